This is an optimization exercise on Yosys and OpenROAD, whose aim is small area, not a production implementation. The RTL was checked by simulation tests, not by an equivalence proof against the original design. Order is by start time. A run may have started before the one above it ended, and the first run may already hold edits. Some runs may be left out. An edit can pass the tests and still lose a function that they never use. Power figures rest on the tool's default switching activity, not on a simulated workload.

## flow/constraint.sdc

```tcl
create_clock -name core_clock -period 8.0 [get_ports {clk}]
set_input_delay 1.6000 -clock core_clock [delete_from_list [all_inputs] [get_ports {clk}]]
set_output_delay 1.6000 -clock core_clock [all_outputs]
set_load 0.01 [all_outputs]
```

## flow/run.sh

```bash
#!/bin/bash
# synth_recipe.tcl (not shown) runs the flow's synth.tcl, then flattens the netlist and writes it again
# the make line also repeats each setting of config.mk as NAME=value (left out here)
make -C /OpenROAD-flow-scripts/flow DESIGN_CONFIG=/design/flow/config.mk WORK_HOME=/design/flow/orfs CLKGATE_MAP_FILE= SYNTH_SCRIPT=/design/flow/synth_recipe.tcl finish
```

## flow/config.mk

```make
export PLATFORM = sky130hd
export DESIGN_NAME = top
export DESIGN_NICKNAME = top
export VERILOG_FILES = /design/flow/design.v
export SDC_FILE = /design/flow/constraint.sdc
export NUM_CORES = 4
export LEC_CHECK = 0
export CAP_MARGIN = 20
export CORE_MARGIN = 2
export CORE_UTILIZATION = 40
export SLEW_MARGIN = 20
```

## flow/design.v

```verilog
`timescale 1ns / 1ps
module dds_sincos_lut(
    input      [7:0] addr,
    output reg [7:0] sin_out,
    output reg [7:0] cos_out
    );
    always @(*)
    begin
        case (addr)
            8'd0: begin sin_out = 8'h02; cos_out = 8'h7f; end
            8'd1: begin sin_out = 8'h05; cos_out = 8'h7f; end
            8'd2: begin sin_out = 8'h08; cos_out = 8'h7f; end
            8'd3: begin sin_out = 8'h0b; cos_out = 8'h7f; end
            8'd4: begin sin_out = 8'h0e; cos_out = 8'h7e; end
            8'd5: begin sin_out = 8'h11; cos_out = 8'h7e; end
            8'd6: begin sin_out = 8'h14; cos_out = 8'h7d; end
            8'd7: begin sin_out = 8'h17; cos_out = 8'h7d; end
            8'd8: begin sin_out = 8'h1a; cos_out = 8'h7c; end
            8'd9: begin sin_out = 8'h1d; cos_out = 8'h7c; end
            8'd10: begin sin_out = 8'h20; cos_out = 8'h7b; end
            8'd11: begin sin_out = 8'h23; cos_out = 8'h7a; end
            8'd12: begin sin_out = 8'h26; cos_out = 8'h79; end
            8'd13: begin sin_out = 8'h29; cos_out = 8'h78; end
            8'd14: begin sin_out = 8'h2c; cos_out = 8'h77; end
            8'd15: begin sin_out = 8'h2f; cos_out = 8'h76; end
            8'd16: begin sin_out = 8'h32; cos_out = 8'h75; end
            8'd17: begin sin_out = 8'h35; cos_out = 8'h73; end
            8'd18: begin sin_out = 8'h38; cos_out = 8'h72; end
            8'd19: begin sin_out = 8'h3a; cos_out = 8'h71; end
            8'd20: begin sin_out = 8'h3d; cos_out = 8'h6f; end
            8'd21: begin sin_out = 8'h40; cos_out = 8'h6e; end
            8'd22: begin sin_out = 8'h43; cos_out = 8'h6c; end
            8'd23: begin sin_out = 8'h45; cos_out = 8'h6a; end
            8'd24: begin sin_out = 8'h48; cos_out = 8'h69; end
            8'd25: begin sin_out = 8'h4a; cos_out = 8'h67; end
            8'd26: begin sin_out = 8'h4d; cos_out = 8'h65; end
            8'd27: begin sin_out = 8'h4f; cos_out = 8'h63; end
            8'd28: begin sin_out = 8'h52; cos_out = 8'h61; end
            8'd29: begin sin_out = 8'h54; cos_out = 8'h5f; end
            8'd30: begin sin_out = 8'h56; cos_out = 8'h5d; end
            8'd31: begin sin_out = 8'h59; cos_out = 8'h5b; end
            8'd32: begin sin_out = 8'h5b; cos_out = 8'h59; end
            8'd33: begin sin_out = 8'h5d; cos_out = 8'h56; end
            8'd34: begin sin_out = 8'h5f; cos_out = 8'h54; end
            8'd35: begin sin_out = 8'h61; cos_out = 8'h52; end
            8'd36: begin sin_out = 8'h63; cos_out = 8'h4f; end
            8'd37: begin sin_out = 8'h65; cos_out = 8'h4d; end
            8'd38: begin sin_out = 8'h67; cos_out = 8'h4a; end
            8'd39: begin sin_out = 8'h69; cos_out = 8'h48; end
            8'd40: begin sin_out = 8'h6a; cos_out = 8'h45; end
            8'd41: begin sin_out = 8'h6c; cos_out = 8'h43; end
            8'd42: begin sin_out = 8'h6e; cos_out = 8'h40; end
            8'd43: begin sin_out = 8'h6f; cos_out = 8'h3d; end
            8'd44: begin sin_out = 8'h71; cos_out = 8'h3a; end
            8'd45: begin sin_out = 8'h72; cos_out = 8'h38; end
            8'd46: begin sin_out = 8'h73; cos_out = 8'h35; end
            8'd47: begin sin_out = 8'h75; cos_out = 8'h32; end
            8'd48: begin sin_out = 8'h76; cos_out = 8'h2f; end
            8'd49: begin sin_out = 8'h77; cos_out = 8'h2c; end
            8'd50: begin sin_out = 8'h78; cos_out = 8'h29; end
            8'd51: begin sin_out = 8'h79; cos_out = 8'h26; end
            8'd52: begin sin_out = 8'h7a; cos_out = 8'h23; end
            8'd53: begin sin_out = 8'h7b; cos_out = 8'h20; end
            8'd54: begin sin_out = 8'h7c; cos_out = 8'h1d; end
            8'd55: begin sin_out = 8'h7c; cos_out = 8'h1a; end
            8'd56: begin sin_out = 8'h7d; cos_out = 8'h17; end
            8'd57: begin sin_out = 8'h7d; cos_out = 8'h14; end
            8'd58: begin sin_out = 8'h7e; cos_out = 8'h11; end
            8'd59: begin sin_out = 8'h7e; cos_out = 8'h0e; end
            8'd60: begin sin_out = 8'h7f; cos_out = 8'h0b; end
            8'd61: begin sin_out = 8'h7f; cos_out = 8'h08; end
            8'd62: begin sin_out = 8'h7f; cos_out = 8'h05; end
            8'd63: begin sin_out = 8'h7f; cos_out = 8'h02; end
            8'd64: begin sin_out = 8'h7f; cos_out = 8'hfe; end
            8'd65: begin sin_out = 8'h7f; cos_out = 8'hfb; end
            8'd66: begin sin_out = 8'h7f; cos_out = 8'hf8; end
            8'd67: begin sin_out = 8'h7f; cos_out = 8'hf5; end
            8'd68: begin sin_out = 8'h7e; cos_out = 8'hf2; end
            8'd69: begin sin_out = 8'h7e; cos_out = 8'hef; end
            8'd70: begin sin_out = 8'h7d; cos_out = 8'hec; end
            8'd71: begin sin_out = 8'h7d; cos_out = 8'he9; end
            8'd72: begin sin_out = 8'h7c; cos_out = 8'he6; end
            8'd73: begin sin_out = 8'h7c; cos_out = 8'he3; end
            8'd74: begin sin_out = 8'h7b; cos_out = 8'he0; end
            8'd75: begin sin_out = 8'h7a; cos_out = 8'hdd; end
            8'd76: begin sin_out = 8'h79; cos_out = 8'hda; end
            8'd77: begin sin_out = 8'h78; cos_out = 8'hd7; end
            8'd78: begin sin_out = 8'h77; cos_out = 8'hd4; end
            8'd79: begin sin_out = 8'h76; cos_out = 8'hd1; end
            8'd80: begin sin_out = 8'h75; cos_out = 8'hce; end
            8'd81: begin sin_out = 8'h73; cos_out = 8'hcb; end
            8'd82: begin sin_out = 8'h72; cos_out = 8'hc8; end
            8'd83: begin sin_out = 8'h71; cos_out = 8'hc6; end
            8'd84: begin sin_out = 8'h6f; cos_out = 8'hc3; end
            8'd85: begin sin_out = 8'h6e; cos_out = 8'hc0; end
            8'd86: begin sin_out = 8'h6c; cos_out = 8'hbd; end
            8'd87: begin sin_out = 8'h6a; cos_out = 8'hbb; end
            8'd88: begin sin_out = 8'h69; cos_out = 8'hb8; end
            8'd89: begin sin_out = 8'h67; cos_out = 8'hb6; end
            8'd90: begin sin_out = 8'h65; cos_out = 8'hb3; end
            8'd91: begin sin_out = 8'h63; cos_out = 8'hb1; end
            8'd92: begin sin_out = 8'h61; cos_out = 8'hae; end
            8'd93: begin sin_out = 8'h5f; cos_out = 8'hac; end
            8'd94: begin sin_out = 8'h5d; cos_out = 8'haa; end
            8'd95: begin sin_out = 8'h5b; cos_out = 8'ha7; end
            8'd96: begin sin_out = 8'h59; cos_out = 8'ha5; end
            8'd97: begin sin_out = 8'h56; cos_out = 8'ha3; end
            8'd98: begin sin_out = 8'h54; cos_out = 8'ha1; end
            8'd99: begin sin_out = 8'h52; cos_out = 8'h9f; end
            8'd100: begin sin_out = 8'h4f; cos_out = 8'h9d; end
            8'd101: begin sin_out = 8'h4d; cos_out = 8'h9b; end
            8'd102: begin sin_out = 8'h4a; cos_out = 8'h99; end
            8'd103: begin sin_out = 8'h48; cos_out = 8'h97; end
            8'd104: begin sin_out = 8'h45; cos_out = 8'h96; end
            8'd105: begin sin_out = 8'h43; cos_out = 8'h94; end
            8'd106: begin sin_out = 8'h40; cos_out = 8'h92; end
            8'd107: begin sin_out = 8'h3d; cos_out = 8'h91; end
            8'd108: begin sin_out = 8'h3a; cos_out = 8'h8f; end
            8'd109: begin sin_out = 8'h38; cos_out = 8'h8e; end
            8'd110: begin sin_out = 8'h35; cos_out = 8'h8d; end
            8'd111: begin sin_out = 8'h32; cos_out = 8'h8b; end
            8'd112: begin sin_out = 8'h2f; cos_out = 8'h8a; end
            8'd113: begin sin_out = 8'h2c; cos_out = 8'h89; end
            8'd114: begin sin_out = 8'h29; cos_out = 8'h88; end
            8'd115: begin sin_out = 8'h26; cos_out = 8'h87; end
            8'd116: begin sin_out = 8'h23; cos_out = 8'h86; end
            8'd117: begin sin_out = 8'h20; cos_out = 8'h85; end
            8'd118: begin sin_out = 8'h1d; cos_out = 8'h84; end
            8'd119: begin sin_out = 8'h1a; cos_out = 8'h84; end
            8'd120: begin sin_out = 8'h17; cos_out = 8'h83; end
            8'd121: begin sin_out = 8'h14; cos_out = 8'h83; end
            8'd122: begin sin_out = 8'h11; cos_out = 8'h82; end
            8'd123: begin sin_out = 8'h0e; cos_out = 8'h82; end
            8'd124: begin sin_out = 8'h0b; cos_out = 8'h81; end
            8'd125: begin sin_out = 8'h08; cos_out = 8'h81; end
            8'd126: begin sin_out = 8'h05; cos_out = 8'h81; end
            8'd127: begin sin_out = 8'h02; cos_out = 8'h81; end
            8'd128: begin sin_out = 8'hfe; cos_out = 8'h81; end
            8'd129: begin sin_out = 8'hfb; cos_out = 8'h81; end
            8'd130: begin sin_out = 8'hf8; cos_out = 8'h81; end
            8'd131: begin sin_out = 8'hf5; cos_out = 8'h81; end
            8'd132: begin sin_out = 8'hf2; cos_out = 8'h82; end
            8'd133: begin sin_out = 8'hef; cos_out = 8'h82; end
            8'd134: begin sin_out = 8'hec; cos_out = 8'h83; end
            8'd135: begin sin_out = 8'he9; cos_out = 8'h83; end
            8'd136: begin sin_out = 8'he6; cos_out = 8'h84; end
            8'd137: begin sin_out = 8'he3; cos_out = 8'h84; end
            8'd138: begin sin_out = 8'he0; cos_out = 8'h85; end
            8'd139: begin sin_out = 8'hdd; cos_out = 8'h86; end
            8'd140: begin sin_out = 8'hda; cos_out = 8'h87; end
            8'd141: begin sin_out = 8'hd7; cos_out = 8'h88; end
            8'd142: begin sin_out = 8'hd4; cos_out = 8'h89; end
            8'd143: begin sin_out = 8'hd1; cos_out = 8'h8a; end
            8'd144: begin sin_out = 8'hce; cos_out = 8'h8b; end
            8'd145: begin sin_out = 8'hcb; cos_out = 8'h8d; end
            8'd146: begin sin_out = 8'hc8; cos_out = 8'h8e; end
            8'd147: begin sin_out = 8'hc6; cos_out = 8'h8f; end
            8'd148: begin sin_out = 8'hc3; cos_out = 8'h91; end
            8'd149: begin sin_out = 8'hc0; cos_out = 8'h92; end
            8'd150: begin sin_out = 8'hbd; cos_out = 8'h94; end
            8'd151: begin sin_out = 8'hbb; cos_out = 8'h96; end
            8'd152: begin sin_out = 8'hb8; cos_out = 8'h97; end
            8'd153: begin sin_out = 8'hb6; cos_out = 8'h99; end
            8'd154: begin sin_out = 8'hb3; cos_out = 8'h9b; end
            8'd155: begin sin_out = 8'hb1; cos_out = 8'h9d; end
            8'd156: begin sin_out = 8'hae; cos_out = 8'h9f; end
            8'd157: begin sin_out = 8'hac; cos_out = 8'ha1; end
            8'd158: begin sin_out = 8'haa; cos_out = 8'ha3; end
            8'd159: begin sin_out = 8'ha7; cos_out = 8'ha5; end
            8'd160: begin sin_out = 8'ha5; cos_out = 8'ha7; end
            8'd161: begin sin_out = 8'ha3; cos_out = 8'haa; end
            8'd162: begin sin_out = 8'ha1; cos_out = 8'hac; end
            8'd163: begin sin_out = 8'h9f; cos_out = 8'hae; end
            8'd164: begin sin_out = 8'h9d; cos_out = 8'hb1; end
            8'd165: begin sin_out = 8'h9b; cos_out = 8'hb3; end
            8'd166: begin sin_out = 8'h99; cos_out = 8'hb6; end
            8'd167: begin sin_out = 8'h97; cos_out = 8'hb8; end
            8'd168: begin sin_out = 8'h96; cos_out = 8'hbb; end
            8'd169: begin sin_out = 8'h94; cos_out = 8'hbd; end
            8'd170: begin sin_out = 8'h92; cos_out = 8'hc0; end
            8'd171: begin sin_out = 8'h91; cos_out = 8'hc3; end
            8'd172: begin sin_out = 8'h8f; cos_out = 8'hc6; end
            8'd173: begin sin_out = 8'h8e; cos_out = 8'hc8; end
            8'd174: begin sin_out = 8'h8d; cos_out = 8'hcb; end
            8'd175: begin sin_out = 8'h8b; cos_out = 8'hce; end
            8'd176: begin sin_out = 8'h8a; cos_out = 8'hd1; end
            8'd177: begin sin_out = 8'h89; cos_out = 8'hd4; end
            8'd178: begin sin_out = 8'h88; cos_out = 8'hd7; end
            8'd179: begin sin_out = 8'h87; cos_out = 8'hda; end
            8'd180: begin sin_out = 8'h86; cos_out = 8'hdd; end
            8'd181: begin sin_out = 8'h85; cos_out = 8'he0; end
            8'd182: begin sin_out = 8'h84; cos_out = 8'he3; end
            8'd183: begin sin_out = 8'h84; cos_out = 8'he6; end
            8'd184: begin sin_out = 8'h83; cos_out = 8'he9; end
            8'd185: begin sin_out = 8'h83; cos_out = 8'hec; end
            8'd186: begin sin_out = 8'h82; cos_out = 8'hef; end
            8'd187: begin sin_out = 8'h82; cos_out = 8'hf2; end
            8'd188: begin sin_out = 8'h81; cos_out = 8'hf5; end
            8'd189: begin sin_out = 8'h81; cos_out = 8'hf8; end
            8'd190: begin sin_out = 8'h81; cos_out = 8'hfb; end
            8'd191: begin sin_out = 8'h81; cos_out = 8'hfe; end
            8'd192: begin sin_out = 8'h81; cos_out = 8'h02; end
            8'd193: begin sin_out = 8'h81; cos_out = 8'h05; end
            8'd194: begin sin_out = 8'h81; cos_out = 8'h08; end
            8'd195: begin sin_out = 8'h81; cos_out = 8'h0b; end
            8'd196: begin sin_out = 8'h82; cos_out = 8'h0e; end
            8'd197: begin sin_out = 8'h82; cos_out = 8'h11; end
            8'd198: begin sin_out = 8'h83; cos_out = 8'h14; end
            8'd199: begin sin_out = 8'h83; cos_out = 8'h17; end
            8'd200: begin sin_out = 8'h84; cos_out = 8'h1a; end
            8'd201: begin sin_out = 8'h84; cos_out = 8'h1d; end
            8'd202: begin sin_out = 8'h85; cos_out = 8'h20; end
            8'd203: begin sin_out = 8'h86; cos_out = 8'h23; end
            8'd204: begin sin_out = 8'h87; cos_out = 8'h26; end
            8'd205: begin sin_out = 8'h88; cos_out = 8'h29; end
            8'd206: begin sin_out = 8'h89; cos_out = 8'h2c; end
            8'd207: begin sin_out = 8'h8a; cos_out = 8'h2f; end
            8'd208: begin sin_out = 8'h8b; cos_out = 8'h32; end
            8'd209: begin sin_out = 8'h8d; cos_out = 8'h35; end
            8'd210: begin sin_out = 8'h8e; cos_out = 8'h38; end
            8'd211: begin sin_out = 8'h8f; cos_out = 8'h3a; end
            8'd212: begin sin_out = 8'h91; cos_out = 8'h3d; end
            8'd213: begin sin_out = 8'h92; cos_out = 8'h40; end
            8'd214: begin sin_out = 8'h94; cos_out = 8'h43; end
            8'd215: begin sin_out = 8'h96; cos_out = 8'h45; end
            8'd216: begin sin_out = 8'h97; cos_out = 8'h48; end
            8'd217: begin sin_out = 8'h99; cos_out = 8'h4a; end
            8'd218: begin sin_out = 8'h9b; cos_out = 8'h4d; end
            8'd219: begin sin_out = 8'h9d; cos_out = 8'h4f; end
            8'd220: begin sin_out = 8'h9f; cos_out = 8'h52; end
            8'd221: begin sin_out = 8'ha1; cos_out = 8'h54; end
            8'd222: begin sin_out = 8'ha3; cos_out = 8'h56; end
            8'd223: begin sin_out = 8'ha5; cos_out = 8'h59; end
            8'd224: begin sin_out = 8'ha7; cos_out = 8'h5b; end
            8'd225: begin sin_out = 8'haa; cos_out = 8'h5d; end
            8'd226: begin sin_out = 8'hac; cos_out = 8'h5f; end
            8'd227: begin sin_out = 8'hae; cos_out = 8'h61; end
            8'd228: begin sin_out = 8'hb1; cos_out = 8'h63; end
            8'd229: begin sin_out = 8'hb3; cos_out = 8'h65; end
            8'd230: begin sin_out = 8'hb6; cos_out = 8'h67; end
            8'd231: begin sin_out = 8'hb8; cos_out = 8'h69; end
            8'd232: begin sin_out = 8'hbb; cos_out = 8'h6a; end
            8'd233: begin sin_out = 8'hbd; cos_out = 8'h6c; end
            8'd234: begin sin_out = 8'hc0; cos_out = 8'h6e; end
            8'd235: begin sin_out = 8'hc3; cos_out = 8'h6f; end
            8'd236: begin sin_out = 8'hc6; cos_out = 8'h71; end
            8'd237: begin sin_out = 8'hc8; cos_out = 8'h72; end
            8'd238: begin sin_out = 8'hcb; cos_out = 8'h73; end
            8'd239: begin sin_out = 8'hce; cos_out = 8'h75; end
            8'd240: begin sin_out = 8'hd1; cos_out = 8'h76; end
            8'd241: begin sin_out = 8'hd4; cos_out = 8'h77; end
            8'd242: begin sin_out = 8'hd7; cos_out = 8'h78; end
            8'd243: begin sin_out = 8'hda; cos_out = 8'h79; end
            8'd244: begin sin_out = 8'hdd; cos_out = 8'h7a; end
            8'd245: begin sin_out = 8'he0; cos_out = 8'h7b; end
            8'd246: begin sin_out = 8'he3; cos_out = 8'h7c; end
            8'd247: begin sin_out = 8'he6; cos_out = 8'h7c; end
            8'd248: begin sin_out = 8'he9; cos_out = 8'h7d; end
            8'd249: begin sin_out = 8'hec; cos_out = 8'h7d; end
            8'd250: begin sin_out = 8'hef; cos_out = 8'h7e; end
            8'd251: begin sin_out = 8'hf2; cos_out = 8'h7e; end
            8'd252: begin sin_out = 8'hf5; cos_out = 8'h7f; end
            8'd253: begin sin_out = 8'hf8; cos_out = 8'h7f; end
            8'd254: begin sin_out = 8'hfb; cos_out = 8'h7f; end
            8'd255: begin sin_out = 8'hfe; cos_out = 8'h7f; end
            default: begin sin_out = 8'h00; cos_out = 8'h00; end
        endcase
    end
endmodule
`timescale 1ns / 1ps
module dds_config_gen(
    input [26:0] freq_config,
    input [26:0] phas_config,
    output [63:0] m_axis_config_tdata,
    output m_axis_config_tvalid
    );
    assign m_axis_config_tdata = { 10'b0, phas_config, freq_config};
    assign m_axis_config_tvalid = 1'b1;
endmodule
`timescale 1ns / 1ps
module dds_compiler(
    input         aclk,
    input         rst,
    input  [63:0] s_axis_config_tdata,
    input         s_axis_config_tvalid,
    output [15:0] m_axis_data_tdata,
    output        m_axis_data_tvalid
    );
    reg  [26:0] pinc;
    reg  [26:0] poff;
    reg  [26:0] acc;
    reg  [26:0] phase;
    reg  [7:0]  sin_r;
    reg  [7:0]  cos_r;
    wire [7:0]  sin_w;
    wire [7:0]  cos_w;
    always @(posedge aclk)
    begin
        if (s_axis_config_tvalid)
        begin
            pinc <= s_axis_config_tdata[26:0];
            poff <= s_axis_config_tdata[53:27];
        end
    end
    always @(posedge aclk)
    begin
        if (rst)
            acc <= 27'd0;
        else
            acc <= acc + pinc;
    end
    always @(posedge aclk)
    begin
        phase <= acc + poff;
    end
    dds_sincos_lut lut(
        .addr(phase[26:19]),
        .sin_out(sin_w),
        .cos_out(cos_w)
    );
    always @(posedge aclk)
    begin
        sin_r <= sin_w;
        cos_r <= cos_w;
    end
    assign m_axis_data_tdata  = {sin_r, cos_r};
    assign m_axis_data_tvalid = 1'b1;
endmodule
`timescale 1ns / 1ps
module cplx_sep(
    input clk,
    input [15:0] s_axis_data_tdata,
    input s_axis_data_tvalid,
    output reg [7:0] q_out,
    output reg [7:0] i_out
    );
    always @ (posedge clk)
    begin
        if (s_axis_data_tvalid)
        begin
            q_out <= s_axis_data_tdata[15:8];
            i_out <= s_axis_data_tdata[7:0];
        end
    end
endmodule
`timescale 1ns / 1ps
module c_counter_binary #(
    parameter WIDTH = 14,
    parameter INCR  = 1
    )(
    input                  CLK,
    input                  SCLR,
    output reg [WIDTH-1:0] Q
    );
    always @(posedge CLK)
    begin
        if (SCLR)
            Q <= {WIDTH{1'b0}};
        else
            Q <= Q + INCR;
    end
endmodule
`timescale 1ns / 1ps
module mult_gen(
    input             CLK,
    input      [13:0] A,
    input      [7:0]  B,
    output reg [12:0] P
    );
    wire signed [22:0] prod = $signed({1'b0, A}) * $signed(B);
    always @(posedge CLK)
    begin
        P <= prod[21:9];
    end
endmodule
`timescale 1ns / 1ps
module c_addsub(
    input             CLK,
    input      [12:0] A,
    input      [12:0] B,
    output reg [13:0] S
    );
    always @(posedge CLK)
    begin
        S <= {A[12], A} + {B[12], B};
    end
endmodule
`timescale 1ns / 1ps
module top(
    input         clk,
    input         rst,
    input  [26:0] freq_config,
    input  [26:0] phas_config,
    output [13:0] S
    );
    wire [63:0] config_tdata;
    wire        config_tvalid;
    wire [15:0] dds_tdata;
    wire        dds_tvalid;
    wire [7:0]  i_out;
    wire [7:0]  q_out;
    wire [13:0] cnt_i;
    wire [13:0] cnt_q;
    wire [12:0] p_i;
    wire [12:0] p_q;
    dds_config_gen dds_config_gen_0(
        .freq_config(freq_config),
        .phas_config(phas_config),
        .m_axis_config_tdata(config_tdata),
        .m_axis_config_tvalid(config_tvalid)
    );
    dds_compiler dds_compiler_0(
        .aclk(clk),
        .rst(rst),
        .s_axis_config_tdata(config_tdata),
        .s_axis_config_tvalid(config_tvalid),
        .m_axis_data_tdata(dds_tdata),
        .m_axis_data_tvalid(dds_tvalid)
    );
    cplx_sep cplx_sep_0(
        .clk(clk),
        .s_axis_data_tdata(dds_tdata),
        .s_axis_data_tvalid(dds_tvalid),
        .q_out(q_out),
        .i_out(i_out)
    );
    c_counter_binary #(.WIDTH(14), .INCR(11)) c_counter_binary_i(
        .CLK(clk),
        .SCLR(rst),
        .Q(cnt_i)
    );
    c_counter_binary #(.WIDTH(14), .INCR(13)) c_counter_binary_q(
        .CLK(clk),
        .SCLR(rst),
        .Q(cnt_q)
    );
    mult_gen mult_gen_i(
        .CLK(clk),
        .A(cnt_i),
        .B(i_out),
        .P(p_i)
    );
    mult_gen mult_gen_q(
        .CLK(clk),
        .A(cnt_q),
        .B(q_out),
        .P(p_q)
    );
    c_addsub c_addsub_0(
        .CLK(clk),
        .A(p_q),
        .B(p_i),
        .S(S)
    );
endmodule
```

==> run_results.csv, run 1 <==
group,metric,value,unit
run_status,outcome,"no timing/DRC/antenna violations",
yosys,synth_ff_type,"dfxtp_1",
grt,grt_pass1_wl,58100,µm
yosys,yosysTopAreaCell,"dfxtp_1",
layout,areaGrowthSynthToFinish,10.5,%
timing,finClkSkew,25.6,ps
yosys,yosys-top-cells-count,"inv_1 (211), dfxtp_1 (189), ha_1 (177), and2_1 (150), fa_1 (144)",
timing,tightest_slew,839,ps
worst_hold_path,worst_hold_path_type,"reg2reg",
timing,finalSetupViolCount,0,
timing,setup_tns,0,ps
worst_setup_path,worst_ep_required_time,8380,ps
worst_setup_path,cp_data_arrival_time,5520,ps
routing,drt-pass1-iter-count,5,
timing,maxSlewViolCount,0,
timing,finalHoldViolCount,0,
routing,via_count,12000,
clock_tree,clock_sinks,189,
layout,drive_gt1_frac,0.0355,
grt,grt.overflow.total,0,
yosys,synth_top_area_share,0.238,
placement,place_hpwl,26100,µm
clock_tree,cts_tree,"yes",
worst_setup_path,critPathKind,"reg2reg",
routing,ant_nets,0,
routing,postRouteWirelength,34000,µm
grt,antenna_found_initial,0,
yosys,yosysSeqAreaShare,0.238,
pwr,p_total,6550,µW
run,maxCapViolCount,0,
clock_tree,clockBufferDepth,2,
grt,grt_usage,0.171,
yosys,synth_area_leaders,"dfxtp_1 (24%), fa_1 (18%), ha_1 (14%), and2_1 (5.9%), inv_1 (5.0%)",
timing,rsz0062_at_grt,"no",
yosys,syn_area_per_cell,8.76,µm²
worst_setup_path,crit_family,"adder cells",
routing,drt_iter0_markers,751,
yosys,ys_ff_latch,189,
worst_setup_path,crit_path_max_incr_delay,600,ps
pwr,power.density,372,mW/mm²
clock_tree,cts_hold_buffers,0,
worst_setup_path,cp_cell_sequence,"nand2_1 > fa_1 > fa_1 > inv_1 > fa_1 > fa_1 > ha_1 > nor2_1 > o311ai_0 > a41oi_1 > o31a_2 > o21ai_2 > or3_1 > a31oi_1 > xnor2_1",
pwr,peakVddDrop,236,µV
worst_setup_path,path_max_fanout,14,
clock_tree,post-cts-setup-buffers,0,
floorplan,dieArea,0.0414,mm²
clock_tree,postCtsResizedCells,0,
worst_setup_path,worst-path-buf-inv,1,
placement,place_inst,2326,
yosys,yosys_warnings,7,
layout,fillerInstances,3811,
placement,port_buffers,69,
grt,grt_max_degree,66,
routing,viasPerCell,5.09,
yosys,async_reset_ff_frac,0,
layout,layout.nets,2197,
timing,max-slew-margin-rel,0.437,
clock_tree,clock_latency,460,ps
layout,diodes,0,
timing,max_freq,0.194,GHz
clock_tree,htree_levels,4,
yosys,syn-cell-area,0.0159,mm²
placement,place_congestion,0.869,
clock_tree,clkTransAtPathRegs,80,ps
timing,hold_ws,326,ps
floorplan,die_w,204,µm
timing,fin_crit_sh,0.643,
yosys,syn_inst,1818,
worst_setup_path,cpMostUsedCell,"fa_1",
clock_tree,cts-root-buf,"clkbuf_16",
floorplan,die_height,204,µm
worst_setup_path,worstSetupStartpointType,"flip-flop",
floorplan,coreArea,0.0395,mm²
routing,drt_drc_violations_left,0,
grt,first_global_vias,12000,
routing,wl_per_cell,14.4,µm
pwr,leakagePower,0.00832,µW
clock_tree,cts_buffers,17,
worst_setup_path,endpoint_kind,"flip-flop",
yosys,synthDistinctLibCells,63,
floorplan,initial_core_util,0.403,
timing,period_minus_slack,5150,ps
worst_setup_path,worst_path_max_delay_cell,"dfxtp_1",
layout,finalNonFillerCells,2358,
yosys,synth_most_common_cell,"inv_1",
floorplan,row_count,73,
yosys,synth_enable_flop_cells,0,
floorplan,ios,70,
==> placed cells by master (no fill, tap or decap), types with 7 or more instances in the layout <==
master	synthesis	final
inv_1	211	211
xor2_1	29	29
and2_1	150	150
o21ai_0	79	79
or3_1	7	7
nand2_1	125	125
nor2b_1	19	19
nand2b_1	17	17
and3_1	19	19
a211oi_1	14	14
nor2_1	139	139
o211ai_1	11	11
a21o_1	31	31
mux2i_1	19	19
clkdlybuf4s50_1	0	68
or2_2	13	13
dfxtp_1	189	188
buf_4	0	7
fa_1	144	144
nand4_1	13	13
xnor2_1	51	51
clkbuf_16	0	17
o21a_1	17	17
o21bai_1	13	13
a21oi_1	105	105
a31oi_1	13	13
nor3_1	23	23
nand3_1	22	22
ha_1	177	177
==> state kept, by name, indices dropped and copies added (netlist names) <==
| register | count |
|---|---|
| dds_compiler_0.pinc | 27 |
| c_counter_binary_i.Q | 14 |
| cplx_sep_0.i_out | 8 |
| dds_compiler_0.phase | 8 |
| cplx_sep_0.q_out | 8 |
| dds_compiler_0.poff | 27 |
| c_addsub_0.S | 14 |
| dds_compiler_0.cos_r | 8 |
| dds_compiler_0.sin_r | 8 |
| mult_gen_i.P | 13 |
| mult_gen_q.P | 13 |
| c_counter_binary_q.Q | 14 |
| dds_compiler_0.acc | 27 |
==> metrics by stage <==
stage / util / setup slack (ps) / area, µm²
2_1_floorplan: - / 3250 / 15900
3_3_place_gp: 0.429 / 2990 / 17000
3_5_place_dp: 0.429 / 2830 / 17000
4_1_cts: 0.445 / 2830 / 17600
5_1_grt: 0.445 / 2630 / 17600
6_report: 0.445 / 2850 / 17600
==> power by group <==
group / total (µW) / switching (µW) / internal, µW
Combinational: 4100 / 2370 / 1740
Clock: 875 / 422 / 454
Sequential: 1570 / 303 / 1260
Total: 6550 / 3090 / 3450
==> worst paths after layout <==
kind,start,end,slack (ps),depth (start not counted)
worst min-delay path,dds_compiler_0.cos_r[0],cplx_sep_0.i_out[0],330,0
worst max-delay path,cplx_sep_0.q_out[6],mult_gen_q.P[12],2850,15
worst max register to register,cplx_sep_0.q_out[6],mult_gen_q.P[12],2850,15
worst min register to register,dds_compiler_0.cos_r[0],cplx_sep_0.i_out[0],330,0
==> cells by family after synthesis <==
kind of cell / Yosys count / share of synthesized area
multiplexers: 23 / 0.0148
AND/OR/NAND/NOR: 555 / 0.174
flip-flops: 189 / 0.238
adder cells (fa/ha/maj): 321 / 0.320
XOR/XNOR: 80 / 0.0440
buffers and inverters: 306 / 0.0724
AO/OA/AOI/OAI: 344 / 0.138
==> final cells by class <==
| type | instances | area (µm²) | share of cell area |
|---|---|---|---|
| Clock buffer | 17 | 425 | 0.0242 |
| Sequential cell | 189 | 3780 | 0.215 |
| Multi-Input combinational cell | 1323 | 11000 | 0.625 |
| Clock inverter | 15 | 199 | 0.0113 |
| Tap cell | 525 | 657 | 0.0373 |
| Inverter | 213 | 800 | 0.0454 |
| Timing Repair Buffer | 76 | 738 | 0.0420 |
==> routing by layer <==
layer	GRT usage	wire, µm	share of wire
met1	0.231	16400	0.48
met2	0.289	16100	0.47
met5	0	0	0
met4	0.0428	427	0.013
met3	0.0251	1080	0.032
==> worst reg2reg max path, delay by kind of cell (launching register included) <==
family,cells,cell delay [ps]
fa+ha+maj,5,2320
simple gates,3,560
flops,1,600
xor+xnor,1,140
buf+inv,1,60
compound gates,5,1400
==> inputs of run 2 (changes only) <==
==> flow/design.v (replaced) <==
`timescale 1ns / 1ps
module top(
    input         clk,
    input         rst,
    input  [26:0] freq_config,
    input  [26:0] phas_config,
    output reg [13:0] S
    );
    reg [26:0] T;
    reg        tc;
    wire [26:0] a = T & {27{~rst}};
    wire        am = tc & ~rst;
    wire s0 = a[0] ^ freq_config[0];
    wire c1 = a[0] & freq_config[0];
    wire s2 = a[1] ^ freq_config[1] ^ c1;
    wire c3 = (a[1] & freq_config[1]) | (c1 & (a[1] ^ freq_config[1]));
    wire s4 = a[2] ^ freq_config[2] ^ c3;
    wire c5 = (a[2] & freq_config[2]) | (c3 & (a[2] ^ freq_config[2]));
    wire s6 = a[3] ^ freq_config[3] ^ c5;
    wire c7 = (a[3] & freq_config[3]) | (c5 & (a[3] ^ freq_config[3]));
    wire s8 = a[4] ^ freq_config[4] ^ c7;
    wire c9 = (a[4] & freq_config[4]) | (c7 & (a[4] ^ freq_config[4]));
    wire s10 = a[5] ^ freq_config[5] ^ c9;
    wire c11 = (a[5] & freq_config[5]) | (c9 & (a[5] ^ freq_config[5]));
    wire s12 = a[6] ^ freq_config[6] ^ c11;
    wire c13 = (a[6] & freq_config[6]) | (c11 & (a[6] ^ freq_config[6]));
    wire s14 = a[7] ^ freq_config[7] ^ c13;
    wire c15 = (a[7] & freq_config[7]) | (c13 & (a[7] ^ freq_config[7]));
    wire s16 = a[8] ^ freq_config[8] ^ c15;
    wire c17 = (a[8] & freq_config[8]) | (c15 & (a[8] ^ freq_config[8]));
    wire s18 = a[9] ^ freq_config[9] ^ c17;
    wire c19 = (a[9] & freq_config[9]) | (c17 & (a[9] ^ freq_config[9]));
    wire s20 = a[10] ^ freq_config[10] ^ c19;
    wire c21 = (a[10] & freq_config[10]) | (c19 & (a[10] ^ freq_config[10]));
    wire s22 = a[11] ^ freq_config[11] ^ c21;
    wire c23 = (a[11] & freq_config[11]) | (c21 & (a[11] ^ freq_config[11]));
    wire s24 = a[12] ^ freq_config[12] ^ c23;
    wire c25 = (a[12] & freq_config[12]) | (c23 & (a[12] ^ freq_config[12]));
    wire s26 = a[13] ^ freq_config[13] ^ c25;
    wire c27 = (a[13] & freq_config[13]) | (c25 & (a[13] ^ freq_config[13]));
    wire s28 = a[14] ^ freq_config[14] ^ am;
    wire c29 = (a[14] & freq_config[14]) | (am & (a[14] ^ freq_config[14]));
    wire s30 = a[15] ^ freq_config[15] ^ c29;
    wire c31 = (a[15] & freq_config[15]) | (c29 & (a[15] ^ freq_config[15]));
    wire s32 = a[16] ^ freq_config[16] ^ c31;
    wire c33 = (a[16] & freq_config[16]) | (c31 & (a[16] ^ freq_config[16]));
    wire s34 = a[17] ^ freq_config[17] ^ c33;
    wire c35 = (a[17] & freq_config[17]) | (c33 & (a[17] ^ freq_config[17]));
    wire s36 = a[18] ^ freq_config[18] ^ c35;
    wire c37 = (a[18] & freq_config[18]) | (c35 & (a[18] ^ freq_config[18]));
    wire s38 = a[19] ^ freq_config[19] ^ c37;
    wire c39 = (a[19] & freq_config[19]) | (c37 & (a[19] ^ freq_config[19]));
    wire s40 = a[20] ^ freq_config[20] ^ c39;
    wire c41 = (a[20] & freq_config[20]) | (c39 & (a[20] ^ freq_config[20]));
    wire s42 = a[21] ^ freq_config[21] ^ c41;
    wire c43 = (a[21] & freq_config[21]) | (c41 & (a[21] ^ freq_config[21]));
    wire s44 = a[22] ^ freq_config[22] ^ c43;
    wire c45 = (a[22] & freq_config[22]) | (c43 & (a[22] ^ freq_config[22]));
    wire s46 = a[23] ^ freq_config[23] ^ c45;
    wire c47 = (a[23] & freq_config[23]) | (c45 & (a[23] ^ freq_config[23]));
    wire s48 = a[24] ^ freq_config[24] ^ c47;
    wire c49 = (a[24] & freq_config[24]) | (c47 & (a[24] ^ freq_config[24]));
    wire s50 = a[25] ^ freq_config[25] ^ c49;
    wire c51 = (a[25] & freq_config[25]) | (c49 & (a[25] ^ freq_config[25]));
    wire s52 = a[26] ^ freq_config[26] ^ c51;
    wire c53 = (a[26] & freq_config[26]) | (c51 & (a[26] ^ freq_config[26]));
    always @(posedge clk) begin
        T  <= {s52, s50, s48, s46, s44, s42, s40, s38, s36, s34, s32, s30, s28, s26, s24, s22, s20, s18, s16, s14, s12, s10, s8, s6, s4, s2, s0};
        tc <= c27;
    end
    wire s54 = a[14] ^ am;
    wire c55 = a[14] & am;
    wire s56 = a[15] ^ c55;
    wire c57 = a[15] & c55;
    wire s58 = a[16] ^ c57;
    wire c59 = a[16] & c57;
    wire s60 = a[17] ^ c59;
    wire c61 = a[17] & c59;
    wire s62 = a[18] ^ c61;
    wire c63 = a[18] & c61;
    wire s64 = a[19] ^ phas_config[19] ^ c63;
    wire c65 = (a[19] & phas_config[19]) | (c63 & (a[19] ^ phas_config[19]));
    wire s66 = a[20] ^ phas_config[20] ^ c65;
    wire c67 = (a[20] & phas_config[20]) | (c65 & (a[20] ^ phas_config[20]));
    wire s68 = a[21] ^ phas_config[21] ^ c67;
    wire c69 = (a[21] & phas_config[21]) | (c67 & (a[21] ^ phas_config[21]));
    wire s70 = a[22] ^ phas_config[22] ^ c69;
    wire c71 = (a[22] & phas_config[22]) | (c69 & (a[22] ^ phas_config[22]));
    wire s72 = a[23] ^ phas_config[23] ^ c71;
    wire c73 = (a[23] & phas_config[23]) | (c71 & (a[23] ^ phas_config[23]));
    wire s74 = a[24] ^ phas_config[24] ^ c73;
    wire c75 = (a[24] & phas_config[24]) | (c73 & (a[24] ^ phas_config[24]));
    wire s76 = a[25] ^ phas_config[25] ^ c75;
    wire c77 = (a[25] & phas_config[25]) | (c75 & (a[25] ^ phas_config[25]));
    wire s78 = a[26] ^ phas_config[26] ^ c77;
    wire c79 = a[0] & phas_config[0];
    wire c80 = (a[1] & phas_config[1]) | (c79 & (a[1] | phas_config[1]));
    wire c81 = (a[2] & phas_config[2]) | (c80 & (a[2] | phas_config[2]));
    wire c82 = (a[3] & phas_config[3]) | (c81 & (a[3] | phas_config[3]));
    wire c83 = (a[4] & phas_config[4]) | (c82 & (a[4] | phas_config[4]));
    wire c84 = (a[5] & phas_config[5]) | (c83 & (a[5] | phas_config[5]));
    wire c85 = (a[6] & phas_config[6]) | (c84 & (a[6] | phas_config[6]));
    wire c86 = (a[7] & phas_config[7]) | (c85 & (a[7] | phas_config[7]));
    wire c87 = (a[8] & phas_config[8]) | (c86 & (a[8] | phas_config[8]));
    wire c88 = (a[9] & phas_config[9]) | (c87 & (a[9] | phas_config[9]));
    wire c89 = (a[10] & phas_config[10]) | (c88 & (a[10] | phas_config[10]));
    wire c90 = (a[11] & phas_config[11]) | (c89 & (a[11] | phas_config[11]));
    wire c91 = (a[12] & phas_config[12]) | (c90 & (a[12] | phas_config[12]));
    wire c92 = (a[13] & phas_config[13]) | (c91 & (a[13] | phas_config[13]));
    wire c93 = (s54 & phas_config[14]) | (c92 & (s54 | phas_config[14]));
    wire c94 = (s56 & phas_config[15]) | (c93 & (s56 | phas_config[15]));
    wire c95 = (s58 & phas_config[16]) | (c94 & (s58 | phas_config[16]));
    wire c96 = (s60 & phas_config[17]) | (c95 & (s60 | phas_config[17]));
    wire c97 = (s62 & phas_config[18]) | (c96 & (s62 | phas_config[18]));
    reg [7:0] z0;
    reg       k0;
    always @(posedge clk) begin
        z0 <= {s78, s76, s74, s72, s70, s68, s66, s64};
        k0 <= c97;
    end
    wire k98 = k0;
    wire s99 = z0[0] ^ k98;
    wire c100 = z0[0] & k98;
    wire s101 = z0[1] ^ c100;
    wire c102 = z0[1] & c100;
    wire s103 = z0[2] ^ c102;
    wire c104 = z0[2] & c102;
    wire s105 = z0[3] ^ c104;
    wire c106 = z0[3] & c104;
    wire s107 = z0[4] ^ c106;
    wire c108 = z0[4] & c106;
    wire s109 = z0[5] ^ c108;
    wire c110 = z0[5] & c108;
    wire s111 = z0[6] ^ c110;
    wire c112 = z0[6] & c110;
    wire s113 = z0[7] ^ c112;
    reg [7:0] ph1, ph2, ph3;
    reg [5:0] u4;
    reg       ss4, sc4;
    always @(posedge clk) begin
        ph1 <= {s113, s111, s109, s107, s105, s103, s101, s99};
        ph2 <= ph1;
        ph3 <= ph2;
        u4  <= ph3[5:0] ^ {6{ph3[6]}};
        ss4 <= ph3[7];
        sc4 <= ph3[7] ^ ph3[6];
    end
    reg        rd;
    reg [13:0] ci, cq;
    wire s114 = ~ci[0];
    wire s115 = ~(ci[1] ^ ci[0]);
    wire c116 = ci[1] | ci[0];
    wire s117 = ci[2] ^ c116;
    wire c118 = ci[2] & c116;
    wire s119 = ~(ci[3] ^ c118);
    wire c120 = ci[3] | c118;
    wire s121 = ci[4] ^ c120;
    wire c122 = ci[4] & c120;
    wire s123 = ci[5] ^ c122;
    wire c124 = ci[5] & c122;
    wire s125 = ci[6] ^ c124;
    wire c126 = ci[6] & c124;
    wire s127 = ci[7] ^ c126;
    wire c128 = ci[7] & c126;
    wire s129 = ci[8] ^ c128;
    wire c130 = ci[8] & c128;
    wire s131 = ci[9] ^ c130;
    wire c132 = ci[9] & c130;
    wire s133 = ci[10] ^ c132;
    wire c134 = ci[10] & c132;
    wire s135 = ci[11] ^ c134;
    wire c136 = ci[11] & c134;
    wire s137 = ci[12] ^ c136;
    wire c138 = ci[12] & c136;
    wire s139 = ci[13] ^ c138;
    wire c140 = ci[13] & c138;
    wire s141 = ~cq[0];
    wire s142 = cq[1] ^ cq[0];
    wire c143 = cq[1] & cq[0];
    wire s144 = ~(cq[2] ^ c143);
    wire c145 = cq[2] | c143;
    wire s146 = ~(cq[3] ^ c145);
    wire c147 = cq[3] | c145;
    wire s148 = cq[4] ^ c147;
    wire c149 = cq[4] & c147;
    wire s150 = cq[5] ^ c149;
    wire c151 = cq[5] & c149;
    wire s152 = cq[6] ^ c151;
    wire c153 = cq[6] & c151;
    wire s154 = cq[7] ^ c153;
    wire c155 = cq[7] & c153;
    wire s156 = cq[8] ^ c155;
    wire c157 = cq[8] & c155;
    wire s158 = cq[9] ^ c157;
    wire c159 = cq[9] & c157;
    wire s160 = cq[10] ^ c159;
    wire c161 = cq[10] & c159;
    wire s162 = cq[11] ^ c161;
    wire c163 = cq[11] & c161;
    wire s164 = cq[12] ^ c163;
    wire c165 = cq[12] & c163;
    wire s166 = cq[13] ^ c165;
    wire c167 = cq[13] & c165;
    always @(posedge clk) begin
        rd <= rst;
        ci <= {s139, s137, s135, s133, s131, s129, s127, s125, s123, s121, s119, s117, s115, s114} & {14{~rd}};
        cq <= {s166, s164, s162, s160, s158, s156, s154, s152, s150, s148, s146, s144, s142, s141} & {14{~rd}};
    end
    wire [5:0] ul = u4;
    reg [3:0] qs_one, qs_two, qs_neg;
    always @(*) begin
        case (u4)
            6'd0: begin qs_one = 4'd2; qs_two = 4'd1; qs_neg = 4'd1; end
            6'd1: begin qs_one = 4'd3; qs_two = 4'd0; qs_neg = 4'd0; end
            6'd2: begin qs_one = 4'd4; qs_two = 4'd2; qs_neg = 4'd2; end
            6'd3: begin qs_one = 4'd7; qs_two = 4'd0; qs_neg = 4'd3; end
            6'd4: begin qs_one = 4'd4; qs_two = 4'd1; qs_neg = 4'd1; end
            6'd5: begin qs_one = 4'd5; qs_two = 4'd0; qs_neg = 4'd0; end
            6'd6: begin qs_one = 4'd6; qs_two = 4'd0; qs_neg = 4'd0; end
            6'd7: begin qs_one = 4'd5; qs_two = 4'd2; qs_neg = 4'd1; end
            6'd8: begin qs_one = 4'd2; qs_two = 4'd5; qs_neg = 4'd3; end
            6'd9: begin qs_one = 4'd3; qs_two = 4'd4; qs_neg = 4'd2; end
            6'd10: begin qs_one = 4'd8; qs_two = 4'd4; qs_neg = 4'd4; end
            6'd11: begin qs_one = 4'd11; qs_two = 4'd4; qs_neg = 4'd5; end
            6'd12: begin qs_one = 4'd8; qs_two = 4'd7; qs_neg = 4'd5; end
            6'd13: begin qs_one = 4'd13; qs_two = 4'd2; qs_neg = 4'd6; end
            6'd14: begin qs_one = 4'd14; qs_two = 4'd0; qs_neg = 4'd6; end
            6'd15: begin qs_one = 4'd13; qs_two = 4'd0; qs_neg = 4'd5; end
            6'd16: begin qs_one = 4'd14; qs_two = 4'd1; qs_neg = 4'd5; end
            6'd17: begin qs_one = 4'd15; qs_two = 4'd0; qs_neg = 4'd4; end
            6'd18: begin qs_one = 4'd8; qs_two = 4'd2; qs_neg = 4'd2; end
            6'd19: begin qs_one = 4'd10; qs_two = 4'd1; qs_neg = 4'd3; end
            6'd20: begin qs_one = 4'd11; qs_two = 4'd0; qs_neg = 4'd2; end
            6'd21: begin qs_one = 4'd8; qs_two = 4'd0; qs_neg = 4'd0; end
            6'd22: begin qs_one = 4'd11; qs_two = 4'd0; qs_neg = 4'd1; end
            6'd23: begin qs_one = 4'd11; qs_two = 4'd0; qs_neg = 4'd0; end
            6'd24: begin qs_one = 4'd12; qs_two = 4'd2; qs_neg = 4'd2; end
            6'd25: begin qs_one = 4'd14; qs_two = 4'd1; qs_neg = 4'd3; end
            6'd26: begin qs_one = 4'd15; qs_two = 4'd0; qs_neg = 4'd2; end
            6'd27: begin qs_one = 4'd13; qs_two = 4'd0; qs_neg = 4'd1; end
            6'd28: begin qs_one = 4'd14; qs_two = 4'd1; qs_neg = 4'd1; end
            6'd29: begin qs_one = 4'd14; qs_two = 4'd0; qs_neg = 4'd0; end
            6'd30: begin qs_one = 4'd12; qs_two = 4'd3; qs_neg = 4'd1; end
            6'd31: begin qs_one = 4'd9; qs_two = 4'd6; qs_neg = 4'd2; end
            6'd32: begin qs_one = 4'd11; qs_two = 4'd4; qs_neg = 4'd3; end
            6'd33: begin qs_one = 4'd11; qs_two = 4'd4; qs_neg = 4'd2; end
            6'd34: begin qs_one = 4'd9; qs_two = 4'd4; qs_neg = 4'd1; end
            6'd35: begin qs_one = 4'd1; qs_two = 4'd12; qs_neg = 4'd4; end
            6'd36: begin qs_one = 4'd3; qs_two = 4'd12; qs_neg = 4'd5; end
            6'd37: begin qs_one = 4'd3; qs_two = 4'd12; qs_neg = 4'd4; end
            6'd38: begin qs_one = 4'd1; qs_two = 4'd14; qs_neg = 4'd5; end
            6'd39: begin qs_one = 4'd5; qs_two = 4'd10; qs_neg = 4'd6; end
            6'd40: begin qs_one = 4'd6; qs_two = 4'd9; qs_neg = 4'd7; end
            6'd41: begin qs_one = 4'd6; qs_two = 4'd8; qs_neg = 4'd6; end
            6'd42: begin qs_one = 4'd4; qs_two = 4'd9; qs_neg = 4'd5; end
            6'd43: begin qs_one = 4'd5; qs_two = 4'd8; qs_neg = 4'd5; end
            6'd44: begin qs_one = 4'd5; qs_two = 4'd8; qs_neg = 4'd4; end
            6'd45: begin qs_one = 4'd6; qs_two = 4'd9; qs_neg = 4'd5; end
            6'd46: begin qs_one = 4'd7; qs_two = 4'd8; qs_neg = 4'd5; end
            6'd47: begin qs_one = 4'd7; qs_two = 4'd8; qs_neg = 4'd4; end
            6'd48: begin qs_one = 4'd4; qs_two = 4'd11; qs_neg = 4'd5; end
            6'd49: begin qs_one = 4'd5; qs_two = 4'd10; qs_neg = 4'd5; end
            6'd50: begin qs_one = 4'd0; qs_two = 4'd10; qs_neg = 4'd2; end
            6'd51: begin qs_one = 4'd1; qs_two = 4'd10; qs_neg = 4'd2; end
            6'd52: begin qs_one = 4'd2; qs_two = 4'd9; qs_neg = 4'd3; end
            6'd53: begin qs_one = 4'd3; qs_two = 4'd8; qs_neg = 4'd3; end
            6'd54: begin qs_one = 4'd2; qs_two = 4'd8; qs_neg = 4'd2; end
            6'd55: begin qs_one = 4'd2; qs_two = 4'd8; qs_neg = 4'd2; end
            6'd56: begin qs_one = 4'd3; qs_two = 4'd8; qs_neg = 4'd2; end
            6'd57: begin qs_one = 4'd3; qs_two = 4'd8; qs_neg = 4'd2; end
            6'd58: begin qs_one = 4'd0; qs_two = 4'd9; qs_neg = 4'd1; end
            6'd59: begin qs_one = 4'd0; qs_two = 4'd9; qs_neg = 4'd1; end
            6'd60: begin qs_one = 4'd1; qs_two = 4'd8; qs_neg = 4'd1; end
            6'd61: begin qs_one = 4'd1; qs_two = 4'd8; qs_neg = 4'd1; end
            6'd62: begin qs_one = 4'd1; qs_two = 4'd8; qs_neg = 4'd1; end
            6'd63: begin qs_one = 4'd1; qs_two = 4'd8; qs_neg = 4'd1; end
            default: begin qs_one = 4'd0; qs_two = 4'd0; qs_neg = 4'd0; end
        endcase
    end
    reg [3:0] qc_one, qc_two, qc_neg;
    always @(*) begin
        case (u4)
            6'd0: begin qc_one = 4'd1; qc_two = 4'd8; qc_neg = 4'd1; end
            6'd1: begin qc_one = 4'd1; qc_two = 4'd8; qc_neg = 4'd1; end
            6'd2: begin qc_one = 4'd1; qc_two = 4'd8; qc_neg = 4'd1; end
            6'd3: begin qc_one = 4'd1; qc_two = 4'd8; qc_neg = 4'd1; end
            6'd4: begin qc_one = 4'd0; qc_two = 4'd9; qc_neg = 4'd1; end
            6'd5: begin qc_one = 4'd0; qc_two = 4'd9; qc_neg = 4'd1; end
            6'd6: begin qc_one = 4'd3; qc_two = 4'd8; qc_neg = 4'd2; end
            6'd7: begin qc_one = 4'd3; qc_two = 4'd8; qc_neg = 4'd2; end
            6'd8: begin qc_one = 4'd2; qc_two = 4'd8; qc_neg = 4'd2; end
            6'd9: begin qc_one = 4'd2; qc_two = 4'd8; qc_neg = 4'd2; end
            6'd10: begin qc_one = 4'd3; qc_two = 4'd8; qc_neg = 4'd3; end
            6'd11: begin qc_one = 4'd2; qc_two = 4'd9; qc_neg = 4'd3; end
            6'd12: begin qc_one = 4'd1; qc_two = 4'd10; qc_neg = 4'd2; end
            6'd13: begin qc_one = 4'd0; qc_two = 4'd10; qc_neg = 4'd2; end
            6'd14: begin qc_one = 4'd5; qc_two = 4'd10; qc_neg = 4'd5; end
            6'd15: begin qc_one = 4'd4; qc_two = 4'd11; qc_neg = 4'd5; end
            6'd16: begin qc_one = 4'd7; qc_two = 4'd8; qc_neg = 4'd4; end
            6'd17: begin qc_one = 4'd7; qc_two = 4'd8; qc_neg = 4'd5; end
            6'd18: begin qc_one = 4'd6; qc_two = 4'd9; qc_neg = 4'd5; end
            6'd19: begin qc_one = 4'd5; qc_two = 4'd8; qc_neg = 4'd4; end
            6'd20: begin qc_one = 4'd5; qc_two = 4'd8; qc_neg = 4'd5; end
            6'd21: begin qc_one = 4'd4; qc_two = 4'd9; qc_neg = 4'd5; end
            6'd22: begin qc_one = 4'd6; qc_two = 4'd8; qc_neg = 4'd6; end
            6'd23: begin qc_one = 4'd6; qc_two = 4'd9; qc_neg = 4'd7; end
            6'd24: begin qc_one = 4'd5; qc_two = 4'd10; qc_neg = 4'd6; end
            6'd25: begin qc_one = 4'd1; qc_two = 4'd14; qc_neg = 4'd5; end
            6'd26: begin qc_one = 4'd3; qc_two = 4'd12; qc_neg = 4'd4; end
            6'd27: begin qc_one = 4'd3; qc_two = 4'd12; qc_neg = 4'd5; end
            6'd28: begin qc_one = 4'd1; qc_two = 4'd12; qc_neg = 4'd4; end
            6'd29: begin qc_one = 4'd9; qc_two = 4'd4; qc_neg = 4'd1; end
            6'd30: begin qc_one = 4'd11; qc_two = 4'd4; qc_neg = 4'd2; end
            6'd31: begin qc_one = 4'd11; qc_two = 4'd4; qc_neg = 4'd3; end
            6'd32: begin qc_one = 4'd9; qc_two = 4'd6; qc_neg = 4'd2; end
            6'd33: begin qc_one = 4'd12; qc_two = 4'd3; qc_neg = 4'd1; end
            6'd34: begin qc_one = 4'd14; qc_two = 4'd0; qc_neg = 4'd0; end
            6'd35: begin qc_one = 4'd14; qc_two = 4'd1; qc_neg = 4'd1; end
            6'd36: begin qc_one = 4'd13; qc_two = 4'd0; qc_neg = 4'd1; end
            6'd37: begin qc_one = 4'd15; qc_two = 4'd0; qc_neg = 4'd2; end
            6'd38: begin qc_one = 4'd14; qc_two = 4'd1; qc_neg = 4'd3; end
            6'd39: begin qc_one = 4'd12; qc_two = 4'd2; qc_neg = 4'd2; end
            6'd40: begin qc_one = 4'd11; qc_two = 4'd0; qc_neg = 4'd0; end
            6'd41: begin qc_one = 4'd11; qc_two = 4'd0; qc_neg = 4'd1; end
            6'd42: begin qc_one = 4'd8; qc_two = 4'd0; qc_neg = 4'd0; end
            6'd43: begin qc_one = 4'd11; qc_two = 4'd0; qc_neg = 4'd2; end
            6'd44: begin qc_one = 4'd10; qc_two = 4'd1; qc_neg = 4'd3; end
            6'd45: begin qc_one = 4'd8; qc_two = 4'd2; qc_neg = 4'd2; end
            6'd46: begin qc_one = 4'd15; qc_two = 4'd0; qc_neg = 4'd4; end
            6'd47: begin qc_one = 4'd14; qc_two = 4'd1; qc_neg = 4'd5; end
            6'd48: begin qc_one = 4'd13; qc_two = 4'd0; qc_neg = 4'd5; end
            6'd49: begin qc_one = 4'd14; qc_two = 4'd0; qc_neg = 4'd6; end
            6'd50: begin qc_one = 4'd13; qc_two = 4'd2; qc_neg = 4'd6; end
            6'd51: begin qc_one = 4'd8; qc_two = 4'd7; qc_neg = 4'd5; end
            6'd52: begin qc_one = 4'd11; qc_two = 4'd4; qc_neg = 4'd5; end
            6'd53: begin qc_one = 4'd8; qc_two = 4'd4; qc_neg = 4'd4; end
            6'd54: begin qc_one = 4'd3; qc_two = 4'd4; qc_neg = 4'd2; end
            6'd55: begin qc_one = 4'd2; qc_two = 4'd5; qc_neg = 4'd3; end
            6'd56: begin qc_one = 4'd5; qc_two = 4'd2; qc_neg = 4'd1; end
            6'd57: begin qc_one = 4'd6; qc_two = 4'd0; qc_neg = 4'd0; end
            6'd58: begin qc_one = 4'd5; qc_two = 4'd0; qc_neg = 4'd0; end
            6'd59: begin qc_one = 4'd4; qc_two = 4'd1; qc_neg = 4'd1; end
            6'd60: begin qc_one = 4'd7; qc_two = 4'd0; qc_neg = 4'd3; end
            6'd61: begin qc_one = 4'd4; qc_two = 4'd2; qc_neg = 4'd2; end
            6'd62: begin qc_one = 4'd3; qc_two = 4'd0; qc_neg = 4'd0; end
            6'd63: begin qc_one = 4'd2; qc_two = 4'd1; qc_neg = 4'd1; end
            default: begin qc_one = 4'd0; qc_two = 4'd0; qc_neg = 4'd0; end
        endcase
    end
    wire g168 = qc_neg[0] ^ sc4;
    wire p169 = ((qc_one[0] & ci[0])) ^ g168;
    wire p170 = ((qc_one[0] & ci[1]) | (qc_two[0] & ci[0])) ^ g168;
    wire p171 = ((qc_one[0] & ci[2]) | (qc_two[0] & ci[1])) ^ g168;
    wire p172 = ((qc_one[0] & ci[3]) | (qc_two[0] & ci[2])) ^ g168;
    wire p173 = ((qc_one[0] & ci[4]) | (qc_two[0] & ci[3])) ^ g168;
    wire p174 = ((qc_one[0] & ci[5]) | (qc_two[0] & ci[4])) ^ g168;
    wire p175 = ((qc_one[0] & ci[6]) | (qc_two[0] & ci[5])) ^ g168;
    wire p176 = ((qc_one[0] & ci[7]) | (qc_two[0] & ci[6])) ^ g168;
    wire p177 = ((qc_one[0] & ci[8]) | (qc_two[0] & ci[7])) ^ g168;
    wire p178 = ((qc_one[0] & ci[9]) | (qc_two[0] & ci[8])) ^ g168;
    wire p179 = ((qc_one[0] & ci[10]) | (qc_two[0] & ci[9])) ^ g168;
    wire p180 = ((qc_one[0] & ci[11]) | (qc_two[0] & ci[10])) ^ g168;
    wire p181 = ((qc_one[0] & ci[12]) | (qc_two[0] & ci[11])) ^ g168;
    wire p182 = ((qc_one[0] & ci[13]) | (qc_two[0] & ci[12])) ^ g168;
    wire p183 = ((qc_two[0] & ci[13])) ^ g168;
    wire g184 = ~g168;
    wire g185 = qc_neg[1] ^ sc4;
    wire p186 = ((qc_one[1] & ci[0])) ^ g185;
    wire p187 = ((qc_one[1] & ci[1]) | (qc_two[1] & ci[0])) ^ g185;
    wire p188 = ((qc_one[1] & ci[2]) | (qc_two[1] & ci[1])) ^ g185;
    wire p189 = ((qc_one[1] & ci[3]) | (qc_two[1] & ci[2])) ^ g185;
    wire p190 = ((qc_one[1] & ci[4]) | (qc_two[1] & ci[3])) ^ g185;
    wire p191 = ((qc_one[1] & ci[5]) | (qc_two[1] & ci[4])) ^ g185;
    wire p192 = ((qc_one[1] & ci[6]) | (qc_two[1] & ci[5])) ^ g185;
    wire p193 = ((qc_one[1] & ci[7]) | (qc_two[1] & ci[6])) ^ g185;
    wire p194 = ((qc_one[1] & ci[8]) | (qc_two[1] & ci[7])) ^ g185;
    wire p195 = ((qc_one[1] & ci[9]) | (qc_two[1] & ci[8])) ^ g185;
    wire p196 = ((qc_one[1] & ci[10]) | (qc_two[1] & ci[9])) ^ g185;
    wire p197 = ((qc_one[1] & ci[11]) | (qc_two[1] & ci[10])) ^ g185;
    wire p198 = ((qc_one[1] & ci[12]) | (qc_two[1] & ci[11])) ^ g185;
    wire p199 = ((qc_one[1] & ci[13]) | (qc_two[1] & ci[12])) ^ g185;
    wire p200 = ((qc_two[1] & ci[13])) ^ g185;
    wire g201 = ~g185;
    wire g202 = qc_neg[2] ^ sc4;
    wire p203 = ((qc_one[2] & ci[0])) ^ g202;
    wire p204 = ((qc_one[2] & ci[1]) | (qc_two[2] & ci[0])) ^ g202;
    wire p205 = ((qc_one[2] & ci[2]) | (qc_two[2] & ci[1])) ^ g202;
    wire p206 = ((qc_one[2] & ci[3]) | (qc_two[2] & ci[2])) ^ g202;
    wire p207 = ((qc_one[2] & ci[4]) | (qc_two[2] & ci[3])) ^ g202;
    wire p208 = ((qc_one[2] & ci[5]) | (qc_two[2] & ci[4])) ^ g202;
    wire p209 = ((qc_one[2] & ci[6]) | (qc_two[2] & ci[5])) ^ g202;
    wire p210 = ((qc_one[2] & ci[7]) | (qc_two[2] & ci[6])) ^ g202;
    wire p211 = ((qc_one[2] & ci[8]) | (qc_two[2] & ci[7])) ^ g202;
    wire p212 = ((qc_one[2] & ci[9]) | (qc_two[2] & ci[8])) ^ g202;
    wire p213 = ((qc_one[2] & ci[10]) | (qc_two[2] & ci[9])) ^ g202;
    wire p214 = ((qc_one[2] & ci[11]) | (qc_two[2] & ci[10])) ^ g202;
    wire p215 = ((qc_one[2] & ci[12]) | (qc_two[2] & ci[11])) ^ g202;
    wire p216 = ((qc_one[2] & ci[13]) | (qc_two[2] & ci[12])) ^ g202;
    wire p217 = ((qc_two[2] & ci[13])) ^ g202;
    wire g218 = ~g202;
    wire g219 = qc_neg[3] ^ sc4;
    wire p220 = ((qc_one[3] & ci[0])) ^ g219;
    wire p221 = ((qc_one[3] & ci[1]) | (qc_two[3] & ci[0])) ^ g219;
    wire p222 = ((qc_one[3] & ci[2]) | (qc_two[3] & ci[1])) ^ g219;
    wire p223 = ((qc_one[3] & ci[3]) | (qc_two[3] & ci[2])) ^ g219;
    wire p224 = ((qc_one[3] & ci[4]) | (qc_two[3] & ci[3])) ^ g219;
    wire p225 = ((qc_one[3] & ci[5]) | (qc_two[3] & ci[4])) ^ g219;
    wire p226 = ((qc_one[3] & ci[6]) | (qc_two[3] & ci[5])) ^ g219;
    wire p227 = ((qc_one[3] & ci[7]) | (qc_two[3] & ci[6])) ^ g219;
    wire p228 = ((qc_one[3] & ci[8]) | (qc_two[3] & ci[7])) ^ g219;
    wire p229 = ((qc_one[3] & ci[9]) | (qc_two[3] & ci[8])) ^ g219;
    wire p230 = ((qc_one[3] & ci[10]) | (qc_two[3] & ci[9])) ^ g219;
    wire p231 = ((qc_one[3] & ci[11]) | (qc_two[3] & ci[10])) ^ g219;
    wire p232 = ((qc_one[3] & ci[12]) | (qc_two[3] & ci[11])) ^ g219;
    wire p233 = ((qc_one[3] & ci[13]) | (qc_two[3] & ci[12])) ^ g219;
    wire p234 = ((qc_two[3] & ci[13])) ^ g219;
    wire g235 = ~g219;
    wire g236 = qs_neg[0] ^ ss4;
    wire p237 = ((qs_one[0] & cq[0])) ^ g236;
    wire p238 = ((qs_one[0] & cq[1]) | (qs_two[0] & cq[0])) ^ g236;
    wire p239 = ((qs_one[0] & cq[2]) | (qs_two[0] & cq[1])) ^ g236;
    wire p240 = ((qs_one[0] & cq[3]) | (qs_two[0] & cq[2])) ^ g236;
    wire p241 = ((qs_one[0] & cq[4]) | (qs_two[0] & cq[3])) ^ g236;
    wire p242 = ((qs_one[0] & cq[5]) | (qs_two[0] & cq[4])) ^ g236;
    wire p243 = ((qs_one[0] & cq[6]) | (qs_two[0] & cq[5])) ^ g236;
    wire p244 = ((qs_one[0] & cq[7]) | (qs_two[0] & cq[6])) ^ g236;
    wire p245 = ((qs_one[0] & cq[8]) | (qs_two[0] & cq[7])) ^ g236;
    wire p246 = ((qs_one[0] & cq[9]) | (qs_two[0] & cq[8])) ^ g236;
    wire p247 = ((qs_one[0] & cq[10]) | (qs_two[0] & cq[9])) ^ g236;
    wire p248 = ((qs_one[0] & cq[11]) | (qs_two[0] & cq[10])) ^ g236;
    wire p249 = ((qs_one[0] & cq[12]) | (qs_two[0] & cq[11])) ^ g236;
    wire p250 = ((qs_one[0] & cq[13]) | (qs_two[0] & cq[12])) ^ g236;
    wire p251 = ((qs_two[0] & cq[13])) ^ g236;
    wire g252 = ~g236;
    wire g253 = qs_neg[1] ^ ss4;
    wire p254 = ((qs_one[1] & cq[0])) ^ g253;
    wire p255 = ((qs_one[1] & cq[1]) | (qs_two[1] & cq[0])) ^ g253;
    wire p256 = ((qs_one[1] & cq[2]) | (qs_two[1] & cq[1])) ^ g253;
    wire p257 = ((qs_one[1] & cq[3]) | (qs_two[1] & cq[2])) ^ g253;
    wire p258 = ((qs_one[1] & cq[4]) | (qs_two[1] & cq[3])) ^ g253;
    wire p259 = ((qs_one[1] & cq[5]) | (qs_two[1] & cq[4])) ^ g253;
    wire p260 = ((qs_one[1] & cq[6]) | (qs_two[1] & cq[5])) ^ g253;
    wire p261 = ((qs_one[1] & cq[7]) | (qs_two[1] & cq[6])) ^ g253;
    wire p262 = ((qs_one[1] & cq[8]) | (qs_two[1] & cq[7])) ^ g253;
    wire p263 = ((qs_one[1] & cq[9]) | (qs_two[1] & cq[8])) ^ g253;
    wire p264 = ((qs_one[1] & cq[10]) | (qs_two[1] & cq[9])) ^ g253;
    wire p265 = ((qs_one[1] & cq[11]) | (qs_two[1] & cq[10])) ^ g253;
    wire p266 = ((qs_one[1] & cq[12]) | (qs_two[1] & cq[11])) ^ g253;
    wire p267 = ((qs_one[1] & cq[13]) | (qs_two[1] & cq[12])) ^ g253;
    wire p268 = ((qs_two[1] & cq[13])) ^ g253;
    wire g269 = ~g253;
    wire g270 = qs_neg[2] ^ ss4;
    wire p271 = ((qs_one[2] & cq[0])) ^ g270;
    wire p272 = ((qs_one[2] & cq[1]) | (qs_two[2] & cq[0])) ^ g270;
    wire p273 = ((qs_one[2] & cq[2]) | (qs_two[2] & cq[1])) ^ g270;
    wire p274 = ((qs_one[2] & cq[3]) | (qs_two[2] & cq[2])) ^ g270;
    wire p275 = ((qs_one[2] & cq[4]) | (qs_two[2] & cq[3])) ^ g270;
    wire p276 = ((qs_one[2] & cq[5]) | (qs_two[2] & cq[4])) ^ g270;
    wire p277 = ((qs_one[2] & cq[6]) | (qs_two[2] & cq[5])) ^ g270;
    wire p278 = ((qs_one[2] & cq[7]) | (qs_two[2] & cq[6])) ^ g270;
    wire p279 = ((qs_one[2] & cq[8]) | (qs_two[2] & cq[7])) ^ g270;
    wire p280 = ((qs_one[2] & cq[9]) | (qs_two[2] & cq[8])) ^ g270;
    wire p281 = ((qs_one[2] & cq[10]) | (qs_two[2] & cq[9])) ^ g270;
    wire p282 = ((qs_one[2] & cq[11]) | (qs_two[2] & cq[10])) ^ g270;
    wire p283 = ((qs_one[2] & cq[12]) | (qs_two[2] & cq[11])) ^ g270;
    wire p284 = ((qs_one[2] & cq[13]) | (qs_two[2] & cq[12])) ^ g270;
    wire p285 = ((qs_two[2] & cq[13])) ^ g270;
    wire g286 = ~g270;
    wire g287 = qs_neg[3] ^ ss4;
    wire p288 = ((qs_one[3] & cq[0])) ^ g287;
    wire p289 = ((qs_one[3] & cq[1]) | (qs_two[3] & cq[0])) ^ g287;
    wire p290 = ((qs_one[3] & cq[2]) | (qs_two[3] & cq[1])) ^ g287;
    wire p291 = ((qs_one[3] & cq[3]) | (qs_two[3] & cq[2])) ^ g287;
    wire p292 = ((qs_one[3] & cq[4]) | (qs_two[3] & cq[3])) ^ g287;
    wire p293 = ((qs_one[3] & cq[5]) | (qs_two[3] & cq[4])) ^ g287;
    wire p294 = ((qs_one[3] & cq[6]) | (qs_two[3] & cq[5])) ^ g287;
    wire p295 = ((qs_one[3] & cq[7]) | (qs_two[3] & cq[6])) ^ g287;
    wire p296 = ((qs_one[3] & cq[8]) | (qs_two[3] & cq[7])) ^ g287;
    wire p297 = ((qs_one[3] & cq[9]) | (qs_two[3] & cq[8])) ^ g287;
    wire p298 = ((qs_one[3] & cq[10]) | (qs_two[3] & cq[9])) ^ g287;
    wire p299 = ((qs_one[3] & cq[11]) | (qs_two[3] & cq[10])) ^ g287;
    wire p300 = ((qs_one[3] & cq[12]) | (qs_two[3] & cq[11])) ^ g287;
    wire p301 = ((qs_one[3] & cq[13]) | (qs_two[3] & cq[12])) ^ g287;
    wire p302 = ((qs_two[3] & cq[13])) ^ g287;
    wire g303 = ~g287;
    wire s304 = g185 ^ p171;
    wire c305 = g185 & p171;
    wire s306 = p172 ^ p187;
    wire c307 = p172 & p187;
    wire s308 = g202 ^ p173 ^ p188;
    wire c309 = (g202 & p173) | (p188 & (g202 ^ p173));
    wire s310 = p203 ^ c307;
    wire c311 = p203 & c307;
    wire s312 = p174 ^ p189 ^ p204;
    wire c313 = (p174 & p189) | (p204 & (p174 ^ p189));
    wire s314 = c309 ^ s312;
    wire c315 = c309 & s312;
    wire s316 = g219 ^ p175 ^ p190;
    wire c317 = (g219 & p175) | (p190 & (g219 ^ p175));
    wire s318 = p205 ^ p220 ^ c313;
    wire c319 = (p205 & p220) | (c313 & (p205 ^ p220));
    wire s320 = s316 ^ c315;
    wire c321 = s316 & c315;
    wire s322 = p176 ^ p191 ^ p206;
    wire c323 = (p176 & p191) | (p206 & (p176 ^ p191));
    wire s324 = p221 ^ c317 ^ s322;
    wire c325 = (p221 & c317) | (s322 & (p221 ^ c317));
    wire s326 = c319 ^ s324;
    wire c327 = c319 & s324;
    wire s328 = p177 ^ p192 ^ p207;
    wire c329 = (p177 & p192) | (p207 & (p177 ^ p192));
    wire s330 = p222 ^ c323 ^ s328;
    wire c331 = (p222 & c323) | (s328 & (p222 ^ c323));
    wire s332 = c325 ^ s330;
    wire c333 = c325 & s330;
    wire [8:0] lxA = {c327, c321, s318, c311, s308, c305, p186, p170, g168};
    wire [8:0] lyA = {s332, s326, s320, s314, s310, s306, s304, 1'b0, p169};
    wire [9:0] lsA = lxA + lyA;
    wire s334 = g253 ^ p239;
    wire c335 = g253 & p239;
    wire s336 = p240 ^ p255;
    wire c337 = p240 & p255;
    wire s338 = g270 ^ p241 ^ p256;
    wire c339 = (g270 & p241) | (p256 & (g270 ^ p241));
    wire s340 = p271 ^ c337;
    wire c341 = p271 & c337;
    wire s342 = p242 ^ p257 ^ p272;
    wire c343 = (p242 & p257) | (p272 & (p242 ^ p257));
    wire s344 = c339 ^ s342;
    wire c345 = c339 & s342;
    wire s346 = g287 ^ p243 ^ p258;
    wire c347 = (g287 & p243) | (p258 & (g287 ^ p243));
    wire s348 = p273 ^ p288 ^ c343;
    wire c349 = (p273 & p288) | (c343 & (p273 ^ p288));
    wire s350 = s346 ^ c345;
    wire c351 = s346 & c345;
    wire s352 = p244 ^ p259 ^ p274;
    wire c353 = (p244 & p259) | (p274 & (p244 ^ p259));
    wire s354 = p289 ^ c347 ^ s352;
    wire c355 = (p289 & c347) | (s352 & (p289 ^ c347));
    wire s356 = c349 ^ s354;
    wire c357 = c349 & s354;
    wire s358 = p245 ^ p260 ^ p275;
    wire c359 = (p245 & p260) | (p275 & (p245 ^ p260));
    wire s360 = p290 ^ c353 ^ s358;
    wire c361 = (p290 & c353) | (s358 & (p290 ^ c353));
    wire s362 = c355 ^ s360;
    wire c363 = c355 & s360;
    wire [8:0] lxB = {c357, c351, s348, c341, s338, c335, p254, p238, g236};
    wire [8:0] lyB = {s362, s356, s350, s344, s340, s336, s334, 1'b0, p237};
    wire [9:0] lsB = lxB + lyB;
    wire s364 = p178 ^ p193 ^ p208;
    wire c365 = (p178 & p193) | (p208 & (p178 ^ p193));
    wire s366 = p223 ^ p246 ^ p261;
    wire c367 = (p223 & p246) | (p261 & (p223 ^ p246));
    wire s368 = p276 ^ p291 ^ c329;
    wire c369 = (p276 & p291) | (c329 & (p276 ^ p291));
    wire s370 = c359 ^ s364 ^ s366;
    wire c371 = (c359 & s364) | (s366 & (c359 ^ s364));
    wire s372 = c331 ^ c361 ^ s368;
    wire c373 = (c331 & c361) | (s368 & (c331 ^ c361));
    wire s374 = s370 ^ c333 ^ c363;
    wire c375 = (s370 & c333) | (c363 & (s370 ^ c333));
    wire s376 = s372 ^ s374;
    wire c377 = s372 & s374;
    wire s378 = p179 ^ p194 ^ p209;
    wire c379 = (p179 & p194) | (p209 & (p179 ^ p194));
    wire s380 = p224 ^ p247 ^ p262;
    wire c381 = (p224 & p247) | (p262 & (p224 ^ p247));
    wire s382 = p277 ^ p292 ^ c365;
    wire c383 = (p277 & p292) | (c365 & (p277 ^ p292));
    wire s384 = c367 ^ s378 ^ s380;
    wire c385 = (c367 & s378) | (s380 & (c367 ^ s378));
    wire s386 = c369 ^ c371 ^ s382;
    wire c387 = (c369 & c371) | (s382 & (c369 ^ c371));
    wire s388 = s384 ^ c373 ^ s386;
    wire c389 = (s384 & c373) | (s386 & (s384 ^ c373));
    wire s390 = c375 ^ s388;
    wire c391 = c375 & s388;
    wire s392 = p180 ^ p195 ^ p210;
    wire c393 = (p180 & p195) | (p210 & (p180 ^ p195));
    wire s394 = p225 ^ p248 ^ p263;
    wire c395 = (p225 & p248) | (p263 & (p225 ^ p248));
    wire s396 = p278 ^ p293 ^ c379;
    wire c397 = (p278 & p293) | (c379 & (p278 ^ p293));
    wire s398 = c381 ^ s392 ^ s394;
    wire c399 = (c381 & s392) | (s394 & (c381 ^ s392));
    wire s400 = c383 ^ c385 ^ s396;
    wire c401 = (c383 & c385) | (s396 & (c383 ^ c385));
    wire s402 = s398 ^ c387 ^ s400;
    wire c403 = (s398 & c387) | (s400 & (s398 ^ c387));
    wire s404 = c389 ^ s402;
    wire c405 = c389 & s402;
    wire s406 = p181 ^ p196 ^ p211;
    wire c407 = (p181 & p196) | (p211 & (p181 ^ p196));
    wire s408 = p226 ^ p249 ^ p264;
    wire c409 = (p226 & p249) | (p264 & (p226 ^ p249));
    wire s410 = p279 ^ p294 ^ c393;
    wire c411 = (p279 & p294) | (c393 & (p279 ^ p294));
    wire s412 = c395 ^ s406 ^ s408;
    wire c413 = (c395 & s406) | (s408 & (c395 ^ s406));
    wire s414 = c397 ^ c399 ^ s410;
    wire c415 = (c397 & c399) | (s410 & (c397 ^ c399));
    wire s416 = s412 ^ c401 ^ s414;
    wire c417 = (s412 & c401) | (s414 & (s412 ^ c401));
    wire s418 = c403 ^ s416;
    wire c419 = c403 & s416;
    wire s420 = p182 ^ p197 ^ p212;
    wire c421 = (p182 & p197) | (p212 & (p182 ^ p197));
    wire s422 = p227 ^ p250 ^ p265;
    wire c423 = (p227 & p250) | (p265 & (p227 ^ p250));
    wire s424 = p280 ^ p295 ^ c407;
    wire c425 = (p280 & p295) | (c407 & (p280 ^ p295));
    wire s426 = c409 ^ s420 ^ s422;
    wire c427 = (c409 & s420) | (s422 & (c409 ^ s420));
    wire s428 = c411 ^ c413 ^ s424;
    wire c429 = (c411 & c413) | (s424 & (c411 ^ c413));
    wire s430 = s426 ^ c415 ^ s428;
    wire c431 = (s426 & c415) | (s428 & (s426 ^ c415));
    wire s432 = c417 ^ s430;
    wire c433 = c417 & s430;
    wire s434 = p183 ^ p198 ^ p213;
    wire c435 = (p183 & p198) | (p213 & (p183 ^ p198));
    wire s436 = p228 ^ p251 ^ p266;
    wire c437 = (p228 & p251) | (p266 & (p228 ^ p251));
    wire s438 = p281 ^ p296 ^ c421;
    wire c439 = (p281 & p296) | (c421 & (p281 ^ p296));
    wire s440 = c423 ^ s434 ^ s436;
    wire c441 = (c423 & s434) | (s436 & (c423 ^ s434));
    wire s442 = c425 ^ c427 ^ s438;
    wire c443 = (c425 & c427) | (s438 & (c425 ^ c427));
    wire s444 = s440 ^ c429 ^ s442;
    wire c445 = (s440 & c429) | (s442 & (s440 ^ c429));
    wire s446 = c431 ^ s444;
    wire c447 = c431 & s444;
    wire s448 = g184 ^ g252 ^ p199;
    wire c449 = (g184 & g252) | (p199 & (g184 ^ g252));
    wire s450 = p214 ^ p229 ^ p267;
    wire c451 = (p214 & p229) | (p267 & (p214 ^ p229));
    wire s452 = p282 ^ p297 ^ c435;
    wire c453 = (p282 & p297) | (c435 & (p282 ^ p297));
    wire s454 = c437 ^ s448 ^ s450;
    wire c455 = (c437 & s448) | (s450 & (c437 ^ s448));
    wire s456 = c439 ^ c441 ^ s452;
    wire c457 = (c439 & c441) | (s452 & (c439 ^ c441));
    wire s458 = s454 ^ c443 ^ s456;
    wire c459 = (s454 & c443) | (s456 & (s454 ^ c443));
    wire s460 = c445 ^ s458;
    wire c461 = c445 & s458;
    wire s462 = 1'b1 ^ p200 ^ p215;
    wire c463 = (1'b1 & p200) | (p215 & (1'b1 ^ p200));
    wire s464 = p230 ^ p268 ^ p283;
    wire c465 = (p230 & p268) | (p283 & (p230 ^ p268));
    wire s466 = p298 ^ c449 ^ c451;
    wire c467 = (p298 & c449) | (c451 & (p298 ^ c449));
    wire s468 = s462 ^ s464 ^ c453;
    wire c469 = (s462 & s464) | (c453 & (s462 ^ s464));
    wire s470 = c455 ^ s466 ^ c457;
    wire c471 = (c455 & s466) | (c457 & (c455 ^ s466));
    wire s472 = s468 ^ c459 ^ s470;
    wire c473 = (s468 & c459) | (s470 & (s468 ^ c459));
    wire s474 = 1'b1 ^ g201 ^ g269;
    wire c475 = (1'b1 & g201) | (g269 & (1'b1 ^ g201));
    wire s476 = p216 ^ p231 ^ p284;
    wire c477 = (p216 & p231) | (p284 & (p216 ^ p231));
    wire s478 = p299 ^ s474 ^ c463;
    wire c479 = (p299 & s474) | (c463 & (p299 ^ s474));
    wire s480 = c465 ^ s476 ^ c467;
    wire c481 = (c465 & s476) | (c467 & (c465 ^ s476));
    wire s482 = s478 ^ c469 ^ s480;
    wire c483 = (s478 & c469) | (s480 & (s478 ^ c469));
    wire s484 = c471 ^ s482;
    wire c485 = c471 & s482;
    wire s486 = p217 ^ p232 ^ p285;
    wire c487 = (p217 & p232) | (p285 & (p217 ^ p232));
    wire s488 = p300 ^ c475 ^ c477;
    wire c489 = (p300 & c475) | (c477 & (p300 ^ c475));
    wire s490 = s486 ^ c479 ^ s488;
    wire c491 = (s486 & c479) | (s488 & (s486 ^ c479));
    wire s492 = c481 ^ s490 ^ c483;
    wire c493 = (c481 & s490) | (c483 & (c481 ^ s490));
    wire s494 = 1'b1 ^ g218 ^ g286;
    wire c495 = (1'b1 & g218) | (g286 & (1'b1 ^ g218));
    wire s496 = p233 ^ p301 ^ s494;
    wire c497 = (p233 & p301) | (s494 & (p233 ^ p301));
    wire s498 = c487 ^ c489 ^ s496;
    wire c499 = (c487 & c489) | (s496 & (c487 ^ c489));
    wire s500 = c491 ^ s498;
    wire c501 = c491 & s498;
    wire s502 = p234 ^ p302 ^ c495;
    wire c503 = (p234 & p302) | (c495 & (p234 ^ p302));
    wire s504 = c497 ^ s502 ^ c499;
    wire c505 = (c497 & s502) | (c499 & (c497 ^ s502));
    wire s506 = 1'b1 ^ g235 ^ g303;
    wire c507 = (1'b1 & g235) | (g303 & (1'b1 ^ g235));
    wire s508 = s506 ^ c503;
    wire c509 = s506 & c503;
    wire [14:0] r1 = {c507, s508, c501, s500, c485, s484, c461, c447, c433, c419, c405, c391, c377, s376, 1'b1};
    wire [14:0] r2 = {c509, c505, s504, c493, s492, c473, s472, s460, s446, s432, s418, s404, s390, lsA[9], lsB[9]};
    wire [14:0] rs = r1 + r2;
    always @(posedge clk) S <= rs[14:1];
endmodule
==> run_results.csv, run 2 <==
group,metric,value,unit
layout,regMostFlops,"T",
yosys,async_reset_ff_frac,0,
clock_tree,postCtsResizedCells,0,
clock_tree,clkTransAtPathRegs,70,ps
timing,fin_crit_sh,0.892,
routing,ant_nets,0,
yosys,synthDistinctLibCells,64,
yosys,yosysSeqAreaShare,0.230,
routing,viasPerCell,5.29,
clock_tree,clockBufferDepth,2,
worst_setup_path,r2r_setup_slack,1870,ps
worst_hold_path,hp-start,"ph1[7]",
layout,postLayoutCellArea,0.0127,mm²
run,maxCapViolCount,0,
worst_setup_path,path_max_fanout,5,
grt,antenna_found_initial,0,
grt,grt_pass1_wl,41300,µm
timing,max-slew-margin-rel,0.273,
grt,grt.overflow.total,0,
yosys,ys_ff_latch,128,
run_status,outcome,"no timing/DRC/antenna violations",
yosys,yosysTopAreaCell,"dfxtp_1",
floorplan,die_w,171,µm
placement,place_congestion,0.866,
timing,rsz0062_at_grt,"no",
yosys,syn_area_per_cell,9.43,µm²
timing,setup_tns,0,ps
layout,multiInputGateArea,0.00797,mm²
timing,tightest_slew,1090,ps
yosys,synth_most_common_cell,"dfxtp_1",
floorplan,die_height,171,µm
layout,diodes,0,
worst_hold_path,worst_hold_path_type,"reg2reg",
layout,drive_gt1_frac,0.0545,
worst_setup_path,worstSetupStartpointType,"input port",
worst_setup_path,cp_data_arrival_time,7510,ps
yosys,synth_ff_type,"dfxtp_1",
placement,port_buffers,69,
timing,max_freq,0.140,GHz
routing,drt_drc_violations_left,0,
worst_setup_path,worst_ep_required_time,8370,ps
floorplan,initial_core_util,0.404,
clock_tree,clock_latency,420,ps
timing,maxSlewViolCount,0,
layout,final_cell_mix,"dfxtp_1 (128), fa_1 (108), xnor2_1 (106)",
worst_hold_path,hold_end,"ph2[7]",
timing,period_minus_slack,7130,ps
placement,dpl_cell_area,0.0121,mm²
worst_hold_path,holdPathStages,0,
worst_setup_path,endpoint_kind,"flip-flop",
worst_setup_path,cp_cell_sequence,"clkdlybuf4s50_1 > nor2b_1 > ha_1 > fa_1 > inv_1 > fa_1 > inv_1 > fa_1 > fa_1 > fa_1 > fa_1 > fa_1 > fa_1 > fa_1 > fa_1 > fa_1 > fa_1 > inv_1 > fa_1 > inv_1",
grt,grt_usage,0.174,
yosys,synth_top_area_share,0.230,
floorplan,row_count,61,
layout,final_common_cell,"dfxtp_1",
routing,via_count,8403,
grt,grt_max_degree,32,
worst_setup_path,critPathKind,"in2reg",
worst_setup_path,crit_path_max_incr_delay,540,ps
clock_tree,htree_levels,4,
placement,place_hpwl,18300,µm
worst_setup_path,r2r-end,"S[12]",
layout,largest_reg_flops,27,
layout,regArea,0.00256,mm²
yosys,yosys_warnings,1,
layout,layout.nets,1459,
clock_tree,cts_buffers,17,
yosys,synth_area_leaders,"dfxtp_1 (23%), fa_1 (19%), ha_1 (11%), xnor2_1 (8.4%), a22oi_1 (7.0%)",
yosys,yosys-top-cells-count,"dfxtp_1 (128), fa_1 (108), xnor2_1 (107), a22oi_1 (104), ha_1 (98)",
floorplan,dieArea,0.0292,mm²
worst_setup_path,reg2reg_from,"sc4",
clock_tree,cts_hold_buffers,0,
routing,drt-pass1-iter-count,5,
worst_setup_path,worst_path_max_delay_cell,"clkdlybuf4s50_1",
timing,finalHoldViolCount,0,
grt,first_global_vias,8476,
clock_tree,post-cts-setup-buffers,0,
yosys,syn_inst,1182,
timing,finalSetupViolCount,0,
layout,fillerInstances,2678,
worst_setup_path,worstRegToRegCells,19,
clock_tree,cts-root-buf,"clkbuf_16",
floorplan,ios,70,
yosys,synth_enable_flop_cells,0,
yosys,syn-cell-area,0.0112,mm²
worst_setup_path,cpMostUsedCell,"fa_1",
clock_tree,clock_sinks,128,
routing,wl_per_cell,15.3,µm
layout,areaGrowthSynthToFinish,14.2,%
floorplan,coreArea,0.0276,mm²
routing,drt_iter0_markers,529,
clock_tree,cts_tree,"yes",
timing,finClkSkew,8.75,ps
routing,postRouteWirelength,24200,µm
[run 2: cell count changes in the layout (fill, tap and decap cells not counted), moves of 36 or more]
cell	change
and2_1	-148
inv_1	-127
a22oi_1	+102
ha_1	-79
nor2_1	-79
nand2_1	-70
dfxtp_1	-60
a21oi_1	-56
xnor2_1	+55
o21ai_0	-49
fa_1	-36
[run 2: final cells by class]
class | count | share of cell area
Multi-Input combinational cell | 880 | 0.625
Clock inverter | 15 | 0.0142
Timing Repair Buffer | 85 | 0.0637
Inverter | 85 | 0.0250
Tap cell | 378 | 0.0371
Clock buffer | 17 | 0.0334
Sequential cell | 128 | 0.201
[run 2: how the worst max path moves through the flow]
stage | startpoint | end | slack [ps] | cells past startpoint
4_1_cts | rst | T[13] | 830 | 20
3_3_place_gp | rst | T[13] | 470 | 20
6_report | rst | T[13] | 870 | 20
5_1_grt | rst | T[13] | 650 | 20
3_5_place_dp | rst | T[13] | 380 | 20
2_1_floorplan | rst | T[13] | 680 | 21
[run 2: cell families (layout without fill, tap and decap cells)]
logic type               Yosys count  after routing  synth area share
flip-flops                       128            128             0.230
buffers and inverters            174            202            0.0607
AND/OR/NAND/NOR                  224            224            0.0979
multiplexers                       4              4           0.00471
adder cells (fa/ha/maj)          209            209             0.307
AO/OA/AOI/OAI                    289            289             0.178
XOR/XNOR                         154            154             0.123
[run 2: worst max-delay path, delay by kind of cell]
family / cells / cell delay, ps
adders and majority gates: 14 / 5020
and+or+nand+nor: 1 / 70
buffers and inverters: 5 / 800
[run 2: per-layer routing]
layer | up-vias | wire [µm] | GRT usage | part of all wire
met5 | - | 0 | 0 | 0
met4 | 0 | 355 | 0.0490 | 0.015
met3 | 35 | 1450 | 0.0368 | 0.060
met2 | 264 | 11400 | 0.291 | 0.47
met1 | 4018 | 11000 | 0.228 | 0.46
li1 | 4086 | - | - | -
[run 2: through the flow]
step	setup slack, ps	utilization	hold slack [ps]	instances
2_1_floorplan	676	-	310	1182
3_3_place_gp	469	0.439	311	1556
3_5_place_dp	379	0.439	312	1556
4_1_cts	832	0.461	323	1588
5_1_grt	645	0.461	319	1588
6_report	866	0.461	325	1588
Power of run 2 is left out: the tool's default activity adds up to more than one toggle a clock period on the data nets, which glitch-free logic cannot reach.
==> inputs of run 3 (changes only) <==
==> flow/design.v (replaced) <==
`timescale 1ns / 1ps
module top(
    input         clk,
    input         rst,
    input  [26:0] freq_config,
    input  [26:0] phas_config,
    output reg [13:0] S
    );
    reg [26:0] T;
    reg        tc;
    wire [26:0] a = T & {27{~rst}};
    wire        am = tc & ~rst;
    wire s0, c1;
    hadd us0 (.a(a[0]), .b(freq_config[0]), .s(s0), .co(c1));
    wire s2, c3;
    fadd us2 (.a(a[1]), .b(freq_config[1]), .c(c1), .s(s2), .co(c3));
    wire s4, c5;
    fadd us4 (.a(a[2]), .b(freq_config[2]), .c(c3), .s(s4), .co(c5));
    wire s6, c7;
    fadd us6 (.a(a[3]), .b(freq_config[3]), .c(c5), .s(s6), .co(c7));
    wire s8, c9;
    fadd us8 (.a(a[4]), .b(freq_config[4]), .c(c7), .s(s8), .co(c9));
    wire s10, c11;
    fadd us10 (.a(a[5]), .b(freq_config[5]), .c(c9), .s(s10), .co(c11));
    wire s12, c13;
    fadd us12 (.a(a[6]), .b(freq_config[6]), .c(c11), .s(s12), .co(c13));
    wire s14, c15;
    fadd us14 (.a(a[7]), .b(freq_config[7]), .c(c13), .s(s14), .co(c15));
    wire s16, c17;
    fadd us16 (.a(a[8]), .b(freq_config[8]), .c(c15), .s(s16), .co(c17));
    wire s18, c19;
    fadd us18 (.a(a[9]), .b(freq_config[9]), .c(c17), .s(s18), .co(c19));
    wire s20, c21;
    fadd us20 (.a(a[10]), .b(freq_config[10]), .c(c19), .s(s20), .co(c21));
    wire s22, c23;
    fadd us22 (.a(a[11]), .b(freq_config[11]), .c(c21), .s(s22), .co(c23));
    wire s24, c25;
    fadd us24 (.a(a[12]), .b(freq_config[12]), .c(c23), .s(s24), .co(c25));
    wire s26, c27;
    fadd us26 (.a(a[13]), .b(freq_config[13]), .c(c25), .s(s26), .co(c27));
    wire s28, c29;
    fadd us28 (.a(a[14]), .b(freq_config[14]), .c(am), .s(s28), .co(c29));
    wire s30, c31;
    fadd us30 (.a(a[15]), .b(freq_config[15]), .c(c29), .s(s30), .co(c31));
    wire s32, c33;
    fadd us32 (.a(a[16]), .b(freq_config[16]), .c(c31), .s(s32), .co(c33));
    wire s34, c35;
    fadd us34 (.a(a[17]), .b(freq_config[17]), .c(c33), .s(s34), .co(c35));
    wire s36, c37;
    fadd us36 (.a(a[18]), .b(freq_config[18]), .c(c35), .s(s36), .co(c37));
    wire s38, c39;
    fadd us38 (.a(a[19]), .b(freq_config[19]), .c(c37), .s(s38), .co(c39));
    wire s40, c41;
    fadd us40 (.a(a[20]), .b(freq_config[20]), .c(c39), .s(s40), .co(c41));
    wire s42, c43;
    fadd us42 (.a(a[21]), .b(freq_config[21]), .c(c41), .s(s42), .co(c43));
    wire s44, c45;
    fadd us44 (.a(a[22]), .b(freq_config[22]), .c(c43), .s(s44), .co(c45));
    wire s46, c47;
    fadd us46 (.a(a[23]), .b(freq_config[23]), .c(c45), .s(s46), .co(c47));
    wire s48, c49;
    fadd us48 (.a(a[24]), .b(freq_config[24]), .c(c47), .s(s48), .co(c49));
    wire s50, c51;
    fadd us50 (.a(a[25]), .b(freq_config[25]), .c(c49), .s(s50), .co(c51));
    wire s52 = a[26] ^ freq_config[26] ^ c51;
    always @(posedge clk) begin
        T  <= {s52, s50, s48, s46, s44, s42, s40, s38, s36, s34, s32, s30, s28, s26, s24, s22, s20, s18, s16, s14, s12, s10, s8, s6, s4, s2, s0};
        tc <= c27;
    end
    wire s53, c54;
    hadd us53 (.a(a[14]), .b(am), .s(s53), .co(c54));
    wire s55, c56;
    hadd us55 (.a(a[15]), .b(c54), .s(s55), .co(c56));
    wire s57, c58;
    hadd us57 (.a(a[16]), .b(c56), .s(s57), .co(c58));
    wire s59, c60;
    hadd us59 (.a(a[17]), .b(c58), .s(s59), .co(c60));
    wire s61, c62;
    hadd us61 (.a(a[18]), .b(c60), .s(s61), .co(c62));
    wire s63, c64;
    fadd us63 (.a(a[19]), .b(phas_config[19]), .c(c62), .s(s63), .co(c64));
    wire s65, c66;
    fadd us65 (.a(a[20]), .b(phas_config[20]), .c(c64), .s(s65), .co(c66));
    wire s67, c68;
    fadd us67 (.a(a[21]), .b(phas_config[21]), .c(c66), .s(s67), .co(c68));
    wire s69, c70;
    fadd us69 (.a(a[22]), .b(phas_config[22]), .c(c68), .s(s69), .co(c70));
    wire s71, c72;
    fadd us71 (.a(a[23]), .b(phas_config[23]), .c(c70), .s(s71), .co(c72));
    wire s73, c74;
    fadd us73 (.a(a[24]), .b(phas_config[24]), .c(c72), .s(s73), .co(c74));
    wire s75, c76;
    fadd us75 (.a(a[25]), .b(phas_config[25]), .c(c74), .s(s75), .co(c76));
    wire s77 = a[26] ^ phas_config[26] ^ c76;
    reg [7:0] z0;
    always @(posedge clk) z0 <= {s77, s75, s73, s71, s69, s67, s65, s63};
    wire c78 = a[0] & phas_config[0];
    wire c79;
    cmaj uc79 (.a(a[1]), .b(phas_config[1]), .c(c78), .co(c79));
    wire c80;
    cmaj uc80 (.a(a[2]), .b(phas_config[2]), .c(c79), .co(c80));
    wire c81;
    cmaj uc81 (.a(a[3]), .b(phas_config[3]), .c(c80), .co(c81));
    wire c82;
    cmaj uc82 (.a(a[4]), .b(phas_config[4]), .c(c81), .co(c82));
    wire c83;
    cmaj uc83 (.a(a[5]), .b(phas_config[5]), .c(c82), .co(c83));
    wire c84;
    cmaj uc84 (.a(a[6]), .b(phas_config[6]), .c(c83), .co(c84));
    wire c85;
    cmaj uc85 (.a(a[7]), .b(phas_config[7]), .c(c84), .co(c85));
    wire c86;
    cmaj uc86 (.a(a[8]), .b(phas_config[8]), .c(c85), .co(c86));
    wire c87;
    cmaj uc87 (.a(a[9]), .b(phas_config[9]), .c(c86), .co(c87));
    wire c88;
    cmaj uc88 (.a(a[10]), .b(phas_config[10]), .c(c87), .co(c88));
    wire c89;
    cmaj uc89 (.a(a[11]), .b(phas_config[11]), .c(c88), .co(c89));
    wire c90;
    cmaj uc90 (.a(a[12]), .b(phas_config[12]), .c(c89), .co(c90));
    wire c91;
    cmaj uc91 (.a(a[13]), .b(phas_config[13]), .c(c90), .co(c91));
    wire c92;
    cmaj uc92 (.a(s53), .b(phas_config[14]), .c(c91), .co(c92));
    wire c93;
    cmaj uc93 (.a(s55), .b(phas_config[15]), .c(c92), .co(c93));
    wire c94;
    cmaj uc94 (.a(s57), .b(phas_config[16]), .c(c93), .co(c94));
    wire c95;
    cmaj uc95 (.a(s59), .b(phas_config[17]), .c(c94), .co(c95));
    wire c96;
    cmaj uc96 (.a(s61), .b(phas_config[18]), .c(c95), .co(c96));
    reg k0;
    always @(posedge clk) k0 <= c96;
    wire k97 = k0;
    wire s98, c99;
    hadd us98 (.a(z0[0]), .b(k97), .s(s98), .co(c99));
    wire s100, c101;
    hadd us100 (.a(z0[1]), .b(c99), .s(s100), .co(c101));
    wire s102, c103;
    hadd us102 (.a(z0[2]), .b(c101), .s(s102), .co(c103));
    wire s104, c105;
    hadd us104 (.a(z0[3]), .b(c103), .s(s104), .co(c105));
    wire s106, c107;
    hadd us106 (.a(z0[4]), .b(c105), .s(s106), .co(c107));
    wire s108, c109;
    hadd us108 (.a(z0[5]), .b(c107), .s(s108), .co(c109));
    wire s110, c111;
    hadd us110 (.a(z0[6]), .b(c109), .s(s110), .co(c111));
    wire s112 = z0[7] ^ c111;
    reg [7:0] ph1, ph2, ph3;
    reg [5:0] u4;
    reg       ss4, sc4;
    always @(posedge clk) begin
        ph1 <= {s112, s110, s108, s106, s104, s102, s100, s98};
        ph2 <= ph1;
        ph3 <= ph2;
        u4  <= ph3[5:0] ^ {6{ph3[6]}};
        ss4 <= ph3[7];
        sc4 <= ph3[7] ^ ph3[6];
    end
    reg        rd;
    reg [13:0] ci, cq;
    wire s113 = ~ci[0];
    wire s114 = ~(ci[1] ^ ci[0]);
    wire c115 = ci[1] | ci[0];
    wire s116, c117;
    hadd us116 (.a(ci[2]), .b(c115), .s(s116), .co(c117));
    wire s118 = ~(ci[3] ^ c117);
    wire c119 = ci[3] | c117;
    wire s120, c121;
    hadd us120 (.a(ci[4]), .b(c119), .s(s120), .co(c121));
    wire s122, c123;
    hadd us122 (.a(ci[5]), .b(c121), .s(s122), .co(c123));
    wire s124, c125;
    hadd us124 (.a(ci[6]), .b(c123), .s(s124), .co(c125));
    wire s126, c127;
    hadd us126 (.a(ci[7]), .b(c125), .s(s126), .co(c127));
    wire s128, c129;
    hadd us128 (.a(ci[8]), .b(c127), .s(s128), .co(c129));
    wire s130, c131;
    hadd us130 (.a(ci[9]), .b(c129), .s(s130), .co(c131));
    wire s132, c133;
    hadd us132 (.a(ci[10]), .b(c131), .s(s132), .co(c133));
    wire s134, c135;
    hadd us134 (.a(ci[11]), .b(c133), .s(s134), .co(c135));
    wire s136, c137;
    hadd us136 (.a(ci[12]), .b(c135), .s(s136), .co(c137));
    wire s138, c139;
    hadd us138 (.a(ci[13]), .b(c137), .s(s138), .co(c139));
    wire s140 = ~cq[0];
    wire s141, c142;
    hadd us141 (.a(cq[1]), .b(cq[0]), .s(s141), .co(c142));
    wire s143 = ~(cq[2] ^ c142);
    wire c144 = cq[2] | c142;
    wire s145 = ~(cq[3] ^ c144);
    wire c146 = cq[3] | c144;
    wire s147, c148;
    hadd us147 (.a(cq[4]), .b(c146), .s(s147), .co(c148));
    wire s149, c150;
    hadd us149 (.a(cq[5]), .b(c148), .s(s149), .co(c150));
    wire s151, c152;
    hadd us151 (.a(cq[6]), .b(c150), .s(s151), .co(c152));
    wire s153, c154;
    hadd us153 (.a(cq[7]), .b(c152), .s(s153), .co(c154));
    wire s155, c156;
    hadd us155 (.a(cq[8]), .b(c154), .s(s155), .co(c156));
    wire s157, c158;
    hadd us157 (.a(cq[9]), .b(c156), .s(s157), .co(c158));
    wire s159, c160;
    hadd us159 (.a(cq[10]), .b(c158), .s(s159), .co(c160));
    wire s161, c162;
    hadd us161 (.a(cq[11]), .b(c160), .s(s161), .co(c162));
    wire s163, c164;
    hadd us163 (.a(cq[12]), .b(c162), .s(s163), .co(c164));
    wire s165, c166;
    hadd us165 (.a(cq[13]), .b(c164), .s(s165), .co(c166));
    always @(posedge clk) begin
        rd <= rst;
        ci <= {s138, s136, s134, s132, s130, s128, s126, s124, s122, s120, s118, s116, s114, s113} & {14{~rd}};
        cq <= {s165, s163, s161, s159, s157, s155, s153, s151, s149, s147, s145, s143, s141, s140} & {14{~rd}};
    end
    wire [3:0] qs_one;
    assign qs_one[0] = 64'hf32ad8ff8cd2aaaa >> u4;
    assign qs_one[1] = 64'h03f0e33336db4b4b >> u4;
    assign qs_one[2] = 64'h0003ff807f03e0fc >> u4;
    assign qs_one[3] = 64'h00000007fffffc00 >> u4;
    wire [3:0] qs_two;
    assign qs_two[0] = 64'h0c11250052091111 >> u4;
    assign qs_two[1] = 64'h000f00c0c1043084 >> u4;
    assign qs_two[2] = 64'h0000007f80001f00 >> u4;
    assign qs_two[3] = 64'hfffffff800000000 >> u4;
    wire [3:0] qs_neg;
    assign qs_neg[0] = 64'hfc336d555a499999 >> u4;
    assign qs_neg[1] = 64'h03fc0383871c630c >> u4;
    assign qs_neg[2] = 64'h0003fff80003fc00 >> u4;
    assign qs_neg[3] = 1'b0;
    wire [3:0] qc_one;
    assign qc_one[0] = 64'h55554b31ff1b54cf >> u4;
    assign qc_one[1] = 64'hd2d2db6cccc70fc0 >> u4;
    assign qc_one[2] = 64'h3f07c0fe01ffc000 >> u4;
    assign qc_one[3] = 64'h003fffffe0000000 >> u4;
    wire [3:0] qc_two;
    assign qc_two[0] = 64'h8888904a00a48830 >> u4;
    assign qc_two[1] = 64'h210c20830300f000 >> u4;
    assign qc_two[2] = 64'h00f80001fe000000 >> u4;
    assign qc_two[3] = 64'h000000001fffffff >> u4;
    wire [3:0] qc_neg;
    assign qc_neg[0] = 64'h9999925aaab6cc3f >> u4;
    assign qc_neg[1] = 64'h30c638e1c1c03fc0 >> u4;
    assign qc_neg[2] = 64'h003fc0001fffc000 >> u4;
    assign qc_neg[3] = 1'b0;
    wire g167 = qc_neg[0] ^ sc4;
    wire p168 = ((qc_one[0] & ci[0])) ^ g167;
    wire p169 = ((qc_one[0] & ci[1]) | (qc_two[0] & ci[0])) ^ g167;
    wire p170 = ((qc_one[0] & ci[2]) | (qc_two[0] & ci[1])) ^ g167;
    wire p171 = ((qc_one[0] & ci[3]) | (qc_two[0] & ci[2])) ^ g167;
    wire p172 = ((qc_one[0] & ci[4]) | (qc_two[0] & ci[3])) ^ g167;
    wire p173 = ((qc_one[0] & ci[5]) | (qc_two[0] & ci[4])) ^ g167;
    wire p174 = ((qc_one[0] & ci[6]) | (qc_two[0] & ci[5])) ^ g167;
    wire p175 = ((qc_one[0] & ci[7]) | (qc_two[0] & ci[6])) ^ g167;
    wire p176 = ((qc_one[0] & ci[8]) | (qc_two[0] & ci[7])) ^ g167;
    wire p177 = ((qc_one[0] & ci[9]) | (qc_two[0] & ci[8])) ^ g167;
    wire p178 = ((qc_one[0] & ci[10]) | (qc_two[0] & ci[9])) ^ g167;
    wire p179 = ((qc_one[0] & ci[11]) | (qc_two[0] & ci[10])) ^ g167;
    wire p180 = ((qc_one[0] & ci[12]) | (qc_two[0] & ci[11])) ^ g167;
    wire p181 = ((qc_one[0] & ci[13]) | (qc_two[0] & ci[12])) ^ g167;
    wire p182 = ((qc_two[0] & ci[13])) ^ g167;
    wire g183 = ~g167;
    wire g184 = qc_neg[1] ^ sc4;
    wire p185 = ((qc_one[1] & ci[0])) ^ g184;
    wire p186 = ((qc_one[1] & ci[1]) | (qc_two[1] & ci[0])) ^ g184;
    wire p187 = ((qc_one[1] & ci[2]) | (qc_two[1] & ci[1])) ^ g184;
    wire p188 = ((qc_one[1] & ci[3]) | (qc_two[1] & ci[2])) ^ g184;
    wire p189 = ((qc_one[1] & ci[4]) | (qc_two[1] & ci[3])) ^ g184;
    wire p190 = ((qc_one[1] & ci[5]) | (qc_two[1] & ci[4])) ^ g184;
    wire p191 = ((qc_one[1] & ci[6]) | (qc_two[1] & ci[5])) ^ g184;
    wire p192 = ((qc_one[1] & ci[7]) | (qc_two[1] & ci[6])) ^ g184;
    wire p193 = ((qc_one[1] & ci[8]) | (qc_two[1] & ci[7])) ^ g184;
    wire p194 = ((qc_one[1] & ci[9]) | (qc_two[1] & ci[8])) ^ g184;
    wire p195 = ((qc_one[1] & ci[10]) | (qc_two[1] & ci[9])) ^ g184;
    wire p196 = ((qc_one[1] & ci[11]) | (qc_two[1] & ci[10])) ^ g184;
    wire p197 = ((qc_one[1] & ci[12]) | (qc_two[1] & ci[11])) ^ g184;
    wire p198 = ((qc_one[1] & ci[13]) | (qc_two[1] & ci[12])) ^ g184;
    wire p199 = ((qc_two[1] & ci[13])) ^ g184;
    wire g200 = ~g184;
    wire g201 = qc_neg[2] ^ sc4;
    wire p202 = ((qc_one[2] & ci[0])) ^ g201;
    wire p203 = ((qc_one[2] & ci[1]) | (qc_two[2] & ci[0])) ^ g201;
    wire p204 = ((qc_one[2] & ci[2]) | (qc_two[2] & ci[1])) ^ g201;
    wire p205 = ((qc_one[2] & ci[3]) | (qc_two[2] & ci[2])) ^ g201;
    wire p206 = ((qc_one[2] & ci[4]) | (qc_two[2] & ci[3])) ^ g201;
    wire p207 = ((qc_one[2] & ci[5]) | (qc_two[2] & ci[4])) ^ g201;
    wire p208 = ((qc_one[2] & ci[6]) | (qc_two[2] & ci[5])) ^ g201;
    wire p209 = ((qc_one[2] & ci[7]) | (qc_two[2] & ci[6])) ^ g201;
    wire p210 = ((qc_one[2] & ci[8]) | (qc_two[2] & ci[7])) ^ g201;
    wire p211 = ((qc_one[2] & ci[9]) | (qc_two[2] & ci[8])) ^ g201;
    wire p212 = ((qc_one[2] & ci[10]) | (qc_two[2] & ci[9])) ^ g201;
    wire p213 = ((qc_one[2] & ci[11]) | (qc_two[2] & ci[10])) ^ g201;
    wire p214 = ((qc_one[2] & ci[12]) | (qc_two[2] & ci[11])) ^ g201;
    wire p215 = ((qc_one[2] & ci[13]) | (qc_two[2] & ci[12])) ^ g201;
    wire p216 = ((qc_two[2] & ci[13])) ^ g201;
    wire g217 = ~g201;
    wire g218 = qc_neg[3] ^ sc4;
    wire p219 = ((qc_one[3] & ci[0])) ^ g218;
    wire p220 = ((qc_one[3] & ci[1]) | (qc_two[3] & ci[0])) ^ g218;
    wire p221 = ((qc_one[3] & ci[2]) | (qc_two[3] & ci[1])) ^ g218;
    wire p222 = ((qc_one[3] & ci[3]) | (qc_two[3] & ci[2])) ^ g218;
    wire p223 = ((qc_one[3] & ci[4]) | (qc_two[3] & ci[3])) ^ g218;
    wire p224 = ((qc_one[3] & ci[5]) | (qc_two[3] & ci[4])) ^ g218;
    wire p225 = ((qc_one[3] & ci[6]) | (qc_two[3] & ci[5])) ^ g218;
    wire p226 = ((qc_one[3] & ci[7]) | (qc_two[3] & ci[6])) ^ g218;
    wire p227 = ((qc_one[3] & ci[8]) | (qc_two[3] & ci[7])) ^ g218;
    wire p228 = ((qc_one[3] & ci[9]) | (qc_two[3] & ci[8])) ^ g218;
    wire p229 = ((qc_one[3] & ci[10]) | (qc_two[3] & ci[9])) ^ g218;
    wire p230 = ((qc_one[3] & ci[11]) | (qc_two[3] & ci[10])) ^ g218;
    wire p231 = ((qc_one[3] & ci[12]) | (qc_two[3] & ci[11])) ^ g218;
    wire p232 = ((qc_one[3] & ci[13]) | (qc_two[3] & ci[12])) ^ g218;
    wire p233 = ((qc_two[3] & ci[13])) ^ g218;
    wire g234 = ~g218;
    wire g235 = qs_neg[0] ^ ss4;
    wire p236 = ((qs_one[0] & cq[0])) ^ g235;
    wire p237 = ((qs_one[0] & cq[1]) | (qs_two[0] & cq[0])) ^ g235;
    wire p238 = ((qs_one[0] & cq[2]) | (qs_two[0] & cq[1])) ^ g235;
    wire p239 = ((qs_one[0] & cq[3]) | (qs_two[0] & cq[2])) ^ g235;
    wire p240 = ((qs_one[0] & cq[4]) | (qs_two[0] & cq[3])) ^ g235;
    wire p241 = ((qs_one[0] & cq[5]) | (qs_two[0] & cq[4])) ^ g235;
    wire p242 = ((qs_one[0] & cq[6]) | (qs_two[0] & cq[5])) ^ g235;
    wire p243 = ((qs_one[0] & cq[7]) | (qs_two[0] & cq[6])) ^ g235;
    wire p244 = ((qs_one[0] & cq[8]) | (qs_two[0] & cq[7])) ^ g235;
    wire p245 = ((qs_one[0] & cq[9]) | (qs_two[0] & cq[8])) ^ g235;
    wire p246 = ((qs_one[0] & cq[10]) | (qs_two[0] & cq[9])) ^ g235;
    wire p247 = ((qs_one[0] & cq[11]) | (qs_two[0] & cq[10])) ^ g235;
    wire p248 = ((qs_one[0] & cq[12]) | (qs_two[0] & cq[11])) ^ g235;
    wire p249 = ((qs_one[0] & cq[13]) | (qs_two[0] & cq[12])) ^ g235;
    wire p250 = ((qs_two[0] & cq[13])) ^ g235;
    wire g251 = ~g235;
    wire g252 = qs_neg[1] ^ ss4;
    wire p253 = ((qs_one[1] & cq[0])) ^ g252;
    wire p254 = ((qs_one[1] & cq[1]) | (qs_two[1] & cq[0])) ^ g252;
    wire p255 = ((qs_one[1] & cq[2]) | (qs_two[1] & cq[1])) ^ g252;
    wire p256 = ((qs_one[1] & cq[3]) | (qs_two[1] & cq[2])) ^ g252;
    wire p257 = ((qs_one[1] & cq[4]) | (qs_two[1] & cq[3])) ^ g252;
    wire p258 = ((qs_one[1] & cq[5]) | (qs_two[1] & cq[4])) ^ g252;
    wire p259 = ((qs_one[1] & cq[6]) | (qs_two[1] & cq[5])) ^ g252;
    wire p260 = ((qs_one[1] & cq[7]) | (qs_two[1] & cq[6])) ^ g252;
    wire p261 = ((qs_one[1] & cq[8]) | (qs_two[1] & cq[7])) ^ g252;
    wire p262 = ((qs_one[1] & cq[9]) | (qs_two[1] & cq[8])) ^ g252;
    wire p263 = ((qs_one[1] & cq[10]) | (qs_two[1] & cq[9])) ^ g252;
    wire p264 = ((qs_one[1] & cq[11]) | (qs_two[1] & cq[10])) ^ g252;
    wire p265 = ((qs_one[1] & cq[12]) | (qs_two[1] & cq[11])) ^ g252;
    wire p266 = ((qs_one[1] & cq[13]) | (qs_two[1] & cq[12])) ^ g252;
    wire p267 = ((qs_two[1] & cq[13])) ^ g252;
    wire g268 = ~g252;
    wire g269 = qs_neg[2] ^ ss4;
    wire p270 = ((qs_one[2] & cq[0])) ^ g269;
    wire p271 = ((qs_one[2] & cq[1]) | (qs_two[2] & cq[0])) ^ g269;
    wire p272 = ((qs_one[2] & cq[2]) | (qs_two[2] & cq[1])) ^ g269;
    wire p273 = ((qs_one[2] & cq[3]) | (qs_two[2] & cq[2])) ^ g269;
    wire p274 = ((qs_one[2] & cq[4]) | (qs_two[2] & cq[3])) ^ g269;
    wire p275 = ((qs_one[2] & cq[5]) | (qs_two[2] & cq[4])) ^ g269;
    wire p276 = ((qs_one[2] & cq[6]) | (qs_two[2] & cq[5])) ^ g269;
    wire p277 = ((qs_one[2] & cq[7]) | (qs_two[2] & cq[6])) ^ g269;
    wire p278 = ((qs_one[2] & cq[8]) | (qs_two[2] & cq[7])) ^ g269;
    wire p279 = ((qs_one[2] & cq[9]) | (qs_two[2] & cq[8])) ^ g269;
    wire p280 = ((qs_one[2] & cq[10]) | (qs_two[2] & cq[9])) ^ g269;
    wire p281 = ((qs_one[2] & cq[11]) | (qs_two[2] & cq[10])) ^ g269;
    wire p282 = ((qs_one[2] & cq[12]) | (qs_two[2] & cq[11])) ^ g269;
    wire p283 = ((qs_one[2] & cq[13]) | (qs_two[2] & cq[12])) ^ g269;
    wire p284 = ((qs_two[2] & cq[13])) ^ g269;
    wire g285 = ~g269;
    wire g286 = qs_neg[3] ^ ss4;
    wire p287 = ((qs_one[3] & cq[0])) ^ g286;
    wire p288 = ((qs_one[3] & cq[1]) | (qs_two[3] & cq[0])) ^ g286;
    wire p289 = ((qs_one[3] & cq[2]) | (qs_two[3] & cq[1])) ^ g286;
    wire p290 = ((qs_one[3] & cq[3]) | (qs_two[3] & cq[2])) ^ g286;
    wire p291 = ((qs_one[3] & cq[4]) | (qs_two[3] & cq[3])) ^ g286;
    wire p292 = ((qs_one[3] & cq[5]) | (qs_two[3] & cq[4])) ^ g286;
    wire p293 = ((qs_one[3] & cq[6]) | (qs_two[3] & cq[5])) ^ g286;
    wire p294 = ((qs_one[3] & cq[7]) | (qs_two[3] & cq[6])) ^ g286;
    wire p295 = ((qs_one[3] & cq[8]) | (qs_two[3] & cq[7])) ^ g286;
    wire p296 = ((qs_one[3] & cq[9]) | (qs_two[3] & cq[8])) ^ g286;
    wire p297 = ((qs_one[3] & cq[10]) | (qs_two[3] & cq[9])) ^ g286;
    wire p298 = ((qs_one[3] & cq[11]) | (qs_two[3] & cq[10])) ^ g286;
    wire p299 = ((qs_one[3] & cq[12]) | (qs_two[3] & cq[11])) ^ g286;
    wire p300 = ((qs_one[3] & cq[13]) | (qs_two[3] & cq[12])) ^ g286;
    wire p301 = ((qs_two[3] & cq[13])) ^ g286;
    wire g302 = ~g286;
    wire s303, c304;
    hadd us303 (.a(g184), .b(p170), .s(s303), .co(c304));
    wire s305, c306;
    hadd us305 (.a(p171), .b(p186), .s(s305), .co(c306));
    wire s307, c308;
    fadd us307 (.a(g201), .b(p172), .c(p187), .s(s307), .co(c308));
    wire s309, c310;
    hadd us309 (.a(p202), .b(c306), .s(s309), .co(c310));
    wire s311, c312;
    fadd us311 (.a(p173), .b(p188), .c(p203), .s(s311), .co(c312));
    wire s313, c314;
    hadd us313 (.a(c308), .b(s311), .s(s313), .co(c314));
    wire s315, c316;
    fadd us315 (.a(g218), .b(p174), .c(p189), .s(s315), .co(c316));
    wire s317, c318;
    fadd us317 (.a(p204), .b(p219), .c(c312), .s(s317), .co(c318));
    wire s319, c320;
    hadd us319 (.a(s315), .b(c314), .s(s319), .co(c320));
    wire s321, c322;
    fadd us321 (.a(p175), .b(p190), .c(p205), .s(s321), .co(c322));
    wire s323, c324;
    fadd us323 (.a(p220), .b(c316), .c(s321), .s(s323), .co(c324));
    wire s325, c326;
    hadd us325 (.a(c318), .b(s323), .s(s325), .co(c326));
    wire s327, c328;
    fadd us327 (.a(p176), .b(p191), .c(p206), .s(s327), .co(c328));
    wire s329, c330;
    fadd us329 (.a(p221), .b(c322), .c(s327), .s(s329), .co(c330));
    wire s331, c332;
    hadd us331 (.a(c324), .b(s329), .s(s331), .co(c332));
    wire lg333 = g167 & p168;
    wire lg334 = p169 & 1'b0;
    wire lg335 = p185 & s303;
    wire lg336 = c304 & s305;
    wire lg337 = s307 & s309;
    wire lg338 = c310 & s313;
    wire lg339 = s317 & s319;
    wire lg340 = c320 & s325;
    wire lg341 = c326 & s331;
    wire lt342 = g167 | p168;
    wire lt343 = p169 | 1'b0;
    wire lt344 = p185 | s303;
    wire lt345 = c304 | s305;
    wire lt346 = s307 | s309;
    wire lt347 = c310 | s313;
    wire lt348 = s317 | s319;
    wire lt349 = c320 | s325;
    wire lt350 = c326 | s331;
    wire lg351 = lg334 | (lt343 & lg333);
    wire lt352 = lt343 & lt342;
    wire lg353 = lg336 | (lt345 & lg335);
    wire lt354 = lt345 & lt344;
    wire lg355 = lg338 | (lt347 & lg337);
    wire lt356 = lt347 & lt346;
    wire lg357 = lg340 | (lt349 & lg339);
    wire lt358 = lt349 & lt348;
    wire lg359 = lg353 | (lt354 & lg351);
    wire lt360 = lt354 & lt352;
    wire lg361 = lg357 | (lt358 & lg355);
    wire lt362 = lt358 & lt356;
    wire lg363 = lg361 | (lt362 & lg359);
    wire lt364 = lt362 & lt360;
    wire lg365 = lg341 | (lt350 & lg363);
    wire lt366 = lt350 & lt364;
    wire s367, c368;
    hadd us367 (.a(g252), .b(p238), .s(s367), .co(c368));
    wire s369, c370;
    hadd us369 (.a(p239), .b(p254), .s(s369), .co(c370));
    wire s371, c372;
    fadd us371 (.a(g269), .b(p240), .c(p255), .s(s371), .co(c372));
    wire s373, c374;
    hadd us373 (.a(p270), .b(c370), .s(s373), .co(c374));
    wire s375, c376;
    fadd us375 (.a(p241), .b(p256), .c(p271), .s(s375), .co(c376));
    wire s377, c378;
    hadd us377 (.a(c372), .b(s375), .s(s377), .co(c378));
    wire s379, c380;
    fadd us379 (.a(g286), .b(p242), .c(p257), .s(s379), .co(c380));
    wire s381, c382;
    fadd us381 (.a(p272), .b(p287), .c(c376), .s(s381), .co(c382));
    wire s383, c384;
    hadd us383 (.a(s379), .b(c378), .s(s383), .co(c384));
    wire s385, c386;
    fadd us385 (.a(p243), .b(p258), .c(p273), .s(s385), .co(c386));
    wire s387, c388;
    fadd us387 (.a(p288), .b(c380), .c(s385), .s(s387), .co(c388));
    wire s389, c390;
    hadd us389 (.a(c382), .b(s387), .s(s389), .co(c390));
    wire s391, c392;
    fadd us391 (.a(p244), .b(p259), .c(p274), .s(s391), .co(c392));
    wire s393, c394;
    fadd us393 (.a(p289), .b(c386), .c(s391), .s(s393), .co(c394));
    wire s395, c396;
    hadd us395 (.a(c388), .b(s393), .s(s395), .co(c396));
    wire lg397 = g235 & p236;
    wire lg398 = p237 & 1'b0;
    wire lg399 = p253 & s367;
    wire lg400 = c368 & s369;
    wire lg401 = s371 & s373;
    wire lg402 = c374 & s377;
    wire lg403 = s381 & s383;
    wire lg404 = c384 & s389;
    wire lg405 = c390 & s395;
    wire lt406 = g235 | p236;
    wire lt407 = p237 | 1'b0;
    wire lt408 = p253 | s367;
    wire lt409 = c368 | s369;
    wire lt410 = s371 | s373;
    wire lt411 = c374 | s377;
    wire lt412 = s381 | s383;
    wire lt413 = c384 | s389;
    wire lt414 = c390 | s395;
    wire lg415 = lg398 | (lt407 & lg397);
    wire lt416 = lt407 & lt406;
    wire lg417 = lg400 | (lt409 & lg399);
    wire lt418 = lt409 & lt408;
    wire lg419 = lg402 | (lt411 & lg401);
    wire lt420 = lt411 & lt410;
    wire lg421 = lg404 | (lt413 & lg403);
    wire lt422 = lt413 & lt412;
    wire lg423 = lg417 | (lt418 & lg415);
    wire lt424 = lt418 & lt416;
    wire lg425 = lg421 | (lt422 & lg419);
    wire lt426 = lt422 & lt420;
    wire lg427 = lg425 | (lt426 & lg423);
    wire lt428 = lt426 & lt424;
    wire lg429 = lg405 | (lt414 & lg427);
    wire lt430 = lt414 & lt428;
    wire s431, c432;
    fadd us431 (.a(p177), .b(p192), .c(p207), .s(s431), .co(c432));
    wire s433, c434;
    fadd us433 (.a(p222), .b(p245), .c(p260), .s(s433), .co(c434));
    wire s435, c436;
    fadd us435 (.a(p275), .b(p290), .c(c328), .s(s435), .co(c436));
    wire s437, c438;
    fadd us437 (.a(c392), .b(s431), .c(s433), .s(s437), .co(c438));
    wire s439, c440;
    fadd us439 (.a(c330), .b(c394), .c(s435), .s(s439), .co(c440));
    wire s441, c442;
    fadd us441 (.a(s437), .b(c332), .c(c396), .s(s441), .co(c442));
    wire s443, c444;
    hadd us443 (.a(s439), .b(s441), .s(s443), .co(c444));
    wire s445, c446;
    fadd us445 (.a(p178), .b(p193), .c(p208), .s(s445), .co(c446));
    wire s447, c448;
    fadd us447 (.a(p223), .b(p246), .c(p261), .s(s447), .co(c448));
    wire s449, c450;
    fadd us449 (.a(p276), .b(p291), .c(c432), .s(s449), .co(c450));
    wire s451, c452;
    fadd us451 (.a(c434), .b(s445), .c(s447), .s(s451), .co(c452));
    wire s453, c454;
    fadd us453 (.a(c436), .b(c438), .c(s449), .s(s453), .co(c454));
    wire s455, c456;
    fadd us455 (.a(s451), .b(c440), .c(s453), .s(s455), .co(c456));
    wire s457, c458;
    hadd us457 (.a(c442), .b(s455), .s(s457), .co(c458));
    wire s459, c460;
    fadd us459 (.a(p179), .b(p194), .c(p209), .s(s459), .co(c460));
    wire s461, c462;
    fadd us461 (.a(p224), .b(p247), .c(p262), .s(s461), .co(c462));
    wire s463, c464;
    fadd us463 (.a(p277), .b(p292), .c(c446), .s(s463), .co(c464));
    wire s465, c466;
    fadd us465 (.a(c448), .b(s459), .c(s461), .s(s465), .co(c466));
    wire s467, c468;
    fadd us467 (.a(c450), .b(c452), .c(s463), .s(s467), .co(c468));
    wire s469, c470;
    fadd us469 (.a(s465), .b(c454), .c(s467), .s(s469), .co(c470));
    wire s471, c472;
    hadd us471 (.a(c456), .b(s469), .s(s471), .co(c472));
    wire s473, c474;
    fadd us473 (.a(p180), .b(p195), .c(p210), .s(s473), .co(c474));
    wire s475, c476;
    fadd us475 (.a(p225), .b(p248), .c(p263), .s(s475), .co(c476));
    wire s477, c478;
    fadd us477 (.a(p278), .b(p293), .c(c460), .s(s477), .co(c478));
    wire s479, c480;
    fadd us479 (.a(c462), .b(s473), .c(s475), .s(s479), .co(c480));
    wire s481, c482;
    fadd us481 (.a(c464), .b(c466), .c(s477), .s(s481), .co(c482));
    wire s483, c484;
    fadd us483 (.a(s479), .b(c468), .c(s481), .s(s483), .co(c484));
    wire s485, c486;
    hadd us485 (.a(c470), .b(s483), .s(s485), .co(c486));
    wire s487, c488;
    fadd us487 (.a(p181), .b(p196), .c(p211), .s(s487), .co(c488));
    wire s489, c490;
    fadd us489 (.a(p226), .b(p249), .c(p264), .s(s489), .co(c490));
    wire s491, c492;
    fadd us491 (.a(p279), .b(p294), .c(c474), .s(s491), .co(c492));
    wire s493, c494;
    fadd us493 (.a(c476), .b(s487), .c(s489), .s(s493), .co(c494));
    wire s495, c496;
    fadd us495 (.a(c478), .b(c480), .c(s491), .s(s495), .co(c496));
    wire s497, c498;
    fadd us497 (.a(s493), .b(c482), .c(s495), .s(s497), .co(c498));
    wire s499, c500;
    hadd us499 (.a(c484), .b(s497), .s(s499), .co(c500));
    wire s501, c502;
    fadd us501 (.a(p182), .b(p197), .c(p212), .s(s501), .co(c502));
    wire s503, c504;
    fadd us503 (.a(p227), .b(p250), .c(p265), .s(s503), .co(c504));
    wire s505, c506;
    fadd us505 (.a(p280), .b(p295), .c(c488), .s(s505), .co(c506));
    wire s507, c508;
    fadd us507 (.a(c490), .b(s501), .c(s503), .s(s507), .co(c508));
    wire s509, c510;
    fadd us509 (.a(c492), .b(c494), .c(s505), .s(s509), .co(c510));
    wire s511, c512;
    fadd us511 (.a(s507), .b(c496), .c(s509), .s(s511), .co(c512));
    wire s513, c514;
    hadd us513 (.a(c498), .b(s511), .s(s513), .co(c514));
    wire s515, c516;
    fadd us515 (.a(g183), .b(g251), .c(p198), .s(s515), .co(c516));
    wire s517, c518;
    fadd us517 (.a(p213), .b(p228), .c(p266), .s(s517), .co(c518));
    wire s519, c520;
    fadd us519 (.a(p281), .b(p296), .c(c502), .s(s519), .co(c520));
    wire s521, c522;
    fadd us521 (.a(c504), .b(s515), .c(s517), .s(s521), .co(c522));
    wire s523, c524;
    fadd us523 (.a(c506), .b(c508), .c(s519), .s(s523), .co(c524));
    wire s525, c526;
    fadd us525 (.a(s521), .b(c510), .c(s523), .s(s525), .co(c526));
    wire s527, c528;
    hadd us527 (.a(c512), .b(s525), .s(s527), .co(c528));
    wire v529 = ~p199;
    wire s530, c531;
    fadd us530 (.a(p214), .b(p229), .c(p267), .s(s530), .co(c531));
    wire s532, c533;
    fadd us532 (.a(p282), .b(p297), .c(v529), .s(s532), .co(c533));
    wire s534, c535;
    fadd us534 (.a(c516), .b(c518), .c(s530), .s(s534), .co(c535));
    wire s536, c537;
    fadd us536 (.a(s532), .b(c520), .c(c522), .s(s536), .co(c537));
    wire s538, c539;
    fadd us538 (.a(s534), .b(c524), .c(s536), .s(s538), .co(c539));
    wire s540, c541;
    hadd us540 (.a(c526), .b(s538), .s(s540), .co(c541));
    wire v542 = ~g200;
    wire s543, c544;
    fadd us543 (.a(g268), .b(v542), .c(p199), .s(s543), .co(c544));
    wire s545, c546;
    fadd us545 (.a(p215), .b(p230), .c(p283), .s(s545), .co(c546));
    wire s547, c548;
    fadd us547 (.a(p298), .b(c531), .c(c533), .s(s547), .co(c548));
    wire s549, c550;
    fadd us549 (.a(s543), .b(s545), .c(c535), .s(s549), .co(c550));
    wire s551, c552;
    fadd us551 (.a(s547), .b(c537), .c(s549), .s(s551), .co(c552));
    wire s553, c554;
    hadd us553 (.a(c539), .b(s551), .s(s553), .co(c554));
    wire s555, c556;
    fadd us555 (.a(g200), .b(p216), .c(p231), .s(s555), .co(c556));
    wire s557, c558;
    fadd us557 (.a(p284), .b(p299), .c(c544), .s(s557), .co(c558));
    wire s559, c560;
    fadd us559 (.a(c546), .b(s555), .c(c548), .s(s559), .co(c560));
    wire s561, c562;
    fadd us561 (.a(s557), .b(c550), .c(s559), .s(s561), .co(c562));
    wire s563, c564;
    hadd us563 (.a(c552), .b(s561), .s(s563), .co(c564));
    wire v565 = ~g217;
    wire s566, c567;
    fadd us566 (.a(g285), .b(v565), .c(p232), .s(s566), .co(c567));
    wire s568, c569;
    fadd us568 (.a(p300), .b(c556), .c(s566), .s(s568), .co(c569));
    wire s570, c571;
    fadd us570 (.a(c558), .b(s568), .c(c560), .s(s570), .co(c571));
    wire s572, c573;
    hadd us572 (.a(c562), .b(s570), .s(s572), .co(c573));
    wire s574, c575;
    fadd us574 (.a(g217), .b(p233), .c(p301), .s(s574), .co(c575));
    wire s576, c577;
    fadd us576 (.a(c567), .b(s574), .c(c569), .s(s576), .co(c577));
    wire s578, c579;
    hadd us578 (.a(s576), .b(c571), .s(s578), .co(c579));
    wire v580 = ~g234;
    wire s581, c582;
    fadd us581 (.a(g302), .b(v580), .c(c575), .s(s581), .co(c582));
    wire s583, c584;
    hadd us583 (.a(s581), .b(c577), .s(s583), .co(c584));
    wire s585, c586;
    hadd us585 (.a(g234), .b(c582), .s(s585), .co(c586));
    wire [14:0] r1 = {s585, s583, s578, s572, c554, c541, c528, c514, c500, c486, c472, c458, c444, s443, 1'b1};
    wire [14:0] r2 = {c584, c579, c573, c564, s563, s553, s540, s527, s513, s499, s485, s471, s457, lg365, lg429};
    wire [14:0] rs = r1 + r2;
    always @(posedge clk) S <= rs[14:1];
endmodule
module fadd(input a, input b, input c, output s, output co);
    assign s  = a ^ b ^ c;
    assign co = (a & b) | (c & (a ^ b));
endmodule
module hadd(input a, input b, output s, output co);
    assign s  = a ^ b;
    assign co = a & b;
endmodule
module cmaj(input a, input b, input c, output co);
    assign co = (a & b) | (c & (a | b));
endmodule
--- a/flow/config.mk
+++ b/flow/config.mk
@@ -9,3 +9,5 @@
 export CORE_MARGIN = 2
-export CORE_UTILIZATION = 40
+export CORE_UTILIZATION = 60
 export SLEW_MARGIN = 20
+export SYNTH_HIERARCHICAL = 1
+export SYNTH_MINIMUM_KEEP_SIZE = 0
==> run_results.csv, run 3 <==
group,metric,value,unit
run_status,outcome,"no timing/DRC/antenna violations",
placement,place_hpwl,19300,µm
yosys,async_reset_ff_frac,0,
yosys,synth_enable_flop_cells,0,
placement,port_buffers,69,
timing,max_freq,0.131,GHz
floorplan,coreArea,0.0172,mm²
yosys,synth_most_common_cell,"dfxtp_1",
worst_setup_path,crit_family,"adder cells",
grt,first_global_vias,7870,
grt,grtUsageMet3,0.0418,
floorplan,ios,70,
routing,wl_per_cell,18.8,µm
routing,via_count,7819,
layout,regArea,0.00224,mm²
yosys,synth_ff_type,"dfxtp_1",
clock_tree,clockBufferDepth,2,
timing,finalSetupViolCount,0,
routing,postRouteWirelength,24500,µm
yosys,synth_top_area_share,0.214,
routing,drt_drc_violations_left,0,
timing,finClkSkew,14.7,ps
clock_tree,cts_tree,"yes",
timing,fin_crit_sh,0.952,
clock_tree,cts_hold_buffers,0,
grt,grt.overflow.total,0,
grt,grt_max_degree,37,
run,maxCapViolCount,0,
floorplan,die_height,136,µm
grt,antenna_found_initial,0,
grt,grt_pass1_wl,40200,µm
routing,viasPerCell,6.00,
floorplan,row_count,48,
layout,areaGrowthSynthToFinish,11.5,%
layout,layout.nets,1328,
yosys,synth_area_leaders,"dfxtp_1 (21%), fa_1 (21%), ha_1 (10%), xnor2_1 (8.6%), a22oi_1 (7.4%)",
clock_tree,post-cts-setup-buffers,0,
worst_setup_path,worst-path-buf-inv,1,
clock_tree,clock_sinks,112,
yosys,yosysTopAreaCell,"dfxtp_1",
timing,finalHoldViolCount,0,
floorplan,initial_core_util,0.611,
layout,fillerInstances,1429,
placement,place_congestion,0.943,
clock_tree,cts_buffers,9,
routing,drt_iter0_markers,642,
yosys,synthDistinctLibCells,82,
clock_tree,cts-root-buf,"clkbuf_16",
timing,period_minus_slack,7620,ps
grt,grt_usage,0.279,
layout,diodes,0,
floorplan,dieArea,0.0186,mm²
layout,regMostFlops,"T",
yosys,syn-cell-area,0.0105,mm²
worst_setup_path,path_max_fanout,2,
worst_setup_path,worst_path_max_delay_cell,"clkdlybuf4s50_1",
timing,rsz0062_at_grt,"no",
timing,maxSlewViolCount,0,
layout,multiInputGateArea,0.00778,mm²
worst_setup_path,critPathKind,"in2reg",
worst_setup_path,cpMostUsedCell,"maj3_2",
clock_tree,htree_levels,3,
timing,tightest_slew,1030,ps
floorplan,die_w,136,µm
grt,grt_use_met2,0.463,
routing,ant_nets,0,
yosys,yosysSeqAreaShare,0.214,
yosys,yosys-top-cells-count,"dfxtp_1 (112), fa_1 (111), a22oi_1 (103), xnor2_1 (103), ha_1 (88)",
worst_setup_path,cp_data_arrival_time,7870,ps
yosys,yosys_warnings,7,
worst_setup_path,cp_cell_sequence,"clkdlybuf4s50_1 > nor2b_1 > and2_1 > maj3_2 > maj3_2 > maj3_2 > maj3_2 > maj3_2 > maj3_2 > maj3_2 > maj3_2 > maj3_2 > maj3_2 > maj3_2 > maj3_2 > maj3_2 > maj3_2 > maj3_2 > maj3_2 > maj3_2 > maj3_2",
clock_tree,clock_latency,370,ps
layout,final_cell_mix,"dfxtp_1 (112), fa_1 (111), a22oi_1 (103)",
worst_setup_path,endpoint_kind,"flip-flop",
yosys,ys_ff_latch,112,
routing,drt-pass1-iter-count,5,
yosys,syn_inst,1041,
layout,final_common_cell,"dfxtp_1",
yosys,syn_area_per_cell,10.1,µm²
layout,drive_gt1_frac,0.0872,
clock_tree,postCtsResizedCells,0,
worst_setup_path,worstSetupStartpointType,"input port",
worst_setup_path,crit_path_max_incr_delay,470,ps
grt,busiest_layer,"met2",
clock_tree,clkTransAtPathRegs,80,ps
grt,met1_usage,0.375,
worst_hold_path,worst_hold_path_type,"reg2reg",
timing,max-slew-margin-rel,0.310,
timing,setup_tns,0,ps
layout,largest_reg_flops,27,
worst_setup_path,worst_ep_required_time,8250,ps
-- run 3: cell types whose count changed in the layout (fill, tap and decap cells not counted), sizes merged, moves of 8 or more --
| cell | delta |
|---|---|
| ha | -10 |
| nand2 | -18 |
| nor2 | -26 |
| buf | +21 |
| inv | -62 |
| maj3 | +17 |
| dfxtp | -16 |
| clkbuf | -8 |
| a21oi | -15 |
| o21ai | -17 |
-- run 3: logic make-up after synthesis --
| group | synth area share |
|---|---|
| compound gates | 0.179 |
| xor+xnor | 0.122 |
| fa+ha+maj | 0.338 |
| buf+inv | 0.0478 |
| flops | 0.214 |
| mux | 0.00608 |
| simple gates | 0.0939 |
-- run 3: routing by layer --
layer	vias to the layer above	wire, µm	share of wire
met1	3748	10600	0.43
met5	-	0	0
met2	308	11800	0.48
met3	42	1490	0.061
li1	3721	-	-
met4	0	665	0.027
-- run 3: final cells by class --
cell class / instances / area share
clock inverter: 7 / 0.00770
multi-input combinational: 813 / 0.665
sequential: 112 / 0.192
timing repair buffer: 106 / 0.0828
clock buffer: 9 / 0.0192
tap: 225 / 0.0241
inverter: 31 / 0.00994
-- run 3: worst reg2reg max path: stages (launching register included) --
cell and delay [ps]:
dfxtp_1 310, inv_1 260, ha_1 410, nand2b_1 170, a311oi_1 400, o221ai_1 350, xnor2_2 640, xnor2_1 210
fa_1 530, fa_1 430, fa_1 530, fa_1 420, ha_1 300, ha_1 340, a21o_1 200, a21oi_1 210
o21bai_1 90, a21oi_1 240, o21bai_1 110, a21oi_1 300, nor2_1 70, o21a_1 210, o21ai_0 270, a211oi_1 120
-- run 3: worst paths after layout --
kind / from / endpoint / slack (ps) / depth (start not counted)
min reg2reg: ph2[1] / ph3[1] / 330 / 0
max: rst / k0 / 380 / 21
min: ph2[1] / ph3[1] / 330 / 0
max reg2reg: u4[1] / S[13] / 780 / 23
-- run 3: through the flow --
step           hold slack [ps]  instance area, µm²  setup slack (ps)  std cells  utilization
6_report                   328               11700               380       1303        0.681
5_1_grt                    334               11700               233       1303        0.681
4_1_cts                    328               11700               354       1303        0.681
3_5_place_dp               312               11400             -14.8       1287        0.663
3_3_place_gp               310               11400              8.10       1287        0.663
2_1_floorplan              310               10500               630       1041            -
-- run 3: Yosys stat by module, one instance, submodules excluded --
| module | flops+latches | cells inside |
|---|---|---|
| cmaj | 0 | 1 |
| hadd | 0 | 1 |
| top | 112 | 850 |
| fadd | 0 | 1 |
Power of run 3 is left out for the same reason.
==> inputs of run 4 (changes only) <==
==> flow/flow/run.sh (new file) <==
#!/bin/bash
# The standard layout (standard.sh), with two changes:
#  - the port buffers are the smallest buffer, sky130_fd_sc_hd__buf_1;
#  - clock tree synthesis inserts no dummy loads.
set -euo pipefail
bash standard.sh \
  'BUFFER_PORTS_ARGS=-buffer_cell sky130_fd_sc_hd__buf_1' \
  'CTS_ARGS=-sink_clustering_enable -repair_clock_nets -dont_use_dummy_load' \
  finish > standard_flow.log 2>&1
==> flow/standard.sh (new file) <==
#!/bin/bash
# synth_recipe.tcl (not shown) runs the flow's synth.tcl, then flattens the netlist and writes it again
# the make line also repeats each setting of config.mk as NAME=value (left out here)
make -C /OpenROAD-flow-scripts/flow DESIGN_CONFIG=/design/flow/config.mk WORK_HOME=/design/flow/orfs CLKGATE_MAP_FILE= SYNTH_SCRIPT=/design/flow/synth_recipe.tcl "${@:-finish}"
removed: flow/run.sh
==> run_results.csv, run 4 <==
group,metric,value,unit
run_status,outcome,"no timing/DRC/antenna violations",
worst_setup_path,worst_path_max_delay_cell,"maj3_2",
layout,layout.nets,1326,
yosys,syn-cell-area,0.0105,mm²
layout,regMostFlops,"T",
placement,place_congestion,0.904,
grt,grt_max_degree,41,
clock_tree,clkTransAtPathRegs,80,ps
yosys,ys_ff_latch,112,
yosys,synth_ff_type,"dfxtp_1",
clock_tree,postCtsResizedCells,0,
yosys,synth_enable_flop_cells,0,
layout,drive_gt1_frac,0.0795,
worst_setup_path,worst_ep_required_time,8240,ps
yosys,yosys-top-cells-count,"dfxtp_1 (112), fa_1 (111), a22oi_1 (103), xnor2_1 (103), ha_1 (88)",
placement,dpl_cell_area,0.0109,mm²
clock_tree,clockBufferDepth,2,
worst_setup_path,cpMostUsedCell,"maj3_2",
worst_hold_path,worst_hold_path_type,"reg2reg",
clock_tree,cts-root-buf,"clkbuf_16",
floorplan,coreArea,0.0172,mm²
layout,postLayoutCellArea,0.0112,mm²
worst_setup_path,r2r_setup_slack,750,ps
grt,grt.overflow.total,0,
layout,diodes,0,
layout,largest_reg_flops,27,
grt,antenna_found_initial,0,
timing,maxSlewViolCount,0,
yosys,syn_area_per_cell,10.1,µm²
worst_setup_path,critPathKind,"in2reg",
timing,finalSetupViolCount,0,
clock_tree,clock_sinks,112,
routing,via_count,7768,
timing,setup_tns,0,ps
timing,tightest_slew,1010,ps
grt,grt_usage,0.274,
routing,viasPerCell,6.00,
worst_setup_path,worstSetupStartpointType,"input port",
floorplan,die_w,136,µm
timing,finClkSkew,25.0,ps
routing,drt_drc_violations_left,0,
timing,rsz0062_at_grt,"no",
yosys,synth_top_area_share,0.214,
routing,drt-pass1-iter-count,5,
layout,final_cell_mix,"dfxtp_1 (112), fa_1 (111), a22oi_1 (103)",
layout,final_common_cell,"dfxtp_1",
placement,port_buffers,69,
routing,drt_iter0_markers,521,
yosys,synthDistinctLibCells,82,
yosys,yosysSeqAreaShare,0.214,
placement,place_hpwl,18900,µm
yosys,yosysTopAreaCell,"dfxtp_1",
yosys,synth_most_common_cell,"dfxtp_1",
yosys,async_reset_ff_frac,0,
routing,ant_nets,0,
timing,fin_crit_sh,0.911,
routing,postRouteWirelength,24400,µm
floorplan,dieArea,0.0186,mm²
grt,first_global_vias,7621,
yosys,syn_inst,1041,
yosys,yosys_warnings,7,
clock_tree,htree_levels,3,
worst_setup_path,path_max_fanout,3,
yosys,synth_area_leaders,"dfxtp_1 (21%), fa_1 (21%), ha_1 (10%), xnor2_1 (8.6%), a22oi_1 (7.4%)",
grt,grt_pass1_wl,39300,µm
worst_setup_path,cp_data_arrival_time,7530,ps
routing,wl_per_cell,18.8,µm
timing,max_freq,0.137,GHz
worst_setup_path,cp_cell_sequence,"buf_1 > nor2b_1 > and2_1 > maj3_2 > maj3_2 > maj3_2 > maj3_2 > maj3_2 > maj3_2 > maj3_2 > maj3_2 > maj3_2 > maj3_2 > maj3_2 > maj3_2 > maj3_2 > maj3_2 > maj3_2 > maj3_2 > maj3_2 > maj3_2",
clock_tree,cts_hold_buffers,0,
clock_tree,cts_buffers,9,
worst_setup_path,crit_path_max_incr_delay,320,ps
floorplan,row_count,48,
floorplan,ios,70,
floorplan,initial_core_util,0.611,
floorplan,die_height,136,µm
timing,period_minus_slack,7290,ps
clock_tree,clock_latency,370,ps
run,maxCapViolCount,0,
timing,finalHoldViolCount,0,
clock_tree,post-cts-setup-buffers,0,
timing,max-slew-margin-rel,0.325,
layout,areaGrowthSynthToFinish,6.34,%
worst_setup_path,endpoint_kind,"flip-flop",
clock_tree,cts_tree,"yes",
## run 4: area by class of cell
cell class | count | area (µm²)
clock buffer | 9 | 225
timing repair buffer | 104 | 522
sequential | 112 | 2240
multi-input combinational | 813 | 7780
tap | 225 | 282
fill | 1455 | 6010
inverter | 31 | 116
## run 4: stage by stage
stage | hold WS, ps | cells | worst slack, ps | utilization
global placement | 310 | 1285 | 364 | 0.637
global route | 322 | 1294 | 301 | 0.650
detailed placement | 312 | 1285 | 332 | 0.637
finish | 315 | 1294 | 713 | 0.650
CTS | 316 | 1294 | 692 | 0.650
floorplan | 310 | 1041 | 630 | -
## run 4: kinds of logic (layout without fill, tap and decap cells)
group	after synthesis	in the layout	share of synthesized area
XOR/XNOR	145	145	0.122
buffers and inverters	116	144	0.0478
multiplexers	5	5	0.00608
AO/OA/AOI/OAI	260	260	0.179
adder cells (fa/ha/maj)	219	219	0.338
flip-flops	112	112	0.214
AND/OR/NAND/NOR	184	184	0.0939
## run 4: Yosys stat by module (local to each module, per instance)
module / times used / flops+latches / cells inside / cell area [µm²]
cmaj: 18 / 0 / 1 / 11.3
hadd: 63 / 0 / 1 / 12.5
fadd: 110 / 0 / 1 / 20.0
top: 1 / 112 / 850 / 7310
## run 4: worst max-delay path, delay by kind of cell
family,cells,cell delay (ps)
buffers and inverters,1,110
adder cells (fa/ha/maj),18,5590
AND/OR/NAND/NOR,2,230
## run 4: per-layer routing
layer / share of wire / vias to the layer above / track usage
met4: 0.035 / 0 / 0.108
li1: - / 3699 / -
met2: 0.47 / 288 / 0.450
met3: 0.052 / 56 / 0.0399
met5: 0 / - / 0
met1: 0.44 / 3725 / 0.364
## run 4: worst paths after layout
check,from,end,cells after the start
worst max-delay path,rst,k0,21
worst min-delay path,ph1[6],ph2[6],0
worst max register to register,u4[3],S[13],25
worst min register to register,ph1[6],ph2[6],0
Power of run 4 is left out for the same reason.
==> inputs of run 5 (changes only) <==
--- a/flow/config.mk
+++ b/flow/config.mk
@@ -7,6 +7,6 @@
 export LEC_CHECK = 0
-export CAP_MARGIN = 20
+export CAP_MARGIN = 0
 export CORE_MARGIN = 2
 export CORE_UTILIZATION = 60
-export SLEW_MARGIN = 20
+export SLEW_MARGIN = 0
 export SYNTH_HIERARCHICAL = 1
==> run_results.csv, run 5 <==
group,metric,value,unit
routing,via_count,7768,
routing,ant_nets,0,
routing,wl_per_cell,18.8,µm
grt,antenna_found_initial,0,
clock_tree,clkTransAtPathRegs,80,ps
yosys,yosysSeqAreaShare,0.214,
yosys,syn_area_per_cell,10.1,µm²
clock_tree,post-cts-setup-buffers,0,
yosys,yosys_warnings,7,
yosys,yosys-top-cells-count,"dfxtp_1 (112), fa_1 (111), a22oi_1 (103), xnor2_1 (103), ha_1 (88)",
yosys,synth_ff_type,"dfxtp_1",
worst_setup_path,worstSetupStartpointType,"input port",
timing,fin_crit_sh,0.911,
floorplan,initial_core_util,0.611,
run_status,outcome,"no timing/DRC/antenna violations",
worst_setup_path,critPathKind,"in2reg",
floorplan,coreArea,0.0172,mm²
layout,drive_gt1_frac,0.0795,
timing,rsz0062_at_grt,"no",
placement,place_hpwl,18900,µm
timing,finalSetupViolCount,0,
routing,postRouteWirelength,24400,µm
layout,largest_reg_flops,27,
grt,grt.overflow.total,0,
yosys,yosys.area_share.simple,0.0939,
yosys,yosysTopAreaCell,"dfxtp_1",
worst_setup_path,cp_data_arrival_time,7530,ps
yosys,synth_most_common_cell,"dfxtp_1",
yosys,synthDistinctLibCells,82,
floorplan,row_count,48,
timing,finalHoldViolCount,0,
yosys,synth_top_area_share,0.214,
layout,regMostFlops,"T",
clock_tree,cts_hold_buffers,0,
timing,finClkSkew,25.0,ps
clock_tree,clock_sinks,112,
worst_setup_path,endpoint_kind,"flip-flop",
clock_tree,cts_tree,"yes",
floorplan,die_height,136,µm
grt,grt_pass1_wl,39300,µm
yosys,synth_enable_flop_cells,0,
routing,viasPerCell,6.00,
timing,max-slew-margin-rel,0.325,
clock_tree,cts_buffers,9,
routing,drt_iter0_markers,521,
layout,final_common_cell,"dfxtp_1",
layout,diodes,0,
yosys,ys_ff_latch,112,
grt,first_global_vias,7621,
yosys,synth_top_family_by_area,"adder cells",
timing,setup_tns,0,ps
floorplan,dieArea,0.0186,mm²
routing,drt_drc_violations_left,0,
worst_hold_path,worst_hold_path_type,"reg2reg",
placement,port_buffers,69,
timing,tightest_slew,1010,ps
layout,fillerInstances,1455,
yosys,synth_xor_area_frac,0.122,
yosys,syn-cell-area,0.0105,mm²
timing,period_minus_slack,7290,ps
layout,areaGrowthSynthToFinish,6.34,%
run,maxCapViolCount,0,
yosys,muxShareOfSynthArea,0.00608,
yosys,async_reset_ff_frac,0,
clock_tree,cts-root-buf,"clkbuf_16",
layout,final_cell_mix,"dfxtp_1 (112), fa_1 (111), a22oi_1 (103)",
grt,grt_max_degree,41,
worst_setup_path,path_max_fanout,3,
floorplan,die_w,136,µm
yosys,synth_area_leaders,"dfxtp_1 (21%), fa_1 (21%), ha_1 (10%), xnor2_1 (8.6%), a22oi_1 (7.4%)",
grt,grt_usage,0.274,
timing,maxSlewViolCount,0,
clock_tree,postCtsResizedCells,0,
routing,drt-pass1-iter-count,5,
clock_tree,clock_latency,370,ps
timing,max_freq,0.137,GHz
placement,place_congestion,0.904,
clock_tree,clockBufferDepth,2,
floorplan,ios,70,
worst_setup_path,worst_ep_required_time,8240,ps
yosys,syn_inst,1041,
layout,layout.nets,1326,
yosys,synth_fa_ha_area_frac,0.338,
clock_tree,htree_levels,3,
yosys,synth_compound_area_frac,0.179,
[run 5: cell counts in the layout (fill, tap and decap cells not counted)]
Identical to the previous run, type by type.
[run 5: through the flow]
| stage | hold slack (ps) | instance area (µm²) | cells | utilization | setup slack, ps |
|---|---|---|---|---|---|
| 4_1_cts | 316 | 11200 | 1294 | 0.650 | 692 |
| 6_report | 315 | 11200 | 1294 | 0.650 | 713 |
| 5_1_grt | 322 | 11200 | 1294 | 0.650 | 301 |
| 2_1_floorplan | 310 | 10500 | 1041 | - | 630 |
| 3_5_place_dp | 312 | 10900 | 1285 | 0.637 | 332 |
| 3_3_place_gp | 310 | 10900 | 1285 | 0.637 | 364 |
[run 5: per-module statistics from Yosys (local to each module, per instance)]
module | cells inside | copies in the design | flip-flops and latches
fadd | 1 | 110 | 0
cmaj | 1 | 18 | 0
hadd | 1 | 63 | 0
top | 850 | 1 | 112
[run 5: cell families after synthesis]
family / after synthesis
compound gates: 260
xor+xnor: 145
mux: 5
flops: 112
fa+ha+maj: 219
simple gates: 184
buf+inv: 116
[run 5: worst paths after layout]
| kind | from | endpoint | slack [ps] | cells after the start |
|---|---|---|---|---|
| setup reg to reg | u4[3] | S[13] | 750 | 25 |
| hold / removal | ph1[6] | ph2[6] | 310 | 0 |
| setup / recovery | rst | k0 | 710 | 21 |
| hold reg to reg | ph1[6] | ph2[6] | 310 | 0 |
[run 5: worst max-delay path, cell delays in order]
cell and delay, ps:
buf_1 110, nor2b_1 70, and2_1 160, maj3_2 310, maj3_2 310, maj3_2 320, maj3_2 310, maj3_2 310
maj3_2 310, maj3_2 310, maj3_2 310, maj3_2 310, maj3_2 320, maj3_2 310, maj3_2 310, maj3_2 310
maj3_2 310, maj3_2 310, maj3_2 310, maj3_2 310, maj3_2 300
[run 5: layout make-up]
class	count	area (µm²)	share of cell area
Clock buffer	9	225	0.0202
Inverter	31	116	0.0104
Multi-Input combinational cell	813	7780	0.697
Sequential cell	112	2240	0.201
Tap cell	225	282	0.0252
Timing Repair Buffer	104	522	0.0467
[run 5: metal layers]
metal  wire length [µm]  GRT usage
met2              11600      0.450
met4                852      0.108
met5                  0          0
met3               1270     0.0399
met1              10700      0.364
Power of run 5 is left out for the same reason.
==> inputs of run 6 (changes only) <==
--- a/flow/flow/run.sh
+++ b/flow/flow/run.sh
@@ -7,3 +7,3 @@
   'BUFFER_PORTS_ARGS=-buffer_cell sky130_fd_sc_hd__buf_1' \
-  'CTS_ARGS=-sink_clustering_enable -repair_clock_nets -dont_use_dummy_load' \
+  'CTS_ARGS=-sink_clustering_enable -repair_clock_nets -dont_use_dummy_load -buf_list sky130_fd_sc_hd__clkbuf_8 -sink_clustering_size 10 -sink_clustering_max_diameter 50' \
   finish > standard_flow.log 2>&1
--- a/flow/config.mk
+++ b/flow/config.mk
@@ -7,6 +7,6 @@
 export LEC_CHECK = 0
-export CAP_MARGIN = 0
+export CAP_MARGIN = 20
 export CORE_MARGIN = 2
 export CORE_UTILIZATION = 60
-export SLEW_MARGIN = 0
+export SLEW_MARGIN = 20
 export SYNTH_HIERARCHICAL = 1
==> run_results.csv, run 6 <==
group,metric,value,unit
clock_tree,clkTransAtPathRegs,110,ps
floorplan,dieArea,0.0186,mm²
yosys,synth_area_leaders,"dfxtp_1 (21%), fa_1 (21%), ha_1 (10%), xnor2_1 (8.6%), a22oi_1 (7.4%)",
worst_setup_path,path_max_fanout,3,
timing,finalSetupViolCount,0,
yosys,yosysTopAreaCell,"dfxtp_1",
worst_setup_path,crit_path_max_incr_delay,320,ps
placement,place_hpwl,18900,µm
timing,finalHoldViolCount,0,
clock_tree,cts_hold_buffers,0,
timing,max-slew-margin-rel,0.319,
placement,port_buffers,69,
worst_hold_path,hp-start,"ph1[6]",
placement,place_inst,1285,
layout,finalNonFillerCells,1294,
worst_setup_path,worst-path-buf-inv,1,
yosys,yosys_warnings,7,
routing,wl_per_cell,18.8,µm
worst_setup_path,worstRegToRegCells,25,
timing,fin_crit_sh,0.908,
routing,drt_drc_violations_left,0,
yosys,syn_inst,1041,
worst_setup_path,worst_ep_required_time,8260,ps
clock_tree,cts_buffers,9,
layout,drive_gt1_frac,0.0795,
yosys,yosysSeqAreaShare,0.214,
worst_setup_path,critPathKind,"in2reg",
worst_setup_path,r2r_setup_slack,740,ps
grt,antenna_found_initial,0,
clock_tree,clockBufferDepth,2,
clock_tree,clock_sinks,112,
floorplan,coreArea,0.0172,mm²
timing,rsz0062_at_grt,"no",
timing,setup_tns,0,ps
worst_setup_path,worstSetupStartpointType,"input port",
worst_setup_path,cp_cell_sequence,"buf_1 > nor2b_1 > and2_1 > maj3_2 > maj3_2 > maj3_2 > maj3_2 > maj3_2 > maj3_2 > maj3_2 > maj3_2 > maj3_2 > maj3_2 > maj3_2 > maj3_2 > maj3_2 > maj3_2 > maj3_2 > maj3_2 > maj3_2 > maj3_2",
worst_setup_path,cpMostUsedCell,"maj3_2",
worst_setup_path,cp_data_arrival_time,7520,ps
yosys,syn-cell-area,0.0105,mm²
routing,viasPerCell,6.00,
layout,layout.nets,1326,
clock_tree,postCtsResizedCells,0,
worst_hold_path,holdPathStages,0,
routing,drt_iter0_markers,550,
layout,diodes,0,
clock_tree,cts-root-buf,"clkbuf_8",
grt,grt.overflow.total,0,
timing,max_freq,0.138,GHz
routing,drt-pass1-iter-count,6,
floorplan,initial_core_util,0.611,
timing,finClkSkew,35.2,ps
worst_setup_path,worst_path_max_delay_cell,"maj3_2",
timing,maxSlewViolCount,0,
yosys,ys_ff_latch,112,
grt,grt_usage,0.273,
floorplan,ios,70,
yosys,yosys-top-cells-count,"dfxtp_1 (112), fa_1 (111), a22oi_1 (103), xnor2_1 (103), ha_1 (88)",
clock_tree,post-cts-setup-buffers,0,
yosys,synth_enable_flop_cells,0,
worst_hold_path,hold_end,"ph2[6]",
layout,regMostFlops,"T",
grt,grt_max_degree,41,
timing,tightest_slew,1020,ps
routing,via_count,7764,
layout,areaGrowthSynthToFinish,5.37,%
clock_tree,htree_levels,3,
floorplan,die_height,136,µm
yosys,synthDistinctLibCells,82,
layout,postLayoutCoreUtil,0.644,
yosys,synth_ff_type,"dfxtp_1",
clock_tree,clock_latency,390,ps
yosys,syn_area_per_cell,10.1,µm²
layout,largest_reg_flops,27,
layout,final_common_cell,"dfxtp_1",
run_status,outcome,"no timing/DRC/antenna violations",
layout,final_cell_mix,"dfxtp_1 (112), fa_1 (111), a22oi_1 (103)",
grt,first_global_vias,7620,
worst_setup_path,r2r-end,"S[13]",
placement,place_congestion,0.904,
floorplan,die_w,136,µm
yosys,async_reset_ff_frac,0,
routing,ant_nets,0,
floorplan,row_count,48,
worst_hold_path,worst_hold_path_type,"reg2reg",
grt,grt_pass1_wl,39300,µm
yosys,synth_top_area_share,0.214,
routing,postRouteWirelength,24300,µm
worst_setup_path,crit_family,"adder cells",
worst_setup_path,endpoint_kind,"flip-flop",
worst_setup_path,reg2reg_from,"u4[3]",
timing,period_minus_slack,7260,ps
yosys,synth_most_common_cell,"dfxtp_1",
clock_tree,cts_tree,"yes",
run,maxCapViolCount,0,
-- run 6: cell counts after synthesis --
Identical to the previous run, type by type.
-- run 6: layout make-up --
type,count,area [µm²]
Timing Repair Buffer,104,522
Sequential cell,112,2240
Inverter,31,116
Clock buffer,9,124
Multi-Input combinational cell,813,7780
Fill cell,1468,6110
Tap cell,225,282
-- run 6: per-stage QoR --
step           setup WS (ps)  hold WS, ps  cell area [µm²]
2_1_floorplan            630          310            10500
3_3_place_gp             364          310            10900
6_report                 740          308            11100
4_1_cts                  727          309            11100
5_1_grt                  297          314            11100
3_5_place_dp             332          312            10900
-- run 6: worst max path at each step --
stage,from,to,slack (ps),cells after the start
floorplan,rst,k0,630,20
global placement,rst,k0,360,21
detailed placement,rst,k0,330,21
CTS,rst,k0,730,21
global route,u4[3],S[13],300,25
finish,rst,k0,740,21
-- run 6: routing by layer --
metal | part of all wire | up-vias | GRT usage
met3 | 0.050 | 50 | 0.0429
met5 | 0 | - | 0
li1 | - | 3698 | -
met2 | 0.48 | 258 | 0.451
met4 | 0.031 | 0 | 0.104
met1 | 0.44 | 3758 | 0.362
-- run 6: logic make-up after synthesis --
kind of cell	count (synthesis)	share of synthesized area
AO/OA/AOI/OAI	260	0.179
flip-flops	112	0.214
adder cells (fa/ha/maj)	219	0.338
AND/OR/NAND/NOR	184	0.0939
buffers and inverters	116	0.0478
XOR/XNOR	145	0.122
multiplexers	5	0.00608
-- run 6: worst register-to-register path: stages (launching register included) --
cell      delay [ps]
dfxtp_1          750
buf_4            360
nand2b_1         220
a21boi_0         200
o21ai_1          110
or3_1            640
a22oi_1          310
xor2_1           120
fa_1             580
fa_1             420
ha_1             310
a31oi_1          150
o32ai_1          110
maj3_1           440
a21o_1           220
fa_1             410
a21o_1           170
a21oi_1          210
o21bai_1         100
a21oi_1          250
o21bai_1         110
a21oi_1          270
nor2_1            70
o21a_1           230
o21ai_0          290
a211oi_1         120
-- run 6: per-module statistics from Yosys (local to each module, per instance) --
module | area [µm²] | cells | copies in the design | flops+latches
cmaj | 11.3 | 1 | 18 | 0
top | 7310 | 850 | 1 | 112
fadd | 20.0 | 1 | 110 | 0
hadd | 12.5 | 1 | 63 | 0
Power of run 6 is left out for the same reason.
==> inputs of run 7 (changes only) <==
--- a/flow/design.v
+++ b/flow/design.v
@@ -97,38 +97,20 @@
     wire c78 = a[0] & phas_config[0];
-    wire c79;
-    cmaj uc79 (.a(a[1]), .b(phas_config[1]), .c(c78), .co(c79));
-    wire c80;
-    cmaj uc80 (.a(a[2]), .b(phas_config[2]), .c(c79), .co(c80));
-    wire c81;
-    cmaj uc81 (.a(a[3]), .b(phas_config[3]), .c(c80), .co(c81));
-    wire c82;
-    cmaj uc82 (.a(a[4]), .b(phas_config[4]), .c(c81), .co(c82));
-    wire c83;
-    cmaj uc83 (.a(a[5]), .b(phas_config[5]), .c(c82), .co(c83));
-    wire c84;
-    cmaj uc84 (.a(a[6]), .b(phas_config[6]), .c(c83), .co(c84));
-    wire c85;
-    cmaj uc85 (.a(a[7]), .b(phas_config[7]), .c(c84), .co(c85));
-    wire c86;
-    cmaj uc86 (.a(a[8]), .b(phas_config[8]), .c(c85), .co(c86));
-    wire c87;
-    cmaj uc87 (.a(a[9]), .b(phas_config[9]), .c(c86), .co(c87));
-    wire c88;
-    cmaj uc88 (.a(a[10]), .b(phas_config[10]), .c(c87), .co(c88));
-    wire c89;
-    cmaj uc89 (.a(a[11]), .b(phas_config[11]), .c(c88), .co(c89));
-    wire c90;
-    cmaj uc90 (.a(a[12]), .b(phas_config[12]), .c(c89), .co(c90));
-    wire c91;
-    cmaj uc91 (.a(a[13]), .b(phas_config[13]), .c(c90), .co(c91));
-    wire c92;
-    cmaj uc92 (.a(s53), .b(phas_config[14]), .c(c91), .co(c92));
-    wire c93;
-    cmaj uc93 (.a(s55), .b(phas_config[15]), .c(c92), .co(c93));
-    wire c94;
-    cmaj uc94 (.a(s57), .b(phas_config[16]), .c(c93), .co(c94));
-    wire c95;
-    cmaj uc95 (.a(s59), .b(phas_config[17]), .c(c94), .co(c95));
-    wire c96;
-    cmaj uc96 (.a(s61), .b(phas_config[18]), .c(c95), .co(c96));
+    wire c79 = (a[1] & phas_config[1]) | (c78 & (a[1] | phas_config[1]));
+    wire c80 = (a[2] & phas_config[2]) | (c79 & (a[2] | phas_config[2]));
+    wire c81 = (a[3] & phas_config[3]) | (c80 & (a[3] | phas_config[3]));
+    wire c82 = (a[4] & phas_config[4]) | (c81 & (a[4] | phas_config[4]));
+    wire c83 = (a[5] & phas_config[5]) | (c82 & (a[5] | phas_config[5]));
+    wire c84 = (a[6] & phas_config[6]) | (c83 & (a[6] | phas_config[6]));
+    wire c85 = (a[7] & phas_config[7]) | (c84 & (a[7] | phas_config[7]));
+    wire c86 = (a[8] & phas_config[8]) | (c85 & (a[8] | phas_config[8]));
+    wire c87 = (a[9] & phas_config[9]) | (c86 & (a[9] | phas_config[9]));
+    wire c88 = (a[10] & phas_config[10]) | (c87 & (a[10] | phas_config[10]));
+    wire c89 = (a[11] & phas_config[11]) | (c88 & (a[11] | phas_config[11]));
+    wire c90 = (a[12] & phas_config[12]) | (c89 & (a[12] | phas_config[12]));
+    wire c91 = (a[13] & phas_config[13]) | (c90 & (a[13] | phas_config[13]));
+    wire c92 = (s53 & phas_config[14]) | (c91 & (s53 | phas_config[14]));
+    wire c93 = (s55 & phas_config[15]) | (c92 & (s55 | phas_config[15]));
+    wire c94 = (s57 & phas_config[16]) | (c93 & (s57 | phas_config[16]));
+    wire c95 = (s59 & phas_config[17]) | (c94 & (s59 | phas_config[17]));
+    wire c96 = (s61 & phas_config[18]) | (c95 & (s61 | phas_config[18]));
     reg k0;
@@ -163,3 +145,5 @@
     reg        rd;
-    reg [13:0] ci, cq;
+    reg [13:0] ci;
+    reg [13:1] cqh;
+    wire [13:0] cq = {cqh, ci[0]};
     wire s113 = ~ci[0];
@@ -221,34 +205,6 @@
         ci <= {s138, s136, s134, s132, s130, s128, s126, s124, s122, s120, s118, s116, s114, s113} & {14{~rd}};
-        cq <= {s165, s163, s161, s159, s157, s155, s153, s151, s149, s147, s145, s143, s141, s140} & {14{~rd}};
+        cqh <= {s165, s163, s161, s159, s157, s155, s153, s151, s149, s147, s145, s143, s141} & {13{~rd}};
     end
-    wire [3:0] qs_one;
-    assign qs_one[0] = 64'hf32ad8ff8cd2aaaa >> u4;
-    assign qs_one[1] = 64'h03f0e33336db4b4b >> u4;
-    assign qs_one[2] = 64'h0003ff807f03e0fc >> u4;
-    assign qs_one[3] = 64'h00000007fffffc00 >> u4;
-    wire [3:0] qs_two;
-    assign qs_two[0] = 64'h0c11250052091111 >> u4;
-    assign qs_two[1] = 64'h000f00c0c1043084 >> u4;
-    assign qs_two[2] = 64'h0000007f80001f00 >> u4;
-    assign qs_two[3] = 64'hfffffff800000000 >> u4;
-    wire [3:0] qs_neg;
-    assign qs_neg[0] = 64'hfc336d555a499999 >> u4;
-    assign qs_neg[1] = 64'h03fc0383871c630c >> u4;
-    assign qs_neg[2] = 64'h0003fff80003fc00 >> u4;
-    assign qs_neg[3] = 1'b0;
-    wire [3:0] qc_one;
-    assign qc_one[0] = 64'h55554b31ff1b54cf >> u4;
-    assign qc_one[1] = 64'hd2d2db6cccc70fc0 >> u4;
-    assign qc_one[2] = 64'h3f07c0fe01ffc000 >> u4;
-    assign qc_one[3] = 64'h003fffffe0000000 >> u4;
-    wire [3:0] qc_two;
-    assign qc_two[0] = 64'h8888904a00a48830 >> u4;
-    assign qc_two[1] = 64'h210c20830300f000 >> u4;
-    assign qc_two[2] = 64'h00f80001fe000000 >> u4;
-    assign qc_two[3] = 64'h000000001fffffff >> u4;
-    wire [3:0] qc_neg;
-    assign qc_neg[0] = 64'h9999925aaab6cc3f >> u4;
-    assign qc_neg[1] = 64'h30c638e1c1c03fc0 >> u4;
-    assign qc_neg[2] = 64'h003fc0001fffc000 >> u4;
-    assign qc_neg[3] = 1'b0;
+    wire [3:0] qs_one, qs_two, qs_neg, qc_one, qc_two, qc_neg;
+    tlut ut(.u(u4), .qs_one(qs_one), .qs_two(qs_two), .qs_neg(qs_neg), .qc_one(qc_one), .qc_two(qc_two), .qc_neg(qc_neg));
     wire g167 = qc_neg[0] ^ sc4;
@@ -689 +645,28 @@
 endmodule
+module tlut(input [5:0] u, output [3:0] qs_one, output [3:0] qs_two, output [3:0] qs_neg,
+            output [3:0] qc_one, output [3:0] qc_two, output [3:0] qc_neg);
+    assign qs_one[0] = 64'hf32ad8ff8cd2aaaa >> u;
+    assign qs_one[1] = 64'h03e0c23364d25a5a >> u;
+    assign qs_one[2] = 64'h000cfe00fc03c1f8 >> u;
+    assign qs_one[3] = 64'h0000017fffffc000 >> u;
+    assign qs_two[0] = 64'h0c11250052091111 >> u;
+    assign qs_two[1] = 64'h001f01c0830c2184 >> u;
+    assign qs_two[2] = 64'h000001ff00003e00 >> u;
+    assign qs_two[3] = 64'hfffffe8000000000 >> u;
+    assign qs_neg[0] = 64'hfc234c5508408888 >> u;
+    assign qs_neg[1] = 64'h03f30203041c4218 >> u;
+    assign qs_neg[2] = 64'h000cfe800003c000 >> u;
+    assign qs_neg[3] = 64'h0000000000000000 >> u;
+    assign qc_one[0] = 64'h55554b31ff1b54cf >> u;
+    assign qc_one[1] = 64'h525a4b26cc4307c0 >> u;
+    assign qc_one[2] = 64'h1f83c03f00ff0000 >> u;
+    assign qc_one[3] = 64'h0003ffffff000000 >> u;
+    assign qc_two[0] = 64'h8888904a00a48830 >> u;
+    assign qc_two[1] = 64'h218430c10380f800 >> u;
+    assign qc_two[2] = 64'h007c0000ff000000 >> u;
+    assign qc_two[3] = 64'h0000000000ffffff >> u;
+    assign qc_neg[0] = 64'h19110210aa32c43f >> u;
+    assign qc_neg[1] = 64'h10423820c0c0ffc0 >> u;
+    assign qc_neg[2] = 64'h0003c00000ff0000 >> u;
+    assign qc_neg[3] = 64'h0000000000000000 >> u;
+endmodule
==> flow/flow/run.sh (replaced) <==
#!/bin/bash
# The standard layout (standard.sh), with two changes:
#  - the port buffers are the smallest buffer, sky130_fd_sc_hd__buf_1;
#  - clock tree synthesis inserts no dummy loads.
set -euo pipefail
bash standard.sh \
  'BUFFER_PORTS_ARGS=-buffer_cell sky130_fd_sc_hd__buf_1' \
  'CTS_ARGS=-sink_clustering_enable -repair_clock_nets -dont_use_dummy_load' \
  finish > standard_flow.log 2>&1
==> run_results.csv, run 7 <==
group,metric,value,unit
routing,drt_iter0_markers,646,
timing,setup_tns,0,ps
yosys,synth_xor_area_frac,0.129,
layout,largest_reg_flops,27,
layout,diodes,0,
floorplan,coreArea,0.0171,mm²
timing,max_freq,0.136,GHz
grt,antenna_found_initial,0,
worst_setup_path,worst_ep_required_time,8250,ps
layout,drive_gt1_frac,0.0657,
clock_tree,htree_levels,3,
layout,largestRegisters,"T (27), S (14), ci (14)",
yosys,synth_top_area_share,0.214,
grt,grt_max_degree,28,
routing,via_count,7893,
placement,dpl_cell_area,0.0109,mm²
floorplan,dieArea,0.0184,mm²
yosys,synth_enable_flop_cells,0,
yosys,synth_area_leaders,"dfxtp_1 (21%), fa_1 (21%), xnor2_1 (11%), ha_1 (10%), a22oi_1 (7.6%)",
routing,postRouteWirelength,23600,µm
yosys,yosysTopAreaCell,"dfxtp_1",
yosys,yosysSeqAreaShare,0.214,
run_status,outcome,"no timing/DRC/antenna violations",
clock_tree,cts-root-buf,"clkbuf_16",
routing,wl_per_cell,18.0,µm
layout,areaGrowthSynthToFinish,7.35,%
layout,postLayoutCellArea,0.0112,mm²
yosys,syn_inst,1046,
timing,finClkSkew,29.7,ps
placement,place_hpwl,18400,µm
timing,finalSetupViolCount,0,
worst_setup_path,cp_data_arrival_time,7580,ps
clock_tree,clockBufferDepth,2,
yosys,muxShareOfSynthArea,0.0124,
layout,regMostFlops,"T",
routing,drt_drc_violations_left,0,
grt,grt.overflow.total,0,
yosys,synth_most_common_cell,"xnor2_1",
floorplan,die_w,136,µm
yosys,async_reset_ff_frac,0,
layout,postLayoutCoreUtil,0.652,
floorplan,row_count,48,
yosys,synth_compound_area_frac,0.181,
yosys,synthDistinctLibCells,75,
worst_setup_path,path_max_fanout,19,
worst_hold_path,worst_hold_path_type,"reg2reg",
run,maxCapViolCount,0,
timing,finalHoldViolCount,0,
yosys,yosys_warnings,7,
grt,first_global_vias,7829,
layout,final_common_cell,"xnor2_1",
worst_setup_path,endpoint_kind,"flip-flop",
yosys,synth_top_family_by_area,"adder cells",
yosys,syn-cell-area,0.0104,mm²
clock_tree,cts_hold_buffers,0,
routing,ant_nets,0,
grt,grt_usage,0.268,
yosys,yosys.area_share.simple,0.0959,
timing,tightest_slew,1130,ps
worst_setup_path,critPathKind,"reg2reg",
yosys,yosys-top-cells-count,"xnor2_1 (127), dfxtp_1 (111), fa_1 (111), a22oi_1 (105), ha_1 (86)",
layout,fillerInstances,1440,
clock_tree,cts_buffers,9,
grt,grt_pass1_wl,38800,µm
yosys,syn_area_per_cell,9.94,µm²
timing,maxSlewViolCount,0,
timing,max-slew-margin-rel,0.248,
routing,viasPerCell,6.04,
timing,rsz0062_at_grt,"no",
layout,regArea,0.00222,mm²
worst_hold_path,holdPathStages,0,
placement,port_buffers,69,
timing,period_minus_slack,7330,ps
yosys,synth_fa_ha_area_frac,0.319,
clock_tree,clock_sinks,111,
timing,fin_crit_sh,0.917,
layout,final_cell_mix,"xnor2_1 (127), dfxtp_1 (111), fa_1 (111)",
clock_tree,clkTransAtPathRegs,90,ps
layout,multiInputGateArea,0.00771,mm²
floorplan,die_height,136,µm
floorplan,initial_core_util,0.607,
floorplan,ios,70,
clock_tree,postCtsResizedCells,0,
worst_setup_path,worstSetupStartpointType,"flip-flop",
placement,place_congestion,0.965,
routing,drt-pass1-iter-count,6,
yosys,synth_ff_type,"dfxtp_1",
yosys,ys_ff_latch,111,
layout,layout.nets,1336,
clock_tree,post-cts-setup-buffers,0,
clock_tree,clock_latency,370,ps
worst_setup_path,worstRegToRegCells,20,
clock_tree,cts_tree,"yes",
-- run 7: cell count changes after synthesis, sizes merged, moves of 4 or more --
cell,before,now
a21o,7,2
inv,30,35
mux2i,3,8
and3,2,6
nor3,9,18
o21bai,6,1
xor2,40,22
and2,9,4
a31oi,9,14
maj3,20,2
o21ai,27,31
xnor2,105,127
nor2,34,27
buf,27,32
-- run 7: final timing paths --
check | end | slack [ps] | startpoint
hold / removal | ph3[4] | 310 | ph2[4]
hold reg to reg | ph3[4] | 310 | ph2[4]
setup reg to reg | S[12] | 670 | u4[3]
setup / recovery | S[12] | 670 | u4[3]
-- run 7: per-layer routing --
metal	global-route usage	share of wire	routed length (µm)
met4	0.113	0.032	743
met1	0.339	0.42	9930
met2	0.464	0.50	11800
met3	0.0299	0.045	1060
met5	0	0	0
-- run 7: cell families (layout without fill, tap and decap cells) --
kind of cell	after synthesis	in the layout
muxes	10	10
DFF	111	111
other	1	2
adders and majority gates	199	199
buffers and inverters	123	157
AOI/OAI and AO/OA	267	267
and+or+nand+nor	186	186
xor gates and xnor gates	149	149
-- run 7: critical path, stage by stage, from the launching register on --
cell and delay [ps]:
dfxtp_1 770, or3b_4 490, o21ai_0 110, a21oi_1 90, a21oi_1 860, a22oi_1 250, xnor2_1 260, fa_1 460
fa_1 470, fa_1 490, fa_1 470, ha_1 290, ha_1 360, o21a_1 170, o221ai_1 150, or3b_2 470
o22ai_1 310, nor3_4 90, o311ai_1 380, a21oi_1 140, xnor2_1 130
-- run 7: modules after synthesis, one instance, submodules excluded --
module	cells	copies in the design	flops+latches
tlut	203	1	0
top	670	1	111
fadd	1	110	0
hadd	1	63	0
-- run 7: final cells by class --
class                           count  share of cell area
Multi-Input combinational cell    813               0.691
Tap cell                          225              0.0252
Timing Repair Buffer              113              0.0528
Inverter                           35              0.0118
Clock buffer                        9              0.0202
Sequential cell                   111               0.199
-- run 7: through the flow --
step                      setup WS (ps)  instances  hold WS [ps]
after CTS                           712       1306           313
after global placement              621       1297           310
after global routing                354       1306           325
final                               667       1306           313
after detailed placement            557       1297           314
after floorplan                     750       1047           310
Power of run 7 is left out for the same reason.
==> inputs of run 8 (changes only) <==
--- a/flow/config.mk
+++ b/flow/config.mk
@@ -9,3 +9,3 @@
 export CORE_MARGIN = 2
-export CORE_UTILIZATION = 60
+export CORE_UTILIZATION = 75
 export SLEW_MARGIN = 20
==> run_results.csv, run 8 <==
group,metric,value,unit
worst_setup_path,worst-path-buf-inv,2,
grt,first_global_vias,7807,
grt,grt_max_degree,48,
clock_tree,htree_levels,3,
yosys,synth_enable_flop_cells,0,
layout,layout.nets,1330,
timing,finalHoldViolCount,0,
routing,wl_per_cell,18.4,µm
clock_tree,clock_latency,370,ps
clock_tree,clockBufferDepth,2,
grt,grt_usage,0.321,
worst_setup_path,crit_path_max_incr_delay,590,ps
routing,drt-pass1-iter-count,5,
routing,postRouteWirelength,23100,µm
timing,fin_crit_sh,0.900,
grt,antenna_found_initial,0,
yosys,async_reset_ff_frac,0,
worst_setup_path,cp_cell_sequence,"inv_1 > ha_1 > inv_1 > a2111oi_0 > o41a_1 > xor2_4 > xnor2_1 > fa_1 > fa_1 > fa_1 > fa_1 > ha_1 > ha_1 > o21a_1 > o221ai_1 > or3b_2 > o22ai_1 > nor3_4 > o311ai_1 > a21oi_1 > xnor2_1",
timing,finalSetupViolCount,0,
worst_setup_path,cpMostUsedCell,"fa_1",
timing,max-slew-margin-rel,0.373,
routing,met2_length,11200,µm
timing,rsz0062_at_grt,"no",
clock_tree,clkTransAtPathRegs,70,ps
worst_setup_path,r2r_setup_slack,800,ps
routing,via_count,8011,
worst_setup_path,critPathKind,"reg2reg",
yosys,synth_area_leaders,"dfxtp_1 (21%), fa_1 (21%), xnor2_1 (11%), ha_1 (10%), a22oi_1 (7.6%)",
clock_tree,postCtsResizedCells,0,
placement,place_hpwl,17800,µm
worst_setup_path,worst_ep_required_time,8240,ps
placement,port_buffers,69,
run,maxCapViolCount,0,
worst_setup_path,worstSetupStartpointType,"flip-flop",
yosys,ys_ff_latch,111,
layout,largest_reg_flops,27,
grt,grt.overflow.total,0,
timing,maxSlewViolCount,0,
worst_setup_path,cp_data_arrival_time,7440,ps
layout,regMostFlops,"T",
floorplan,die_w,122,µm
clock_tree,post-cts-setup-buffers,0,
clock_tree,cts_tree,"yes",
floorplan,ios,70,
worst_setup_path,path_max_fanout,12,
yosys,syn_area_per_cell,9.94,µm²
timing,max_freq,0.139,GHz
timing,tightest_slew,940,ps
placement,place_congestion,0.930,
yosys,yosys-top-cells-count,"xnor2_1 (127), dfxtp_1 (111), fa_1 (111), a22oi_1 (105), ha_1 (86)",
grt,grt_pass1_wl,37500,µm
floorplan,row_count,43,
layout,areaGrowthSynthToFinish,6.38,%
routing,ant_nets,0,
yosys,yosysTopAreaCell,"dfxtp_1",
yosys,synth_top_area_share,0.214,
timing,setup_tns,0,ps
routing,wl_met3,1620,µm
layout,largestRegisters,"T (27), S (14), ci (14)",
yosys,synthDistinctLibCells,75,
routing,dr.max_layer_used,"met4",
clock_tree,cts_buffers,9,
yosys,syn-cell-area,0.0104,mm²
yosys,synth_most_common_cell,"xnor2_1",
yosys,synth_ff_type,"dfxtp_1",
layout,final_cell_mix,"xnor2_1 (127), dfxtp_1 (111), fa_1 (111)",
worst_hold_path,worst_hold_path_type,"reg2reg",
routing,viasPerCell,6.38,
yosys,syn_inst,1046,
layout,diodes,0,
clock_tree,cts-root-buf,"clkbuf_16",
floorplan,die_height,122,µm
yosys,yosys_warnings,7,
layout,drive_gt1_frac,0.0605,
routing,m1WireLength,9320,µm
routing,drt_drc_violations_left,0,
floorplan,coreArea,0.0137,mm²
clock_tree,cts_hold_buffers,0,
yosys,yosysSeqAreaShare,0.214,
timing,period_minus_slack,7200,ps
floorplan,initial_core_util,0.758,
routing,drt_iter0_markers,666,
layout,final_common_cell,"xnor2_1",
worst_setup_path,worst_path_max_delay_cell,"dfxtp_1",
clock_tree,clock_sinks,111,
worst_setup_path,crit_family,"adder cells",
floorplan,dieArea,0.0148,mm²
run_status,outcome,"no timing/DRC/antenna violations",
worst_setup_path,endpoint_kind,"flip-flop",
timing,finClkSkew,25.8,ps
run 8: final timing paths:
| path | from | to | cells past startpoint |
|---|---|---|---|
| worst max-delay path | u4[0] | S[12] | 21 |
| worst min register to register | ph1[0] | ph2[0] | 0 |
| worst max register to register | u4[0] | S[12] | 21 |
| worst min-delay path | ph1[0] | ph2[0] | 0 |
run 8: per-stage QoR:
step	std cells	instance area (µm²)	setup slack, ps	utilization	hold slack [ps]
after floorplan	1047	10400	750	-	310
after global placement	1246	10800	739	0.790	310
after detailed placement	1246	10800	667	0.790	312
after CTS	1255	11100	816	0.806	333
after global routing	1255	11100	466	0.806	336
final	1255	11100	804	0.806	331
run 8: kinds of logic after synthesis:
family / share of synthesized area
AOI/OAI and AO/OA: 0.181
xor gates and xnor gates: 0.129
adders and majority gates: 0.319
buffers and inverters: 0.0478
DFF: 0.214
muxes: 0.0124
other: 0.000361
and+or+nand+nor: 0.0959
run 8: cell type report:
type	instances	area, µm²
repair buffers	107	544
inverters	35	131
multi-input cells	813	7710
flip-flops and latches	111	2220
clock buffers	9	225
well taps	180	225
fillers	905	2660
run 8: routing by layer:
layer  global-route usage  up-vias
met5                    0        -
met1                0.409     3830
met3               0.0393       51
li1                     -     3740
met4                0.149        0
met2                0.547      390
run 8: per-module statistics from Yosys, one instance, submodules excluded:
module | cells | flip-flops and latches | copies in the design | area [µm²]
tlut | 203 | 0 | 1 | 1290
fadd | 1 | 0 | 110 | 20.0
top | 670 | 111 | 1 | 6110
hadd | 1 | 0 | 63 | 12.5
run 8: worst register-to-register path, stage by stage, from the launching register on:
cell and delay, ps:
dfxtp_1 590, inv_1 180, ha_1 350, inv_1 160, a2111oi_0 110, o41a_1 540
xor2_4 510, xnor2_1 230, fa_1 480, fa_1 410, fa_1 540, fa_1 420
ha_1 290, ha_1 390, o21a_1 150, o221ai_1 150, or3b_2 460, o22ai_1 330
nor3_4 90, o311ai_1 420, a21oi_1 150, xnor2_1 140
Power of run 8 is left out for the same reason.
==> inputs of run 9 (changes only) <==
--- a/flow/flow/run.sh
+++ b/flow/flow/run.sh
@@ -8,2 +8,3 @@
   'CTS_ARGS=-sink_clustering_enable -repair_clock_nets -dont_use_dummy_load' \
+  REMOVE_ABC_BUFFERS=1 \
   finish > standard_flow.log 2>&1
--- a/flow/config.mk
+++ b/flow/config.mk
@@ -9,3 +9,4 @@
 export CORE_MARGIN = 2
-export CORE_UTILIZATION = 75
+export CORE_UTILIZATION = 60
+export GPL_TIMING_DRIVEN = 0
 export SLEW_MARGIN = 20
==> run_results.csv, run 9 <==
group,metric,value,unit
yosys,async_reset_ff_frac,0,
routing,via_count,7690,
layout,fillerInstances,1471,
timing,max-slew-margin-rel,0.341,
floorplan,initial_core_util,0.607,
worst_setup_path,cp_data_arrival_time,7820,ps
run_status,outcome,"no timing/DRC/antenna violations",
worst_setup_path,worstSetupStartpointType,"flip-flop",
routing,drt-pass1-iter-count,5,
worst_setup_path,crit_end,"S[12]",
timing,max_freq,0.132,GHz
routing,drt_iter0_markers,671,
clock_tree,cts-root-buf,"clkbuf_16",
yosys,synth_most_common_cell,"xnor2_1",
yosys,synth_ff_type,"dfxtp_1",
clock_tree,cts_buffers,9,
grt,first_global_vias,7443,
placement,dp_slack,-19.0,ps
yosys,synthDistinctLibCells,75,
yosys,syn_area_per_cell,9.94,µm²
routing,wl_per_cell,17.8,µm
timing,finalHoldViolCount,0,
layout,regMostFlops,"T",
layout,final_cell_mix,"xnor2_1 (127), fa_1 (111), dfxtp_1 (106)",
worst_hold_path,worst_hold_path_type,"reg2reg",
timing,finClkSkew,27.9,ps
timing,fin_crit_sh,0.947,
routing,ant_nets,0,
yosys,synth_enable_flop_cells,0,
worst_setup_path,worstRegToRegCells,21,
run,maxCapViolCount,0,
timing,maxSlewViolCount,0,
clock_tree,clock_latency,360,ps
clock_tree,clkTransAtPathRegs,80,ps
timing,fin_ws,427,ps
layout,diodes,0,
clock_tree,htree_levels,3,
yosys,syn-cell-area,0.0104,mm²
grt,grt_max_degree,48,
worst_setup_path,endpoint_kind,"flip-flop",
layout,drive_gt1_frac,0.0570,
routing,viasPerCell,6.02,
grt,grt.overflow.total,0,
yosys,synth_area_leaders,"dfxtp_1 (21%), fa_1 (21%), xnor2_1 (11%), ha_1 (10%), a22oi_1 (7.6%)",
yosys,yosysTopAreaCell,"dfxtp_1",
worst_setup_path,critPathKind,"reg2reg",
floorplan,coreArea,0.0171,mm²
worst_setup_path,reg2reg_from,"u4[0]",
layout,final_common_cell,"xnor2_1",
floorplan,dieArea,0.0184,mm²
floorplan,die_w,136,µm
worst_setup_path,r2r-end,"S[12]",
layout,layout.nets,1307,
clock_tree,clock_sinks,111,
routing,postRouteWirelength,22700,µm
grt,grt_usage,0.257,
yosys,yosys_warnings,7,
yosys,ys_ff_latch,111,
layout,areaGrowthSynthToFinish,7.27,%
timing,tightest_slew,987,ps
clock_tree,cts_tree,"yes",
worst_setup_path,critPathLaunch,"u4[0]",
floorplan,row_count,48,
floorplan,ios,70,
yosys,yosys-top-cells-count,"xnor2_1 (127), dfxtp_1 (111), fa_1 (111), a22oi_1 (105), ha_1 (86)",
worst_setup_path,worst_ep_required_time,8240,ps
clock_tree,cts_hold_buffers,0,
routing,drt_drc_violations_left,0,
grt,grt_pass1_wl,37300,µm
layout,largestRegisters,"T (27), S (14), ci (14)",
worst_setup_path,path_max_fanout,11,
layout,largest_reg_flops,27,
yosys,yosysSeqAreaShare,0.214,
placement,place_hpwl,17400,µm
clock_tree,clockBufferDepth,2,
timing,finalSetupViolCount,0,
timing,rsz0062_at_grt,"no",
grt,antenna_found_initial,0,
floorplan,die_height,136,µm
yosys,syn_inst,1046,
placement,port_buffers,69,
worst_setup_path,r2r_setup_slack,430,ps
yosys,synth_top_area_share,0.214,
timing,period_minus_slack,7570,ps
placement,place_congestion,0.911,
run 9: changes by cell type in the layout (fill, tap and decap cells not counted), sizes merged:
cell | previous run | this run
buf | 107 | 84
run 9: worst min-delay path by stage:
stage	start	end	slack (ps)	depth (start not counted)
after global placement	ph2[7]	ph3[7]	310	0
final	ph2[3]	ph3[3]	310	0
after CTS	ph2[3]	ph3[3]	300	0
after floorplan	ph1[0]	ph2[0]	310	0
after global routing	ph2[4]	ph3[4]	320	0
after detailed placement	ph2[0]	ph3[0]	310	0
run 9: per-module statistics from Yosys (local to each module, per instance):
module  copies in the design  flip-flops and latches
hadd                      63                       0
fadd                     110                       0
tlut                       1                       0
top                        1                     111
run 9: timing repair:
item	4_1_cts	5_1_grt
setup endpoints to repair	1	3
buffers inserted	0	3
pin swaps	0	1
resized for setup	1	3
run 9: cell type report:
cell class                      instances  area (µm²)  area share
Clock buffer                            9         225      0.0202
Inverter                               35         131      0.0118
Sequential cell                       111        2230       0.200
Timing Repair Buffer                   84         448      0.0402
Tap cell                              225         282      0.0252
Multi-Input combinational cell        813        7830       0.702
run 9: per-layer routing:
layer	GRT usage	vias up	wire length, µm
met2	0.416	249	10800
met4	0.106	0	789
li1	-	3690	-
met3	0.0397	42	1240
met5	0	-	0
met1	0.345	3709	9930
run 9: kinds of logic after synthesis:
logic type	Yosys count	synth area share
muxes	10	0.0124
AOI/OAI and AO/OA	267	0.181
adders and majority gates	199	0.319
other	1	0.000361
and+or+nand+nor	186	0.0959
xor gates and xnor gates	149	0.129
DFF	111	0.214
buffers and inverters	123	0.0478
run 9: critical path, stage by stage (launching register included):
cell,delay [ps]
dfxtp_1,600
ha_1,420
nand2b_1,250
mux4_2,510
o22ai_1,260
xor2_2,450
buf_6,230
xnor2_1,200
fa_1,500
fa_1,450
fa_1,570
fa_1,420
ha_1,280
ha_1,370
o21a_1,150
o221ai_1,160
or3b_2,470
o22ai_1,340
nor3_4,90
o311ai_1,420
a21oi_1,160
xnor2_1,150
run 9: through the flow:
step	hold WS (ps)	std cells	utilization	cell area [µm²]	TNS [ps]
final	308	1277	0.652	11200	0
after CTS	303	1273	0.648	11100	0
after floorplan	310	959	-	10000	0
after global routing	321	1277	0.652	11200	0
after detailed placement	312	1264	0.635	10900	-19.0
after global placement	310	1253	0.618	10600	-6330
Power of run 9 is left out for the same reason.
==> inputs of run 10 (changes only) <==
--- a/flow/design.v
+++ b/flow/design.v
@@ -648,4 +648,4 @@
     assign qs_one[0] = 64'hf32ad8ff8cd2aaaa >> u;
-    assign qs_one[1] = 64'h03e0c23364d25a5a >> u;
-    assign qs_one[2] = 64'h000cfe00fc03c1f8 >> u;
+    assign qs_one[1] = 64'h03e0e23364d25a5a >> u;
+    assign qs_one[2] = 64'h0004fe00fc03c1f8 >> u;
     assign qs_one[3] = 64'h0000017fffffc000 >> u;
@@ -655,5 +655,5 @@
     assign qs_two[3] = 64'hfffffe8000000000 >> u;
-    assign qs_neg[0] = 64'hfc234c5508408888 >> u;
-    assign qs_neg[1] = 64'h03f30203041c4218 >> u;
-    assign qs_neg[2] = 64'h000cfe800003c000 >> u;
+    assign qs_neg[0] = 64'hfc236c5508408888 >> u;
+    assign qs_neg[1] = 64'h03fb0203041c4218 >> u;
+    assign qs_neg[2] = 64'h0004fe800003c000 >> u;
     assign qs_neg[3] = 64'h0000000000000000 >> u;
--- a/flow/flow/run.sh
+++ b/flow/flow/run.sh
@@ -8,3 +8,2 @@
   'CTS_ARGS=-sink_clustering_enable -repair_clock_nets -dont_use_dummy_load' \
-  REMOVE_ABC_BUFFERS=1 \
   finish > standard_flow.log 2>&1
--- a/flow/config.mk
+++ b/flow/config.mk
@@ -7,2 +7,3 @@
 export LEC_CHECK = 0
+export ABC_AREA = 1
 export CAP_MARGIN = 20
@@ -10,3 +11,2 @@
 export CORE_UTILIZATION = 60
-export GPL_TIMING_DRIVEN = 0
 export SLEW_MARGIN = 20
==> run_results.csv, run 10 <==
group,metric,value,unit
timing,finalSetupViolCount,0,
clock_tree,clock_sinks,111,
yosys,async_reset_ff_frac,0,
clock_tree,postCtsResizedCells,0,
worst_setup_path,endpoint_kind,"flip-flop",
clock_tree,cts_hold_buffers,0,
placement,port_buffers,69,
yosys,synth_fa_ha_area_frac,0.324,
floorplan,die_w,134,µm
layout,largestRegisters,"T (27), S (14), ci (14)",
worst_setup_path,cp_cell_sequence,"buf_1 > nor2_1 > ha_1 > fa_1 > fa_1 > fa_1 > fa_1 > fa_1 > fa_1 > fa_1 > fa_1 > fa_1 > fa_1 > fa_1 > fa_1 > fa_1",
worst_setup_path,cp_data_arrival_time,7200,ps
placement,place_hpwl,18400,µm
floorplan,initial_core_util,0.615,
yosys,yosys.area_share.simple,0.142,
routing,via_count,8121,
worst_setup_path,crit_family,"adder cells",
clock_tree,cts_buffers,9,
yosys,synth_compound_area_frac,0.114,
yosys,synth_xor_area_frac,0.124,
routing,viasPerCell,5.59,
timing,max-slew-margin-rel,0.318,
clock_tree,clock_latency,360,ps
layout,fillerInstances,1488,
layout,layout.nets,1487,
yosys,muxShareOfSynthArea,0,
worst_setup_path,r2r_setup_slack,1150,ps
layout,regArea,0.00222,mm²
worst_hold_path,worst_hold_path_type,"reg2reg",
worst_setup_path,path_max_fanout,4,
worst_setup_path,worst_ep_required_time,8220,ps
yosys,synth_ff_type,"dfxtp_1",
yosys,yosys-top-cells-count,"nand2_1 (178), inv_1 (136), xor2_1 (134), dfxtp_1 (111), fa_1 (111)",
floorplan,ios,70,
yosys,synth_enable_flop_cells,0,
run_status,outcome,"no timing/DRC/antenna violations",
routing,postRouteWirelength,23100,µm
timing,rsz0062_at_grt,"no",
timing,finalHoldViolCount,0,
worst_setup_path,worstSetupStartpointType,"input port",
timing,finClkSkew,30.1,ps
floorplan,dieArea,0.0180,mm²
yosys,synth_top_area_share,0.218,
yosys,synthDistinctLibCells,46,
yosys,syn_area_per_cell,8.59,µm²
clock_tree,clockBufferDepth,2,
clock_tree,htree_levels,3,
yosys,ys_ff_latch,111,
clock_tree,post-cts-setup-buffers,0,
yosys,yosys_warnings,7,
floorplan,die_height,134,µm
routing,drt_drc_violations_left,0,
layout,largest_reg_flops,27,
yosys,syn-cell-area,0.0102,mm²
run,maxCapViolCount,0,
clock_tree,cts-root-buf,"clkbuf_16",
grt,grt_usage,0.272,
yosys,yosysTopAreaCell,"dfxtp_1",
layout,final_common_cell,"nand2_1",
routing,ant_nets,0,
yosys,synth_area_leaders,"dfxtp_1 (22%), fa_1 (22%), xor2_1 (12%), ha_1 (11%), nand2_1 (6.6%)",
timing,period_minus_slack,6980,ps
worst_setup_path,worst-path-buf-inv,1,
layout,final_cell_mix,"nand2_1 (178), inv_1 (136), xor2_1 (134)",
grt,grt_max_degree,28,
yosys,synth_top_family_by_area,"adder cells",
timing,max_freq,0.143,GHz
timing,tightest_slew,1020,ps
yosys,synth_most_common_cell,"nand2_1",
timing,setup_tns,0,ps
layout,diodes,0,
yosys,yosysSeqAreaShare,0.218,
timing,maxSlewViolCount,0,
worst_setup_path,crit_path_max_incr_delay,420,ps
layout,multiInputGateArea,0.00717,mm²
floorplan,row_count,47,
clock_tree,clkTransAtPathRegs,80,ps
routing,drt-pass1-iter-count,5,
floorplan,coreArea,0.0166,mm²
routing,wl_per_cell,15.9,µm
grt,first_global_vias,7754,
worst_setup_path,critPathKind,"in2reg",
routing,drt_iter0_markers,629,
grt,grt.overflow.total,0,
timing,fin_crit_sh,0.872,
layout,regMostFlops,"T",
yosys,syn_inst,1187,
layout,areaGrowthSynthToFinish,6.31,%
placement,place_congestion,0.975,
worst_setup_path,worst_path_max_delay_cell,"fa_1",
worst_setup_path,cpMostUsedCell,"fa_1",
clock_tree,cts_tree,"yes",
grt,grt_pass1_wl,38500,µm
grt,antenna_found_initial,0,
layout,drive_gt1_frac,0.0479,
==> run 10: final timing paths <==
path,start,end,depth (start not counted)
setup / recovery,rst,T[13],16
hold / removal,ph2[1],ph3[1],0
setup reg to reg,u4[4],S[13],28
hold reg to reg,ph2[1],ph3[1],0
==> run 10: metal layers <==
metal	up-vias	track usage	routed length (µm)
li1	3937	-	-
met1	3823	0.393	10500
met2	319	0.403	10300
met3	42	0.0525	1670
met4	0	0.105	694
met5	-	0	0
==> run 10: metrics by stage <==
step                worst slack, ps   util  cell area [µm²]  std cells  hold WS, ps
CTS                            1040  0.653            10800       1452          311
floorplan                       574      -            10200       1188          310
global route                    649  0.653            10800       1452          318
finish                         1020  0.653            10800       1452          309
global placement                702  0.640            10600       1443          310
detailed placement              669  0.640            10600       1443          312
==> run 10: layout make-up <==
type                            count  area share
Multi-Input combinational cell    876       0.662
Sequential cell                   111       0.205
Inverter                          154      0.0536
Timing Repair Buffer               82      0.0329
Tap cell                          220      0.0254
Clock buffer                        9      0.0208
==> run 10: cell families (layout without fill, tap and decap cells) <==
logic type / after synthesis / in the layout
simple gates: 345 / 345
compound gates: 189 / 189
flops: 111 / 111
other cells: 1 / 2
buf+inv: 201 / 245
fa+ha+maj: 197 / 197
xor+xnor: 143 / 143
==> run 10: modules after synthesis (local to each module, per instance) <==
module	cells	area, µm²	copies in the design
tlut	251	1160	1
fadd	1	20.0	110
hadd	1	12.5	63
top	763	6040	1
Power of run 10 is left out for the same reason.
==> inputs of run 11 (changes only) <==
--- a/flow/design.v
+++ b/flow/design.v
@@ -631,3 +631,17 @@
     wire [14:0] r2 = {c584, c579, c573, c564, s563, s553, s540, s527, s513, s499, s485, s471, s457, lg365, lg429};
-    wire [14:0] rs = r1 + r2;
+    wire [14:0] rs;
+    assign rs[0] = 1'b0;
+    wire s587, c588;
+    fadd us587 (.a(r1[1]), .b(r2[1]), .c(r2[0]), .s(s587), .co(c588));
+    assign rs[1] = s587;
+    wire s589, c590;
+    fadd us589 (.a(r1[2]), .b(r2[2]), .c(c588), .s(s589), .co(c590));
+    assign rs[2] = s589;
+    wire [11:0] sg591 = {1'b0, r1[12:3], 1'b1} + {1'b0, r2[12:3], c590};
+    assign rs[12:3] = sg591[10:1];
+    wire s592, c593;
+    fadd us592 (.a(r1[13]), .b(r2[13]), .c(sg591[11]), .s(s592), .co(c593));
+    assign rs[13] = s592;
+    wire s594 = r1[14] ^ r2[14] ^ c593;
+    assign rs[14] = s594;
     always @(posedge clk) S <= rs[14:1];
==> run_results.csv, run 11 <==
group,metric,value,unit
yosys,async_reset_ff_frac,0,
layout,layout.nets,1481,
worst_hold_path,worst_hold_path_type,"reg2reg",
grt,grt_usage,0.264,
grt,first_global_vias,7572,
routing,postRouteWirelength,22600,µm
worst_setup_path,worst_path_max_delay_cell,"fa_1",
layout,regMostFlops,"T",
clock_tree,clock_latency,370,ps
yosys,synth_enable_flop_cells,0,
worst_setup_path,worstSetupStartpointType,"flip-flop",
timing,max_freq,0.136,GHz
worst_setup_path,critPathLaunch,"u4[3]",
worst_setup_path,r2r_setup_slack,640,ps
layout,drive_gt1_frac,0.0457,
grt,grt_pass1_wl,37400,µm
timing,fin_crit_sh,0.920,
routing,ant_nets,0,
routing,drt-pass1-iter-count,6,
yosys,yosys-top-cells-count,"nand2_1 (180), inv_1 (145), xor2_1 (129), fa_1 (114), dfxtp_1 (111)",
timing,finalHoldViolCount,0,
run,maxCapViolCount,0,
timing,period_minus_slack,7360,ps
layout,largestRegisters,"T (27), S (14), ci (14)",
clock_tree,postCtsResizedCells,0,
clock_tree,cts_tree,"yes",
floorplan,initial_core_util,0.610,
layout,diodes,0,
floorplan,row_count,47,
floorplan,coreArea,0.0165,mm²
yosys,syn_area_per_cell,8.59,µm²
timing,finClkSkew,29.8,ps
worst_setup_path,crit_end,"S[13]",
placement,place_hpwl,17900,µm
yosys,syn-cell-area,0.0101,mm²
clock_tree,cts_buffers,9,
timing,setup_tns,0,ps
layout,final_cell_mix,"nand2_1 (180), inv_1 (145), xor2_1 (129)",
clock_tree,htree_levels,3,
timing,maxSlewViolCount,0,
clock_tree,clkTransAtPathRegs,70,ps
placement,place_congestion,0.963,
yosys,synth_area_leaders,"fa_1 (23%), dfxtp_1 (22%), xor2_1 (11%), ha_1 (10%), nand2_1 (6.7%)",
worst_setup_path,crit_path_max_incr_delay,580,ps
timing,max-slew-margin-rel,0.527,
routing,drt_iter0_markers,734,
layout,areaGrowthSynthToFinish,6.82,%
routing,wl_per_cell,15.6,µm
worst_setup_path,r2r-end,"S[13]",
floorplan,die_w,134,µm
grt,grt_max_degree,28,
floorplan,die_height,134,µm
timing,finalSetupViolCount,0,
yosys,synth_most_common_cell,"nand2_1",
worst_setup_path,critPathKind,"reg2reg",
worst_setup_path,cp_data_arrival_time,7590,ps
grt,antenna_found_initial,0,
worst_setup_path,endpoint_kind,"flip-flop",
worst_setup_path,worst_ep_required_time,8230,ps
worst_setup_path,reg2reg_from,"u4[3]",
worst_setup_path,cpMostUsedCell,"fa_1",
timing,tightest_slew,709,ps
floorplan,ios,70,
yosys,synth_top_area_share,0.227,
placement,port_buffers,69,
clock_tree,post-cts-setup-buffers,0,
layout,largest_reg_flops,27,
yosys,yosysTopAreaCell,"fa_1",
yosys,ys_ff_latch,111,
timing,rsz0062_at_grt,"no",
routing,viasPerCell,5.51,
yosys,syn_inst,1173,
clock_tree,clockBufferDepth,2,
worst_setup_path,worstRegToRegCells,29,
routing,drt_drc_violations_left,0,
grt,grt.overflow.total,0,
clock_tree,cts-root-buf,"clkbuf_16",
yosys,synthDistinctLibCells,34,
layout,final_common_cell,"nand2_1",
yosys,yosys_warnings,7,
clock_tree,clock_sinks,111,
yosys,synth_ff_type,"dfxtp_1",
clock_tree,cts_hold_buffers,0,
yosys,yosysSeqAreaShare,0.221,
worst_setup_path,path_max_fanout,22,
run_status,outcome,"no timing/DRC/antenna violations",
floorplan,dieArea,0.0178,mm²
routing,via_count,7973,
## run 11: cell count changes after synthesis, moves of 3 or more
| cell | previous run | this run |
|---|---|---|
| buf_1 | 11 | 1 |
| buf_2 | 9 | 17 |
| clkinv_1 | 6 | 11 |
| fa_1 | 111 | 114 |
| ha_1 | 86 | 83 |
| inv_1 | 136 | 145 |
| inv_2 | 11 | 5 |
| nand3_1 | 51 | 47 |
| nor2_1 | 81 | 78 |
| o21ai_0 | 22 | 18 |
| or2_1 | 6 | 0 |
| or2_2 | 9 | 15 |
| xor2_1 | 134 | 129 |
## run 11: how the worst min path moves through the flow
stage | to | from | cells past startpoint | slack (ps)
2_1_floorplan | ph2[0] | ph1[0] | 0 | 310
3_3_place_gp | ph2[3] | ph1[3] | 0 | 310
3_5_place_dp | ph2[0] | ph1[0] | 0 | 310
6_report | ph3[3] | ph2[3] | 0 | 330
4_1_cts | ph3[0] | ph2[0] | 0 | 330
5_1_grt | ph2[7] | ph1[7] | 0 | 340
## run 11: logic make-up (layout without fill, tap and decap cells)
family / count (synthesis) / after routing / synth area share
AO/OA/AOI/OAI: 183 / 183 / 0.108
XOR/XNOR: 139 / 139 / 0.121
adder cells (fa/ha/maj): 197 / 197 / 0.330
buffers and inverters: 209 / 261 / 0.0840
flip-flops: 111 / 111 / 0.221
other: 1 / 2 / 0.000372
AND/OR/NAND/NOR: 333 / 333 / 0.136
## run 11: area by class of cell
type                            count  area, µm²
Clock buffer                        9        225
Fill cell                        1454       5770
Inverter                          162        611
Multi-Input combinational cell    854       7010
Sequential cell                   111       2220
Tap cell                          220        275
Timing Repair Buffer               90        417
## run 11: per-layer routing
metal / track usage / vias to the layer above / wire length, µm
met1: 0.383 / 3752 / 10300
met4: 0.0822 / 0 / 443
met5: 0 / - / 0
met3: 0.0377 / 29 / 1660
met2: 0.412 / 316 / 10200
li1: - / 3876 / -
## run 11: modules after synthesis, one instance, submodules excluded
module,area (µm²),cells
top,5860,746
tlut,1160,251
fadd,20.0,1
hadd,12.5,1
## run 11: through the flow
step,hold slack [ps],setup WS (ps),std cells,util,area (µm²)
2_1_floorplan,310,766,1174,-,10100
3_3_place_gp,311,721,1437,0.637,10500
3_5_place_dp,312,688,1437,0.637,10500
4_1_cts,330,666,1446,0.651,10800
5_1_grt,340,117,1446,0.651,10800
6_report,328,642,1446,0.651,10800
## run 11: critical path: cells and delay by family, from the launching register on
kind	cells	cell delay, ps
fa+ha+maj	8	3140
compound gates	8	1450
buf+inv	4	980
simple gates	7	910
xor+xnor	2	420
flops	1	310
Power of run 11 is left out for the same reason.
==> inputs of run 12 (changes only) <==
--- a/flow/config.mk
+++ b/flow/config.mk
@@ -10,3 +10,3 @@
 export CORE_MARGIN = 2
-export CORE_UTILIZATION = 60
+export CORE_UTILIZATION = 75
 export SLEW_MARGIN = 20
==> run_results.csv, run 12 <==
group,metric,value,unit
yosys,yosysSeqAreaShare,0.221,
timing,max-slew-margin-rel,0.583,
floorplan,initial_core_util,0.764,
routing,ant_nets,0,
layout,largest_reg_flops,27,
yosys,synth_top_area_share,0.227,
routing,viasPerCell,5.98,
run_status,outcome,"no timing/DRC/antenna violations",
timing,fin_crit_sh,0.938,
routing,drt_drc_violations_left,0,
clock_tree,cts-root-buf,"clkbuf_16",
timing,max_freq,0.133,GHz
grt,antenna_found_initial,0,
worst_setup_path,cp_data_arrival_time,7740,ps
timing,maxSlewViolCount,0,
layout,layout.nets,1480,
clock_tree,clock_sinks,111,
placement,port_buffers,69,
timing,tightest_slew,626,ps
routing,met2_length,11700,µm
clock_tree,htree_levels,3,
routing,m1WireLength,9830,µm
timing,setup_tns,0,ps
layout,diodes,0,
routing,wl_met3,2120,µm
yosys,syn_inst,1173,
grt,first_global_vias,8453,
worst_setup_path,critPathKind,"reg2reg",
layout,largestRegisters,"T (27), S (14), ci (14)",
layout,drive_gt1_frac,0.0449,
timing,rsz0062_at_grt,"no",
placement,place_hpwl,18700,µm
layout,regArea,0.00222,mm²
clock_tree,clock_latency,360,ps
timing,period_minus_slack,7510,ps
yosys,yosys_warnings,7,
grt,grt_pass1_wl,40600,µm
clock_tree,cts_buffers,9,
yosys,ys_ff_latch,111,
clock_tree,cts_hold_buffers,0,
clock_tree,post-cts-setup-buffers,0,
floorplan,die_height,120,µm
floorplan,die_w,120,µm
worst_setup_path,cpMostUsedCell,"fa_1",
yosys,syn-cell-area,0.0101,mm²
worst_setup_path,worst_path_max_delay_cell,"fa_1",
yosys,yosysTopAreaCell,"fa_1",
clock_tree,postCtsResizedCells,0,
floorplan,dieArea,0.0144,mm²
worst_setup_path,crit_path_max_incr_delay,580,ps
routing,dr.max_layer_used,"met4",
grt,grt_max_degree,28,
floorplan,ios,70,
clock_tree,clockBufferDepth,2,
clock_tree,cts_tree,"yes",
yosys,syn_area_per_cell,8.59,µm²
routing,drt_iter0_markers,855,
grt,grt_usage,0.363,
worst_setup_path,endpoint_kind,"flip-flop",
worst_setup_path,path_max_fanout,12,
layout,final_common_cell,"nand2_1",
grt,grt.overflow.total,0,
layout,regMostFlops,"T",
yosys,synth_ff_type,"dfxtp_1",
floorplan,coreArea,0.0132,mm²
yosys,synth_most_common_cell,"nand2_1",
yosys,synth_enable_flop_cells,0,
run,maxCapViolCount,0,
worst_setup_path,worstSetupStartpointType,"flip-flop",
clock_tree,clkTransAtPathRegs,60,ps
timing,finalHoldViolCount,0,
layout,multiInputGateArea,0.00701,mm²
yosys,async_reset_ff_frac,0,
placement,place_congestion,1.02,
layout,fillerInstances,843,
yosys,yosys-top-cells-count,"nand2_1 (180), inv_1 (145), xor2_1 (129), fa_1 (114), dfxtp_1 (111)",
routing,postRouteWirelength,24800,µm
yosys,synthDistinctLibCells,34,
yosys,synth_area_leaders,"fa_1 (23%), dfxtp_1 (22%), xor2_1 (11%), ha_1 (10%), nand2_1 (6.7%)",
routing,wl_per_cell,17.7,µm
timing,finalSetupViolCount,0,
worst_setup_path,worst_ep_required_time,8230,ps
routing,via_count,8373,
timing,finClkSkew,21.2,ps
routing,drt-pass1-iter-count,6,
layout,final_cell_mix,"nand2_1 (180), inv_1 (145), xor2_1 (129)",
layout,areaGrowthSynthToFinish,6.20,%
worst_hold_path,worst_hold_path_type,"reg2reg",
floorplan,row_count,42,
run 12: cell counts after synthesis:
No cell type changed its count.
run 12: metal layers:
layer / global-route usage / vias to the layer above
li1: - / 3872
met1: 0.464 / 3951
met2: 0.590 / 455
met3: 0.0789 / 95
met4: 0.174 / 0
met5: 0 / -
run 12: Yosys stat by module (local to each module, per instance):
module	flip-flops and latches	area (µm²)	copies in the design	cells
top	111	5860	1	746
hadd	0	12.5	63	1
tlut	0	1160	1	251
fadd	0	20.0	113	1
run 12: cell families after synthesis:
logic type / count (synthesis) / share of synthesized area
fa+ha+maj: 197 / 0.330
compound gates: 183 / 0.108
buf+inv: 209 / 0.0840
flops: 111 / 0.221
simple gates: 333 / 0.136
other cells: 1 / 0.000372
xor+xnor: 139 / 0.121
run 12: through the flow:
stage	std cells	area [µm²]	hold slack, ps	worst slack [ps]	utilization
final	1401	10700	330	494	0.811
after detailed placement	1392	10500	312	610	0.794
after floorplan	1174	10100	310	766	-
after CTS	1401	10700	331	603	0.811
after global routing	1401	10700	335	120	0.811
after global placement	1392	10500	310	704	0.794
run 12: final cells by class:
class                           count  share of cell area
Tap cell                          176              0.0206
Inverter                          162              0.0571
Timing Repair Buffer               89              0.0383
Clock buffer                        9              0.0211
Sequential cell                   111               0.208
Multi-Input combinational cell    854               0.655
run 12: critical path: cells and delay by family (launching register included):
kind / cells / cell delay [ps]
AND/OR/NAND/NOR: 8 / 960
adder cells (fa/ha/maj): 9 / 3420
XOR/XNOR: 2 / 400
buffers and inverters: 5 / 700
AO/OA/AOI/OAI: 7 / 1370
flip-flops: 1 / 530
run 12: worst paths after layout:
kind / startpoint / endpoint / slack [ps] / cells past startpoint
worst max-delay path: u4[1] / S[13] / 490 / 31
worst max register to register: u4[1] / S[13] / 490 / 31
worst min register to register: ph2[7] / ph3[7] / 330 / 0
worst min-delay path: ph2[7] / ph3[7] / 330 / 0
Power of run 12 is left out for the same reason.
==> inputs of run 13 (changes only) <==
--- a/flow/flow/run.sh
+++ b/flow/flow/run.sh
@@ -7,3 +7,3 @@
   'BUFFER_PORTS_ARGS=-buffer_cell sky130_fd_sc_hd__buf_1' \
-  'CTS_ARGS=-sink_clustering_enable -repair_clock_nets -dont_use_dummy_load' \
+  'CTS_ARGS=-sink_clustering_enable -repair_clock_nets -dont_use_dummy_load -sink_clustering_size 25 -sink_clustering_max_diameter 100' \
   finish > standard_flow.log 2>&1
--- a/flow/config.mk
+++ b/flow/config.mk
@@ -10,3 +10,3 @@
 export CORE_MARGIN = 2
-export CORE_UTILIZATION = 75
+export CORE_UTILIZATION = 60
 export SLEW_MARGIN = 20
==> run_results.csv, run 13 <==
group,metric,value,unit
yosys,yosysSeqAreaShare,0.221,
floorplan,ios,70,
timing,hold_ws,328,ps
yosys,synth_enable_flop_cells,0,
yosys,synth_xor_area_frac,0.121,
floorplan,initial_core_util,0.610,
grt,grt_usage,0.264,
yosys,synth_compound_area_frac,0.108,
yosys,synth_most_common_cell,"nand2_1",
timing,finalHoldViolCount,0,
clock_tree,clkTransAtPathRegs,70,ps
layout,fillerInstances,1454,
yosys,yosys-top-cells-count,"nand2_1 (180), inv_1 (145), xor2_1 (129), fa_1 (114), dfxtp_1 (111)",
worst_setup_path,critPathKind,"reg2reg",
clock_tree,postCtsResizedCells,0,
clock_tree,post-cts-setup-buffers,0,
layout,postLayoutCoreUtil,0.651,
grt,grt_pass1_wl,37400,µm
yosys,syn_area_per_cell,8.59,µm²
timing,tightest_slew,709,ps
routing,postRouteWirelength,22600,µm
yosys,syn_inst,1173,
layout,drive_gt1_frac,0.0457,
clock_tree,clockBufferDepth,2,
yosys,async_reset_ff_frac,0,
worst_setup_path,worstSetupStartpointType,"flip-flop",
worst_setup_path,worstRegToRegCells,29,
layout,diodes,0,
worst_setup_path,path_max_fanout,22,
layout,final_common_cell,"nand2_1",
worst_setup_path,worst_ep_required_time,8230,ps
yosys,yosys.area_share.simple,0.136,
worst_setup_path,crit_path_max_incr_delay,580,ps
worst_setup_path,endpoint_kind,"flip-flop",
run_status,outcome,"no timing/DRC/antenna violations",
placement,place_inst,1437,
layout,largest_reg_flops,27,
placement,port_buffers,69,
placement,place_congestion,0.963,
floorplan,row_count,47,
worst_setup_path,cpMostUsedCell,"fa_1",
timing,finClkSkew,29.8,ps
clock_tree,cts_hold_buffers,0,
layout,regMostFlops,"T",
routing,drt_drc_violations_left,0,
floorplan,die_height,134,µm
routing,drt-pass1-iter-count,6,
floorplan,coreArea,0.0165,mm²
layout,finalNonFillerCells,1446,
routing,wl_per_cell,15.6,µm
worst_setup_path,reg2reg_from,"u4[3]",
timing,finalSetupViolCount,0,
yosys,syn-cell-area,0.0101,mm²
worst_setup_path,r2r-end,"S[13]",
timing,setup_tns,0,ps
yosys,synth_top_area_share,0.227,
clock_tree,clock_sinks,111,
worst_setup_path,crit_end,"S[13]",
clock_tree,cts_buffers,9,
timing,fin_crit_sh,0.920,
clock_tree,clock_latency,370,ps
yosys,synthDistinctLibCells,34,
worst_setup_path,worst_path_max_delay_cell,"fa_1",
clock_tree,cts_tree,"yes",
routing,viasPerCell,5.51,
worst_setup_path,critPathLaunch,"u4[3]",
layout,final_cell_mix,"nand2_1 (180), inv_1 (145), xor2_1 (129)",
routing,via_count,7973,
floorplan,die_w,134,µm
timing,maxSlewViolCount,0,
placement,place_hpwl,17900,µm
yosys,ys_ff_latch,111,
grt,antenna_found_initial,0,
routing,ant_nets,0,
grt,first_global_vias,7572,
yosys,synth_ff_type,"dfxtp_1",
run,maxCapViolCount,0,
worst_setup_path,cp_data_arrival_time,7590,ps
clock_tree,htree_levels,3,
yosys,synth_top_family_by_area,"adder cells",
timing,period_minus_slack,7360,ps
clock_tree,cts-root-buf,"clkbuf_16",
grt,grt_max_degree,28,
yosys,synth_area_leaders,"fa_1 (23%), dfxtp_1 (22%), xor2_1 (11%), ha_1 (10%), nand2_1 (6.7%)",
layout,largestRegisters,"T (27), S (14), ci (14)",
yosys,yosys_warnings,7,
routing,drt_iter0_markers,734,
floorplan,dieArea,0.0178,mm²
yosys,synth_fa_ha_area_frac,0.330,
timing,rsz0062_at_grt,"no",
layout,layout.nets,1481,
timing,max-slew-margin-rel,0.527,
yosys,yosysTopAreaCell,"fa_1",
yosys,muxShareOfSynthArea,0,
worst_hold_path,worst_hold_path_type,"reg2reg",
grt,grt.overflow.total,0,
layout,areaGrowthSynthToFinish,6.82,%
timing,max_freq,0.136,GHz
worst_setup_path,r2r_setup_slack,640,ps
## run 13: cell counts after synthesis
No cell type changed its count.
## run 13: stage by stage
step | setup WS, ps | instance area, µm²
floorplan | 766 | 10100
global placement | 721 | 10500
detailed placement | 688 | 10500
CTS | 666 | 10800
global route | 117 | 10800
finish | 642 | 10800
## run 13: kinds of logic after synthesis
kind of cell	after synthesis
and+or+nand+nor	333
DFF	111
buffers and inverters	209
xor gates and xnor gates	139
AOI/OAI and AO/OA	183
adders and majority gates	197
other	1
## run 13: final cells by class
cell class                 count  area [µm²]  share of cell area
clock buffer                   9         225              0.0209
inverter                     162         611              0.0568
multi-input combinational    854        7010               0.651
sequential                   111        2220               0.207
tap                          220         275              0.0256
timing repair buffer          90         417              0.0387
## run 13: worst min-delay path by stage
stage           start      to  slack, ps  depth (start not counted)
6_report       ph2[3]  ph3[3]        330                          0
5_1_grt        ph1[7]  ph2[7]        340                          0
4_1_cts        ph2[0]  ph3[0]        330                          0
3_5_place_dp   ph1[0]  ph2[0]        310                          0
3_3_place_gp   ph1[3]  ph2[3]        310                          0
2_1_floorplan  ph1[0]  ph2[0]        310                          0
## run 13: per-layer routing
layer	global-route usage	vias up	wire, µm
met1	0.383	3752	10300
li1	-	3876	-
met4	0.0822	0	443
met5	0	-	0
met3	0.0377	29	1660
met2	0.412	316	10200
## run 13: worst max-delay path, delay by kind of cell (launching register included)
kind | cells | cell delay [ps]
AO/OA/AOI/OAI | 8 | 1450
XOR/XNOR | 2 | 420
adder cells (fa/ha/maj) | 8 | 3140
buffers and inverters | 4 | 980
flip-flops | 1 | 310
AND/OR/NAND/NOR | 7 | 910
## run 13: modules after synthesis (local to each module, per instance)
module / cell area, µm² / copies in the design / flip-flops and latches / cells
top: 5860 / 1 / 111 / 746
tlut: 1160 / 1 / 0 / 251
fadd: 20.0 / 113 / 0 / 1
hadd: 12.5 / 63 / 0 / 1
Power of run 13 is left out for the same reason.
==> inputs of run 14 (changes only) <==
--- a/flow/flow/run.sh
+++ b/flow/flow/run.sh
@@ -7,3 +7,4 @@
   'BUFFER_PORTS_ARGS=-buffer_cell sky130_fd_sc_hd__buf_1' \
-  'CTS_ARGS=-sink_clustering_enable -repair_clock_nets -dont_use_dummy_load -sink_clustering_size 25 -sink_clustering_max_diameter 100' \
+  'CTS_ARGS=-sink_clustering_enable -repair_clock_nets -dont_use_dummy_load' \
+  REMOVE_ABC_BUFFERS=1 \
   finish > standard_flow.log 2>&1
--- a/flow/config.mk
+++ b/flow/config.mk
@@ -11,2 +11,3 @@
 export CORE_UTILIZATION = 60
+export GPL_TIMING_DRIVEN = 0
 export SLEW_MARGIN = 20
==> run_results.csv, run 14 <==
group,metric,value,unit
timing,maxSlewViolCount,0,
timing,period_minus_slack,7600,ps
layout,largest_reg_flops,27,
timing,max-slew-margin-rel,0.496,
clock_tree,cts_buffers,9,
clock_tree,clockBufferDepth,2,
worst_setup_path,worstSetupStartpointType,"flip-flop",
floorplan,die_w,134,µm
clock_tree,cts_tree,"yes",
timing,tightest_slew,751,ps
floorplan,die_height,134,µm
grt,first_global_vias,7626,
yosys,synth_enable_flop_cells,0,
clock_tree,cts-root-buf,"clkbuf_16",
timing,fin_ws,400,ps
floorplan,ios,70,
worst_setup_path,critPathKind,"reg2reg",
yosys,synthDistinctLibCells,34,
routing,wl_per_cell,15.7,µm
yosys,syn-cell-area,0.0101,mm²
routing,via_count,7927,
yosys,yosys-top-cells-count,"nand2_1 (180), inv_1 (145), xor2_1 (129), fa_1 (114), dfxtp_1 (111)",
grt,grt_max_degree,32,
floorplan,row_count,47,
yosys,yosysTopAreaCell,"fa_1",
yosys,synth_top_area_share,0.227,
worst_hold_path,worst_hold_path_type,"reg2reg",
grt,grt_pass1_wl,38200,µm
routing,ant_nets,0,
timing,finalHoldViolCount,0,
run,maxCapViolCount,0,
worst_setup_path,path_max_fanout,21,
worst_setup_path,endpoint_kind,"flip-flop",
clock_tree,clock_sinks,111,
yosys,synth_area_leaders,"fa_1 (23%), dfxtp_1 (22%), xor2_1 (11%), ha_1 (10%), nand2_1 (6.7%)",
layout,final_cell_mix,"nand2_1 (180), inv_1 (141), xor2_1 (129)",
yosys,synth_ff_type,"dfxtp_1",
placement,dp_slack,-388,ps
yosys,syn_area_per_cell,8.59,µm²
worst_setup_path,worst_path_max_delay_cell,"dfxtp_2",
layout,diodes,0,
routing,drt_drc_violations_left,0,
layout,largestRegisters,"T (27), S (14), ci (14)",
timing,finalSetupViolCount,0,
floorplan,dieArea,0.0178,mm²
placement,place_congestion,0.908,
layout,fillerInstances,1492,
timing,fin_crit_sh,0.950,
grt,grt_usage,0.270,
worst_setup_path,cpMostUsedCell,"fa_1",
yosys,async_reset_ff_frac,0,
layout,drive_gt1_frac,0.0525,
grt,grt.overflow.total,0,
layout,final_common_cell,"nand2_1",
timing,max_freq,0.132,GHz
worst_setup_path,worst_ep_required_time,8250,ps
yosys,yosys_warnings,7,
floorplan,coreArea,0.0165,mm²
floorplan,initial_core_util,0.610,
placement,place_hpwl,17300,µm
yosys,ys_ff_latch,111,
yosys,syn_inst,1173,
routing,viasPerCell,5.50,
routing,drt-pass1-iter-count,5,
placement,port_buffers,69,
layout,areaGrowthSynthToFinish,6.65,%
layout,layout.nets,1475,
yosys,synth_most_common_cell,"nand2_1",
worst_setup_path,cp_data_arrival_time,7850,ps
routing,postRouteWirelength,22600,µm
run_status,outcome,"no timing/DRC/antenna violations",
yosys,yosysSeqAreaShare,0.221,
worst_setup_path,crit_family,"adder cells",
clock_tree,clkTransAtPathRegs,90,ps
routing,drt_iter0_markers,562,
worst_setup_path,crit_path_max_incr_delay,630,ps
timing,finClkSkew,23.7,ps
clock_tree,htree_levels,3,
clock_tree,clock_latency,370,ps
grt,antenna_found_initial,0,
worst_setup_path,worst-path-buf-inv,6,
layout,regMostFlops,"T",
## run 14: cell count changes in the layout (fill, tap and decap cells not counted), sizes merged
cell	before	now
clkinvlp	0	6
inv	151	150
buf	90	82
clkinv	11	8
## run 14: metal layers
| metal | global-route usage | vias up | share of wire | wire length [µm] |
|---|---|---|---|---|
| li1 | - | 3872 | - | - |
| met1 | 0.387 | 3692 | 0.45 | 10100 |
| met2 | 0.420 | 331 | 0.46 | 10300 |
| met3 | 0.0346 | 32 | 0.069 | 1560 |
| met4 | 0.100 | 0 | 0.025 | 561 |
| met5 | 0 | - | 0 | 0 |
## run 14: per-stage QoR
stage	setup TNS (ps)	utilization	instance area [µm²]	instances	hold WS, ps
5_1_grt	-1.37	0.650	10700	1440	330
4_1_cts	0	0.642	10600	1426	318
6_report	0	0.650	10700	1440	317
2_1_floorplan	0	-	9840	1127	310
3_3_place_gp	-1470	0.628	10400	1416	310
3_5_place_dp	-856	0.628	10400	1416	312
## run 14: worst register-to-register path: cells and delay by family (launching register included)
kind	cells	cell delay, ps
fa+ha+maj	8	3210
compound gates	7	1230
xor+xnor	2	320
buf+inv	6	850
flops	1	630
simple gates	9	1270
## run 14: layout make-up
class	count	area (µm²)	area share
multi-input combinational	854	7010	0.653
sequential	111	2230	0.207
inverter	162	634	0.0591
timing repair buffer	82	358	0.0333
tap	220	275	0.0256
clock buffer	9	225	0.0210
timing repair inverter	2	10.0	0.000932
## run 14: kinds of logic after synthesis
group                    count (synthesis)  share of synthesized area
AO/OA/AOI/OAI                          183                      0.108
AND/OR/NAND/NOR                        333                      0.136
buffers and inverters                  209                     0.0840
flip-flops                             111                      0.221
adder cells (fa/ha/maj)                197                      0.330
other                                    1                   0.000372
XOR/XNOR                               139                      0.121
## run 14: path summary, 6_finish.rpt
check | start | to | slack (ps) | cells past startpoint
worst min register to register | ph1[0] | ph2[0] | 320 | 0
worst min-delay path | ph1[0] | ph2[0] | 320 | 0
worst max register to register | u4[3] | S[13] | 400 | 32
worst max-delay path | u4[3] | S[13] | 400 | 32
## run 14: modules after synthesis, one instance, submodules excluded
| module | flip-flops and latches | times used | area [µm²] | cells inside |
|---|---|---|---|---|
| hadd | 0 | 63 | 12.5 | 1 |
| top | 111 | 1 | 5860 | 746 |
| fadd | 0 | 113 | 20.0 | 1 |
| tlut | 0 | 1 | 1160 | 251 |
## run 14: repair_timing
| action | in CTS | in global routing |
|---|---|---|
| hold buffers | 0 | 0 |
| setup endpoints to repair | 3 | 3 |
| resized for setup | 6 | 10 |
| buffers inserted | 0 | 13 |
| gates cloned | 1 | 1 |
| endpoints found under the hold margin | 0 | 0 |
Power of run 14 is left out for the same reason.
==> inputs of run 15 (changes only) <==
--- a/flow/design.v
+++ b/flow/design.v
@@ -134,4 +134,5 @@
     reg [7:0] ph1, ph2, ph3;
-    reg [5:0] u4;
-    reg       ss4, sc4;
+    reg [4:0] v4;       
+    reg       f4;       
+    reg       sa4, sb4;  
     always @(posedge clk) begin
@@ -140,5 +141,6 @@
         ph3 <= ph2;
-        u4  <= ph3[5:0] ^ {6{ph3[6]}};
-        ss4 <= ph3[7];
-        sc4 <= ph3[7] ^ ph3[6];
+        f4  <= ph3[5] ^ ph3[6];
+        v4  <= ph3[4:0] ^ {5{ph3[5] ^ ph3[6]}} ^ {5{ph3[6]}};
+        sa4 <= (ph3[5] ^ ph3[6]) ? (ph3[7] ^ ph3[6]) : ph3[7];
+        sb4 <= (ph3[5] ^ ph3[6]) ? ph3[7] : (ph3[7] ^ ph3[6]);
     end
@@ -207,139 +209,141 @@
     end
-    wire [3:0] qs_one, qs_two, qs_neg, qc_one, qc_two, qc_neg;
-    tlut ut(.u(u4), .qs_one(qs_one), .qs_two(qs_two), .qs_neg(qs_neg), .qc_one(qc_one), .qc_two(qc_two), .qc_neg(qc_neg));
-    wire g167 = qc_neg[0] ^ sc4;
-    wire p168 = ((qc_one[0] & ci[0])) ^ g167;
-    wire p169 = ((qc_one[0] & ci[1]) | (qc_two[0] & ci[0])) ^ g167;
-    wire p170 = ((qc_one[0] & ci[2]) | (qc_two[0] & ci[1])) ^ g167;
-    wire p171 = ((qc_one[0] & ci[3]) | (qc_two[0] & ci[2])) ^ g167;
-    wire p172 = ((qc_one[0] & ci[4]) | (qc_two[0] & ci[3])) ^ g167;
-    wire p173 = ((qc_one[0] & ci[5]) | (qc_two[0] & ci[4])) ^ g167;
-    wire p174 = ((qc_one[0] & ci[6]) | (qc_two[0] & ci[5])) ^ g167;
-    wire p175 = ((qc_one[0] & ci[7]) | (qc_two[0] & ci[6])) ^ g167;
-    wire p176 = ((qc_one[0] & ci[8]) | (qc_two[0] & ci[7])) ^ g167;
-    wire p177 = ((qc_one[0] & ci[9]) | (qc_two[0] & ci[8])) ^ g167;
-    wire p178 = ((qc_one[0] & ci[10]) | (qc_two[0] & ci[9])) ^ g167;
-    wire p179 = ((qc_one[0] & ci[11]) | (qc_two[0] & ci[10])) ^ g167;
-    wire p180 = ((qc_one[0] & ci[12]) | (qc_two[0] & ci[11])) ^ g167;
-    wire p181 = ((qc_one[0] & ci[13]) | (qc_two[0] & ci[12])) ^ g167;
-    wire p182 = ((qc_two[0] & ci[13])) ^ g167;
+    wire [3:0] ta_one, ta_two, ta_neg, tb_one, tb_two, tb_neg;
+    hlut ut(.v(v4), .ta_one(ta_one), .ta_two(ta_two), .ta_neg(ta_neg), .tb_one(tb_one), .tb_two(tb_two), .tb_neg(tb_neg));
+    wire [13:0] ca = f4 ? ci : cq;
+    wire [13:0] cb = f4 ? cq : ci;
+    wire g167 = ta_neg[0] ^ sa4;
+    wire p168 = ((ta_one[0] & ca[0])) ^ g167;
+    wire p169 = ((ta_one[0] & ca[1]) | (ta_two[0] & ca[0])) ^ g167;
+    wire p170 = ((ta_one[0] & ca[2]) | (ta_two[0] & ca[1])) ^ g167;
+    wire p171 = ((ta_one[0] & ca[3]) | (ta_two[0] & ca[2])) ^ g167;
+    wire p172 = ((ta_one[0] & ca[4]) | (ta_two[0] & ca[3])) ^ g167;
+    wire p173 = ((ta_one[0] & ca[5]) | (ta_two[0] & ca[4])) ^ g167;
+    wire p174 = ((ta_one[0] & ca[6]) | (ta_two[0] & ca[5])) ^ g167;
+    wire p175 = ((ta_one[0] & ca[7]) | (ta_two[0] & ca[6])) ^ g167;
+    wire p176 = ((ta_one[0] & ca[8]) | (ta_two[0] & ca[7])) ^ g167;
+    wire p177 = ((ta_one[0] & ca[9]) | (ta_two[0] & ca[8])) ^ g167;
+    wire p178 = ((ta_one[0] & ca[10]) | (ta_two[0] & ca[9])) ^ g167;
+    wire p179 = ((ta_one[0] & ca[11]) | (ta_two[0] & ca[10])) ^ g167;
+    wire p180 = ((ta_one[0] & ca[12]) | (ta_two[0] & ca[11])) ^ g167;
+    wire p181 = ((ta_one[0] & ca[13]) | (ta_two[0] & ca[12])) ^ g167;
+    wire p182 = ((ta_two[0] & ca[13])) ^ g167;
     wire g183 = ~g167;
-    wire g184 = qc_neg[1] ^ sc4;
-    wire p185 = ((qc_one[1] & ci[0])) ^ g184;
-    wire p186 = ((qc_one[1] & ci[1]) | (qc_two[1] & ci[0])) ^ g184;
-    wire p187 = ((qc_one[1] & ci[2]) | (qc_two[1] & ci[1])) ^ g184;
-    wire p188 = ((qc_one[1] & ci[3]) | (qc_two[1] & ci[2])) ^ g184;
-    wire p189 = ((qc_one[1] & ci[4]) | (qc_two[1] & ci[3])) ^ g184;
-    wire p190 = ((qc_one[1] & ci[5]) | (qc_two[1] & ci[4])) ^ g184;
-    wire p191 = ((qc_one[1] & ci[6]) | (qc_two[1] & ci[5])) ^ g184;
-    wire p192 = ((qc_one[1] & ci[7]) | (qc_two[1] & ci[6])) ^ g184;
-    wire p193 = ((qc_one[1] & ci[8]) | (qc_two[1] & ci[7])) ^ g184;
-    wire p194 = ((qc_one[1] & ci[9]) | (qc_two[1] & ci[8])) ^ g184;
-    wire p195 = ((qc_one[1] & ci[10]) | (qc_two[1] & ci[9])) ^ g184;
-    wire p196 = ((qc_one[1] & ci[11]) | (qc_two[1] & ci[10])) ^ g184;
-    wire p197 = ((qc_one[1] & ci[12]) | (qc_two[1] & ci[11])) ^ g184;
-    wire p198 = ((qc_one[1] & ci[13]) | (qc_two[1] & ci[12])) ^ g184;
-    wire p199 = ((qc_two[1] & ci[13])) ^ g184;
+    wire g184 = ta_neg[1] ^ sa4;
+    wire p185 = ((ta_one[1] & ca[0])) ^ g184;
+    wire p186 = ((ta_one[1] & ca[1]) | (ta_two[1] & ca[0])) ^ g184;
+    wire p187 = ((ta_one[1] & ca[2]) | (ta_two[1] & ca[1])) ^ g184;
+    wire p188 = ((ta_one[1] & ca[3]) | (ta_two[1] & ca[2])) ^ g184;
+    wire p189 = ((ta_one[1] & ca[4]) | (ta_two[1] & ca[3])) ^ g184;
+    wire p190 = ((ta_one[1] & ca[5]) | (ta_two[1] & ca[4])) ^ g184;
+    wire p191 = ((ta_one[1] & ca[6]) | (ta_two[1] & ca[5])) ^ g184;
+    wire p192 = ((ta_one[1] & ca[7]) | (ta_two[1] & ca[6])) ^ g184;
+    wire p193 = ((ta_one[1] & ca[8]) | (ta_two[1] & ca[7])) ^ g184;
+    wire p194 = ((ta_one[1] & ca[9]) | (ta_two[1] & ca[8])) ^ g184;
+    wire p195 = ((ta_one[1] & ca[10]) | (ta_two[1] & ca[9])) ^ g184;
+    wire p196 = ((ta_one[1] & ca[11]) | (ta_two[1] & ca[10])) ^ g184;
+    wire p197 = ((ta_one[1] & ca[12]) | (ta_two[1] & ca[11])) ^ g184;
+    wire p198 = ((ta_one[1] & ca[13]) | (ta_two[1] & ca[12])) ^ g184;
+    wire p199 = ((ta_two[1] & ca[13])) ^ g184;
     wire g200 = ~g184;
-    wire g201 = qc_neg[2] ^ sc4;
-    wire p202 = ((qc_one[2] & ci[0])) ^ g201;
-    wire p203 = ((qc_one[2] & ci[1]) | (qc_two[2] & ci[0])) ^ g201;
-    wire p204 = ((qc_one[2] & ci[2]) | (qc_two[2] & ci[1])) ^ g201;
-    wire p205 = ((qc_one[2] & ci[3]) | (qc_two[2] & ci[2])) ^ g201;
-    wire p206 = ((qc_one[2] & ci[4]) | (qc_two[2] & ci[3])) ^ g201;
-    wire p207 = ((qc_one[2] & ci[5]) | (qc_two[2] & ci[4])) ^ g201;
-    wire p208 = ((qc_one[2] & ci[6]) | (qc_two[2] & ci[5])) ^ g201;
-    wire p209 = ((qc_one[2] & ci[7]) | (qc_two[2] & ci[6])) ^ g201;
-    wire p210 = ((qc_one[2] & ci[8]) | (qc_two[2] & ci[7])) ^ g201;
-    wire p211 = ((qc_one[2] & ci[9]) | (qc_two[2] & ci[8])) ^ g201;
-    wire p212 = ((qc_one[2] & ci[10]) | (qc_two[2] & ci[9])) ^ g201;
-    wire p213 = ((qc_one[2] & ci[11]) | (qc_two[2] & ci[10])) ^ g201;
-    wire p214 = ((qc_one[2] & ci[12]) | (qc_two[2] & ci[11])) ^ g201;
-    wire p215 = ((qc_one[2] & ci[13]) | (qc_two[2] & ci[12])) ^ g201;
-    wire p216 = ((qc_two[2] & ci[13])) ^ g201;
+    wire g201 = ta_neg[2] ^ sa4;
+    wire p202 = ((ta_one[2] & ca[0])) ^ g201;
+    wire p203 = ((ta_one[2] & ca[1]) | (ta_two[2] & ca[0])) ^ g201;
+    wire p204 = ((ta_one[2] & ca[2]) | (ta_two[2] & ca[1])) ^ g201;
+    wire p205 = ((ta_one[2] & ca[3]) | (ta_two[2] & ca[2])) ^ g201;
+    wire p206 = ((ta_one[2] & ca[4]) | (ta_two[2] & ca[3])) ^ g201;
+    wire p207 = ((ta_one[2] & ca[5]) | (ta_two[2] & ca[4])) ^ g201;
+    wire p208 = ((ta_one[2] & ca[6]) | (ta_two[2] & ca[5])) ^ g201;
+    wire p209 = ((ta_one[2] & ca[7]) | (ta_two[2] & ca[6])) ^ g201;
+    wire p210 = ((ta_one[2] & ca[8]) | (ta_two[2] & ca[7])) ^ g201;
+    wire p211 = ((ta_one[2] & ca[9]) | (ta_two[2] & ca[8])) ^ g201;
+    wire p212 = ((ta_one[2] & ca[10]) | (ta_two[2] & ca[9])) ^ g201;
+    wire p213 = ((ta_one[2] & ca[11]) | (ta_two[2] & ca[10])) ^ g201;
+    wire p214 = ((ta_one[2] & ca[12]) | (ta_two[2] & ca[11])) ^ g201;
+    wire p215 = ((ta_one[2] & ca[13]) | (ta_two[2] & ca[12])) ^ g201;
+    wire p216 = ((ta_two[2] & ca[13])) ^ g201;
     wire g217 = ~g201;
-    wire g218 = qc_neg[3] ^ sc4;
-    wire p219 = ((qc_one[3] & ci[0])) ^ g218;
-    wire p220 = ((qc_one[3] & ci[1]) | (qc_two[3] & ci[0])) ^ g218;
-    wire p221 = ((qc_one[3] & ci[2]) | (qc_two[3] & ci[1])) ^ g218;
-    wire p222 = ((qc_one[3] & ci[3]) | (qc_two[3] & ci[2])) ^ g218;
-    wire p223 = ((qc_one[3] & ci[4]) | (qc_two[3] & ci[3])) ^ g218;
-    wire p224 = ((qc_one[3] & ci[5]) | (qc_two[3] & ci[4])) ^ g218;
-    wire p225 = ((qc_one[3] & ci[6]) | (qc_two[3] & ci[5])) ^ g218;
-    wire p226 = ((qc_one[3] & ci[7]) | (qc_two[3] & ci[6])) ^ g218;
-    wire p227 = ((qc_one[3] & ci[8]) | (qc_two[3] & ci[7])) ^ g218;
-    wire p228 = ((qc_one[3] & ci[9]) | (qc_two[3] & ci[8])) ^ g218;
-    wire p229 = ((qc_one[3] & ci[10]) | (qc_two[3] & ci[9])) ^ g218;
-    wire p230 = ((qc_one[3] & ci[11]) | (qc_two[3] & ci[10])) ^ g218;
-    wire p231 = ((qc_one[3] & ci[12]) | (qc_two[3] & ci[11])) ^ g218;
-    wire p232 = ((qc_one[3] & ci[13]) | (qc_two[3] & ci[12])) ^ g218;
-    wire p233 = ((qc_two[3] & ci[13])) ^ g218;
+    wire g218 = ta_neg[3] ^ sa4;
+    wire p219 = ((ta_one[3] & ca[0])) ^ g218;
+    wire p220 = ((ta_one[3] & ca[1]) | (ta_two[3] & ca[0])) ^ g218;
+    wire p221 = ((ta_one[3] & ca[2]) | (ta_two[3] & ca[1])) ^ g218;
+    wire p222 = ((ta_one[3] & ca[3]) | (ta_two[3] & ca[2])) ^ g218;
+    wire p223 = ((ta_one[3] & ca[4]) | (ta_two[3] & ca[3])) ^ g218;
+    wire p224 = ((ta_one[3] & ca[5]) | (ta_two[3] & ca[4])) ^ g218;
+    wire p225 = ((ta_one[3] & ca[6]) | (ta_two[3] & ca[5])) ^ g218;
+    wire p226 = ((ta_one[3] & ca[7]) | (ta_two[3] & ca[6])) ^ g218;
+    wire p227 = ((ta_one[3] & ca[8]) | (ta_two[3] & ca[7])) ^ g218;
+    wire p228 = ((ta_one[3] & ca[9]) | (ta_two[3] & ca[8])) ^ g218;
+    wire p229 = ((ta_one[3] & ca[10]) | (ta_two[3] & ca[9])) ^ g218;
+    wire p230 = ((ta_one[3] & ca[11]) | (ta_two[3] & ca[10])) ^ g218;
+    wire p231 = ((ta_one[3] & ca[12]) | (ta_two[3] & ca[11])) ^ g218;
+    wire p232 = ((ta_one[3] & ca[13]) | (ta_two[3] & ca[12])) ^ g218;
+    wire p233 = ((ta_two[3] & ca[13])) ^ g218;
     wire g234 = ~g218;
-    wire g235 = qs_neg[0] ^ ss4;
-    wire p236 = ((qs_one[0] & cq[0])) ^ g235;
-    wire p237 = ((qs_one[0] & cq[1]) | (qs_two[0] & cq[0])) ^ g235;
-    wire p238 = ((qs_one[0] & cq[2]) | (qs_two[0] & cq[1])) ^ g235;
-    wire p239 = ((qs_one[0] & cq[3]) | (qs_two[0] & cq[2])) ^ g235;
-    wire p240 = ((qs_one[0] & cq[4]) | (qs_two[0] & cq[3])) ^ g235;
-    wire p241 = ((qs_one[0] & cq[5]) | (qs_two[0] & cq[4])) ^ g235;
-    wire p242 = ((qs_one[0] & cq[6]) | (qs_two[0] & cq[5])) ^ g235;
-    wire p243 = ((qs_one[0] & cq[7]) | (qs_two[0] & cq[6])) ^ g235;
-    wire p244 = ((qs_one[0] & cq[8]) | (qs_two[0] & cq[7])) ^ g235;
-    wire p245 = ((qs_one[0] & cq[9]) | (qs_two[0] & cq[8])) ^ g235;
-    wire p246 = ((qs_one[0] & cq[10]) | (qs_two[0] & cq[9])) ^ g235;
-    wire p247 = ((qs_one[0] & cq[11]) | (qs_two[0] & cq[10])) ^ g235;
-    wire p248 = ((qs_one[0] & cq[12]) | (qs_two[0] & cq[11])) ^ g235;
-    wire p249 = ((qs_one[0] & cq[13]) | (qs_two[0] & cq[12])) ^ g235;
-    wire p250 = ((qs_two[0] & cq[13])) ^ g235;
+    wire g235 = tb_neg[0] ^ sb4;
+    wire p236 = ((tb_one[0] & cb[0])) ^ g235;
+    wire p237 = ((tb_one[0] & cb[1]) | (tb_two[0] & cb[0])) ^ g235;
+    wire p238 = ((tb_one[0] & cb[2]) | (tb_two[0] & cb[1])) ^ g235;
+    wire p239 = ((tb_one[0] & cb[3]) | (tb_two[0] & cb[2])) ^ g235;
+    wire p240 = ((tb_one[0] & cb[4]) | (tb_two[0] & cb[3])) ^ g235;
+    wire p241 = ((tb_one[0] & cb[5]) | (tb_two[0] & cb[4])) ^ g235;
+    wire p242 = ((tb_one[0] & cb[6]) | (tb_two[0] & cb[5])) ^ g235;
+    wire p243 = ((tb_one[0] & cb[7]) | (tb_two[0] & cb[6])) ^ g235;
+    wire p244 = ((tb_one[0] & cb[8]) | (tb_two[0] & cb[7])) ^ g235;
+    wire p245 = ((tb_one[0] & cb[9]) | (tb_two[0] & cb[8])) ^ g235;
+    wire p246 = ((tb_one[0] & cb[10]) | (tb_two[0] & cb[9])) ^ g235;
+    wire p247 = ((tb_one[0] & cb[11]) | (tb_two[0] & cb[10])) ^ g235;
+    wire p248 = ((tb_one[0] & cb[12]) | (tb_two[0] & cb[11])) ^ g235;
+    wire p249 = ((tb_one[0] & cb[13]) | (tb_two[0] & cb[12])) ^ g235;
+    wire p250 = ((tb_two[0] & cb[13])) ^ g235;
     wire g251 = ~g235;
-    wire g252 = qs_neg[1] ^ ss4;
-    wire p253 = ((qs_one[1] & cq[0])) ^ g252;
-    wire p254 = ((qs_one[1] & cq[1]) | (qs_two[1] & cq[0])) ^ g252;
-    wire p255 = ((qs_one[1] & cq[2]) | (qs_two[1] & cq[1])) ^ g252;
-    wire p256 = ((qs_one[1] & cq[3]) | (qs_two[1] & cq[2])) ^ g252;
-    wire p257 = ((qs_one[1] & cq[4]) | (qs_two[1] & cq[3])) ^ g252;
-    wire p258 = ((qs_one[1] & cq[5]) | (qs_two[1] & cq[4])) ^ g252;
-    wire p259 = ((qs_one[1] & cq[6]) | (qs_two[1] & cq[5])) ^ g252;
-    wire p260 = ((qs_one[1] & cq[7]) | (qs_two[1] & cq[6])) ^ g252;
-    wire p261 = ((qs_one[1] & cq[8]) | (qs_two[1] & cq[7])) ^ g252;
-    wire p262 = ((qs_one[1] & cq[9]) | (qs_two[1] & cq[8])) ^ g252;
-    wire p263 = ((qs_one[1] & cq[10]) | (qs_two[1] & cq[9])) ^ g252;
-    wire p264 = ((qs_one[1] & cq[11]) | (qs_two[1] & cq[10])) ^ g252;
-    wire p265 = ((qs_one[1] & cq[12]) | (qs_two[1] & cq[11])) ^ g252;
-    wire p266 = ((qs_one[1] & cq[13]) | (qs_two[1] & cq[12])) ^ g252;
-    wire p267 = ((qs_two[1] & cq[13])) ^ g252;
+    wire g252 = tb_neg[1] ^ sb4;
+    wire p253 = ((tb_one[1] & cb[0])) ^ g252;
+    wire p254 = ((tb_one[1] & cb[1]) | (tb_two[1] & cb[0])) ^ g252;
+    wire p255 = ((tb_one[1] & cb[2]) | (tb_two[1] & cb[1])) ^ g252;
+    wire p256 = ((tb_one[1] & cb[3]) | (tb_two[1] & cb[2])) ^ g252;
+    wire p257 = ((tb_one[1] & cb[4]) | (tb_two[1] & cb[3])) ^ g252;
+    wire p258 = ((tb_one[1] & cb[5]) | (tb_two[1] & cb[4])) ^ g252;
+    wire p259 = ((tb_one[1] & cb[6]) | (tb_two[1] & cb[5])) ^ g252;
+    wire p260 = ((tb_one[1] & cb[7]) | (tb_two[1] & cb[6])) ^ g252;
+    wire p261 = ((tb_one[1] & cb[8]) | (tb_two[1] & cb[7])) ^ g252;
+    wire p262 = ((tb_one[1] & cb[9]) | (tb_two[1] & cb[8])) ^ g252;
+    wire p263 = ((tb_one[1] & cb[10]) | (tb_two[1] & cb[9])) ^ g252;
+    wire p264 = ((tb_one[1] & cb[11]) | (tb_two[1] & cb[10])) ^ g252;
+    wire p265 = ((tb_one[1] & cb[12]) | (tb_two[1] & cb[11])) ^ g252;
+    wire p266 = ((tb_one[1] & cb[13]) | (tb_two[1] & cb[12])) ^ g252;
+    wire p267 = ((tb_two[1] & cb[13])) ^ g252;
     wire g268 = ~g252;
-    wire g269 = qs_neg[2] ^ ss4;
-    wire p270 = ((qs_one[2] & cq[0])) ^ g269;
-    wire p271 = ((qs_one[2] & cq[1]) | (qs_two[2] & cq[0])) ^ g269;
-    wire p272 = ((qs_one[2] & cq[2]) | (qs_two[2] & cq[1])) ^ g269;
-    wire p273 = ((qs_one[2] & cq[3]) | (qs_two[2] & cq[2])) ^ g269;
-    wire p274 = ((qs_one[2] & cq[4]) | (qs_two[2] & cq[3])) ^ g269;
-    wire p275 = ((qs_one[2] & cq[5]) | (qs_two[2] & cq[4])) ^ g269;
-    wire p276 = ((qs_one[2] & cq[6]) | (qs_two[2] & cq[5])) ^ g269;
-    wire p277 = ((qs_one[2] & cq[7]) | (qs_two[2] & cq[6])) ^ g269;
-    wire p278 = ((qs_one[2] & cq[8]) | (qs_two[2] & cq[7])) ^ g269;
-    wire p279 = ((qs_one[2] & cq[9]) | (qs_two[2] & cq[8])) ^ g269;
-    wire p280 = ((qs_one[2] & cq[10]) | (qs_two[2] & cq[9])) ^ g269;
-    wire p281 = ((qs_one[2] & cq[11]) | (qs_two[2] & cq[10])) ^ g269;
-    wire p282 = ((qs_one[2] & cq[12]) | (qs_two[2] & cq[11])) ^ g269;
-    wire p283 = ((qs_one[2] & cq[13]) | (qs_two[2] & cq[12])) ^ g269;
-    wire p284 = ((qs_two[2] & cq[13])) ^ g269;
+    wire g269 = tb_neg[2] ^ sb4;
+    wire p270 = ((tb_one[2] & cb[0])) ^ g269;
+    wire p271 = ((tb_one[2] & cb[1]) | (tb_two[2] & cb[0])) ^ g269;
+    wire p272 = ((tb_one[2] & cb[2]) | (tb_two[2] & cb[1])) ^ g269;
+    wire p273 = ((tb_one[2] & cb[3]) | (tb_two[2] & cb[2])) ^ g269;
+    wire p274 = ((tb_one[2] & cb[4]) | (tb_two[2] & cb[3])) ^ g269;
+    wire p275 = ((tb_one[2] & cb[5]) | (tb_two[2] & cb[4])) ^ g269;
+    wire p276 = ((tb_one[2] & cb[6]) | (tb_two[2] & cb[5])) ^ g269;
+    wire p277 = ((tb_one[2] & cb[7]) | (tb_two[2] & cb[6])) ^ g269;
+    wire p278 = ((tb_one[2] & cb[8]) | (tb_two[2] & cb[7])) ^ g269;
+    wire p279 = ((tb_one[2] & cb[9]) | (tb_two[2] & cb[8])) ^ g269;
+    wire p280 = ((tb_one[2] & cb[10]) | (tb_two[2] & cb[9])) ^ g269;
+    wire p281 = ((tb_one[2] & cb[11]) | (tb_two[2] & cb[10])) ^ g269;
+    wire p282 = ((tb_one[2] & cb[12]) | (tb_two[2] & cb[11])) ^ g269;
+    wire p283 = ((tb_one[2] & cb[13]) | (tb_two[2] & cb[12])) ^ g269;
+    wire p284 = ((tb_two[2] & cb[13])) ^ g269;
     wire g285 = ~g269;
-    wire g286 = qs_neg[3] ^ ss4;
-    wire p287 = ((qs_one[3] & cq[0])) ^ g286;
-    wire p288 = ((qs_one[3] & cq[1]) | (qs_two[3] & cq[0])) ^ g286;
-    wire p289 = ((qs_one[3] & cq[2]) | (qs_two[3] & cq[1])) ^ g286;
-    wire p290 = ((qs_one[3] & cq[3]) | (qs_two[3] & cq[2])) ^ g286;
-    wire p291 = ((qs_one[3] & cq[4]) | (qs_two[3] & cq[3])) ^ g286;
-    wire p292 = ((qs_one[3] & cq[5]) | (qs_two[3] & cq[4])) ^ g286;
-    wire p293 = ((qs_one[3] & cq[6]) | (qs_two[3] & cq[5])) ^ g286;
-    wire p294 = ((qs_one[3] & cq[7]) | (qs_two[3] & cq[6])) ^ g286;
-    wire p295 = ((qs_one[3] & cq[8]) | (qs_two[3] & cq[7])) ^ g286;
-    wire p296 = ((qs_one[3] & cq[9]) | (qs_two[3] & cq[8])) ^ g286;
-    wire p297 = ((qs_one[3] & cq[10]) | (qs_two[3] & cq[9])) ^ g286;
-    wire p298 = ((qs_one[3] & cq[11]) | (qs_two[3] & cq[10])) ^ g286;
-    wire p299 = ((qs_one[3] & cq[12]) | (qs_two[3] & cq[11])) ^ g286;
-    wire p300 = ((qs_one[3] & cq[13]) | (qs_two[3] & cq[12])) ^ g286;
-    wire p301 = ((qs_two[3] & cq[13])) ^ g286;
+    wire g286 = tb_neg[3] ^ sb4;
+    wire p287 = ((tb_one[3] & cb[0])) ^ g286;
+    wire p288 = ((tb_one[3] & cb[1]) | (tb_two[3] & cb[0])) ^ g286;
+    wire p289 = ((tb_one[3] & cb[2]) | (tb_two[3] & cb[1])) ^ g286;
+    wire p290 = ((tb_one[3] & cb[3]) | (tb_two[3] & cb[2])) ^ g286;
+    wire p291 = ((tb_one[3] & cb[4]) | (tb_two[3] & cb[3])) ^ g286;
+    wire p292 = ((tb_one[3] & cb[5]) | (tb_two[3] & cb[4])) ^ g286;
+    wire p293 = ((tb_one[3] & cb[6]) | (tb_two[3] & cb[5])) ^ g286;
+    wire p294 = ((tb_one[3] & cb[7]) | (tb_two[3] & cb[6])) ^ g286;
+    wire p295 = ((tb_one[3] & cb[8]) | (tb_two[3] & cb[7])) ^ g286;
+    wire p296 = ((tb_one[3] & cb[9]) | (tb_two[3] & cb[8])) ^ g286;
+    wire p297 = ((tb_one[3] & cb[10]) | (tb_two[3] & cb[9])) ^ g286;
+    wire p298 = ((tb_one[3] & cb[11]) | (tb_two[3] & cb[10])) ^ g286;
+    wire p299 = ((tb_one[3] & cb[12]) | (tb_two[3] & cb[11])) ^ g286;
+    wire p300 = ((tb_one[3] & cb[13]) | (tb_two[3] & cb[12])) ^ g286;
+    wire p301 = ((tb_two[3] & cb[13])) ^ g286;
     wire g302 = ~g286;
@@ -659,28 +663,28 @@
 endmodule
-module tlut(input [5:0] u, output [3:0] qs_one, output [3:0] qs_two, output [3:0] qs_neg,
-            output [3:0] qc_one, output [3:0] qc_two, output [3:0] qc_neg);
-    assign qs_one[0] = 64'hf32ad8ff8cd2aaaa >> u;
-    assign qs_one[1] = 64'h03e0e23364d25a5a >> u;
-    assign qs_one[2] = 64'h0004fe00fc03c1f8 >> u;
-    assign qs_one[3] = 64'h0000017fffffc000 >> u;
-    assign qs_two[0] = 64'h0c11250052091111 >> u;
-    assign qs_two[1] = 64'h001f01c0830c2184 >> u;
-    assign qs_two[2] = 64'h000001ff00003e00 >> u;
-    assign qs_two[3] = 64'hfffffe8000000000 >> u;
-    assign qs_neg[0] = 64'hfc236c5508408888 >> u;
-    assign qs_neg[1] = 64'h03fb0203041c4218 >> u;
-    assign qs_neg[2] = 64'h0004fe800003c000 >> u;
-    assign qs_neg[3] = 64'h0000000000000000 >> u;
-    assign qc_one[0] = 64'h55554b31ff1b54cf >> u;
-    assign qc_one[1] = 64'h525a4b26cc4307c0 >> u;
-    assign qc_one[2] = 64'h1f83c03f00ff0000 >> u;
-    assign qc_one[3] = 64'h0003ffffff000000 >> u;
-    assign qc_two[0] = 64'h8888904a00a48830 >> u;
-    assign qc_two[1] = 64'h218430c10380f800 >> u;
-    assign qc_two[2] = 64'h007c0000ff000000 >> u;
-    assign qc_two[3] = 64'h0000000000ffffff >> u;
-    assign qc_neg[0] = 64'h19110210aa32c43f >> u;
-    assign qc_neg[1] = 64'h10423820c0c0ffc0 >> u;
-    assign qc_neg[2] = 64'h0003c00000ff0000 >> u;
-    assign qc_neg[3] = 64'h0000000000000000 >> u;
+module hlut(input [4:0] v, output [3:0] ta_one, output [3:0] ta_two, output [3:0] ta_neg,
+            output [3:0] tb_one, output [3:0] tb_two, output [3:0] tb_neg);
+    assign ta_one[0] = 32'h8cd2aaaa >> v;
+    assign ta_one[1] = 32'h64da5a5a >> v;
+    assign ta_one[2] = 32'hfc03c1f8 >> v;
+    assign ta_one[3] = 32'hffffc400 >> v;
+    assign ta_two[0] = 32'h52091111 >> v;
+    assign ta_two[1] = 32'h83042184 >> v;
+    assign ta_two[2] = 32'h00003e00 >> v;
+    assign ta_two[3] = 32'h00000000 >> v;
+    assign ta_neg[0] = 32'h08488888 >> v;
+    assign ta_neg[1] = 32'h041c4218 >> v;
+    assign ta_neg[2] = 32'h0003c400 >> v;
+    assign ta_neg[3] = 32'h00000000 >> v;
+    assign tb_one[0] = 32'hff1b54cf >> v;
+    assign tb_one[1] = 32'hcc4307c0 >> v;
+    assign tb_one[2] = 32'h00ff1000 >> v;
+    assign tb_one[3] = 32'hff000000 >> v;
+    assign tb_two[0] = 32'h00a48830 >> v;
+    assign tb_two[1] = 32'h0380f800 >> v;
+    assign tb_two[2] = 32'hff000000 >> v;
+    assign tb_two[3] = 32'h00ffffff >> v;
+    assign tb_neg[0] = 32'haa32c43f >> v;
+    assign tb_neg[1] = 32'hc0c0efc0 >> v;
+    assign tb_neg[2] = 32'h00ff1000 >> v;
+    assign tb_neg[3] = 32'h00000000 >> v;
 endmodule
--- a/flow/flow/run.sh
+++ b/flow/flow/run.sh
@@ -8,3 +8,2 @@
   'CTS_ARGS=-sink_clustering_enable -repair_clock_nets -dont_use_dummy_load' \
-  REMOVE_ABC_BUFFERS=1 \
   finish > standard_flow.log 2>&1
--- a/flow/config.mk
+++ b/flow/config.mk
@@ -11,3 +11,2 @@
 export CORE_UTILIZATION = 60
-export GPL_TIMING_DRIVEN = 0
 export SLEW_MARGIN = 20
==> run_results.csv, run 15 <==
group,metric,value,unit
timing,rsz0062_at_grt,"no",
timing,finClkSkew,24.0,ps
worst_setup_path,worst-path-buf-inv,3,
timing,setup_tns,0,ps
routing,drt_iter0_markers,496,
worst_setup_path,critPathKind,"reg2reg",
yosys,ys_ff_latch,111,
worst_setup_path,crit_cells,27,
timing,period_minus_slack,7110,ps
routing,via_count,7301,
worst_setup_path,endpoint_kind,"flip-flop",
worst_setup_path,worst_ep_required_time,8250,ps
clock_tree,cts_buffers,9,
routing,drt_drc_violations_left,0,
layout,largest_reg_flops,27,
yosys,synthDistinctLibCells,35,
placement,place_congestion,0.907,
floorplan,dieArea,0.0173,mm²
routing,wl_met3,1390,µm
yosys,syn_area_per_cell,9.02,µm²
layout,largestRegisters,"T (27), S (14), ci (14)",
floorplan,row_count,46,
timing,max-slew-margin-rel,0.367,
routing,met2_length,9650,µm
floorplan,die_height,131,µm
worst_setup_path,r2r-end,"S[13]",
floorplan,coreArea,0.0159,mm²
clock_tree,clkTransAtPathRegs,80,ps
grt,grt_usage,0.254,
layout,drive_gt1_frac,0.0435,
layout,areaGrowthSynthToFinish,6.57,%
yosys,yosys_warnings,7,
clock_tree,postCtsResizedCells,0,
routing,m1WireLength,9050,µm
worst_setup_path,worstRegToRegCells,27,
clock_tree,clock_latency,350,ps
grt,grt.overflow.total,0,
timing,maxSlewViolCount,0,
timing,max_freq,0.141,GHz
worst_setup_path,path_max_fanout,18,
run,maxCapViolCount,0,
clock_tree,clock_sinks,111,
floorplan,initial_core_util,0.614,
worst_setup_path,crit_path_max_incr_delay,680,ps
clock_tree,post-cts-setup-buffers,0,
yosys,synth_ff_type,"dfxtp_1",
layout,regMostFlops,"T",
worst_setup_path,crit_end,"S[13]",
clock_tree,clockBufferDepth,2,
grt,first_global_vias,7363,
routing,ant_nets,0,
grt,antenna_found_initial,0,
grt,grt_pass1_wl,35400,µm
run_status,outcome,"no timing/DRC/antenna violations",
floorplan,die_w,131,µm
routing,dr.max_layer_used,"met4",
layout,final_cell_mix,"xor2_1 (129), inv_1 (120), nand2_1 (114), fa_1 (114), dfxtp_1 (111)",
timing,finalSetupViolCount,0,
routing,postRouteWirelength,20800,µm
worst_setup_path,cpMostUsedCell,"fa_1",
clock_tree,htree_levels,3,
routing,wl_per_cell,15.5,µm
routing,viasPerCell,5.44,
yosys,syn-cell-area,0.00975,mm²
layout,postLayoutCoreUtil,0.654,
placement,place_hpwl,16200,µm
clock_tree,cts-root-buf,"clkbuf_16",
yosys,yosysSeqAreaShare,0.228,
yosys,synth_enable_flop_cells,0,
floorplan,ios,70,
worst_setup_path,crit_family,"adder cells",
yosys,synth_top_area_share,0.234,
worst_setup_path,worstSetupStartpointType,"flip-flop",
worst_setup_path,r2r_setup_slack,890,ps
layout,layout.nets,1382,
layout,diodes,0,
yosys,yosys-top-cells-count,"xor2_1 (129), inv_1 (120), fa_1 (114), nand2_1 (114), dfxtp_1 (111)",
yosys,synth_area_leaders,"fa_1 (23%), dfxtp_1 (23%), xor2_1 (12%), ha_1 (11%), o22ai_1 (6.7%)",
worst_setup_path,worst_path_max_delay_cell,"dfxtp_1",
yosys,syn_inst,1080,
timing,finalHoldViolCount,0,
timing,tightest_slew,949,ps
worst_setup_path,reg2reg_from,"v4[2]",
grt,grt_max_degree,33,
yosys,async_reset_ff_frac,0,
layout,final_common_cell,"xor2_1",
yosys,yosysTopAreaCell,"fa_1",
timing,fin_crit_sh,0.889,
routing,drt-pass1-iter-count,6,
clock_tree,cts_hold_buffers,0,
clock_tree,cts_tree,"yes",
worst_setup_path,cp_data_arrival_time,7360,ps
worst_hold_path,worst_hold_path_type,"reg2reg",
placement,port_buffers,69,
worst_setup_path,critPathLaunch,"v4[2]",
yosys,synth_most_common_cell,"xor2_1",
-- run 15: per-layer routing --
layer | GRT usage | vias to the layer above
met5 | 0 | -
met3 | 0.0544 | 46
met1 | 0.333 | 3416
met2 | 0.414 | 259
met4 | 0.0966 | 0
li1 | - | 3580
-- run 15: Yosys stat by module, one instance, submodules excluded --
module	flip-flops and latches	times used	area, µm²	cells
fadd	0	113	20.0	1
top	111	1	6130	789
hlut	0	1	569	115
hadd	0	63	12.5	1
-- run 15: how the worst min path moves through the flow --
stage                       from  endpoint  cells after the start
after floorplan           ph1[0]    ph2[0]                      0
after global placement    ph1[3]    ph2[3]                      0
after detailed placement  ph1[3]    ph2[3]                      0
after CTS                 ph1[2]    ph2[2]                      0
after global routing      ph1[2]    ph2[2]                      0
final                     ph2[6]    ph3[6]                      0
-- run 15: area by class of cell --
cell class / count / area (µm²)
repair buffers: 82 / 357
inverters: 136 / 510
multi-input cells: 788 / 6800
clock buffers: 9 / 225
well taps: 216 / 270
flip-flops and latches: 111 / 2220
fillers: 1416 / 5500
-- run 15: metrics by stage --
step | cells | instance area [µm²] | worst slack (ps) | hold slack, ps
floorplan | 1082 | 9750 | 757 | 310
global placement | 1333 | 10200 | 720 | 312
detailed placement | 1333 | 10200 | 664 | 312
CTS | 1342 | 10400 | 901 | 329
global route | 1342 | 10400 | 355 | 331
finish | 1342 | 10400 | 887 | 327
-- run 15: cells by family (layout without fill, tap and decap cells) --
group	Yosys count	count (layout)	synth area share
buffers and inverters	183	227	0.0748
and+or+nand+nor	247	247	0.104
xor gates and xnor gates	152	152	0.137
DFF	111	111	0.228
adders and majority gates	198	198	0.342
AOI/OAI and AO/OA	188	188	0.114
other	1	3	0.000385
-- run 15: worst reg2reg max path, stage by stage, from the launching register on --
cell      delay, ps
dfxtp_1         680
inv_2           180
nand2_1         180
nor2_1           80
a21oi_1         130
nand2_1          80
xnor2_1         380
inv_2           310
xor2_1          330
fa_1            470
fa_1            450
ha_1            240
fa_1            470
ha_1            310
fa_1            440
fa_1            370
inv_1           100
nor2_1           50
a211oi_1        300
o21ai_0         210
nand3_1         110
nand2_1         150
a21oi_1         170
o21bai_1        110
a21oi_1         140
o21bai_1         90
fa_1            380
xnor2_1         130
Power of run 15 is left out for the same reason.
==> inputs of run 16 (changes only) <==
--- a/flow/design.v
+++ b/flow/design.v
@@ -210,3 +210,8 @@
     wire [3:0] ta_one, ta_two, ta_neg, tb_one, tb_two, tb_neg;
-    hlut ut(.v(v4), .ta_one(ta_one), .ta_two(ta_two), .ta_neg(ta_neg), .tb_one(tb_one), .tb_two(tb_two), .tb_neg(tb_neg));
+    assign ta_two[3] = 1'b0;
+    assign ta_neg[3] = 1'b0;
+    assign tb_one[3] = 1'b0;
+    assign tb_two[3] = 1'b1;
+    assign tb_neg[3] = 1'b0;
+    hlut ut(.v(v4), .ta_one0(ta_one[0]), .ta_one1(ta_one[1]), .ta_one2(ta_one[2]), .ta_one3(ta_one[3]), .ta_two0(ta_two[0]), .ta_two1(ta_two[1]), .ta_two2(ta_two[2]), .ta_neg0(ta_neg[0]), .ta_neg1(ta_neg[1]), .ta_neg2(ta_neg[2]), .tb_one0(tb_one[0]), .tb_one1(tb_one[1]), .tb_one2(tb_one[2]), .tb_two0(tb_two[0]), .tb_two1(tb_two[1]), .tb_two2(tb_two[2]), .tb_neg0(tb_neg[0]), .tb_neg1(tb_neg[1]), .tb_neg2(tb_neg[2]));
     wire [13:0] ca = f4 ? ci : cq;
@@ -663,28 +668,22 @@
 endmodule
-module hlut(input [4:0] v, output [3:0] ta_one, output [3:0] ta_two, output [3:0] ta_neg,
-            output [3:0] tb_one, output [3:0] tb_two, output [3:0] tb_neg);
-    assign ta_one[0] = 32'h8cd2aaaa >> v;
-    assign ta_one[1] = 32'h64da5a5a >> v;
-    assign ta_one[2] = 32'hfc03c1f8 >> v;
-    assign ta_one[3] = 32'hffffc400 >> v;
-    assign ta_two[0] = 32'h52091111 >> v;
-    assign ta_two[1] = 32'h83042184 >> v;
-    assign ta_two[2] = 32'h00003e00 >> v;
-    assign ta_two[3] = 32'h00000000 >> v;
-    assign ta_neg[0] = 32'h08488888 >> v;
-    assign ta_neg[1] = 32'h041c4218 >> v;
-    assign ta_neg[2] = 32'h0003c400 >> v;
-    assign ta_neg[3] = 32'h00000000 >> v;
-    assign tb_one[0] = 32'hff1b54cf >> v;
-    assign tb_one[1] = 32'hcc4307c0 >> v;
-    assign tb_one[2] = 32'h00ff1000 >> v;
-    assign tb_one[3] = 32'hff000000 >> v;
-    assign tb_two[0] = 32'h00a48830 >> v;
-    assign tb_two[1] = 32'h0380f800 >> v;
-    assign tb_two[2] = 32'hff000000 >> v;
-    assign tb_two[3] = 32'h00ffffff >> v;
-    assign tb_neg[0] = 32'haa32c43f >> v;
-    assign tb_neg[1] = 32'hc0c0efc0 >> v;
-    assign tb_neg[2] = 32'h00ff1000 >> v;
-    assign tb_neg[3] = 32'h00000000 >> v;
+module hlut(input [4:0] v, output ta_one0, output ta_one1, output ta_one2, output ta_one3, output ta_two0, output ta_two1, output ta_two2, output ta_neg0, output ta_neg1, output ta_neg2, output tb_one0, output tb_one1, output tb_one2, output tb_two0, output tb_two1, output tb_two2, output tb_neg0, output tb_neg1, output tb_neg2);
+    assign ta_one0 = 32'h8cd2aaaa >> v;
+    assign ta_one1 = 32'h64da5a5a >> v;
+    assign ta_one2 = 32'hfc03c0f8 >> v;
+    assign ta_one3 = 32'hffffc400 >> v;
+    assign ta_two0 = 32'h52091111 >> v;
+    assign ta_two1 = 32'h83042184 >> v;
+    assign ta_two2 = 32'h00003f00 >> v;
+    assign ta_neg0 = 32'h08488888 >> v;
+    assign ta_neg1 = 32'h041c4318 >> v;
+    assign ta_neg2 = 32'h0003c400 >> v;
+    assign tb_one0 = 32'hff1b54cf >> v;
+    assign tb_one1 = 32'hcc470fc0 >> v;
+    assign tb_one2 = 32'h00ff7000 >> v;
+    assign tb_two0 = 32'h00a48830 >> v;
+    assign tb_two1 = 32'h0380f000 >> v;
+    assign tb_two2 = 32'hff000000 >> v;
+    assign tb_neg0 = 32'haa36cc3f >> v;
+    assign tb_neg1 = 32'hc0c08fc0 >> v;
+    assign tb_neg2 = 32'hffff7000 >> v;
 endmodule
==> run_results.csv, run 16 <==
group,metric,value,unit
routing,viasPerCell,5.22,
grt,grt_usage,0.236,
placement,port_buffers,69,
yosys,yosysTopAreaCell,"fa_1",
yosys,syn-cell-area,0.00954,mm²
clock_tree,post-cts-setup-buffers,0,
worst_setup_path,reg2reg_from,"v4[0]",
worst_setup_path,worstRegToRegCells,28,
grt,grt.overflow.total,0,
grt,antenna_found_initial,0,
floorplan,die_height,130,µm
worst_setup_path,crit_family,"adder cells",
timing,fin_crit_sh,0.901,
yosys,syn_area_per_cell,9.02,µm²
layout,final_common_cell,"xor2_1",
floorplan,die_w,130,µm
routing,wl_per_cell,14.1,µm
routing,drt_iter0_markers,454,
worst_setup_path,r2r-end,"S[13]",
routing,ant_nets,0,
worst_hold_path,worst_hold_path_type,"reg2reg",
layout,postLayoutCoreUtil,0.652,
yosys,synthDistinctLibCells,32,
yosys,yosysSeqAreaShare,0.233,
clock_tree,cts_hold_buffers,0,
clock_tree,clock_sinks,111,
routing,drt_drc_violations_left,0,
worst_setup_path,crit_end,"S[13]",
worst_setup_path,cp_data_arrival_time,7430,ps
run_status,outcome,"no timing/DRC/antenna violations",
timing,max_freq,0.139,GHz
worst_setup_path,critPathLaunch,"v4[0]",
worst_setup_path,path_max_fanout,10,
worst_hold_path,hp-start,"ph1[0]",
yosys,async_reset_ff_frac,0,
layout,regMostFlops,"T",
clock_tree,postCtsResizedCells,0,
timing,tightest_slew,893,ps
yosys,yosys_warnings,7,
timing,finalHoldViolCount,0,
grt,grt_max_degree,53,
placement,place_congestion,0.905,
layout,layout.nets,1367,
floorplan,ios,70,
worst_setup_path,r2r_setup_slack,790,ps
placement,place_inst,1319,
worst_setup_path,crit_cells,28,
yosys,synth_top_area_share,0.239,
yosys,synth_area_leaders,"fa_1 (24%), dfxtp_1 (23%), xor2_1 (12%), ha_1 (11%), o22ai_1 (5.0%)",
run,maxCapViolCount,0,
worst_setup_path,crit_path_max_incr_delay,570,ps
routing,drt-pass1-iter-count,5,
grt,grt_pass1_wl,31500,µm
timing,rsz0062_at_grt,"no",
clock_tree,cts_tree,"yes",
layout,finalNonFillerCells,1328,
layout,diodes,0,
floorplan,row_count,46,
placement,place_hpwl,14900,µm
yosys,syn_inst,1057,
routing,via_count,6930,
timing,finClkSkew,26.1,ps
clock_tree,cts-root-buf,"clkbuf_16",
clock_tree,clockBufferDepth,2,
timing,setup_tns,0,ps
grt,first_global_vias,6773,
worst_setup_path,cpMostUsedCell,"fa_1",
layout,final_cell_mix,"xor2_1 (127), inv_1 (122), nand2_1 (116)",
worst_setup_path,worst_path_max_delay_cell,"fa_1",
yosys,synth_most_common_cell,"xor2_1",
layout,largestRegisters,"T (27), S (14), ci (14)",
routing,postRouteWirelength,18700,µm
clock_tree,clkTransAtPathRegs,80,ps
yosys,synth_ff_type,"dfxtp_1",
layout,largest_reg_flops,27,
clock_tree,htree_levels,3,
clock_tree,clock_latency,360,ps
floorplan,coreArea,0.0157,mm²
worst_setup_path,worstSetupStartpointType,"flip-flop",
timing,finalSetupViolCount,0,
timing,max-slew-margin-rel,0.404,
yosys,synth_enable_flop_cells,0,
yosys,ys_ff_latch,111,
layout,drive_gt1_frac,0.0405,
worst_setup_path,worst-path-buf-inv,4,
yosys,yosys-top-cells-count,"xor2_1 (127), inv_1 (122), nand2_1 (116), fa_1 (114), dfxtp_1 (111)",
worst_setup_path,endpoint_kind,"flip-flop",
floorplan,dieArea,0.0169,mm²
floorplan,initial_core_util,0.607,
worst_setup_path,critPathKind,"reg2reg",
layout,areaGrowthSynthToFinish,7.36,%
worst_setup_path,worst_ep_required_time,8220,ps
timing,period_minus_slack,7210,ps
timing,maxSlewViolCount,0,
clock_tree,cts_buffers,9,
## run 16: cells by family (layout without fill, tap and decap cells)
| group | count (synthesis) | in the layout | share of synthesized area |
|---|---|---|---|
| AO/OA/AOI/OAI | 160 | 160 | 0.0982 |
| AND/OR/NAND/NOR | 268 | 268 | 0.113 |
| XOR/XNOR | 147 | 147 | 0.135 |
| adder cells (fa/ha/maj) | 197 | 197 | 0.348 |
| buffers and inverters | 174 | 229 | 0.0724 |
| flip-flops | 111 | 111 | 0.233 |
## run 16: final cells by class
cell class	count	area (µm²)
sequential	111	2220
inverter	132	495
clock buffer	9	225
multi-input combinational	772	6630
tap	216	270
fill	1380	5470
timing repair buffer	88	402
## run 16: through the flow
| stage | area (µm²) | worst slack [ps] | hold slack, ps |
|---|---|---|---|
| final | 10200 | 793 | 317 |
| after global routing | 10200 | 229 | 329 |
| after detailed placement | 10000 | 666 | 312 |
| after floorplan | 9540 | 766 | 310 |
| after CTS | 10200 | 739 | 315 |
| after global placement | 10000 | 711 | 311 |
## run 16: worst min-delay path by stage
stage / to / slack [ps] / depth (start not counted)
after CTS: ph2[0] / 320 / 0
after global routing: ph3[6] / 330 / 0
after global placement: ph2[6] / 310 / 0
final: ph2[0] / 320 / 0
after floorplan: ph2[0] / 310 / 0
after detailed placement: ph3[4] / 310 / 0
## run 16: Yosys stat by module, one instance, submodules excluded
module  times used  flops+latches
top              1            111
hlut             1              0
fadd           113              0
hadd            63              0
## run 16: per-layer routing
metal	share of wire	GRT usage	vias up
met1	0.47	0.325	3234
met4	0.012	0.0670	0
met2	0.47	0.387	182
li1	-	-	3500
met5	0	0	-
met3	0.053	0.0410	14
Power of run 16 is left out for the same reason.
==> inputs of run 17 (changes only) <==
--- a/flow/design.v
+++ b/flow/design.v
@@ -210,8 +210,34 @@
     wire [3:0] ta_one, ta_two, ta_neg, tb_one, tb_two, tb_neg;
+    wire ta_none0;
+    assign ta_one[0] = ~ta_none0;
+    wire ta_none1;
+    assign ta_one[1] = ~ta_none1;
+    wire ta_none2;
+    assign ta_one[2] = ~ta_none2;
+    wire ta_none3;
+    assign ta_one[3] = ~ta_none3;
+    wire ta_ntwo0;
+    assign ta_two[0] = ~ta_ntwo0;
+    wire ta_ntwo1;
+    assign ta_two[1] = ~ta_ntwo1;
+    wire ta_ntwo2;
+    assign ta_two[2] = ~ta_ntwo2;
     assign ta_two[3] = 1'b0;
     assign ta_neg[3] = 1'b0;
+    wire tb_none0;
+    assign tb_one[0] = ~tb_none0;
+    wire tb_none1;
+    assign tb_one[1] = ~tb_none1;
+    wire tb_none2;
+    assign tb_one[2] = ~tb_none2;
     assign tb_one[3] = 1'b0;
+    wire tb_ntwo0;
+    assign tb_two[0] = ~tb_ntwo0;
+    wire tb_ntwo1;
+    assign tb_two[1] = ~tb_ntwo1;
+    wire tb_ntwo2;
+    assign tb_two[2] = ~tb_ntwo2;
     assign tb_two[3] = 1'b1;
     assign tb_neg[3] = 1'b0;
-    hlut ut(.v(v4), .ta_one0(ta_one[0]), .ta_one1(ta_one[1]), .ta_one2(ta_one[2]), .ta_one3(ta_one[3]), .ta_two0(ta_two[0]), .ta_two1(ta_two[1]), .ta_two2(ta_two[2]), .ta_neg0(ta_neg[0]), .ta_neg1(ta_neg[1]), .ta_neg2(ta_neg[2]), .tb_one0(tb_one[0]), .tb_one1(tb_one[1]), .tb_one2(tb_one[2]), .tb_two0(tb_two[0]), .tb_two1(tb_two[1]), .tb_two2(tb_two[2]), .tb_neg0(tb_neg[0]), .tb_neg1(tb_neg[1]), .tb_neg2(tb_neg[2]));
+    hlut ut(.v(v4), .ta_none0(ta_none0), .ta_none1(ta_none1), .ta_none2(ta_none2), .ta_none3(ta_none3), .ta_ntwo0(ta_ntwo0), .ta_ntwo1(ta_ntwo1), .ta_ntwo2(ta_ntwo2), .ta_neg0(ta_neg[0]), .ta_neg1(ta_neg[1]), .ta_neg2(ta_neg[2]), .tb_none0(tb_none0), .tb_none1(tb_none1), .tb_none2(tb_none2), .tb_ntwo0(tb_ntwo0), .tb_ntwo1(tb_ntwo1), .tb_ntwo2(tb_ntwo2), .tb_neg0(tb_neg[0]), .tb_neg1(tb_neg[1]), .tb_neg2(tb_neg[2]));
     wire [13:0] ca = f4 ? ci : cq;
@@ -668,10 +694,10 @@
 endmodule
-module hlut(input [4:0] v, output ta_one0, output ta_one1, output ta_one2, output ta_one3, output ta_two0, output ta_two1, output ta_two2, output ta_neg0, output ta_neg1, output ta_neg2, output tb_one0, output tb_one1, output tb_one2, output tb_two0, output tb_two1, output tb_two2, output tb_neg0, output tb_neg1, output tb_neg2);
-    assign ta_one0 = 32'h8cd2aaaa >> v;
-    assign ta_one1 = 32'h64da5a5a >> v;
-    assign ta_one2 = 32'hfc03c0f8 >> v;
-    assign ta_one3 = 32'hffffc400 >> v;
-    assign ta_two0 = 32'h52091111 >> v;
-    assign ta_two1 = 32'h83042184 >> v;
-    assign ta_two2 = 32'h00003f00 >> v;
+module hlut(input [4:0] v, output ta_none0, output ta_none1, output ta_none2, output ta_none3, output ta_ntwo0, output ta_ntwo1, output ta_ntwo2, output ta_neg0, output ta_neg1, output ta_neg2, output tb_none0, output tb_none1, output tb_none2, output tb_ntwo0, output tb_ntwo1, output tb_ntwo2, output tb_neg0, output tb_neg1, output tb_neg2);
+    assign ta_none0 = 32'h732d5555 >> v;
+    assign ta_none1 = 32'h9b25a5a5 >> v;
+    assign ta_none2 = 32'h03fc3f07 >> v;
+    assign ta_none3 = 32'h00003bff >> v;
+    assign ta_ntwo0 = 32'hadf6eeee >> v;
+    assign ta_ntwo1 = 32'h7cfbde7b >> v;
+    assign ta_ntwo2 = 32'hffffc0ff >> v;
     assign ta_neg0 = 32'h08488888 >> v;
@@ -679,8 +705,8 @@
     assign ta_neg2 = 32'h0003c400 >> v;
-    assign tb_one0 = 32'hff1b54cf >> v;
-    assign tb_one1 = 32'hcc470fc0 >> v;
-    assign tb_one2 = 32'h00ff7000 >> v;
-    assign tb_two0 = 32'h00a48830 >> v;
-    assign tb_two1 = 32'h0380f000 >> v;
-    assign tb_two2 = 32'hff000000 >> v;
+    assign tb_none0 = 32'h00e4ab30 >> v;
+    assign tb_none1 = 32'h33b8f03f >> v;
+    assign tb_none2 = 32'hff008fff >> v;
+    assign tb_ntwo0 = 32'hff5b77cf >> v;
+    assign tb_ntwo1 = 32'hfc7f0fff >> v;
+    assign tb_ntwo2 = 32'h00ffffff >> v;
     assign tb_neg0 = 32'haa36cc3f >> v;
==> run_results.csv, run 17 <==
group,metric,value,unit
placement,port_buffers,69,
grt,grt_pass1_wl,31400,µm
timing,max-slew-margin-rel,0.409,
run_status,outcome,"no timing/DRC/antenna violations",
layout,largest_reg_flops,27,
grt,antenna_found_initial,0,
clock_tree,clkTransAtPathRegs,80,ps
layout,final_common_cell,"xor2_1",
worst_setup_path,cp_data_arrival_time,7280,ps
layout,drive_gt1_frac,0.0521,
worst_setup_path,worst_path_max_delay_cell,"dfxtp_1",
routing,ant_nets,0,
timing,max_freq,0.142,GHz
routing,drt-pass1-iter-count,5,
routing,via_count,6905,
yosys,yosysTopAreaCell,"fa_1",
placement,place_congestion,0.889,
timing,finClkSkew,26.5,ps
clock_tree,clock_latency,360,ps
timing,setup_tns,0,ps
layout,areaGrowthSynthToFinish,7.34,%
layout,fillerInstances,1364,
timing,period_minus_slack,7060,ps
timing,fin_crit_sh,0.882,
layout,layout.nets,1348,
timing,hold_ws,321,ps
clock_tree,clockBufferDepth,2,
floorplan,die_w,130,µm
clock_tree,cts_tree,"yes",
worst_setup_path,worst-path-buf-inv,4,
yosys,yosys_warnings,7,
yosys,synth_top_area_share,0.240,
worst_hold_path,worst_hold_path_type,"reg2reg",
yosys,yosysSeqAreaShare,0.234,
grt,first_global_vias,6541,
layout,diodes,0,
worst_setup_path,worstSetupStartpointType,"flip-flop",
floorplan,row_count,46,
timing,fin_ws,945,ps
worst_setup_path,worst_ep_required_time,8220,ps
yosys,syn_inst,1038,
clock_tree,postCtsResizedCells,0,
worst_setup_path,critPathKind,"reg2reg",
timing,tightest_slew,885,ps
floorplan,ios,70,
yosys,synthDistinctLibCells,36,
clock_tree,cts-root-buf,"clkbuf_16",
worst_setup_path,r2r_setup_slack,940,ps
timing,maxSlewViolCount,0,
yosys,synth_area_leaders,"fa_1 (24%), dfxtp_1 (23%), xor2_1 (12%), ha_1 (11%), o22ai_1 (5.0%)",
yosys,synth_ff_type,"dfxtp_1",
layout,multiInputGateArea,0.00665,mm²
yosys,ys_ff_latch,111,
yosys,async_reset_ff_frac,0,
routing,postRouteWirelength,18600,µm
grt,grt.overflow.total,0,
yosys,syn-cell-area,0.00951,mm²
floorplan,initial_core_util,0.606,
timing,rsz0062_at_grt,"no",
routing,drt_drc_violations_left,0,
layout,regMostFlops,"T",
routing,drt_iter0_markers,487,
yosys,yosys-top-cells-count,"xor2_1 (128), fa_1 (114), nand2_1 (113), dfxtp_1 (111), inv_1 (103)",
worst_setup_path,endpoint_kind,"flip-flop",
yosys,syn_area_per_cell,9.17,µm²
worst_setup_path,path_max_fanout,14,
clock_tree,htree_levels,3,
floorplan,die_height,130,µm
layout,largestRegisters,"T (27), S (14), ci (14)",
worst_setup_path,cpMostUsedCell,"fa_1",
layout,final_cell_mix,"xor2_1 (128), fa_1 (114), nand2_1 (113)",
floorplan,dieArea,0.0169,mm²
layout,regArea,0.00222,mm²
clock_tree,cts_hold_buffers,0,
grt,grt_max_degree,53,
clock_tree,clock_sinks,111,
placement,place_hpwl,14900,µm
worst_setup_path,crit_family,"adder cells",
worst_setup_path,crit_path_max_incr_delay,610,ps
placement,dp_slack,662,ps
timing,finalSetupViolCount,0,
routing,wl_per_cell,14.2,µm
timing,finalHoldViolCount,0,
clock_tree,cts_buffers,9,
floorplan,coreArea,0.0157,mm²
yosys,synth_enable_flop_cells,0,
grt,grt_usage,0.237,
routing,viasPerCell,5.27,
run,maxCapViolCount,0,
yosys,synth_most_common_cell,"xor2_1",
clock_tree,post-cts-setup-buffers,0,
==> run 17: cell count changes after synthesis, moves of 3 or more <==
cell,before,now
nand2_2,0,4
o21ai_0,16,5
buf_4,3,0
buf_6,1,4
nand2_1,116,113
inv_1,122,103
nand3_1,30,34
==> run 17: metal layers <==
metal / global-route usage / up-vias / share of wire
met4: 0.0645 / 0 / 0.017
met2: 0.382 / 210 / 0.46
met3: 0.0492 / 19 / 0.063
met5: 0 / - / 0
met1: 0.329 / 3228 / 0.46
li1: - / 3448 / -
==> run 17: through the flow <==
step | cell area, µm² | utilization | instances
2_1_floorplan | 9510 | - | 1038
5_1_grt | 10200 | 0.650 | 1310
6_report | 10200 | 0.650 | 1310
4_1_cts | 10200 | 0.650 | 1310
3_5_place_dp | 9990 | 0.636 | 1301
3_3_place_gp | 9980 | 0.635 | 1300
==> run 17: path summary, 6_finish.rpt <==
check / endpoint / startpoint / cells after the start
max: S[13] / v4[4] / 26
min: ph2[0] / ph1[0] / 0
max reg2reg: S[13] / v4[4] / 26
min reg2reg: ph2[0] / ph1[0] / 0
==> run 17: kinds of logic (layout without fill, tap and decap cells) <==
family | count (synthesis) | count (layout) | share of synthesized area
AND/OR/NAND/NOR | 273 | 273 | 0.119
adder cells (fa/ha/maj) | 196 | 196 | 0.348
XOR/XNOR | 148 | 148 | 0.136
flip-flops | 111 | 111 | 0.234
buffers and inverters | 158 | 214 | 0.0677
AO/OA/AOI/OAI | 152 | 152 | 0.0955
==> run 17: per-module statistics from Yosys (local to each module, per instance) <==
module / cells inside / flops+latches
top: 748 / 111
fadd: 1 / 0
hadd: 1 / 0
hlut: 114 / 0
==> run 17: cell type report <==
class / count / share of cell area
timing repair buffer: 89 / 0.0401
inverter: 116 / 0.0429
clock buffer: 9 / 0.0221
multi-input combinational: 769 / 0.651
tap: 216 / 0.0265
sequential: 111 / 0.218
==> run 17: worst reg2reg max path, cell delays in order (launching register included) <==
cell      delay (ps)
dfxtp_1          610
inv_1            350
nand2_1          170
o211ai_1         150
xnor2_1          470
clkinv_1         120
buf_4            230
xor2_1           200
fa_1             560
fa_1             420
ha_1             240
fa_1             460
ha_1             310
fa_1             440
fa_1             400
nand3_1           80
nand2_1           90
a21oi_1          130
inv_1             50
a21oi_1          200
o21ai_0          160
a21oi_1          170
o21bai_1         110
a21oi_1          170
o21bai_1         120
fa_1             390
xnor2_1          130
Power of run 17 is left out for the same reason.
==> inputs of run 18 (changes only) <==
==> flow/design.v: back to that of run 16 <==
--- a/flow/flow/run.sh
+++ b/flow/flow/run.sh
@@ -7,3 +7,3 @@
   'BUFFER_PORTS_ARGS=-buffer_cell sky130_fd_sc_hd__buf_1' \
-  'CTS_ARGS=-sink_clustering_enable -repair_clock_nets -dont_use_dummy_load' \
+  'CTS_ARGS=-sink_clustering_enable -repair_clock_nets -dont_use_dummy_load -root_buf sky130_fd_sc_hd__clkbuf_16 -buf_list sky130_fd_sc_hd__clkbuf_8' \
   finish > standard_flow.log 2>&1
==> run_results.csv, run 18 <==
group,metric,value,unit
run_status,outcome,"no timing/DRC/antenna violations",
floorplan,row_count,46,
yosys,synthDistinctLibCells,32,
placement,port_buffers,69,
worst_setup_path,r2r_setup_slack,790,ps
worst_setup_path,worst_path_max_delay_cell,"fa_1",
grt,grt_pass1_wl,31500,µm
yosys,async_reset_ff_frac,0,
clock_tree,cts_buffers,9,
clock_tree,cts_hold_buffers,0,
timing,hold_ws,317,ps
routing,drt_iter0_markers,454,
yosys,yosys_warnings,7,
yosys,synth_most_common_cell,"xor2_1",
yosys,syn-cell-area,0.00954,mm²
worst_setup_path,crit_path_max_incr_delay,570,ps
clock_tree,postCtsResizedCells,0,
clock_tree,clkTransAtPathRegs,80,ps
yosys,syn_area_per_cell,9.02,µm²
floorplan,die_height,130,µm
placement,place_congestion,0.905,
worst_setup_path,reg2reg_from,"v4[0]",
timing,max-slew-margin-rel,0.404,
floorplan,dieArea,0.0169,mm²
worst_setup_path,path_max_fanout,10,
yosys,synth_area_leaders,"fa_1 (24%), dfxtp_1 (23%), xor2_1 (12%), ha_1 (11%), o22ai_1 (5.0%)",
yosys,synth_ff_type,"dfxtp_1",
floorplan,coreArea,0.0157,mm²
worst_setup_path,cp_data_arrival_time,7430,ps
layout,largest_reg_flops,27,
yosys,synth_enable_flop_cells,0,
routing,via_count,6930,
grt,grt_usage,0.236,
routing,drt-pass1-iter-count,5,
clock_tree,cts-root-buf,"clkbuf_16",
timing,tightest_slew,893,ps
worst_setup_path,worstSetupStartpointType,"flip-flop",
layout,regArea,0.00222,mm²
layout,final_common_cell,"xor2_1",
clock_tree,clock_latency,360,ps
grt,grt.overflow.total,0,
timing,rsz0062_at_grt,"no",
floorplan,die_w,130,µm
layout,drive_gt1_frac,0.0405,
grt,grt_max_degree,53,
layout,multiInputGateArea,0.00663,mm²
worst_hold_path,hp-start,"ph1[0]",
yosys,yosysSeqAreaShare,0.233,
run,maxCapViolCount,0,
routing,postRouteWirelength,18700,µm
yosys,ys_ff_latch,111,
worst_setup_path,worstRegToRegCells,28,
worst_setup_path,endpoint_kind,"flip-flop",
routing,ant_nets,0,
timing,period_minus_slack,7210,ps
worst_hold_path,worst_hold_path_type,"reg2reg",
timing,finalHoldViolCount,0,
layout,diodes,0,
timing,finalSetupViolCount,0,
worst_setup_path,worst_ep_required_time,8220,ps
layout,layout.nets,1367,
layout,postLayoutCellArea,0.0102,mm²
layout,regMostFlops,"T",
clock_tree,clock_sinks,111,
clock_tree,post-cts-setup-buffers,0,
clock_tree,cts_tree,"yes",
layout,final_cell_mix,"xor2_1 (127), inv_1 (122), nand2_1 (116)",
yosys,synth_top_area_share,0.239,
worst_setup_path,critPathKind,"reg2reg",
clock_tree,clockBufferDepth,2,
grt,antenna_found_initial,0,
worst_hold_path,hold_end,"ph2[0]",
layout,largestRegisters,"T (27), S (14), ci (14)",
timing,max_freq,0.139,GHz
grt,first_global_vias,6773,
placement,place_hpwl,14900,µm
timing,setup_tns,0,ps
floorplan,initial_core_util,0.607,
worst_setup_path,cpMostUsedCell,"fa_1",
worst_setup_path,r2r-end,"S[13]",
timing,finClkSkew,26.1,ps
routing,viasPerCell,5.22,
layout,areaGrowthSynthToFinish,7.36,%
yosys,yosysTopAreaCell,"fa_1",
layout,fillerInstances,1380,
timing,fin_crit_sh,0.901,
yosys,yosys-top-cells-count,"xor2_1 (127), inv_1 (122), nand2_1 (116), fa_1 (114), dfxtp_1 (111)",
placement,dpl_cell_area,0.0100,mm²
routing,drt_drc_violations_left,0,
worst_setup_path,critPathLaunch,"v4[0]",
timing,maxSlewViolCount,0,
floorplan,ios,70,
yosys,syn_inst,1057,
worst_hold_path,holdPathStages,0,
clock_tree,htree_levels,3,
routing,wl_per_cell,14.1,µm
==> run 18: cell type report <==
cell class / count / area share
inverters: 132 / 0.0484
well taps: 216 / 0.0264
clock buffers: 9 / 0.0220
multi-input cells: 772 / 0.647
repair buffers: 88 / 0.0392
flip-flops and latches: 111 / 0.217
==> run 18: kinds of logic after synthesis <==
| group | after synthesis | synth area share |
|---|---|---|
| AO/OA/AOI/OAI | 160 | 0.0982 |
| XOR/XNOR | 147 | 0.135 |
| adder cells (fa/ha/maj) | 197 | 0.348 |
| buffers and inverters | 174 | 0.0724 |
| flip-flops | 111 | 0.233 |
| AND/OR/NAND/NOR | 268 | 0.113 |
==> run 18: Yosys stat by module (local to each module, per instance) <==
module  flops+latches  times used  area (µm²)  cells inside
fadd                0         113        20.0             1
hadd                0          63        12.5             1
hlut                0           1         549           114
top               111           1        5940           767
==> run 18: worst max-delay path, delay by kind of cell (launching register included) <==
family,cells,cell delay [ps]
compound gates,7,1110
xor+xnor,3,770
fa+ha+maj,9,3500
buf+inv,4,810
flops,1,510
simple gates,5,400
==> run 18: stage by stage <==
stage | worst slack [ps] | util | std cells
floorplan | 766 | - | 1057
global placement | 711 | 0.637 | 1319
detailed placement | 666 | 0.637 | 1319
CTS | 739 | 0.652 | 1328
global route | 229 | 0.652 | 1328
finish | 793 | 0.652 | 1328
==> run 18: metal layers <==
| layer | routed length (µm) | vias up | global-route usage |
|---|---|---|---|
| met5 | 0 | - | 0 |
| met4 | 221 | 0 | 0.0670 |
| met3 | 989 | 14 | 0.0410 |
| met2 | 8690 | 182 | 0.387 |
| met1 | 8760 | 3234 | 0.325 |
| li1 | - | 3500 | - |
==> run 18: worst max-delay path by stage <==
| stage | cells after the start | slack (ps) | end |
|---|---|---|---|
| floorplan | 17 | 770 | T[13] |
| global placement | 17 | 710 | T[26] |
| detailed placement | 17 | 670 | T[26] |
| CTS | 28 | 740 | S[13] |
| global route | 28 | 230 | S[13] |
| finish | 28 | 790 | S[13] |
Power of run 18 is left out for the same reason.
==> inputs of run 19 (changes only) <==
==> flow/design.v: back to that of run 17 <==
--- a/flow/flow/run.sh
+++ b/flow/flow/run.sh
@@ -7,3 +7,3 @@
   'BUFFER_PORTS_ARGS=-buffer_cell sky130_fd_sc_hd__buf_1' \
-  'CTS_ARGS=-sink_clustering_enable -repair_clock_nets -dont_use_dummy_load -root_buf sky130_fd_sc_hd__clkbuf_16 -buf_list sky130_fd_sc_hd__clkbuf_8' \
+  'CTS_ARGS=-sink_clustering_enable -repair_clock_nets -dont_use_dummy_load' \
   finish > standard_flow.log 2>&1
--- a/flow/config.mk
+++ b/flow/config.mk
@@ -10,3 +10,3 @@
 export CORE_MARGIN = 2
-export CORE_UTILIZATION = 60
+export CORE_UTILIZATION = 70
 export SLEW_MARGIN = 20
==> run_results.csv, run 19 <==
group,metric,value,unit
run_status,outcome,"no timing/DRC/antenna violations",
floorplan,die_w,121,µm
worst_setup_path,worst-path-buf-inv,2,
yosys,yosys_warnings,7,
layout,layout.nets,1351,
worst_setup_path,cp_cell_sequence,"buf_1 > buf_4 > nor2_1 > fa_1 > fa_1 > fa_1 > fa_1 > fa_1 > fa_1 > fa_1 > fa_1 > fa_1 > fa_1 > fa_1 > fa_1 > fa_1",
timing,fin_crit_sh,0.890,
clock_tree,cts-root-buf,"clkbuf_16",
grt,grt_usage,0.278,
yosys,syn_inst,1038,
floorplan,die_height,121,µm
routing,drt_iter0_markers,571,
grt,grt.overflow.total,0,
placement,place_congestion,0.955,
clock_tree,postCtsResizedCells,0,
yosys,synth_enable_flop_cells,0,
timing,fin_ws,880,ps
yosys,ys_ff_latch,111,
worst_hold_path,worst_hold_path_type,"reg2reg",
timing,finalSetupViolCount,0,
routing,postRouteWirelength,18900,µm
worst_setup_path,r2r_setup_slack,1050,ps
layout,drive_gt1_frac,0.0547,
yosys,yosys.area_share.simple,0.119,
floorplan,coreArea,0.0132,mm²
floorplan,initial_core_util,0.718,
yosys,syn_area_per_cell,9.17,µm²
layout,diodes,0,
layout,final_cell_mix,"xor2_1 (128), fa_1 (114), nand2_1 (113)",
yosys,synth_ff_type,"dfxtp_1",
grt,first_global_vias,6947,
clock_tree,clock_latency,350,ps
yosys,synth_most_common_cell,"xor2_1",
routing,drt_drc_violations_left,0,
worst_setup_path,cpMostUsedCell,"fa_1",
timing,max_freq,0.140,GHz
layout,final_common_cell,"xor2_1",
worst_setup_path,worstSetupStartpointType,"input port",
yosys,yosysTopAreaCell,"fa_1",
routing,viasPerCell,5.59,
grt,grt_max_degree,29,
worst_setup_path,worst_ep_required_time,8230,ps
yosys,synth_fa_ha_area_frac,0.348,
yosys,synth_compound_area_frac,0.0955,
yosys,yosysSeqAreaShare,0.234,
grt,grt_pass1_wl,32200,µm
grt,antenna_found_initial,0,
clock_tree,cts_tree,"yes",
clock_tree,clock_sinks,111,
placement,dp_slack,523,ps
timing,max-slew-margin-rel,0.347,
timing,finClkSkew,26.0,ps
floorplan,dieArea,0.0145,mm²
yosys,async_reset_ff_frac,0,
layout,areaGrowthSynthToFinish,7.05,%
timing,period_minus_slack,7120,ps
layout,regMostFlops,"T",
worst_setup_path,endpoint_kind,"flip-flop",
routing,ant_nets,0,
timing,rsz0062_at_grt,"no",
clock_tree,htree_levels,3,
floorplan,row_count,42,
timing,tightest_slew,975,ps
routing,wl_per_cell,14.9,µm
clock_tree,clkTransAtPathRegs,80,ps
worst_setup_path,crit_family,"adder cells",
yosys,synth_top_area_share,0.240,
timing,finalHoldViolCount,0,
floorplan,ios,70,
placement,dpl_cell_area,0.00996,mm²
yosys,yosys-top-cells-count,"xor2_1 (128), fa_1 (114), nand2_1 (113), dfxtp_1 (111), inv_1 (103)",
worst_setup_path,critPathKind,"in2reg",
yosys,syn-cell-area,0.00951,mm²
yosys,synth_area_leaders,"fa_1 (24%), dfxtp_1 (23%), xor2_1 (12%), ha_1 (11%), o22ai_1 (5.0%)",
timing,maxSlewViolCount,0,
yosys,muxShareOfSynthArea,0,
layout,largest_reg_flops,27,
placement,place_hpwl,14900,µm
layout,postLayoutCellArea,0.0102,mm²
clock_tree,clockBufferDepth,2,
worst_setup_path,worst_path_max_delay_cell,"fa_1",
timing,setup_tns,0,ps
clock_tree,cts_hold_buffers,0,
worst_setup_path,cp_data_arrival_time,7350,ps
worst_setup_path,crit_path_max_incr_delay,440,ps
routing,drt-pass1-iter-count,5,
worst_setup_path,crit_cells,16,
clock_tree,post-cts-setup-buffers,0,
worst_setup_path,path_max_fanout,7,
clock_tree,cts_buffers,9,
yosys,synthDistinctLibCells,36,
worst_setup_path,worstRegToRegCells,27,
routing,via_count,7116,
yosys,synth_top_family_by_area,"adder cells",
placement,port_buffers,69,
worst_hold_path,holdPathStages,0,
layout,largestRegisters,"T (27), S (14), ci (14)",
run,maxCapViolCount,0,
layout,fillerInstances,1002,
yosys,synth_xor_area_frac,0.136,
run 19: path summary, 6_finish.rpt:
kind | startpoint | end
max reg2reg | v4[0] | S[13]
min | ph2[2] | ph3[2]
min reg2reg | ph2[2] | ph3[2]
max | rst | T[13]
run 19: final cells by class:
class                   instances  area (µm²)  area share
clock buffers                   9         225      0.0221
inverters                     116         438      0.0430
multi-input cells             769        6650       0.653
flip-flops and latches        111        2220       0.218
well taps                     176         220      0.0216
repair buffers                 92         432      0.0424
run 19: metal layers:
layer,track usage,share of wire
met1,0.369,0.42
met2,0.463,0.48
met3,0.0519,0.072
met4,0.0916,0.023
met5,0,0
run 19: cell families after synthesis:
family	after synthesis
buffers and inverters	158
adders and majority gates	196
and+or+nand+nor	273
DFF	111
AOI/OAI and AO/OA	152
xor gates and xnor gates	148
run 19: worst register-to-register path, cell delays in order, from the launching register on:
cell,delay [ps]
dfxtp_1,440
inv_1,140
ha_1,270
nor2_1,240
nand2_1,90
nand3_1,70
nand3_1,490
o22ai_1,330
xor2_1,220
fa_1,460
fa_1,440
ha_1,240
fa_1,460
ha_1,310
fa_1,440
fa_1,420
nand3_1,90
nand2_1,90
a21oi_1,140
inv_1,50
a21oi_1,210
o21ai_0,160
a21oi_1,160
o21bai_1,110
a21oi_1,140
o21bai_1,90
fa_1,390
xnor2_1,130
run 19: modules after synthesis, one instance, submodules excluded:
module	cells	copies in the design	cell area, µm²
fadd	1	113	20.0
top	748	1	5890
hadd	1	63	12.5
hlut	114	1	571
run 19: through the flow:
stage,instances,hold WS [ps],utilization
floorplan,1038,310,-
global placement,1264,310,0.752
detailed placement,1264,312,0.752
CTS,1273,328,0.769
global route,1273,330,0.769
finish,1273,326,0.769
Power of run 19 is left out for the same reason.
==> inputs of run 20 (changes only) <==
--- a/flow/flow/run.sh
+++ b/flow/flow/run.sh
@@ -8,2 +8,3 @@
   'CTS_ARGS=-sink_clustering_enable -repair_clock_nets -dont_use_dummy_load' \
+  REMOVE_ABC_BUFFERS=1 \
   finish > standard_flow.log 2>&1
--- a/flow/config.mk
+++ b/flow/config.mk
@@ -10,3 +10,4 @@
 export CORE_MARGIN = 2
-export CORE_UTILIZATION = 70
+export CORE_UTILIZATION = 60
+export GPL_TIMING_DRIVEN = 0
 export SLEW_MARGIN = 20
==> run_results.csv, run 20 <==
group,metric,value,unit
layout,largest_reg_flops,27,
run,maxCapViolCount,0,
floorplan,initial_core_util,0.606,
worst_setup_path,path_max_fanout,15,
placement,place_hpwl,14500,µm
grt,grt.overflow.total,0,
yosys,syn_area_per_cell,9.17,µm²
timing,setup_tns,0,ps
layout,largestRegisters,"T (27), S (14), ci (14)",
clock_tree,clock_latency,360,ps
worst_setup_path,worstSetupStartpointType,"flip-flop",
yosys,synth_enable_flop_cells,0,
floorplan,dieArea,0.0169,mm²
floorplan,ios,70,
yosys,synth_most_common_cell,"xor2_1",
clock_tree,cts_buffers,9,
clock_tree,clockBufferDepth,2,
placement,dpl_cell_area,0.00984,mm²
routing,drt_drc_violations_left,0,
yosys,yosys-top-cells-count,"xor2_1 (128), fa_1 (114), nand2_1 (113), dfxtp_1 (111), inv_1 (103)",
yosys,async_reset_ff_frac,0,
worst_setup_path,cp_data_arrival_time,7810,ps
yosys,synthDistinctLibCells,36,
floorplan,coreArea,0.0157,mm²
floorplan,die_height,130,µm
worst_setup_path,crit_path_max_incr_delay,710,ps
worst_setup_path,cpMostUsedCell,"fa_1",
layout,drive_gt1_frac,0.0454,
yosys,syn_inst,1038,
layout,layout.nets,1334,
routing,wl_per_cell,14.1,µm
layout,postLayoutCellArea,0.0101,mm²
clock_tree,clock_sinks,111,
layout,final_cell_mix,"xor2_1 (128), fa_1 (114), nand2_1 (113)",
routing,drt-pass1-iter-count,5,
grt,antenna_found_initial,0,
placement,port_buffers,69,
clock_tree,cts-root-buf,"clkbuf_16",
worst_setup_path,endpoint_kind,"flip-flop",
layout,final_common_cell,"xor2_1",
layout,regMostFlops,"T",
routing,drt_iter0_markers,433,
worst_setup_path,worst-path-buf-inv,2,
timing,period_minus_slack,7580,ps
grt,grt_pass1_wl,30500,µm
yosys,synth_ff_type,"dfxtp_1",
routing,viasPerCell,5.29,
yosys,yosysSeqAreaShare,0.234,
routing,via_count,6855,
timing,tightest_slew,928,ps
run_status,outcome,"no timing/DRC/antenna violations",
timing,maxSlewViolCount,0,
yosys,yosysTopAreaCell,"fa_1",
yosys,syn-cell-area,0.00951,mm²
clock_tree,clkTransAtPathRegs,70,ps
worst_setup_path,worst_path_max_delay_cell,"nand3_1",
yosys,synth_top_area_share,0.240,
floorplan,die_w,130,µm
clock_tree,htree_levels,3,
yosys,yosys_warnings,7,
timing,finClkSkew,26.5,ps
clock_tree,cts_tree,"yes",
worst_setup_path,crit_family,"adder cells",
worst_setup_path,critPathKind,"reg2reg",
timing,finalHoldViolCount,0,
timing,finalSetupViolCount,0,
timing,max_freq,0.132,GHz
timing,rsz0062_at_grt,"no",
worst_hold_path,worst_hold_path_type,"reg2reg",
layout,areaGrowthSynthToFinish,6.39,%
routing,postRouteWirelength,18300,µm
yosys,synth_area_leaders,"fa_1 (24%), dfxtp_1 (23%), xor2_1 (12%), ha_1 (11%), o22ai_1 (5.0%)",
floorplan,row_count,46,
routing,ant_nets,0,
yosys,ys_ff_latch,111,
timing,max-slew-margin-rel,0.381,
clock_tree,cts_hold_buffers,0,
timing,fin_crit_sh,0.947,
grt,grt_usage,0.230,
placement,place_congestion,0.890,
worst_setup_path,worst_ep_required_time,8230,ps
grt,first_global_vias,6459,
worst_setup_path,cp_cell_sequence,"inv_1 > nand3_1 > nand3_1 > o22ai_1 > xor2_1 > fa_1 > fa_1 > ha_1 > fa_1 > ha_1 > fa_1 > fa_1 > nand3_1 > nand2_1 > a21oi_1 > inv_1 > a21oi_1 > o21ai_0 > a21oi_1 > o21bai_1 > a21oi_1 > o21bai_1 > fa_1 > xnor2_1",
layout,fillerInstances,1362,
grt,grt_max_degree,53,
layout,diodes,0,
run 20: worst paths after layout:
| check | startpoint | endpoint | slack [ps] | cells past startpoint |
|---|---|---|---|---|
| max | v4[4] | S[13] | 420 | 24 |
| min | ph2[0] | ph3[0] | 330 | 0 |
| max reg2reg | v4[4] | S[13] | 420 | 24 |
| min reg2reg | ph2[0] | ph3[0] | 330 | 0 |
run 20: layer usage:
metal,GRT usage,vias to the layer above,share of wire
met2,0.363,250,0.46
li1,-,3426,-
met5,0,-,0
met4,0.0778,0,0.024
met1,0.318,3149,0.45
met3,0.0463,30,0.065
run 20: layout make-up:
type	instances	area (µm²)	share of cell area
well taps	216	270	0.0267
flip-flops and latches	111	2220	0.220
repair buffers	75	305	0.0302
inverters	116	445	0.0440
clock buffers	9	225	0.0222
multi-input cells	769	6650	0.657
run 20: what timing repair did:
action | CTS | global route
hold endpoints to repair | 0 | 0
resized for setup | 0 | 2
buffers inserted | 0 | 5
setup endpoints to repair | 0 | 3
run 20: per-module statistics from Yosys (local to each module, per instance):
module  cell area [µm²]  cells  times used
fadd               20.0      1         113
hlut                571    114           1
top                5890    748           1
hadd               12.5      1          63
run 20: per-stage QoR:
step,util,setup slack [ps],hold WS [ps],std cells
finish,0.644,423,327,1296
global route,0.644,20.8,333,1296
CTS,0.641,282,328,1290
detailed placement,0.627,225,312,1281
global placement,0.626,-330,310,1281
floorplan,-,1090,310,996
run 20: cells by family (layout without fill, tap and decap cells):
group	Yosys count	after routing	synth area share
AND/OR/NAND/NOR	273	273	0.119
adder cells (fa/ha/maj)	196	196	0.348
buffers and inverters	158	200	0.0677
AO/OA/AOI/OAI	152	152	0.0955
XOR/XNOR	148	148	0.136
flip-flops	111	111	0.234
Power of run 20 is left out for the same reason.
==> inputs of run 21 (changes only) <==
--- a/flow/design.v
+++ b/flow/design.v
@@ -148,4 +148,4 @@
     reg [13:0] ci;
-    reg [13:1] cqh;
-    wire [13:0] cq = {cqh, ci[0]};
+    reg [13:2] cqh;
+    wire [13:0] cq = {cqh, ci[1] ^ ci[0], ci[0]};
     wire s113 = ~ci[0];
@@ -207,3 +207,3 @@
         ci <= {s138, s136, s134, s132, s130, s128, s126, s124, s122, s120, s118, s116, s114, s113} & {14{~rd}};
-        cqh <= {s165, s163, s161, s159, s157, s155, s153, s151, s149, s147, s145, s143, s141} & {13{~rd}};
+        cqh <= {s165, s163, s161, s159, s157, s155, s153, s151, s149, s147, s145, s143} & {12{~rd}};
     end
@@ -712,3 +712,3 @@
     assign tb_neg0 = 32'haa36cc3f >> v;
-    assign tb_neg1 = 32'hc0c08fc0 >> v;
+    assign tb_neg1 = 32'hc0c88fc0 >> v;
     assign tb_neg2 = 32'hffff7000 >> v;
--- a/flow/flow/run.sh
+++ b/flow/flow/run.sh
@@ -1,5 +1,10 @@
 #!/bin/bash
-# The standard layout (standard.sh), with two changes:
+# The standard layout (standard.sh), with three changes:
 #  - the port buffers are the smallest buffer, sky130_fd_sc_hd__buf_1;
-#  - clock tree synthesis inserts no dummy loads.
+#  - clock tree synthesis inserts no dummy loads;
+#  - the buffers that synthesis inserted are removed at floorplan
+#    (REMOVE_ABC_BUFFERS), since placement is not timing driven
+#    (GPL_TIMING_DRIVEN 0 in config.mk) and so does not remove them itself.
+# The make output goes to standard_flow.log; each ORFS step keeps its own log
+# under orfs/logs.
 set -euo pipefail
==> run_results.csv, run 21 <==
group,metric,value,unit
grt,grt_pass1_wl,31300,µm
grt,grt.overflow.total,0,
layout,postLayoutCoreUtil,0.659,
yosys,synth_enable_flop_cells,0,
worst_setup_path,worst_path_max_delay_cell,"xnor2_1",
floorplan,initial_core_util,0.620,
routing,m1WireLength,8280,µm
clock_tree,cts_buffers,9,
timing,rsz0062_at_grt,"no",
yosys,syn-cell-area,0.00949,mm²
worst_setup_path,worstSetupStartpointType,"flip-flop",
yosys,async_reset_ff_frac,0,
routing,wl_per_cell,14.3,µm
routing,wl_met3,1170,µm
grt,grt_max_degree,53,
routing,met2_length,8680,µm
worst_setup_path,endpoint_kind,"flip-flop",
floorplan,coreArea,0.0153,mm²
run,maxCapViolCount,0,
layout,areaGrowthSynthToFinish,6.34,%
yosys,yosys-top-cells-count,"xor2_1 (128), nand2_1 (124), fa_1 (114), dfxtp_1 (110), inv_1 (109)",
grt,antenna_found_initial,0,
layout,drive_gt1_frac,0.0397,
worst_setup_path,crit_path_max_incr_delay,660,ps
worst_setup_path,worst_ep_required_time,8230,ps
timing,setup_tns,0,ps
worst_hold_path,worst_hold_path_type,"reg2reg",
timing,max_freq,0.132,GHz
layout,largest_reg_flops,27,
timing,tightest_slew,1140,ps
yosys,ys_ff_latch,110,
worst_setup_path,critPathKind,"reg2reg",
worst_setup_path,r2r_setup_slack,420,ps
routing,drt_drc_violations_left,0,
layout,final_cell_mix,"xor2_1 (128), nand2_1 (124), fa_1 (114)",
yosys,yosysSeqAreaShare,0.232,
floorplan,die_w,130,µm
placement,port_buffers,69,
routing,postRouteWirelength,18600,µm
timing,period_minus_slack,7580,ps
timing,finClkSkew,20.3,ps
layout,diodes,0,
yosys,yosys_warnings,7,
worst_hold_path,hp-start,"ph1[2]",
floorplan,die_height,130,µm
floorplan,row_count,45,
timing,max-slew-margin-rel,0.236,
routing,via_count,6778,
yosys,syn_inst,1042,
yosys,synth_ff_type,"dfxtp_1",
yosys,synth_top_area_share,0.240,
timing,fin_ws,418,ps
grt,first_global_vias,6660,
timing,finalSetupViolCount,0,
yosys,synthDistinctLibCells,37,
layout,layout.nets,1337,
clock_tree,clock_sinks,110,
timing,finalHoldViolCount,0,
placement,place_congestion,0.900,
worst_setup_path,cp_data_arrival_time,7810,ps
worst_setup_path,path_max_fanout,7,
routing,ant_nets,0,
clock_tree,clockBufferDepth,2,
clock_tree,cts-root-buf,"clkbuf_16",
routing,viasPerCell,5.24,
placement,place_hpwl,14800,µm
worst_setup_path,cpMostUsedCell,"fa_1",
floorplan,dieArea,0.0168,mm²
timing,fin_crit_sh,0.948,
layout,final_common_cell,"xor2_1",
yosys,yosysTopAreaCell,"fa_1",
worst_setup_path,reg2reg_from,"v4[1]",
floorplan,ios,70,
layout,regMostFlops,"T",
timing,hold_ws,311,ps
clock_tree,htree_levels,3,
yosys,synth_area_leaders,"fa_1 (24%), dfxtp_1 (23%), xor2_1 (12%), ha_1 (11%), o22ai_1 (5.1%)",
routing,dr.max_layer_used,"met4",
yosys,syn_area_per_cell,9.11,µm²
layout,fillerInstances,1323,
grt,grt_usage,0.236,
routing,drt_iter0_markers,286,
clock_tree,clkTransAtPathRegs,80,ps
clock_tree,clock_latency,360,ps
run_status,outcome,"no timing/DRC/antenna violations",
clock_tree,cts_tree,"yes",
layout,largestRegisters,"T (27), S (14), ci (14)",
yosys,synth_most_common_cell,"xor2_1",
timing,maxSlewViolCount,0,
worst_setup_path,critPathLaunch,"v4[1]",
placement,dp_slack,73.3,ps
routing,drt-pass1-iter-count,5,
## run 21: changes by cell type in the layout (fill, tap and decap cells not counted), moves of 4 or more
| cell | delta |
|---|---|
| nor2_1 | -5 |
| o21ai_0 | +5 |
| a21oi_1 | -4 |
| nand2_1 | +11 |
| inv_1 | +6 |
| nand3_1 | -4 |
## run 21: timing repair
| item | in CTS | in global routing |
|---|---|---|
| endpoints found under the setup margin | 0 | 2 |
| hold buffers | 0 | 0 |
| buffers inserted | 0 | 4 |
| resized for setup | 0 | 1 |
## run 21: final cells by class
cell class,instances,area [µm²],area share
inverter,120,454,0.0450
clock buffer,9,225,0.0223
timing repair buffer,74,298,0.0295
tap,211,264,0.0261
sequential,110,2200,0.218
multi-input combinational,770,6650,0.659
## run 21: per-module statistics from Yosys (local to each module, per instance)
module | area, µm² | flip-flops and latches | cells | copies in the design
top | 5880 | 110 | 751 | 1
hadd | 12.5 | 0 | 1 | 63
hlut | 559 | 0 | 115 | 1
fadd | 20.0 | 0 | 1 | 113
## run 21: worst paths after layout
check | endpoint | cells past startpoint
worst max-delay path | S[13] | 29
worst min register to register | ph2[2] | 0
worst min-delay path | ph2[2] | 0
worst max register to register | S[13] | 29
## run 21: metal layers
| metal | up-vias | track usage |
|---|---|---|
| li1 | 3425 | - |
| met1 | 3128 | 0.318 |
| met2 | 200 | 0.386 |
| met3 | 25 | 0.0467 |
| met4 | 0 | 0.0778 |
| met5 | - | 0 |
## run 21: metrics by stage
step | area [µm²] | instances
floorplan | 9300 | 1000
global placement | 9820 | 1280
detailed placement | 9840 | 1281
CTS | 10100 | 1290
global route | 10100 | 1294
finish | 10100 | 1294
## run 21: cells by family after synthesis
logic type,synth area share
DFF,0.232
buffers and inverters,0.0683
xor gates and xnor gates,0.137
adders and majority gates,0.348
and+or+nand+nor,0.118
AOI/OAI and AO/OA,0.0970
## run 21: critical path, delay by kind of cell, from the launching register on
| kind | cells | cell delay (ps) |
|---|---|---|
| XOR/XNOR | 3 | 970 |
| AND/OR/NAND/NOR | 4 | 530 |
| adder cells (fa/ha/maj) | 9 | 3470 |
| buffers and inverters | 5 | 730 |
| AO/OA/AOI/OAI | 8 | 1270 |
| flip-flops | 1 | 480 |
Power of run 21 is left out for the same reason.
==> inputs of run 22 (changes only) <==
--- a/flow/design.v
+++ b/flow/design.v
@@ -697,4 +697,4 @@
     assign ta_none1 = 32'h9b25a5a5 >> v;
-    assign ta_none2 = 32'h03fc3f07 >> v;
-    assign ta_none3 = 32'h00003bff >> v;
+    assign ta_none2 = 32'h03fc3f03 >> v;
+    assign ta_none3 = 32'h00003fff >> v;
     assign ta_ntwo0 = 32'hadf6eeee >> v;
@@ -703,7 +703,7 @@
     assign ta_neg0 = 32'h08488888 >> v;
-    assign ta_neg1 = 32'h041c4318 >> v;
-    assign ta_neg2 = 32'h0003c400 >> v;
+    assign ta_neg1 = 32'h041c431c >> v;
+    assign ta_neg2 = 32'h0003c000 >> v;
     assign tb_none0 = 32'h00e4ab30 >> v;
     assign tb_none1 = 32'h33b8f03f >> v;
-    assign tb_none2 = 32'hff008fff >> v;
+    assign tb_none2 = 32'hff00afff >> v;
     assign tb_ntwo0 = 32'hff5b77cf >> v;
@@ -711,5 +711,5 @@
     assign tb_ntwo2 = 32'h00ffffff >> v;
-    assign tb_neg0 = 32'haa36cc3f >> v;
-    assign tb_neg1 = 32'hc0c88fc0 >> v;
-    assign tb_neg2 = 32'hffff7000 >> v;
+    assign tb_neg0 = 32'haa76cc3f >> v;
+    assign tb_neg1 = 32'hc0c8afc0 >> v;
+    assign tb_neg2 = 32'hffff7011 >> v;
 endmodule
==> run_results.csv, run 22 <==
group,metric,value,unit
routing,ant_nets,0,
layout,finalNonFillerCells,1281,
yosys,yosys-top-cells-count,"xor2_1 (128), fa_1 (114), inv_1 (114), dfxtp_1 (110), nand2_1 (104)",
worst_hold_path,worst_hold_path_type,"reg2reg",
clock_tree,cts_tree,"yes",
run_status,outcome,"no timing/DRC/antenna violations",
timing,tightest_slew,1080,ps
worst_setup_path,worst_ep_required_time,8230,ps
worst_setup_path,worst_path_max_delay_cell,"fa_1",
yosys,ys_ff_latch,110,
grt,grt.overflow.total,0,
worst_setup_path,endpoint_kind,"flip-flop",
grt,grt_pass1_wl,30900,µm
routing,drt-pass1-iter-count,4,
floorplan,die_height,130,µm
layout,largestRegisters,"T (27), S (14), ci (14)",
yosys,synth_top_area_share,0.241,
worst_setup_path,cpMostUsedCell,"fa_1",
worst_setup_path,critPathKind,"reg2reg",
run,maxCapViolCount,0,
timing,fin_crit_sh,0.938,
timing,finalHoldViolCount,0,
layout,postLayoutCellArea,0.0101,mm²
layout,largest_reg_flops,27,
clock_tree,cts-root-buf,"clkbuf_16",
routing,drt_iter0_markers,377,
placement,place_inst,1271,
yosys,async_reset_ff_frac,0,
placement,port_buffers,69,
layout,diodes,0,
layout,drive_gt1_frac,0.0402,
routing,drt_drc_violations_left,0,
yosys,syn_inst,1030,
layout,postLayoutCoreUtil,0.658,
timing,maxSlewViolCount,0,
layout,final_cell_mix,"xor2_1 (128), inv_1 (114), fa_1 (114)",
yosys,yosys_warnings,7,
layout,regMostFlops,"T",
routing,wl_per_cell,14.4,µm
placement,dpl_cell_area,0.00982,mm²
floorplan,ios,70,
layout,fillerInstances,1314,
timing,max_freq,0.133,GHz
worst_setup_path,path_max_fanout,13,
clock_tree,cts_buffers,9,
placement,place_congestion,0.909,
yosys,yosysTopAreaCell,"fa_1",
yosys,syn_area_per_cell,9.18,µm²
grt,first_global_vias,6518,
grt,antenna_found_initial,0,
yosys,synth_most_common_cell,"xor2_1",
floorplan,row_count,45,
yosys,synthDistinctLibCells,38,
floorplan,die_w,130,µm
yosys,synth_enable_flop_cells,0,
routing,postRouteWirelength,18500,µm
grt,grt_max_degree,53,
placement,place_hpwl,14700,µm
timing,finClkSkew,22.4,ps
layout,areaGrowthSynthToFinish,6.60,%
yosys,synth_ff_type,"dfxtp_1",
yosys,synth_area_leaders,"fa_1 (24%), dfxtp_1 (23%), xor2_1 (12%), ha_1 (11%), o22ai_1 (5.3%)",
clock_tree,post-cts-setup-buffers,0,
floorplan,coreArea,0.0153,mm²
floorplan,initial_core_util,0.617,
clock_tree,clockBufferDepth,2,
timing,finalSetupViolCount,0,
grt,grt_usage,0.234,
yosys,syn-cell-area,0.00945,mm²
worst_setup_path,worstSetupStartpointType,"flip-flop",
floorplan,dieArea,0.0168,mm²
clock_tree,clkTransAtPathRegs,60,ps
timing,rsz0062_at_grt,"no",
yosys,yosysSeqAreaShare,0.233,
timing,max-slew-margin-rel,0.278,
routing,viasPerCell,5.27,
worst_setup_path,crit_path_max_incr_delay,570,ps
routing,via_count,6752,
clock_tree,cts_hold_buffers,0,
clock_tree,postCtsResizedCells,0,
layout,layout.nets,1324,
layout,final_common_cell,"xor2_1",
worst_setup_path,cp_data_arrival_time,7730,ps
timing,period_minus_slack,7510,ps
clock_tree,clock_latency,360,ps
clock_tree,clock_sinks,110,
clock_tree,htree_levels,3,
[run 22: layout make-up]
class | instances | area, µm² | share of cell area
flip-flops and latches | 110 | 2200 | 0.219
clock buffers | 9 | 225 | 0.0223
well taps | 211 | 264 | 0.0262
repair buffers | 71 | 279 | 0.0277
inverters | 124 | 473 | 0.0469
multi-input cells | 756 | 6630 | 0.658
[run 22: path summary, 6_finish.rpt]
kind / slack, ps / endpoint / cells past startpoint / startpoint
worst max-delay path: 490 / S[13] / 28 / v4[0]
worst min-delay path: 330 / ph3[0] / 0 / ph2[0]
worst max register to register: 490 / S[13] / 28 / v4[0]
worst min register to register: 330 / ph3[0] / 0 / ph2[0]
[run 22: cell families (layout without fill, tap and decap cells)]
kind of cell               count (synthesis)  in the layout  synth area share
DFF                                      110            110             0.233
xor gates and xnor gates                 148            148             0.137
adders and majority gates                196            196             0.350
buffers and inverters                    164            204            0.0684
AOI/OAI and AO/OA                        168            168             0.105
and+or+nand+nor                          244            244             0.106
[run 22: stage by stage]
step	setup TNS [ps]	hold slack, ps	setup WS [ps]
2_1_floorplan	0	310	1090
3_3_place_gp	-527	310	-278
3_5_place_dp	0	312	90.1
4_1_cts	0	330	46.8
5_1_grt	0	334	2.73
6_report	0	329	495
[run 22: worst max-delay path: cells and delay by family (launching register included)]
family,cells,cell delay (ps)
compound gates,9,1340
flops,1,480
buf+inv,4,790
simple gates,3,430
fa+ha+maj,9,3460
xor+xnor,3,910
[run 22: modules after synthesis (local to each module, per instance)]
module | area [µm²] | cells inside | flip-flops and latches | copies in the design
fadd | 20.0 | 1 | 0 | 113
hadd | 12.5 | 1 | 0 | 63
hlut | 519 | 103 | 0 | 1
top | 5880 | 751 | 110 | 1
[run 22: metal layers]
layer,global-route usage,part of all wire,vias up
li1,-,-,3406
met1,0.319,0.46,3153
met2,0.397,0.47,177
met3,0.0339,0.051,16
met4,0.0582,0.014,0
met5,0,0,-
Power of run 22 is left out for the same reason.
==> inputs of run 23 (changes only) <==
--- a/flow/design.v
+++ b/flow/design.v
@@ -674,9 +674,15 @@
     assign rs[2] = s589;
-    wire [11:0] sg591 = {1'b0, r1[12:3], 1'b1} + {1'b0, r2[12:3], c590};
-    assign rs[12:3] = sg591[10:1];
-    wire s592, c593;
-    fadd us592 (.a(r1[13]), .b(r2[13]), .c(sg591[11]), .s(s592), .co(c593));
-    assign rs[13] = s592;
-    wire s594 = r1[14] ^ r2[14] ^ c593;
-    assign rs[14] = s594;
+    wire s591, c592;
+    fadd us591 (.a(r1[3]), .b(r2[3]), .c(c590), .s(s591), .co(c592));
+    assign rs[3] = s591;
+    wire [9:0] sg593 = {1'b0, r1[11:4], 1'b1} + {1'b0, r2[11:4], c592};
+    assign rs[11:4] = sg593[8:1];
+    wire s594, c595;
+    fadd us594 (.a(r1[12]), .b(r2[12]), .c(sg593[9]), .s(s594), .co(c595));
+    assign rs[12] = s594;
+    wire s596, c597;
+    fadd us596 (.a(r1[13]), .b(r2[13]), .c(c595), .s(s596), .co(c597));
+    assign rs[13] = s596;
+    wire s598 = r1[14] ^ r2[14] ^ c597;
+    assign rs[14] = s598;
     always @(posedge clk) S <= rs[14:1];
==> run_results.csv, run 23 <==
group,metric,value,unit
run_status,outcome,"no timing/DRC/antenna violations",
routing,postRouteWirelength,17800,µm
timing,max-slew-margin-rel,0.431,
layout,largest_reg_flops,27,
floorplan,row_count,45,
routing,wl_met3,782,µm
floorplan,coreArea,0.0153,mm²
worst_setup_path,worst-path-buf-inv,3,
layout,postLayoutCellArea,0.0101,mm²
yosys,yosys-top-cells-count,"xor2_1 (126), fa_1 (116), inv_1 (114), dfxtp_1 (110), nor2_1 (101)",
worst_setup_path,critPathLaunch,"v4[0]",
worst_hold_path,worst_hold_path_type,"reg2reg",
worst_setup_path,cp_data_arrival_time,7820,ps
routing,via_count,6687,
routing,ant_nets,0,
routing,wl_per_cell,13.9,µm
yosys,syn-cell-area,0.00941,mm²
yosys,synth_ff_type,"dfxtp_1",
clock_tree,cts_hold_buffers,0,
worst_setup_path,path_max_fanout,14,
clock_tree,clockBufferDepth,2,
floorplan,die_w,129,µm
routing,drt_iter0_markers,295,
worst_hold_path,hp-start,"ph2[4]",
run,maxCapViolCount,0,
layout,areaGrowthSynthToFinish,7.38,%
yosys,async_reset_ff_frac,0,
clock_tree,cts-root-buf,"clkbuf_16",
placement,place_congestion,0.878,
worst_setup_path,r2r-end,"S[13]",
grt,grt_pass1_wl,30200,µm
yosys,synthDistinctLibCells,37,
layout,final_cell_mix,"xor2_1 (126), fa_1 (116), inv_1 (114)",
timing,fin_crit_sh,0.950,
routing,met2_length,8460,µm
grt,grt_max_degree,53,
routing,drt-pass1-iter-count,4,
worst_setup_path,endpoint_kind,"flip-flop",
yosys,syn_area_per_cell,9.21,µm²
yosys,syn_inst,1022,
routing,viasPerCell,5.23,
placement,dpl_cell_area,0.00976,mm²
worst_setup_path,worst_path_max_delay_cell,"fa_1",
placement,place_hpwl,14500,µm
clock_tree,clkTransAtPathRegs,60,ps
routing,drt_drc_violations_left,0,
timing,finalSetupViolCount,0,
grt,grt_usage,0.228,
timing,max_freq,0.132,GHz
worst_setup_path,worstSetupStartpointType,"flip-flop",
worst_setup_path,crit_path_max_incr_delay,610,ps
layout,largestRegisters,"T (27), S (14), ci (14)",
timing,maxSlewViolCount,0,
worst_setup_path,crit_family,"adder cells",
layout,fillerInstances,1313,
layout,final_common_cell,"xor2_1",
timing,hold_ws,325,ps
timing,tightest_slew,853,ps
grt,first_global_vias,6552,
placement,port_buffers,69,
worst_setup_path,crit_end,"S[13]",
timing,rsz0062_at_grt,"no",
floorplan,initial_core_util,0.617,
layout,diodes,0,
clock_tree,cts_buffers,9,
clock_tree,cts_tree,"yes",
clock_tree,clock_sinks,110,
layout,drive_gt1_frac,0.0506,
floorplan,dieArea,0.0167,mm²
routing,dr.max_layer_used,"met4",
floorplan,die_height,129,µm
placement,dp_slack,-455,ps
worst_setup_path,worst_ep_required_time,8220,ps
timing,finClkSkew,25.5,ps
layout,regMostFlops,"T",
floorplan,ios,70,
layout,layout.nets,1322,
worst_setup_path,reg2reg_from,"v4[0]",
timing,period_minus_slack,7600,ps
yosys,yosysTopAreaCell,"fa_1",
clock_tree,clock_latency,350,ps
worst_setup_path,r2r_setup_slack,400,ps
timing,fin_ws,401,ps
yosys,synth_most_common_cell,"xor2_1",
yosys,ys_ff_latch,110,
timing,finalHoldViolCount,0,
worst_setup_path,cpMostUsedCell,"fa_1",
yosys,synth_enable_flop_cells,0,
clock_tree,htree_levels,3,
worst_setup_path,critPathKind,"reg2reg",
worst_setup_path,worstRegToRegCells,27,
grt,grt.overflow.total,0,
routing,m1WireLength,8160,µm
yosys,synth_top_area_share,0.247,
grt,antenna_found_initial,0,
yosys,yosys_warnings,7,
layout,postLayoutCoreUtil,0.662,
yosys,synth_area_leaders,"fa_1 (25%), dfxtp_1 (23%), xor2_1 (12%), ha_1 (11%), o22ai_1 (5.3%)",
worst_setup_path,crit_cells,27,
yosys,yosysSeqAreaShare,0.234,
==> run 23: metrics by stage <==
step | instances | setup TNS (ps)
after floorplan | 982 | 0
after global placement | 1262 | -1320
after detailed placement | 1263 | -856
after CTS | 1272 | 0
after global routing | 1279 | 0
final | 1279 | 0
==> run 23: routing by layer <==
metal	vias to the layer above	GRT usage
met4	0	0.0671
met1	3128	0.299
met2	163	0.388
met3	19	0.0396
met5	-	0
li1	3377	-
==> run 23: logic make-up (layout without fill, tap and decap cells) <==
logic type / Yosys count / in the layout / synth area share
simple gates: 240 / 240 / 0.103
fa+ha+maj: 196 / 196 / 0.353
compound gates: 167 / 167 / 0.105
buf+inv: 164 / 210 / 0.0697
xor+xnor: 145 / 145 / 0.135
flops: 110 / 110 / 0.234
==> run 23: Yosys stat by module (local to each module, per instance) <==
module	cells inside	times used	flops+latches
top	741	1	110
fadd	1	115	0
hadd	1	63	0
hlut	103	1	0
==> run 23: layout make-up <==
type	instances	area [µm²]	share of cell area
inverters	124	470	0.0466
flip-flops and latches	110	2200	0.218
well taps	211	264	0.0261
multi-input cells	748	6620	0.655
clock buffers	9	225	0.0223
repair buffers	77	318	0.0315
==> run 23: timing repair <==
| item | in CTS | in global routing |
|---|---|---|
| endpoints found under the setup margin | 3 | 2 |
| buffers inserted | 0 | 6 |
| pin swaps | 0 | 3 |
| gates resized for setup | 4 | 10 |
==> run 23: how the worst min path moves through the flow <==
stage / endpoint / cells after the start
6_report: ph3[4] / 0
2_1_floorplan: ph2[0] / 0
4_1_cts: ph3[5] / 0
3_5_place_dp: ph3[7] / 0
3_3_place_gp: ph3[6] / 0
5_1_grt: ph3[4] / 0
Power of run 23 is left out for the same reason.

-- port drivers added, routing unchanged --
No port has a modelled driver above. Below, the same layouts with a new extraction and two added sets of constraints.
Step 1 (the two cells are an assumption about what drives the block):
set clk [get_ports {clk}]
set_driving_cell -lib_cell sky130_fd_sc_hd__clkbuf_16 $clk
set_driving_cell -lib_cell sky130_fd_sc_hd__buf_2 [delete_from_list [all_inputs] $clk]
Step 2 also shifts input and output timing later by t, the mid clock arrival at the registers, as if the neighbouring blocks saw the same clock.
Three values: no drivers, after step 1, after step 2; two values: the first two.
| run | t (ns) | setup WS [ns] | worst setup path at the end | latest minus earliest clock arrival (ns) | worst data-port slew with drivers (ns) |
|---|---|---|---|---|---|
| run 1 | 0.492 | 2.854 / 2.854 / 2.854 | register to register | 0.026 / 0.026 | 0.04 |
| run 2 | 0.465 | 0.866 / 0.891 / 0.426 | input to register | 0.008 / 0.008 | 0.04 |
| run 3 | 0.411 | 0.380 / 0.406 / -0.005 | input to register | 0.015 / 0.015 | 0.04 |
| run 4 | 0.400 | 0.713 / 0.738 / 0.337 | input to register | 0.027 / 0.027 | 0.04 |
| run 5 | 0.400 | 0.713 / 0.738 / 0.337 | input to register | 0.027 / 0.027 | 0.04 |
| run 6 | 0.418 | 0.740 / 0.744 / 0.343 | input to register | 0.041 / 0.042 | 0.04 |
| run 7 | 0.399 | 0.667 / 0.667 / 0.571 | input to register | 0.031 / 0.031 | 0.03 |
| run 8 | 0.394 | 0.804 / 0.804 / 0.639 | input to register | 0.034 / 0.034 | 0.04 |
| run 9 | 0.390 | 0.427 / 0.427 / 0.275 | input to register | 0.028 / 0.028 | 0.03 |
| run 10 | 0.387 | 1.025 / 1.041 / 0.654 | input to register | 0.030 / 0.030 | 0.03 |
| run 11 | 0.399 | 0.642 / 0.642 / 0.642 | register to register | 0.036 / 0.035 | 0.05 |
| run 12 | 0.388 | 0.494 / 0.494 / 0.494 | register to register | 0.024 / 0.024 | 0.04 |
| run 13 | 0.399 | 0.642 / 0.642 / 0.642 | register to register | 0.036 / 0.035 | 0.05 |
| run 14 | 0.399 | 0.400 / 0.400 / 0.323 | input to register | 0.025 / 0.025 | 0.03 |
| run 15 | 0.384 | 0.887 / 0.887 / 0.692 | input to register | 0.028 / 0.028 | 0.03 |
| run 16 | 0.391 | 0.793 / 0.793 / 0.686 | input to register | 0.030 / 0.031 | 0.03 |
| run 17 | 0.388 | 0.945 / 0.945 / 0.689 | input to register | 0.030 / 0.030 | 0.04 |
| run 18 | 0.391 | 0.793 / 0.793 / 0.686 | input to register | 0.030 / 0.031 | 0.03 |
| run 19 | 0.379 | 0.880 / 0.898 / 0.519 | input to register | 0.027 / 0.027 | 0.04 |
| run 20 | 0.390 | 0.423 / 0.423 / 0.232 | input to register | 0.027 / 0.027 | 0.04 |
| run 21 | 0.386 | 0.418 / 0.418 / 0.259 | input to register | 0.025 / 0.025 | 0.04 |
| run 22 | 0.389 | 0.495 / 0.495 / 0.226 | input to register | 0.026 / 0.026 | 0.04 |
| run 23 | 0.382 | 0.401 / 0.401 / 0.278 | input to register | 0.028 / 0.028 | 0.04 |
Met with ideal ports but missed after step 2: setup timing in run 3. The setup slack of run 2, which loses most, moves by +0.025 ns with the drivers and by -0.440 ns with both steps.
